Context: an optimization exercise on an open-source flow, tuned for small area. The choices shown serve that exercise and are no tape-out recipe. Where RTL was checked, it was by simulation tests only, not by an equivalence proof against the original. Runs are listed by start time; runs that overlapped did not see each other's results, and the first one shown may already differ from the original design. The series may have gaps, and a smaller design here may also do less where the tests do not look. The RTL of runs 1 to 5, 7 to 12, 14, 21, 24, 34 and 35 was laid out without a check of its function. The clock port is modelled as an ideal driver, which makes a skipped or thinned clock tree look cheaper than it is; a real chip needs a root buffer or a tree. Power figures rest on the tool's default switching activity, not on a simulated workload.

$ cat design/flow/run.sh
#!/bin/bash
# synth_recipe.tcl (not shown) runs the flow's synth.tcl, then flattens the netlist and writes it again
# the make line also repeats each setting of config.mk as NAME=value (left out here)
make -C /OpenROAD-flow-scripts/flow DESIGN_CONFIG=/design/flow/config.mk WORK_HOME=/design/flow/orfs CLKGATE_MAP_FILE= SYNTH_SCRIPT=/design/flow/synth_recipe.tcl finish
$ cat design/flow/config.mk
export PLATFORM = sky130hd
export DESIGN_NAME = Convolution_pipeline
export DESIGN_NICKNAME = Convolution_pipeline
export VERILOG_FILES = /design/flow/design.v
export SDC_FILE = /design/flow/constraint.sdc
export NUM_CORES = 4
export LEC_CHECK = 0
export CAP_MARGIN = 20
export CORE_MARGIN = 2
export CORE_UTILIZATION = 40
export SLEW_MARGIN = 20
$ cat design/flow/constraint.sdc
create_clock -name core_clock -period 3.0 [get_ports {clk}]
set_input_delay 0.6000 -clock core_clock [delete_from_list [all_inputs] [get_ports {clk}]]
set_output_delay 0.6000 -clock core_clock [all_outputs]
set_load 0.01 [all_outputs]
$ cat design/flow/design.v
module Convolution_pipeline(
    clk,
    rst_n,
	in_valid,
	In_IFM_1,
	In_IFM_2,
	In_IFM_3,
	In_IFM_4,	
	In_Weight_1,
	In_Weight_2,
	In_Weight_3,
	In_Weight_4,	
	Out_OFM
    );
input clk, rst_n;
input in_valid;
input[3:0]In_IFM_1;
input[3:0]In_IFM_2;
input[3:0]In_IFM_3;
input[3:0]In_IFM_4;
input[3:0]In_Weight_1;
input[3:0]In_Weight_2;
input[3:0]In_Weight_3;
input[3:0]In_Weight_4;
output reg [11:0]Out_OFM;
reg [3:0]In_1;
reg [3:0]In_2;
reg [3:0]In_3;
reg [3:0]In_4;
reg [3:0]weight1;
reg [3:0]weight2;
reg [3:0]weight3;
reg [3:0]weight4;
reg [11:0] PPR1_1;
reg [11:0] PPR1_2;
reg [11:0] PPR1_3;
reg [11:0] PPR1_4;
reg [11:0] PPR2_1;
reg [11:0] PPR2_2;
always@(posedge clk or negedge rst_n)   
begin
	if(!rst_n)
		begin
			In_1 <= 4'd0;
			In_2 <= 4'd0;
			In_3 <= 4'd0;
			In_4 <= 4'd0;
			weight1 <= 4'd0;
			weight2 <= 4'd0;
			weight3 <= 4'd0;
			weight4 <= 4'd0;
			PPR1_1 <= 12'd0;
			PPR1_2 <= 12'd0;
			PPR1_3 <= 12'd0;
			PPR1_4 <= 12'd0;
			PPR2_1 <= 12'd0;
			PPR2_2 <= 12'd0;
			Out_OFM <= 12'd0;
		end
	else if(in_valid == 1)
		begin
			In_1 <= In_IFM_1;
			In_2 <= In_IFM_2;	
			In_3 <= In_IFM_3;	
			In_4 <= In_IFM_4;	
			weight1 <= In_Weight_1;
			weight2 <= In_Weight_2;
			weight3 <= In_Weight_3;
			weight4 <= In_Weight_4;
			PPR1_1 <= In_1 * weight1;
			PPR1_2 <= In_2 * weight2;
			PPR1_3 <= In_3 * weight3;
			PPR1_4 <= In_4 * weight4;
			PPR2_1 <= PPR1_1 + PPR1_2;
			PPR2_2 <= PPR1_3 + PPR1_4;
			Out_OFM <= PPR2_1 + PPR2_2;
		end	
	else
		begin
			In_1 <= In_1;
			In_2 <= In_2;
			In_3 <= In_3;
			In_4 <= In_4;
			weight1 <= weight1;
			weight2 <= weight2;
			weight3 <= weight3;
			weight4 <= weight4;
			PPR1_1 <= PPR1_1;
			PPR1_2 <= PPR1_2;
			PPR1_3 <= PPR1_3;
			PPR1_4 <= PPR1_4;
			PPR2_1 <= PPR2_1;
			PPR2_2 <= PPR2_2;
			Out_OFM <= Out_OFM;
		end
end
endmodule
==> run notes, run 1 <==
* Setup TNS Final at 0 ps
* Clk slew on worst S/H paths at 70 ps
* Largest net degree at the start of global routing at 76
* Final setup skew at 10.3 ps
* Multi-input logic area at 3550 µm²
* Critical path arrival at 3110 ps
* Synth top area cells: dfrtp_1 (38%), ha_1 (15%), mux2_2 (12%)
* Final ANT Viol Nets at 0
* Netlist Area Pre-Place at 6050 µm²
* Final min period at 2870 ps
* Area Growth Syn to Fin at 18.4%
* Yosys reg bits at 92
* Area leader, netlist: dfrtp_1
* Number of max-cap violations at 0
* Buffers on Ports at 44
* DRC Markers at 0
* Worst-skew pair later-pin latency at 350 ps
* Main flop type after synthesis: dfrtp_1
* Fin crit share at 95.6%
* CTS Hold Bufs at 0
* Clock root cell: clkbuf_16
* Die ar. at 16100 µm²
* Gr ovfl total at 0
* Final #Nets at 738
* Fillers at 1334
* Avg Cell Area, Syn at 11.1 µm²
* Mapped Cells at 546
* Unique masters post-synth at 37
* Via count at 4087
* Initial antenna violation count at 0
* Core area at 14600 µm²
* TritonCTS clock tree: built
* Drt first pass iters at 4
* Crit Path Max Fanout at 2
* Reg2reg path depth at 10
* Initial Util at 41.3%
* Slew Viols, Final at 0
* Crit path top cell by count: fa_1
* Via/cell ratio at 5.11
* CTS Buf Count at 9
* Critical path required time at 3240 ps
* Die Wd at 127 µm
* Outcome: no timing/DRC/antenna violations
* Leak at 0.00341 µW
* Crit-path cells: nand2_1 > fa_1 > fa_1 > inv_1 > ha_1 > a21o_1 > a31o_2 > a21oi_2 > xnor2_1 > mux2_2
* GRT Util Overall at 15.3%
* Synth top area share at 38.1%
* Placer congestion estimate at 0.821
* Most frequent cells after synthesis: dfrtp_1 (92), ha_1 (73), mux2_2 (64)
* PD cells at 784 nW/µm²
* Io pins at 47
* Slew HR at 62.9%
* Worst path max stage delay at 540 ps
* DR iter-0 viols at 165
* Syn. warnings at 1
* Worst Tran Pin Value at 557 ps
* Critical path class: reg2reg
* Fmax at 349 MHz
* Final Hold Vio Count at 0
* Final wirelength at 11600 µm
* WL/cell at 14.5 µm
* Hold Path Class: in2async
* Endpoints failing setup at 0
* Number of H-tree levels at 3
* DP Wirelength at 8650 µm
* Number of clock sinks at 92
* First-pass GRT wire length at 19900 µm
* Count leader, synth: dfrtp_1
* ANT cells at 0
* Die H at 127 µm
* Deepest clock path buffer count at 2
* Sequential Area at 2300 µm²
* Crit end category: flip-flop
* Final hold slack at 228 ps
* Rows at 44
* Fraction of registers with async set/reset at 100%
* CP max stage cell: fa_1
* Share of layout cells above drive strength 1 at 20.0%
* Sequential cell area fraction in the yosys report at 38.1%
* Maximum vdd drop at 0.000391 V
* Vias in the first global route at 4163
* EDFF count, synth at 0
* Crit start category: flip-flop
-- routing by layer --
| metal | vias to the layer above | global-route usage [%] | share of wire (%) |
|---|---|---|---|
| li1 | 2044 | - | - |
| met1 | 1967 | 21.3 | 51 |
| met2 | 58 | 23.6 | 44 |
| met3 | 18 | 3.67 | 3.2 |
| met4 | 0 | 5.17 | 1.8 |
| met5 | - | 0 | 0 |
-- placed cells by master (no fill, tap or decap), drive strengths merged, types with 2 or more instances in the layout --
| cell | Yosys | routed |
|---|---|---|
| a211oi | 9 | 9 |
| a21o | 18 | 18 |
| a21oi | 17 | 17 |
| a31o | 6 | 6 |
| a31oi | 4 | 4 |
| and2 | 41 | 41 |
| buf | 7 | 26 |
| clkbuf | 8 | 10 |
| clkdlybuf4s50 | 0 | 42 |
| clkinvlp | 0 | 4 |
| conb | 1 | 2 |
| dfrtp | 92 | 92 |
| fa | 19 | 19 |
| ha | 73 | 73 |
| inv | 40 | 41 |
| mux2 | 64 | 64 |
| mux2i | 2 | 2 |
| nand2 | 30 | 30 |
| nand3 | 5 | 5 |
| nor2 | 11 | 11 |
| nor2b | 4 | 4 |
| nor3 | 12 | 12 |
| o21a | 7 | 7 |
| o21ai | 32 | 32 |
| o21bai | 5 | 5 |
| o2bb2ai | 5 | 5 |
| o31a | 3 | 3 |
| xnor2 | 23 | 23 |
| xor2 | 2 | 2 |
-- cell families (layout without fill, tap and decap cells) --
| logic type | Yosys count | count (layout) | synth area share [%] |
|---|---|---|---|
| adder cells (fa/ha/maj) | 92 | 92 | 21.4 |
| XOR/XNOR | 25 | 25 | 3.62 |
| flip-flops | 92 | 92 | 38.1 |
| buffers and inverters | 55 | 124 | 3.64 |
| other | 1 | 2 | 0.0620 |
| AND/OR/NAND/NOR | 107 | 107 | 9.17 |
| AO/OA/AOI/OAI | 108 | 108 | 11.8 |
| multiplexers | 66 | 66 | 12.3 |
-- path summary, 6_finish.rpt --
check / from / endpoint / slack, ps
worst max-delay path: weight1[3] / PPR1_1[7] / 130
max in group asynchronous: rst_n / In_4[2] / 2080
min in group core_clock: PPR2_1[4] / PPR2_1[4] / 490
worst min register to register: PPR2_1[4] / PPR2_1[4] / 490
worst min-delay path: rst_n / In_1[0] / 230
worst max register to register: weight1[3] / PPR1_1[7] / 130
-- power breakdown --
group	internal, µW	leakage [µW]	switching (µW)
Combinational	1370	0.00217	1310
Sequential	1600	0.00112	239
Clock	588	0.000127	504
-- final cells by class --
class / instances / area share [%]
inverter: 40 / 2.10
tap: 184 / 3.22
timing repair buffer: 68 / 8.95
sequential: 92 / 32.2
clock inverter: 6 / 0.664
clock buffer: 10 / 3.34
multi-input combinational: 400 / 49.6
-- sequential cells by signal (all words and copies together), names as in the netlist --
name,flops
Out_OFM,10
weight1,4
weight4,4
PPR1_2,8
weight3,4
In_1,4
In_4,4
In_2,4
weight2,4
In_3,4
PPR2_2,9
PPR1_1,8
PPR2_1,9
PPR1_3,8
PPR1_4,8
-- per-stage QoR --
step                total power (µW)  utilization (%)  cells  setup slack [ps]  area [µm²]
floorplan                       3780                -    547               138        6050
global placement                4430             46.4    777               107        6800
detailed placement              4500             46.4    777              35.2        6800
CTS                             5630             48.4    793              19.9        7080
global route                    6100             48.9    800             -27.6        7160
finish                          5610             48.9    800               132        7160
-- worst max-delay path, delay by kind of cell, from the launching register on --
kind / cells / cell delay [ps]
AO/OA/AOI/OAI: 3 / 610
AND/OR/NAND/NOR: 1 / 80
XOR/XNOR: 1 / 80
buffers and inverters: 1 / 50
flip-flops: 1 / 360
adder cells (fa/ha/maj): 3 / 1320
multiplexers: 1 / 260
-- timing repair --
item | 4_1_cts | 5_1_grt
setup endpoints to repair | 0 | 7
resized for setup | 0 | 8
setup buffers | 0 | 7
==> inputs of run 2 (changes only) <==
==> design/flow/design.v (replaced) <==
module Convolution_pipeline(
    clk,
    rst_n,
    in_valid,
    In_IFM_1,
    In_IFM_2,
    In_IFM_3,
    In_IFM_4,
    In_Weight_1,
    In_Weight_2,
    In_Weight_3,
    In_Weight_4,
    Out_OFM
    );
input clk, rst_n;
input in_valid;
input [3:0] In_IFM_1;
input [3:0] In_IFM_2;
input [3:0] In_IFM_3;
input [3:0] In_IFM_4;
input [3:0] In_Weight_1;
input [3:0] In_Weight_2;
input [3:0] In_Weight_3;
input [3:0] In_Weight_4;
output [11:0] Out_OFM;
wire [9:0] dot = In_IFM_1 * In_Weight_1 + In_IFM_2 * In_Weight_2
               + In_IFM_3 * In_Weight_3 + In_IFM_4 * In_Weight_4;
reg [9:0] s1, s2, s3;
always @(posedge clk) begin
    if (in_valid) begin
        s1 <= dot;
        s2 <= s1;
        s3 <= s2;
    end
end
reg [1:0] cnt;
always @(posedge clk or negedge rst_n) begin
    if (!rst_n)
        cnt <= 2'd0;
    else if (in_valid && cnt != 2'd3)
        cnt <= cnt + 2'd1;
end
reg [9:0] ofm;
always @(posedge clk or negedge rst_n) begin
    if (!rst_n)
        ofm <= 10'd0;
    else if (in_valid && cnt == 2'd3)
        ofm <= s3;
end
assign Out_OFM = {2'b00, ofm};
endmodule
==> run notes, run 2 <==
* Post-route cell area at 4580 µm²
* Endpoints failing setup at 8
* Number of H-tree levels at 2
* Layout Check Failures: setup timing
* DRC Markers at 0
* Final min period at 4840 ps
* Final ANT Viol Nets at 0
* Crit Path Max Fanout at 4
* Overall power at 4830 µW
* Synth top area cells: fa_1 (27%), edfxtp_1 (25%), ha_1 (13%)
* Fraction of registers with async set/reset at 28.6%
* Share of layout cells above drive strength 1 at 34.2%
* PD cells at 1050 nW/µm²
* Final Hold Vio Count at 0
* Most frequent cells after synthesis: inv_1 (75), fa_1 (48), and2_1 (42)
* Via count at 2188
* Final setup skew at 4.92 ps
* TritonCTS clock tree: built
* ANT cells at 0
* Die Wd at 98.3 µm
* WL/cell at 12.6 µm
* Final #Nets at 502
* Drt first pass iters at 4
* Clock root cell: clkbuf_8
* Rows at 34
* Die ar. at 9660 µm²
* M1 GR Usage at 19.1%
* Worst Tran Pin Value at 548 ps
* Yosys reg bits at 42
* Setup TNS Final at -12530 ps
* Largest net degree at the start of global routing at 32
* Final wirelength at 6190 µm
* Crit start category: primary input
* Deepest clock path buffer count at 2
* Main flop type after synthesis: edfxtp_1
* Placer congestion estimate at 0.857
* Maximum vdd drop at 0.000724 V
* Final Non-Filler Cells at 491
* Slew Viols, Final at 0
* Fmax at 207 MHz
* DR iter-0 viols at 62
* Fin util at 52.7%
* Worst-skew pair later-pin latency at 300 ps
* Via/cell ratio at 4.46
* CTS Buf Count at 5
* Critical path class: in2reg
* Gr busiest metal: met2
* Mapped Cells at 303
* Sequential cell area fraction in the yosys report at 33.8%
* Fin crit share at 161%
* Critical path arrival at 4890 ps
* Cell Count Post-Placement at 479
* Syn. warnings at 1
* Synth top area share at 27.0%
* Buffers & Inverters on Critical Path at 5
* Fillers at 791
* CP max stage cell: fa_2
* Avg Cell Area, Syn at 11.7 µm²
* Unique masters post-synth at 21
* Placed cell areas at 4400 µm²
* Delay-heaviest family, CP: adder cells
* Final WS setup at -1840 ps
* Leak at 0.00214 µW
* Core area at 8680 µm²
* Number of max-cap violations at 0
* Initial Util at 41.0%
* Buffers on Ports at 44
* Die H at 98.3 µm
* First-pass GRT wire length at 10600 µm
* Worst path max stage delay at 560 ps
* Slew HR at 63.3%
* Met3 Resource Use GR at 1.36%
* Area leader, netlist: fa_1
* Count leader, synth: inv_1
* Outcome: failed layout checks
* Met2 Use GR at 23.1%
* Gr ovfl total at 0
* Most common cell after layout, fill and taps aside: inv_1
* EDFF count, synth at 30
* Io pins at 47
* Number of clock sinks at 42
* Hold Path Class: reg2reg
* Netlist Area Pre-Place at 3560 µm²
* RSZ-0062 raised after global routing: true
* Commonest non-fill, non-tap cells in the layout: inv_1 (65), fa_1 (39), and2_1 (32), edfxtp_1 (30), ha_1 (28)
* Critical path required time at 3060 ps
* Vias in the first global route at 2335
* Area Growth Syn to Fin at 28.6%
* Clk slew on worst S/H paths at 80 ps
* GRT Util Overall at 13.9%
* Crit end category: flip-flop
* Initial antenna violation count at 0
* DP Wirelength at 5370 µm
* Crit-path cells: buf_8 > and2_4 > fa_1 > inv_2 > fa_1 > fa_1 > inv_2 > fa_2 > inv_2 > fa_2 > fa_1 > inv_2 > ha_4 > nor2b_4 > a311oi_4 > a21oi_2 > xor2_1
==> run 2: cell count changes after synthesis, sizes merged, moves of 29 or more <==
cell	change
ha	-36
o21ai	-32
edfxtp	+30
inv	+35
mux2	-53
fa	+29
dfrtp	-80
==> run 2: area by class of cell <==
cell class                      instances  area, µm²  share of cell area (%)
Multi-Input combinational cell        185       2270                    49.6
Inverter                               75        282                    6.15
Clock inverter                          3       43.8                   0.957
Sequential cell                        42       1200                    26.3
Timing Repair Buffer                   73        574                    12.6
Tap cell                              108        135                    2.95
Clock buffer                            5       68.8                    1.50
==> run 2: path summary, 6_finish.rpt <==
| kind | startpoint | end | slack, ps | cells after the start |
|---|---|---|---|---|
| min reg2reg | s1[4] | s2[4] | 420 | 0 |
| max reg2reg | cnt[0] | ofm[5] | 1530 | 3 |
| min in group asynchronous | rst_n | ofm[7] | 650 | 1 |
| min | s1[4] | s2[4] | 420 | 0 |
| max | In_Weight_4[2] | s1[9] | -1840 | 17 |
| max in group asynchronous | rst_n | ofm[2] | 1980 | 1 |
==> run 2: where the power goes <==
part	total (µW)	switching [µW]	internal [µW]	leakage (µW)
Combinational	3340	1490	1850	0.00164
Sequential	1040	70.8	974	0.000435
Clock	443	194	249	0.0000585
Total	4830	1750	3070	0.00214
==> run 2: what timing repair did <==
item / CTS / global route
buffers inserted: 4 / 3
gates cloned: 0 / 0
gates resized for setup: 120 / 44
hold buffers: 0 / 0
pin swaps: 46 / 42
setup endpoints to repair: 9 / 9
==> run 2: kinds of logic after synthesis <==
group                    Yosys count  synth area share, %
flip-flops                        42                 33.8
adder cells (fa/ha/maj)           85                 40.0
multiplexers                      11                 3.48
AO/OA/AOI/OAI                      9                 1.97
other                              1                0.105
AND/OR/NAND/NOR                   71                 10.6
XOR/XNOR                           7                 1.72
buffers and inverters             77                 8.34
==> run 2: worst reg2reg max path: stages (launching register included) <==
cell and delay (ps):
dfrtp_1 400, ha_1 220, nand2_1 340, mux2_2 400
==> run 2: per-stage QoR <==
step / worst slack, ps / hold WS (ps)
after CTS: -1990 / 423
after global placement: -2540 / 401
after detailed placement: -2580 / 405
after floorplan: -1930 / 304
final: -1840 / 424
after global routing: -1960 / 431
==> run 2: routing by layer <==
metal,vias up,share of wire [%]
met5,-,0
met4,0,1.7
met3,6,3.1
met2,47,49
met1,1052,46
li1,1083,-
==> inputs of run 3 (changes only) <==
--- a/design/flow/design.v
+++ b/design/flow/design.v
@@ -23,13 +23,15 @@
 input [3:0] In_Weight_3;
 input [3:0] In_Weight_4;
 output [11:0] Out_OFM;
-wire [9:0] dot = In_IFM_1 * In_Weight_1 + In_IFM_2 * In_Weight_2
-               + In_IFM_3 * In_Weight_3 + In_IFM_4 * In_Weight_4;
-reg [9:0] s1, s2, s3;
+reg [7:0] p1, p2, p3, p4;
+reg [9:0] s2, s3;
 always @(posedge clk) begin
     if (in_valid) begin
-        s1 <= dot;
-        s2 <= s1;
+        p1 <= In_IFM_1 * In_Weight_1;
+        p2 <= In_IFM_2 * In_Weight_2;
+        p3 <= In_IFM_3 * In_Weight_3;
+        p4 <= In_IFM_4 * In_Weight_4;
+        s2 <= (p1 + p2) + (p3 + p4);
         s3 <= s2;
     end
 end
==> run notes, run 3 <==
* Avg Cell Area, Syn at 12.0 µm²
* Via count at 2806
* Drt first pass iters at 4
* Clk slew on worst S/H paths at 70 ps
* Worst-skew pair later-pin latency at 350 ps
* Fillers at 969
* Final wirelength at 7160 µm
* Final #Nets at 606
* Post-route cell area at 5790 µm²
* Die H at 110 µm
* Count leader, synth: inv_1
* Most common cell after layout, fill and taps aside: inv_1
* Final Hold Vio Count at 0
* Critical path arrival at 2990 ps
* Cell Count Post-Placement at 605
* Most frequent cells after synthesis: inv_1 (67), ha_1 (58), edfxtp_1 (52)
* Internal at 2820 µW
* Slew Viols, Final at 0
* Commonest non-fill, non-tap cells in the layout: inv_1 (65), ha_1 (56), buf_4 (55), edfxtp_1 (52), and2_1 (46)
* Main flop type after synthesis: edfxtp_1
* Initial antenna violation count at 0
* Fin crit share at 96.2%
* Final setup skew at 8.33 ps
* Yosys reg bits at 64
* Placer congestion estimate at 0.792
* Critical path class: reg2reg
* Synth top area cells: edfxtp_1 (35%), ha_1 (16%), fa_1 (14%)
* Core area at 10900 µm²
* Area leader, netlist: edfxtp_1
* Outcome: no timing/DRC/antenna violations
* CP max stage cell: fa_1
* Syn. warnings at 1
* Io pins at 47
* Number of clock sinks at 64
* GRT Util Overall at 13.5%
* Crit start category: flip-flop
* Switching share of power at 31.4%
* Mux contribution to synthesized area at 2.77%
* First-pass GRT wire length at 12400 µm
* DRC Markers at 0
* Combinational Power Share at 45.3%
* Vias in the first global route at 2844
* Synth Area in Compound Gates at 4.31%
* TritonCTS clock tree: built
* Rows at 38
* Hold Path Class: reg2reg
* Sequential cell area fraction in the yosys report at 41.7%
* Crit Path Max Fanout at 2
* Worst Tran Pin Value at 650 ps
* Number of max-cap violations at 0
* Unique masters post-synth at 27
* CTS Buf Count at 9
* WL/cell at 11.4 µm
* Slew HR at 56.7%
* Gr ovfl total at 0
* Critical path required time at 3100 ps
* Endpoints failing setup at 0
* Largest net degree at the start of global routing at 54
* Clock root cell: clkbuf_8
* Placed cell areas at 5440 µm²
* Overall power at 4110 µW
* Die ar. at 12000 µm²
* Maximum vdd drop at 0.000463 V
* Crit end category: flip-flop
* Fin util at 53.2%
* Clk network pwr share at 19.9%
* Setup TNS Final at 0 ps
* Synth top area share at 34.9%
* RSZ-0062 raised after global routing: false
* Mapped Cells at 372
* Xor-xnor portion of the synthesized cell area at 4.51%
* Net Sw Power at 1290 µW
* Number of H-tree levels at 3
* Worst path max stage delay at 530 ps
* Crit-path cells: inv_1 > fa_1 > inv_1 > fa_1 > ha_2 > inv_2 > fa_2 > nor2b_2 > o21ai_2 > a21oi_2 > nor3b_2 > xnor2_1
* Final min period at 2890 ps
* Deepest clock path buffer count at 2
* DR iter-0 viols at 93
* Initial Util at 41.0%
* Adder-cell share of the synthesized area at 30.6%
* ANT cells at 0
* Final ANT Viol Nets at 0
* Die Wd at 110 µm
* Main combinational cell family by area after synthesis: adder cells
* Share of layout cells above drive strength 1 at 21.2%
* Leak at 0.00288 µW
* Largest registers: ofm (10), s2 (10), s3 (10)
* Via/cell ratio at 4.48
* EDFF count, synth at 52
* Final Non-Filler Cells at 626
* Synth Area in Simple Gates at 10.1%
* PD cells at 709 nW/µm²
* Area Growth Syn to Fin at 29.6%
* R2R Setup Slk at 110 ps
* Netlist Area Pre-Place at 4470 µm²
* DP Wirelength at 5730 µm
* Seq pwr share at 34.8%
* Fmax at 347 MHz
* Fraction of registers with async set/reset at 18.8%
* Buffers on Ports at 44
[run 3: changes by cell type after synthesis, moves of 2 or more]
cell      before  now
edfxtp_1      30   52
ha_1          37   58
fa_1          48   32
xnor2_1        5   19
a21oi_1        3   15
inv_1         75   67
nor2_1         4   10
mux2_1         0    5
mux2_2        11    6
a21o_1         1    5
and2_1        42   46
o21bai_1       1    4
xor2_1         2    4
[run 3: metrics by stage]
stage	setup slack [ps]	hold WS (ps)
after global placement	-474	401
final	114	419
after detailed placement	-536	405
after floorplan	39.8	304
after CTS	0.129	421
after global routing	3.38	429
[run 3: cells by family after synthesis]
logic type	Yosys count
muxes	11
and+or+nand+nor	83
xor gates and xnor gates	23
other	1
DFF	64
adders and majority gates	90
AOI/OAI and AO/OA	30
buffers and inverters	70
[run 3: final cells by class]
type / count / area (µm²) / area share [%]
clock buffers: 11 / 141 / 2.44
flip-flops and latches: 64 / 1860 / 32.1
repair buffers: 99 / 882 / 15.2
inverters: 68 / 255 / 4.41
multi-input cells: 239 / 2400 / 41.4
clock inverters: 5 / 80.1 / 1.38
well taps: 140 / 175 / 3.02
[run 3: repair_timing]
item                                    CTS  global route
hold buffers                              0             0
endpoints found under the setup margin   15            13
gates resized for setup                  19            29
buffers inserted                          1             4
pin swaps                                31            43
[run 3: worst max-delay path, delay by kind of cell, from the launching register on]
kind,cells,cell delay (ps)
xor+xnor,1,120
buf+inv,3,150
simple gates,2,210
fa+ha+maj,4,1600
compound gates,2,240
flops,1,340
[run 3: power by group through the flow]
stage	sequential [µW]	combinational (µW)	clock, µW
after floorplan	1460	1220	0
after global placement	1440	1750	0
after CTS	1430	1830	836
after global routing	1450	2110	878
after detailed placement	1450	1790	0
final	1430	1860	817
[run 3: worst paths after layout]
kind / start / cells past startpoint / end
min in group asynchronous: rst_n / 1 / ofm[7]
hold reg to reg: s2[4] / 0 / s3[4]
setup / recovery: p3[1] / 12 / s2[7]
hold / removal: s2[4] / 0 / s3[4]
max in group asynchronous: rst_n / 1 / ofm[6]
setup reg to reg: p3[1] / 12 / s2[7]
[run 3: routing by layer]
| metal | routed length [µm] | global-route usage (%) | share of wire [%] |
|---|---|---|---|
| met1 | 3250 | 17.1 | 45 |
| met4 | 155 | 5.61 | 2.2 |
| met5 | 0 | 0 | 0 |
| met2 | 3500 | 22.1 | 49 |
| met3 | 255 | 3.08 | 3.6 |
==> inputs of run 4 (changes only) <==
--- a/design/flow/design.v
+++ b/design/flow/design.v
@@ -23,15 +23,13 @@
 input [3:0] In_Weight_3;
 input [3:0] In_Weight_4;
 output [11:0] Out_OFM;
-reg [7:0] p1, p2, p3, p4;
+reg [8:0] q1, q2;
 reg [9:0] s2, s3;
 always @(posedge clk) begin
     if (in_valid) begin
-        p1 <= In_IFM_1 * In_Weight_1;
-        p2 <= In_IFM_2 * In_Weight_2;
-        p3 <= In_IFM_3 * In_Weight_3;
-        p4 <= In_IFM_4 * In_Weight_4;
-        s2 <= (p1 + p2) + (p3 + p4);
+        q1 <= In_IFM_1 * In_Weight_1 + In_IFM_2 * In_Weight_2;
+        q2 <= In_IFM_3 * In_Weight_3 + In_IFM_4 * In_Weight_4;
+        s2 <= q1 + q2;
         s3 <= s2;
     end
 end
==> run notes, run 4 <==
* Number of max-cap violations at 0
* Syn. warnings at 1
* Fin crit share at 127%
* Worst-skew pair later-pin latency at 300 ps
* Synth top area cells: edfxtp_1 (28%), fa_1 (18%), ha_1 (16%)
* Crit-path cells: buf_12 > and2_4 > fa_1 > fa_1 > fa_1 > inv_1 > fa_1 > inv_2 > ha_4 > nor2b_4 > o21a_1 > o21a_1 > o311ai_2
* Multi-input logic area at 2610 µm²
* Worst Tran Pin Value at 522 ps
* Via count at 2740
* Unique masters post-synth at 32
* Final WS setup at -816 ps
* Main flop type after synthesis: edfxtp_1
* Clock root cell: clkbuf_8
* Commonest non-fill, non-tap cells in the layout: inv_1 (71), buf_4 (50), ha_1 (45), and2_1 (42), edfxtp_1 (38)
* ANT cells at 0
* Final wirelength at 6850 µm
* Hold Path Class: reg2reg
* Buffers & Inverters on Critical Path at 3
* CTS Buf Count at 5
* Met2 Use GR at 22.0%
* Buffers on Ports at 44
* R2R Setup Slk at 1100 ps
* GRT Util Overall at 13.1%
* Maximum vdd drop at 0.000360 V
* Synth top area share at 27.7%
* Cell Count Post-Placement at 589
* Sequential Area at 1440 µm²
* Leak at 0.00255 µW
* Avg Cell Area, Syn at 11.2 µm²
* Vias in the first global route at 2760
* Most frequent cells after synthesis: inv_1 (74), ha_1 (52), and2_1 (48)
* Crit end category: flip-flop
* Critical path arrival at 3940 ps
* Die ar. at 11100 µm²
* Via/cell ratio at 4.52
* Final min period at 3820 ps
* First-pass GRT wire length at 12100 µm
* Endpoints failing setup at 12
* Critical path class: in2reg
* Final Hold Vio Count at 0
* Final hold slack at 426 ps
* Critical path required time at 3120 ps
* Die Wd at 106 µm
* Placer congestion estimate at 0.818
* Clk slew on worst S/H paths at 90 ps
* Outcome: failed layout checks
* TritonCTS clock tree: built
* Slew Viols, Final at 0
* DRC Markers at 0
* Sequential cell area fraction in the yosys report at 35.0%
* Drt first pass iters at 4
* Final Non-Filler Cells at 606
* Delay-heaviest family, CP: adder cells
* Final ANT Viol Nets at 0
* CTS Hold Bufs at 0
* PD cells at 677 nW/µm²
* WL/cell at 11.3 µm
* Met3 Resource Use GR at 2.23%
* Gr ovfl total at 0
* Fmax at 262 MHz
* DR iter-0 viols at 82
* Crit Path Max Fanout at 4
* Fraction of registers with async set/reset at 24.0%
* Number of clock sinks at 50
* Number of H-tree levels at 2
* Die H at 106 µm
* RSZ-0062 raised after global routing: true
* Io pins at 47
* Crit start category: primary input
* Rows at 37
* Core area at 10200 µm²
* Largest net degree at the start of global routing at 39
* Layout Check Failures: setup timing
* Deepest clock path buffer count at 2
* EDFF count, synth at 38
* Crit path top cell by count: fa_1
* Most common cell after layout, fill and taps aside: inv_1
* Initial Util at 40.5%
* M1 GR Usage at 18.0%
* Initial antenna violation count at 0
* Yosys reg bits at 50
* Mapped Cells at 367
* Netlist Area Pre-Place at 4120 µm²
* Worst path max stage delay at 560 ps
* Fillers at 926
* Slew HR at 65.1%
* DP Wirelength at 5690 µm
* Area leader, netlist: edfxtp_1
* Count leader, synth: inv_1
* Share of layout cells above drive strength 1 at 29.8%
* Gr busiest metal: met2
* Final #Nets at 593
* Final setup skew at 4.73 ps
* Area Growth Syn to Fin at 32.3%
* Overall power at 3690 µW
* Largest registers: ofm (10), s2 (10), s3 (10)
* CP max stage cell: fa_1
==> run 4: path summary, 6_finish.rpt <==
kind,start,to,cells after the start
max,In_Weight_2[1],q1[8],13
min,s2[6],s3[6],0
max reg2reg,q2[0],s2[8],7
min reg2reg,s2[6],s3[6],0
max in group asynchronous,rst_n,ofm[5],1
min in group asynchronous,rst_n,ofm[4],1
==> run 4: cell families (layout without fill, tap and decap cells) <==
logic type | after synthesis | count (layout) | synth area share (%)
and+or+nand+nor | 96 | 96 | 13.0
adders and majority gates | 89 | 89 | 33.7
buffers and inverters | 76 | 178 | 7.10
DFF | 50 | 50 | 35.0
AOI/OAI and AO/OA | 32 | 32 | 5.55
xor gates and xnor gates | 12 | 12 | 2.55
muxes | 11 | 11 | 3.00
other | 1 | 2 | 0.0909
==> run 4: power breakdown <==
group,switching [µW],total (µW),internal (µW)
clock network,218,382,164
logic,960,2080,1120
registers,92.3,1230,1140
==> run 4: routing by layer <==
metal	wire (µm)	vias to the layer above
met5	0	-
met4	62	0
met3	159	8
met2	3400	29
met1	3230	1305
li1	-	1398
==> run 4: repair_timing <==
action                                  4_1_cts  5_1_grt
pin swaps                                    42       30
gates resized for setup                     160       22
setup buffers                                 4        5
endpoints found under the setup margin       14       12
==> run 4: area by class of cell <==
class	count	share of cell area, %
Tap cell	136	3.12
Timing Repair Buffer	96	15.9
Sequential cell	50	26.4
Clock buffer	5	1.26
Inverter	74	5.09
Clock inverter	3	0.390
Multi-Input combinational cell	242	47.8
==> run 4: stage by stage <==
| step | TNS [ps] | worst slack (ps) | utilization, % | area, µm² |
|---|---|---|---|---|
| 2_1_floorplan | -7540 | -846 | - | 4210 |
| 3_3_place_gp | -17960 | -1530 | 50.3 | 5120 |
| 4_1_cts | -7660 | -831 | 52.3 | 5320 |
| 6_report | -7240 | -816 | 53.6 | 5460 |
| 3_5_place_dp | -18460 | -1580 | 50.3 | 5120 |
| 5_1_grt | -8620 | -925 | 53.6 | 5460 |
==> run 4: worst register-to-register path, stage by stage (launching register included) <==
cell and delay, ps:
edfxtp_1 380, ha_1 180, inv_1 50, fa_1 390, nor2b_1 170, o2111ai_1 160
a31oi_1 220, xor2_1 100
==> inputs of run 5 (changes only) <==
--- a/design/flow/design.v
+++ b/design/flow/design.v
@@ -23,13 +23,15 @@
 input [3:0] In_Weight_3;
 input [3:0] In_Weight_4;
 output [11:0] Out_OFM;
-reg [8:0] q1, q2;
+reg [7:0] p1, p2, p3, p4;
 reg [9:0] s2, s3;
 always @(posedge clk) begin
     if (in_valid) begin
-        q1 <= In_IFM_1 * In_Weight_1 + In_IFM_2 * In_Weight_2;
-        q2 <= In_IFM_3 * In_Weight_3 + In_IFM_4 * In_Weight_4;
-        s2 <= q1 + q2;
+        p1 <= In_IFM_1 * In_Weight_1;
+        p2 <= In_IFM_2 * In_Weight_2;
+        p3 <= In_IFM_3 * In_Weight_3;
+        p4 <= In_IFM_4 * In_Weight_4;
+        s2 <= (p1 + p2) + (p3 + p4);
         s3 <= s2;
     end
 end
==> design/flow/flow/run.sh (new file) <==
#!/bin/bash
# Standard layout, with the port buffers made of buf_1 cells.
cp standard.sh standard_copy.sh.txt
export BUFFER_PORTS_ARGS="-buffer_cell sky130_fd_sc_hd__buf_1"
bash standard.sh > standard.log 2>&1
==> design/flow/standard.sh (new file) <==
#!/bin/bash
# synth_recipe.tcl (not shown) runs the flow's synth.tcl, then flattens the netlist and writes it again
# the make line also repeats each setting of config.mk as NAME=value (left out here)
make -C /OpenROAD-flow-scripts/flow DESIGN_CONFIG=/design/flow/config.mk WORK_HOME=/design/flow/orfs CLKGATE_MAP_FILE= SYNTH_SCRIPT=/design/flow/synth_recipe.tcl "${@:-finish}"
removed: design/flow/run.sh
==> run notes, run 5 <==
* Via/cell ratio at 4.50
* Mapped Cells at 372
* Post-route cell area at 5310 µm²
* Sequential Area at 1860 µm²
* Multi-input logic area at 2360 µm²
* Initial Util at 41.0%
* Die Wd at 110 µm
* Metal2 WL at 3340 µm
* Fraction of registers with async set/reset at 18.8%
* Clock root cell: clkbuf_8
* Main flop type after synthesis: edfxtp_1
* First-pass GRT wire length at 12000 µm
* Largest net degree at the start of global routing at 53
* TritonCTS clock tree: built
* Syn. warnings at 1
* Share of layout cells above drive strength 1 at 16.0%
* Most frequent cells after synthesis: inv_1 (67), ha_1 (58), edfxtp_1 (52)
* Placed cell areas at 5080 µm²
* Metal3 WL at 273 µm
* Hold Path Class: in2async
* Netlist Area Pre-Place at 4470 µm²
* Fillers at 1001
* Critical path arrival at 2970 ps
* Endpoints failing setup at 0
* Final Hold Vio Count at 0
* Die ar. at 12000 µm²
* Clk slew on worst S/H paths at 70 ps
* M1 WL at 3030 µm
* DRC Markers at 0
* Most common cell after layout, fill and taps aside: inv_1
* Final hold slack at 237 ps
* Leak at 0.00253 µW
* Count leader, synth: inv_1
* Largest registers: ofm (10), s2 (10), s3 (10)
* Avg Cell Area, Syn at 12.0 µm²
* Core area at 10900 µm²
* Final WS setup at 130 ps
* Crit start category: flip-flop
* Drt first pass iters at 3
* Final min period at 2870 ps
* Area Growth Syn to Fin at 18.8%
* Gr ovfl total at 0
* Number of max-cap violations at 0
* Worst-skew pair later-pin latency at 340 ps
* Final setup skew at 4.25 ps
* Via count at 2743
* Die H at 110 µm
* Crit Path Max Fanout at 2
* GRT Util Overall at 12.9%
* Yosys reg bits at 64
* Critical path required time at 3100 ps
* Placer congestion estimate at 0.812
* CTS Buf Count at 9
* DR iter-0 viols at 67
* Rows at 38
* Area leader, netlist: edfxtp_1
* Critical path class: reg2reg
* Final ANT Viol Nets at 0
* DP Wirelength at 5590 µm
* Deepest clock path buffer count at 2
* Number of H-tree levels at 3
* Overall power at 3840 µW
* WL/cell at 11.1 µm
* DR top layer: met4
* Fmax at 348 MHz
* Fin util at 48.8%
* Slew Viols, Final at 0
* Fin crit share at 95.7%
* Pre-CTS setup slack at -147 ps
* Maximum vdd drop at 0.000495 V
* Sequential cell area fraction in the yosys report at 41.7%
* Buffers on Ports at 44
* Initial antenna violation count at 0
* EDFF count, synth at 52
* Crit end category: flip-flop
* ANT cells at 0
* Slew HR at 56.5%
* Final wirelength at 6760 µm
* Synth top area share at 34.9%
* Io pins at 47
* CTS Hold Bufs at 0
* Worst Tran Pin Value at 653 ps
* Number of clock sinks at 64
* Outcome: no timing/DRC/antenna violations
* Synth top area cells: edfxtp_1 (35%), ha_1 (16%), fa_1 (14%)
* Commonest non-fill, non-tap cells in the layout: inv_1 (65), ha_1 (57), edfxtp_1 (52), and2_1 (46), buf_1 (43)
* PD cells at 722 nW/µm²
* Unique masters post-synth at 27
* RSZ-0062 raised after global routing: false
* Vias in the first global route at 2775
* Final #Nets at 590
[run 5: cell types whose count changed in the layout (fill, tap and decap cells not counted), moves of 8 or more]
cell / delta
a21oi_1: +8
buf_1: +43
edfxtp_1: +14
clkdlybuf4s50_1: -12
nand2_1: +15
ha_1: +12
nand2_2: -8
buf_4: -11
xnor2_1: +13
buf_6: -15
[run 5: metal layers]
metal	track usage, %	vias to the layer above
met1	16.0	1288
met5	0	-
li1	-	1400
met3	3.73	11
met2	21.7	44
met4	4.43	0
[run 5: through the flow]
step	setup TNS, ps	std cells
after floorplan	0	373
after global placement	-526	592
after detailed placement	-1020	592
after CTS	0	608
after global routing	0	610
final	0	610
[run 5: cell families after synthesis]
| kind of cell | share of synthesized area (%) |
|---|---|
| and+or+nand+nor | 10.1 |
| xor gates and xnor gates | 4.51 |
| buffers and inverters | 6.05 |
| other | 0.0839 |
| DFF | 41.7 |
| muxes | 2.77 |
| AOI/OAI and AO/OA | 4.31 |
| adders and majority gates | 30.6 |
[run 5: critical path, cell delays in order, from the launching register on]
cell and delay [ps]:
edfxtp_1 380, inv_1 110, fa_1 410, fa_1 550
inv_1 60, ha_1 280, a21oi_1 150, nor2b_1 90
a311oi_2 340, a21oi_2 90, xor2_1 140
[run 5: area by class of cell]
class | count | share of cell area (%)
multi-input cells | 239 | 44.4
flip-flops and latches | 64 | 35.1
repair buffers | 83 | 8.65
inverters | 68 | 4.81
well taps | 140 | 3.30
clock buffers | 11 | 3.06
clock inverters | 5 | 0.707
[run 5: power breakdown]
| part | internal [µW] | leakage (µW) | switching (µW) |
|---|---|---|---|
| combinational | 826 | 0.00178 | 873 |
| clock | 375 | 0.0000971 | 333 |
| sequential | 1350 | 0.000649 | 84.5 |
[run 5: what timing repair did]
action | in CTS | in global routing
pin swaps | 0 | 10
gates cloned | 0 | 0
resized for setup | 1 | 7
buffers inserted | 0 | 2
setup endpoints to repair | 1 | 3
[run 5: final timing paths]
path / start / endpoint / slack [ps] / depth (start not counted)
setup reg to reg: p1[2] / s2[8] / 130 / 10
setup / recovery: p1[2] / s2[8] / 130 / 10
hold / removal: rst_n / ofm[4] / 240 / 1
min in group core_clock: s2[8] / s3[8] / 420 / 0
hold reg to reg: s2[8] / s3[8] / 420 / 0
max in group asynchronous: rst_n / ofm[3] / 2370 / 1
==> inputs of run 6 (changes only) <==
--- a/design/flow/design.v
+++ b/design/flow/design.v
@@ -23,15 +23,199 @@
 input [3:0] In_Weight_3;
 input [3:0] In_Weight_4;
 output [11:0] Out_OFM;
-reg [7:0] p1, p2, p3, p4;
+wire pp1_00, pp1_01, pp1_02, pp1_03, pp1_10, pp1_11, pp1_12, pp1_13, pp1_20, pp1_21, pp1_22, pp1_23, pp1_30, pp1_31, pp1_32, pp1_33, pp2_00, pp2_01, pp2_02, pp2_03, pp2_10, pp2_11, pp2_12, pp2_13, pp2_20, pp2_21, pp2_22, pp2_23, pp2_30, pp2_31, pp2_32, pp2_33, pp3_00, pp3_01, pp3_02, pp3_03, pp3_10, pp3_11, pp3_12, pp3_13, pp3_20, pp3_21, pp3_22, pp3_23, pp3_30, pp3_31, pp3_32, pp3_33, pp4_00, pp4_01, pp4_02, pp4_03, pp4_10, pp4_11, pp4_12, pp4_13, pp4_20, pp4_21, pp4_22, pp4_23, pp4_30, pp4_31, pp4_32, pp4_33, fs1, fc2, fs3, fc4, fs5, fc6, fs7, fc8, fs9, fc10, fs11, fc12, fs13, fc14, fs15, fc16, fs17, fc18, fs19, fc20, fs21, fc22, fs23, fc24, fs25, fc26, fs27, fc28, fs29, fc30, fs31, fc32, fs33, fc34, fs35, fc36, fs37, fc38, fs39, fc40, fs41, fc42, fs43, fc44, fs45, fc46, fs47, fc48, fs49, fc50, fs51, fc52, fs53, fc54, fs55, fc56, fs57, fc58, fs59, fc60, fs61, fc62, fs63, fc64, fs65, fc66, fs67, fc68, fs69, fc70, fs71, fc72, fs73, fc74, fs75, fc76, fs77, fc78, fs79, fc80, fs81, fc82, fs83, fc84, fs85, fc86, fs87, fc88, fs89, fc90, fs91, fc92, fs93, fc94, fs95, fc96, fs97, fc98, fs99, fc100, fs101, fc102;
+assign pp1_00 = In_IFM_1[0] & In_Weight_1[0];
+assign pp1_01 = In_IFM_1[0] & In_Weight_1[1];
+assign pp1_02 = In_IFM_1[0] & In_Weight_1[2];
+assign pp1_03 = In_IFM_1[0] & In_Weight_1[3];
+assign pp1_10 = In_IFM_1[1] & In_Weight_1[0];
+assign pp1_11 = In_IFM_1[1] & In_Weight_1[1];
+assign pp1_12 = In_IFM_1[1] & In_Weight_1[2];
+assign pp1_13 = In_IFM_1[1] & In_Weight_1[3];
+assign pp1_20 = In_IFM_1[2] & In_Weight_1[0];
+assign pp1_21 = In_IFM_1[2] & In_Weight_1[1];
+assign pp1_22 = In_IFM_1[2] & In_Weight_1[2];
+assign pp1_23 = In_IFM_1[2] & In_Weight_1[3];
+assign pp1_30 = In_IFM_1[3] & In_Weight_1[0];
+assign pp1_31 = In_IFM_1[3] & In_Weight_1[1];
+assign pp1_32 = In_IFM_1[3] & In_Weight_1[2];
+assign pp1_33 = In_IFM_1[3] & In_Weight_1[3];
+assign pp2_00 = In_IFM_2[0] & In_Weight_2[0];
+assign pp2_01 = In_IFM_2[0] & In_Weight_2[1];
+assign pp2_02 = In_IFM_2[0] & In_Weight_2[2];
+assign pp2_03 = In_IFM_2[0] & In_Weight_2[3];
+assign pp2_10 = In_IFM_2[1] & In_Weight_2[0];
+assign pp2_11 = In_IFM_2[1] & In_Weight_2[1];
+assign pp2_12 = In_IFM_2[1] & In_Weight_2[2];
+assign pp2_13 = In_IFM_2[1] & In_Weight_2[3];
+assign pp2_20 = In_IFM_2[2] & In_Weight_2[0];
+assign pp2_21 = In_IFM_2[2] & In_Weight_2[1];
+assign pp2_22 = In_IFM_2[2] & In_Weight_2[2];
+assign pp2_23 = In_IFM_2[2] & In_Weight_2[3];
+assign pp2_30 = In_IFM_2[3] & In_Weight_2[0];
+assign pp2_31 = In_IFM_2[3] & In_Weight_2[1];
+assign pp2_32 = In_IFM_2[3] & In_Weight_2[2];
+assign pp2_33 = In_IFM_2[3] & In_Weight_2[3];
+assign pp3_00 = In_IFM_3[0] & In_Weight_3[0];
+assign pp3_01 = In_IFM_3[0] & In_Weight_3[1];
+assign pp3_02 = In_IFM_3[0] & In_Weight_3[2];
+assign pp3_03 = In_IFM_3[0] & In_Weight_3[3];
+assign pp3_10 = In_IFM_3[1] & In_Weight_3[0];
+assign pp3_11 = In_IFM_3[1] & In_Weight_3[1];
+assign pp3_12 = In_IFM_3[1] & In_Weight_3[2];
+assign pp3_13 = In_IFM_3[1] & In_Weight_3[3];
+assign pp3_20 = In_IFM_3[2] & In_Weight_3[0];
+assign pp3_21 = In_IFM_3[2] & In_Weight_3[1];
+assign pp3_22 = In_IFM_3[2] & In_Weight_3[2];
+assign pp3_23 = In_IFM_3[2] & In_Weight_3[3];
+assign pp3_30 = In_IFM_3[3] & In_Weight_3[0];
+assign pp3_31 = In_IFM_3[3] & In_Weight_3[1];
+assign pp3_32 = In_IFM_3[3] & In_Weight_3[2];
+assign pp3_33 = In_IFM_3[3] & In_Weight_3[3];
+assign pp4_00 = In_IFM_4[0] & In_Weight_4[0];
+assign pp4_01 = In_IFM_4[0] & In_Weight_4[1];
+assign pp4_02 = In_IFM_4[0] & In_Weight_4[2];
+assign pp4_03 = In_IFM_4[0] & In_Weight_4[3];
+assign pp4_10 = In_IFM_4[1] & In_Weight_4[0];
+assign pp4_11 = In_IFM_4[1] & In_Weight_4[1];
+assign pp4_12 = In_IFM_4[1] & In_Weight_4[2];
+assign pp4_13 = In_IFM_4[1] & In_Weight_4[3];
+assign pp4_20 = In_IFM_4[2] & In_Weight_4[0];
+assign pp4_21 = In_IFM_4[2] & In_Weight_4[1];
+assign pp4_22 = In_IFM_4[2] & In_Weight_4[2];
+assign pp4_23 = In_IFM_4[2] & In_Weight_4[3];
+assign pp4_30 = In_IFM_4[3] & In_Weight_4[0];
+assign pp4_31 = In_IFM_4[3] & In_Weight_4[1];
+assign pp4_32 = In_IFM_4[3] & In_Weight_4[2];
+assign pp4_33 = In_IFM_4[3] & In_Weight_4[3];
+assign fs1 = pp1_00 ^ pp2_00 ^ pp3_00;
+assign fc2 = (pp1_00 & pp2_00) | (pp3_00 & (pp1_00 ^ pp2_00));
+assign fs3 = pp1_01 ^ pp1_10 ^ pp2_01;
+assign fc4 = (pp1_01 & pp1_10) | (pp2_01 & (pp1_01 ^ pp1_10));
+assign fs5 = pp2_10 ^ pp3_01 ^ pp3_10;
+assign fc6 = (pp2_10 & pp3_01) | (pp3_10 & (pp2_10 ^ pp3_01));
+assign fs7 = pp1_02 ^ pp1_11 ^ pp1_20;
+assign fc8 = (pp1_02 & pp1_11) | (pp1_20 & (pp1_02 ^ pp1_11));
+assign fs9 = pp2_02 ^ pp2_11 ^ pp2_20;
+assign fc10 = (pp2_02 & pp2_11) | (pp2_20 & (pp2_02 ^ pp2_11));
+assign fs11 = pp3_02 ^ pp3_11 ^ pp3_20;
+assign fc12 = (pp3_02 & pp3_11) | (pp3_20 & (pp3_02 ^ pp3_11));
+assign fs13 = pp4_02 ^ pp4_11 ^ pp4_20;
+assign fc14 = (pp4_02 & pp4_11) | (pp4_20 & (pp4_02 ^ pp4_11));
+assign fs15 = pp1_03 ^ pp1_12 ^ pp1_21;
+assign fc16 = (pp1_03 & pp1_12) | (pp1_21 & (pp1_03 ^ pp1_12));
+assign fs17 = pp1_30 ^ pp2_03 ^ pp2_12;
+assign fc18 = (pp1_30 & pp2_03) | (pp2_12 & (pp1_30 ^ pp2_03));
+assign fs19 = pp2_21 ^ pp2_30 ^ pp3_03;
+assign fc20 = (pp2_21 & pp2_30) | (pp3_03 & (pp2_21 ^ pp2_30));
+assign fs21 = pp3_12 ^ pp3_21 ^ pp3_30;
+assign fc22 = (pp3_12 & pp3_21) | (pp3_30 & (pp3_12 ^ pp3_21));
+assign fs23 = pp4_03 ^ pp4_12 ^ pp4_21;
+assign fc24 = (pp4_03 & pp4_12) | (pp4_21 & (pp4_03 ^ pp4_12));
+assign fs25 = pp1_13 ^ pp1_22 ^ pp1_31;
+assign fc26 = (pp1_13 & pp1_22) | (pp1_31 & (pp1_13 ^ pp1_22));
+assign fs27 = pp2_13 ^ pp2_22 ^ pp2_31;
+assign fc28 = (pp2_13 & pp2_22) | (pp2_31 & (pp2_13 ^ pp2_22));
+assign fs29 = pp3_13 ^ pp3_22 ^ pp3_31;
+assign fc30 = (pp3_13 & pp3_22) | (pp3_31 & (pp3_13 ^ pp3_22));
+assign fs31 = pp4_13 ^ pp4_22 ^ pp4_31;
+assign fc32 = (pp4_13 & pp4_22) | (pp4_31 & (pp4_13 ^ pp4_22));
+assign fs33 = pp1_23 ^ pp1_32 ^ pp2_23;
+assign fc34 = (pp1_23 & pp1_32) | (pp2_23 & (pp1_23 ^ pp1_32));
+assign fs35 = pp2_32 ^ pp3_23 ^ pp3_32;
+assign fc36 = (pp2_32 & pp3_23) | (pp3_32 & (pp2_32 ^ pp3_23));
+assign fs37 = pp1_33 ^ pp2_33 ^ pp3_33;
+assign fc38 = (pp1_33 & pp2_33) | (pp3_33 & (pp1_33 ^ pp2_33));
+assign fs39 = pp4_01 ^ pp4_10 ^ fc2;
+assign fc40 = (pp4_01 & pp4_10) | (fc2 & (pp4_01 ^ pp4_10));
+assign fs41 = pp4_30 ^ fc10 ^ fc12;
+assign fc42 = (pp4_30 & fc10) | (fc12 & (pp4_30 ^ fc10));
+assign fs43 = fc16 ^ fc18 ^ fc20;
+assign fc44 = (fc16 & fc18) | (fc20 & (fc16 ^ fc18));
+assign fs45 = pp4_23 ^ pp4_32 ^ fc26;
+assign fc46 = (pp4_23 & pp4_32) | (fc26 & (pp4_23 ^ pp4_32));
+assign fs47 = fc28 ^ fc30 ^ fc32;
+assign fc48 = (fc28 & fc30) | (fc32 & (fc28 ^ fc30));
+assign fs49 = pp4_33 ^ fc34 ^ fc36;
+assign fc50 = (pp4_33 & fc34) | (fc36 & (pp4_33 ^ fc34));
+assign fs51 = fc4 ^ fc6 ^ fs11;
+assign fc52 = (fc4 & fc6) | (fs11 & (fc4 ^ fc6));
+assign fs53 = fs13 ^ fs7 ^ fs9;
+assign fc54 = (fs13 & fs7) | (fs9 & (fs13 ^ fs7));
+assign fs55 = fc14 ^ fc8 ^ fs15;
+assign fc56 = (fc14 & fc8) | (fs15 & (fc14 ^ fc8));
+assign fs57 = fs17 ^ fs19 ^ fs21;
+assign fc58 = (fs17 & fs19) | (fs21 & (fs17 ^ fs19));
+assign fs59 = fc22 ^ fc24 ^ fs25;
+assign fc60 = (fc22 & fc24) | (fs25 & (fc22 ^ fc24));
+assign fs61 = fs27 ^ fs29 ^ fs31;
+assign fc62 = (fs27 & fs29) | (fs31 & (fs27 ^ fs29));
+assign fs63 = fs33 ^ fs35 ^ fc44;
+assign fc64 = (fs33 & fs35) | (fc44 & (fs33 ^ fs35));
+assign fs65 = fs37 ^ fc46 ^ fc48;
+assign fc66 = (fs37 & fc46) | (fc48 & (fs37 ^ fc46));
+assign fs67 = fs23 ^ fc52 ^ fc54;
+assign fc68 = (fs23 & fc52) | (fc54 & (fs23 ^ fc52));
+assign fs69 = fc42 ^ fc56 ^ fc58;
+assign fc70 = (fc42 & fc56) | (fc58 & (fc42 ^ fc56));
+assign fs71 = fs3 ^ fs5 ^ fs39;
+assign fc72 = (fs3 & fs5) | (fs39 & (fs3 ^ fs5));
+assign fs73 = fc60 ^ fc62 ^ fs45;
+assign fc74 = (fc60 & fc62) | (fs45 & (fc60 ^ fc62));
+assign fs75 = fc40 ^ fs51 ^ fs53;
+assign fc76 = (fc40 & fs51) | (fs53 & (fc40 ^ fs51));
+assign fs77 = fs41 ^ fs55 ^ fs57;
+assign fc78 = (fs41 & fs55) | (fs57 & (fs41 ^ fs55));
+assign fs79 = fs43 ^ fs59 ^ fs61;
+assign fc80 = (fs43 & fs59) | (fs61 & (fs43 ^ fs59));
+assign fs81 = fc38 ^ fc50 ^ fc66;
+assign fc82 = (fc38 & fc50) | (fc66 & (fc38 ^ fc50));
+assign fs83 = fs47 ^ fc70 ^ fs63;
+assign fc84 = (fs47 & fc70) | (fs63 & (fs47 ^ fc70));
+assign fs85 = fs49 ^ fc64 ^ fc74;
+assign fc86 = (fs49 & fc64) | (fc74 & (fs49 ^ fc64));
+assign fs87 = fc68 ^ fc78 ^ fs69;
+assign fc88 = (fc68 & fc78) | (fs69 & (fc68 ^ fc78));
+assign fs89 = fc76 ^ fs67 ^ fs77;
+assign fc90 = (fc76 & fs67) | (fs77 & (fc76 ^ fs67));
+assign fs91 = r1[6] ^ r1[7] ^ r1[8];
+assign fc92 = (r1[6] & r1[7]) | (r1[8] & (r1[6] ^ r1[7]));
+assign fs93 = r1[10] ^ r1[11] ^ r1[12];
+assign fc94 = (r1[10] & r1[11]) | (r1[12] & (r1[10] ^ r1[11]));
+assign fs95 = r1[9] ^ fc92 ^ fs93;
+assign fc96 = (r1[9] & fc92) | (fs93 & (r1[9] ^ fc92));
+assign fs97 = r1[13] ^ r1[14] ^ r1[15];
+assign fc98 = (r1[13] & r1[14]) | (r1[15] & (r1[13] ^ r1[14]));
+assign fs99 = fc94 ^ fs97 ^ fc96;
+assign fc100 = (fc94 & fs97) | (fc96 & (fc94 ^ fs97));
+assign fs101 = r1[16] ^ r1[17] ^ fc98;
+assign fc102 = (r1[16] & r1[17]) | (fc98 & (r1[16] ^ r1[17]));
+wire [9:0] rowA = {1'b0, r1[18], fc100, fs99, fs95, fs91, r1[5], r1[3], r1[2], r1[0]};
+wire [9:0] rowB = {1'b0, fc102, fs101, 1'b0, 1'b0, 1'b0, 1'b0, r1[4], 1'b0, r1[1]};
+reg [18:0] r1;
 reg [9:0] s2, s3;
 always @(posedge clk) begin
     if (in_valid) begin
-        p1 <= In_IFM_1 * In_Weight_1;
-        p2 <= In_IFM_2 * In_Weight_2;
-        p3 <= In_IFM_3 * In_Weight_3;
-        p4 <= In_IFM_4 * In_Weight_4;
-        s2 <= (p1 + p2) + (p3 + p4);
+        r1[0] <= pp4_00;
+        r1[1] <= fs1;
+        r1[2] <= fs71;
+        r1[3] <= fc72;
+        r1[4] <= fs75;
+        r1[5] <= fs89;
+        r1[6] <= fs79;
+        r1[7] <= fs87;
+        r1[8] <= fc90;
+        r1[9] <= fc80;
+        r1[10] <= fs73;
+        r1[11] <= fs83;
+        r1[12] <= fc88;
+        r1[13] <= fs65;
+        r1[14] <= fc84;
+        r1[15] <= fs85;
+        r1[16] <= fs81;
+        r1[17] <= fc86;
+        r1[18] <= fc82;
+        s2 <= rowA + rowB;
         s3 <= s2;
     end
 end
==> run notes, run 6 <==
* Yosys reg bits at 51
* Rows at 33
* R2R Setup Slk at 420 ps
* DP Wirelength at 5090 µm
* Final min period at 2930 ps
* Worst Tran Pin Value at 645 ps
* FF-to-FF Start: r1[11]
* RSZ-0062 raised after global routing: true
* Reg2reg end: s2[7]
* Outcome: no timing/DRC/antenna violations
* Final wirelength at 5840 µm
* Endpoints failing setup at 0
* Fin crit share at 97.6%
* Crit end category: flip-flop
* Synth top area share at 34.7%
* Most frequent cells after synthesis: fa_1 (51), inv_1 (51), edfxtp_1 (39)
* Synth Area in Compound Gates at 0.778%
* PD cells at 697 nW/µm²
* EDFF count, synth at 39
* Final hold slack at 294 ps
* Xor-xnor portion of the synthesized cell area at 2.07%
* Register with the most flip-flops: r1
* Netlist Area Pre-Place at 3380 µm²
* Final ANT Viol Nets at 0
* Placed cell areas at 3810 µm²
* Initial Util at 41.1%
* Final Hold Vio Count at 0
* Critical path arrival at 3000 ps
* Final #Nets at 420
* Main combinational cell family by area after synthesis: adder cells
* Share of layout cells above drive strength 1 at 14.6%
* Fraction of registers with async set/reset at 23.5%
* Slew HR at 57.0%
* Sequential cell area fraction in the yosys report at 43.6%
* Hold Path Class: in2async
* Post-route cell area at 3900 µm²
* Maximum vdd drop at 0.000243 V
* Crit Path Max Fanout at 4
* GRT Util Overall at 14.7%
* Final Non-Filler Cells at 434
* Number of max-cap violations at 0
* Area leader, netlist: edfxtp_1
* Cell Count Post-Placement at 426
* Slew Viols, Final at 0
* Reg2reg path depth at 7
* Gr ovfl total at 0
* Post-CTS Setup Bufs at 0
* Avg Cell Area, Syn at 13.0 µm²
* DRC Markers at 0
* Fillers at 777
* Die H at 95.9 µm
* Sequential Area at 1470 µm²
* Final setup skew at 4.41 ps
* Initial antenna violation count at 0
* ANT cells at 0
* Io pins at 47
* Core area at 8220 µm²
* WL/cell at 13.4 µm
* Buffers on Ports at 44
* Synth top area cells: edfxtp_1 (35%), fa_1 (30%), dfrtp_1 (8.9%)
* Crit start category: primary input
* First-pass GRT wire length at 10100 µm
* Mapped Cells at 259
* Mux contribution to synthesized area at 3.67%
* TritonCTS clock tree: built
* Drt first pass iters at 4
* Number of H-tree levels at 2
* Syn. warnings at 1
* Clock root cell: clkbuf_8
* DR iter-0 viols at 75
* Number of clock sinks at 51
* Fmax at 342 MHz
* Via count at 1985
* Synth Area in Simple Gates at 11.3%
* Multi-input logic area at 1710 µm²
* Worst-skew pair later-pin latency at 300 ps
* Deepest clock path buffer count at 2
* Area Growth Syn to Fin at 15.5%
* Via/cell ratio at 4.57
* Die ar. at 9200 µm²
* Clk slew on worst S/H paths at 90 ps
* Critical path required time at 3070 ps
* Commonest non-fill, non-tap cells in the layout: inv_1 (51), fa_1 (50), edfxtp_1 (39), nand2_1 (37), buf_1 (37)
* Placer congestion estimate at 0.926
* Leak at 0.00168 µW
* Most common cell after layout, fill and taps aside: inv_1
* Max reg flops at 19
* Unique masters post-synth at 22
* Adder-cell share of the synthesized area at 32.4%
* Largest net degree at the start of global routing at 22
* CTS Buf Count at 5
* Vias in the first global route at 2189
* Critical path class: in2reg
* Die Wd at 95.9 µm
* Main flop type after synthesis: edfxtp_1
run 6: cell types whose count changed in the layout (fill, tap and decap cells not counted), sizes merged, moves of 4 or more:
cell	change
o21bai	-4
edfxtp	-13
inv	-18
a21oi	-16
nand2	+16
xnor2	-14
nor2	-9
a21o	-4
buf	-26
ha	-52
fa	+19
and2	-16
run 6: per-stage QoR:
step	util (%)	total power, µW	worst slack [ps]	setup TNS (ps)
floorplan	-	2070	-65.9	-65.9
global placement	46.4	2330	-248	-630
detailed placement	46.4	2400	-272	-755
CTS	47.4	2770	66.1	0
global route	47.5	3010	-3.05	-3.05
finish	47.5	2720	72.6	0
run 6: repair_timing:
item	in CTS	in global routing
resized for setup	0	7
setup endpoints to repair	0	1
hold buffers	0	0
run 6: worst max-delay path, stage by stage:
cell	delay [ps]
clkbuf_2	100
and2_4	160
fa_1	530
inv_1	50
fa_1	470
inv_1	50
fa_1	480
inv_1	60
fa_1	470
inv_1	30
run 6: logic make-up (layout without fill, tap and decap cells):
logic type,after synthesis,count (layout)
AO/OA/AOI/OAI,4,4
XOR/XNOR,8,8
adder cells (fa/ha/maj),57,57
buffers and inverters,53,122
flip-flops,51,51
multiplexers,11,11
other,1,2
AND/OR/NAND/NOR,74,74
run 6: how the worst max path moves through the flow:
stage,start,endpoint,slack (ps),cells past startpoint
floorplan,In_Weight_3[0],r1[5],-70,9
global placement,In_Weight_4[2],r1[5],-250,8
detailed placement,In_IFM_1[3],r1[5],-270,9
CTS,In_Weight_4[2],r1[5],70,8
global route,In_Weight_3[0],r1[5],-3,10
finish,In_Weight_3[0],r1[5],70,10
run 6: layout make-up:
type / count / area share, %
Clock buffer: 7 / 1.96
Clock inverter: 1 / 0.128
Inverter: 51 / 4.91
Multi-Input combinational cell: 156 / 43.8
Sequential cell: 51 / 37.7
Tap cell: 105 / 3.37
Timing Repair Buffer: 63 / 8.11
run 6: per-layer routing:
layer,part of all wire (%),wire length (µm),GRT usage (%),up-vias
met2,52,3050,27.7,58
met5,0,0,0,-
met1,41,2380,16.8,986
met3,4.7,276,2.35,11
met4,2.2,130,5.36,0
li1,-,-,-,930
run 6: report_power, final:
group / leakage, µW / switching [µW] / internal (µW) / total, µW
Sequential: 0.000523 / 93.1 / 1130 / 1220
Clock: 0.0000422 / 206 / 164 / 369
Combinational: 0.00112 / 577 / 551 / 1130
Total: 0.00168 / 876 / 1840 / 2720
==> inputs of run 7 (changes only) <==
==> design/flow/design.v (replaced) <==
module Convolution_pipeline(
    clk,
    rst_n,
    in_valid,
    In_IFM_1,
    In_IFM_2,
    In_IFM_3,
    In_IFM_4,
    In_Weight_1,
    In_Weight_2,
    In_Weight_3,
    In_Weight_4,
    Out_OFM
    );
input clk, rst_n;
input in_valid;
input [3:0] In_IFM_1;
input [3:0] In_IFM_2;
input [3:0] In_IFM_3;
input [3:0] In_IFM_4;
input [3:0] In_Weight_1;
input [3:0] In_Weight_2;
input [3:0] In_Weight_3;
input [3:0] In_Weight_4;
output [11:0] Out_OFM;
wire pp1_00, pp1_01, pp1_02, pp1_03, pp1_10, pp1_11, pp1_12, pp1_13, pp1_20, pp1_21, pp1_22, pp1_23, pp1_30, pp1_31, pp1_32, pp1_33, pp2_00, pp2_01, pp2_02, pp2_03, pp2_10, pp2_11, pp2_12, pp2_13, pp2_20, pp2_21, pp2_22, pp2_23, pp2_30, pp2_31, pp2_32, pp2_33, pp3_00, pp3_01, pp3_02, pp3_03, pp3_10, pp3_11, pp3_12, pp3_13, pp3_20, pp3_21, pp3_22, pp3_23, pp3_30, pp3_31, pp3_32, pp3_33, pp4_00, pp4_01, pp4_02, pp4_03, pp4_10, pp4_11, pp4_12, pp4_13, pp4_20, pp4_21, pp4_22, pp4_23, pp4_30, pp4_31, pp4_32, pp4_33, fs1, fc2, fs3, fc4, fs5, fc6, fs7, fc8, fs9, fc10, fs11, fc12, fs13, fc14, fs15, fc16, fs17, fc18, fs19, fc20, fs21, fc22, fs23, fc24, fs25, fc26, fs27, fc28, fs29, fc30, fs31, fc32, fs33, fc34, fs35, fc36, fs37, fc38, fs39, fc40, fs41, fc42, fs43, fc44, fs45, fc46, fs47, fc48, fs49, fc50, fs51, fc52, fs53, fc54, fs55, fc56, fs57, fc58, fs59, fc60, fs61, fc62, fs63, fc64, fs65, fc66, fs67, fc68, fs69, fc70, fs71, fc72, fs73, fc74, fs75, fc76, fs77, fc78, fs79, fc80, fs81, fc82, fs83, fc84, fs85, fc86, fs87, fc88, fs89, fc90, fs91, fc92, fs93, fc94, fs95, fc96, fs97, fc98, fs99, fc100, fs101, fc102;
assign pp1_00 = ~(In_IFM_1[0] & In_Weight_1[0]);
assign pp1_01 = ~(In_IFM_1[0] & In_Weight_1[1]);
assign pp1_02 = ~(In_IFM_1[0] & In_Weight_1[2]);
assign pp1_03 = ~(In_IFM_1[0] & In_Weight_1[3]);
assign pp1_10 = ~(In_IFM_1[1] & In_Weight_1[0]);
assign pp1_11 = ~(In_IFM_1[1] & In_Weight_1[1]);
assign pp1_12 = ~(In_IFM_1[1] & In_Weight_1[2]);
assign pp1_13 = ~(In_IFM_1[1] & In_Weight_1[3]);
assign pp1_20 = ~(In_IFM_1[2] & In_Weight_1[0]);
assign pp1_21 = ~(In_IFM_1[2] & In_Weight_1[1]);
assign pp1_22 = ~(In_IFM_1[2] & In_Weight_1[2]);
assign pp1_23 = ~(In_IFM_1[2] & In_Weight_1[3]);
assign pp1_30 = ~(In_IFM_1[3] & In_Weight_1[0]);
assign pp1_31 = ~(In_IFM_1[3] & In_Weight_1[1]);
assign pp1_32 = ~(In_IFM_1[3] & In_Weight_1[2]);
assign pp1_33 = ~(In_IFM_1[3] & In_Weight_1[3]);
assign pp2_00 = ~(In_IFM_2[0] & In_Weight_2[0]);
assign pp2_01 = ~(In_IFM_2[0] & In_Weight_2[1]);
assign pp2_02 = ~(In_IFM_2[0] & In_Weight_2[2]);
assign pp2_03 = ~(In_IFM_2[0] & In_Weight_2[3]);
assign pp2_10 = ~(In_IFM_2[1] & In_Weight_2[0]);
assign pp2_11 = ~(In_IFM_2[1] & In_Weight_2[1]);
assign pp2_12 = ~(In_IFM_2[1] & In_Weight_2[2]);
assign pp2_13 = ~(In_IFM_2[1] & In_Weight_2[3]);
assign pp2_20 = ~(In_IFM_2[2] & In_Weight_2[0]);
assign pp2_21 = ~(In_IFM_2[2] & In_Weight_2[1]);
assign pp2_22 = ~(In_IFM_2[2] & In_Weight_2[2]);
assign pp2_23 = ~(In_IFM_2[2] & In_Weight_2[3]);
assign pp2_30 = ~(In_IFM_2[3] & In_Weight_2[0]);
assign pp2_31 = ~(In_IFM_2[3] & In_Weight_2[1]);
assign pp2_32 = ~(In_IFM_2[3] & In_Weight_2[2]);
assign pp2_33 = ~(In_IFM_2[3] & In_Weight_2[3]);
assign pp3_00 = ~(In_IFM_3[0] & In_Weight_3[0]);
assign pp3_01 = ~(In_IFM_3[0] & In_Weight_3[1]);
assign pp3_02 = ~(In_IFM_3[0] & In_Weight_3[2]);
assign pp3_03 = ~(In_IFM_3[0] & In_Weight_3[3]);
assign pp3_10 = ~(In_IFM_3[1] & In_Weight_3[0]);
assign pp3_11 = ~(In_IFM_3[1] & In_Weight_3[1]);
assign pp3_12 = ~(In_IFM_3[1] & In_Weight_3[2]);
assign pp3_13 = ~(In_IFM_3[1] & In_Weight_3[3]);
assign pp3_20 = ~(In_IFM_3[2] & In_Weight_3[0]);
assign pp3_21 = ~(In_IFM_3[2] & In_Weight_3[1]);
assign pp3_22 = ~(In_IFM_3[2] & In_Weight_3[2]);
assign pp3_23 = ~(In_IFM_3[2] & In_Weight_3[3]);
assign pp3_30 = ~(In_IFM_3[3] & In_Weight_3[0]);
assign pp3_31 = ~(In_IFM_3[3] & In_Weight_3[1]);
assign pp3_32 = ~(In_IFM_3[3] & In_Weight_3[2]);
assign pp3_33 = ~(In_IFM_3[3] & In_Weight_3[3]);
assign pp4_00 = ~(In_IFM_4[0] & In_Weight_4[0]);
assign pp4_01 = ~(In_IFM_4[0] & In_Weight_4[1]);
assign pp4_02 = ~(In_IFM_4[0] & In_Weight_4[2]);
assign pp4_03 = ~(In_IFM_4[0] & In_Weight_4[3]);
assign pp4_10 = ~(In_IFM_4[1] & In_Weight_4[0]);
assign pp4_11 = ~(In_IFM_4[1] & In_Weight_4[1]);
assign pp4_12 = ~(In_IFM_4[1] & In_Weight_4[2]);
assign pp4_13 = ~(In_IFM_4[1] & In_Weight_4[3]);
assign pp4_20 = ~(In_IFM_4[2] & In_Weight_4[0]);
assign pp4_21 = ~(In_IFM_4[2] & In_Weight_4[1]);
assign pp4_22 = ~(In_IFM_4[2] & In_Weight_4[2]);
assign pp4_23 = ~(In_IFM_4[2] & In_Weight_4[3]);
assign pp4_30 = ~(In_IFM_4[3] & In_Weight_4[0]);
assign pp4_31 = ~(In_IFM_4[3] & In_Weight_4[1]);
assign pp4_32 = ~(In_IFM_4[3] & In_Weight_4[2]);
assign pp4_33 = ~(In_IFM_4[3] & In_Weight_4[3]);
Conv_fa u_fs1 (.a(pp1_00), .b(pp2_00), .c(pp3_00), .s(fs1), .co(fc2));
Conv_fa u_fs3 (.a(pp1_01), .b(pp1_10), .c(pp2_01), .s(fs3), .co(fc4));
Conv_fa u_fs5 (.a(pp2_10), .b(pp3_01), .c(pp3_10), .s(fs5), .co(fc6));
Conv_fa u_fs7 (.a(pp1_02), .b(pp1_11), .c(pp1_20), .s(fs7), .co(fc8));
Conv_fa u_fs9 (.a(pp2_02), .b(pp2_11), .c(pp2_20), .s(fs9), .co(fc10));
Conv_fa u_fs11 (.a(pp3_02), .b(pp3_11), .c(pp3_20), .s(fs11), .co(fc12));
Conv_fa u_fs13 (.a(pp4_02), .b(pp4_11), .c(pp4_20), .s(fs13), .co(fc14));
Conv_fa u_fs15 (.a(pp1_03), .b(pp1_12), .c(pp1_21), .s(fs15), .co(fc16));
Conv_fa u_fs17 (.a(pp1_30), .b(pp2_03), .c(pp2_12), .s(fs17), .co(fc18));
Conv_fa u_fs19 (.a(pp2_21), .b(pp2_30), .c(pp3_03), .s(fs19), .co(fc20));
Conv_fa u_fs21 (.a(pp3_12), .b(pp3_21), .c(pp3_30), .s(fs21), .co(fc22));
Conv_fa u_fs23 (.a(pp4_03), .b(pp4_12), .c(pp4_21), .s(fs23), .co(fc24));
Conv_fa u_fs25 (.a(pp1_13), .b(pp1_22), .c(pp1_31), .s(fs25), .co(fc26));
Conv_fa u_fs27 (.a(pp2_13), .b(pp2_22), .c(pp2_31), .s(fs27), .co(fc28));
Conv_fa u_fs29 (.a(pp3_13), .b(pp3_22), .c(pp3_31), .s(fs29), .co(fc30));
Conv_fa u_fs31 (.a(pp4_13), .b(pp4_22), .c(pp4_31), .s(fs31), .co(fc32));
Conv_fa u_fs33 (.a(pp1_23), .b(pp1_32), .c(pp2_23), .s(fs33), .co(fc34));
Conv_fa u_fs35 (.a(pp2_32), .b(pp3_23), .c(pp3_32), .s(fs35), .co(fc36));
Conv_fa u_fs37 (.a(pp1_33), .b(pp2_33), .c(pp3_33), .s(fs37), .co(fc38));
Conv_fa u_fs39 (.a(pp4_01), .b(pp4_10), .c(fc2), .s(fs39), .co(fc40));
Conv_fa u_fs41 (.a(pp4_30), .b(fc10), .c(fc12), .s(fs41), .co(fc42));
Conv_fa u_fs43 (.a(fc16), .b(fc18), .c(fc20), .s(fs43), .co(fc44));
Conv_fa u_fs45 (.a(pp4_23), .b(pp4_32), .c(fc26), .s(fs45), .co(fc46));
Conv_fa u_fs47 (.a(fc28), .b(fc30), .c(fc32), .s(fs47), .co(fc48));
Conv_fa u_fs49 (.a(pp4_33), .b(fc34), .c(fc36), .s(fs49), .co(fc50));
Conv_fa u_fs51 (.a(fc4), .b(fc6), .c(fs11), .s(fs51), .co(fc52));
Conv_fa u_fs53 (.a(fs13), .b(fs7), .c(fs9), .s(fs53), .co(fc54));
Conv_fa u_fs55 (.a(fc14), .b(fc8), .c(fs15), .s(fs55), .co(fc56));
Conv_fa u_fs57 (.a(fs17), .b(fs19), .c(fs21), .s(fs57), .co(fc58));
Conv_fa u_fs59 (.a(fc22), .b(fc24), .c(fs25), .s(fs59), .co(fc60));
Conv_fa u_fs61 (.a(fs27), .b(fs29), .c(fs31), .s(fs61), .co(fc62));
Conv_fa u_fs63 (.a(fs33), .b(fs35), .c(fc44), .s(fs63), .co(fc64));
Conv_fa u_fs65 (.a(fs37), .b(fc46), .c(fc48), .s(fs65), .co(fc66));
Conv_fa u_fs67 (.a(fs23), .b(fc52), .c(fc54), .s(fs67), .co(fc68));
Conv_fa u_fs69 (.a(fc42), .b(fc56), .c(fc58), .s(fs69), .co(fc70));
Conv_fa u_fs71 (.a(fs3), .b(fs5), .c(fs39), .s(fs71), .co(fc72));
Conv_fa u_fs73 (.a(fc60), .b(fc62), .c(fs45), .s(fs73), .co(fc74));
Conv_fa u_fs75 (.a(fc40), .b(fs51), .c(fs53), .s(fs75), .co(fc76));
Conv_fa u_fs77 (.a(fs41), .b(fs55), .c(fs57), .s(fs77), .co(fc78));
Conv_fa u_fs79 (.a(fs43), .b(fs59), .c(fs61), .s(fs79), .co(fc80));
Conv_fa u_fs81 (.a(fc38), .b(fc50), .c(fc66), .s(fs81), .co(fc82));
Conv_fa u_fs83 (.a(fs47), .b(fc70), .c(fs63), .s(fs83), .co(fc84));
Conv_fa u_fs85 (.a(fs49), .b(fc64), .c(fc74), .s(fs85), .co(fc86));
Conv_fa u_fs87 (.a(fc68), .b(fc78), .c(fs69), .s(fs87), .co(fc88));
Conv_fa u_fs89 (.a(fc76), .b(fs67), .c(fs77), .s(fs89), .co(fc90));
Conv_fa u_fs91 (.a(r1[6]), .b(r1[7]), .c(r1[8]), .s(fs91), .co(fc92));
Conv_fa u_fs93 (.a(r1[10]), .b(r1[11]), .c(r1[12]), .s(fs93), .co(fc94));
Conv_fa u_fs95 (.a(r1[9]), .b(fc92), .c(fs93), .s(fs95), .co(fc96));
Conv_fa u_fs97 (.a(r1[13]), .b(r1[14]), .c(r1[15]), .s(fs97), .co(fc98));
Conv_fa u_fs99 (.a(fc94), .b(fs97), .c(fc96), .s(fs99), .co(fc100));
Conv_fa u_fs101 (.a(r1[16]), .b(r1[17]), .c(fc98), .s(fs101), .co(fc102));
wire [9:0] rowA = {1'b1, r1[18], fc100, fs99, fs95, fs91, r1[5], r1[3], r1[2], r1[0]};
wire [9:0] rowB = {1'b1, fc102, fs101, 1'b1, 1'b1, 1'b1, 1'b1, r1[4], 1'b1, r1[1]};
reg [18:0] r1;
reg [9:0] s2, s3;
always @(posedge clk) begin
    if (in_valid) begin
        r1[0] <= pp4_00;
        r1[1] <= fs1;
        r1[2] <= fs71;
        r1[3] <= fc72;
        r1[4] <= fs75;
        r1[5] <= fs89;
        r1[6] <= fs79;
        r1[7] <= fs87;
        r1[8] <= fc90;
        r1[9] <= fc80;
        r1[10] <= fs73;
        r1[11] <= fs83;
        r1[12] <= fc88;
        r1[13] <= fs65;
        r1[14] <= fc84;
        r1[15] <= fs85;
        r1[16] <= fs81;
        r1[17] <= fc86;
        r1[18] <= fc82;
        s2 <= ~(rowA + rowB + 10'd1);
        s3 <= s2;
    end
end
reg [1:0] cnt;
always @(posedge clk or negedge rst_n) begin
    if (!rst_n)
        cnt <= 2'd0;
    else if (in_valid && cnt != 2'd3)
        cnt <= cnt + 2'd1;
end
reg [9:0] ofm;
always @(posedge clk or negedge rst_n) begin
    if (!rst_n)
        ofm <= 10'd0;
    else if (in_valid && cnt == 2'd3)
        ofm <= s3;
end
assign Out_OFM = {2'b00, ofm};
endmodule
module Conv_fa(a, b, c, s, co);
input a, b, c;
output s, co;
assign s = a ^ b ^ c;
assign co = (a & b) | (c & (a ^ b));
endmodule
--- a/design/flow/config.mk
+++ b/design/flow/config.mk
@@ -9,3 +9,5 @@
 export CORE_MARGIN = 2
 export CORE_UTILIZATION = 40
 export SLEW_MARGIN = 20
+export SYNTH_HIERARCHICAL = 1
+export SYNTH_MINIMUM_KEEP_SIZE = 0
==> run notes, run 7 <==
* Outcome: no timing/DRC/antenna violations
* Most common cell after layout, fill and taps aside: nand2_1
* Register with the most flip-flops: r1
* Number of max-cap violations at 0
* Max reg flops at 19
* Critical path class: reg2reg
* EDFF count, synth at 39
* Switching share of power at 32.9%
* Slew HR at 57.8%
* Seq pwr share at 43.5%
* Mapped Cells at 215
* Sequential Area at 1470 µm²
* FF-to-FF Start: r1[10]
* Worst path max stage delay at 500 ps
* Crit start category: flip-flop
* Fin crit share at 93.9%
* R2R Setup Slk at 180 ps
* Gr ovfl total at 0
* First-pass GRT wire length at 9050 µm
* Rows at 32
* Die Wd at 92.9 µm
* Core area at 7690 µm²
* Main flop type after synthesis: edfxtp_1
* Clock root cell: clkbuf_8
* Critical path arrival at 2860 ps
* Slew Viols, Final at 0
* Synth top area share at 37.0%
* Final Hold Vio Count at 0
* Final min period at 2820 ps
* Largest net degree at the start of global routing at 41
* Final setup skew at 4.21 ps
* Sequential cell area fraction in the yosys report at 46.5%
* Die ar. at 8640 µm²
* Origin of the worst setup path: r1[10]
* Crit end category: flip-flop
* Net Sw Power at 944 µW
* Unique masters post-synth at 21
* Placer congestion estimate at 0.936
* Hold Path Class: in2async
* Final wirelength at 5430 µm
* DP Wirelength at 4670 µm
* GRT Util Overall at 13.9%
* TritonCTS clock tree: built
* Buffers on Ports at 44
* Number of clock sinks at 51
* Netlist Area Pre-Place at 3160 µm²
* Synth top area cells: edfxtp_1 (37%), fa_1 (32%), dfrtp_1 (9.5%)
* Crit Path Max Fanout at 2
* Clk slew on worst S/H paths at 90 ps
* Fraction of registers with async set/reset at 23.5%
* Fmax at 355 MHz
* Final ANT Viol Nets at 0
* Initial Util at 41.1%
* Combinational Power Share at 43.3%
* Clk network pwr share at 13.1%
* CTS Hold Bufs at 0
* Syn. warnings at 7
* Worst-skew pair later-pin latency at 300 ps
* Final #Nets at 375
* Reg2reg end: s2[7]
* Initial antenna violation count at 0
* Via/cell ratio at 4.61
* Avg Cell Area, Syn at 14.7 µm²
* Final hold slack at 285 ps
* Internal at 1930 µW
* Post-route cell area at 3670 µm²
* Deepest clock path buffer count at 2
* CP max stage cell: fa_1
* Most frequent cells after synthesis: nand2_1 (67), fa_1 (51), edfxtp_1 (39)
* Critical Path End: s2[7]
* Post-CTS Setup Bufs at 0
* DR iter-0 viols at 45
* Multi-input logic area at 1670 µm²
* PD cells at 783 nW/µm²
* Reg2reg path depth at 6
* Worst Tran Pin Value at 633 ps
* Maximum vdd drop at 0.000317 V
* CTS Buf Count at 5
* Area leader, netlist: edfxtp_1
* Critical path required time at 3040 ps
* Commonest non-fill, non-tap cells in the layout: nand2_1 (67), fa_1 (51), buf_1 (43), edfxtp_1 (39), buf_4 (18)
* Share of layout cells above drive strength 1 at 14.1%
* Crit-path cells: fa_1 > fa_1 > fa_1 > or3_4 > a2111oi_4 > xor2_1
* Crit path top cell by count: fa_1
* Number of H-tree levels at 2
* Drt first pass iters at 4
* Via count at 1778
* Endpoints failing setup at 0
* Fillers at 695
* CTS-repair resized insts at 0
* DRC Markers at 0
* WL/cell at 14.1 µm
* Area Growth Syn to Fin at 16.0%
* ANT cells at 0
* Die H at 92.9 µm
* Placed cell areas at 3580 µm²
* Io pins at 47
* Leak at 0.00131 µW
* Yosys reg bits at 51
* Count leader, synth: nand2_1
* RSZ-0062 raised after global routing: false
* Vias in the first global route at 2025
run 7: changes by cell type in the layout (fill, tap and decap cells not counted), moves of 3 or more:
cell	before	now
buf_1	37	43
and2_1	29	0
nor2_1	1	4
nand2_1	37	67
clkbuf_2	7	1
inv_1	51	3
run 7: metal layers:
layer	wire [µm]	vias up	global-route usage [%]	part of all wire (%)
li1	-	848	-	-
met1	2140	879	15.0	39
met2	2980	44	27.2	55
met3	220	7	2.60	4.0
met4	94	0	3.80	1.7
met5	0	-	0	0
run 7: cell type report:
cell class / instances / share of cell area (%)
Multi-Input combinational cell: 160 / 45.5
Sequential cell: 51 / 40.1
Timing Repair Buffer: 62 / 8.22
Tap cell: 102 / 3.48
Clock buffer: 5 / 1.88
Clock inverter: 3 / 0.546
Inverter: 3 / 0.307
run 7: worst min path at each step:
| stage | from | endpoint | slack, ps | cells past startpoint |
|---|---|---|---|---|
| 6_report | rst_n | ofm[4] | 290 | 1 |
| 5_1_grt | rst_n | ofm[4] | 330 | 1 |
| 4_1_cts | rst_n | ofm[4] | 310 | 1 |
| 3_5_place_dp | s2[2] | s3[2] | 410 | 0 |
| 3_3_place_gp | s2[8] | s3[8] | 400 | 0 |
| 2_1_floorplan | rst_n | cnt[0] | 300 | 0 |
run 7: kinds of logic (layout without fill, tap and decap cells):
family / after synthesis / in the layout / synth area share (%)
and+or+nand+nor: 76 / 76 / 9.77
adders and majority gates: 57 / 57 / 34.7
DFF: 51 / 51 / 46.5
muxes: 11 / 11 / 3.92
xor gates and xnor gates: 8 / 8 / 2.21
AOI/OAI and AO/OA: 6 / 6 / 1.98
buffers and inverters: 5 / 73 / 0.831
other: 1 / 2 / 0.119
run 7: per-module statistics from Yosys (local to each module, per instance):
module                times used  cells  area, µm²  flops+latches
Convolution_pipeline           1    164       2140             51
Conv_fa                       51      1       20.0              0
run 7: worst max-delay path, delay by kind of cell, from the launching register on:
family | cells | cell delay, ps
adders and majority gates | 3 | 1360
and+or+nand+nor | 1 | 410
DFF | 1 | 400
AOI/OAI and AO/OA | 1 | 270
xor gates and xnor gates | 1 | 120
run 7: stage by stage:
| step | worst slack [ps] | total power (µW) | setup TNS, ps | utilization, % | instances |
|---|---|---|---|---|---|
| floorplan | 150 | 2170 | 0 | - | 216 |
| finish | 184 | 2870 | 0 | 47.7 | 386 |
| detailed placement | -132 | 2550 | -390 | 46.6 | 378 |
| global placement | -88.2 | 2490 | -240 | 46.6 | 378 |
| CTS | 51.7 | 2930 | 0 | 47.7 | 386 |
| global route | 67.2 | 3130 | 0 | 47.7 | 386 |
run 7: power by group through the flow:
stage	logic (µW)	clock network [µW]	registers, µW
after global routing	1420	425	1280
after detailed placement	1270	0	1270
after CTS	1280	397	1260
after global placement	1230	0	1260
final	1240	378	1250
after floorplan	887	0	1280
==> inputs of run 8 (changes only) <==
--- a/design/flow/config.mk
+++ b/design/flow/config.mk
@@ -5,9 +5,11 @@
 export SDC_FILE = /design/flow/constraint.sdc
 export NUM_CORES = 4
 export LEC_CHECK = 0
+export ABC_AREA = 1
 export CAP_MARGIN = 20
 export CORE_MARGIN = 2
 export CORE_UTILIZATION = 40
+export GPL_TIMING_DRIVEN = 0
 export SLEW_MARGIN = 20
 export SYNTH_HIERARCHICAL = 1
 export SYNTH_MINIMUM_KEEP_SIZE = 0
==> run notes, run 8 <==
* Outcome: no timing/DRC/antenna violations
* DR top layer: met4
* Maximum vdd drop at 0.000328 V
* Crit end category: flip-flop
* Worst path max stage delay at 580 ps
* Crit. path cell count at 6
* Via/cell ratio at 4.70
* CP max stage cell: fa_1
* CTS Hold Bufs at 0
* GRT Util Overall at 14.0%
* Reg2reg path depth at 9
* Max reg flops at 19
* Post-CTS Setup Bufs at 0
* Syn. warnings at 7
* Crit start category: primary input
* Area Growth Syn to Fin at 12.8%
* ANT cells at 0
* DR iter-0 viols at 52
* Register with the most flip-flops: r1
* Number of clock sinks at 51
* Final setup skew at 6.59 ps
* Crit-path cells: buf_1 > nand2_1 > fa_1 > fa_1 > fa_1 > fa_1
* Fin crit share at 93.6%
* Final WS setup at 191 ps
* Mapped Cells at 244
* DRC Markers at 0
* Worst Tran Pin Value at 637 ps
* Clock root cell: clkbuf_8
* Io pins at 47
* Hold Path Class: in2async
* Area leader, netlist: edfxtp_1
* Final Non-Filler Cells at 400
* Rows at 32
* Crit Path Max Fanout at 4
* Fraction of registers with async set/reset at 23.5%
* Slew HR at 57.6%
* Avg Cell Area, Syn at 13.3 µm²
* Final hold slack at 282 ps
* Reg2reg end: s2[8]
* Yosys reg bits at 51
* M1 WL at 2250 µm
* Fillers at 724
* TritonCTS clock tree: built
* DP Wirelength at 4610 µm
* Critical path arrival at 2850 ps
* Die ar. at 8820 µm²
* Number of H-tree levels at 2
* CTS-repair resized insts at 0
* Final wirelength at 5470 µm
* CTS Buf Count at 5
* R2R Setup Slk at 280 ps
* Die Wd at 93.9 µm
* Metal3 WL at 280 µm
* Number of max-cap violations at 0
* Fin util at 47.0%
* Buffers & Inverters on Critical Path at 1
* FF-to-FF Start: r1[10]
* Final ANT Viol Nets at 0
* Critical Path End: r1[5]
* Drt first pass iters at 4
* Gr ovfl total at 0
* Vias in the first global route at 1971
* Sequential Area at 1470 µm²
* Slew Viols, Final at 0
* Placer congestion estimate at 0.872
* Critical path class: in2reg
* Synth top area share at 36.2%
* Sequential cell area fraction in the yosys report at 45.5%
* Core area at 7770 µm²
* Final min period at 2810 ps
* Pre-CTS setup slack at -146 ps
* Origin of the worst setup path: In_Weight_3[2]
* Initial antenna violation count at 0
* Die H at 93.9 µm
* Most common cell after layout, fill and taps aside: nand2_1
* Unique masters post-synth at 21
* Critical path required time at 3040 ps
* Via count at 1880
* Final #Nets at 389
* Crit path top cell by count: fa_1
* PD cells at 841 nW/µm²
* Cell Count Post-Placement at 392
* Multi-input logic area at 1700 µm²
* Netlist Area Pre-Place at 3240 µm²
* RSZ-0062 raised after global routing: false
* Leak at 0.00134 µW
* Most frequent cells after synthesis: nand2_1 (80), fa_1 (51), edfxtp_1 (39)
* Endpoints failing setup at 0
* Buffers on Ports at 44
* Fmax at 356 MHz
* Commonest non-fill, non-tap cells in the layout: nand2_1 (80), fa_1 (51), buf_1 (43), edfxtp_1 (39), inv_1 (13)
* Main flop type after synthesis: edfxtp_1
* Delay-heaviest family, CP: adder cells
* EDFF count, synth at 39
* Worst-skew pair later-pin latency at 300 ps
* Initial Util at 41.7%
* Count leader, synth: nand2_1
* Synth top area cells: edfxtp_1 (36%), fa_1 (32%), dfrtp_1 (9.3%)
* Share of layout cells above drive strength 1 at 10.1%
* Deepest clock path buffer count at 2
* Metal2 WL at 2880 µm
* Final Hold Vio Count at 0
* Largest net degree at the start of global routing at 24
* WL/cell at 13.7 µm
* First-pass GRT wire length at 9200 µm
* Clk slew on worst S/H paths at 90 ps
==> run 8: cell types whose count changed in the layout (fill, tap and decap cells not counted), sizes merged, moves of 2 or more <==
cell / change
xnor2: -3
nand3: +3
a2111oi: -2
inv: +10
nand2b: -3
nor2: +5
nand2: +19
buf: -14
==> run 8: modules after synthesis, one instance, submodules excluded <==
module | times used | cells | cell area (µm²) | flip-flops and latches
Convolution_pipeline | 1 | 193 | 2210 | 51
Conv_fa | 51 | 1 | 20.0 | 0
==> run 8: worst min path at each step <==
stage                     start      to  slack [ps]
after global routing      rst_n  ofm[5]         320
after global placement    s2[6]   s3[6]         400
final                     rst_n  ofm[1]         280
after CTS                 rst_n  ofm[1]         300
after detailed placement  s2[6]   s3[6]         400
after floorplan           rst_n  cnt[0]         300
==> run 8: logic make-up (layout without fill, tap and decap cells) <==
family | count (synthesis) | after routing | share of synthesized area [%]
AND/OR/NAND/NOR | 101 | 101 | 12.9
flip-flops | 51 | 51 | 45.5
buffers and inverters | 15 | 68 | 1.97
XOR/XNOR | 5 | 5 | 1.35
other | 1 | 2 | 0.116
adder cells (fa/ha/maj) | 57 | 57 | 33.9
AO/OA/AOI/OAI | 3 | 3 | 0.464
multiplexers | 11 | 11 | 3.83
==> run 8: through the flow <==
stage	power (µW)	TNS (ps)	instance area [µm²]
6_report	3070	0	3650
2_1_floorplan	2350	0	3240
3_5_place_dp	2730	-340	3560
3_3_place_gp	2660	-543	3530
4_1_cts	3110	0	3650
5_1_grt	3390	0	3650
==> run 8: per-layer routing <==
layer / vias to the layer above / track usage [%]
met2: 56 / 25.7
li1: 895 / -
met1: 924 / 16.6
met5: - / 0
met4: 0 / 3.99
met3: 5 / 2.57
==> run 8: area by class of cell <==
cell class / count / share of cell area [%]
multi-input combinational: 179 / 46.7
sequential: 51 / 40.3
timing repair buffer: 45 / 5.31
tap: 102 / 3.50
clock buffer: 5 / 1.89
inverter: 13 / 1.34
clock inverter: 3 / 0.549
buffer: 2 / 0.411
==> run 8: report_power, final <==
part	leakage, µW	switching (µW)	internal [µW]
combinational	0.000777	832	617
clock	0.0000418	216	163
sequential	0.000525	97.5	1150
==> inputs of run 9 (changes only) <==
--- a/design/flow/config.mk
+++ b/design/flow/config.mk
@@ -5,7 +5,6 @@
 export SDC_FILE = /design/flow/constraint.sdc
 export NUM_CORES = 4
 export LEC_CHECK = 0
-export ABC_AREA = 1
 export CAP_MARGIN = 20
 export CORE_MARGIN = 2
 export CORE_UTILIZATION = 40
==> run notes, run 9 <==
* FF-to-FF Start: r1[6]
* Crit end category: flip-flop
* Final Non-Filler Cells at 371
* Slew Viols, Final at 0
* Mapped Cells at 215
* Via/cell ratio at 4.72
* Seq pwr share at 42.9%
* Endpoints failing setup at 0
* Final min period at 2820 ps
* Core area at 7690 µm²
* Adder-cell share of the synthesized area at 34.7%
* CTS-repair resized insts at 0
* Sequential cell area fraction in the yosys report at 46.5%
* Main flop type after synthesis: edfxtp_1
* Xor-xnor portion of the synthesized cell area at 2.22%
* Fmax at 355 MHz
* Maximum vdd drop at 0.000291 V
* Initial antenna violation count at 0
* Final Hold Vio Count at 0
* Synth top area share at 37.0%
* Clock root cell: clkbuf_8
* Die Wd at 92.9 µm
* Register with the most flip-flops: r1
* DRC Markers at 0
* Unique masters post-synth at 21
* Via count at 1752
* Outcome: no timing/DRC/antenna violations
* First-pass GRT wire length at 8960 µm
* Switching share of power at 32.0%
* Syn. warnings at 7
* Slew HR at 57.5%
* Count leader, synth: nand2_1
* Commonest non-fill, non-tap cells in the layout: nand2_1 (67), fa_1 (51), buf_1 (43), edfxtp_1 (39), dfrtp_1 (12)
* Vias in the first global route at 1856
* Crit Path Max Fanout at 4
* DP Wirelength at 4580 µm
* Cell Count Post-Placement at 363
* Sequential Area at 1470 µm²
* Final wirelength at 5280 µm
* Worst Tran Pin Value at 637 ps
* Reg2reg path depth at 6
* Deepest clock path buffer count at 2
* Worst-skew pair later-pin latency at 300 ps
* Max reg flops at 19
* Internal at 1980 µW
* Multi-input logic area at 1670 µm²
* Combinational Power Share at 40.8%
* Overall power at 2910 µW
* Fin crit share at 94.0%
* Synth top area cells: edfxtp_1 (37%), fa_1 (32%), dfrtp_1 (9.5%)
* Number of clock sinks at 51
* Most common cell after layout, fill and taps aside: nand2_1
* Gr ovfl total at 0
* RSZ-0062 raised after global routing: false
* Most frequent cells after synthesis: nand2_1 (67), fa_1 (51), edfxtp_1 (39)
* Critical path required time at 3040 ps
* Fillers at 719
* Number of max-cap violations at 0
* Hold Path Class: in2async
* GRT Util Overall at 13.7%
* CTS Buf Count at 5
* Leak at 0.00126 µW
* Crit start category: primary input
* Yosys reg bits at 51
* R2R Setup Slk at 180 ps
* Fraction of registers with async set/reset at 23.5%
* Buffers on Ports at 44
* Setup TNS Final at 0 ps
* Rows at 32
* Reg2reg end: s2[7]
* PD cells at 808 nW/µm²
* Synth Area in Compound Gates at 1.98%
* Critical path class: in2reg
* Initial Util at 41.1%
* Final ANT Viol Nets at 0
* Post-route cell area at 3600 µm²
* Largest net degree at the start of global routing at 23
* Io pins at 47
* Final WS setup at 181 ps
* Main combinational cell family by area after synthesis: adder cells
* ANT cells at 0
* Critical path arrival at 2860 ps
* Die H at 92.9 µm
* Netlist Area Pre-Place at 3160 µm²
* Net Sw Power at 933 µW
* Pre-CTS setup slack at -141 ps
* EDFF count, synth at 39
* Drt first pass iters at 4
* TritonCTS clock tree: built
* Avg Cell Area, Syn at 14.7 µm²
* DR iter-0 viols at 59
* Final setup skew at 10.3 ps
* Clk slew on worst S/H paths at 90 ps
* Share of layout cells above drive strength 1 at 9.67%
* Mux contribution to synthesized area at 3.92%
* Area Growth Syn to Fin at 13.9%
* Synth Area in Simple Gates at 9.77%
* WL/cell at 14.2 µm
* Placer congestion estimate at 0.917
* Die ar. at 8640 µm²
* Final #Nets at 360
* Placed cell areas at 3490 µm²
* Area leader, netlist: edfxtp_1
* Clk network pwr share at 16.3%
* Number of H-tree levels at 2
[run 9: cell type report]
type                            count  share of cell area (%)
Inverter                            3                   0.313
Multi-Input combinational cell    160                    46.3
Buffer                              2                   0.417
Sequential cell                    51                    40.8
Clock inverter                      3                    1.25
Tap cell                          102                    3.54
Timing Repair Buffer               45                    5.38
Clock buffer                        5                    1.91
[run 9: worst max path at each step]
| stage | startpoint | slack [ps] | depth (start not counted) | endpoint |
|---|---|---|---|---|
| floorplan | r1[10] | 150 | 6 | s2[7] |
| global placement | in_valid | -550 | 3 | ofm[9] |
| detailed placement | In_IFM_1[3] | -140 | 6 | r1[5] |
| CTS | r1[6] | 20 | 6 | s2[7] |
| global route | In_IFM_1[3] | 90 | 6 | r1[5] |
| finish | In_IFM_1[3] | 180 | 6 | r1[5] |
[run 9: stage by stage]
step / hold WS (ps) / utilization (%)
after floorplan: 304 / -
after global routing: 319 / 46.9
after global placement: 400 / 45.0
after detailed placement: 406 / 45.4
final: 284 / 46.9
after CTS: 296 / 46.9
[run 9: logic make-up after synthesis]
family / after synthesis
AOI/OAI and AO/OA: 6
muxes: 11
and+or+nand+nor: 76
buffers and inverters: 5
adders and majority gates: 57
DFF: 51
other: 1
xor gates and xnor gates: 8
[run 9: routing by layer]
layer	part of all wire [%]	track usage, %	up-vias
met3	4.1	2.20	5
met1	41	16.7	887
met5	0	0	-
met4	0.78	3.68	0
met2	54	25.1	44
li1	-	-	816
[run 9: what timing repair did]
item / in CTS / in global routing
endpoints found under the setup margin: 0 / 1
buffers inserted: 0 / 0
hold buffers: 0 / 0
[run 9: Yosys stat by module, one instance, submodules excluded]
module                cell area (µm²)  flops+latches  cells
Conv_fa                          20.0              0      1
Convolution_pipeline             2140             51    164
[run 9: critical path, stage by stage]
cell and delay [ps]:
buf_1 160, nand2_1 110, fa_1 520, fa_1 590, fa_1 450, fa_1 430
[run 9: power by group through the flow]
stage / Combinational, µW / Sequential [µW] / Clock, µW
after floorplan: 887 / 1280 / 0
after global placement: 1180 / 1260 / 0
after detailed placement: 1220 / 1270 / 0
after CTS: 1220 / 1250 / 493
after global routing: 1380 / 1280 / 515
final: 1190 / 1250 / 473
==> inputs of run 10 (changes only) <==
==> design/flow/flow/run.sh (replaced) <==
#!/bin/bash
# Standard layout, with the port buffers made of buf_1 cells and no dummy clock loads.
export BUFFER_PORTS_ARGS="-buffer_cell sky130_fd_sc_hd__buf_1"
export CTS_ARGS="-sink_clustering_enable -repair_clock_nets -dont_use_dummy_load"
bash standard.sh > standard.log 2>&1
==> run notes, run 10 <==
* Final ANT Viol Nets at 0
* Synth Area in Simple Gates at 9.77%
* Sequential cell area fraction in the yosys report at 46.5%
* Register with the most flip-flops: r1
* Unique masters post-synth at 21
* Hold Path Class: in2async
* Crit. path cell count at 6
* Clock root cell: clkbuf_8
* CP max stage cell: fa_1
* Final Hold Vio Count at 0
* Number of H-tree levels at 2
* Fmax at 352 MHz
* Fraction of registers with async set/reset at 23.5%
* Fin crit share at 94.7%
* Slew HR at 57.4%
* Sequential Area at 1470 µm²
* Maximum vdd drop at 0.000290 V
* Delay-heaviest family, CP: adder cells
* Deepest clock path buffer count at 2
* Core area at 7690 µm²
* Area Growth Syn to Fin at 12.5%
* Io pins at 47
* Count leader, synth: nand2_1
* Seq pwr share at 45.0%
* Critical path arrival at 2860 ps
* Via/cell ratio at 4.74
* Placed cell areas at 3490 µm²
* Buffers on Ports at 44
* Clk network pwr share at 12.2%
* ANT cells at 0
* Combinational Power Share at 42.8%
* Fillers at 721
* Net Sw Power at 899 µW
* First-pass GRT wire length at 8920 µm
* Initial Util at 41.1%
* Main combinational cell family by area after synthesis: adder cells
* Crit start category: primary input
* Final hold slack at 283 ps
* Final wirelength at 5260 µm
* Initial antenna violation count at 0
* Crit path top cell by count: fa_1
* Rows at 32
* Via count at 1746
* Switching share of power at 32.4%
* Drt first pass iters at 6
* Synth Area in Compound Gates at 1.98%
* GRT Util Overall at 13.6%
* Worst-skew pair later-pin latency at 300 ps
* Largest net degree at the start of global routing at 23
* Die Wd at 92.9 µm
* Main flop type after synthesis: edfxtp_1
* Fin util at 46.3%
* Gr ovfl total at 0
* Crit-path cells: buf_1 > nand2_1 > fa_1 > fa_1 > fa_1 > fa_1
* Most common cell after layout, fill and taps aside: nand2_1
* Share of layout cells above drive strength 1 at 8.65%
* Most frequent cells after synthesis: nand2_1 (67), fa_1 (51), edfxtp_1 (39)
* Critical path class: in2reg
* Endpoints failing setup at 0
* TritonCTS clock tree: built
* Yosys reg bits at 51
* Worst Tran Pin Value at 639 ps
* Clk slew on worst S/H paths at 90 ps
* EDFF count, synth at 39
* WL/cell at 14.3 µm
* Buffers & Inverters on Critical Path at 1
* Vias in the first global route at 1856
* Adder-cell share of the synthesized area at 34.7%
* Final setup skew at 28.4 ps
* Max reg flops at 19
* Crit Path Max Fanout at 4
* CTS Buf Count at 5
* Number of clock sinks at 51
* Post-route cell area at 3560 µm²
* DRC Markers at 0
* Netlist Area Pre-Place at 3160 µm²
* DP Wirelength at 4580 µm
* RSZ-0062 raised after global routing: false
* Die H at 92.9 µm
* Crit end category: flip-flop
* Reg2reg path depth at 6
* Internal at 1880 µW
* Commonest non-fill, non-tap cells in the layout: nand2_1 (67), fa_1 (51), buf_1 (43), edfxtp_1 (39), dfrtp_1 (12)
* CTS Hold Bufs at 0
* Final min period at 2840 ps
* Leak at 0.00124 µW
* DR iter-0 viols at 72
* Syn. warnings at 7
* Slew Viols, Final at 0
* Xor-xnor portion of the synthesized cell area at 2.22%
* Mapped Cells at 215
* Number of max-cap violations at 0
* Outcome: no timing/DRC/antenna violations
* Avg Cell Area, Syn at 14.7 µm²
* Mux contribution to synthesized area at 3.92%
* Area leader, netlist: edfxtp_1
* Final #Nets at 360
* Multi-input logic area at 1670 µm²
* Synth top area cells: edfxtp_1 (37%), fa_1 (32%), dfrtp_1 (9.5%)
* Placer congestion estimate at 0.917
* CTS-repair resized insts at 0
* Die ar. at 8640 µm²
* Post-CTS Setup Bufs at 0
* Critical path required time at 3020 ps
* Synth top area share at 37.0%
* PD cells at 781 nW/µm²
* Worst path max stage delay at 590 ps
-- run 10: cell counts after synthesis --
Identical to the previous run, type by type.
-- run 10: cells by family (layout without fill, tap and decap cells) --
logic type                 after synthesis  after routing
AOI/OAI and AO/OA                        6              6
xor gates and xnor gates                 8              8
adders and majority gates               57             57
buffers and inverters                    5             55
DFF                                     51             51
muxes                                   11             11
other                                    1              2
and+or+nand+nor                         76             76
-- run 10: layer usage --
metal	track usage (%)	part of all wire [%]	wire [µm]
met3	2.69	4.4	234
met5	0	0	0
met4	2.94	0.91	48
met2	24.8	54	2830
met1	16.6	41	2150
-- run 10: worst reg2reg max path, stage by stage (launching register included) --
cell       delay, ps
edfxtp_1         400
fa_1             470
fa_1             420
fa_1             500
or3_4            420
a2111oi_4        250
xor2_1           110
-- run 10: power groups by stage --
stage / registers (µW) / logic, µW / clock network [µW]
after detailed placement: 1270 / 1220 / 0
after CTS: 1250 / 1220 / 357
after global placement: 1260 / 1180 / 0
final: 1250 / 1190 / 339
after global routing: 1280 / 1370 / 380
after floorplan: 1280 / 887 / 0
-- run 10: path summary, 6_finish.rpt --
check | slack, ps | to | startpoint
max reg2reg | 200 | s2[7] | r1[6]
min in group core_clock | 400 | s3[0] | s2[0]
min reg2reg | 400 | s3[0] | s2[0]
max | 160 | r1[5] | In_IFM_1[3]
min | 280 | cnt[1] | rst_n
max in group asynchronous | 2290 | ofm[3] | rst_n
-- run 10: area by class of cell --
class	count	share of cell area, %
multi-input combinational	160	46.9
timing repair buffer	45	5.45
tap	102	3.59
sequential	51	41.4
buffer	2	0.422
inverter	3	0.317
clock buffer	5	1.93
-- run 10: per-stage QoR --
step / instances / setup TNS, ps / total power (µW) / worst slack, ps
after floorplan: 216 / 0 / 2170 / 150
after global placement: 362 / -5750 / 2440 / -549
after detailed placement: 363 / -434 / 2490 / -141
after CTS: 368 / 0 / 2830 / 40.2
after global routing: 368 / 0 / 3030 / 66.5
final: 368 / 0 / 2780 / 159
-- run 10: per-module statistics from Yosys (local to each module, per instance) --
module	flip-flops and latches	times used	cells inside
Conv_fa	0	51	1
Convolution_pipeline	51	1	164
==> inputs of run 11 (changes only) <==
==> design/flow/flow/run.sh (replaced) <==
#!/bin/bash
# Standard layout, with the port buffers made of buf_1 cells and no dummy clock loads.
export BUFFER_PORTS_ARGS="-buffer_cell sky130_fd_sc_hd__buf_1"
export CTS_ARGS="-sink_clustering_enable -repair_clock_nets -dont_use_dummy_load -buf_list {sky130_fd_sc_hd__clkbuf_4 sky130_fd_sc_hd__clkbuf_8}"
bash standard.sh > standard.log 2>&1
==> run notes, run 11 <==
* Crit-path cells: buf_1 > nand2_1 > fa_1 > fa_1 > fa_1 > fa_1
* Reg2reg end: s2[7]
* Via count at 1746
* Outcome: no timing/DRC/antenna violations
* Commonest non-fill, non-tap cells in the layout: nand2_1 (67), fa_1 (51), buf_1 (43), edfxtp_1 (39), dfrtp_1 (12)
* Synth Area in Compound Gates at 1.98%
* Synth top area share at 37.0%
* Mapped Cells at 215
* Register with the most flip-flops: r1
* Final Hold Vio Count at 0
* Crit Path Max Fanout at 4
* Maximum vdd drop at 0.000290 V
* Worst Tran Pin Value at 639 ps
* Hold Path Class: in2async
* DRC Markers at 0
* Sequential cell area fraction in the yosys report at 46.5%
* Metal2 WL at 2830 µm
* Yosys reg bits at 51
* Final Non-Filler Cells at 368
* Initial Util at 41.1%
* Die H at 92.9 µm
* CTS Hold Bufs at 0
* Pre-CTS setup slack at -141 ps
* Critical Path End: r1[5]
* Synth top area cells: edfxtp_1 (37%), fa_1 (32%), dfrtp_1 (9.5%)
* Vias in the first global route at 1856
* Delay-heaviest family, CP: adder cells
* Origin of the worst setup path: In_IFM_1[3]
* Largest net degree at the start of global routing at 23
* Share of layout cells above drive strength 1 at 8.65%
* Number of clock sinks at 51
* Main flop type after synthesis: edfxtp_1
* Crit path top cell by count: fa_1
* Mux contribution to synthesized area at 3.92%
* Worst-skew pair later-pin latency at 300 ps
* Post-CTS Setup Bufs at 0
* Count leader, synth: nand2_1
* Cell Count Post-Placement at 363
* Most frequent cells after synthesis: nand2_1 (67), fa_1 (51), edfxtp_1 (39)
* Die Wd at 92.9 µm
* Number of max-cap violations at 0
* Worst path max stage delay at 590 ps
* Final wirelength at 5260 µm
* CTS Buf Count at 5
* Sequential Area at 1470 µm²
* Leak at 0.00124 µW
* Clk slew on worst S/H paths at 90 ps
* Fmax at 352 MHz
* Final min period at 2840 ps
* Drt first pass iters at 6
* Final ANT Viol Nets at 0
* Critical path class: in2reg
* Io pins at 47
* Rows at 32
* Max reg flops at 19
* Gr ovfl total at 0
* Unique masters post-synth at 21
* Die ar. at 8640 µm²
* Final #Nets at 360
* Xor-xnor portion of the synthesized cell area at 2.22%
* Final hold slack at 283 ps
* Multi-input logic area at 1670 µm²
* CTS-repair resized insts at 0
* Most common cell after layout, fill and taps aside: nand2_1
* Setup TNS Final at 0 ps
* Final WS setup at 159 ps
* Area Growth Syn to Fin at 12.5%
* TritonCTS clock tree: built
* Slew Viols, Final at 0
* Fillers at 721
* WL/cell at 14.3 µm
* Synth Area in Simple Gates at 9.77%
* Clock root cell: clkbuf_8
* Number of H-tree levels at 2
* ANT cells at 0
* Initial antenna violation count at 0
* Placer congestion estimate at 0.917
* Metal3 WL at 234 µm
* CP max stage cell: fa_1
* PD cells at 781 nW/µm²
* Crit. path cell count at 6
* Area leader, netlist: edfxtp_1
* FF-to-FF Start: r1[6]
* First-pass GRT wire length at 8920 µm
* Buffers & Inverters on Critical Path at 1
* Avg Cell Area, Syn at 14.7 µm²
* Critical path arrival at 2860 ps
* Reg2reg path depth at 6
* GRT Util Overall at 13.6%
* Critical path required time at 3020 ps
* Via/cell ratio at 4.74
* M1 WL at 2150 µm
* Deepest clock path buffer count at 2
* Fraction of registers with async set/reset at 23.5%
* EDFF count, synth at 39
* Slew HR at 57.4%
* DP Wirelength at 4580 µm
* DR iter-0 viols at 72
* Final setup skew at 28.4 ps
* Crit start category: primary input
* Adder-cell share of the synthesized area at 34.7%
* Syn. warnings at 7
* Buffers on Ports at 44
* Endpoints failing setup at 0
* Crit end category: flip-flop
* Core area at 7690 µm²
* Netlist Area Pre-Place at 3160 µm²
* Fin crit share at 94.7%
* R2R Setup Slk at 200 ps
* DR top layer: met4
* RSZ-0062 raised after global routing: false
* Main combinational cell family by area after synthesis: adder cells
[run 11: cell counts after synthesis]
Identical to the previous run, type by type.
[run 11: logic make-up after synthesis]
logic type | after synthesis
AO/OA/AOI/OAI | 6
other | 1
adder cells (fa/ha/maj) | 57
AND/OR/NAND/NOR | 76
flip-flops | 51
XOR/XNOR | 8
multiplexers | 11
buffers and inverters | 5
[run 11: through the flow]
stage          power, µW  instance area (µm²)  utilization (%)
3_5_place_dp        2490                 3490             45.4
3_3_place_gp        2440                 3460             45.0
4_1_cts             2830                 3560             46.3
6_report            2780                 3560             46.3
5_1_grt             3030                 3560             46.3
2_1_floorplan       2170                 3170                -
[run 11: where the power goes]
| group | internal [µW] | switching (µW) | leakage, µW |
|---|---|---|---|
| clock | 151 | 188 | 0.0000359 |
| combinational | 582 | 606 | 0.000678 |
| sequential | 1140 | 105 | 0.000525 |
[run 11: modules after synthesis (local to each module, per instance)]
module / area [µm²] / flops+latches / times used / cells
Conv_fa: 20.0 / 0 / 51 / 1
Convolution_pipeline: 2140 / 51 / 1 / 164
[run 11: worst min path at each step]
stage          start  endpoint  cells after the start
6_report       rst_n    cnt[1]                      1
5_1_grt        rst_n    ofm[5]                      1
4_1_cts        rst_n    ofm[5]                      1
3_5_place_dp   s2[9]     s3[9]                      0
3_3_place_gp   s2[8]     s3[8]                      0
2_1_floorplan  rst_n    cnt[0]                      0
[run 11: metal layers]
metal  vias to the layer above  track usage [%]
met1                       882             16.6
met2                        44             24.8
met4                         0             2.94
met5                         -                0
li1                        814                -
met3                         6             2.69
[run 11: area by class of cell]
cell class                      count  share of cell area (%)
Timing Repair Buffer               45                    5.45
Tap cell                          102                    3.59
Sequential cell                    51                    41.4
Clock buffer                        5                    1.93
Multi-Input combinational cell    160                    46.9
Buffer                              2                   0.422
Inverter                            3                   0.317
==> inputs of run 12 (changes only) <==
==> design/flow/flow/run.sh (replaced) <==
#!/bin/bash
# Standard layout, with the port buffers made of buf_1 cells and no dummy clock loads.
export BUFFER_PORTS_ARGS="-buffer_cell sky130_fd_sc_hd__buf_1"
export CTS_ARGS="-sink_clustering_enable -repair_clock_nets -dont_use_dummy_load"
bash standard.sh > standard.log 2>&1
--- a/design/flow/config.mk
+++ b/design/flow/config.mk
@@ -7,8 +7,9 @@
 export LEC_CHECK = 0
 export CAP_MARGIN = 20
 export CORE_MARGIN = 2
-export CORE_UTILIZATION = 40
+export CORE_UTILIZATION = 60
 export GPL_TIMING_DRIVEN = 0
+export PLACE_DENSITY = 0.7
 export SLEW_MARGIN = 20
 export SYNTH_HIERARCHICAL = 1
 export SYNTH_MINIMUM_KEEP_SIZE = 0
==> run notes, run 12 <==
* Number of clock sinks at 51
* Area leader, netlist: edfxtp_1
* Clk slew on worst S/H paths at 90 ps
* Final min period at 2850 ps
* WL/cell at 15.6 µm
* Outcome: no timing/DRC/antenna violations
* Die Wd at 76.6 µm
* Fin crit share at 94.9%
* Metal3 WL at 248 µm
* Core area at 5110 µm²
* RSZ-0062 raised after global routing: false
* Slew Viols, Final at 0
* Mapped Cells at 215
* DR iter-0 viols at 81
* Crit end category: flip-flop
* Rows at 26
* Most frequent cells after synthesis: nand2_1 (67), fa_1 (51), edfxtp_1 (39)
* Synth top area share at 37.0%
* DRC Markers at 0
* Main flop type after synthesis: edfxtp_1
* Drt first pass iters at 4
* GRT Util Overall at 20.6%
* Metal2 WL at 2900 µm
* Most common cell after layout, fill and taps aside: nand2_1
* Die H at 76.6 µm
* CP max stage cell: fa_1
* Clock root cell: clkbuf_8
* Final setup skew at 18.9 ps
* Final wirelength at 5250 µm
* Worst-skew pair later-pin latency at 300 ps
* Final Hold Vio Count at 0
* Crit Path Max Fanout at 3
* Via/cell ratio at 5.25
* Overall power at 2790 µW
* Register with the most flip-flops: r1
* Final ANT Viol Nets at 0
* Area Growth Syn to Fin at 11.0%
* Crit-path cells: fa_1 > fa_1 > fa_1 > or3_4 > a2111oi_4 > xor2_1
* DR top layer: met4
* Sequential cell area fraction in the yosys report at 46.5%
* Number of max-cap violations at 0
* Max reg flops at 19
* Commonest non-fill, non-tap cells in the layout: nand2_1 (67), fa_1 (51), buf_1 (43), edfxtp_1 (39), dfrtp_1 (12)
* Placed cell areas at 3440 µm²
* Fillers at 395
* DP Wirelength at 4500 µm
* TritonCTS clock tree: built
* Critical path arrival at 2890 ps
* Die ar. at 5870 µm²
* Netlist Area Pre-Place at 3160 µm²
* Crit path top cell by count: fa_1
* Via count at 1764
* Largest net degree at the start of global routing at 37
* Fmax at 351 MHz
* Number of H-tree levels at 2
* CTS Hold Bufs at 0
* Buffers on Ports at 44
* ANT cells at 0
* Initial Util at 61.9%
* Post-CTS Setup Bufs at 0
* Worst path max stage delay at 510 ps
* Post-route cell area at 3510 µm²
* Maximum vdd drop at 0.000321 V
* CTS Buf Count at 5
* Final #Nets at 360
* Final hold slack at 277 ps
* EDFF count, synth at 39
* PD cells at 794 nW/µm²
* Hold Path Class: in2async
* Synth top area cells: edfxtp_1 (37%), fa_1 (32%), dfrtp_1 (9.5%)
* Count leader, synth: nand2_1
* Gr ovfl total at 0
* Io pins at 47
* Leak at 0.00124 µW
* Fraction of registers with async set/reset at 23.5%
* Cell Count Post-Placement at 331
* Vias in the first global route at 1958
* Worst Tran Pin Value at 620 ps
* Critical path class: reg2reg
* Critical path required time at 3050 ps
* Final WS setup at 152 ps
* Reg2reg path depth at 6
* Final Non-Filler Cells at 336
* Syn. warnings at 7
* Avg Cell Area, Syn at 14.7 µm²
* CTS-repair resized insts at 0
* Pre-CTS setup slack at -86.2 ps
* Yosys reg bits at 51
* Share of layout cells above drive strength 1 at 8.65%
* Initial antenna violation count at 0
* Endpoints failing setup at 0
* Crit start category: flip-flop
* Deepest clock path buffer count at 2
* Slew HR at 58.7%
* M1 WL at 1990 µm
* Placer congestion estimate at 0.882
* Unique masters post-synth at 21
* First-pass GRT wire length at 8980 µm
==> run 12: cell counts after synthesis <==
No cell type changed its count.
==> run 12: final cells by class <==
class	instances	area [µm²]	share of cell area, %
well taps	70	87.6	2.50
repair buffers	45	186	5.31
clock buffers	5	68.8	1.96
multi-input cells	160	1670	47.6
inverters	3	11.3	0.321
flip-flops and latches	51	1470	41.9
plain buffers	2	15.0	0.428
==> run 12: per-module statistics from Yosys, one instance, submodules excluded <==
module	flip-flops and latches	area, µm²
Conv_fa	0	20.0
Convolution_pipeline	51	2140
==> run 12: worst max-delay path: cells and delay by family (launching register included) <==
| kind | cells | cell delay, ps |
|---|---|---|
| compound gates | 1 | 270 |
| simple gates | 1 | 420 |
| fa+ha+maj | 3 | 1400 |
| xor+xnor | 1 | 110 |
| flops | 1 | 400 |
==> run 12: through the flow <==
step	setup TNS (ps)	utilization (%)
after floorplan	0	-
after global placement	-5400	67.0
after detailed placement	-230	67.4
after CTS	0	68.7
after global routing	0	68.7
final	0	68.7
==> run 12: final timing paths <==
check / to / startpoint / slack [ps]
setup / recovery: s2[7] / r1[10] / 150
hold / removal: ofm[4] / rst_n / 280
setup reg to reg: s2[7] / r1[10] / 150
hold reg to reg: s3[5] / s2[5] / 410
max in group asynchronous: cnt[1] / rst_n / 2310
min in group core_clock: s3[5] / s2[5] / 410
==> run 12: routing by layer <==
layer,GRT usage [%],vias up
met5,0,-
met4,6.36,0
met3,3.79,10
met2,38.4,69
met1,24.0,869
li1,-,816
==> run 12: cells by family after synthesis <==
kind of cell | after synthesis | share of synthesized area (%)
xor+xnor | 8 | 2.21
simple gates | 76 | 9.77
fa+ha+maj | 57 | 34.7
buf+inv | 5 | 0.831
other cells | 1 | 0.119
mux | 11 | 3.92
flops | 51 | 46.5
compound gates | 6 | 1.98
==> run 12: where the power goes <==
part | switching, µW | internal (µW)
Sequential | 111 | 1150
Clock | 186 | 150
Combinational | 615 | 579
==> inputs of run 13 (changes only) <==
--- a/design/flow/design.v
+++ b/design/flow/design.v
@@ -171,15 +171,15 @@
 reg [1:0] cnt;
 always @(posedge clk or negedge rst_n) begin
     if (!rst_n)
-        cnt <= 2'd0;
-    else if (in_valid && cnt != 2'd3)
-        cnt <= cnt + 2'd1;
+        cnt <= 2'b00;
+    else if (in_valid)
+        cnt <= {cnt[1] | cnt[0], ~cnt[1]};
 end
 reg [9:0] ofm;
 always @(posedge clk or negedge rst_n) begin
     if (!rst_n)
         ofm <= 10'd0;
-    else if (in_valid && cnt == 2'd3)
+    else if (in_valid && cnt == 2'b10)
         ofm <= s3;
 end
 assign Out_OFM = {2'b00, ofm};
==> design/flow/flow/run.sh (replaced) <==
#!/bin/bash
# The standard layout (standard.sh), with two changes:
#  - the port buffers are buf_1 cells (the default picks a 10 um2 delay buffer)
#  - CTS inserts no dummy clock loads
export BUFFER_PORTS_ARGS="-buffer_cell sky130_fd_sc_hd__buf_1"
export CTS_ARGS="-sink_clustering_enable -repair_clock_nets -dont_use_dummy_load"
bash standard.sh > standard.log 2>&1
==> run notes, run 13 <==
* Critical Path End: r1[5]
* Number of clock sinks at 51
* Most common cell after layout, fill and taps aside: nand2_1
* Die ar. at 5790 µm²
* Register with the most flip-flops: r1
* GRT Util Overall at 20.9%
* Count leader, synth: nand2_1
* Placer congestion estimate at 0.897
* Crit start category: primary input
* Most frequent cells after synthesis: nand2_1 (67), fa_1 (51), edfxtp_1 (39)
* Avg Cell Area, Syn at 14.6 µm²
* FF-to-FF Start: r1[10]
* Core area at 5070 µm²
* Buffers on Ports at 44
* Final WS setup at 188 ps
* Endpoints failing setup at 0
* TritonCTS clock tree: built
* Setup TNS Final at 0 ps
* Via count at 1799
* Final wirelength at 5250 µm
* R2R Setup Slk at 410 ps
* Via/cell ratio at 5.37
* Fin crit share at 93.7%
* Number of max-cap violations at 0
* Main flop type after synthesis: edfxtp_1
* EDFF count, synth at 39
* Worst Tran Pin Value at 612 ps
* CTS Buf Count at 5
* Die Wd at 76.1 µm
* Post-CTS Setup Bufs at 0
* Area leader, netlist: edfxtp_1
* Max reg flops at 19
* Rows at 26
* Share of layout cells above drive strength 1 at 7.55%
* Crit Path Max Fanout at 4
* Crit end category: flip-flop
* Hold Path Class: in2async
* Slew Viols, Final at 0
* First-pass GRT wire length at 9090 µm
* Yosys reg bits at 51
* Worst-skew pair later-pin latency at 300 ps
* Vias in the first global route at 1986
* Final min period at 2810 ps
* Initial antenna violation count at 0
* DR iter-0 viols at 76
* Fin util at 68.4%
* Netlist Area Pre-Place at 3120 µm²
* Overall power at 2550 µW
* Final Non-Filler Cells at 335
* Pre-CTS setup slack at -114 ps
* Drt first pass iters at 4
* Cell Count Post-Placement at 330
* Critical path class: in2reg
* Synth top area cells: edfxtp_1 (38%), fa_1 (33%), dfrtp_1 (9.6%)
* Reg2reg path depth at 5
* Number of H-tree levels at 2
* DRC Markers at 0
* RSZ-0062 raised after global routing: false
* DP Wirelength at 4530 µm
* Final #Nets at 358
* Clk slew on worst S/H paths at 80 ps
* Unique masters post-synth at 23
* Die H at 76.1 µm
* PD cells at 733 nW/µm²
* Io pins at 47
* Largest net degree at the start of global routing at 23
* Reg2reg end: s2[7]
* Synth top area share at 37.5%
* Initial Util at 61.5%
* Clock root cell: clkbuf_8
* Sequential cell area fraction in the yosys report at 47.2%
* Maximum vdd drop at 0.000444 V
* Final ANT Viol Nets at 0
* Slew HR at 59.2%
* Commonest non-fill, non-tap cells in the layout: nand2_1 (67), fa_1 (51), buf_1 (43), edfxtp_1 (39), dfrtp_1 (12)
* Area Growth Syn to Fin at 11.4%
* CTS Hold Bufs at 0
* Fmax at 356 MHz
* Critical path required time at 3030 ps
* Final setup skew at 13.5 ps
* CTS-repair resized insts at 0
* Leak at 0.00122 µW
* Mapped Cells at 214
* WL/cell at 15.7 µm
* Outcome: no timing/DRC/antenna violations
* Origin of the worst setup path: In_Weight_3[2]
* Deepest clock path buffer count at 2
* ANT cells at 0
* Critical path arrival at 2840 ps
* Gr ovfl total at 0
* Final Hold Vio Count at 0
* Syn. warnings at 7
* Fraction of registers with async set/reset at 23.5%
## run 13: worst min path at each step
stage / endpoint
after floorplan: cnt[0]
after global placement: s3[0]
after detailed placement: s3[8]
after CTS: ofm[2]
after global routing: ofm[3]
final: ofm[6]
## run 13: kinds of logic (layout without fill, tap and decap cells)
logic type	Yosys count	count (layout)	synth area share, %
buf+inv	6	56	0.962
other cells	1	2	0.120
compound gates	7	7	1.69
mux	11	11	3.93
flops	51	51	47.2
fa+ha+maj	56	56	34.7
xor+xnor	7	7	1.97
simple gates	75	75	9.43
## run 13: layer usage
layer	vias up	share of wire, %	global-route usage [%]
li1	810	-	-
met3	10	5.6	3.67
met1	907	35	22.8
met5	-	0	0
met2	72	57	40.6
met4	0	2.1	7.27
## run 13: where the power goes
group	internal, µW	switching [µW]
logic	482	530
clock network	150	185
registers	1110	89.2
## run 13: critical path, stage by stage
cell     delay [ps]
buf_1           190
nand2_1         110
fa_1            560
fa_1            470
fa_1            440
fa_1            470
## run 13: final cells by class
cell class	count	area (µm²)
repair buffers	45	194
flip-flops and latches	51	1470
well taps	70	87.6
inverters	4	15.0
multi-input cells	158	1620
plain buffers	2	15.0
fillers	387	1600
clock buffers	5	68.8
## run 13: modules after synthesis (local to each module, per instance)
module,cells inside,flops+latches
Convolution_pipeline,163,51
Conv_fa,1,0
## run 13: through the flow
step,hold slack (ps),instance area [µm²]
2_1_floorplan,304,3120
3_3_place_gp,400,3380
3_5_place_dp,406,3400
4_1_cts,303,3470
5_1_grt,341,3470
6_report,281,3470
==> inputs of run 14 (changes only) <==
--- a/design/flow/design.v
+++ b/design/flow/design.v
@@ -164,7 +164,7 @@
         r1[16] <= fs81;
         r1[17] <= fc86;
         r1[18] <= fc82;
-        s2 <= ~(rowA + rowB + 10'd1);
+        s2 <= rowA + rowB + 10'd1;
         s3 <= s2;
     end
 end
@@ -180,7 +180,7 @@
     if (!rst_n)
         ofm <= 10'd0;
     else if (in_valid && cnt == 2'b10)
-        ofm <= s3;
+        ofm <= ~s3;
 end
 assign Out_OFM = {2'b00, ofm};
 endmodule
==> run notes, run 14 <==
* Deepest clock path buffer count at 2
* Most frequent cells after synthesis: nand2_1 (76), fa_1 (51), edfxtp_1 (39)
* Sequential Area at 1470 µm²
* Core area at 5070 µm²
* PD cells at 746 nW/µm²
* Die H at 76.3 µm
* EDFF count, synth at 39
* Number of clock sinks at 51
* Hold Path Class: in2async
* Placed cell areas at 3410 µm²
* Crit path top cell by count: fa_1
* Initial Util at 61.7%
* Placer congestion estimate at 0.867
* Via count at 1844
* Final min period at 2800 ps
* Fraction of registers with async set/reset at 23.5%
* Die Wd at 76.3 µm
* Crit-path cells: buf_1 > nand2_1 > fa_1 > fa_1 > fa_1 > fa_1
* Fin crit share at 93.5%
* Sequential cell area fraction in the yosys report at 47.0%
* TritonCTS clock tree: built
* Final ANT Viol Nets at 0
* Syn. warnings at 7
* Crit start category: primary input
* Cell Count Post-Placement at 345
* Synth top area cells: edfxtp_1 (37%), fa_1 (33%), dfrtp_1 (9.6%)
* Worst Tran Pin Value at 630 ps
* CTS Hold Bufs at 0
* Gr ovfl total at 0
* Number of max-cap violations at 0
* CTS Buf Count at 5
* Critical path required time at 3020 ps
* DP Wirelength at 4420 µm
* Io pins at 47
* Largest net degree at the start of global routing at 29
* Fmax at 357 MHz
* Mapped Cells at 229
* Worst-skew pair later-pin latency at 300 ps
* Post-route cell area at 3480 µm²
* Clock root cell: clkbuf_8
* Crit end category: flip-flop
* Number of H-tree levels at 2
* Vias in the first global route at 1993
* Count leader, synth: nand2_1
* Register with the most flip-flops: r1
* Post-CTS Setup Bufs at 0
* Area Growth Syn to Fin at 11.1%
* Via/cell ratio at 5.27
* Most common cell after layout, fill and taps aside: nand2_1
* Slew HR at 58.0%
* Multi-input logic area at 1620 µm²
* Fillers at 390
* GRT Util Overall at 20.9%
* DR iter-0 viols at 107
* Initial antenna violation count at 0
* RSZ-0062 raised after global routing: false
* Area leader, netlist: edfxtp_1
* Commonest non-fill, non-tap cells in the layout: nand2_1 (76), fa_1 (51), buf_1 (43), edfxtp_1 (39), dfrtp_1 (12)
* ANT cells at 0
* Delay-heaviest family, CP: adder cells
* Final wirelength at 5170 µm
* DRC Markers at 0
* Crit Path Max Fanout at 4
* Synth top area share at 37.4%
* Clk slew on worst S/H paths at 90 ps
* Leak at 0.00124 µW
* Netlist Area Pre-Place at 3130 µm²
* Avg Cell Area, Syn at 13.7 µm²
* Worst path max stage delay at 540 ps
* Unique masters post-synth at 24
* Maximum vdd drop at 0.000383 V
* Final Non-Filler Cells at 350
* Share of layout cells above drive strength 1 at 3.93%
* Final Hold Vio Count at 0
* Die ar. at 5820 µm²
* Critical path class: in2reg
* Outcome: no timing/DRC/antenna violations
* Final setup skew at 20.6 ps
* Yosys reg bits at 51
* Rows at 26
* Endpoints failing setup at 0
* CTS-repair resized insts at 0
* WL/cell at 14.8 µm
* CP max stage cell: fa_1
* First-pass GRT wire length at 9250 µm
* Max reg flops at 19
* Critical path arrival at 2820 ps
* Slew Viols, Final at 0
* Buffers on Ports at 44
* Drt first pass iters at 4
* R2R Setup Slk at 400 ps
* Main flop type after synthesis: edfxtp_1
* Buffers & Inverters on Critical Path at 1
* Final #Nets at 373
-- run 14: layout make-up --
type | instances | area share, %
Timing Repair Buffer | 45 | 5.36
Sequential cell | 51 | 42.3
Multi-Input combinational cell | 169 | 46.6
Buffer | 4 | 0.647
Clock buffer | 5 | 1.98
Inverter | 6 | 0.647
Tap cell | 70 | 2.52
-- run 14: layer usage --
metal  up-vias  track usage, %  part of all wire [%]
li1        855               -                     -
met1       922            25.4                    38
met2        63            38.4                    56
met3         4            3.44                   4.9
met4         0            6.00                   1.2
met5         -               0                     0
-- run 14: modules after synthesis, one instance, submodules excluded --
module                cell area, µm²  cells  times used
Convolution_pipeline            2110    178           1
Conv_fa                         20.0      1          51
-- run 14: final timing paths --
path / end / from / depth (start not counted)
max: r1[5] / In_IFM_4[0] / 6
min: ofm[3] / rst_n / 1
min in group core_clock: s3[7] / s2[7] / 0
max in group asynchronous: ofm[5] / rst_n / 1
min reg2reg: s3[7] / s2[7] / 0
max reg2reg: s2[8] / r1[6] / 7
-- run 14: kinds of logic (layout without fill, tap and decap cells) --
family                   after synthesis  after routing  share of synthesized area, %
AND/OR/NAND/NOR                       85             85                          10.7
adder cells (fa/ha/maj)               56             56                          34.6
flip-flops                            51             51                          47.0
AO/OA/AOI/OAI                         18             18                          3.87
buffers and inverters                 10             60                          1.44
XOR/XNOR                               7              7                          1.96
other                                  1              2                         0.120
multiplexers                           1              1                         0.320
-- run 14: where the power goes --
part | leakage [µW] | switching, µW | internal (µW)
clock network | 0.0000359 | 183 | 150
logic | 0.000671 | 590 | 490
registers | 0.000529 | 83.8 | 1100
-- run 14: stage by stage --
| stage | total power, µW | util [%] | setup TNS (ps) | hold WS (ps) | worst slack (ps) |
|---|---|---|---|---|---|
| final | 2590 | 68.6 | 0 | 286 | 195 |
| after global routing | 2850 | 68.6 | 0 | 334 | 84.1 |
| after CTS | 2640 | 68.6 | 0 | 297 | 210 |
| after detailed placement | 2300 | 67.2 | -243 | 405 | -95.8 |
| after global placement | 2220 | 66.8 | -119 | 402 | -82.2 |
| after floorplan | 2010 | - | 0 | 304 | 182 |
==> inputs of run 15 (changes only) <==
--- a/design/flow/design.v
+++ b/design/flow/design.v
@@ -23,7 +23,7 @@
 input [3:0] In_Weight_3;
 input [3:0] In_Weight_4;
 output [11:0] Out_OFM;
-wire pp1_00, pp1_01, pp1_02, pp1_03, pp1_10, pp1_11, pp1_12, pp1_13, pp1_20, pp1_21, pp1_22, pp1_23, pp1_30, pp1_31, pp1_32, pp1_33, pp2_00, pp2_01, pp2_02, pp2_03, pp2_10, pp2_11, pp2_12, pp2_13, pp2_20, pp2_21, pp2_22, pp2_23, pp2_30, pp2_31, pp2_32, pp2_33, pp3_00, pp3_01, pp3_02, pp3_03, pp3_10, pp3_11, pp3_12, pp3_13, pp3_20, pp3_21, pp3_22, pp3_23, pp3_30, pp3_31, pp3_32, pp3_33, pp4_00, pp4_01, pp4_02, pp4_03, pp4_10, pp4_11, pp4_12, pp4_13, pp4_20, pp4_21, pp4_22, pp4_23, pp4_30, pp4_31, pp4_32, pp4_33, fs1, fc2, fs3, fc4, fs5, fc6, fs7, fc8, fs9, fc10, fs11, fc12, fs13, fc14, fs15, fc16, fs17, fc18, fs19, fc20, fs21, fc22, fs23, fc24, fs25, fc26, fs27, fc28, fs29, fc30, fs31, fc32, fs33, fc34, fs35, fc36, fs37, fc38, fs39, fc40, fs41, fc42, fs43, fc44, fs45, fc46, fs47, fc48, fs49, fc50, fs51, fc52, fs53, fc54, fs55, fc56, fs57, fc58, fs59, fc60, fs61, fc62, fs63, fc64, fs65, fc66, fs67, fc68, fs69, fc70, fs71, fc72, fs73, fc74, fs75, fc76, fs77, fc78, fs79, fc80, fs81, fc82, fs83, fc84, fs85, fc86, fs87, fc88, fs89, fc90, fs91, fc92, fs93, fc94, fs95, fc96, fs97, fc98, fs99, fc100, fs101, fc102;
+wire pp1_00, pp1_01, pp1_02, pp1_03, pp1_10, pp1_11, pp1_12, pp1_13, pp1_20, pp1_21, pp1_22, pp1_23, pp1_30, pp1_31, pp1_32, pp1_33, pp2_00, pp2_01, pp2_02, pp2_03, pp2_10, pp2_11, pp2_12, pp2_13, pp2_20, pp2_21, pp2_22, pp2_23, pp2_30, pp2_31, pp2_32, pp2_33, pp3_00, pp3_01, pp3_02, pp3_03, pp3_10, pp3_11, pp3_12, pp3_13, pp3_20, pp3_21, pp3_22, pp3_23, pp3_30, pp3_31, pp3_32, pp3_33, pp4_00, pp4_01, pp4_02, pp4_03, pp4_10, pp4_11, pp4_12, pp4_13, pp4_20, pp4_21, pp4_22, pp4_23, pp4_30, pp4_31, pp4_32, pp4_33, fs1, fc2, fs3, fc4, fs5, fc6, fs7, fc8, fs9, fc10, fs11, fc12, fs13, fc14, fs15, fc16, fs17, fc18, fs19, fc20, fs21, fc22, fs23, fc24, fs25, fc26, fs27, fc28, fs29, fc30, fs31, fc32, fs33, fc34, fs35, fc36, fs37, fc38, fs39, fc40, fs41, fc42, fs43, fc44, fs45, fc46, fs47, fc48, fs49, fc50, fs51, fc52, fs53, fc54, fs55, fc56, fs57, fc58, fs59, fc60, fs61, fc62, fs63, fc64, fs65, fc66, fs67, fc68, fs69, fc70, fs71, fc72, fs73, fc74, fs75, fc76, fs77, fc78, fs79, fc80, fs81, fc82, fs83, fc84, fs85, fc86, fs87, fc88, fs89, fc90, fs91, fc92, fs93, fc94, fs95, fc96, fs97, fc98, fs99, fc100, fs101, fc102, x103, cn104, x105, cn106, x107, x108, cn109, x110, cn111, x112, cn113, x114, cn115, x116, cn117, x118, x119, cn120, x121, x122, cn123;
 assign pp1_00 = ~(In_IFM_1[0] & In_Weight_1[0]);
 assign pp1_01 = ~(In_IFM_1[0] & In_Weight_1[1]);
 assign pp1_02 = ~(In_IFM_1[0] & In_Weight_1[2]);
@@ -139,8 +139,27 @@
 Conv_fa u_fs97 (.a(r1[13]), .b(r1[14]), .c(r1[15]), .s(fs97), .co(fc98));
 Conv_fa u_fs99 (.a(fc94), .b(fs97), .c(fc96), .s(fs99), .co(fc100));
 Conv_fa u_fs101 (.a(r1[16]), .b(r1[17]), .c(fc98), .s(fs101), .co(fc102));
-wire [9:0] rowA = {1'b1, r1[18], fc100, fs99, fs95, fs91, r1[5], r1[3], r1[2], r1[0]};
-wire [9:0] rowB = {1'b1, fc102, fs101, 1'b1, 1'b1, 1'b1, 1'b1, r1[4], 1'b1, r1[1]};
+Conv_xor u_x103 (.a(r1[0]), .b(r1[1]), .y(x103));
+assign cn104 = r1[0] | r1[1];
+Conv_xor u_x105 (.a(r1[2]), .b(cn104), .y(x105));
+assign cn106 = r1[2] | cn104;
+Conv_xor u_x107 (.a(r1[3]), .b(r1[4]), .y(x107));
+Conv_xor u_x108 (.a(x107), .b(cn106), .y(x108));
+assign cn109 = x107 ? cn106 : r1[3];
+Conv_xor u_x110 (.a(r1[5]), .b(cn109), .y(x110));
+assign cn111 = r1[5] | cn109;
+Conv_xor u_x112 (.a(fs91), .b(cn111), .y(x112));
+assign cn113 = fs91 | cn111;
+Conv_xor u_x114 (.a(fs95), .b(cn113), .y(x114));
+assign cn115 = fs95 | cn113;
+Conv_xor u_x116 (.a(fs99), .b(cn115), .y(x116));
+assign cn117 = fs99 | cn115;
+Conv_xor u_x118 (.a(fc100), .b(fs101), .y(x118));
+Conv_xor u_x119 (.a(x118), .b(cn117), .y(x119));
+assign cn120 = x118 ? cn117 : fc100;
+Conv_xor u_x121 (.a(r1[18]), .b(fc102), .y(x121));
+Conv_xor u_x122 (.a(x121), .b(cn120), .y(x122));
+assign cn123 = x121 ? cn120 : r1[18];
 reg [18:0] r1;
 reg [9:0] s2, s3;
 always @(posedge clk) begin
@@ -164,7 +183,7 @@
         r1[16] <= fs81;
         r1[17] <= fc86;
         r1[18] <= fc82;
-        s2 <= rowA + rowB + 10'd1;
+        s2 <= {cn123, x122, x119, x116, x114, x112, x110, x108, x105, x103};
         s3 <= s2;
     end
 end
@@ -180,7 +199,7 @@
     if (!rst_n)
         ofm <= 10'd0;
     else if (in_valid && cnt == 2'b10)
-        ofm <= ~s3;
+        ofm <= {~s3[9], ~s3[8], ~s3[7], s3[6], s3[5], s3[4], s3[3], ~s3[2], s3[1], s3[0]};
 end
 assign Out_OFM = {2'b00, ofm};
 endmodule
@@ -190,3 +209,8 @@
 assign s = a ^ b ^ c;
 assign co = (a & b) | (c & (a ^ b));
 endmodule
+module Conv_xor(a, b, y);
+input a, b;
+output y;
+assign y = a ^ b;
+endmodule
==> run notes, run 15 <==
* Origin of the worst setup path: In_Weight_4[2]
* R2R Setup Slk at 180 ps
* Largest net degree at the start of global routing at 35
* Number of clock sinks at 51
* Commonest non-fill, non-tap cells in the layout: nand2_1 (69), fa_1 (51), buf_1 (43), edfxtp_1 (39)
* DP Wirelength at 4120 µm
* Yosys reg bits at 51
* Buffers on Ports at 44
* Io pins at 47
* Register with the most flip-flops: r1
* Hold Path Class: in2async
* Die H at 75.8 µm
* Via count at 1781
* Main flop type after synthesis: edfxtp_1
* Post-route cell area at 3440 µm²
* Number of max-cap violations at 0
* Placer congestion estimate at 0.889
* Final WS setup at 172 ps
* Net Sw Power at 761 µW
* CP max stage cell: fa_1
* Worst path max stage delay at 540 ps
* Seq pwr share at 48.7%
* Delay-heaviest family, CP: adder cells
* Internal at 1680 µW
* Most frequent cells after synthesis: nand2_1 (69), fa_1 (51), edfxtp_1 (39)
* Final hold slack at 283 ps
* Synth top area cells: edfxtp_1 (38%), fa_1 (33%), dfrtp_1 (9.7%)
* Count leader, synth: nand2_1
* Initial Util at 61.4%
* Critical path required time at 3030 ps
* Clk slew on worst S/H paths at 90 ps
* TritonCTS clock tree: built
* Slew HR at 58.6%
* Placed cell areas at 3370 µm²
* Sequential cell area fraction in the yosys report at 47.5%
* Final setup skew at 12.9 ps
* Deepest clock path buffer count at 2
* Area leader, netlist: edfxtp_1
* Critical Path End: r1[5]
* Vias in the first global route at 1838
* Critical path class: in2reg
* CTS Hold Bufs at 0
* Clock root cell: clkbuf_8
* Clk network pwr share at 13.8%
* Reg2reg path depth at 7
* Netlist Area Pre-Place at 3100 µm²
* Gr ovfl total at 0
* Outcome: no timing/DRC/antenna violations
* Most common cell after layout, fill and taps aside: nand2_1
* Drt first pass iters at 4
* Met2 Use GR at 37.0%
* M1 GR Usage at 23.6%
* Die ar. at 5750 µm²
* Final #Nets at 356
* Rows at 26
* Final ANT Viol Nets at 0
* Final wirelength at 4930 µm
* Crit end category: flip-flop
* Die Wd at 75.8 µm
* Maximum vdd drop at 0.000285 V
* Crit-path cells: buf_1 > nand2_1 > fa_1 > fa_1 > fa_1 > fa_1
* Leak at 0.00118 µW
* Fraction of registers with async set/reset at 23.5%
* Max reg flops at 19
* Fin crit share at 94.3%
* Post-CTS Setup Bufs at 0
* Crit Path Max Fanout at 4
* PD cells at 709 nW/µm²
* Final min period at 2830 ps
* Slew Viols, Final at 0
* Mapped Cells at 217
* Unique masters post-synth at 25
* Via/cell ratio at 5.27
* Share of layout cells above drive strength 1 at 7.46%
* Switching share of power at 31.2%
* Fmax at 354 MHz
* Initial antenna violation count at 0
* ANT cells at 0
* Core area at 5040 µm²
* Final Hold Vio Count at 0
* Pre-CTS setup slack at -103 ps
* Area Growth Syn to Fin at 11.2%
* DRC Markers at 0
* Syn. warnings at 7
* Reg2reg end: s2[8]
* Met3 Resource Use GR at 4.50%
* Crit start category: primary input
* First-pass GRT wire length at 8340 µm
* Worst Tran Pin Value at 622 ps
* FF-to-FF Start: r1[6]
* DR iter-0 viols at 71
* WL/cell at 14.6 µm
* CTS-repair resized insts at 0
* CTS Buf Count at 5
* EDFF count, synth at 39
* Crit. path cell count at 6
* Combinational Power Share at 37.5%
* Number of H-tree levels at 2
* Gr busiest metal: met2
* Worst-skew pair later-pin latency at 300 ps
* RSZ-0062 raised after global routing: false
* Synth top area share at 37.8%
* Buffers & Inverters on Critical Path at 1
* Avg Cell Area, Syn at 14.3 µm²
* Critical path arrival at 2860 ps
* GRT Util Overall at 20.7%
* Overall power at 2440 µW
* Endpoints failing setup at 0
* Crit path top cell by count: fa_1
## run 15: changes by cell type after synthesis, sizes merged, moves of 3 or more
cell   previous run  this run
xor2              3        12
nand2            76        69
mux2              0         6
o21ai            11         5
ha                5         0
inv               6         1
xnor2             4         0
or2               0         3
## run 15: cell families after synthesis
group,after synthesis,synth area share [%]
other,1,0.121
xor gates and xnor gates,12,3.39
muxes,7,2.50
and+or+nand+nor,82,11.2
buffers and inverters,4,0.727
DFF,51,47.5
AOI/OAI and AO/OA,9,1.62
adders and majority gates,51,33.0
## run 15: power by group through the flow
stage,clock network (µW),registers (µW),logic (µW)
2_1_floorplan,0,1210,675
3_3_place_gp,0,1200,892
3_5_place_dp,0,1210,932
4_1_cts,353,1190,933
5_1_grt,376,1220,1090
6_report,336,1190,915
## run 15: cell type report
cell class | instances | area (µm²)
Multi-Input combinational cell | 163 | 1610
Fill cell | 379 | 1600
Sequential cell | 51 | 1470
Timing Repair Buffer | 45 | 186
Tap cell | 70 | 87.6
Clock buffer | 5 | 68.8
Buffer | 3 | 18.8
Inverter | 1 | 3.75
## run 15: worst min-delay path by stage
stage | to | slack, ps
2_1_floorplan | cnt[0] | 300
3_3_place_gp | s3[0] | 400
3_5_place_dp | s3[7] | 410
4_1_cts | ofm[5] | 300
5_1_grt | ofm[5] | 320
6_report | ofm[5] | 280
## run 15: layer usage
metal	vias up	share of wire [%]
met5	-	0
met4	0	2.6
met3	11	5.5
met2	67	53
met1	890	39
li1	813	-
## run 15: through the flow
step	setup TNS [ps]	cells	util, %
after CTS	0	338	68.3
after global routing	0	338	68.3
after floorplan	0	218	-
after detailed placement	-247	333	66.9
final	0	338	68.3
after global placement	-2950	332	66.5
## run 15: modules after synthesis, one instance, submodules excluded
module,flip-flops and latches,copies in the design,cells inside,cell area (µm²)
Convolution_pipeline,51,1,154,1970
Conv_fa,0,51,1,20.0
Conv_xor,0,12,1,8.76
==> inputs of run 16 (changes only) <==
--- a/design/flow/config.mk
+++ b/design/flow/config.mk
@@ -7,9 +7,9 @@
 export LEC_CHECK = 0
 export CAP_MARGIN = 20
 export CORE_MARGIN = 2
-export CORE_UTILIZATION = 60
+export CORE_UTILIZATION = 70
 export GPL_TIMING_DRIVEN = 0
-export PLACE_DENSITY = 0.7
+export PLACE_DENSITY = 0.8
 export SLEW_MARGIN = 20
 export SYNTH_HIERARCHICAL = 1
 export SYNTH_MINIMUM_KEEP_SIZE = 0
==> run notes, run 16 <==
* Outcome: no timing/DRC/antenna violations
* Endpoints failing setup at 0
* Drt first pass iters at 5
* GRT Util Overall at 24.1%
* Die Wd at 70.5 µm
* Most common cell after layout, fill and taps aside: nand2_1
* CP max stage cell: fa_1
* Synth Area in Simple Gates at 11.2%
* Crit-path cells: buf_1 > nand2_1 > fa_1 > fa_1 > fa_1 > fa_1
* Initial antenna violation count at 0
* Leak at 0.00119 µW
* Critical path required time at 3030 ps
* Number of clock sinks at 51
* Mux contribution to synthesized area at 2.51%
* Buffers on Ports at 44
* Placer congestion estimate at 0.914
* Buffers & Inverters on Critical Path at 1
* Synth Area in Compound Gates at 1.62%
* Rows at 24
* Final min period at 2830 ps
* Final #Nets at 356
* Crit Path Max Fanout at 4
* Critical path class: in2reg
* Yosys reg bits at 51
* Final setup skew at 18.7 ps
* Via/cell ratio at 5.61
* Main flop type after synthesis: edfxtp_1
* PD cells at 728 nW/µm²
* Fmax at 353 MHz
* Die H at 70.5 µm
* Die ar. at 4970 µm²
* Xor-xnor portion of the synthesized cell area at 3.39%
* Worst path max stage delay at 540 ps
* Fraction of registers with async set/reset at 23.5%
* Via count at 1795
* CTS Buf Count at 5
* Maximum vdd drop at 0.000303 V
* Number of max-cap violations at 0
* Synth top area share at 37.8%
* EDFF count, synth at 39
* CTS Hold Bufs at 0
* WL/cell at 16.3 µm
* Gr ovfl total at 0
* Fillers at 262
* Crit start category: primary input
* Register with the most flip-flops: r1
* Initial Util at 72.1%
* Area Growth Syn to Fin at 10.8%
* Critical path arrival at 2860 ps
* Io pins at 47
* DR iter-0 viols at 90
* Max reg flops at 19
* Core area at 4290 µm²
* Crit path top cell by count: fa_1
* Worst-skew pair later-pin latency at 300 ps
* Clock root cell: clkbuf_8
* DRC Markers at 0
* Area leader, netlist: edfxtp_1
* Hold Path Class: in2async
* Final Hold Vio Count at 0
* Post-CTS Setup Bufs at 0
* Deepest clock path buffer count at 2
* Adder-cell share of the synthesized area at 33.0%
* CTS-repair resized insts at 0
* Sequential Area at 1470 µm²
* Sequential cell area fraction in the yosys report at 47.5%
* TritonCTS clock tree: built
* Final ANT Viol Nets at 0
* RSZ-0062 raised after global routing: false
* Share of layout cells above drive strength 1 at 7.84%
* Final wirelength at 5220 µm
* Mapped Cells at 217
* Synth top area cells: edfxtp_1 (38%), fa_1 (33%), dfrtp_1 (9.7%)
* Multi-input logic area at 1610 µm²
* Commonest non-fill, non-tap cells in the layout: nand2_1 (69), fa_1 (51), buf_1 (43), edfxtp_1 (39)
* Fin util at 79.9%
* Avg Cell Area, Syn at 14.3 µm²
* Clk slew on worst S/H paths at 80 ps
* Netlist Area Pre-Place at 3100 µm²
* Unique masters post-synth at 25
* Crit end category: flip-flop
* Slew HR at 57.7%
* Vias in the first global route at 1975
* Most frequent cells after synthesis: nand2_1 (69), fa_1 (51), edfxtp_1 (39)
* Syn. warnings at 7
* Number of H-tree levels at 2
* Worst Tran Pin Value at 634 ps
* Main combinational cell family by area after synthesis: adder cells
* Count leader, synth: nand2_1
* Largest net degree at the start of global routing at 27
* Setup TNS Final at 0 ps
* ANT cells at 0
* DP Wirelength at 4420 µm
* Fin crit share at 94.4%
* Slew Viols, Final at 0
* First-pass GRT wire length at 8890 µm
* Delay-heaviest family, CP: adder cells
==> run 16: changes by cell type in the layout (fill, tap and decap cells not counted) <==
cell / change
buf_12: -1
a21boi_2: +1
a21boi_1: -1
buf_16: +1
==> run 16: layer usage <==
| metal | part of all wire, % | vias to the layer above | global-route usage, % |
|---|---|---|---|
| met2 | 55 | 66 | 43.1 |
| met5 | 0 | - | 0 |
| li1 | - | 814 | - |
| met3 | 4.0 | 14 | 3.46 |
| met1 | 38 | 901 | 29.3 |
| met4 | 2.7 | 0 | 10.9 |
==> run 16: logic make-up after synthesis <==
family | Yosys count
simple gates | 82
fa+ha+maj | 51
flops | 51
xor+xnor | 12
compound gates | 9
mux | 7
buf+inv | 4
other cells | 1
==> run 16: per-module statistics from Yosys, one instance, submodules excluded <==
module	area, µm²	copies in the design	flip-flops and latches
Conv_xor	8.76	12	0
Conv_fa	20.0	51	0
Convolution_pipeline	1970	1	51
==> run 16: stage by stage <==
| stage | hold slack [ps] | power (µW) | cells | instance area (µm²) | setup WS [ps] |
|---|---|---|---|---|---|
| global placement | 400 | 2090 | 314 | 3330 | -394 |
| CTS | 303 | 2520 | 320 | 3430 | 34.7 |
| detailed placement | 405 | 2180 | 315 | 3360 | -154 |
| finish | 288 | 2500 | 320 | 3430 | 169 |
| global route | 320 | 2690 | 320 | 3430 | 57.9 |
| floorplan | 304 | 1890 | 218 | 3100 | 182 |
==> run 16: worst paths after layout <==
check	cells after the start	slack (ps)	start	endpoint
max	6	170	In_IFM_4[0]	r1[5]
min	1	290	rst_n	ofm[4]
max reg2reg	7	200	r1[10]	s2[8]
min reg2reg	0	420	s2[3]	s3[3]
max in group asynchronous	1	2290	rst_n	ofm[0]
min in group core_clock	0	420	s2[3]	s3[3]
==> run 16: cell type report <==
class	count	share of cell area, %
plain buffers	3	0.547
well taps	52	1.90
inverters	1	0.109
multi-input cells	163	46.9
repair buffers	45	5.65
flip-flops and latches	51	42.9
clock buffers	5	2.01
==> run 16: where the power goes <==
group | leakage [µW] | switching, µW | internal (µW)
clock | 0.0000359 | 195 | 151
combinational | 0.000626 | 515 | 438
sequential | 0.000524 | 96.5 | 1100
==> inputs of run 17 (changes only) <==
==> design/flow/flow/run.sh (replaced) <==
#!/bin/bash
# The standard layout (standard.sh), with two changes:
#  - the port buffers are buf_1 cells (the default picks a 10 um2 delay buffer)
#  - CTS inserts no dummy clock loads
export BUFFER_PORTS_ARGS="-buffer_cell sky130_fd_sc_hd__buf_1"
export CTS_ARGS="-sink_clustering_enable -sink_clustering_size 60 -sink_clustering_max_diameter 500 -repair_clock_nets -dont_use_dummy_load -buf_list sky130_fd_sc_hd__clkbuf_16 -root_buf sky130_fd_sc_hd__clkbuf_16"
bash standard.sh > standard.log 2>&1
==> design/flow/config.mk (replaced) <==
export PLATFORM = sky130hd
export DESIGN_NAME = Convolution_pipeline
export DESIGN_NICKNAME = Convolution_pipeline
export VERILOG_FILES = /design/flow/design.v
export SDC_FILE = /design/flow/constraint.sdc
export NUM_CORES = 4
export LEC_CHECK = 0
export CAP_MARGIN = 0
export CORE_MARGIN = 2
export CORE_UTILIZATION = 60
export GPL_TIMING_DRIVEN = 0
export PLACE_DENSITY = 0.7
export SLEW_MARGIN = 0
export SYNTH_HIERARCHICAL = 1
export SYNTH_MINIMUM_KEEP_SIZE = 0
==> run notes, run 17 <==
* Outcome: no timing/DRC/antenna violations
* Clock root cell: clkbuf_16
* Internal at 1830 µW
* Drt first pass iters at 5
* Register with the most flip-flops: r1
* Initial Util at 61.4%
* Vias in the first global route at 1804
* Placed cell areas at 3350 µm²
* Synth top area share at 37.8%
* Crit Path Max Fanout at 4
* Rows at 26
* Pre-CTS setup slack at -95.8 ps
* Crit path top cell by count: fa_1
* Leak at 0.00120 µW
* Io pins at 47
* Max reg flops at 19
* Synth top area cells: edfxtp_1 (38%), fa_1 (33%), dfrtp_1 (9.7%)
* Avg Cell Area, Syn at 14.3 µm²
* Area leader, netlist: edfxtp_1
* Net Sw Power at 784 µW
* Worst path max stage delay at 570 ps
* EDFF count, synth at 39
* Clk slew on worst S/H paths at 60 ps
* Initial antenna violation count at 0
* Die H at 75.8 µm
* Endpoints failing setup at 0
* Gr ovfl total at 0
* Final WS setup at 202 ps
* Final min period at 2800 ps
* Critical path required time at 3020 ps
* Fmax at 357 MHz
* Post-route cell area at 3480 µm²
* PD cells at 749 nW/µm²
* Area Growth Syn to Fin at 12.5%
* Via count at 1780
* Final Hold Vio Count at 0
* Slew Viols, Final at 0
* Number of H-tree levels at 2
* Sequential cell area fraction in the yosys report at 47.5%
* Slew HR at 40.2%
* Number of max-cap violations at 0
* Yosys reg bits at 51
* Core area at 5040 µm²
* Deepest clock path buffer count at 2
* Switching share of power at 30.0%
* DRC Markers at 0
* Count leader, synth: nand2_1
* Crit-path cells: buf_1 > nand2_1 > fa_1 > fa_1 > fa_1 > fa_1
* Combinational Power Share at 35.2%
* Main flop type after synthesis: edfxtp_1
* Fraction of registers with async set/reset at 23.5%
* Maximum vdd drop at 0.000340 V
* Via/cell ratio at 5.28
* Number of clock sinks at 51
* Final wirelength at 4970 µm
* Netlist Area Pre-Place at 3100 µm²
* Most common cell after layout, fill and taps aside: nand2_1
* DR iter-0 viols at 99
* Placer congestion estimate at 0.889
* Final ANT Viol Nets at 0
* Final #Nets at 355
* Largest net degree at the start of global routing at 44
* Crit end category: flip-flop
* Final setup skew at 7.86 ps
* Hold Path Class: in2async
* Critical path arrival at 2820 ps
* R2R Setup Slk at 220 ps
* CTS Hold Bufs at 0
* Syn. warnings at 7
* Fin crit share at 93.3%
* RSZ-0062 raised after global routing: false
* TritonCTS clock tree: built
* First-pass GRT wire length at 8300 µm
* WL/cell at 14.7 µm
* Most frequent cells after synthesis: nand2_1 (69), fa_1 (51), edfxtp_1 (39)
* Worst-skew pair later-pin latency at 280 ps
* Crit start category: primary input
* Worst Tran Pin Value at 896 ps
* Unique masters post-synth at 25
* Critical path class: in2reg
* Seq pwr share at 45.7%
* Post-CTS Setup Bufs at 0
* Buffers on Ports at 44
* DP Wirelength at 4040 µm
* ANT cells at 0
* Commonest non-fill, non-tap cells in the layout: nand2_1 (69), fa_1 (51), buf_1 (43), edfxtp_1 (39)
* Mapped Cells at 217
* Die Wd at 75.8 µm
* Clk network pwr share at 19.2%
* CTS Buf Count at 5
* GRT Util Overall at 20.7%
* CP max stage cell: fa_1
* Share of layout cells above drive strength 1 at 7.49%
* Die ar. at 5750 µm²
run 17: layout make-up:
| cell class | count | area (µm²) |
|---|---|---|
| multi-input cells | 163 | 1610 |
| fillers | 364 | 1560 |
| flip-flops and latches | 51 | 1470 |
| repair buffers | 44 | 166 |
| clock buffers | 5 | 125 |
| well taps | 70 | 87.6 |
| plain buffers | 3 | 18.8 |
| inverters | 1 | 3.75 |
run 17: modules after synthesis (local to each module, per instance):
module	cells	flops+latches	cell area (µm²)
Convolution_pipeline	154	51	1970
Conv_xor	1	0	8.76
Conv_fa	1	0	20.0
run 17: worst max-delay path: cells and delay by family:
kind,cells,cell delay [ps]
fa+ha+maj,4,1960
buf+inv,1,160
simple gates,1,100
run 17: worst paths after layout:
kind                                start  endpoint  depth (start not counted)
max                        In_Weight_1[0]     r1[5]                          6
min                                 rst_n    ofm[5]                          1
max reg2reg                         r1[6]     s2[8]                          7
min reg2reg                         s2[2]     s3[2]                          0
max in group asynchronous           rst_n    ofm[3]                          1
min in group core_clock             s2[2]     s3[2]                          0
run 17: power groups by stage:
stage	registers [µW]	clock network, µW	logic [µW]
CTS	1200	515	936
global route	1230	538	1080
detailed placement	1210	0	929
floorplan	1210	0	675
global placement	1200	0	892
finish	1190	500	917
run 17: logic make-up (layout without fill, tap and decap cells):
logic type	count (synthesis)	in the layout	share of synthesized area, %
AND/OR/NAND/NOR	82	82	11.2
other	1	2	0.121
XOR/XNOR	12	12	3.39
flip-flops	51	51	47.5
multiplexers	7	7	2.50
buffers and inverters	4	53	0.727
adder cells (fa/ha/maj)	51	51	33.0
AO/OA/AOI/OAI	9	9	1.62
run 17: stage by stage:
stage	total power, µW	TNS, ps	cells	hold slack (ps)	utilization [%]
detailed placement	2140	-201	332	406	66.5
global route	2850	0	337	348	69.1
global placement	2090	-2950	332	401	66.5
floorplan	1890	0	218	304	-
CTS	2650	0	337	319	69.0
finish	2610	0	337	300	69.1
run 17: per-layer routing:
| metal | track usage [%] | vias up | wire (µm) |
|---|---|---|---|
| li1 | - | 816 | - |
| met1 | 24.7 | 894 | 2000 |
| met2 | 36.3 | 58 | 2630 |
| met3 | 4.37 | 12 | 198 |
| met4 | 9.16 | 0 | 138 |
| met5 | 0 | - | 0 |
run 17: timing repair:
action	CTS	global route
resized for setup	1	1
endpoints found under the setup margin	1	1
endpoints found under the hold margin	0	0
==> inputs of run 18 (changes only) <==
==> design/flow/flow/run.sh (replaced) <==
#!/bin/bash
# The standard layout (standard.sh), with two changes:
#  - the port buffers are buf_1 cells (the default picks a 10 um2 delay buffer)
#  - CTS inserts no dummy clock loads
export BUFFER_PORTS_ARGS="-buffer_cell sky130_fd_sc_hd__buf_1"
export CTS_ARGS="-repair_clock_nets -dont_use_dummy_load -buf_list sky130_fd_sc_hd__clkbuf_16 -root_buf sky130_fd_sc_hd__clkbuf_16"
bash standard.sh > standard.log 2>&1
==> run notes, run 18 <==
* Fin crit share at 93.3%
* Crit start category: primary input
* GRT Util Overall at 20.7%
* Avg Cell Area, Syn at 14.3 µm²
* Die ar. at 5750 µm²
* Most common cell after layout, fill and taps aside: nand2_1
* Main flop type after synthesis: edfxtp_1
* DRC Markers at 0
* Worst path max stage delay at 570 ps
* Clk slew on worst S/H paths at 60 ps
* Hold Path Class: in2async
* Slew HR at 40.2%
* Final setup skew at 7.86 ps
* Crit path top cell by count: fa_1
* Unique masters post-synth at 25
* Io pins at 47
* Endpoints failing setup at 0
* Via/cell ratio at 5.28
* Initial antenna violation count at 0
* Die H at 75.8 µm
* Netlist Area Pre-Place at 3100 µm²
* Critical path required time at 3020 ps
* Deepest clock path buffer count at 2
* Final min period at 2800 ps
* Vias in the first global route at 1804
* Post-CTS Setup Bufs at 0
* Die Wd at 75.8 µm
* Critical path class: in2reg
* Maximum vdd drop at 0.000340 V
* Final Non-Filler Cells at 337
* Slew Viols, Final at 0
* PD cells at 749 nW/µm²
* Largest net degree at the start of global routing at 44
* Most frequent cells after synthesis: nand2_1 (69), fa_1 (51), edfxtp_1 (39)
* Synth top area cells: edfxtp_1 (38%), fa_1 (33%), dfrtp_1 (9.7%)
* ANT cells at 0
* EDFF count, synth at 39
* Share of layout cells above drive strength 1 at 7.49%
* WL/cell at 14.7 µm
* Commonest non-fill, non-tap cells in the layout: nand2_1 (69), fa_1 (51), buf_1 (43), edfxtp_1 (39)
* Fmax at 357 MHz
* Delay-heaviest family, CP: adder cells
* Worst-skew pair later-pin latency at 280 ps
* Count leader, synth: nand2_1
* Buffers & Inverters on Critical Path at 1
* Final Hold Vio Count at 0
* Area leader, netlist: edfxtp_1
* Fraction of registers with async set/reset at 23.5%
* CP max stage cell: fa_1
* Mapped Cells at 217
* Synth top area share at 37.8%
* Outcome: no timing/DRC/antenna violations
* Yosys reg bits at 51
* Clock root cell: clkbuf_16
* Fin util at 69.1%
* Core area at 5040 µm²
* Sequential Area at 1470 µm²
* Overall power at 2610 µW
* Crit Path Max Fanout at 4
* Leak at 0.00120 µW
* Worst Tran Pin Value at 896 ps
* Register with the most flip-flops: r1
* Crit end category: flip-flop
* Number of H-tree levels at 2
* Sequential cell area fraction in the yosys report at 47.5%
* Final #Nets at 355
* Cell Count Post-Placement at 332
* Crit-path cells: buf_1 > nand2_1 > fa_1 > fa_1 > fa_1 > fa_1
* Via count at 1780
* DR iter-0 viols at 99
* Rows at 26
* Fillers at 364
* CTS Buf Count at 5
* DP Wirelength at 4040 µm
* Max reg flops at 19
* Drt first pass iters at 5
* Syn. warnings at 7
* TritonCTS clock tree: built
* Final wirelength at 4970 µm
* First-pass GRT wire length at 8300 µm
* Number of clock sinks at 51
* Multi-input logic area at 1610 µm²
* Area Growth Syn to Fin at 12.5%
* Buffers on Ports at 44
* Critical path arrival at 2820 ps
* Placer congestion estimate at 0.889
* Number of max-cap violations at 0
* Setup TNS Final at 0 ps
* Initial Util at 61.4%
* Gr ovfl total at 0
* Final hold slack at 300 ps
* Final ANT Viol Nets at 0
* RSZ-0062 raised after global routing: false
-- run 18: worst register-to-register path: stages, from the launching register on --
cell and delay (ps):
edfxtp_1 400, fa_1 470, fa_1 410, fa_1 480, nor4_1 210, a21boi_2 260, a21oi_1 110, xor2_1 180
-- run 18: cell families after synthesis --
family	count (synthesis)	share of synthesized area, %
and+or+nand+nor	82	11.2
adders and majority gates	51	33.0
DFF	51	47.5
xor gates and xnor gates	12	3.39
AOI/OAI and AO/OA	9	1.62
muxes	7	2.50
buffers and inverters	4	0.727
other	1	0.121
-- run 18: final timing paths --
| check | from | to | slack [ps] | cells after the start |
|---|---|---|---|---|
| hold reg to reg | s2[2] | s3[2] | 410 | 0 |
| setup / recovery | In_Weight_1[0] | r1[5] | 200 | 6 |
| setup reg to reg | r1[6] | s2[8] | 220 | 7 |
| hold / removal | rst_n | ofm[5] | 300 | 1 |
| min in group core_clock | s2[2] | s3[2] | 410 | 0 |
| max in group asynchronous | rst_n | ofm[3] | 2300 | 1 |
-- run 18: through the flow --
step	cell area [µm²]	setup slack, ps
after floorplan	3100	182
after global placement	3350	-418
after detailed placement	3350	-95.8
after CTS	3480	99.5
after global routing	3480	66.3
final	3480	202
-- run 18: area by class of cell --
cell class	count	share of cell area [%]
well taps	70	2.51
plain buffers	3	0.539
inverters	1	0.108
repair buffers	44	4.78
clock buffers	5	3.59
multi-input cells	163	46.2
flip-flops and latches	51	42.2
-- run 18: what timing repair did --
action                     CTS  global route
gates resized for setup      1             1
pin swaps                    0             0
setup endpoints to repair    1             1
hold buffers                 0             0
-- run 18: layer usage --
layer  GRT usage, %  part of all wire (%)  vias up
met5              0                     0        -
met4           9.16                   2.8        0
met3           4.37                   4.0       12
met2           36.3                    53       58
met1           24.7                    40      894
li1               -                     -      816
-- run 18: per-module statistics from Yosys, one instance, submodules excluded --
module / flops+latches / cells inside / copies in the design
Conv_fa: 0 / 1 / 51
Conv_xor: 0 / 1 / 12
Convolution_pipeline: 51 / 154 / 1
-- run 18: power breakdown --
group / switching [µW] / internal [µW]
Combinational: 491 / 427
Clock: 206 / 294
Sequential: 87.7 / 1100
Total: 784 / 1830
==> inputs of run 19 (changes only) <==
==> design/flow/flow/run.sh (replaced) <==
#!/bin/bash
# The standard layout (standard.sh), with two changes:
#  - the port buffers are buf_1 cells (the default picks a 10 um2 delay buffer)
#  - CTS inserts no dummy clock loads
export BUFFER_PORTS_ARGS="-buffer_cell sky130_fd_sc_hd__buf_1"
export CTS_ARGS="-sink_clustering_enable -repair_clock_nets -dont_use_dummy_load"
bash standard.sh > standard.log 2>&1
==> run notes, run 19 <==
* Unique masters post-synth at 25
* Fin crit share at 92.9%
* Final wirelength at 4900 µm
* Via count at 1763
* Initial antenna violation count at 0
* CTS Buf Count at 5
* Synth top area cells: edfxtp_1 (38%), fa_1 (33%), dfrtp_1 (9.7%)
* Avg Cell Area, Syn at 14.3 µm²
* PD cells at 711 nW/µm²
* First-pass GRT wire length at 8210 µm
* Number of max-cap violations at 0
* Gr ovfl total at 0
* DRC Markers at 0
* DP Wirelength at 4040 µm
* Placed cell areas at 3350 µm²
* Sequential Area at 1470 µm²
* Slew HR at 40.1%
* Mux contribution to synthesized area at 2.51%
* Count leader, synth: nand2_1
* Final Non-Filler Cells at 337
* Fraction of registers with async set/reset at 23.5%
* CTS-repair resized insts at 0
* Vias in the first global route at 1800
* Main flop type after synthesis: edfxtp_1
* Drt first pass iters at 4
* Yosys reg bits at 51
* Critical path required time at 3030 ps
* Maximum vdd drop at 0.000301 V
* Initial Util at 61.4%
* Area Growth Syn to Fin at 10.7%
* Register with the most flip-flops: r1
* Synth Area in Simple Gates at 11.2%
* CTS Hold Bufs at 0
* Crit path top cell by count: fa_1
* Final #Nets at 355
* Most frequent cells after synthesis: nand2_1 (69), fa_1 (51), edfxtp_1 (39)
* Crit-path cells: buf_1 > nand2_1 > fa_1 > fa_1 > fa_1 > fa_1
* Mapped Cells at 217
* Die Wd at 75.8 µm
* Buffers on Ports at 44
* Number of H-tree levels at 2
* Share of layout cells above drive strength 1 at 7.49%
* Clk slew on worst S/H paths at 90 ps
* Final ANT Viol Nets at 0
* Max reg flops at 19
* Synth Area in Compound Gates at 1.62%
* Crit end category: flip-flop
* Most common cell after layout, fill and taps aside: nand2_1
* Final WS setup at 213 ps
* CP max stage cell: fa_1
* TritonCTS clock tree: built
* Worst Tran Pin Value at 899 ps
* Netlist Area Pre-Place at 3100 µm²
* Final setup skew at 12.5 ps
* EDFF count, synth at 39
* Buffers & Inverters on Critical Path at 1
* Area leader, netlist: edfxtp_1
* Outcome: no timing/DRC/antenna violations
* DR iter-0 viols at 92
* WL/cell at 14.6 µm
* ANT cells at 0
* Slew Viols, Final at 0
* Number of clock sinks at 51
* Final hold slack at 281 ps
* Fmax at 359 MHz
* Sequential cell area fraction in the yosys report at 47.5%
* Main combinational cell family by area after synthesis: adder cells
* Largest net degree at the start of global routing at 44
* Io pins at 47
* Die H at 75.8 µm
* Fillers at 372
* Core area at 5040 µm²
* Delay-heaviest family, CP: adder cells
* Xor-xnor portion of the synthesized cell area at 3.39%
* Syn. warnings at 7
* Critical path class: in2reg
* Crit start category: primary input
* Setup TNS Final at 0 ps
* Crit Path Max Fanout at 4
* Endpoints failing setup at 0
* Post-route cell area at 3430 µm²
* Final Hold Vio Count at 0
* Hold Path Class: in2async
* Via/cell ratio at 5.23
* Final min period at 2790 ps
* Cell Count Post-Placement at 332
* Critical path arrival at 2820 ps
* Clock root cell: clkbuf_8
* Pre-CTS setup slack at -95.8 ps
* Leak at 0.00117 µW
* Post-CTS Setup Bufs at 0
* Adder-cell share of the synthesized area at 33.0%
* Deepest clock path buffer count at 2
* Commonest non-fill, non-tap cells in the layout: nand2_1 (69), fa_1 (51), buf_1 (43), edfxtp_1 (39)
* Die ar. at 5750 µm²
* Worst path max stage delay at 540 ps
* Rows at 26
* RSZ-0062 raised after global routing: false
* Synth top area share at 37.8%
* GRT Util Overall at 20.5%
* Multi-input logic area at 1610 µm²
* Worst-skew pair later-pin latency at 300 ps
* Placer congestion estimate at 0.889
## run 19: cell count changes in the layout (fill, tap and decap cells not counted)
cell | before | now
clkbuf_8 | 0 | 5
clkbuf_16 | 5 | 0
## run 19: kinds of logic after synthesis
family / Yosys count
muxes: 7
adders and majority gates: 51
other: 1
DFF: 51
xor gates and xnor gates: 12
and+or+nand+nor: 82
buffers and inverters: 4
AOI/OAI and AO/OA: 9
## run 19: cell type report
cell class	instances	share of cell area [%]
sequential	51	42.9
inverter	1	0.110
clock buffer	5	2.01
timing repair buffer	44	4.86
buffer	3	0.548
tap	70	2.56
multi-input combinational	163	47.0
## run 19: final timing paths
check,from,endpoint,slack [ps],cells past startpoint
min in group core_clock,s2[1],s3[1],420,0
max in group asynchronous,rst_n,ofm[4],2320,1
setup reg to reg,r1[6],s2[8],240,7
setup / recovery,In_Weight_4[2],r1[5],210,6
hold / removal,rst_n,ofm[5],280,1
hold reg to reg,s2[1],s3[1],420,0
## run 19: stage by stage
step | utilization (%) | power [µW]
6_report | 68.0 | 2440
5_1_grt | 68.0 | 2680
2_1_floorplan | - | 1890
3_3_place_gp | 66.5 | 2090
4_1_cts | 67.9 | 2470
3_5_place_dp | 66.5 | 2140
## run 19: routing by layer
metal  vias to the layer above  track usage [%]  share of wire (%)
li1                        813                -                  -
met1                       880             24.0                 39
met2                        59             36.2                 54
met3                        11             3.97                4.5
met4                         0             9.75                2.5
met5                         -                0                  0
## run 19: Yosys stat by module, one instance, submodules excluded
module	flip-flops and latches	cell area, µm²	times used
Convolution_pipeline	51	1970	1
Conv_fa	0	20.0	51
Conv_xor	0	8.76	12
## run 19: power by group
group          switching (µW)  internal (µW)  leakage [µW]
registers                86.7           1100      0.000524
clock network             187            150     0.0000359
logic                     484            426      0.000613
total                     758           1680       0.00117
==> inputs of run 20 (changes only) <==
--- a/design/flow/config.mk
+++ b/design/flow/config.mk
@@ -8,6 +8,7 @@
 export CAP_MARGIN = 0
 export CORE_MARGIN = 2
 export CORE_UTILIZATION = 60
+export GPL_ROUTABILITY_DRIVEN = 0
 export GPL_TIMING_DRIVEN = 0
 export PLACE_DENSITY = 0.7
 export SLEW_MARGIN = 0
==> run notes, run 20 <==
* Final #Nets at 355
* Register with the most flip-flops: r1
* DP Wirelength at 3980 µm
* Syn. warnings at 7
* Die H at 75.8 µm
* Critical path required time at 3020 ps
* CTS Hold Bufs at 0
* Area Growth Syn to Fin at 10.7%
* Initial antenna violation count at 0
* Crit Path Max Fanout at 4
* Setup TNS Final at 0 ps
* Max reg flops at 19
* Number of max-cap violations at 0
* Final setup skew at 23.0 ps
* Deepest clock path buffer count at 2
* Largest net degree at the start of global routing at 44
* Switching share of power at 31.2%
* Vias in the first global route at 1738
* Maximum vdd drop at 0.000300 V
* Area leader, netlist: edfxtp_1
* Endpoints failing setup at 0
* Worst-skew pair later-pin latency at 300 ps
* Post-CTS Setup Bufs at 0
* Drt first pass iters at 4
* Avg Cell Area, Syn at 14.3 µm²
* GRT Util Overall at 18.9%
* Net Sw Power at 762 µW
* DRC Markers at 0
* Synth top area cells: edfxtp_1 (38%), fa_1 (33%), dfrtp_1 (9.7%)
* Fmax at 355 MHz
* Placed cell areas at 3350 µm²
* Share of layout cells above drive strength 1 at 7.49%
* Internal at 1680 µW
* Number of clock sinks at 51
* Core area at 5040 µm²
* Die Wd at 75.8 µm
* Crit end category: flip-flop
* Gr ovfl total at 0
* Critical path class: in2reg
* Fraction of registers with async set/reset at 23.5%
* Slew Viols, Final at 0
* EDFF count, synth at 39
* Via/cell ratio at 5.08
* Commonest non-fill, non-tap cells in the layout: nand2_1 (69), fa_1 (51), buf_1 (43), edfxtp_1 (39)
* Seq pwr share at 48.6%
* TritonCTS clock tree: built
* CTS-repair resized insts at 0
* R2R Setup Slk at 250 ps
* Final Hold Vio Count at 0
* ANT cells at 0
* PD cells at 713 nW/µm²
* Unique masters post-synth at 25
* Leak at 0.00117 µW
* Main flop type after synthesis: edfxtp_1
* Most common cell after layout, fill and taps aside: nand2_1
* Combinational Power Share at 37.6%
* CTS Buf Count at 5
* Fin crit share at 93.9%
* Netlist Area Pre-Place at 3100 µm²
* Count leader, synth: nand2_1
* FF-to-FF Start: r1[10]
* Reg2reg end: s2[8]
* Die ar. at 5750 µm²
* Clk network pwr share at 13.8%
* Crit start category: primary input
* DR iter-0 viols at 102
* Most frequent cells after synthesis: nand2_1 (69), fa_1 (51), edfxtp_1 (39)
* Number of H-tree levels at 2
* Via count at 1711
* Sequential cell area fraction in the yosys report at 47.5%
* Initial Util at 61.4%
* Post-route cell area at 3430 µm²
* Buffers on Ports at 44
* Rows at 26
* Slew HR at 41.0%
* Clk slew on worst S/H paths at 90 ps
* Fin util at 68.0%
* First-pass GRT wire length at 7730 µm
* Final ANT Viol Nets at 0
* Worst Tran Pin Value at 886 ps
* WL/cell at 14.1 µm
* Critical path arrival at 2830 ps
* Hold Path Class: in2async
* Mapped Cells at 217
* Final min period at 2820 ps
* Io pins at 47
* Outcome: no timing/DRC/antenna violations
* RSZ-0062 raised after global routing: false
* Synth top area share at 37.8%
* Reg2reg path depth at 7
* Final wirelength at 4750 µm
* Yosys reg bits at 51
* Clock root cell: clkbuf_8
[run 20: cell counts in the layout (fill, tap and decap cells not counted)]
No cell type changed its count.
[run 20: routing by layer]
layer	global-route usage [%]	vias to the layer above	part of all wire, %
met5	0	-	0
met4	4.68	0	0.44
met3	3.17	2	4.0
met2	36.3	47	57
met1	21.6	852	38
li1	-	810	-
[run 20: cell families (layout without fill, tap and decap cells)]
group / after synthesis / in the layout / synth area share, %
multiplexers: 7 / 7 / 2.50
AO/OA/AOI/OAI: 9 / 9 / 1.62
XOR/XNOR: 12 / 12 / 3.39
buffers and inverters: 4 / 53 / 0.727
adder cells (fa/ha/maj): 51 / 51 / 33.0
other: 1 / 2 / 0.121
flip-flops: 51 / 51 / 47.5
AND/OR/NAND/NOR: 82 / 82 / 11.2
[run 20: worst max path at each step]
| stage | from | endpoint | slack (ps) | cells after the start |
|---|---|---|---|---|
| final | In_IFM_4[1] | r1[5] | 180 | 6 |
| after global routing | r1[10] | s2[8] | 70 | 7 |
| after CTS | r1[10] | s2[8] | 30 | 7 |
| after detailed placement | In_IFM_4[0] | r1[5] | -110 | 6 |
| after global placement | in_valid | ofm[5] | -400 | 4 |
| after floorplan | In_IFM_1[3] | r1[5] | 180 | 5 |
[run 20: critical path, cell delays in order]
cell     delay [ps]
buf_1           200
nand2_1         130
fa_1            440
fa_1            520
fa_1            530
fa_1            420
[run 20: stage by stage]
stage          std cells  hold WS (ps)  power, µW  worst slack (ps)
6_report             337           279       2440               182
5_1_grt              337           327       2670              71.0
4_1_cts              337           297       2470              26.0
3_5_place_dp         332           405       2140              -108
3_3_place_gp         332           401       2090              -402
2_1_floorplan        218           304       1890               182
[run 20: power groups by stage]
stage / combinational (µW) / clock (µW) / sequential (µW)
2_1_floorplan: 675 / 0 / 1210
3_3_place_gp: 890 / 0 / 1200
3_5_place_dp: 931 / 0 / 1210
4_1_cts: 931 / 350 / 1190
5_1_grt: 1070 / 374 / 1220
6_report: 919 / 337 / 1190
[run 20: modules after synthesis (local to each module, per instance)]
module | flops+latches | cell area (µm²)
Convolution_pipeline | 51 | 1970
Conv_fa | 0 | 20.0
Conv_xor | 0 | 8.76
[run 20: final cells by class]
class                      count  area [µm²]
timing repair buffer          44         166
fill                         376        1620
inverter                       1        3.75
tap                           70        87.6
multi-input combinational    163        1610
clock buffer                   5        68.8
buffer                         3        18.8
sequential                    51        1470
==> inputs of run 21 (changes only) <==
--- a/design/flow/design.v
+++ b/design/flow/design.v
@@ -23,7 +23,7 @@
 input [3:0] In_Weight_3;
 input [3:0] In_Weight_4;
 output [11:0] Out_OFM;
-wire pp1_00, pp1_01, pp1_02, pp1_03, pp1_10, pp1_11, pp1_12, pp1_13, pp1_20, pp1_21, pp1_22, pp1_23, pp1_30, pp1_31, pp1_32, pp1_33, pp2_00, pp2_01, pp2_02, pp2_03, pp2_10, pp2_11, pp2_12, pp2_13, pp2_20, pp2_21, pp2_22, pp2_23, pp2_30, pp2_31, pp2_32, pp2_33, pp3_00, pp3_01, pp3_02, pp3_03, pp3_10, pp3_11, pp3_12, pp3_13, pp3_20, pp3_21, pp3_22, pp3_23, pp3_30, pp3_31, pp3_32, pp3_33, pp4_00, pp4_01, pp4_02, pp4_03, pp4_10, pp4_11, pp4_12, pp4_13, pp4_20, pp4_21, pp4_22, pp4_23, pp4_30, pp4_31, pp4_32, pp4_33, fs1, fc2, fs3, fc4, fs5, fc6, fs7, fc8, fs9, fc10, fs11, fc12, fs13, fc14, fs15, fc16, fs17, fc18, fs19, fc20, fs21, fc22, fs23, fc24, fs25, fc26, fs27, fc28, fs29, fc30, fs31, fc32, fs33, fc34, fs35, fc36, fs37, fc38, fs39, fc40, fs41, fc42, fs43, fc44, fs45, fc46, fs47, fc48, fs49, fc50, fs51, fc52, fs53, fc54, fs55, fc56, fs57, fc58, fs59, fc60, fs61, fc62, fs63, fc64, fs65, fc66, fs67, fc68, fs69, fc70, fs71, fc72, fs73, fc74, fs75, fc76, fs77, fc78, fs79, fc80, fs81, fc82, fs83, fc84, fs85, fc86, fs87, fc88, fs89, fc90, fs91, fc92, fs93, fc94, fs95, fc96, fs97, fc98, fs99, fc100, fs101, fc102, x103, cn104, x105, cn106, x107, x108, cn109, x110, cn111, x112, cn113, x114, cn115, x116, cn117, x118, x119, cn120, x121, x122, cn123;
+wire pp1_00, pp1_01, pp1_02, pp1_03, pp1_10, pp1_11, pp1_12, pp1_13, pp1_20, pp1_21, pp1_22, pp1_23, pp1_30, pp1_31, pp1_32, pp1_33, pp2_00, pp2_01, pp2_02, pp2_03, pp2_10, pp2_11, pp2_12, pp2_13, pp2_20, pp2_21, pp2_22, pp2_23, pp2_30, pp2_31, pp2_32, pp2_33, pp3_00, pp3_01, pp3_02, pp3_03, pp3_10, pp3_11, pp3_12, pp3_13, pp3_20, pp3_21, pp3_22, pp3_23, pp3_30, pp3_31, pp3_32, pp3_33, pp4_00, pp4_01, pp4_02, pp4_03, pp4_10, pp4_11, pp4_12, pp4_13, pp4_20, pp4_21, pp4_22, pp4_23, pp4_30, pp4_31, pp4_32, pp4_33, fs1, fc2, fs3, fc4, fs5, fc6, fs7, fc8, fs9, fc10, fs11, fc12, fs13, fc14, fs15, fc16, fs17, fc18, fs19, fc20, fs21, fc22, fs23, fc24, fs25, fc26, fs27, fc28, fs29, fc30, fs31, fc32, fs33, fc34, fs35, fc36, fs37, fc38, fs39, fc40, fs41, fc42, fs43, fc44, fs45, fc46, fs47, fc48, fs49, fc50, fs51, fc52, fs53, fc54, fs55, fc56, fs57, fc58, fs59, fc60, fs61, fc62, fs63, fc64, fs65, fc66, fs67, fc68, fs69, fc70, fs71, fc72, fs73, fc74, fs75, fc76, fs77, fc78, fs79, fc80, fs81, fc82, fs83, fc84, fs85, fc86, fs87, fc88, fs89, fc90, x91, cn92, x93, cn94, x95, x96, cn97, fs98, fc99, fs100, fc101, fs102, fc103, fs104, fc105, fs106, fc107, fs108, fc109, x110, cn111, x112, cn113, x114, cn115, x116, cn117, x118, x119, cn120, x121, x122, cn123;
 assign pp1_00 = ~(In_IFM_1[0] & In_Weight_1[0]);
 assign pp1_01 = ~(In_IFM_1[0] & In_Weight_1[1]);
 assign pp1_02 = ~(In_IFM_1[0] & In_Weight_1[2]);
@@ -133,57 +133,56 @@
 Conv_fa u_fs85 (.a(fs49), .b(fc64), .c(fc74), .s(fs85), .co(fc86));
 Conv_fa u_fs87 (.a(fc68), .b(fc78), .c(fs69), .s(fs87), .co(fc88));
 Conv_fa u_fs89 (.a(fc76), .b(fs67), .c(fs77), .s(fs89), .co(fc90));
-Conv_fa u_fs91 (.a(r1[6]), .b(r1[7]), .c(r1[8]), .s(fs91), .co(fc92));
-Conv_fa u_fs93 (.a(r1[10]), .b(r1[11]), .c(r1[12]), .s(fs93), .co(fc94));
-Conv_fa u_fs95 (.a(r1[9]), .b(fc92), .c(fs93), .s(fs95), .co(fc96));
-Conv_fa u_fs97 (.a(r1[13]), .b(r1[14]), .c(r1[15]), .s(fs97), .co(fc98));
-Conv_fa u_fs99 (.a(fc94), .b(fs97), .c(fc96), .s(fs99), .co(fc100));
-Conv_fa u_fs101 (.a(r1[16]), .b(r1[17]), .c(fc98), .s(fs101), .co(fc102));
-Conv_xor u_x103 (.a(r1[0]), .b(r1[1]), .y(x103));
-assign cn104 = r1[0] | r1[1];
-Conv_xor u_x105 (.a(r1[2]), .b(cn104), .y(x105));
-assign cn106 = r1[2] | cn104;
-Conv_xor u_x107 (.a(r1[3]), .b(r1[4]), .y(x107));
-Conv_xor u_x108 (.a(x107), .b(cn106), .y(x108));
-assign cn109 = x107 ? cn106 : r1[3];
-Conv_xor u_x110 (.a(r1[5]), .b(cn109), .y(x110));
-assign cn111 = r1[5] | cn109;
-Conv_xor u_x112 (.a(fs91), .b(cn111), .y(x112));
-assign cn113 = fs91 | cn111;
-Conv_xor u_x114 (.a(fs95), .b(cn113), .y(x114));
-assign cn115 = fs95 | cn113;
-Conv_xor u_x116 (.a(fs99), .b(cn115), .y(x116));
-assign cn117 = fs99 | cn115;
-Conv_xor u_x118 (.a(fc100), .b(fs101), .y(x118));
+Conv_xor u_x91 (.a(pp4_00), .b(fs1), .y(x91));
+assign cn92 = pp4_00 | fs1;
+Conv_xor u_x93 (.a(fs71), .b(cn92), .y(x93));
+assign cn94 = fs71 | cn92;
+Conv_xor u_x95 (.a(fc72), .b(fs75), .y(x95));
+Conv_xor u_x96 (.a(x95), .b(cn94), .y(x96));
+assign cn97 = x95 ? cn94 : fc72;
+Conv_fa u_fs98 (.a(r1[5]), .b(r1[6]), .c(r1[7]), .s(fs98), .co(fc99));
+Conv_fa u_fs100 (.a(r1[10]), .b(r1[11]), .c(r1[8]), .s(fs100), .co(fc101));
+Conv_fa u_fs102 (.a(r1[9]), .b(fc99), .c(fs100), .s(fs102), .co(fc103));
+Conv_fa u_fs104 (.a(r1[12]), .b(r1[13]), .c(r1[14]), .s(fs104), .co(fc105));
+Conv_fa u_fs106 (.a(fc101), .b(fs104), .c(fc103), .s(fs106), .co(fc107));
+Conv_fa u_fs108 (.a(r1[15]), .b(r1[16]), .c(fc105), .s(fs108), .co(fc109));
+Conv_xor u_x110 (.a(r1[3]), .b(r1[4]), .y(x110));
+assign cn111 = r1[3] | r1[4];
+Conv_xor u_x112 (.a(fs98), .b(cn111), .y(x112));
+assign cn113 = fs98 | cn111;
+Conv_xor u_x114 (.a(fs102), .b(cn113), .y(x114));
+assign cn115 = fs102 | cn113;
+Conv_xor u_x116 (.a(fs106), .b(cn115), .y(x116));
+assign cn117 = fs106 | cn115;
+Conv_xor u_x118 (.a(fc107), .b(fs108), .y(x118));
 Conv_xor u_x119 (.a(x118), .b(cn117), .y(x119));
-assign cn120 = x118 ? cn117 : fc100;
-Conv_xor u_x121 (.a(r1[18]), .b(fc102), .y(x121));
+assign cn120 = x118 ? cn117 : fc107;
+Conv_xor u_x121 (.a(r1[17]), .b(fc109), .y(x121));
 Conv_xor u_x122 (.a(x121), .b(cn120), .y(x122));
-assign cn123 = x121 ? cn120 : r1[18];
-reg [18:0] r1;
+assign cn123 = x121 ? cn120 : r1[17];
+reg [17:0] r1;
 reg [9:0] s2, s3;
 always @(posedge clk) begin
     if (in_valid) begin
-        r1[0] <= pp4_00;
-        r1[1] <= fs1;
-        r1[2] <= fs71;
-        r1[3] <= fc72;
-        r1[4] <= fs75;
-        r1[5] <= fs89;
-        r1[6] <= fs79;
-        r1[7] <= fs87;
-        r1[8] <= fc90;
-        r1[9] <= fc80;
-        r1[10] <= fs73;
-        r1[11] <= fs83;
-        r1[12] <= fc88;
-        r1[13] <= fs65;
-        r1[14] <= fc84;
-        r1[15] <= fs85;
-        r1[16] <= fs81;
-        r1[17] <= fc86;
-        r1[18] <= fc82;
-        s2 <= {cn123, x122, x119, x116, x114, x112, x110, x108, x105, x103};
+        r1[0] <= x91;
+        r1[1] <= x93;
+        r1[2] <= x96;
+        r1[3] <= fs89;
+        r1[4] <= cn97;
+        r1[5] <= fs79;
+        r1[6] <= fs87;
+        r1[7] <= fc90;
+        r1[8] <= fc80;
+        r1[9] <= fs73;
+        r1[10] <= fs83;
+        r1[11] <= fc88;
+        r1[12] <= fs65;
+        r1[13] <= fc84;
+        r1[14] <= fs85;
+        r1[15] <= fs81;
+        r1[16] <= fc86;
+        r1[17] <= fc82;
+        s2 <= {cn123, x122, x119, x116, x114, x112, x110, r1[2], r1[1], r1[0]};
         s3 <= s2;
     end
 end
--- a/design/flow/config.mk
+++ b/design/flow/config.mk
@@ -8,7 +8,6 @@
 export CAP_MARGIN = 0
 export CORE_MARGIN = 2
 export CORE_UTILIZATION = 60
-export GPL_ROUTABILITY_DRIVEN = 0
 export GPL_TIMING_DRIVEN = 0
 export PLACE_DENSITY = 0.7
 export SLEW_MARGIN = 0
==> run notes, run 21 <==
* Final Hold Vio Count at 0
* RSZ-0062 raised after global routing: false
* Slew HR at 42.2%
* Slew Viols, Final at 0
* Worst path max stage delay at 580 ps
* Leak at 0.00123 µW
* Gr ovfl total at 0
* Share of layout cells above drive strength 1 at 7.52%
* Worst Tran Pin Value at 867 ps
* Critical path class: in2reg
* Core area at 5040 µm²
* CTS Hold Bufs at 0
* Delay-heaviest family, CP: adder cells
* Buffers on Ports at 44
* Syn. warnings at 7
* Die Wd at 76.0 µm
* Die H at 76.0 µm
* First-pass GRT wire length at 9060 µm
* Final ANT Viol Nets at 0
* Die ar. at 5770 µm²
* Largest net degree at the start of global routing at 43
* Most common cell after layout, fill and taps aside: nand2_1
* Fraction of registers with async set/reset at 24.0%
* Pre-CTS setup slack at -232 ps
* Count leader, synth: nand2_1
* ANT cells at 0
* Number of max-cap violations at 0
* Main flop type after synthesis: edfxtp_1
* DRC Markers at 0
* Final Non-Filler Cells at 336
* CTS Buf Count at 5
* Commonest non-fill, non-tap cells in the layout: nand2_1 (65), fa_1 (51), buf_1 (43), edfxtp_1 (38), dfrtp_1 (12)
* Hold Path Class: in2async
* PD cells at 736 nW/µm²
* Worst-skew pair later-pin latency at 290 ps
* Yosys reg bits at 50
* Vias in the first global route at 1966
* Overall power at 2540 µW
* Maximum vdd drop at 0.000385 V
* Register with the most flip-flops: r1
* Clock root cell: clkbuf_8
* Final #Nets at 354
* WL/cell at 15.5 µm
* Synth top area share at 36.7%
* Crit end category: flip-flop
* Io pins at 47
* Area Growth Syn to Fin at 10.7%
* Most frequent cells after synthesis: nand2_1 (65), fa_1 (51), edfxtp_1 (38)
* Initial antenna violation count at 0
* Mapped Cells at 216
* Avg Cell Area, Syn at 14.4 µm²
* Endpoints failing setup at 0
* EDFF count, synth at 38
* Number of clock sinks at 50
* Crit-path cells: buf_1 > nand2_1 > fa_1 > fa_1 > fa_1 > xor2_2 > a41oi_1
* Initial Util at 61.7%
* Crit Path Max Fanout at 6
* Deepest clock path buffer count at 2
* Fin crit share at 97.1%
* Clk slew on worst S/H paths at 90 ps
* Buffers & Inverters on Critical Path at 1
* Drt first pass iters at 4
* Synth top area cells: edfxtp_1 (37%), fa_1 (33%), dfrtp_1 (9.7%)
* Final setup skew at 21.4 ps
* Crit path top cell by count: fa_1
* Via/cell ratio at 5.23
* Setup TNS Final at 0 ps
* Final hold slack at 291 ps
* DR iter-0 viols at 137
* Placer congestion estimate at 0.942
* GRT Util Overall at 20.5%
* Final min period at 2910 ps
* Final wirelength at 5210 µm
* Critical path required time at 3000 ps
* TritonCTS clock tree: built
* Fillers at 383
* CP max stage cell: fa_1
* Max reg flops at 18
* Final WS setup at 87.2 ps
* Number of H-tree levels at 2
* Rows at 26
* Unique masters post-synth at 24
* DP Wirelength at 4450 µm
* Netlist Area Pre-Place at 3110 µm²
* Critical path arrival at 2920 ps
* Via count at 1757
* Outcome: no timing/DRC/antenna violations
* Area leader, netlist: edfxtp_1
* Cell Count Post-Placement at 331
* Crit start category: primary input
* Fmax at 343 MHz
* Sequential cell area fraction in the yosys report at 46.4%
* Post-CTS Setup Bufs at 0
run 21: cell count changes in the layout (fill, tap and decap cells not counted), moves of 4 or more:
cell     previous run  this run
inv_1               1         6
mux2_2              6         0
mux2_4              0         6
nand2_1            69        65
o21ai_0             5         0
run 21: stage by stage:
stage,cell area [µm²],utilization (%)
after floorplan,3110,-
after global placement,3370,66.7
after detailed placement,3370,66.8
after CTS,3440,68.1
after global routing,3440,68.3
final,3440,68.3
run 21: cells by family after synthesis:
family | count (synthesis) | synth area share, %
mux | 10 | 4.19
compound gates | 5 | 1.17
flops | 50 | 46.4
xor+xnor | 12 | 3.38
fa+ha+maj | 51 | 32.8
simple gates | 78 | 10.4
buf+inv | 9 | 1.57
other cells | 1 | 0.121
run 21: where the power goes:
| part | internal [µW] | switching, µW |
|---|---|---|
| clock network | 151 | 186 |
| logic | 470 | 547 |
| registers | 1090 | 93.7 |
| total | 1710 | 826 |
run 21: path summary, 6_finish.rpt:
| path | startpoint | endpoint | slack [ps] | cells past startpoint |
|---|---|---|---|---|
| worst max-delay path | In_IFM_4[0] | r1[4] | 90 | 7 |
| worst min-delay path | rst_n | ofm[6] | 290 | 1 |
| worst max register to register | r1[5] | s2[8] | 320 | 7 |
| worst min register to register | s2[1] | s3[1] | 410 | 0 |
| max in group asynchronous | rst_n | ofm[0] | 2290 | 1 |
| min in group core_clock | s2[1] | s3[1] | 410 | 0 |
run 21: timing repair:
action | CTS | global route
endpoints found under the setup margin | 0 | 1
hold endpoints to repair | 0 | 0
gates resized for setup | 0 | 1
run 21: per-layer routing:
layer	part of all wire [%]	GRT usage, %	vias up
met5	0	0	-
met4	1.1	5.09	0
met3	4.3	3.32	6
met2	55	39.4	58
met1	40	24.0	890
li1	-	-	803
run 21: worst reg2reg max path: cells and delay by family (launching register included):
family,cells,cell delay (ps)
xor gates and xnor gates,2,410
AOI/OAI and AO/OA,1,170
and+or+nand+nor,1,80
DFF,1,430
adders and majority gates,3,1340
run 21: layout make-up:
| class | count | area [µm²] | area share, % |
|---|---|---|---|
| inverters | 6 | 22.5 | 0.654 |
| flip-flops and latches | 50 | 1440 | 41.9 |
| clock buffers | 5 | 68.8 | 2.00 |
| well taps | 70 | 87.6 | 2.54 |
| multi-input cells | 158 | 1630 | 47.3 |
| repair buffers | 44 | 166 | 4.83 |
| plain buffers | 3 | 26.3 | 0.763 |
run 21: modules after synthesis, one instance, submodules excluded:
module                copies in the design  cells inside
Conv_xor                                12             1
Conv_fa                                 51             1
Convolution_pipeline                     1           153
==> inputs of run 22 (changes only) <==
--- a/design/flow/design.v
+++ b/design/flow/design.v
@@ -194,11 +194,24 @@
         cnt <= {cnt[1] | cnt[0], ~cnt[1]};
 end
 reg [9:0] ofm;
+wire [9:0] ofm_d;
+wire ofm_en = in_valid && cnt == 2'b10;
+wire ofm_en_n = ~ofm_en;
+Conv_hold u_hold0 (.en(ofm_en), .en_n(ofm_en_n), .d(s3[0]), .q(ofm[0]), .y(ofm_d[0]));
+Conv_hold u_hold1 (.en(ofm_en), .en_n(ofm_en_n), .d(s3[1]), .q(ofm[1]), .y(ofm_d[1]));
+Conv_holdn u_hold2 (.en_n(ofm_en_n), .d(s3[2]), .q(ofm[2]), .y(ofm_d[2]));
+Conv_hold u_hold3 (.en(ofm_en), .en_n(ofm_en_n), .d(s3[3]), .q(ofm[3]), .y(ofm_d[3]));
+Conv_hold u_hold4 (.en(ofm_en), .en_n(ofm_en_n), .d(s3[4]), .q(ofm[4]), .y(ofm_d[4]));
+Conv_hold u_hold5 (.en(ofm_en), .en_n(ofm_en_n), .d(s3[5]), .q(ofm[5]), .y(ofm_d[5]));
+Conv_hold u_hold6 (.en(ofm_en), .en_n(ofm_en_n), .d(s3[6]), .q(ofm[6]), .y(ofm_d[6]));
+Conv_holdn u_hold7 (.en_n(ofm_en_n), .d(s3[7]), .q(ofm[7]), .y(ofm_d[7]));
+Conv_holdn u_hold8 (.en_n(ofm_en_n), .d(s3[8]), .q(ofm[8]), .y(ofm_d[8]));
+Conv_holdn u_hold9 (.en_n(ofm_en_n), .d(s3[9]), .q(ofm[9]), .y(ofm_d[9]));
 always @(posedge clk or negedge rst_n) begin
     if (!rst_n)
         ofm <= 10'd0;
-    else if (in_valid && cnt == 2'b10)
-        ofm <= {~s3[9], ~s3[8], ~s3[7], s3[6], s3[5], s3[4], s3[3], ~s3[2], s3[1], s3[0]};
+    else
+        ofm <= ofm_d;
 end
 assign Out_OFM = {2'b00, ofm};
 endmodule
@@ -208,6 +221,16 @@
 assign s = a ^ b ^ c;
 assign co = (a & b) | (c & (a ^ b));
 endmodule
+module Conv_hold(en, en_n, d, q, y);
+input en, en_n, d, q;
+output y;
+assign y = (en & d) | (en_n & q);
+endmodule
+module Conv_holdn(en_n, d, q, y);
+input en_n, d, q;
+output y;
+assign y = (~en_n & ~d) | (en_n & q);
+endmodule
 module Conv_xor(a, b, y);
 input a, b;
 output y;
--- a/design/flow/config.mk
+++ b/design/flow/config.mk
@@ -5,6 +5,7 @@
 export SDC_FILE = /design/flow/constraint.sdc
 export NUM_CORES = 4
 export LEC_CHECK = 0
+export ABC_AREA = 1
 export CAP_MARGIN = 0
 export CORE_MARGIN = 2
 export CORE_UTILIZATION = 60
==> run notes, run 22 <==
* Initial antenna violation count at 0
* Clk slew on worst S/H paths at 90 ps
* Critical path class: in2reg
* Post-CTS Setup Bufs at 0
* Maximum vdd drop at 0.000406 V
* First-pass GRT wire length at 8870 µm
* CP max stage cell: fa_1
* Final #Nets at 418
* Xor-xnor portion of the synthesized cell area at 0%
* Register with the most flip-flops: r1
* Slew Viols, Final at 0
* Fin crit share at 94.6%
* Number of max-cap violations at 0
* Synth Area in Compound Gates at 1.37%
* Count leader, synth: nand2_1
* Final setup skew at 20.5 ps
* Avg Cell Area, Syn at 11.4 µm²
* Final Non-Filler Cells at 400
* Core area at 5110 µm²
* Io pins at 47
* Buffers on Ports at 44
* Main flop type after synthesis: edfxtp_1
* Fmax at 352 MHz
* Origin of the worst setup path: In_IFM_4[0]
* Sequential cell area fraction in the yosys report at 45.2%
* RSZ-0062 raised after global routing: false
* DR iter-0 viols at 139
* Initial Util at 62.4%
* Final min period at 2840 ps
* Placed cell areas at 3440 µm²
* Critical path arrival at 2870 ps
* Crit start category: primary input
* Leak at 0.00145 µW
* Share of layout cells above drive strength 1 at 4.24%
* WL/cell at 12.7 µm
* Max reg flops at 18
* PD cells at 721 nW/µm²
* Drt first pass iters at 6
* Outcome: no timing/DRC/antenna violations
* Rows at 26
* Fraction of registers with async set/reset at 24.0%
* GRT Util Overall at 19.6%
* EDFF count, synth at 38
* Main combinational cell family by area after synthesis: adder cells
* Final wirelength at 5080 µm
* FF-to-FF Start: r1[10]
* Netlist Area Pre-Place at 3190 µm²
* Post-route cell area at 3510 µm²
* CTS Buf Count at 5
* Area leader, netlist: edfxtp_1
* Mux contribution to synthesized area at 0%
* Synth Area in Simple Gates at 17.0%
* Die H at 76.9 µm
* Worst path max stage delay at 550 ps
* Deepest clock path buffer count at 2
* Via/cell ratio at 4.84
* Number of H-tree levels at 2
* DRC Markers at 0
* Syn. warnings at 7
* CTS Hold Bufs at 0
* Synth top area cells: edfxtp_1 (36%), fa_1 (32%), nand2_1 (15%)
* Adder-cell share of the synthesized area at 32.0%
* CTS-repair resized insts at 0
* Number of clock sinks at 50
* Final Hold Vio Count at 0
* TritonCTS clock tree: built
* Clock root cell: clkbuf_8
* R2R Setup Slk at 480 ps
* Hold Path Class: in2async
* Most frequent cells after synthesis: nand2_1 (129), fa_1 (51), edfxtp_1 (38)
* Crit end category: flip-flop
* Gr ovfl total at 0
* Largest net degree at the start of global routing at 42
* Die Wd at 76.9 µm
* Worst-skew pair later-pin latency at 290 ps
* Mapped Cells at 280
* Synth top area share at 35.8%
* Unique masters post-synth at 18
* Crit Path Max Fanout at 4
* Yosys reg bits at 50
* Endpoints failing setup at 0
* Via count at 1936
* Die ar. at 5910 µm²
* Critical path required time at 3040 ps
* Vias in the first global route at 1982
* Crit-path cells: buf_1 > nand2_1 > fa_1 > fa_1 > fa_1 > fa_1
* DP Wirelength at 4250 µm
* Commonest non-fill, non-tap cells in the layout: nand2_1 (129), fa_1 (51), buf_1 (43), edfxtp_1 (38), inv_1 (32)
* Most common cell after layout, fill and taps aside: nand2_1
* Cell Count Post-Placement at 395
* Final hold slack at 301 ps
* Placer congestion estimate at 0.865
* Crit path top cell by count: fa_1
* Final ANT Viol Nets at 0
* Worst Tran Pin Value at 875 ps
* Slew HR at 41.7%
* ANT cells at 0
* Area Growth Syn to Fin at 10.2%
==> run 22: routing by layer <==
layer / wire [µm] / GRT usage, % / up-vias
met5: 0 / 0 / -
met3: 244 / 3.41 / 8
met4: 101 / 6.91 / 0
met1: 2120 / 24.9 / 916
li1: - / - / 953
met2: 2620 / 34.2 / 59
==> run 22: per-stage QoR <==
step / setup TNS [ps] / power, µW / utilization [%] / worst slack [ps]
after detailed placement: -685 / 2240 / 67.4 / -159
final: 0 / 2530 / 68.8 / 162
after floorplan: 0 / 1960 / - / 182
after global placement: -3600 / 2160 / 67.4 / -340
after CTS: 0 / 2580 / 68.8 / 163
after global routing: 0 / 2810 / 68.8 / 77.7
==> run 22: report_power, final <==
part,internal (µW),switching (µW)
Sequential,1060,78.5
Combinational,427,631
Clock,151,190
Total,1630,900
==> run 22: final cells by class <==
type	count	area [µm²]
Tap cell	70	87.6
Buffer	2	15.0
Sequential cell	50	1440
Inverter	32	120
Timing Repair Buffer	44	166
Multi-Input combinational cell	197	1610
Clock buffer	5	68.8
Fill cell	423	1590
==> run 22: worst paths after layout <==
kind,endpoint,depth (start not counted)
worst min register to register,s3[1],0
min in group core_clock,s3[1],0
worst min-delay path,ofm[8],1
worst max-delay path,r1[3],6
worst max register to register,s2[8],10
max in group asynchronous,ofm[1],1
==> run 22: logic make-up (layout without fill, tap and decap cells) <==
family | after synthesis | in the layout
buffers and inverters | 34 | 83
and+or+nand+nor | 137 | 137
AOI/OAI and AO/OA | 7 | 7
other | 1 | 2
DFF | 50 | 50
adders and majority gates | 51 | 51
==> run 22: modules after synthesis, one instance, submodules excluded <==
module / cell area [µm²] / times used / cells
Conv_fa: 20.0 / 51 / 1
Conv_xor: 18.8 / 12 / 5
Convolution_pipeline: 1840 / 1 / 143
Conv_holdn: 8.76 / 4 / 2
Conv_hold: 11.3 / 6 / 3
==> run 22: worst max-delay path: cells and delay by family <==
kind                     cells  cell delay [ps]
adder cells (fa/ha/maj)      4             1960
buffers and inverters        1              190
AND/OR/NAND/NOR              1              130
==> inputs of run 23 (changes only) <==
--- a/design/flow/config.mk
+++ b/design/flow/config.mk
@@ -5,7 +5,6 @@
 export SDC_FILE = /design/flow/constraint.sdc
 export NUM_CORES = 4
 export LEC_CHECK = 0
-export ABC_AREA = 1
 export CAP_MARGIN = 0
 export CORE_MARGIN = 2
 export CORE_UTILIZATION = 60
==> run notes, run 23 <==
* EDFF count, synth at 38
* WL/cell at 15.6 µm
* Final min period at 2890 ps
* Slew HR at 41.8%
* Critical path class: in2reg
* Crit end category: flip-flop
* Origin of the worst setup path: In_IFM_4[0]
* Outcome: no timing/DRC/antenna violations
* Avg Cell Area, Syn at 14.2 µm²
* Fraction of registers with async set/reset at 24.0%
* Count leader, synth: nand2_1
* Max reg flops at 18
* Rows at 25
* Number of H-tree levels at 2
* Via count at 1819
* Gr ovfl total at 0
* Hold Path Class: in2async
* Share of layout cells above drive strength 1 at 4.51%
* Initial antenna violation count at 0
* Maximum vdd drop at 0.000421 V
* Area Growth Syn to Fin at 10.8%
* Mapped Cells at 216
* Endpoints failing setup at 0
* Overall power at 2490 µW
* CTS Buf Count at 5
* Worst Tran Pin Value at 873 ps
* Synth top area share at 37.3%
* Buffers on Ports at 44
* Io pins at 47
* Die H at 75.4 µm
* Final Hold Vio Count at 0
* ANT cells at 0
* Number of max-cap violations at 0
* First-pass GRT wire length at 8290 µm
* Largest net degree at the start of global routing at 43
* Most common cell after layout, fill and taps aside: nand2_1
* Main flop type after synthesis: edfxtp_1
* Critical path arrival at 2890 ps
* Final WS setup at 106 ps
* Critical path required time at 3000 ps
* Setup TNS Final at 0 ps
* Final ANT Viol Nets at 0
* Adder-cell share of the synthesized area at 33.4%
* Placer congestion estimate at 0.957
* Worst-skew pair later-pin latency at 290 ps
* Final hold slack at 292 ps
* Die Wd at 75.4 µm
* Final setup skew at 15.2 ps
* Clock root cell: clkbuf_8
* DR iter-0 viols at 106
* Fmax at 346 MHz
* Synth top area cells: edfxtp_1 (37%), fa_1 (33%), dfrtp_1 (9.8%)
* Fillers at 360
* Drt first pass iters at 6
* TritonCTS clock tree: built
* Fin crit share at 96.5%
* Area leader, netlist: edfxtp_1
* Xor-xnor portion of the synthesized cell area at 3.44%
* Slew Viols, Final at 0
* Mux contribution to synthesized area at 0.327%
* Final wirelength at 5200 µm
* DP Wirelength at 4410 µm
* Synth Area in Compound Gates at 3.36%
* Yosys reg bits at 50
* Unique masters post-synth at 23
* FF-to-FF Start: r1[10]
* Syn. warnings at 7
* Netlist Area Pre-Place at 3060 µm²
* Register with the most flip-flops: r1
* Die ar. at 5680 µm²
* Via/cell ratio at 5.46
* Vias in the first global route at 1864
* DRC Markers at 0
* Commonest non-fill, non-tap cells in the layout: nand2_1 (69), fa_1 (51), buf_1 (43), edfxtp_1 (38), dfrtp_1 (12)
* Leak at 0.00118 µW
* Main combinational cell family by area after synthesis: adder cells
* Cell Count Post-Placement at 328
* Most frequent cells after synthesis: nand2_1 (69), fa_1 (51), edfxtp_1 (38)
* Number of clock sinks at 50
* Final Non-Filler Cells at 333
* Initial Util at 63.5%
* GRT Util Overall at 20.4%
* PD cells at 736 nW/µm²
* Sequential cell area fraction in the yosys report at 47.2%
* Final #Nets at 354
* Clk slew on worst S/H paths at 80 ps
* Deepest clock path buffer count at 2
* Reg2reg path depth at 7
* Core area at 4820 µm²
* Synth Area in Simple Gates at 11.3%
* Pre-CTS setup slack at -215 ps
* Crit start category: primary input
* Crit Path Max Fanout at 6
==> run 23: cell count changes after synthesis, moves of 2 or more <==
cell     previous run  this run
inv_1              32         3
xor2_1              0        12
a22o_1              0         6
nor2_1              2         4
nand2_1           129        69
or2_2               0         2
==> run 23: logic make-up (layout without fill, tap and decap cells) <==
| family | Yosys count | in the layout |
|---|---|---|
| AOI/OAI and AO/OA | 14 | 14 |
| xor gates and xnor gates | 12 | 12 |
| adders and majority gates | 51 | 51 |
| buffers and inverters | 5 | 54 |
| DFF | 50 | 50 |
| muxes | 1 | 1 |
| other | 1 | 2 |
| and+or+nand+nor | 82 | 82 |
==> run 23: critical path, stage by stage <==
cell and delay (ps):
buf_1 210, nand2_1 140, fa_1 530, fa_1 570, fa_1 460, xor2_2 240
a41oi_1 160
==> run 23: path summary, 6_finish.rpt <==
check / end / slack [ps]
worst max-delay path: r1[4] / 110
worst min register to register: s3[1] / 410
worst max register to register: s2[8] / 370
min in group core_clock: s3[1] / 410
worst min-delay path: ofm[6] / 290
max in group asynchronous: ofm[0] / 2290
==> run 23: Yosys stat by module (local to each module, per instance) <==
module | cells | copies in the design | flops+latches | area, µm²
Convolution_pipeline | 139 | 1 | 50 | 1840
Conv_holdn | 2 | 4 | 0 | 8.76
Conv_hold | 1 | 6 | 0 | 8.76
Conv_xor | 1 | 12 | 0 | 8.76
Conv_fa | 1 | 51 | 0 | 20.0
==> run 23: power breakdown <==
part           leakage, µW  total (µW)  internal, µW  switching (µW)
clock            0.0000359         333           150             183
sequential        0.000518        1170          1080            92.8
combinational     0.000622         992           444             548
==> run 23: layout make-up <==
cell class | count | area (µm²) | area share [%]
plain buffers | 2 | 15.0 | 0.443
clock buffers | 5 | 68.8 | 2.03
inverters | 3 | 11.3 | 0.332
multi-input cells | 162 | 1600 | 47.2
flip-flops and latches | 50 | 1440 | 42.6
well taps | 67 | 83.8 | 2.48
repair buffers | 44 | 166 | 4.91
==> run 23: repair_timing <==
action                                  4_1_cts  5_1_grt
hold buffers                                  0        0
gates resized for setup                       0        1
endpoints found under the setup margin        0        1
setup buffers                                 0        0
==> run 23: stage by stage <==
stage | instance area [µm²] | util (%)
6_report | 3390 | 70.3
5_1_grt | 3390 | 70.3
4_1_cts | 3380 | 70.2
3_5_place_dp | 3310 | 68.7
3_3_place_gp | 3310 | 68.7
2_1_floorplan | 3060 | -
==> run 23: routing by layer <==
metal / vias to the layer above / wire (µm) / GRT usage, % / part of all wire [%]
met5: - / 0 / 0 / 0
met4: 0 / 110 / 7.41 / 2.1
met3: 14 / 308 / 5.03 / 5.9
met2: 72 / 2850 / 38.6 / 55
met1: 918 / 1930 / 21.8 / 37
li1: 815 / - / - / -
==> inputs of run 24 (changes only) <==
--- a/design/flow/design.v
+++ b/design/flow/design.v
@@ -134,9 +134,9 @@
 Conv_fa u_fs87 (.a(fc68), .b(fc78), .c(fs69), .s(fs87), .co(fc88));
 Conv_fa u_fs89 (.a(fc76), .b(fs67), .c(fs77), .s(fs89), .co(fc90));
 Conv_xor u_x91 (.a(pp4_00), .b(fs1), .y(x91));
-assign cn92 = pp4_00 | fs1;
+Conv_or u_cn92 (.a(pp4_00), .b(fs1), .y(cn92));
 Conv_xor u_x93 (.a(fs71), .b(cn92), .y(x93));
-assign cn94 = fs71 | cn92;
+Conv_or u_cn94 (.a(fs71), .b(cn92), .y(cn94));
 Conv_xor u_x95 (.a(fc72), .b(fs75), .y(x95));
 Conv_xor u_x96 (.a(x95), .b(cn94), .y(x96));
 assign cn97 = x95 ? cn94 : fc72;
@@ -147,13 +147,13 @@
 Conv_fa u_fs106 (.a(fc101), .b(fs104), .c(fc103), .s(fs106), .co(fc107));
 Conv_fa u_fs108 (.a(r1[15]), .b(r1[16]), .c(fc105), .s(fs108), .co(fc109));
 Conv_xor u_x110 (.a(r1[3]), .b(r1[4]), .y(x110));
-assign cn111 = r1[3] | r1[4];
+Conv_or u_cn111 (.a(r1[3]), .b(r1[4]), .y(cn111));
 Conv_xor u_x112 (.a(fs98), .b(cn111), .y(x112));
-assign cn113 = fs98 | cn111;
+Conv_or u_cn113 (.a(fs98), .b(cn111), .y(cn113));
 Conv_xor u_x114 (.a(fs102), .b(cn113), .y(x114));
-assign cn115 = fs102 | cn113;
+Conv_or u_cn115 (.a(fs102), .b(cn113), .y(cn115));
 Conv_xor u_x116 (.a(fs106), .b(cn115), .y(x116));
-assign cn117 = fs106 | cn115;
+Conv_or u_cn117 (.a(fs106), .b(cn115), .y(cn117));
 Conv_xor u_x118 (.a(fc107), .b(fs108), .y(x118));
 Conv_xor u_x119 (.a(x118), .b(cn117), .y(x119));
 assign cn120 = x118 ? cn117 : fc107;
@@ -231,6 +231,11 @@
 output y;
 assign y = (~en_n & ~d) | (en_n & q);
 endmodule
+module Conv_or(a, b, y);
+input a, b;
+output y;
+assign y = a | b;
+endmodule
 module Conv_xor(a, b, y);
 input a, b;
 output y;
==> run notes, run 24 <==
* PD cells at 709 nW/µm²
* WL/cell at 14.9 µm
* Yosys reg bits at 50
* Crit path top cell by count: fa_1
* Area leader, netlist: edfxtp_1
* Endpoints failing setup at 0
* Share of layout cells above drive strength 1 at 6.59%
* Commonest non-fill, non-tap cells in the layout: nand2_1 (68), fa_1 (51), buf_1 (38), edfxtp_1 (38), dfrtp_1 (12)
* Maximum vdd drop at 0.000270 V
* Die H at 75.0 µm
* Gr ovfl total at 0
* Reg2reg end: s2[9]
* Number of clock sinks at 50
* Unique masters post-synth at 17
* FF-to-FF Start: r1[10]
* Worst path max stage delay at 570 ps
* Final min period at 2950 ps
* Fmax at 339 MHz
* Fraction of registers with async set/reset at 24.0%
* Delay-heaviest family, CP: adder cells
* Vias in the first global route at 1721
* Buffers on Ports at 44
* Largest net degree at the start of global routing at 43
* Xor-xnor portion of the synthesized cell area at 3.47%
* Max reg flops at 18
* Origin of the worst setup path: In_IFM_3[0]
* RSZ-0062 raised after global routing: false
* Sequential cell area fraction in the yosys report at 47.6%
* Initial Util at 63.2%
* Die Wd at 75.0 µm
* Clk slew on worst S/H paths at 90 ps
* Slew Viols, Final at 0
* Placer congestion estimate at 0.891
* GRT Util Overall at 19.9%
* Netlist Area Pre-Place at 3030 µm²
* Via count at 1707
* Mux contribution to synthesized area at 1.70%
* Via/cell ratio at 5.25
* EDFF count, synth at 38
* Most common cell after layout, fill and taps aside: nand2_1
* Main combinational cell family by area after synthesis: adder cells
* Avg Cell Area, Syn at 14.5 µm²
* Critical path class: in2reg
* Area Growth Syn to Fin at 11.1%
* Register with the most flip-flops: r1
* Worst-skew pair later-pin latency at 290 ps
* Deepest clock path buffer count at 2
* Final setup skew at 27.1 ps
* Core area at 4790 µm²
* Count leader, synth: nand2_1
* Leak at 0.00118 µW
* Most frequent cells after synthesis: nand2_1 (68), fa_1 (51), edfxtp_1 (38)
* Synth top area cells: edfxtp_1 (38%), fa_1 (34%), dfrtp_1 (9.9%)
* CTS Hold Bufs at 0
* Number of max-cap violations at 0
* Slew HR at 40.2%
* Syn. warnings at 7
* Synth Area in Simple Gates at 10.0%
* Fin util at 70.2%
* Critical path arrival at 2970 ps
* Final ANT Viol Nets at 0
* TritonCTS clock tree: built
* ANT cells at 0
* Drt first pass iters at 4
* Adder-cell share of the synthesized area at 33.7%
* Die ar. at 5630 µm²
* DP Wirelength at 4040 µm
* Crit end category: flip-flop
* Buffers & Inverters on Critical Path at 1
* R2R Setup Slk at 220 ps
* Io pins at 47
* Crit start category: primary input
* Crit Path Max Fanout at 4
* Crit-path cells: buf_1 > nand2_1 > fa_1 > fa_1 > fa_1 > xor2_2 > mux2_2
* DRC Markers at 0
* Worst Tran Pin Value at 897 ps
* Main flop type after synthesis: edfxtp_1
* DR iter-0 viols at 85
* Synth Area in Compound Gates at 2.65%
* Clock root cell: clkbuf_8
* Critical path required time at 3020 ps
* Reg2reg path depth at 6
* Fin crit share at 98.4%
* Rows at 25
* First-pass GRT wire length at 7880 µm
* CTS Buf Count at 5
* Number of H-tree levels at 2
* Final Hold Vio Count at 0
* CP max stage cell: fa_1
* Hold Path Class: in2async
* Final wirelength at 4850 µm
* Initial antenna violation count at 0
* Mapped Cells at 208
* Overall power at 2390 µW
* Final #Nets at 346
* Outcome: no timing/DRC/antenna violations
* Synth top area share at 37.7%
-- run 24: cell types whose count changed after synthesis, moves of 2 or more --
cell	before	now
mux2_4	0	2
nor2_1	4	0
inv_1	3	1
or2_2	2	0
or2_1	0	6
-- run 24: kinds of logic after synthesis --
kind of cell / after synthesis
DFF: 50
and+or+nand+nor: 76
other: 1
buffers and inverters: 3
adders and majority gates: 51
xor gates and xnor gates: 12
muxes: 4
AOI/OAI and AO/OA: 11
-- run 24: worst max-delay path by stage --
stage                     endpoint  slack [ps]  cells after the start
after floorplan              r1[4]          40                      6
after global placement      ofm[0]        -600                      3
after CTS                    r1[4]          20                      7
after detailed placement     r1[4]        -300                      7
after global routing         r1[4]          10                      7
final                        r1[4]          50                      7
-- run 24: timing repair --
item                                    CTS  global route
endpoints found under the setup margin    1             1
setup buffers                             0             0
resized for setup                         1             5
-- run 24: where the power goes --
part,internal (µW),switching (µW),total (µW)
Sequential,1080,78.4,1160
Combinational,444,456,900
Clock,150,179,329
Total,1670,714,2390
-- run 24: Yosys stat by module (local to each module, per instance) --
| module | area [µm²] | cells | copies in the design | flip-flops and latches |
|---|---|---|---|---|
| Convolution_pipeline | 1770 | 125 | 1 | 50 |
| Conv_fa | 20.0 | 1 | 51 | 0 |
| Conv_hold | 8.76 | 1 | 6 | 0 |
| Conv_holdn | 8.76 | 2 | 4 | 0 |
| Conv_xor | 8.76 | 1 | 12 | 0 |
| Conv_or | 6.26 | 1 | 6 | 0 |
-- run 24: metal layers --
layer  GRT usage (%)  share of wire, %  wire length [µm]
met5               0                 0                 0
met4            8.33               2.7               131
met3            4.15               4.4               213
met2            34.4                52              2510
met1            24.5                41              1990
-- run 24: final cells by class --
type,instances,area (µm²)
buffer,2,15.0
clock buffer,5,68.8
fill,348,1420
inverter,1,3.75
multi-input combinational,156,1580
sequential,50,1440
tap,67,83.8
timing repair buffer,44,173
-- run 24: stage by stage --
stage                     hold slack, ps  std cells  area (µm²)  setup slack (ps)  TNS [ps]
after global routing                 321        325        3360              13.8         0
after global placement               401        320        3280              -597     -5910
after detailed placement             405        320        3280              -304      -641
after CTS                            311        325        3360              24.7         0
final                                289        325        3360              47.1         0
after floorplan                      304        209        3030              35.2         0
==> inputs of run 25 (changes only) <==
--- a/design/flow/design.v
+++ b/design/flow/design.v
@@ -139,7 +139,7 @@
 Conv_or u_cn94 (.a(fs71), .b(cn92), .y(cn94));
 Conv_xor u_x95 (.a(fc72), .b(fs75), .y(x95));
 Conv_xor u_x96 (.a(x95), .b(cn94), .y(x96));
-assign cn97 = x95 ? cn94 : fc72;
+assign cn97 = (fc72 & fs75) | (cn94 & (fc72 | fs75));
 Conv_fa u_fs98 (.a(r1[5]), .b(r1[6]), .c(r1[7]), .s(fs98), .co(fc99));
 Conv_fa u_fs100 (.a(r1[10]), .b(r1[11]), .c(r1[8]), .s(fs100), .co(fc101));
 Conv_fa u_fs102 (.a(r1[9]), .b(fc99), .c(fs100), .s(fs102), .co(fc103));
@@ -156,10 +156,10 @@
 Conv_or u_cn117 (.a(fs106), .b(cn115), .y(cn117));
 Conv_xor u_x118 (.a(fc107), .b(fs108), .y(x118));
 Conv_xor u_x119 (.a(x118), .b(cn117), .y(x119));
-assign cn120 = x118 ? cn117 : fc107;
+assign cn120 = (fc107 & fs108) | (cn117 & (fc107 | fs108));
 Conv_xor u_x121 (.a(r1[17]), .b(fc109), .y(x121));
 Conv_xor u_x122 (.a(x121), .b(cn120), .y(x122));
-assign cn123 = x121 ? cn120 : r1[17];
+assign cn123 = (r1[17] & fc109) | (cn120 & (r1[17] | fc109));
 reg [17:0] r1;
 reg [9:0] s2, s3;
 always @(posedge clk) begin
==> run notes, run 25 <==
* Outcome: no timing/DRC/antenna violations
* Netlist Area Pre-Place at 3010 µm²
* Crit start category: flip-flop
* Critical path class: reg2reg
* CTS Hold Bufs at 0
* Maximum vdd drop at 0.000299 V
* R2R Setup Slk at 130 ps
* Final setup skew at 12.9 ps
* Core area at 4790 µm²
* CP max stage cell: fa_1
* Synth top area share at 37.9%
* Slew HR at 43.0%
* Die Wd at 74.9 µm
* Main flop type after synthesis: edfxtp_1
* Buffers on Ports at 44
* Crit Path Max Fanout at 2
* Count leader, synth: nand2_1
* Most frequent cells after synthesis: nand2_1 (69), fa_1 (51), edfxtp_1 (38)
* Sequential Area at 1440 µm²
* Final ANT Viol Nets at 0
* Clk slew on worst S/H paths at 80 ps
* EDFF count, synth at 38
* PD cells at 692 nW/µm²
* Pre-CTS setup slack at -123 ps
* Final wirelength at 4690 µm
* Critical path required time at 3050 ps
* Sequential cell area fraction in the yosys report at 47.8%
* Number of max-cap violations at 0
* Drt first pass iters at 4
* Post-CTS Setup Bufs at 0
* Number of H-tree levels at 2
* Clock root cell: clkbuf_8
* DR iter-0 viols at 107
* Endpoints failing setup at 0
* Mapped Cells at 208
* FF-to-FF Start: r1[10]
* Final Hold Vio Count at 0
* DRC Markers at 0
* Via count at 1701
* Multi-input logic area at 1560 µm²
* CTS Buf Count at 5
* Fin util at 69.8%
* Fraction of registers with async set/reset at 24.0%
* Final #Nets at 346
* Most common cell after layout, fill and taps aside: nand2_1
* Leak at 0.00115 µW
* Yosys reg bits at 50
* Fmax at 348 MHz
* Io pins at 47
* Final Non-Filler Cells at 325
* Fin crit share at 95.7%
* Syn. warnings at 7
* Via/cell ratio at 5.23
* Share of layout cells above drive strength 1 at 4.65%
* Max reg flops at 18
* Synth top area cells: edfxtp_1 (38%), fa_1 (34%), dfrtp_1 (10%)
* Reg2reg end: s2[9]
* Hold Path Class: in2async
* DP Wirelength at 3920 µm
* Die ar. at 5600 µm²
* Largest net degree at the start of global routing at 42
* Final WS setup at 128 ps
* Worst Tran Pin Value at 855 ps
* Unique masters post-synth at 16
* Die H at 74.9 µm
* Commonest non-fill, non-tap cells in the layout: nand2_1 (69), fa_1 (50), buf_1 (43), edfxtp_1 (38)
* GRT Util Overall at 19.1%
* Vias in the first global route at 1726
* Final hold slack at 288 ps
* Initial Util at 63.0%
* First-pass GRT wire length at 7650 µm
* Final min period at 2870 ps
* Fillers at 342
* Number of clock sinks at 50
* Placer congestion estimate at 0.873
* Register with the most flip-flops: r1
* Crit-path cells: fa_1 > fa_2 > fa_1 > or2_1 > maj3_2 > maj3_2
* Gr ovfl total at 0
* Worst path max stage delay at 510 ps
* Worst-skew pair later-pin latency at 290 ps
* RSZ-0062 raised after global routing: false
* Overall power at 2310 µW
* Slew Viols, Final at 0
* TritonCTS clock tree: built
* Deepest clock path buffer count at 2
* Area leader, netlist: edfxtp_1
* Area Growth Syn to Fin at 10.8%
* ANT cells at 0
* Avg Cell Area, Syn at 14.5 µm²
* Cell Count Post-Placement at 320
* Critical path arrival at 2920 ps
* WL/cell at 14.4 µm
* Rows at 25
* Crit end category: flip-flop
* Reg2reg path depth at 6
* Initial antenna violation count at 0
==> run 25: power by group <==
group | total [µW] | switching, µW | internal (µW)
Sequential | 1140 | 74.9 | 1070
Combinational | 839 | 440 | 400
Clock | 329 | 179 | 150
Total | 2310 | 693 | 1620
==> run 25: metal layers <==
metal	up-vias	track usage, %	wire length (µm)	part of all wire, %
li1	782	-	-	-
met1	852	23.6	1880	40
met2	63	34.0	2530	54
met3	4	2.95	234	5.0
met4	0	7.54	39	0.83
met5	-	0	0	0
==> run 25: worst max path at each step <==
stage,from,to,slack [ps],cells after the start
floorplan,In_IFM_1[0],r1[4],140,6
global placement,in_valid,ofm[0],-200,4
detailed placement,In_Weight_1[0],r1[4],-120,7
CTS,r1[10],s2[9],70,6
global route,r1[11],s2[9],30,6
finish,r1[10],s2[9],130,6
==> run 25: per-stage QoR <==
stage | TNS (ps) | cell area [µm²]
floorplan | 0 | 3020
global placement | -1910 | 3270
detailed placement | -354 | 3270
CTS | 0 | 3340
global route | 0 | 3340
finish | 0 | 3340
==> run 25: repair_timing <==
action,CTS,global route
gates resized for setup,0,1
setup endpoints to repair,0,1
hold endpoints to repair,0,0
==> run 25: layout make-up <==
| class | instances | share of cell area (%) |
|---|---|---|
| Clock buffer | 5 | 2.06 |
| Timing Repair Buffer | 44 | 4.99 |
| Tap cell | 67 | 2.51 |
| Multi-Input combinational cell | 157 | 46.8 |
| Buffer | 2 | 0.450 |
| Sequential cell | 50 | 43.2 |
==> run 25: critical path: cells and delay by family (launching register included) <==
kind	cells	cell delay [ps]
flip-flops	1	400
adder cells (fa/ha/maj)	5	1970
AND/OR/NAND/NOR	1	260
==> run 25: cell families (layout without fill, tap and decap cells) <==
group,count (synthesis),count (layout),synth area share [%]
DFF,50,50,47.8
adders and majority gates,54,54,35.0
xor gates and xnor gates,12,12,3.49
AOI/OAI and AO/OA,12,12,2.91
and+or+nand+nor,77,77,10.2
buffers and inverters,2,51,0.498
other,1,2,0.124
==> run 25: per-module statistics from Yosys, one instance, submodules excluded <==
module	area, µm²	cells	times used	flops+latches
Conv_xor	8.76	1	12	0
Convolution_pipeline	1760	125	1	50
Conv_holdn	8.76	2	4	0
Conv_or	6.26	1	6	0
Conv_hold	8.76	1	6	0
Conv_fa	20.0	1	51	0
==> inputs of run 26 (changes only) <==
--- a/design/flow/design.v
+++ b/design/flow/design.v
@@ -23,7 +23,7 @@
 input [3:0] In_Weight_3;
 input [3:0] In_Weight_4;
 output [11:0] Out_OFM;
-wire pp1_00, pp1_01, pp1_02, pp1_03, pp1_10, pp1_11, pp1_12, pp1_13, pp1_20, pp1_21, pp1_22, pp1_23, pp1_30, pp1_31, pp1_32, pp1_33, pp2_00, pp2_01, pp2_02, pp2_03, pp2_10, pp2_11, pp2_12, pp2_13, pp2_20, pp2_21, pp2_22, pp2_23, pp2_30, pp2_31, pp2_32, pp2_33, pp3_00, pp3_01, pp3_02, pp3_03, pp3_10, pp3_11, pp3_12, pp3_13, pp3_20, pp3_21, pp3_22, pp3_23, pp3_30, pp3_31, pp3_32, pp3_33, pp4_00, pp4_01, pp4_02, pp4_03, pp4_10, pp4_11, pp4_12, pp4_13, pp4_20, pp4_21, pp4_22, pp4_23, pp4_30, pp4_31, pp4_32, pp4_33, fs1, fc2, fs3, fc4, fs5, fc6, fs7, fc8, fs9, fc10, fs11, fc12, fs13, fc14, fs15, fc16, fs17, fc18, fs19, fc20, fs21, fc22, fs23, fc24, fs25, fc26, fs27, fc28, fs29, fc30, fs31, fc32, fs33, fc34, fs35, fc36, fs37, fc38, fs39, fc40, fs41, fc42, fs43, fc44, fs45, fc46, fs47, fc48, fs49, fc50, fs51, fc52, fs53, fc54, fs55, fc56, fs57, fc58, fs59, fc60, fs61, fc62, fs63, fc64, fs65, fc66, fs67, fc68, fs69, fc70, fs71, fc72, fs73, fc74, fs75, fc76, fs77, fc78, fs79, fc80, fs81, fc82, fs83, fc84, fs85, fc86, fs87, fc88, fs89, fc90, x91, cn92, x93, cn94, x95, x96, cn97, fs98, fc99, fs100, fc101, fs102, fc103, fs104, fc105, fs106, fc107, fs108, fc109, x110, cn111, x112, cn113, x114, cn115, x116, cn117, x118, x119, cn120, x121, x122, cn123;
+wire pp1_00, pp1_01, pp1_02, pp1_03, pp1_10, pp1_11, pp1_12, pp1_13, pp1_20, pp1_21, pp1_22, pp1_23, pp1_30, pp1_31, pp1_32, pp1_33, pp2_00, pp2_01, pp2_02, pp2_03, pp2_10, pp2_11, pp2_12, pp2_13, pp2_20, pp2_21, pp2_22, pp2_23, pp2_30, pp2_31, pp2_32, pp2_33, pp3_00, pp3_01, pp3_02, pp3_03, pp3_10, pp3_11, pp3_12, pp3_13, pp3_20, pp3_21, pp3_22, pp3_23, pp3_30, pp3_31, pp3_32, pp3_33, pp4_00, pp4_01, pp4_02, pp4_03, pp4_10, pp4_11, pp4_12, pp4_13, pp4_20, pp4_21, pp4_22, pp4_23, pp4_30, pp4_31, pp4_32, pp4_33, fs1, fc2, fs3, fc4, fs5, fc6, fs7, fc8, fs9, fc10, fs11, fc12, fs13, fc14, fs15, fc16, fs17, fc18, fs19, fc20, fs21, fc22, fs23, fc24, fs25, fc26, fs27, fc28, fs29, fc30, fs31, fc32, fs33, fc34, fs35, fc36, fs37, fc38, fs39, fc40, fs41, fc42, fs43, fc44, fs45, fc46, fs47, fc48, fs49, fc50, fs51, fc52, fs53, fc54, fs55, fc56, fs57, fc58, fs59, fc60, fs61, fc62, fs63, fc64, fs65, fc66, fs67, fc68, fs69, fc70, fs71, fc72, fs73, fc74, fs75, fc76, fs77, fc78, fs79, fc80, fs81, fc82, fs83, fc84, fs85, fc86, fs87, fc88, fs89, fc90, x91, x92, cn93, x94, cn95, x96, cn97, x98, x99, cn100, fs101, fc102, fs103, fc104, fs105, fc106, fs107, fc108, fs109, fc110, x111, cn112, x113, cn114, x115, cn116, x117, cn118, fs119, fc120, x121, x122, cn123;
 assign pp1_00 = ~(In_IFM_1[0] & In_Weight_1[0]);
 assign pp1_01 = ~(In_IFM_1[0] & In_Weight_1[1]);
 assign pp1_02 = ~(In_IFM_1[0] & In_Weight_1[2]);
@@ -133,56 +133,55 @@
 Conv_fa u_fs85 (.a(fs49), .b(fc64), .c(fc74), .s(fs85), .co(fc86));
 Conv_fa u_fs87 (.a(fc68), .b(fc78), .c(fs69), .s(fs87), .co(fc88));
 Conv_fa u_fs89 (.a(fc76), .b(fs67), .c(fs77), .s(fs89), .co(fc90));
-Conv_xor u_x91 (.a(pp4_00), .b(fs1), .y(x91));
-Conv_or u_cn92 (.a(pp4_00), .b(fs1), .y(cn92));
-Conv_xor u_x93 (.a(fs71), .b(cn92), .y(x93));
-Conv_or u_cn94 (.a(fs71), .b(cn92), .y(cn94));
-Conv_xor u_x95 (.a(fc72), .b(fs75), .y(x95));
-Conv_xor u_x96 (.a(x95), .b(cn94), .y(x96));
-assign cn97 = (fc72 & fs75) | (cn94 & (fc72 | fs75));
-Conv_fa u_fs98 (.a(r1[5]), .b(r1[6]), .c(r1[7]), .s(fs98), .co(fc99));
-Conv_fa u_fs100 (.a(r1[10]), .b(r1[11]), .c(r1[8]), .s(fs100), .co(fc101));
-Conv_fa u_fs102 (.a(r1[9]), .b(fc99), .c(fs100), .s(fs102), .co(fc103));
-Conv_fa u_fs104 (.a(r1[12]), .b(r1[13]), .c(r1[14]), .s(fs104), .co(fc105));
-Conv_fa u_fs106 (.a(fc101), .b(fs104), .c(fc103), .s(fs106), .co(fc107));
-Conv_fa u_fs108 (.a(r1[15]), .b(r1[16]), .c(fc105), .s(fs108), .co(fc109));
-Conv_xor u_x110 (.a(r1[3]), .b(r1[4]), .y(x110));
-Conv_or u_cn111 (.a(r1[3]), .b(r1[4]), .y(cn111));
-Conv_xor u_x112 (.a(fs98), .b(cn111), .y(x112));
-Conv_or u_cn113 (.a(fs98), .b(cn111), .y(cn113));
-Conv_xor u_x114 (.a(fs102), .b(cn113), .y(x114));
-Conv_or u_cn115 (.a(fs102), .b(cn113), .y(cn115));
-Conv_xor u_x116 (.a(fs106), .b(cn115), .y(x116));
-Conv_or u_cn117 (.a(fs106), .b(cn115), .y(cn117));
-Conv_xor u_x118 (.a(fc107), .b(fs108), .y(x118));
-Conv_xor u_x119 (.a(x118), .b(cn117), .y(x119));
-assign cn120 = (fc107 & fs108) | (cn117 & (fc107 | fs108));
-Conv_xor u_x121 (.a(r1[17]), .b(fc109), .y(x121));
-Conv_xor u_x122 (.a(x121), .b(cn120), .y(x122));
-assign cn123 = (r1[17] & fc109) | (cn120 & (r1[17] | fc109));
-reg [17:0] r1;
+Conv_xor u_x91 (.a(fc80), .b(fs73), .y(x91));
+Conv_xor u_x92 (.a(x91), .b(fc88), .y(x92));
+assign cn93 = (fc80 & fs73) | (fc88 & (fc80 | fs73));
+Conv_xor u_x94 (.a(pp4_00), .b(fs1), .y(x94));
+Conv_or u_cn95 (.a(pp4_00), .b(fs1), .y(cn95));
+Conv_xor u_x96 (.a(fs71), .b(cn95), .y(x96));
+Conv_or u_cn97 (.a(fs71), .b(cn95), .y(cn97));
+Conv_xor u_x98 (.a(fc72), .b(fs75), .y(x98));
+Conv_xor u_x99 (.a(x98), .b(cn97), .y(x99));
+assign cn100 = (fc72 & fs75) | (cn97 & (fc72 | fs75));
+Conv_fa u_fs101 (.a(r1[5]), .b(r1[6]), .c(r1[7]), .s(fs101), .co(fc102));
+Conv_fa u_fs103 (.a(r1[8]), .b(r1[9]), .c(fc102), .s(fs103), .co(fc104));
+Conv_fa u_fs105 (.a(r1[10]), .b(r1[11]), .c(r1[12]), .s(fs105), .co(fc106));
+Conv_fa u_fs107 (.a(r1[13]), .b(fs105), .c(fc104), .s(fs107), .co(fc108));
+Conv_fa u_fs109 (.a(r1[14]), .b(r1[15]), .c(fc106), .s(fs109), .co(fc110));
+Conv_xor u_x111 (.a(r1[3]), .b(r1[4]), .y(x111));
+Conv_or u_cn112 (.a(r1[3]), .b(r1[4]), .y(cn112));
+Conv_xor u_x113 (.a(fs101), .b(cn112), .y(x113));
+Conv_or u_cn114 (.a(fs101), .b(cn112), .y(cn114));
+Conv_xor u_x115 (.a(fs103), .b(cn114), .y(x115));
+Conv_or u_cn116 (.a(fs103), .b(cn114), .y(cn116));
+Conv_xor u_x117 (.a(fs107), .b(cn116), .y(x117));
+Conv_or u_cn118 (.a(fs107), .b(cn116), .y(cn118));
+Conv_fa u_fs119 (.a(fc108), .b(fs109), .c(cn118), .s(fs119), .co(fc120));
+Conv_xor u_x121 (.a(r1[16]), .b(fc110), .y(x121));
+Conv_xor u_x122 (.a(x121), .b(fc120), .y(x122));
+assign cn123 = (r1[16] & fc110) | (fc120 & (r1[16] | fc110));
+reg [16:0] r1;
 reg [9:0] s2, s3;
 always @(posedge clk) begin
     if (in_valid) begin
-        r1[0] <= x91;
-        r1[1] <= x93;
-        r1[2] <= x96;
+        r1[0] <= x94;
+        r1[1] <= x96;
+        r1[2] <= x99;
         r1[3] <= fs89;
-        r1[4] <= cn97;
+        r1[4] <= cn100;
         r1[5] <= fs79;
         r1[6] <= fs87;
         r1[7] <= fc90;
-        r1[8] <= fc80;
-        r1[9] <= fs73;
-        r1[10] <= fs83;
-        r1[11] <= fc88;
-        r1[12] <= fs65;
-        r1[13] <= fc84;
-        r1[14] <= fs85;
-        r1[15] <= fs81;
-        r1[16] <= fc86;
-        r1[17] <= fc82;
-        s2 <= {cn123, x122, x119, x116, x114, x112, x110, r1[2], r1[1], r1[0]};
+        r1[8] <= fs83;
+        r1[9] <= x92;
+        r1[10] <= fs65;
+        r1[11] <= fc84;
+        r1[12] <= fs85;
+        r1[13] <= cn93;
+        r1[14] <= fs81;
+        r1[15] <= fc86;
+        r1[16] <= fc82;
+        s2 <= {cn123, x122, fs119, x117, x115, x113, x111, r1[2], r1[1], r1[0]};
         s3 <= s2;
     end
 end
==> run notes, run 26 <==
* Outcome: no timing/DRC/antenna violations
* WL/cell at 14.6 µm
* Maximum vdd drop at 0.000280 V
* Via count at 1677
* EDFF count, synth at 37
* Final min period at 2960 ps
* Number of max-cap violations at 0
* Fin util at 69.9%
* Most frequent cells after synthesis: nand2_1 (68), fa_1 (51), edfxtp_1 (37)
* Max reg flops at 17
* Multi-input logic area at 1570 µm²
* Placer congestion estimate at 0.888
* Register with the most flip-flops: r1
* Worst Tran Pin Value at 858 ps
* Number of clock sinks at 49
* Count leader, synth: nand2_1
* Leak at 0.00117 µW
* Sequential Area at 1410 µm²
* DR iter-0 viols at 96
* Drt first pass iters at 4
* Final Hold Vio Count at 0
* Final #Nets at 345
* Core area at 4750 µm²
* Clock root cell: clkbuf_8
* Via/cell ratio at 5.18
* Die ar. at 5560 µm²
* Post-CTS Setup Bufs at 0
* Buffers on Ports at 44
* Final ANT Viol Nets at 0
* Number of H-tree levels at 2
* Gr ovfl total at 0
* Area Growth Syn to Fin at 11.3%
* Endpoints failing setup at 0
* Final wirelength at 4720 µm
* Fillers at 354
* Final Non-Filler Cells at 324
* Slew HR at 42.8%
* Deepest clock path buffer count at 2
* Main flop type after synthesis: edfxtp_1
* GRT Util Overall at 19.2%
* Most common cell after layout, fill and taps aside: nand2_1
* Critical path class: in2reg
* Rows at 25
* ANT cells at 0
* Fraction of registers with async set/reset at 24.5%
* CTS Buf Count at 5
* Die Wd at 74.6 µm
* Sequential cell area fraction in the yosys report at 47.2%
* Initial Util at 62.8%
* Crit end category: flip-flop
* Cell Count Post-Placement at 319
* Commonest non-fill, non-tap cells in the layout: nand2_1 (68), fa_1 (49), edfxtp_1 (37), buf_1 (35)
* Area leader, netlist: edfxtp_1
* PD cells at 684 nW/µm²
* Die H at 74.6 µm
* Hold Path Class: in2async
* Share of layout cells above drive strength 1 at 8.17%
* Largest net degree at the start of global routing at 42
* Netlist Area Pre-Place at 2990 µm²
* Synth top area share at 37.2%
* Avg Cell Area, Syn at 14.4 µm²
* Crit Path Max Fanout at 4
* Final setup skew at 12.9 ps
* Critical path arrival at 3010 ps
* RSZ-0062 raised after global routing: false
* Crit start category: primary input
* Synth top area cells: edfxtp_1 (37%), fa_1 (34%), dfrtp_1 (10%)
* TritonCTS clock tree: built
* Fin crit share at 98.6%
* Io pins at 47
* Initial antenna violation count at 0
* Yosys reg bits at 49
* Slew Viols, Final at 0
* Worst-skew pair later-pin latency at 290 ps
* First-pass GRT wire length at 7490 µm
* Unique masters post-synth at 16
* DRC Markers at 0
* DP Wirelength at 3960 µm
* Clk slew on worst S/H paths at 80 ps
* Mapped Cells at 207
* Vias in the first global route at 1639
* Critical path required time at 3050 ps
* Fmax at 338 MHz
* Syn. warnings at 7
run 26: final timing paths:
| kind | startpoint | to | slack [ps] | depth (start not counted) |
|---|---|---|---|---|
| setup reg to reg | r1[5] | s2[9] | 130 | 6 |
| max in group asynchronous | rst_n | ofm[4] | 2300 | 1 |
| hold / removal | rst_n | ofm[5] | 290 | 1 |
| hold reg to reg | s3[2] | ofm[2] | 410 | 1 |
| setup / recovery | In_Weight_1[3] | r1[13] | 40 | 7 |
| min in group core_clock | s3[2] | ofm[2] | 410 | 1 |
run 26: metal layers:
metal  up-vias  part of all wire [%]  GRT usage (%)
met4         0                  0.85           6.55
met1       834                    41           23.9
met5         -                     0              0
met2        58                    53           33.9
met3         4                   4.8           3.79
li1        781                     -              -
run 26: layout make-up:
cell class,count,area share (%)
clock buffer,5,2.07
sequential,49,42.4
inverter,1,0.113
buffer,2,0.451
multi-input combinational,156,47.1
timing repair buffer,44,5.30
tap,67,2.52
run 26: repair_timing:
item,CTS,global route
hold buffers,0,0
endpoints found under the hold margin,0,0
setup endpoints to repair,0,2
gates resized for setup,0,9
run 26: cell families (layout without fill, tap and decap cells):
family | Yosys count | in the layout | synth area share, %
buf+inv | 3 | 52 | 0.628
flops | 49 | 49 | 47.2
fa+ha+maj | 54 | 54 | 35.3
mux | 1 | 1 | 0.335
compound gates | 11 | 11 | 2.68
simple gates | 76 | 76 | 10.2
other cells | 1 | 2 | 0.126
xor+xnor | 12 | 12 | 3.52
run 26: where the power goes:
part | switching [µW] | leakage (µW) | total [µW] | internal (µW)
Sequential | 74.7 | 0.000508 | 1130 | 1050
Clock | 178 | 0.0000359 | 328 | 150
Combinational | 425 | 0.000624 | 820 | 394
run 26: worst max-delay path, cell delays in order:
cell and delay (ps):
buf_1 160, nand2_1 100, fa_1 570, fa_1 440, fa_1 430, fa_2 390, maj3_2 310
run 26: Yosys stat by module, one instance, submodules excluded:
| module | flip-flops and latches | times used | area (µm²) | cells inside |
|---|---|---|---|---|
| Conv_xor | 0 | 12 | 8.76 | 1 |
| Conv_fa | 0 | 51 | 20.0 | 1 |
| Conv_or | 0 | 6 | 6.26 | 1 |
| Convolution_pipeline | 49 | 1 | 1740 | 124 |
| Conv_holdn | 0 | 4 | 8.76 | 2 |
| Conv_hold | 0 | 6 | 8.76 | 1 |
run 26: stage by stage:
stage	total power [µW]	hold slack, ps	setup WS [ps]	cell area (µm²)	setup TNS [ps]
global placement	1920	400	-566	3240	-5960
finish	2270	293	41.1	3330	0
global route	2470	349	1.33	3330	0
detailed placement	1960	405	-306	3240	-906
floorplan	1740	304	4.41	2990	0
CTS	2290	309	16.7	3310	0
==> inputs of run 27 (changes only) <==
==> design/flow/flow/run.sh (replaced) <==
#!/bin/bash
# The standard layout (standard.sh), with three changes:
#  - the port buffers are buf_1 cells (the default picks a 10 um2 delay buffer)
#  - CTS inserts no dummy clock loads
#  - after CTS, regroup_clock.tcl drives the clock pins from three of CTS's
#    four leaf buffers instead of four (same tree depth)
export BUFFER_PORTS_ARGS="-buffer_cell sky130_fd_sc_hd__buf_1"
export CTS_ARGS="-sink_clustering_enable -repair_clock_nets -dont_use_dummy_load"
export POST_CTS_TCL="$PWD/flow/regroup_clock.tcl"
export CLOCK_LEAVES=3
bash standard.sh > standard.log 2>&1
==> design/flow/flow/regroup_clock.tcl (new file) <==
# Rebuild the leaf level of the clock tree that CTS made: the clock pins are
# split into CLOCK_LEAVES groups by position (k-means), each driven by one of
# CTS's own leaf buffers moved to the middle of its group; the leaf buffers
# left over are removed.  No clock pin changes its depth in the tree.
set block [ord::get_db_block]
set nleaf $::env(CLOCK_LEAVES)
set root [$block findInst clkbuf_0_clk]
set rootnet [[$root findITerm X] getNet]
set leaves {}
foreach it [$rootnet getITerms] {
  set inst [$it getInst]
  if {$inst != $root && [string match "*clkbuf*" [[$inst getMaster] getName]]} { lappend leaves $inst }
}
# clock pins and their positions
set sinks {}
foreach leaf $leaves {
  foreach it [[[$leaf findITerm X] getNet] getITerms] {
    if {[$it getInst] == $leaf} { continue }
    set bb [[$it getInst] getBBox]
    lappend sinks [list $it [expr {([$bb xMin]+[$bb xMax])/2.0}] [expr {([$bb yMin]+[$bb yMax])/2.0}]]
  }
}
puts "clock regroup: [llength $sinks] clock pins, [llength $leaves] leaf buffers -> $nleaf"
# k-means, seeded by the sinks sorted along x
set srt [lsort -real -index 1 $sinks]
set n [llength $srt]
set cx {}; set cy {}
for {set k 0} {$k < $nleaf} {incr k} {
  set s [lindex $srt [expr {int(($k+0.5)*$n/$nleaf)}]]
  lappend cx [lindex $s 1]; lappend cy [lindex $s 2]
}
for {set iter 0} {$iter < 50} {incr iter} {
  set asg {}
  foreach s $sinks {
    set best 0; set bd 1e30
    for {set k 0} {$k < $nleaf} {incr k} {
      set d [expr {abs([lindex $s 1]-[lindex $cx $k]) + abs([lindex $s 2]-[lindex $cy $k])}]
      if {$d < $bd} { set bd $d; set best $k }
    }
    lappend asg $best
  }
  # balance: cap each group at ceil(n/nleaf)+1 by moving farthest members
  set ncx {}; set ncy {}
  for {set k 0} {$k < $nleaf} {incr k} {
    set sx 0; set sy 0; set c 0
    foreach s $sinks a $asg { if {$a == $k} { set sx [expr {$sx+[lindex $s 1]}]; set sy [expr {$sy+[lindex $s 2]}]; incr c } }
    if {$c > 0} { lappend ncx [expr {$sx/$c}]; lappend ncy [expr {$sy/$c}] } else { lappend ncx [lindex $cx $k]; lappend ncy [lindex $cy $k] }
  }
  set cx $ncx; set cy $ncy
}
set counts {}
for {set k 0} {$k < $nleaf} {incr k} { set c 0; foreach a $asg { if {$a == $k} { incr c } }; lappend counts $c }
puts "clock regroup: group sizes $counts"
# drop the extra leaf buffers
foreach leaf [lrange $leaves $nleaf end] {
  set onet [[$leaf findITerm X] getNet]
  foreach it [$onet getITerms] { $it disconnect }
  [$leaf findITerm A] disconnect
  odb::dbInst_destroy $leaf
  odb::dbNet_destroy $onet
}
set leaves [lrange $leaves 0 [expr {$nleaf-1}]]
# reconnect the clock pins and move the leaf buffers
foreach s $sinks { [lindex $s 0] disconnect }
for {set k 0} {$k < $nleaf} {incr k} {
  set leaf [lindex $leaves $k]
  set onet [[$leaf findITerm X] getNet]
  foreach s $sinks a $asg { if {$a == $k} { [lindex $s 0] connect $onet } }
  set bb [$leaf getBBox]
  $leaf setLocation [expr {int([lindex $cx $k] - ([$bb xMax]-[$bb xMin])/2)}] [expr {int([lindex $cy $k])}]
  $leaf setPlacementStatus PLACED
}
if {[info exists ::env(CLOCK_ROOT_CELL)]} { replace_cell [get_cells [$root getName]] $::env(CLOCK_ROOT_CELL) }
detailed_placement
estimate_parasitics -placement
==> run notes, run 27 <==
* Final Non-Filler Cells at 323
* Sequential cell area fraction in the yosys report at 47.2%
* Main combinational cell family by area after synthesis: adder cells
* Netlist Area Pre-Place at 2990 µm²
* Share of layout cells above drive strength 1 at 7.42%
* Rows at 25
* Cell Count Post-Placement at 319
* Most frequent cells after synthesis: nand2_1 (68), fa_1 (51), edfxtp_1 (37)
* Slew Viols, Final at 0
* Largest net degree at the start of global routing at 42
* Initial Util at 62.8%
* Synth top area cells: edfxtp_1 (37%), fa_1 (34%), dfrtp_1 (10%)
* Mux contribution to synthesized area at 0.335%
* Area leader, netlist: edfxtp_1
* Crit path top cell by count: fa_1
* DRC Markers at 0
* EDFF count, synth at 37
* Setup TNS Final at 0 ps
* Avg Cell Area, Syn at 14.4 µm²
* Reg2reg path depth at 6
* CP max stage cell: fa_1
* Final wirelength at 4690 µm
* Register with the most flip-flops: r1
* Placer congestion estimate at 0.888
* Fin crit share at 98.6%
* Crit start category: primary input
* Adder-cell share of the synthesized area at 35.3%
* Worst-skew pair later-pin latency at 300 ps
* Die H at 74.6 µm
* Worst Tran Pin Value at 856 ps
* Commonest non-fill, non-tap cells in the layout: nand2_1 (68), fa_1 (49), edfxtp_1 (37), buf_1 (36)
* Synth Area in Compound Gates at 2.68%
* Crit end category: flip-flop
* Crit. path cell count at 7
* Slew HR at 42.9%
* Via/cell ratio at 5.21
* Buffers on Ports at 44
* Gr ovfl total at 0
* Number of clock sinks at 49
* Drt first pass iters at 4
* Final #Nets at 344
* Fin util at 69.6%
* Vias in the first global route at 1631
* Critical path required time at 3050 ps
* Hold Path Class: in2async
* Fraction of registers with async set/reset at 24.5%
* Yosys reg bits at 49
* Die ar. at 5560 µm²
* Final ANT Viol Nets at 0
* Synth top area share at 37.2%
* Fmax at 338 MHz
* WL/cell at 14.5 µm
* Max reg flops at 17
* Buffers & Inverters on Critical Path at 1
* Mapped Cells at 207
* Area Growth Syn to Fin at 10.8%
* Initial antenna violation count at 0
* PD cells at 676 nW/µm²
* Io pins at 47
* Xor-xnor portion of the synthesized cell area at 3.52%
* Crit Path Max Fanout at 4
* DR iter-0 viols at 114
* First-pass GRT wire length at 7550 µm
* Fillers at 360
* Number of max-cap violations at 0
* Outcome: no timing/DRC/antenna violations
* Unique masters post-synth at 16
* Clk slew on worst S/H paths at 100 ps
* Core area at 4750 µm²
* Endpoints failing setup at 0
* ANT cells at 0
* Delay-heaviest family, CP: adder cells
* Worst path max stage delay at 570 ps
* Via count at 1682
* Critical path class: in2reg
* Crit-path cells: buf_1 > nand2_1 > fa_1 > fa_1 > fa_1 > fa_2 > maj3_2
* Synth Area in Simple Gates at 10.2%
* Main flop type after synthesis: edfxtp_1
* Maximum vdd drop at 0.000318 V
* Final Hold Vio Count at 0
* GRT Util Overall at 19.4%
* DP Wirelength at 3960 µm
* Syn. warnings at 7
* Most common cell after layout, fill and taps aside: nand2_1
* Die Wd at 74.6 µm
* RSZ-0062 raised after global routing: false
* Count leader, synth: nand2_1
* Leak at 0.00116 µW
* Final min period at 2960 ps
* Final setup skew at 12.7 ps
* Critical path arrival at 3010 ps
==> run 27: worst paths after layout <==
kind | start | end | slack, ps
setup / recovery | In_Weight_1[3] | r1[13] | 40
hold / removal | rst_n | ofm[3] | 270
setup reg to reg | r1[5] | s2[9] | 130
hold reg to reg | s3[8] | ofm[8] | 410
max in group asynchronous | rst_n | ofm[2] | 2310
min in group core_clock | s3[8] | ofm[8] | 410
==> run 27: cells by family after synthesis <==
family	after synthesis
buffers and inverters	3
other	1
DFF	49
xor gates and xnor gates	12
adders and majority gates	54
and+or+nand+nor	76
AOI/OAI and AO/OA	11
muxes	1
==> run 27: report_power, final <==
part | leakage, µW | switching [µW] | internal (µW)
Combinational | 0.000621 | 423 | 392
Sequential | 0.000508 | 75.2 | 1050
Clock | 0.0000288 | 177 | 121
==> run 27: per-layer routing <==
metal / global-route usage (%) / routed length [µm] / up-vias
li1: - / - / 780
met1: 24.2 / 1900 / 839
met2: 33.9 / 2510 / 59
met3: 4.20 / 244 / 4
met4: 6.55 / 46 / 0
met5: 0 / 0 / -
==> run 27: per-stage QoR <==
stage | power (µW) | worst slack, ps | area [µm²] | hold slack, ps
finish | 2240 | 42.9 | 3310 | 274
global route | 2430 | 0.122 | 3310 | 322
detailed placement | 1960 | -306 | 3240 | 405
global placement | 1920 | -566 | 3240 | 400
floorplan | 1740 | 4.41 | 2990 | 304
==> run 27: area by class of cell <==
cell class	instances	area [µm²]	area share, %
clock buffer	4	55.1	1.66
timing repair buffer	44	175	5.29
inverter	1	3.75	0.113
sequential	49	1410	42.6
tap	67	83.8	2.53
multi-input combinational	156	1570	47.3
buffer	2	15.0	0.454
==> run 27: per-module statistics from Yosys, one instance, submodules excluded <==
module / cell area (µm²) / flops+latches / cells
Conv_hold: 8.76 / 0 / 1
Convolution_pipeline: 1740 / 49 / 124
Conv_holdn: 8.76 / 0 / 2
Conv_or: 6.26 / 0 / 1
Conv_xor: 8.76 / 0 / 1
Conv_fa: 20.0 / 0 / 1
==> run 27: worst reg2reg max path, stage by stage, from the launching register on <==
cell	delay, ps
edfxtp_1	410
fa_1	450
fa_1	390
fa_1	460
or2_1	240
fa_2	360
maj3_2	310
==> inputs of run 28 (changes only) <==
--- a/design/flow/flow/regroup_clock.tcl
+++ b/design/flow/flow/regroup_clock.tcl
@@ -10,6 +10,10 @@
 foreach it [$rootnet getITerms] {
   set inst [$it getInst]
   if {$inst != $root && [string match "*clkbuf*" [[$inst getMaster] getName]]} { lappend leaves $inst }
+}
+if {[llength $leaves] <= $nleaf} {
+  puts "clock regroup: [llength $leaves] leaf buffers, nothing to do"
+  return
 }
 # clock pins and their positions
 set sinks {}
==> run notes, run 28 <==
* Outcome: no timing/DRC/antenna violations
* Crit end category: flip-flop
* Syn. warnings at 7
* Rows at 25
* Met3 Resource Use GR at 4.20%
* Buffers on Ports at 44
* Mapped Cells at 207
* Main flop type after synthesis: edfxtp_1
* Via/cell ratio at 5.21
* Fillers at 360
* Share of layout cells above drive strength 1 at 7.42%
* Final ANT Viol Nets at 0
* PD cells at 676 nW/µm²
* Count leader, synth: nand2_1
* Fin crit share at 98.6%
* Slew HR at 42.9%
* Switching share of power at 30.2%
* Seq pwr share at 50.3%
* Endpoints failing setup at 0
* M1 GR Usage at 24.2%
* Die H at 74.6 µm
* Netlist Area Pre-Place at 2990 µm²
* Most frequent cells after synthesis: nand2_1 (68), fa_1 (51), edfxtp_1 (37)
* First-pass GRT wire length at 7550 µm
* Crit Path Max Fanout at 4
* Area leader, netlist: edfxtp_1
* Via count at 1682
* Number of clock sinks at 49
* Hold Path Class: in2async
* Final wirelength at 4690 µm
* Largest net degree at the start of global routing at 42
* Die ar. at 5560 µm²
* Net Sw Power at 676 µW
* Avg Cell Area, Syn at 14.4 µm²
* Initial Util at 62.8%
* Unique masters post-synth at 16
* Crit start category: primary input
* Clk network pwr share at 13.3%
* WL/cell at 14.5 µm
* EDFF count, synth at 37
* Slew Viols, Final at 0
* Area Growth Syn to Fin at 10.8%
* Io pins at 47
* Maximum vdd drop at 0.000318 V
* DRC Markers at 0
* Worst-skew pair later-pin latency at 300 ps
* Final Non-Filler Cells at 323
* Final setup skew at 12.7 ps
* Vias in the first global route at 1631
* Final hold slack at 274 ps
* Register with the most flip-flops: r1
* Drt first pass iters at 4
* Gr ovfl total at 0
* Fin util at 69.6%
* Synth top area cells: edfxtp_1 (37%), fa_1 (34%), dfrtp_1 (10%)
* Final #Nets at 344
* ANT cells at 0
* Core area at 4750 µm²
* GRT Util Overall at 19.4%
* Gr busiest metal: met2
* Final Hold Vio Count at 0
* Yosys reg bits at 49
* R2R Setup Slk at 130 ps
* RSZ-0062 raised after global routing: false
* DR iter-0 viols at 114
* Synth top area share at 37.2%
* Number of max-cap violations at 0
* Critical path required time at 3050 ps
* Fmax at 338 MHz
* Leak at 0.00116 µW
* Placer congestion estimate at 0.888
* Final min period at 2960 ps
* Combinational Power Share at 36.4%
* Max reg flops at 17
* Internal at 1560 µW
* Most common cell after layout, fill and taps aside: nand2_1
* Critical path class: in2reg
* Sequential cell area fraction in the yosys report at 47.2%
* Commonest non-fill, non-tap cells in the layout: nand2_1 (68), fa_1 (49), edfxtp_1 (37), buf_1 (36)
* Fraction of registers with async set/reset at 24.5%
* Clk slew on worst S/H paths at 100 ps
* Worst Tran Pin Value at 856 ps
* DP Wirelength at 3960 µm
* Initial antenna violation count at 0
* Critical path arrival at 3010 ps
* Cell Count Post-Placement at 319
* Met2 Use GR at 33.9%
* Reg2reg path depth at 6
* Die Wd at 74.6 µm
-- run 28: Yosys stat by module (local to each module, per instance) --
module	flip-flops and latches	cells inside
Convolution_pipeline	49	124
Conv_fa	0	1
Conv_or	0	1
Conv_xor	0	1
Conv_hold	0	1
Conv_holdn	0	2
-- run 28: through the flow --
step                      power [µW]  worst slack (ps)  setup TNS [ps]  area [µm²]
after floorplan                 1740              4.41               0        2990
after global placement          1920              -566           -5960        3240
after detailed placement        1960              -306            -906        3240
after global routing            2430             0.122               0        3310
final                           2240              42.9               0        3310
-- run 28: logic make-up (layout without fill, tap and decap cells) --
kind of cell	count (synthesis)	after routing	share of synthesized area, %
multiplexers	1	1	0.335
AO/OA/AOI/OAI	11	11	2.68
buffers and inverters	3	51	0.628
AND/OR/NAND/NOR	76	76	10.2
adder cells (fa/ha/maj)	54	54	35.3
flip-flops	49	49	47.2
other	1	2	0.126
XOR/XNOR	12	12	3.52
-- run 28: power by group through the flow --
stage	clock network, µW	logic, µW	registers [µW]
5_1_grt	335	953	1150
2_1_floorplan	0	595	1150
3_5_place_dp	0	821	1140
3_3_place_gp	0	782	1140
6_report	298	815	1130
-- run 28: layout make-up --
type | count | area (µm²) | area share (%)
Timing Repair Buffer | 44 | 175 | 5.29
Multi-Input combinational cell | 156 | 1570 | 47.3
Inverter | 1 | 3.75 | 0.113
Clock buffer | 4 | 55.1 | 1.66
Buffer | 2 | 15.0 | 0.454
Tap cell | 67 | 83.8 | 2.53
Sequential cell | 49 | 1410 | 42.6
-- run 28: layer usage --
layer / part of all wire, % / vias up
li1: - / 780
met1: 40 / 839
met2: 53 / 59
met3: 5.2 / 4
met4: 0.98 / 0
met5: 0 / -
-- run 28: worst paths after layout --
path / end / start
worst max-delay path: r1[13] / In_Weight_1[3]
worst min-delay path: ofm[3] / rst_n
worst max register to register: s2[9] / r1[5]
worst min register to register: ofm[8] / s3[8]
max in group asynchronous: ofm[2] / rst_n
min in group core_clock: ofm[8] / s3[8]
-- run 28: critical path: stages --
cell,delay (ps)
buf_1,160
nand2_1,100
fa_1,570
fa_1,440
fa_1,430
fa_2,390
maj3_2,310
==> inputs of run 29 (changes only) <==
==> design/flow/design.v: back to that of run 25 <==
==> run notes, run 29 <==
* Die ar. at 5600 µm²
* Gr ovfl total at 0
* EDFF count, synth at 38
* Placer congestion estimate at 0.873
* Critical path class: reg2reg
* Via count at 1709
* Unique masters post-synth at 16
* Share of layout cells above drive strength 1 at 4.28%
* Clk slew on worst S/H paths at 100 ps
* Number of max-cap violations at 0
* Vias in the first global route at 1730
* Final Non-Filler Cells at 324
* Worst Tran Pin Value at 863 ps
* Internal at 1590 µW
* Setup TNS Final at 0 ps
* Final wirelength at 4720 µm
* DR iter-0 viols at 109
* Endpoints failing setup at 0
* FF-to-FF Start: r1[10]
* Placed cell areas at 3270 µm²
* Commonest non-fill, non-tap cells in the layout: nand2_1 (69), fa_1 (50), buf_1 (43), edfxtp_1 (38)
* Cell Count Post-Placement at 320
* Buffers on Ports at 44
* Yosys reg bits at 50
* Origin of the worst setup path: r1[10]
* Critical path arrival at 2950 ps
* Net Sw Power at 691 µW
* Hold Path Class: in2async
* Slew HR at 42.4%
* Fin crit share at 96.0%
* Final ANT Viol Nets at 0
* Initial antenna violation count at 0
* PD cells at 685 nW/µm²
* Synth top area share at 37.9%
* Worst-skew pair later-pin latency at 300 ps
* Crit end category: flip-flop
* Slew Viols, Final at 0
* Fmax at 347 MHz
* RSZ-0062 raised after global routing: false
* Most common cell after layout, fill and taps aside: nand2_1
* Synth top area cells: edfxtp_1 (38%), fa_1 (34%), dfrtp_1 (10%)
* Rows at 25
* Final #Nets at 345
* Crit Path Max Fanout at 2
* WL/cell at 14.6 µm
* First-pass GRT wire length at 7730 µm
* Largest net degree at the start of global routing at 42
* Sequential cell area fraction in the yosys report at 47.8%
* Post-route cell area at 3320 µm²
* Final min period at 2880 ps
* Most frequent cells after synthesis: nand2_1 (69), fa_1 (51), edfxtp_1 (38)
* Netlist Area Pre-Place at 3010 µm²
* Clk network pwr share at 13.1%
* Switching share of power at 30.3%
* Mapped Cells at 208
* DP Wirelength at 3920 µm
* Initial Util at 63.0%
* Core area at 4790 µm²
* Register with the most flip-flops: r1
* Count leader, synth: nand2_1
* Area Growth Syn to Fin at 10.3%
* DRC Markers at 0
* Die H at 74.9 µm
* Maximum vdd drop at 0.000306 V
* Max reg flops at 18
* Main flop type after synthesis: edfxtp_1
* ANT cells at 0
* Final Hold Vio Count at 0
* Io pins at 47
* Avg Cell Area, Syn at 14.5 µm²
* Syn. warnings at 7
* Outcome: no timing/DRC/antenna violations
* Final setup skew at 24.1 ps
* Area leader, netlist: edfxtp_1
* Number of clock sinks at 50
* Leak at 0.00114 µW
* Critical path required time at 3070 ps
* Crit start category: flip-flop
* Final WS setup at 120 ps
* Via/cell ratio at 5.27
* Combinational Power Share at 36.8%
* GRT Util Overall at 19.4%
* Seq pwr share at 50.1%
* Pre-CTS setup slack at -123 ps
* Drt first pass iters at 4
* Die Wd at 74.9 µm
* Fraction of registers with async set/reset at 24.0%
run 29: cell count changes after synthesis, sizes merged:
cell	change
nand2	+1
and3	-1
mux2i	-1
nand3	-1
inv	-1
nor2	+1
o21a	+1
or2	+1
edfxtp	+1
run 29: worst max-delay path, stage by stage, from the launching register on:
cell and delay (ps):
edfxtp_1 410, fa_1 510, fa_2 360, fa_1 470
or2_1 260, maj3_2 340, maj3_2 300
run 29: power groups by stage:
stage	Sequential, µW	Combinational (µW)	Clock [µW]
5_1_grt	1170	971	329
3_5_place_dp	1160	846	0
2_1_floorplan	1160	611	0
6_report	1140	839	298
3_3_place_gp	1150	797	0
run 29: worst paths after layout:
path	slack, ps	depth (start not counted)	endpoint
hold / removal	270	1	ofm[2]
min in group core_clock	420	1	ofm[7]
max in group asynchronous	2310	1	ofm[9]
hold reg to reg	420	1	ofm[7]
setup / recovery	120	6	s2[9]
setup reg to reg	120	6	s2[9]
run 29: final cells by class:
class	instances	area (µm²)
clock buffers	4	55.1
fillers	344	1460
repair buffers	44	166
plain buffers	2	15.0
well taps	67	83.8
flip-flops and latches	50	1440
multi-input cells	157	1560
run 29: Yosys stat by module, one instance, submodules excluded:
module,area [µm²],flops+latches
Conv_fa,20.0,0
Convolution_pipeline,1760,50
Conv_holdn,8.76,0
Conv_hold,8.76,0
Conv_or,6.26,0
Conv_xor,8.76,0
run 29: per-layer routing:
| metal | GRT usage (%) | vias to the layer above | wire [µm] |
|---|---|---|---|
| li1 | - | 782 | - |
| met2 | 34.0 | 60 | 2490 |
| met4 | 8.13 | 0 | 88 |
| met3 | 2.95 | 8 | 204 |
| met5 | 0 | - | 0 |
| met1 | 24.1 | 859 | 1940 |
run 29: logic make-up after synthesis:
family / after synthesis / synth area share, %
adder cells (fa/ha/maj): 54 / 35.0
buffers and inverters: 2 / 0.498
flip-flops: 50 / 47.8
AO/OA/AOI/OAI: 12 / 2.91
XOR/XNOR: 12 / 3.49
other: 1 / 0.124
AND/OR/NAND/NOR: 77 / 10.2
run 29: through the flow:
stage          hold WS, ps  power [µW]  util (%)
2_1_floorplan          304        1770         -
3_3_place_gp           401        1950      68.2
3_5_place_dp           405        2010      68.3
5_1_grt                329        2470      69.5
6_report               272        2280      69.5
==> inputs of run 30 (changes only) <==
==> design/flow/design.v: back to that of run 26 <==
==> design/flow/flow/run.sh (replaced) <==
#!/bin/bash
# The standard layout (standard.sh), with these changes:
#  - the port buffers are buf_1 cells (the default picks a 10 um2 delay buffer)
#  - CTS inserts no dummy clock loads
#  - after CTS (post_cts.tcl): regroup_clock.tcl drives the clock pins from
#    three of CTS's four leaf buffers (same tree depth), and tiebuf.tcl makes
#    the buffers between tie cells and output ports buf_1
export BUFFER_PORTS_ARGS="-buffer_cell sky130_fd_sc_hd__buf_1"
export CTS_ARGS="-sink_clustering_enable -repair_clock_nets -dont_use_dummy_load"
export POST_CTS_TCL="$PWD/flow/post_cts.tcl"
export CLOCK_LEAVES=3
export TIE_BUF_CELL=sky130_fd_sc_hd__buf_1
bash standard.sh > standard.log 2>&1
==> design/flow/flow/post_cts.tcl (new file) <==
# Run after CTS (POST_CTS_TCL): regroup the clock tree's leaves, then shrink
# the buffers that drive constant output ports.
set flowdir [file dirname [info script]]
source [file join $flowdir regroup_clock.tcl]
source [file join $flowdir tiebuf.tcl]
--- a/design/flow/flow/regroup_clock.tcl
+++ b/design/flow/flow/regroup_clock.tcl
@@ -2,6 +2,7 @@
 # split into CLOCK_LEAVES groups by position (k-means), each driven by one of
 # CTS's own leaf buffers moved to the middle of its group; the leaf buffers
 # left over are removed.  No clock pin changes its depth in the tree.
+proc regroup_clock {} {
 set block [ord::get_db_block]
 set nleaf $::env(CLOCK_LEAVES)
 set root [$block findInst clkbuf_0_clk]
@@ -77,3 +78,5 @@
 if {[info exists ::env(CLOCK_ROOT_CELL)]} { replace_cell [get_cells [$root getName]] $::env(CLOCK_ROOT_CELL) }
 detailed_placement
 estimate_parasitics -placement
+}
+regroup_clock
==> design/flow/flow/tiebuf.tcl (new file) <==
# Buffers that only pass a tie cell's constant to an output port need no
# drive: make them TIE_BUF_CELL.
set block [ord::get_db_block]
foreach inst [$block getInsts] {
  set m [[$inst getMaster] getName]
  if {![string match "sky130_fd_sc_hd__buf_*" $m]} { continue }
  set a [$inst findITerm A]
  if {$a eq "NULL" || $a eq ""} { continue }
  set net [$a getNet]
  if {$net eq "NULL" || $net eq ""} { continue }
  set tie 0
  foreach it [$net getITerms] {
    if {[string match "sky130_fd_sc_hd__conb_*" [[[$it getInst] getMaster] getName]]} { set tie 1 }
  }
  if {$tie && $m ne $::env(TIE_BUF_CELL)} {
    puts "tie buffer [$inst getName]: $m -> $::env(TIE_BUF_CELL)"
    replace_cell [get_cells [$inst getName]] $::env(TIE_BUF_CELL)
  }
}
==> run notes, run 30 <==
* Rows at 25
* Fmax at 338 MHz
* CP max stage cell: fa_1
* Crit end category: flip-flop
* Maximum vdd drop at 0.000319 V
* Endpoints failing setup at 0
* Clk slew on worst S/H paths at 100 ps
* Setup TNS Final at 0 ps
* Crit Path Max Fanout at 4
* Slew HR at 42.6%
* Initial antenna violation count at 0
* Commonest non-fill, non-tap cells in the layout: nand2_1 (68), fa_1 (49), buf_1 (38), edfxtp_1 (37)
* Synth top area share at 37.2%
* Initial Util at 62.8%
* Fillers at 362
* EDFF count, synth at 37
* Worst path max stage delay at 570 ps
* First-pass GRT wire length at 7550 µm
* Syn. warnings at 7
* Final setup skew at 13.0 ps
* Delay-heaviest family, CP: adder cells
* ANT cells at 0
* Post-route cell area at 3300 µm²
* Avg Cell Area, Syn at 14.4 µm²
* Final Hold Vio Count at 0
* Critical path arrival at 3010 ps
* Register with the most flip-flops: r1
* Unique masters post-synth at 16
* Final #Nets at 344
* Largest net degree at the start of global routing at 42
* Crit start category: primary input
* Sequential cell area fraction in the yosys report at 47.2%
* Final wirelength at 4710 µm
* Synth top area cells: edfxtp_1 (37%), fa_1 (34%), dfrtp_1 (10%)
* Mapped Cells at 207
* RSZ-0062 raised after global routing: false
* DR iter-0 viols at 114
* Crit path top cell by count: fa_1
* Fin crit share at 98.6%
* Via/cell ratio at 5.21
* Core area at 4750 µm²
* Via count at 1684
* Vias in the first global route at 1631
* Hold Path Class: in2async
* Die Wd at 74.6 µm
* Number of max-cap violations at 0
* DP Wirelength at 3960 µm
* Critical path required time at 3050 ps
* Share of layout cells above drive strength 1 at 6.64%
* Placer congestion estimate at 0.888
* Die H at 74.6 µm
* Main flop type after synthesis: edfxtp_1
* WL/cell at 14.6 µm
* Buffers & Inverters on Critical Path at 1
* Io pins at 47
* Pre-CTS setup slack at -306 ps
* Final WS setup at 42.8 ps
* Placed cell areas at 3240 µm²
* Area Growth Syn to Fin at 10.6%
* Final ANT Viol Nets at 0
* Slew Viols, Final at 0
* DRC Markers at 0
* Outcome: no timing/DRC/antenna violations
* Yosys reg bits at 49
* Number of clock sinks at 49
* Critical path class: in2reg
* Worst Tran Pin Value at 862 ps
* Buffers on Ports at 44
* Gr ovfl total at 0
* Fraction of registers with async set/reset at 24.5%
* Max reg flops at 17
* PD cells at 678 nW/µm²
* Area leader, netlist: edfxtp_1
* Count leader, synth: nand2_1
* Most common cell after layout, fill and taps aside: nand2_1
* Final min period at 2960 ps
* Crit-path cells: buf_1 > nand2_1 > fa_1 > fa_1 > fa_1 > fa_2 > maj3_2
* Most frequent cells after synthesis: nand2_1 (68), fa_1 (51), edfxtp_1 (37)
* FF-to-FF Start: r1[5]
* Drt first pass iters at 4
* Leak at 0.00115 µW
* Netlist Area Pre-Place at 2990 µm²
* Origin of the worst setup path: In_Weight_1[3]
* GRT Util Overall at 19.4%
* Die ar. at 5560 µm²
* Worst-skew pair later-pin latency at 300 ps
==> run 30: cell type report <==
| type | instances | area, µm² | area share (%) |
|---|---|---|---|
| Multi-Input combinational cell | 156 | 1570 | 47.4 |
| Clock buffer | 4 | 55.1 | 1.67 |
| Buffer | 2 | 7.51 | 0.227 |
| Inverter | 1 | 3.75 | 0.114 |
| Timing Repair Buffer | 44 | 175 | 5.30 |
| Sequential cell | 49 | 1410 | 42.7 |
| Tap cell | 67 | 83.8 | 2.54 |
==> run 30: final timing paths <==
path	endpoint	slack, ps	cells past startpoint
setup / recovery	r1[13]	40	7
hold / removal	ofm[3]	270	1
setup reg to reg	s2[9]	130	6
hold reg to reg	ofm[8]	410	1
max in group asynchronous	ofm[2]	2310	1
min in group core_clock	ofm[8]	410	1
==> run 30: stage by stage <==
stage | utilization (%) | hold slack (ps) | power, µW | std cells
6_report | 69.5 | 274 | 2240 | 323
2_1_floorplan | - | 304 | 1740 | 208
5_1_grt | 69.5 | 322 | 2430 | 323
3_5_place_dp | 68.2 | 405 | 1960 | 319
3_3_place_gp | 68.2 | 400 | 1920 | 319
==> run 30: logic make-up (layout without fill, tap and decap cells) <==
logic type / count (synthesis) / count (layout) / synth area share, %
simple gates: 76 / 76 / 10.2
fa+ha+maj: 54 / 54 / 35.3
buf+inv: 3 / 51 / 0.628
xor+xnor: 12 / 12 / 3.52
compound gates: 11 / 11 / 2.68
other cells: 1 / 2 / 0.126
mux: 1 / 1 / 0.335
flops: 49 / 49 / 47.2
==> run 30: layer usage <==
metal,global-route usage [%],wire length [µm],up-vias
met5,0,0,-
met4,6.55,46,0
met3,4.20,244,4
met2,33.9,2510,59
met1,24.2,1910,841
li1,-,-,780
==> run 30: modules after synthesis, one instance, submodules excluded <==
module                cells  flops+latches
Conv_or                   1              0
Convolution_pipeline    124             49
Conv_holdn                2              0
Conv_xor                  1              0
Conv_fa                   1              0
Conv_hold                 1              0
==> run 30: worst register-to-register path: stages (launching register included) <==
cell and delay [ps]:
edfxtp_1 410, fa_1 450, fa_1 390, fa_1 460
or2_1 240, fa_2 360, maj3_2 310
==> run 30: where the power goes <==
part | internal (µW) | switching, µW
combinational | 392 | 425
clock | 121 | 177
sequential | 1050 | 75.2
==> inputs of run 31 (changes only) <==
==> design/flow/design.v: back to that of run 25 <==
==> run notes, run 31 <==
* Outcome: no timing/DRC/antenna violations
* Maximum vdd drop at 0.000306 V
* Met3 Resource Use GR at 2.95%
* Register with the most flip-flops: r1
* Core area at 4790 µm²
* GRT Util Overall at 19.4%
* Rows at 25
* Die H at 74.9 µm
* Share of layout cells above drive strength 1 at 3.50%
* Die ar. at 5600 µm²
* RSZ-0062 raised after global routing: false
* Final min period at 2880 ps
* Crit Path Max Fanout at 2
* Gr ovfl total at 0
* Unique masters post-synth at 16
* Main flop type after synthesis: edfxtp_1
* First-pass GRT wire length at 7730 µm
* Critical path arrival at 2950 ps
* Critical path required time at 3070 ps
* Setup TNS Final at 0 ps
* Yosys reg bits at 50
* Number of clock sinks at 50
* DP Wirelength at 3920 µm
* Fmax at 347 MHz
* Commonest non-fill, non-tap cells in the layout: nand2_1 (69), fa_1 (50), buf_1 (45), edfxtp_1 (38)
* Fin crit share at 96.0%
* Sequential cell area fraction in the yosys report at 47.8%
* Fraction of registers with async set/reset at 24.0%
* Number of max-cap violations at 0
* Area Growth Syn to Fin at 10.1%
* Slew HR at 42.4%
* EDFF count, synth at 38
* Netlist Area Pre-Place at 3010 µm²
* Clk slew on worst S/H paths at 100 ps
* Synth top area cells: edfxtp_1 (38%), fa_1 (34%), dfrtp_1 (10%)
* Met2 Use GR at 34.0%
* Buffers on Ports at 44
* Avg Cell Area, Syn at 14.5 µm²
* Final Hold Vio Count at 0
* Fillers at 348
* Count leader, synth: nand2_1
* Final #Nets at 345
* Most frequent cells after synthesis: nand2_1 (69), fa_1 (51), edfxtp_1 (38)
* Post-route cell area at 3320 µm²
* ANT cells at 0
* PD cells at 686 nW/µm²
* Final setup skew at 24.1 ps
* Final wirelength at 4720 µm
* Vias in the first global route at 1730
* DR iter-0 viols at 109
* Crit end category: flip-flop
* Hold Path Class: in2async
* Most common cell after layout, fill and taps aside: nand2_1
* WL/cell at 14.6 µm
* Mapped Cells at 208
* Syn. warnings at 7
* Synth top area share at 37.9%
* Placer congestion estimate at 0.873
* M1 GR Usage at 24.1%
* Die Wd at 74.9 µm
* Crit start category: flip-flop
* Largest net degree at the start of global routing at 42
* Initial antenna violation count at 0
* DRC Markers at 0
* Area leader, netlist: edfxtp_1
* Worst-skew pair later-pin latency at 300 ps
* Critical path class: reg2reg
* Gr busiest metal: met2
* Slew Viols, Final at 0
* Drt first pass iters at 4
* Initial Util at 63.0%
* Final ANT Viol Nets at 0
* Via count at 1709
* Io pins at 47
* Placed cell areas at 3270 µm²
* Worst Tran Pin Value at 863 ps
* Max reg flops at 18
* Endpoints failing setup at 0
* Leak at 0.00113 µW
* Via/cell ratio at 5.27
==> run 31: power by group <==
| part | total, µW | internal [µW] | switching, µW |
|---|---|---|---|
| logic | 838 | 398 | 440 |
| registers | 1140 | 1070 | 74.8 |
| clock network | 298 | 121 | 177 |
| total | 2280 | 1590 | 691 |
==> run 31: area by class of cell <==
type	count	area [µm²]	share of cell area (%)
buffer	2	7.51	0.226
clock buffer	4	55.1	1.66
multi-input combinational	157	1560	47.1
sequential	50	1440	43.5
tap	67	83.8	2.53
timing repair buffer	44	166	5.02
==> run 31: cells by family after synthesis <==
logic type      share of synthesized area, %
fa+ha+maj                               35.0
simple gates                            10.2
xor+xnor                                3.49
buf+inv                                0.498
flops                                   47.8
other cells                            0.124
compound gates                          2.91
==> run 31: final timing paths <==
path                       startpoint     end  slack [ps]  cells past startpoint
setup / recovery               r1[10]   s2[9]         120                      6
hold / removal                  rst_n  ofm[2]         270                      1
setup reg to reg               r1[10]   s2[9]         120                      6
hold reg to reg                 s3[7]  ofm[7]         420                      1
max in group asynchronous       rst_n  ofm[9]        2310                      1
min in group core_clock         s3[7]  ofm[7]         420                      1
==> run 31: Yosys stat by module, one instance, submodules excluded <==
module	flops+latches	cells	area (µm²)	copies in the design
Conv_xor	0	1	8.76	12
Convolution_pipeline	50	125	1760	1
Conv_or	0	1	6.26	6
Conv_hold	0	1	8.76	6
Conv_holdn	0	2	8.76	4
Conv_fa	0	1	20.0	51
==> run 31: critical path: stages (launching register included) <==
cell	delay, ps
edfxtp_1	410
fa_1	510
fa_2	360
fa_1	470
or2_1	260
maj3_2	340
maj3_2	300
==> run 31: stage by stage <==
stage | instances | setup WS (ps) | util, % | hold slack [ps] | total power (µW)
floorplan | 209 | 143 | - | 304 | 1770
global placement | 320 | -199 | 68.2 | 401 | 1950
detailed placement | 320 | -123 | 68.3 | 405 | 2010
global route | 324 | 23.3 | 69.3 | 329 | 2460
finish | 324 | 120 | 69.3 | 272 | 2280
==> run 31: metal layers <==
layer | part of all wire [%] | vias to the layer above
met5 | 0 | -
met1 | 41 | 859
met2 | 53 | 60
met4 | 1.9 | 0
li1 | - | 782
met3 | 4.3 | 8
==> inputs of run 32 (changes only) <==
==> design/flow/design.v: back to that of run 26 <==
--- a/design/flow/config.mk
+++ b/design/flow/config.mk
@@ -7,9 +7,9 @@
 export LEC_CHECK = 0
 export CAP_MARGIN = 0
 export CORE_MARGIN = 2
-export CORE_UTILIZATION = 60
+export CORE_UTILIZATION = 50
 export GPL_TIMING_DRIVEN = 0
-export PLACE_DENSITY = 0.7
+export PLACE_DENSITY = 0.6
 export SLEW_MARGIN = 0
 export SYNTH_HIERARCHICAL = 1
 export SYNTH_MINIMUM_KEEP_SIZE = 0
==> run notes, run 32 <==
* Maximum vdd drop at 0.000361 V
* Pre-CTS setup slack at -321 ps
* Drt first pass iters at 4
* Initial Util at 51.1%
* Share of layout cells above drive strength 1 at 8.98%
* Final wirelength at 4750 µm
* Xor-xnor portion of the synthesized cell area at 3.52%
* Clk slew on worst S/H paths at 110 ps
* EDFF count, synth at 37
* R2R Setup Slk at 150 ps
* Clk network pwr share at 13.1%
* Adder-cell share of the synthesized area at 35.3%
* Number of max-cap violations at 0
* Net Sw Power at 664 µW
* Critical path arrival at 2970 ps
* Final Hold Vio Count at 0
* Sequential cell area fraction in the yosys report at 47.2%
* Gr busiest metal: met2
* Register with the most flip-flops: r1
* Mapped Cells at 207
* Main combinational cell family by area after synthesis: adder cells
* Final #Nets at 344
* Worst Tran Pin Value at 866 ps
* Most common cell after layout, fill and taps aside: nand2_1
* Core area at 5850 µm²
* Final Non-Filler Cells at 331
* First-pass GRT wire length at 7910 µm
* WL/cell at 14.4 µm
* Critical path class: in2reg
* Cell Count Post-Placement at 327
* Final WS setup at 63.6 ps
* Combinational Power Share at 36.5%
* Largest net degree at the start of global routing at 42
* Endpoints failing setup at 0
* ANT cells at 0
* Area Growth Syn to Fin at 11.3%
* Syn. warnings at 7
* Most frequent cells after synthesis: nand2_1 (68), fa_1 (51), edfxtp_1 (37)
* Seq pwr share at 50.3%
* Die ar. at 6610 µm²
* Placer congestion estimate at 0.863
* Via count at 1673
* Gr ovfl total at 0
* Io pins at 47
* Origin of the worst setup path: In_IFM_3[1]
* Mux contribution to synthesized area at 0.335%
* Final min period at 2940 ps
* Count leader, synth: nand2_1
* Critical path required time at 3030 ps
* Slew HR at 42.3%
* Met2 Use GR at 28.8%
* Commonest non-fill, non-tap cells in the layout: nand2_1 (68), fa_1 (44), buf_1 (37), edfxtp_1 (37)
* Unique masters post-synth at 16
* Die H at 81.3 µm
* Avg Cell Area, Syn at 14.4 µm²
* Number of clock sinks at 49
* Synth Area in Simple Gates at 10.2%
* Area leader, netlist: edfxtp_1
* Crit end category: flip-flop
* Crit start category: primary input
* Die Wd at 81.3 µm
* GRT Util Overall at 16.5%
* Fmax at 341 MHz
* Reg2reg end: s2[9]
* Switching share of power at 29.8%
* Leak at 0.00115 µW
* Fraction of registers with async set/reset at 24.5%
* Rows at 28
* Internal at 1570 µW
* DRC Markers at 0
* RSZ-0062 raised after global routing: false
* Synth Area in Compound Gates at 2.68%
* Initial antenna violation count at 0
* Buffers on Ports at 44
* Final setup skew at 25.7 ps
* Met3 Resource Use GR at 3.22%
* Hold Path Class: in2async
* Final ANT Viol Nets at 0
* Crit Path Max Fanout at 4
* Main flop type after synthesis: edfxtp_1
* Synth top area cells: edfxtp_1 (37%), fa_1 (34%), dfrtp_1 (10%)
* Slew Viols, Final at 0
* Synth top area share at 37.2%
* Via/cell ratio at 5.05
* Netlist Area Pre-Place at 2990 µm²
* DR iter-0 viols at 34
* Yosys reg bits at 49
* Max reg flops at 17
* Reg2reg path depth at 6
* M1 GR Usage at 19.5%
* Vias in the first global route at 1732
* Outcome: no timing/DRC/antenna violations
* Fin crit share at 97.9%
* Worst-skew pair later-pin latency at 300 ps
* PD cells at 671 nW/µm²
* DP Wirelength at 4000 µm
* FF-to-FF Start: r1[6]
## run 32: power groups by stage
stage | combinational, µW | clock (µW) | sequential, µW
after floorplan | 595 | 0 | 1150
after global placement | 784 | 0 | 1140
after detailed placement | 814 | 0 | 1140
after global routing | 964 | 345 | 1150
final | 815 | 293 | 1120
## run 32: per-layer routing
layer | up-vias | part of all wire [%]
met5 | - | 0
met4 | 0 | 3.4
met3 | 8 | 4.4
met2 | 51 | 53
met1 | 836 | 40
li1 | 778 | -
## run 32: Yosys stat by module, one instance, submodules excluded
module / copies in the design / flip-flops and latches
Conv_fa: 51 / 0
Conv_hold: 6 / 0
Conv_holdn: 4 / 0
Conv_or: 6 / 0
Conv_xor: 12 / 0
Convolution_pipeline: 1 / 49
## run 32: cells by family (layout without fill, tap and decap cells)
kind of cell               after synthesis  after routing
other                                    1              2
and+or+nand+nor                         76             76
buffers and inverters                    3             51
muxes                                    1              1
adders and majority gates               54             54
xor gates and xnor gates                12             12
AOI/OAI and AO/OA                       11             11
DFF                                     49             49
## run 32: through the flow
stage	hold slack, ps	instance area, µm²	util (%)	setup TNS (ps)	power, µW
final	289	3330	56.9	0	2230
after global routing	316	3330	56.9	0	2460
after detailed placement	405	3250	55.6	-935	1960
after global placement	401	3250	55.6	-6190	1920
after floorplan	304	2990	-	0	1740
## run 32: worst max-delay path by stage
stage | to | slack [ps] | cells past startpoint
finish | r1[13] | 60 | 7
global route | r1[13] | 20 | 7
detailed placement | r1[13] | -320 | 7
global placement | ofm[0] | -590 | 3
floorplan | r1[13] | 4 | 6
## run 32: worst max-delay path, cell delays in order
cell and delay (ps):
buf_1 160, nand2_1 110, fa_1 580, fa_2 460
fa_2 360, fa_2 390, maj3_2 310
## run 32: cell type report
type	count	area (µm²)
Inverter	1	3.75
Tap cell	75	93.8
Fill cell	498	2520
Clock buffer	4	55.1
Buffer	2	7.51
Sequential cell	49	1410
Timing Repair Buffer	44	176
Multi-Input combinational cell	156	1580
==> inputs of run 33 (changes only) <==
--- a/design/flow/config.mk
+++ b/design/flow/config.mk
@@ -7,9 +7,9 @@
 export LEC_CHECK = 0
 export CAP_MARGIN = 0
 export CORE_MARGIN = 2
-export CORE_UTILIZATION = 50
-export GPL_TIMING_DRIVEN = 0
-export PLACE_DENSITY = 0.6
+export CORE_UTILIZATION = 60
+export GPL_TIMING_DRIVEN = 1
+export PLACE_DENSITY = 0.7
 export SLEW_MARGIN = 0
 export SYNTH_HIERARCHICAL = 1
 export SYNTH_MINIMUM_KEEP_SIZE = 0
==> run notes, run 33 <==
* DP Wirelength at 4770 µm
* Reg2reg path depth at 6
* Count leader, synth: nand2_1
* Syn. warnings at 7
* Buffers on Ports at 44
* Multi-input logic area at 1570 µm²
* Worst-skew pair later-pin latency at 310 ps
* Sequential cell area fraction in the yosys report at 47.2%
* Via/cell ratio at 5.21
* Final min period at 2940 ps
* Avg Cell Area, Syn at 14.4 µm²
* Met3 Resource Use GR at 4.88%
* Setup TNS Final at 0 ps
* Pre-CTS setup slack at -295 ps
* Final setup skew at 27.1 ps
* Synth top area share at 37.2%
* Fin crit share at 97.9%
* Leak at 0.00131 µW
* PD cells at 656 nW/µm²
* Sequential Area at 1410 µm²
* M1 GR Usage at 25.0%
* Crit path top cell by count: fa_1
* Commonest non-fill, non-tap cells in the layout: nand2_1 (68), fa_1 (46), edfxtp_1 (37), buf_1 (35), buf_4 (33)
* Register with the most flip-flops: r1
* Most common cell after layout, fill and taps aside: nand2_1
* Gr ovfl total at 0
* Slew HR at 58.7%
* Combinational Power Share at 38.6%
* Number of max-cap violations at 0
* Maximum vdd drop at 0.000296 V
* Crit Path Max Fanout at 4
* R2R Setup Slk at 90 ps
* Largest net degree at the start of global routing at 41
* GRT Util Overall at 22.6%
* Placer congestion estimate at 0.995
* Critical path required time at 3030 ps
* Clk network pwr share at 12.8%
* RSZ-0062 raised after global routing: false
* Slew Viols, Final at 0
* Area leader, netlist: edfxtp_1
* Most frequent cells after synthesis: nand2_1 (68), fa_1 (51), edfxtp_1 (37)
* Endpoints failing setup at 0
* Switching share of power at 30.8%
* Initial antenna violation count at 0
* Mapped Cells at 207
* Drt first pass iters at 4
* Critical path class: in2reg
* Seq pwr share at 48.6%
* Main flop type after synthesis: edfxtp_1
* Final WS setup at 63.5 ps
* Via count at 1846
* Critical path arrival at 2970 ps
* Die H at 74.6 µm
* Fillers at 346
* Worst Tran Pin Value at 619 ps
* Rows at 25
* CP max stage cell: fa_1
* EDFF count, synth at 37
* Final #Nets at 375
* Core area at 4750 µm²
* Final ANT Viol Nets at 0
* Synth top area cells: edfxtp_1 (37%), fa_1 (34%), dfrtp_1 (10%)
* Max reg flops at 17
* Met2 Use GR at 41.3%
* Die Wd at 74.6 µm
* Initial Util at 62.8%
* First-pass GRT wire length at 8770 µm
* Internal at 1610 µW
* Outcome: no timing/DRC/antenna violations
* Netlist Area Pre-Place at 2990 µm²
* Final Hold Vio Count at 0
* Worst path max stage delay at 510 ps
* DR iter-0 viols at 136
* Crit-path cells: buf_1 > nand2_1 > fa_1 > fa_1 > fa_1 > fa_2 > maj3_2
* Hold Path Class: in2async
* Io pins at 47
* Fraction of registers with async set/reset at 24.5%
* Share of layout cells above drive strength 1 at 18.8%
* Origin of the worst setup path: In_IFM_2[2]
* Yosys reg bits at 49
* FF-to-FF Start: r1[5]
* Overall power at 2330 µW
* Area Growth Syn to Fin at 18.9%
* Crit start category: primary input
* Critical Path End: r1[13]
* Final wirelength at 5460 µm
* Clk slew on worst S/H paths at 110 ps
* DRC Markers at 0
* Fmax at 341 MHz
* Gr busiest metal: met2
* ANT cells at 0
* Crit end category: flip-flop
* Unique masters post-synth at 16
* Die ar. at 5560 µm²
* Net Sw Power at 718 µW
* Reg2reg end: s2[9]
* Vias in the first global route at 1968
* WL/cell at 15.4 µm
* Number of clock sinks at 49
## run 33: modules after synthesis (local to each module, per instance)
module	times used	cell area, µm²	cells
Conv_xor	12	8.76	1
Convolution_pipeline	1	1740	124
Conv_holdn	4	8.76	2
Conv_or	6	6.26	1
Conv_fa	51	20.0	1
Conv_hold	6	8.76	1
## run 33: stage by stage
stage,util (%),hold WS (ps),area [µm²],instances
floorplan,-,304,2990,208
global placement,73.1,401,3480,350
detailed placement,73.1,405,3480,350
global route,74.7,300,3550,354
finish,74.7,264,3550,354
## run 33: critical path, delay by kind of cell
family | cells | cell delay, ps
adders and majority gates | 5 | 2100
buffers and inverters | 1 | 160
and+or+nand+nor | 1 | 110
## run 33: logic make-up after synthesis
group / count (synthesis) / share of synthesized area (%)
buf+inv: 3 / 0.628
compound gates: 11 / 2.68
xor+xnor: 12 / 3.52
flops: 49 / 47.2
other cells: 1 / 0.126
simple gates: 76 / 10.2
mux: 1 / 0.335
fa+ha+maj: 54 / 35.3
## run 33: worst min path at each step
stage | startpoint | end | slack, ps
6_report | rst_n | ofm[3] | 260
2_1_floorplan | rst_n | cnt[0] | 300
3_5_place_dp | s2[7] | s3[7] | 410
5_1_grt | rst_n | ofm[3] | 300
3_3_place_gp | r1[1] | s2[1] | 400
## run 33: power groups by stage
stage	registers [µW]	logic (µW)	clock network (µW)
after floorplan	1150	595	0
after global placement	1130	829	0
after detailed placement	1150	898	0
after global routing	1160	1020	339
final	1130	899	299
## run 33: area by class of cell
type                            count  share of cell area [%]
Sequential cell                    49                    39.7
Tap cell                           67                    2.36
Inverter                            1                   0.106
Clock buffer                        4                    1.55
Timing Repair Buffer               77                    11.9
Multi-Input combinational cell    156                    44.3
## run 33: layer usage
metal	vias to the layer above	wire [µm]	part of all wire, %
li1	840	-	-
met1	912	1970	36
met2	80	2970	54
met3	14	307	5.6
met4	0	210	3.8
met5	-	0	0
==> inputs of run 34 (changes only) <==
--- a/design/flow/design.v
+++ b/design/flow/design.v
@@ -23,7 +23,7 @@
 input [3:0] In_Weight_3;
 input [3:0] In_Weight_4;
 output [11:0] Out_OFM;
-wire pp1_00, pp1_01, pp1_02, pp1_03, pp1_10, pp1_11, pp1_12, pp1_13, pp1_20, pp1_21, pp1_22, pp1_23, pp1_30, pp1_31, pp1_32, pp1_33, pp2_00, pp2_01, pp2_02, pp2_03, pp2_10, pp2_11, pp2_12, pp2_13, pp2_20, pp2_21, pp2_22, pp2_23, pp2_30, pp2_31, pp2_32, pp2_33, pp3_00, pp3_01, pp3_02, pp3_03, pp3_10, pp3_11, pp3_12, pp3_13, pp3_20, pp3_21, pp3_22, pp3_23, pp3_30, pp3_31, pp3_32, pp3_33, pp4_00, pp4_01, pp4_02, pp4_03, pp4_10, pp4_11, pp4_12, pp4_13, pp4_20, pp4_21, pp4_22, pp4_23, pp4_30, pp4_31, pp4_32, pp4_33, fs1, fc2, fs3, fc4, fs5, fc6, fs7, fc8, fs9, fc10, fs11, fc12, fs13, fc14, fs15, fc16, fs17, fc18, fs19, fc20, fs21, fc22, fs23, fc24, fs25, fc26, fs27, fc28, fs29, fc30, fs31, fc32, fs33, fc34, fs35, fc36, fs37, fc38, fs39, fc40, fs41, fc42, fs43, fc44, fs45, fc46, fs47, fc48, fs49, fc50, fs51, fc52, fs53, fc54, fs55, fc56, fs57, fc58, fs59, fc60, fs61, fc62, fs63, fc64, fs65, fc66, fs67, fc68, fs69, fc70, fs71, fc72, fs73, fc74, fs75, fc76, fs77, fc78, fs79, fc80, fs81, fc82, fs83, fc84, fs85, fc86, fs87, fc88, fs89, fc90, x91, x92, cn93, x94, cn95, x96, cn97, x98, x99, cn100, fs101, fc102, fs103, fc104, fs105, fc106, fs107, fc108, fs109, fc110, x111, cn112, x113, cn114, x115, cn116, x117, cn118, fs119, fc120, x121, x122, cn123;
+wire pp1_00, pp1_01, pp1_02, pp1_03, pp1_10, pp1_11, pp1_12, pp1_13, pp1_20, pp1_21, pp1_22, pp1_23, pp1_30, pp1_31, pp1_32, pp1_33, pp2_00, pp2_01, pp2_02, pp2_03, pp2_10, pp2_11, pp2_12, pp2_13, pp2_20, pp2_21, pp2_22, pp2_23, pp2_30, pp2_31, pp2_32, pp2_33, pp3_00, pp3_01, pp3_02, pp3_03, pp3_10, pp3_11, pp3_12, pp3_13, pp3_20, pp3_21, pp3_22, pp3_23, pp3_30, pp3_31, pp3_32, pp3_33, pp4_00, pp4_01, pp4_02, pp4_03, pp4_10, pp4_11, pp4_12, pp4_13, pp4_20, pp4_21, pp4_22, pp4_23, pp4_30, pp4_31, pp4_32, pp4_33, fs1, fc2, fs3, fc4, fs5, fc6, fs7, fc8, fs9, fc10, fs11, fc12, fs13, fc14, fs15, fc16, fs17, fc18, fs19, fc20, fs21, fc22, fs23, fc24, fs25, fc26, fs27, fc28, fs29, fc30, fs31, fc32, fs33, fc34, fs35, fc36, fs37, fc38, fs39, fc40, fs41, fc42, fs43, fc44, fs45, fc46, fs47, fc48, fs49, fc50, fs51, fc52, fs53, fc54, fs55, fc56, fs57, fc58, fs59, fc60, fs61, fc62, fs63, fc64, fs65, fc66, fs67, fc68, fs69, fc70, fs71, fc72, fs73, fc74, fs75, fc76, fs77, fc78, fs79, fc80, fs81, fc82, fs83, fc84, fs85, fc86, fs87, fc88, fs89, fc90, x91, x92, cn93, x94, ct95, x96, cn97, x98, x99, cn100, fs101, fc102, fs103, fc104, fs105, fc106, fs107, fc108, fs109, fc110, x111, ct112, x113, cn114, x115, ct116, x117, cn118, fs119, fc120, x121, x122, cn123;
 assign pp1_00 = ~(In_IFM_1[0] & In_Weight_1[0]);
 assign pp1_01 = ~(In_IFM_1[0] & In_Weight_1[1]);
 assign pp1_02 = ~(In_IFM_1[0] & In_Weight_1[2]);
@@ -137,9 +137,9 @@
 Conv_xor u_x92 (.a(x91), .b(fc88), .y(x92));
 assign cn93 = (fc80 & fs73) | (fc88 & (fc80 | fs73));
 Conv_xor u_x94 (.a(pp4_00), .b(fs1), .y(x94));
-Conv_or u_cn95 (.a(pp4_00), .b(fs1), .y(cn95));
-Conv_xor u_x96 (.a(fs71), .b(cn95), .y(x96));
-Conv_or u_cn97 (.a(fs71), .b(cn95), .y(cn97));
+Conv_nor u_ct95 (.a(pp4_00), .b(fs1), .y(ct95));
+Conv_xor u_x96 (.a(fs71), .b(ct95), .y(x96));
+Conv_orb u_cn97 (.a(fs71), .b(ct95), .y(cn97));
 Conv_xor u_x98 (.a(fc72), .b(fs75), .y(x98));
 Conv_xor u_x99 (.a(x98), .b(cn97), .y(x99));
 assign cn100 = (fc72 & fs75) | (cn97 & (fc72 | fs75));
@@ -149,13 +149,13 @@
 Conv_fa u_fs107 (.a(r1[13]), .b(fs105), .c(fc104), .s(fs107), .co(fc108));
 Conv_fa u_fs109 (.a(r1[14]), .b(r1[15]), .c(fc106), .s(fs109), .co(fc110));
 Conv_xor u_x111 (.a(r1[3]), .b(r1[4]), .y(x111));
-Conv_or u_cn112 (.a(r1[3]), .b(r1[4]), .y(cn112));
-Conv_xor u_x113 (.a(fs101), .b(cn112), .y(x113));
-Conv_or u_cn114 (.a(fs101), .b(cn112), .y(cn114));
+Conv_nor u_ct112 (.a(r1[3]), .b(r1[4]), .y(ct112));
+Conv_xor u_x113 (.a(fs101), .b(ct112), .y(x113));
+Conv_orb u_cn114 (.a(fs101), .b(ct112), .y(cn114));
 Conv_xor u_x115 (.a(fs103), .b(cn114), .y(x115));
-Conv_or u_cn116 (.a(fs103), .b(cn114), .y(cn116));
-Conv_xor u_x117 (.a(fs107), .b(cn116), .y(x117));
-Conv_or u_cn118 (.a(fs107), .b(cn116), .y(cn118));
+Conv_nor u_ct116 (.a(fs103), .b(cn114), .y(ct116));
+Conv_xor u_x117 (.a(fs107), .b(ct116), .y(x117));
+Conv_orb u_cn118 (.a(fs107), .b(ct116), .y(cn118));
 Conv_fa u_fs119 (.a(fc108), .b(fs109), .c(cn118), .s(fs119), .co(fc120));
 Conv_xor u_x121 (.a(r1[16]), .b(fc110), .y(x121));
 Conv_xor u_x122 (.a(x121), .b(fc120), .y(x122));
@@ -197,12 +197,12 @@
 wire ofm_en = in_valid && cnt == 2'b10;
 wire ofm_en_n = ~ofm_en;
 Conv_hold u_hold0 (.en(ofm_en), .en_n(ofm_en_n), .d(s3[0]), .q(ofm[0]), .y(ofm_d[0]));
-Conv_hold u_hold1 (.en(ofm_en), .en_n(ofm_en_n), .d(s3[1]), .q(ofm[1]), .y(ofm_d[1]));
+Conv_holdn u_hold1 (.en_n(ofm_en_n), .d(s3[1]), .q(ofm[1]), .y(ofm_d[1]));
 Conv_holdn u_hold2 (.en_n(ofm_en_n), .d(s3[2]), .q(ofm[2]), .y(ofm_d[2]));
 Conv_hold u_hold3 (.en(ofm_en), .en_n(ofm_en_n), .d(s3[3]), .q(ofm[3]), .y(ofm_d[3]));
-Conv_hold u_hold4 (.en(ofm_en), .en_n(ofm_en_n), .d(s3[4]), .q(ofm[4]), .y(ofm_d[4]));
+Conv_holdn u_hold4 (.en_n(ofm_en_n), .d(s3[4]), .q(ofm[4]), .y(ofm_d[4]));
 Conv_hold u_hold5 (.en(ofm_en), .en_n(ofm_en_n), .d(s3[5]), .q(ofm[5]), .y(ofm_d[5]));
-Conv_hold u_hold6 (.en(ofm_en), .en_n(ofm_en_n), .d(s3[6]), .q(ofm[6]), .y(ofm_d[6]));
+Conv_holdn u_hold6 (.en_n(ofm_en_n), .d(s3[6]), .q(ofm[6]), .y(ofm_d[6]));
 Conv_holdn u_hold7 (.en_n(ofm_en_n), .d(s3[7]), .q(ofm[7]), .y(ofm_d[7]));
 Conv_holdn u_hold8 (.en_n(ofm_en_n), .d(s3[8]), .q(ofm[8]), .y(ofm_d[8]));
 Conv_holdn u_hold9 (.en_n(ofm_en_n), .d(s3[9]), .q(ofm[9]), .y(ofm_d[9]));
@@ -230,6 +230,16 @@
 output y;
 assign y = (~en_n & ~d) | (en_n & q);
 endmodule
+module Conv_nor(a, b, y);
+input a, b;
+output y;
+assign y = ~(a | b);
+endmodule
+module Conv_orb(a, b, y);
+input a, b;
+output y;
+assign y = a | ~b;
+endmodule
 module Conv_or(a, b, y);
 input a, b;
 output y;
--- a/design/flow/config.mk
+++ b/design/flow/config.mk
@@ -8,7 +8,7 @@
 export CAP_MARGIN = 0
 export CORE_MARGIN = 2
 export CORE_UTILIZATION = 60
-export GPL_TIMING_DRIVEN = 1
+export GPL_TIMING_DRIVEN = 0
 export PLACE_DENSITY = 0.7
 export SLEW_MARGIN = 0
 export SYNTH_HIERARCHICAL = 1
==> run notes, run 34 <==
* Most common cell after layout, fill and taps aside: nand2_1
* Reg2reg end: s2[9]
* Gr busiest metal: met2
* Slew HR at 42.4%
* Initial Util at 62.7%
* Reg2reg path depth at 6
* Mapped Cells at 210
* Die ar. at 5550 µm²
* Overall power at 2240 µW
* Final #Nets at 347
* RSZ-0062 raised after global routing: false
* Gr ovfl total at 0
* Core area at 4750 µm²
* Final ANT Viol Nets at 0
* Share of layout cells above drive strength 1 at 10.0%
* Clk slew on worst S/H paths at 100 ps
* Area Growth Syn to Fin at 11.0%
* DP Wirelength at 3940 µm
* ANT cells at 0
* Synth top area cells: edfxtp_1 (37%), fa_1 (34%), dfrtp_1 (10%)
* Main flop type after synthesis: edfxtp_1
* Maximum vdd drop at 0.000363 V
* R2R Setup Slk at 150 ps
* Avg Cell Area, Syn at 14.2 µm²
* Outcome: no timing/DRC/antenna violations
* Die H at 74.5 µm
* Critical path arrival at 2950 ps
* Final Hold Vio Count at 0
* Met2 Use GR at 36.4%
* Via/cell ratio at 5.20
* Post-route cell area at 3310 µm²
* Worst Tran Pin Value at 865 ps
* Critical path required time at 3020 ps
* Sequential cell area fraction in the yosys report at 47.4%
* Slew Viols, Final at 0
* Endpoints failing setup at 0
* Worst-skew pair later-pin latency at 290 ps
* Final min period at 2930 ps
* Number of max-cap violations at 0
* EDFF count, synth at 37
* Final wirelength at 4660 µm
* Leak at 0.00118 µW
* M1 GR Usage at 23.6%
* WL/cell at 14.3 µm
* Rows at 25
* Met3 Resource Use GR at 3.39%
* Unique masters post-synth at 17
* Fin crit share at 97.6%
* Drt first pass iters at 4
* Netlist Area Pre-Place at 2980 µm²
* Via count at 1695
* Crit end category: flip-flop
* Fmax at 341 MHz
* Count leader, synth: nand2_1
* Initial antenna violation count at 0
* Io pins at 47
* Hold Path Class: in2async
* Max reg flops at 17
* FF-to-FF Start: r1[5]
* Fillers at 360
* DRC Markers at 0
* Syn. warnings at 7
* Critical path class: in2reg
* Synth top area share at 37.3%
* Final setup skew at 27.1 ps
* Crit start category: primary input
* Setup TNS Final at 0 ps
* First-pass GRT wire length at 7830 µm
* Register with the most flip-flops: r1
* PD cells at 679 nW/µm²
* Number of clock sinks at 49
* Vias in the first global route at 1767
* Yosys reg bits at 49
* Area leader, netlist: edfxtp_1
* Most frequent cells after synthesis: nand2_1 (71), fa_1 (51), edfxtp_1 (37)
* Placed cell areas at 3240 µm²
* DR iter-0 viols at 131
* Placer congestion estimate at 0.898
* Buffers on Ports at 44
* Die Wd at 74.5 µm
* Largest net degree at the start of global routing at 42
* Fraction of registers with async set/reset at 24.5%
* Commonest non-fill, non-tap cells in the layout: nand2_1 (71), fa_1 (48), edfxtp_1 (37), buf_1 (30), clkbuf_2 (15)
* GRT Util Overall at 19.9%
* Crit Path Max Fanout at 4
* Final hold slack at 282 ps
==> run 34: cell types whose count changed after synthesis <==
cell | previous run | this run
or2_1 | 6 | 0
a22o_1 | 6 | 3
nand2_1 | 68 | 71
nand2b_1 | 0 | 3
nor2_1 | 0 | 3
o21ai_1 | 4 | 7
==> run 34: area by class of cell <==
cell class,count,area (µm²),area share [%]
inverters,1,3.75,0.113
plain buffers,2,7.51,0.227
clock buffers,4,55.1,1.66
repair buffers,44,185,5.60
multi-input cells,159,1560,47.2
well taps,67,83.8,2.53
flip-flops and latches,49,1410,42.7
==> run 34: stage by stage <==
step / cells / util, % / worst slack, ps
after detailed placement: 322 / 68.1 / -294
after global routing: 326 / 69.6 / 6.05
after global placement: 322 / 68.1 / -667
final: 326 / 69.6 / 70.7
after floorplan: 211 / - / 4.41
==> run 34: per-layer routing <==
layer	routed length, µm	vias to the layer above
met3	260	8
met1	1780	840
li1	-	789
met5	0	-
met4	111	0
met2	2510	58
==> run 34: cells by family after synthesis <==
kind of cell    count (synthesis)  synth area share (%)
compound gates                 11                  2.31
xor+xnor                       12                  3.53
fa+ha+maj                      54                  35.4
buf+inv                         3                 0.629
flops                          49                  47.4
mux                             1                 0.336
other cells                     1                 0.126
simple gates                   79                  10.3
==> run 34: Yosys stat by module, one instance, submodules excluded, a selection <==
| module | cells inside | flip-flops and latches |
|---|---|---|
| Conv_holdn | 2 | 0 |
| Conv_fa | 1 | 0 |
| Conv_orb | 1 | 0 |
| Conv_hold | 1 | 0 |
| Conv_xor | 1 | 0 |
| Convolution_pipeline | 124 | 49 |
==> run 34: report_power, final <==
| group | switching, µW | internal, µW |
|---|---|---|
| registers | 79.1 | 1050 |
| logic | 429 | 395 |
| clock network | 170 | 121 |
| total | 678 | 1570 |
==> run 34: how the worst max path moves through the flow <==
stage / from / to / slack [ps] / cells past startpoint
finish: In_IFM_2[1] / r1[13] / 70 / 7
global route: In_Weight_4[2] / r1[13] / 6 / 7
detailed placement: In_Weight_4[2] / r1[13] / -290 / 7
global placement: in_valid / ofm[3] / -670 / 3
floorplan: In_Weight_1[3] / r1[13] / 4 / 6
==> run 34: critical path, stage by stage <==
cell,delay (ps)
buf_1,150
nand2_1,100
fa_1,500
fa_1,460
fa_1,470
fa_2,370
maj3_2,310
==> inputs of run 35 (changes only) <==
--- a/design/flow/flow/run.sh
+++ b/design/flow/flow/run.sh
@@ -4,7 +4,7 @@
 #  - CTS inserts no dummy clock loads
 #  - after CTS (post_cts.tcl): regroup_clock.tcl drives the clock pins from
 #    three of CTS's four leaf buffers (same tree depth), and tiebuf.tcl makes
-#    the buffers between tie cells and output ports buf_1
+#    the buffers between tie cells and output ports buf_1, fed by one tie cell
 export BUFFER_PORTS_ARGS="-buffer_cell sky130_fd_sc_hd__buf_1"
 export CTS_ARGS="-sink_clustering_enable -repair_clock_nets -dont_use_dummy_load"
 export POST_CTS_TCL="$PWD/flow/post_cts.tcl"
==> design/flow/flow/tiebuf.tcl (replaced) <==
# Buffers that only pass a tie cell's constant to an output port need no
# drive: make them TIE_BUF_CELL, and let one tie cell drive them all.
proc tie_buffers {} {
  set block [ord::get_db_block]
  set keep ""
  foreach inst [$block getInsts] {
    set m [[$inst getMaster] getName]
    if {![string match "sky130_fd_sc_hd__buf_*" $m]} { continue }
    set net [[$inst findITerm A] getNet]
    if {$net eq "NULL" || $net eq ""} { continue }
    set tie ""
    foreach it [$net getITerms] {
      set ti [$it getInst]
      if {[string match "sky130_fd_sc_hd__conb_*" [[$ti getMaster] getName]]} { set tie $ti; set tiepin [[$it getMTerm] getName] }
    }
    if {$tie eq ""} { continue }
    if {$m ne $::env(TIE_BUF_CELL)} {
      puts "tie buffer [$inst getName]: $m -> $::env(TIE_BUF_CELL)"
      replace_cell [get_cells [$inst getName]] $::env(TIE_BUF_CELL)
    }
    # one tie cell for all: move this buffer to the first tie cell's net
    if {$keep eq ""} {
      if {[llength [$net getITerms]] == 2} { set keep [list $tie $tiepin $net] }
      continue
    }
    if {[lindex $keep 1] ne $tiepin || [llength [$net getITerms]] != 2} { continue }
    [$inst findITerm A] disconnect
    [$inst findITerm A] connect [lindex $keep 2]
    foreach it [$tie getITerms] { if {[$it getNet] ne "NULL" && [$it getNet] ne ""} { $it disconnect } }
    puts "tie cell [$tie getName] removed: [$inst getName] now driven by [[lindex $keep 0] getName]"
    odb::dbInst_destroy $tie
    odb::dbNet_destroy $net
  }
}
tie_buffers
==> run notes, run 35 <==
* Fraction of registers with async set/reset at 24.5%
* Die Wd at 74.5 µm
* First-pass GRT wire length at 7890 µm
* Syn. warnings at 7
* Cell Count Post-Placement at 322
* Core area at 4750 µm²
* Number of clock sinks at 49
* Drt first pass iters at 4
* Max reg flops at 17
* Worst Tran Pin Value at 865 ps
* Multi-input logic area at 1560 µm²
* Critical path class: in2reg
* Fin crit share at 97.6%
* Final #Nets at 346
* Netlist Area Pre-Place at 2980 µm²
* ANT cells at 0
* RSZ-0062 raised after global routing: false
* Crit end category: flip-flop
* Most frequent cells after synthesis: nand2_1 (71), fa_1 (51), edfxtp_1 (37)
* Xor-xnor portion of the synthesized cell area at 3.53%
* Crit start category: primary input
* Rows at 25
* Buffers on Ports at 44
* Final setup skew at 27.1 ps
* Yosys reg bits at 49
* Placer congestion estimate at 0.898
* DRC Markers at 0
* PD cells at 680 nW/µm²
* Most common cell after layout, fill and taps aside: nand2_1
* Unique masters post-synth at 17
* EDFF count, synth at 37
* Final Non-Filler Cells at 325
* Leak at 0.00118 µW
* Outcome: no timing/DRC/antenna violations
* Gr ovfl total at 0
* Via/cell ratio at 5.22
* Placed cell areas at 3240 µm²
* Slew HR at 42.4%
* CP max stage cell: fa_1
* Share of layout cells above drive strength 1 at 10.1%
* Clk network pwr share at 13.0%
* Mux contribution to synthesized area at 0.336%
* Sequential Area at 1410 µm²
* Synth Area in Simple Gates at 10.3%
* Register with the most flip-flops: r1
* Maximum vdd drop at 0.000363 V
* Avg Cell Area, Syn at 14.2 µm²
* Post-route cell area at 3300 µm²
* Fmax at 341 MHz
* GRT Util Overall at 20.1%
* Worst-skew pair later-pin latency at 290 ps
* WL/cell at 14.5 µm
* Final ANT Viol Nets at 0
* Sequential cell area fraction in the yosys report at 47.4%
* Die ar. at 5550 µm²
* Hold Path Class: in2async
* Area leader, netlist: edfxtp_1
* Clk slew on worst S/H paths at 100 ps
* Vias in the first global route at 1769
* Overall power at 2250 µW
* Endpoints failing setup at 0
* Initial Util at 62.7%
* Crit Path Max Fanout at 4
* Seq pwr share at 50.3%
* Area Growth Syn to Fin at 10.9%
* Largest net degree at the start of global routing at 42
* Switching share of power at 30.2%
* Internal at 1570 µW
* Slew Viols, Final at 0
* Fin util at 69.5%
* DR iter-0 viols at 142
* Number of max-cap violations at 0
* Io pins at 47
* Net Sw Power at 679 µW
* Combinational Power Share at 36.7%
* Final Hold Vio Count at 0
* Adder-cell share of the synthesized area at 35.4%
* DP Wirelength at 3940 µm
* Die H at 74.5 µm
* Final hold slack at 282 ps
* Crit path top cell by count: fa_1
* Mapped Cells at 210
* Crit-path cells: buf_1 > nand2_1 > fa_1 > fa_1 > fa_1 > fa_2 > maj3_2
* Commonest non-fill, non-tap cells in the layout: nand2_1 (71), fa_1 (48), edfxtp_1 (37), buf_1 (30), clkbuf_2 (15)
* Synth Area in Compound Gates at 2.31%
* Fillers at 362
* Critical path arrival at 2950 ps
* Via count at 1695
* Final wirelength at 4720 µm
* Worst path max stage delay at 500 ps
* Synth top area cells: edfxtp_1 (37%), fa_1 (34%), dfrtp_1 (10%)
* Main flop type after synthesis: edfxtp_1
* Synth top area share at 37.3%
* Initial antenna violation count at 0
* Count leader, synth: nand2_1
* Final min period at 2930 ps
* Main combinational cell family by area after synthesis: adder cells
* Critical path required time at 3020 ps
run 35: modules after synthesis, one instance, submodules excluded:
module	cell area (µm²)	copies in the design	flops+latches	cells inside
Conv_fa	20.0	51	0	1
Conv_nor	3.75	3	0	1
Conv_orb	6.26	3	0	1
Conv_hold	8.76	3	0	1
Conv_holdn	8.76	7	0	2
Convolution_pipeline	1740	1	49	124
Conv_xor	8.76	12	0	1
run 35: power by group through the flow:
stage,Sequential [µW],Clock (µW),Combinational [µW]
2_1_floorplan,1150,0,604
3_3_place_gp,1140,0,785
3_5_place_dp,1150,0,836
5_1_grt,1150,329,963
6_report,1130,291,824
run 35: worst max-delay path: cells and delay by family:
family / cells / cell delay (ps)
adders and majority gates: 5 / 2110
buffers and inverters: 1 / 150
and+or+nand+nor: 1 / 100
run 35: worst paths after layout:
path / cells after the start / to / slack [ps] / from
max reg2reg: 6 / s2[9] / 150 / r1[5]
min: 1 / cnt[1] / 280 / rst_n
max: 7 / r1[13] / 70 / In_IFM_2[1]
min reg2reg: 0 / s3[7] / 400 / s2[7]
max in group asynchronous: 1 / ofm[0] / 2320 / rst_n
min in group core_clock: 0 / s3[7] / 400 / s2[7]
run 35: cell type report:
| cell class | count | share of cell area, % |
|---|---|---|
| Buffer | 2 | 0.227 |
| Clock buffer | 4 | 1.67 |
| Inverter | 1 | 0.114 |
| Multi-Input combinational cell | 158 | 47.1 |
| Sequential cell | 49 | 42.7 |
| Tap cell | 67 | 2.54 |
| Timing Repair Buffer | 44 | 5.60 |
run 35: layer usage:
layer,GRT usage (%),wire length (µm),share of wire (%),vias up
li1,-,-,-,788
met1,23.6,1770,38,840
met2,37.2,2570,54,59
met3,3.39,273,5.8,8
met4,7.14,111,2.4,0
met5,0,0,0,-
run 35: cells by family after synthesis:
group,after synthesis
flip-flops,49
buffers and inverters,3
AND/OR/NAND/NOR,79
XOR/XNOR,12
other,1
adder cells (fa/ha/maj),54
multiplexers,1
AO/OA/AOI/OAI,11
run 35: metrics by stage:
step | setup WS (ps) | TNS [ps]
global placement | -667 | -6480
global route | 6.05 | 0
floorplan | 4.41 | 0
detailed placement | -294 | -737
finish | 71.1 | 0
==> inputs of run 36 (changes only) <==
==> design/flow/design.v: back to that of run 26 <==
==> run notes, run 36 <==
* Crit start category: primary input
* Pre-CTS setup slack at -306 ps
* Syn. warnings at 7
* Die ar. at 5560 µm²
* First-pass GRT wire length at 7610 µm
* Largest net degree at the start of global routing at 42
* DR iter-0 viols at 116
* Fmax at 340 MHz
* Share of layout cells above drive strength 1 at 6.67%
* DP Wirelength at 3960 µm
* GRT Util Overall at 19.6%
* Vias in the first global route at 1633
* Netlist Area Pre-Place at 2990 µm²
* Final min period at 2950 ps
* ANT cells at 0
* Critical path required time at 3050 ps
* Clk slew on worst S/H paths at 100 ps
* Synth top area cells: edfxtp_1 (37%), fa_1 (34%), dfrtp_1 (10%)
* Outcome: no timing/DRC/antenna violations
* Final WS setup at 54.7 ps
* Most common cell after layout, fill and taps aside: nand2_1
* Die Wd at 74.6 µm
* Number of max-cap violations at 0
* WL/cell at 14.8 µm
* Fraction of registers with async set/reset at 24.5%
* Count leader, synth: nand2_1
* Gr ovfl total at 0
* Buffers on Ports at 44
* Core area at 4750 µm²
* DRC Markers at 0
* Final ANT Viol Nets at 0
* Via count at 1677
* Area Growth Syn to Fin at 10.4%
* Critical path arrival at 3000 ps
* Commonest non-fill, non-tap cells in the layout: nand2_1 (68), fa_1 (49), buf_1 (38), edfxtp_1 (37)
* Initial antenna violation count at 0
* Maximum vdd drop at 0.000319 V
* Hold Path Class: in2async
* Crit Path Max Fanout at 4
* Setup TNS Final at 0 ps
* Leak at 0.00115 µW
* Multi-input logic area at 1560 µm²
* Final setup skew at 13.4 ps
* EDFF count, synth at 37
* Slew Viols, Final at 0
* Sequential Area at 1410 µm²
* Die H at 74.6 µm
* Rows at 25
* Drt first pass iters at 4
* Worst Tran Pin Value at 858 ps
* Synth top area share at 37.2%
* Number of clock sinks at 49
* Io pins at 47
* RSZ-0062 raised after global routing: false
* Placer congestion estimate at 0.888
* Fillers at 364
* Mapped Cells at 207
* Final Hold Vio Count at 0
* Initial Util at 62.8%
* Final wirelength at 4750 µm
* Area leader, netlist: edfxtp_1
* PD cells at 679 nW/µm²
* Via/cell ratio at 5.21
* Worst-skew pair later-pin latency at 300 ps
* Fin crit share at 98.2%
* Max reg flops at 17
* Slew HR at 42.8%
* Crit end category: flip-flop
* Sequential cell area fraction in the yosys report at 47.2%
* Main flop type after synthesis: edfxtp_1
* Endpoints failing setup at 0
* Most frequent cells after synthesis: nand2_1 (68), fa_1 (51), edfxtp_1 (37)
* Register with the most flip-flops: r1
* Final #Nets at 343
* Critical path class: in2reg
* Yosys reg bits at 49
* Unique masters post-synth at 16
* Avg Cell Area, Syn at 14.4 µm²
run 36: changes by cell type after synthesis, sizes merged:
cell / before / now
nand2: 71 / 68
nand2b: 3 / 0
nor2: 3 / 0
or2: 0 / 6
o21ai: 7 / 4
a22o: 3 / 6
run 36: final cells by class:
cell class,count,area share [%]
buffer,2,0.228
sequential,49,42.8
timing repair buffer,44,5.31
multi-input combinational,155,47.4
tap,67,2.54
clock buffer,4,1.67
inverter,1,0.114
run 36: modules after synthesis (local to each module, per instance):
module                cell area (µm²)  flops+latches  times used
Conv_hold                        8.76              0           6
Conv_or                          6.26              0           6
Conv_xor                         8.76              0          12
Conv_fa                          20.0              0          51
Conv_holdn                       8.76              0           4
Convolution_pipeline             1740             49           1
run 36: stage by stage:
stage	instances	utilization (%)	hold slack, ps	instance area, µm²	power (µW)
floorplan	208	-	304	2990	1740
global placement	319	68.2	400	3240	1920
detailed placement	319	68.2	405	3240	1960
global route	322	69.4	322	3300	2430
finish	322	69.4	284	3300	2240
run 36: routing by layer:
| metal | track usage [%] | share of wire, % | up-vias | wire (µm) |
|---|---|---|---|---|
| met5 | 0 | 0 | - | 0 |
| met4 | 6.55 | 0.97 | 0 | 46 |
| li1 | - | - | 779 | - |
| met3 | 4.20 | 5.1 | 4 | 242 |
| met2 | 34.7 | 54 | 63 | 2550 |
| met1 | 24.2 | 40 | 831 | 1920 |
run 36: path summary, 6_finish.rpt:
| check | from | to | slack, ps | depth (start not counted) |
|---|---|---|---|---|
| worst min register to register | s3[8] | ofm[8] | 400 | 1 |
| max in group asynchronous | rst_n | ofm[2] | 2290 | 1 |
| worst max register to register | r1[5] | s2[9] | 130 | 6 |
| min in group core_clock | s3[8] | ofm[8] | 400 | 1 |
| worst max-delay path | In_Weight_2[2] | r1[13] | 50 | 7 |
| worst min-delay path | rst_n | ofm[3] | 280 | 1 |
run 36: power by group:
| group | leakage (µW) | total (µW) | internal [µW] | switching, µW |
|---|---|---|---|---|
| logic | 0.000609 | 817 | 392 | 425 |
| clock network | 0.0000288 | 299 | 121 | 178 |
| registers | 0.000508 | 1130 | 1050 | 75.0 |
| total | 0.00115 | 2240 | 1560 | 677 |
run 36: logic make-up after synthesis:
logic type | share of synthesized area, %
xor gates and xnor gates | 3.52
muxes | 0.335
DFF | 47.2
AOI/OAI and AO/OA | 2.68
buffers and inverters | 0.628
other | 0.126
and+or+nand+nor | 10.2
adders and majority gates | 35.3
run 36: critical path, cell delays in order:
cell and delay (ps):
buf_1 160, nand2_1 100, fa_1 510, fa_1 520, fa_1 410, fa_2 390
maj3_2 310
==> inputs of run 37 (changes only) <==
--- a/design/flow/config.mk
+++ b/design/flow/config.mk
@@ -9,7 +9,7 @@
 export CORE_MARGIN = 2
 export CORE_UTILIZATION = 60
 export GPL_TIMING_DRIVEN = 0
-export PLACE_DENSITY = 0.7
+export PLACE_DENSITY = 0.8
 export SLEW_MARGIN = 0
 export SYNTH_HIERARCHICAL = 1
 export SYNTH_MINIMUM_KEEP_SIZE = 0
==> run notes, run 37 <==
* Number of clock sinks at 49
* Die Wd at 74.6 µm
* DRC Markers at 0
* Via count at 1711
* Crit end category: flip-flop
* Combinational Power Share at 37.2%
* Max reg flops at 17
* Final min period at 2940 ps
* Final WS setup at 59.6 ps
* Io pins at 47
* DP Wirelength at 4120 µm
* Number of max-cap violations at 0
* Placer congestion estimate at 0.904
* Maximum vdd drop at 0.000378 V
* Clk network pwr share at 12.7%
* Cell Count Post-Placement at 319
* Buffers on Ports at 44
* ANT cells at 0
* Crit Path Max Fanout at 4
* Final #Nets at 343
* Endpoints failing setup at 0
* Final setup skew at 18.8 ps
* Commonest non-fill, non-tap cells in the layout: nand2_1 (68), fa_1 (45), edfxtp_1 (37), buf_1 (36)
* Worst Tran Pin Value at 850 ps
* Sequential cell area fraction in the yosys report at 47.2%
* Final Non-Filler Cells at 322
* Via/cell ratio at 5.31
* Die ar. at 5560 µm²
* WL/cell at 15.5 µm
* Avg Cell Area, Syn at 14.4 µm²
* Drt first pass iters at 5
* Initial antenna violation count at 0
* Fmax at 340 MHz
* Leak at 0.00115 µW
* Rows at 25
* Mapped Cells at 207
* Gr ovfl total at 0
* Initial Util at 62.8%
* Net Sw Power at 691 µW
* Seq pwr share at 50.1%
* Vias in the first global route at 1790
* Most frequent cells after synthesis: nand2_1 (68), fa_1 (51), edfxtp_1 (37)
* Largest net degree at the start of global routing at 42
* Area Growth Syn to Fin at 10.8%
* Area leader, netlist: edfxtp_1
* Fraction of registers with async set/reset at 24.5%
* Synth top area share at 37.2%
* Synth top area cells: edfxtp_1 (37%), fa_1 (34%), dfrtp_1 (10%)
* Share of layout cells above drive strength 1 at 9.02%
* Register with the most flip-flops: r1
* GRT Util Overall at 20.5%
* R2R Setup Slk at 120 ps
* EDFF count, synth at 37
* Critical path arrival at 2970 ps
* Outcome: no timing/DRC/antenna violations
* Slew Viols, Final at 0
* PD cells at 685 nW/µm²
* Critical path class: in2reg
* DR iter-0 viols at 61
* Worst-skew pair later-pin latency at 290 ps
* Yosys reg bits at 49
* Fin util at 69.7%
* Final ANT Viol Nets at 0
* Main flop type after synthesis: edfxtp_1
* Overall power at 2270 µW
* Slew HR at 43.3%
* Fin crit share at 98.0%
* Critical path required time at 3030 ps
* Netlist Area Pre-Place at 2990 µm²
* Die H at 74.6 µm
* Final wirelength at 4980 µm
* RSZ-0062 raised after global routing: false
* Syn. warnings at 7
* First-pass GRT wire length at 8050 µm
* Switching share of power at 30.5%
* Crit start category: primary input
* Core area at 4750 µm²
* Clk slew on worst S/H paths at 100 ps
* Count leader, synth: nand2_1
* Hold Path Class: in2async
* Most common cell after layout, fill and taps aside: nand2_1
* Internal at 1580 µW
* Final Hold Vio Count at 0
* Unique masters post-synth at 16
* Pre-CTS setup slack at -289 ps
-- run 37: cell counts after synthesis --
Identical to the previous run, type by type.
-- run 37: final timing paths --
kind | from | end | cells past startpoint
setup / recovery | In_Weight_2[3] | r1[13] | 7
hold / removal | rst_n | ofm[2] | 1
setup reg to reg | r1[5] | s2[9] | 6
hold reg to reg | s2[9] | s3[9] | 0
max in group asynchronous | rst_n | ofm[6] | 1
min in group core_clock | s2[9] | s3[9] | 0
-- run 37: through the flow --
| stage | area (µm²) | hold slack [ps] | setup TNS, ps |
|---|---|---|---|
| floorplan | 2990 | 304 | 0 |
| global placement | 3240 | 401 | -5100 |
| detailed placement | 3240 | 406 | -770 |
| global route | 3310 | 317 | 0 |
| finish | 3310 | 287 | 0 |
-- run 37: modules after synthesis (local to each module, per instance) --
module | area (µm²) | cells | times used
Conv_fa | 20.0 | 1 | 51
Convolution_pipeline | 1740 | 124 | 1
Conv_or | 6.26 | 1 | 6
Conv_holdn | 8.76 | 2 | 4
Conv_hold | 8.76 | 1 | 6
Conv_xor | 8.76 | 1 | 12
-- run 37: power by group through the flow --
stage | Sequential [µW] | Combinational (µW) | Clock (µW)
2_1_floorplan | 1150 | 595 | 0
3_3_place_gp | 1130 | 770 | 0
3_5_place_dp | 1150 | 839 | 0
5_1_grt | 1160 | 973 | 335
6_report | 1140 | 845 | 289
-- run 37: final cells by class --
class / instances / area (µm²)
plain buffers: 2 / 7.51
clock buffers: 4 / 55.1
fillers: 359 / 1440
inverters: 1 / 3.75
multi-input cells: 155 / 1570
flip-flops and latches: 49 / 1410
well taps: 67 / 83.8
repair buffers: 44 / 178
-- run 37: critical path: stages --
cell and delay (ps):
buf_1 160, nand2_1 100, fa_1 500, fa_1 460
fa_1 470, fa_2 370, maj3_2 310
-- run 37: routing by layer --
layer	wire length, µm	part of all wire, %	vias up	GRT usage, %
met5	0	0	-	0
met4	137	2.8	0	7.34
met1	1820	37	858	22.7
met3	211	4.2	12	3.66
met2	2810	56	59	39.0
li1	-	-	782	-
-- run 37: logic make-up (layout without fill, tap and decap cells) --
logic type / count (synthesis) / in the layout / synth area share (%)
other: 1 / 1 / 0.126
muxes: 1 / 1 / 0.335
xor gates and xnor gates: 12 / 12 / 3.52
adders and majority gates: 54 / 54 / 35.3
buffers and inverters: 3 / 51 / 0.628
and+or+nand+nor: 76 / 76 / 10.2
AOI/OAI and AO/OA: 11 / 11 / 2.68
DFF: 49 / 49 / 47.2

-- re-timing with driven ports --
The flow's constraints put no driver on any port. The routed layouts listed below were extracted and timed again, unchanged, in two steps.
Step 1, drivers: a clkbuf_16 drives clk and a buf_2 each remaining input, both assumed.
Step 2 adds t to the input delays and takes it off the output delays; t is the mean of the earliest and latest rising clock arrival at the registers after step 1. Input paths then give back, and output paths get back, about the clock's delay inside the block.
Slacks: ideal ports / drivers / drivers and shift; pairs: ideal ports / drivers.
run | t (ns) | setup slack, ns | worst setup path after step 2
run 1 | 0.386 | 0.132 / 0.132 / 0.132 | register to register
run 2 | 0.323 | -1.838 / -1.846 / -2.169 | input to register
run 3 | 0.373 | 0.114 / 0.114 / -0.225 | input to register
run 4 | 0.319 | -0.816 / -0.839 / -1.158 | input to register
run 5 | 0.370 | 0.130 / 0.130 / -0.154 | input to register
run 6 | 0.322 | 0.073 / 0.077 / -0.245 | input to register
run 7 | 0.323 | 0.184 / 0.184 / -0.133 | input to register
run 8 | 0.323 | 0.191 / 0.198 / -0.124 | input to register
run 9 | 0.322 | 0.181 / 0.181 / -0.135 | input to register
run 10 | 0.314 | 0.159 / 0.165 / -0.149 | input to register
run 11 | 0.314 | 0.159 / 0.165 / -0.149 | input to register
run 12 | 0.318 | 0.152 / 0.152 / -0.102 | input to register
run 13 | 0.316 | 0.188 / 0.194 / -0.122 | input to register
run 14 | 0.314 | 0.195 / 0.203 / -0.111 | input to register
run 15 | 0.317 | 0.172 / 0.176 / -0.141 | input to register
run 16 | 0.316 | 0.169 / 0.171 / -0.145 | input to register
run 17 | 0.309 | 0.202 / 0.205 / -0.104 | input to register
run 18 | 0.309 | 0.202 / 0.205 / -0.104 | input to register
run 19 | 0.317 | 0.213 / 0.209 / -0.107 | input to register
run 20 | 0.309 | 0.182 / 0.179 / -0.130 | input to register
run 21 | 0.310 | 0.087 / 0.094 / -0.216 | input to register
run 22 | 0.308 | 0.162 / 0.168 / -0.141 | input to register
run 23 | 0.309 | 0.106 / 0.108 / -0.201 | input to register
run 24 | 0.306 | 0.047 / 0.052 / -0.255 | input to register
run 25 | 0.308 | 0.128 / 0.128 / -0.148 | input to register
run 26 | 0.309 | 0.041 / 0.044 / -0.265 | input to register
run 27 | 0.322 | 0.043 / 0.046 / -0.276 | input to register
run 28 | 0.322 | 0.043 / 0.046 / -0.276 | input to register
run 29 | 0.317 | 0.120 / 0.120 / -0.126 | input to register
run 30 | 0.321 | 0.043 / 0.046 / -0.275 | input to register
run 31 | 0.317 | 0.120 / 0.120 / -0.126 | input to register
run 32 | 0.312 | 0.064 / 0.068 / -0.244 | input to register
run 33 | 0.322 | 0.064 / 0.070 / -0.251 | input to register
run 34 | 0.307 | 0.071 / 0.078 / -0.229 | input to register
run 35 | 0.307 | 0.071 / 0.079 / -0.228 | input to register
run 36 | 0.321 | 0.055 / 0.055 / -0.266 | input to register
run 37 | 0.310 | 0.060 / 0.066 / -0.245 | input to register
Met with ideal ports but missed after step 2: setup timing in 34 of these runs. The setup slack of run 4, which loses most, moves by -0.023 ns with the drivers and by -0.342 ns with both steps.
